What follows belongs to an exercise in optimizing a design on an open flow for small area and a short achievable clock period; a production flow would make more cautious choices. Where RTL was checked, it was by simulation tests only, not by an equivalence proof against the original. Order is by start time. A run may have started before the one above it ended, and the first run may already hold edits. The series may have gaps, and a smaller design here may also do less where the tests do not look. Only the layout flow was run in runs 11, 13, 15 to 17, 19, 22 to 24, 26, 27, 29, 31 and 33 to 35; the RTL was not checked for function there.

File: flow/design.v
module video_uut (
    input  wire         clk_i       ,
    input  wire         cen_i       ,
    input  wire         rst_i       ,
    input  wire         vid_sel_i   ,
    input  wire [23:0]  vid_rgb_i   ,
    input  wire [1:0]   vh_blank_i  ,
    input  wire [2:0]   dvh_sync_i  ,
    output wire [2:0]   dvh_sync_o  ,
    output wire [23:0]  vid_rgb_o    
); 
    localparam H_RES = 1920; 
    localparam V_RES = 1080;
    localparam V_MID = V_RES / 2; 
    localparam [23:0] BG_COLOR   = 24'h00_00_00;  
    localparam [23:0] WAVE_COLOR = 24'h00_FF_00;  
    localparam LINE_THICKNESS = 6;   
    localparam ANIM_SPEED     = 1;   
    typedef enum logic [1:0] {
        S_IDLE   = 2'd0,
        S_ATTACK = 2'd1,
        S_HOLD   = 2'd2,
        S_DECAY  = 2'd3
    } state_t;
    reg [23:0]  vid_rgb_d1;
    reg [2:0]   dvh_sync_d1;
    reg [11:0]  x_cnt;
    reg [11:0]  y_cnt;
    reg         prev_de, prev_vs; 
    state_t     current_state;
    reg [7:0]   state_timer;      
    reg [3:0]   global_amp;      
    reg [3:0]   target_amp;      
    reg [5:0]   speed_cnt; 
    reg [15:0]  lfsr; 
    reg [15:0]  phase_ofs; 
    reg [4:0]   freq_1;  
    reg [4:0]   freq_2;  
    logic [15:0] idx_1, idx_2;       
    logic [7:0]  saw_1, saw_2;       
    logic signed [8:0]  tri_1, tri_2;  
    logic signed [10:0] combined_raw; 
    logic signed [12:0] wave_height;
    logic signed [12:0] target_y; 
    logic signed [3:0]  jitter;  
    assign idx_1 = (x_cnt + phase_ofs) * (freq_1);
    assign idx_2 = (x_cnt + phase_ofs) * (freq_2);
    assign saw_1 = idx_1[12:5]; 
    assign saw_2 = idx_2[12:5];
    assign tri_1 = (saw_1 > 127) ? (255 - saw_1) - 64 : saw_1 - 64;
    assign tri_2 = (saw_2 > 127) ? (255 - saw_2) - 64 : saw_2 - 64;
    assign combined_raw = tri_1 + tri_2;
    assign wave_height = (combined_raw * $signed({1'b0, global_amp})) / 2;
    assign jitter   = {1'b0, lfsr[1:0]} - 1; 
    assign target_y = $signed(V_MID) + wave_height + jitter;
    always @(posedge clk_i) begin
        if (rst_i) begin
            current_state <= S_IDLE;
            state_timer   <= 0;
            global_amp    <= 0;
            target_amp    <= 0;
            speed_cnt     <= 0;
            lfsr          <= 16'hACE1;
            phase_ofs     <= 0;
            freq_1        <= 12;
            freq_2        <= 18;
            x_cnt         <= 0;
            y_cnt         <= 0;
            prev_de       <= 0;
            prev_vs       <= 0;
            vid_rgb_d1    <= 0;
            dvh_sync_d1   <= 0;
        end
        else if(cen_i) begin
            lfsr <= {lfsr[14:0], lfsr[15] ^ lfsr[13] ^ lfsr[12] ^ lfsr[10]};
            prev_vs <= dvh_sync_i[1];
            if (dvh_sync_i[1] && !prev_vs) begin 
                if (speed_cnt >= ANIM_SPEED) begin 
                    speed_cnt <= 0;
                    case (current_state)
                        S_IDLE: begin
                            global_amp <= 0;
                            if (state_timer == 0) begin
                                current_state <= S_ATTACK;
                                phase_ofs <= lfsr;  
                                if (lfsr[3:0] < 4) target_amp <= 5; 
                                else if (lfsr[3:0] > 10) target_amp <= 10;
                                else target_amp <= lfsr[3:0];
                                freq_1 <= {1'b0, lfsr[3:0]} + 10;  
                                freq_2 <= {1'b0, lfsr[7:4]} + 14; 
                            end
                            else state_timer <= state_timer - 1;
                        end
                        S_ATTACK: begin
                            if (global_amp >= target_amp) begin
                                current_state <= S_HOLD;
                                state_timer   <= {lfsr[4:0], 2'b00};  
                            end
                            else global_amp <= global_amp + 2;  
                        end
                        S_HOLD: begin
                            if (state_timer == 0) current_state <= S_DECAY;
                            else begin
                                state_timer <= state_timer - 1;
                                if (lfsr[1:0] == 2'b11) freq_1 <= freq_1 + 1;
                                if (lfsr[2:0] == 3'b000 && target_amp < 10) target_amp <= target_amp + 1;
                                if (lfsr[2:0] == 3'b111 && target_amp > 3)  target_amp <= target_amp - 1;
                                if (global_amp < target_amp) global_amp <= global_amp + 1;
                                if (global_amp > target_amp) global_amp <= global_amp - 1;
                            end
                        end
                        S_DECAY: begin
                            if (global_amp <= 1) begin  
                                global_amp    <= 0;
                                current_state <= S_IDLE;
                                state_timer   <= {lfsr[5:0], 2'b00};  
                            end
                            else global_amp <= global_amp - 1;
                        end
                    endcase
                end 
                else speed_cnt <= speed_cnt + 1;
            end
            prev_de <= dvh_sync_i[2]; 
            if (dvh_sync_i[1]) begin 
                y_cnt <= 0; x_cnt <= 0;
            end 
            else if (dvh_sync_i[2]) begin
                x_cnt <= x_cnt + 1;
            end 
            else if (prev_de && !dvh_sync_i[2]) begin
                y_cnt <= y_cnt + 1; x_cnt <= 0;
            end
            if ( (y_cnt >= (target_y - (LINE_THICKNESS/2))) && 
                 (y_cnt <  (target_y + (LINE_THICKNESS/2))) ) 
            begin
                vid_rgb_d1 <= WAVE_COLOR; 
            end 
            else begin
                vid_rgb_d1 <= (vid_sel_i) ? BG_COLOR : vid_rgb_i;
            end
            dvh_sync_d1 <= dvh_sync_i;
        end
    end
    assign dvh_sync_o  = dvh_sync_d1;
    assign vid_rgb_o   = vid_rgb_d1;
endmodule
File: flow/config.mk
export PLATFORM = sky130hd
export DESIGN_NAME = video_uut
export DESIGN_NICKNAME = video_uut
export VERILOG_FILES = /design/flow/design.v
export SDC_FILE = /design/flow/constraint.sdc
export NUM_CORES = 4
export LEC_CHECK = 0
export CAP_MARGIN = 20
export CORE_MARGIN = 2
export CORE_UTILIZATION = 40
export SLEW_MARGIN = 20
File: flow/constraint.sdc
create_clock -name core_clock -period 14.0 [get_ports {clk_i}]
set_input_delay 2.8000 -clock core_clock [delete_from_list [all_inputs] [get_ports {clk_i}]]
set_output_delay 2.8000 -clock core_clock [all_outputs]
set_load 0.01 [all_outputs]
File: flow/run.sh
#!/bin/bash
# synth_recipe.tcl (not shown) runs the flow's synth.tcl, then flattens the netlist and writes it again
# the make line also repeats each setting of config.mk as NAME=value (left out here)
make -C /OpenROAD-flow-scripts/flow DESIGN_CONFIG=/design/flow/config.mk WORK_HOME=/design/flow/orfs CLKGATE_MAP_FILE= SYNTH_SCRIPT=/design/flow/synth_recipe.tcl finish
==> run_results.csv, run 1 <==
group,metric,value,unit
worst_hold_path,hold-path-endpoint,"vid_rgb_d1[7]",
global_routing,antenna_found_initial,0,
worst_hold_path,worstHoldPathType,"reg -> reg",
die,start_util,40.5,%
detailed_routing,drt-initial-drc-count,450,
setup_path,worstSetupEndpointType,"register",
setup_path,crit_type,"reg -> reg",
die,die_w,179,µm
setup_path,cp_slowest_stage_delay,540,ps
setup_path,cp_slowest_cell,"fa_1",
detailed_routing,wl,28600,µm
synthesis,synthCells,1499,
synthesis,syn_nets,1759,
timing,finalCriticalPeriod,13540,ps
setup_path,worstPathRequired,14300,ps
global_routing,grt_pass1_vias,9980,
detailed_routing,routedWlPerCell,14.0,µm
synthesis,yosys.area.top_type_share,18.4,%
detailed_routing,via_per_inst,5.11,
detailed_routing,ant_nets,0,
placement,io_buffers,57,
clocking,clockRootBuffer,"clkbuf_16",
cells_and_area,antenna_cells,0,
timing,setup_viol,0,
timing,finalHoldViolations,0,
global_routing,grt.total_usage,17.0,%
die,die_y,179,µm
clocking,clk_pin_slew,50,ps
synthesis,ys_types,80,
timing,worst_pin_slew,1180,ps
detailed_routing,drt_pre_antenna_iters,5,
clocking,cts_tree,"yes",
clocking,cts_max_level,4,
setup_path,startpoint_type,"register",
synthesis,ys.flop_type,"dfxtp_1",
synthesis,synth_edf_count,0,
global_routing,grt_pass1_wl,46700,µm
worst_hold_path,hp-start,"vid_rgb_d1[7]",
clocking,clockBufferDepth,2,
synthesis,synth_area_leaders,"dfxtp_1, ha_1, fa_1, inv_1, and2_1",
setup_path,crit_arrival,13850,ps
cells_and_area,area_delta_synth_final,25.8,%
detailed_routing,vias,10400,
flow_run,max-cap-violations,0,
setup_path,critPathMaxFanout,6,
setup_path,r2r_slack,460,ps
synthesis,syn-cell-area,12300,µm²
setup_path,worstRegToRegCells,60,
synthesis,yosys.area.top_type,"dfxtp_1",
synthesis,synth_seq_cells,113,
timing,fmax,73.8,MHz
placement,place_hpwl,21100,µm
clocking,clock_latency,420,ps
outcome,status,"finished clean",
die,pin_count,60,
timing,setup_tns,0,ps
global_routing,grt-ovfl-total,0,
global_routing,grt_max_degree,65,
cells_and_area,drive_above_1_share,17.5,%
clocking,cts_made_buffers,17,
timing,max-slew-margin-rel,21.3,%
timing,finalCritPeriodShare,96.7,%
synthesis,synth-seq-area-share,18.4,%
clocking,hold_buffers,0,
synthesis,yosysWarnings,1,
synthesis,async_flop_share,0,%
timing,drv_slew,0,
timing,fin_skew,8.20,ps
setup_path,r2r-start,"x_cnt[1]",
cells_and_area,fillCellCount,2809,
worst_hold_path,whs_path_depth,1,
detailed_routing,drc_errors,0,
die,core_area,30400,µm²
synthesis,synth.avg_cell_area,8.21,µm²
placement,place_congestion,0.808,
die,dieArea,32200,µm²
die,rows,64,
cells_and_area,nets,1894,
clocking,numClockSinks,113,
cells_and_area,multi_input_area,10000,µm²
setup_path,r2r-end,"vid_rgb_d1[18]",
cells_and_area,regArea,2260,µm²
[stage by stage]
step | cell area [µm²] | hold slack (ps) | std cells | util (%) | setup WS [ps]
finish | 15500 | 461 | 2042 | 50.9 | 456
global route | 15500 | 477 | 2042 | 50.9 | -119
CTS | 14500 | 465 | 2023 | 47.8 | 25.5
detailed placement | 13800 | 453 | 1986 | 45.4 | -320
global placement | 13800 | 448 | 1985 | 45.3 | -291
floorplan | 12300 | 438 | 1499 | - | 698
[synth_stat cells (7+ instances only)]
master / count
xnor2_1: 58
nor4_1: 9
nand4_1: 12
and3_1: 10
nand2b_1: 24
a21o_1: 14
a32o_1: 17
inv_1: 167
nand3_1: 20
clkbuf_1: 42
or2_2: 7
or3_1: 16
o21a_1: 14
o21ai_0: 44
a21oi_1: 84
xor2_1: 53
nor3_1: 26
fa_1: 76
and2_1: 93
mux2i_1: 18
dfxtp_1: 113
a211oi_1: 13
o211ai_1: 11
a311oi_2: 8
nor2b_1: 20
nand2_1: 144
nor2_1: 125
ha_1: 151
[layout make-up]
type | instances | share of cell area, %
clock buffers | 23 | 3.21
well taps | 396 | 3.20
flip-flops and latches | 113 | 14.6
multi-input cells | 1168 | 64.8
repair buffers | 166 | 9.10
clock inverters | 8 | 0.969
inverters | 168 | 4.07
[repair_timing]
action	CTS	global route
cloned	1	2
gates resized for setup	11	141
endpoints found under the hold margin	0	0
pin swaps	5	112
endpoints found under the setup margin	24	24
setup buffers	5	18
[flip-flops by register name (all words and copies together) (netlist names)]
register and flops:
dvh_sync_d1 3, x_cnt 12, phase_ofs 13, state_timer 8
y_cnt 12, vid_rgb_d1 24, freq_2 4, target_amp 4
lfsr 16, global_amp 4, freq_1 5, speed_cnt 6
current_state 2
[cells by family (layout without fill, tap and decap cells)]
kind of cell,Yosys count,count (layout),synth area share [%]
multiplexers,19,19,1.55
XOR/XNOR,117,117,8.79
buffers and inverters,221,365,6.95
flip-flops,113,113,18.4
AO/OA/AOI/OAI,269,272,15.1
AND/OR/NAND/NOR,533,533,21.5
adder cells (fa/ha/maj),227,227,27.7
[cells in the final DEF, fill, tap and decap left out, drive strengths merged, types with 9 or more instances in the layout]
cell	count
a211oi	13
a21o	15
a21oi	84
a311oi	13
a32o	17
and2	94
and3	11
buf	111
clkbuf	23
clkdlybuf4s50	55
dfxtp	113
fa	76
ha	151
inv	167
mux2i	18
nand2	144
nand2b	24
nand3	20
nand4	12
nor2	126
nor2b	20
nor3	26
nor4	9
o211ai	11
o21a	14
o21ai	48
or3	16
xnor2	62
xor2	53
[routing by layer]
metal | vias up | part of all wire (%) | global-route usage, %
li1 | 5325 | - | -
met1 | 4970 | 49 | 23.3
met2 | 113 | 48 | 29.1
met3 | 24 | 2.4 | 2.15
met4 | 0 | 1.2 | 2.93
met5 | - | 0 | 0
[worst max-delay path, delay by kind of cell, from the launching register on]
family | cells | cell delay [ps]
mux | 1 | 190
simple gates | 10 | 1970
xor+xnor | 7 | 1450
buf+inv | 8 | 720
flops | 1 | 320
compound gates | 19 | 3710
fa+ha+maj | 15 | 5050
[how the worst max path moves through the flow]
| stage | slack, ps | to | start | cells past startpoint |
|---|---|---|---|---|
| floorplan | 700 | vid_rgb_d1[6] | x_cnt[0] | 61 |
| CTS | 30 | vid_rgb_d1[20] | x_cnt[0] | 62 |
| finish | 460 | vid_rgb_d1[18] | x_cnt[1] | 60 |
| detailed placement | -320 | vid_rgb_d1[20] | x_cnt[0] | 61 |
| global placement | -290 | vid_rgb_d1[6] | x_cnt[0] | 63 |
| global route | -120 | vid_rgb_d1[17] | x_cnt[2] | 59 |
Power of run 1 is not shown: the default activity estimate is doubtful for this run.
==> run 2, diff against run 1 <==
==> flow/design.v (replaced) <==
module video_uut (
    input  wire         clk_i       ,
    input  wire         cen_i       ,
    input  wire         rst_i       ,
    input  wire         vid_sel_i   ,
    input  wire [23:0]  vid_rgb_i   ,
    input  wire [1:0]   vh_blank_i  ,
    input  wire [2:0]   dvh_sync_i  ,
    output wire [2:0]   dvh_sync_o  ,
    output wire [23:0]  vid_rgb_o
);
    localparam [1:0] S_IDLE = 2'd0, S_ATTACK = 2'd1, S_HOLD = 2'd2, S_DECAY = 2'd3;
    reg [23:0] vid_rgb_d1;
    reg [2:0]  dvh_sync_d1;
    reg [11:0] x_cnt, y_cnt;
    reg        prev_de, prev_vs;
    reg [1:0]  state;
    reg [7:0]  timer;
    reg [3:0]  amp, tamp;
    reg        spd;            
    reg [15:0] lfsr;
    reg [12:0] phase;          
    reg [4:0]  freq_1, freq_2;
    wire [12:0] s_x   = {1'b0, x_cnt} + phase;
    wire [12:0] idx_1 = s_x * freq_1;
    wire [12:0] idx_2 = s_x * freq_2;
    wire [6:0]  t_1 = idx_1[11:5] ^ {7{idx_1[12]}};
    wire [6:0]  t_2 = idx_2[11:5] ^ {7{idx_2[12]}};
    wire [7:0]  sum = t_1 + t_2;                  
    wire [11:0] q    = sum * amp;
    wire        corr = ~sum[7] & sum[0] & amp[0];
    wire signed [13:0] kbase = $signed({4'b0, 10'd536 | {8'd0, lfsr[1:0]}}) - $signed({4'b0, amp, 6'b0});
    wire signed [13:0] tline = kbase + $signed({3'b0, q[11:1]}) + $signed({13'b0, corr});
    wire signed [13:0] diff  = $signed({2'b0, y_cnt}) - tline;
    wire draw = ~tline[13] & ~diff[13] & (diff < 14'sd6);
    wire vs_rise = dvh_sync_i[1] & ~prev_vs;
    always @(posedge clk_i) begin
        if (rst_i) begin
            state <= S_IDLE; timer <= 0; amp <= 0; tamp <= 0; spd <= 0;
            lfsr <= 16'hACE1; phase <= 0; freq_1 <= 5'd12; freq_2 <= 5'd18;
            x_cnt <= 0; y_cnt <= 0; prev_de <= 0; prev_vs <= 0;
            vid_rgb_d1 <= 0; dvh_sync_d1 <= 0;
        end else if (cen_i) begin
            lfsr <= {lfsr[14:0], lfsr[15] ^ lfsr[13] ^ lfsr[12] ^ lfsr[10]};
            prev_vs <= dvh_sync_i[1];
            if (vs_rise) begin
                spd <= ~spd;
                if (spd) begin
                    case (state)
                        S_IDLE: begin
                            if (timer == 0) begin
                                state <= S_ATTACK;
                                phase <= lfsr[12:0];
                                if (lfsr[3:0] < 4) tamp <= 5;
                                else if (lfsr[3:0] > 10) tamp <= 10;
                                else tamp <= lfsr[3:0];
                                freq_1 <= {1'b0, lfsr[3:0]} + 5'd10;
                                freq_2 <= {1'b0, lfsr[7:4]} + 5'd14;
                            end else timer <= timer - 1;
                        end
                        S_ATTACK: begin
                            if (amp >= tamp) begin
                                state <= S_HOLD;
                                timer <= {1'b0, lfsr[4:0], 2'b00};
                            end else amp <= amp + 2;
                        end
                        S_HOLD: begin
                            if (timer == 0) state <= S_DECAY;
                            else begin
                                timer <= timer - 1;
                                if (lfsr[1:0] == 2'b11) freq_1 <= freq_1 + 1;
                                if (lfsr[2:0] == 3'b000 && tamp < 10) tamp <= tamp + 1;
                                if (lfsr[2:0] == 3'b111 && tamp > 3)  tamp <= tamp - 1;
                                if (amp < tamp) amp <= amp + 1;
                                if (amp > tamp) amp <= amp - 1;
                            end
                        end
                        S_DECAY: begin
                            if (amp <= 1) begin
                                amp <= 0;
                                state <= S_IDLE;
                                timer <= {lfsr[5:0], 2'b00};
                            end else amp <= amp - 1;
                        end
                    endcase
                end
            end
            prev_de <= dvh_sync_i[2];
            if (dvh_sync_i[1]) begin
                y_cnt <= 0; x_cnt <= 0;
            end else if (dvh_sync_i[2]) begin
                x_cnt <= x_cnt + 1;
            end else if (prev_de) begin
                y_cnt <= y_cnt + 1; x_cnt <= 0;
            end
            if (draw) vid_rgb_d1 <= 24'h00FF00;
            else      vid_rgb_d1 <= vid_sel_i ? 24'h0 : vid_rgb_i;
            dvh_sync_d1 <= dvh_sync_i;
        end
    end
    assign dvh_sync_o = dvh_sync_d1;
    assign vid_rgb_o  = vid_rgb_d1;
endmodule
==> run 2 against run 1 <==
Synthesized area is 12% lower. Worst hold slack worse by 4.5 ps. Sequential share of layout area is 3.4 points higher. Critical path type unchanged. Critical endpoint is now vid_rgb_d1[21]. Largest cell class unchanged.
==> run_results.csv, run 2 <==
group,metric,value,unit
worst_hold_path,hp-start,"vid_rgb_d1[6]",
timing,fmax,77.0,MHz
timing,max-slew-margin-rel,34.4,%
timing,worst_pin_slew,977,ps
synthesis,yosys.area.top_type_share,19.9,%
timing,drv_slew,0,
synthesis,synth_common_cells,"nand2_1, inv_1, dfxtp_1, ha_1, nor2_1",
global_routing,grt_pass1_vias,8490,
setup_path,startpoint_type,"register",
synthesis,synth.avg_cell_area,8.10,µm²
timing,rsz0062_at_grt,"false",
global_routing,grt-ovfl-total,0,
synthesis,syn_nets,1547,
timing,finalHoldViolations,0,
die,pin_count,60,
setup_path,r2r-start,"x_cnt[0]",
setup_path,critPathMaxFanout,15,
cells_and_area,layout_commonest_cell,"nand2_1",
setup_path,crit_type,"reg -> reg",
cells_and_area,area_delta_synth_final,10.5,%
synthesis,yosysWarnings,1,
global_routing,grt_pass1_wl,41200,µm
setup_path,worstRegToRegCells,55,
global_routing,grt_max_degree,70,
timing,holdWs,456,ps
global_routing,antenna_found_initial,0,
detailed_routing,ant_nets,0,
worst_hold_path,worstHoldPathType,"reg -> reg",
setup_path,r2r-end,"vid_rgb_d1[21]",
detailed_routing,via_per_inst,5.23,
synthesis,synth_edf_count,0,
detailed_routing,top_layer_used,"met4",
placement,place_hpwl,18500,µm
placement,io_buffers,57,
setup_path,crit_arrival,13270,ps
clocking,hold_buffers,0,
detailed_routing,wl_met2,10900,µm
detailed_routing,vias,8945,
synthesis,ys.flop_type,"dfxtp_1",
setup_path,r2r_slack,1010,ps
timing,finalCriticalPeriod,12990,ps
global_routing,grt.total_usage,17.2,%
timing,setup_viol,0,
die,die_w,169,µm
synthesis,synthMostInstantiatedCell,"nand2_1",
clocking,clk_pin_slew,80,ps
die,dieArea,28500,µm²
placement,place_congestion,0.797,
synthesis,synthCells,1342,
setup_path,crit_family,"adder cells",
setup_path,cp_slowest_cell,"or4b_2",
cells_and_area,largest_register_ffs,24,
detailed_routing,wl_met3,772,µm
die,die_y,169,µm
synthesis,ys_types,70,
detailed_routing,drc_errors,0,
synthesis,yosys.area.top_type,"dfxtp_1",
die,start_util,40.5,%
flow_run,max-cap-violations,0,
clocking,numClockSinks,108,
clocking,clockRootBuffer,"clkbuf_16",
synthesis,syn-cell-area,10900,µm²
cells_and_area,drive_above_1_share,5.69,%
setup_path,worstPathRequired,14270,ps
cells_and_area,antenna_cells,0,
cells_and_area,regMostFlops,"vid_rgb_d1",
clocking,clockBufferDepth,2,
clocking,post_cts.repair.setup_buffers,0,
clocking,clock_latency,350,ps
synthesis,async_flop_share,0,%
worst_hold_path,hold-path-endpoint,"vid_rgb_d1[6]",
detailed_routing,routedWlPerCell,14.1,µm
synthesis,synth_area_leaders,"dfxtp_1, fa_1, ha_1, nand2_1, xnor2_1",
timing,fin_skew,9.85,ps
cells_and_area,final_util,44.8,%
synthesis,synth_seq_cells,108,
die,core_area,26800,µm²
setup_path,worstSetupEndpointType,"register",
cells_and_area,reg_top3,"vid_rgb_d1: 24 flops, lfsr: 16 flops",
outcome,status,"finished clean",
die,rows,60,
timing,finalCritPeriodShare,92.8,%
detailed_routing,wl,24100,µm
clocking,cts_max_level,3,
clocking,cts_made_buffers,9,
clocking,post_cts_resized,0,
cells_and_area,nets,1572,
setup_path,cp_slowest_stage_delay,700,ps
detailed_routing,met1Wirelength,12200,µm
cells_and_area,final_cell_mix,"nand2_1, inv_1, dfxtp_1",
synthesis,synth-seq-area-share,19.9,%
detailed_routing,drt-initial-drc-count,385,
timing,setup_tns,0,ps
worst_hold_path,whs_path_depth,2,
detailed_routing,drt_pre_antenna_iters,5,
setup_path,cp_num_buf_inv,7,
clocking,cts_tree,"yes",
## run 2: how the worst max path moves through the flow
| stage | start | endpoint | slack (ps) | cells past startpoint |
|---|---|---|---|---|
| after floorplan | x_cnt[0] | vid_rgb_d1[16] | 1840 | 57 |
| after global placement | x_cnt[0] | vid_rgb_d1[17] | 1090 | 55 |
| after detailed placement | x_cnt[0] | vid_rgb_d1[21] | 970 | 55 |
| after CTS | x_cnt[0] | vid_rgb_d1[21] | 920 | 55 |
| after global routing | x_cnt[2] | vid_rgb_d1[7] | 10 | 52 |
| final | x_cnt[0] | vid_rgb_d1[21] | 1010 | 55 |
## run 2: routing by layer
| layer | track usage (%) | vias to the layer above |
|---|---|---|
| met5 | 0 | - |
| met4 | 3.64 | 0 |
| met3 | 1.85 | 17 |
| met2 | 28.1 | 128 |
| met1 | 24.8 | 4232 |
| li1 | - | 4568 |
## run 2: cells by family (layout without fill, tap and decap cells)
group           Yosys count  in the layout  synth area share, %
simple gates            493            493                 22.9
compound gates          271            271                 15.8
buf+inv                 184            212                 6.47
mux                      20             20                 1.84
flops                   108            108                 19.9
fa+ha+maj               172            172                 24.5
xor+xnor                 94             94                 8.52
## run 2: per-stage QoR
stage,setup WS (ps),instances,cell area [µm²]
2_1_floorplan,1840,1342,10900
3_3_place_gp,1090,1697,11700
3_5_place_dp,970,1697,11700
4_1_cts,924,1711,12000
5_1_grt,11.3,1711,12000
6_report,1010,1711,12000
## run 2: cell type report
type,instances,area [µm²]
clock buffer,9,225
clock inverter,5,47.5
tap,341,427
fill,2705,14800
multi-input combinational,1050,8000
sequential,108,2160
inverter,128,480
timing repair buffer,70,658
## run 2: worst register-to-register path: cells and delay by family, from the launching register on
family / cells / cell delay (ps)
adders and majority gates: 14 / 5460
buffers and inverters: 7 / 500
DFF: 1 / 430
and+or+nand+nor: 11 / 2010
xor gates and xnor gates: 7 / 1610
AOI/OAI and AO/OA: 16 / 2910
Power of run 2 is not shown: the default activity estimate is doubtful for this run.
==> run 3, diff against run 2 <==
--- a/flow/design.v
+++ b/flow/design.v
@@ -21,28 +21,93 @@
     reg [15:0] lfsr;
     reg [12:0] phase;          
     reg [4:0]  freq_1, freq_2;
-    wire [12:0] s_x   = {1'b0, x_cnt} + phase;
-    wire [12:0] idx_1 = s_x * freq_1;
-    wire [12:0] idx_2 = s_x * freq_2;
-    wire [6:0]  t_1 = idx_1[11:5] ^ {7{idx_1[12]}};
-    wire [6:0]  t_2 = idx_2[11:5] ^ {7{idx_2[12]}};
+    reg [12:0] acc_1, acc_2;   
+    reg [12:0] base_1, base_2; 
+    reg [2:0]  bstep;          
+    function [12:0] add13(input [12:0] a, input [12:0] b);
+        integer i; reg c;
+        begin
+            c = 1'b0;
+            for (i = 0; i < 13; i = i + 1) begin
+                add13[i] = a[i] ^ b[i] ^ c;
+                c = (a[i] & b[i]) | (c & (a[i] ^ b[i]));
+            end
+        end
+    endfunction
+    function [12:0] addf(input [12:0] a, input [4:0] f);
+        integer i; reg c;
+        begin
+            c = 1'b0;
+            for (i = 0; i < 5; i = i + 1) begin
+                addf[i] = a[i] ^ f[i] ^ c;
+                c = (a[i] & f[i]) | (c & (a[i] ^ f[i]));
+            end
+            for (i = 5; i < 13; i = i + 1) begin
+                addf[i] = a[i] ^ c;
+                c = a[i] & c;
+            end
+        end
+    endfunction
+    wire [6:0]  t_1 = acc_1[11:5] ^ {7{acc_1[12]}};
+    wire [6:0]  t_2 = acc_2[11:5] ^ {7{acc_2[12]}};
     wire [7:0]  sum = t_1 + t_2;                  
-    wire [11:0] q    = sum * amp;
-    wire        corr = ~sum[7] & sum[0] & amp[0];
-    wire signed [13:0] kbase = $signed({4'b0, 10'd536 | {8'd0, lfsr[1:0]}}) - $signed({4'b0, amp, 6'b0});
-    wire signed [13:0] tline = kbase + $signed({3'b0, q[11:1]}) + $signed({13'b0, corr});
-    wire signed [13:0] diff  = $signed({2'b0, y_cnt}) - tline;
-    wire draw = ~tline[13] & ~diff[13] & (diff < 14'sd6);
-    wire vs_rise = dvh_sync_i[1] & ~prev_vs;
+    reg  [1:0] a1; reg a1_en; reg a2; reg a2_en; reg a2_neg;
+    always @* begin
+        a1 = 2'd0; a1_en = 1'b1; a2 = 1'b0; a2_en = 1'b0; a2_neg = 1'b0;
+        case (amp)
+            4'd0:  a1_en = 1'b0;
+            4'd1:  a1 = 2'd0;
+            4'd2:  a1 = 2'd1;
+            4'd3:  begin a1 = 2'd1; a2_en = 1'b1; end
+            4'd4:  a1 = 2'd2;
+            4'd5:  begin a1 = 2'd2; a2_en = 1'b1; end
+            4'd6:  begin a1 = 2'd2; a2_en = 1'b1; a2 = 1'b1; end
+            4'd7:  begin a1 = 2'd3; a2_en = 1'b1; a2_neg = 1'b1; end
+            4'd8:  a1 = 2'd3;
+            4'd9:  begin a1 = 2'd3; a2_en = 1'b1; end
+            4'd10: begin a1 = 2'd3; a2_en = 1'b1; a2 = 1'b1; end
+            default: begin a1 = 2'd3; a2_en = 1'b1; a2 = 1'b1; end
+        endcase
+    end
+    wire [10:0] term1 = a1_en ? ({3'b0, sum} << a1) : 11'd0;
+    wire [8:0]  term2 = a2_en ? ({1'b0, sum} << a2) : 9'd0;
+    wire signed [14:0] ybase = $signed({2'b0, y_cnt, 1'b0}) - $signed({3'b0, 11'd1072 | {8'd0, lfsr[1:0], 1'b0}})
+                               + $signed({4'b0, amp, 7'b0});
+    wire        fix  = sum[7] & sum[0] & amp[0];
+    wire signed [14:0] e = ybase - $signed({4'b0, term1}) + (a2_neg ? $signed({6'b0, term2}) : -$signed({6'b0, term2}))
+                           + $signed({14'b0, fix});
+    wire [2:0]  dv = e[3:1];
+    wire draw = (e[14:4] == 11'd0) & (e[3:0] <= 4'd11) & ((y_cnt[11:3] != 0) | (y_cnt[2:0] >= dv));
+    wire vs_rise  = dvh_sync_i[1] & ~prev_vs;
+    wire upd      = vs_rise & spd;
+    wire go       = upd & (state == S_IDLE) & (timer == 0);
+    wire glitch   = upd & (state == S_HOLD) & (timer != 0) & (lfsr[1:0] == 2'b11);
+    wire [4:0] f1_new = {1'b0, lfsr[3:0]} + 5'd10;
+    wire [4:0] f2_new = {1'b0, lfsr[7:4]} + 5'd14;
+    wire        stepping = (bstep != 0);
+    wire [1:0]  bbit = bstep[1:0] - 2'd1;        
+    wire [12:0] b1_sum = add13(stepping ? {base_1[11:0], 1'b0} : base_1, phase & {13{~stepping | freq_1[bbit]}});
+    wire [12:0] b2_sum = add13({base_2[11:0], 1'b0}, phase & {13{freq_2[bbit]}});
+    wire [12:0] b1_nxt = go ? (lfsr[12:0] & {13{f1_new[4]}}) :
+                         (glitch & (&freq_1)) ? 13'd0 :    
+                         (glitch | stepping) ? b1_sum : base_1;
+    wire [12:0] b2_nxt = go ? (lfsr[12:0] & {13{f2_new[4]}}) : stepping ? b2_sum : base_2;
+    wire x_rst = dvh_sync_i[1] | (~dvh_sync_i[2] & prev_de) | (dvh_sync_i[2] & (&x_cnt));
+    wire x_inc = ~dvh_sync_i[1] & dvh_sync_i[2];
     always @(posedge clk_i) begin
         if (rst_i) begin
             state <= S_IDLE; timer <= 0; amp <= 0; tamp <= 0; spd <= 0;
             lfsr <= 16'hACE1; phase <= 0; freq_1 <= 5'd12; freq_2 <= 5'd18;
             x_cnt <= 0; y_cnt <= 0; prev_de <= 0; prev_vs <= 0;
+            acc_1 <= 0; acc_2 <= 0; base_1 <= 0; base_2 <= 0; bstep <= 0;
             vid_rgb_d1 <= 0; dvh_sync_d1 <= 0;
         end else if (cen_i) begin
             lfsr <= {lfsr[14:0], lfsr[15] ^ lfsr[13] ^ lfsr[12] ^ lfsr[10]};
             prev_vs <= dvh_sync_i[1];
+            base_1 <= b1_nxt;
+            base_2 <= b2_nxt;
+            if (go) bstep <= 3'd4;
+            else if (stepping) bstep <= bstep - 1;
             if (vs_rise) begin
                 spd <= ~spd;
                 if (spd) begin
@@ -54,8 +119,8 @@
                                 if (lfsr[3:0] < 4) tamp <= 5;
                                 else if (lfsr[3:0] > 10) tamp <= 10;
                                 else tamp <= lfsr[3:0];
-                                freq_1 <= {1'b0, lfsr[3:0]} + 5'd10;
-                                freq_2 <= {1'b0, lfsr[7:4]} + 5'd14;
+                                freq_1 <= f1_new;
+                                freq_2 <= f2_new;
                             end else timer <= timer - 1;
                         end
                         S_ATTACK: begin
@@ -86,12 +151,12 @@
                 end
             end
             prev_de <= dvh_sync_i[2];
-            if (dvh_sync_i[1]) begin
-                y_cnt <= 0; x_cnt <= 0;
-            end else if (dvh_sync_i[2]) begin
-                x_cnt <= x_cnt + 1;
-            end else if (prev_de) begin
-                y_cnt <= y_cnt + 1; x_cnt <= 0;
+            if (dvh_sync_i[1]) y_cnt <= 0;
+            else if (~dvh_sync_i[2] & prev_de) y_cnt <= y_cnt + 1;
+            if (x_rst) begin
+                x_cnt <= 0; acc_1 <= b1_nxt; acc_2 <= b2_nxt;
+            end else if (x_inc) begin
+                x_cnt <= x_cnt + 1; acc_1 <= addf(acc_1, freq_1); acc_2 <= addf(acc_2, freq_2);
             end
             if (draw) vid_rgb_d1 <= 24'h00FF00;
             else      vid_rgb_d1 <= vid_sel_i ? 24'h0 : vid_rgb_i;
==> run 3 against run 2 <==
Non-clock buffer count did not move. Cell count rose by 12%. First-iteration DRC count rose by 48%. Still clean on timing, DRC and antenna. Routed wire length rose by 26%. Clock-buffer cell count rose by 10.
==> run_results.csv, run 3 <==
group,metric,value,unit
synthesis,yosysWarnings,1,
detailed_routing,drt_pre_antenna_iters,7,
clocking,post_cts_resized,0,
detailed_routing,drc_errors,0,
detailed_routing,via_per_inst,5.47,
setup_path,startpoint_type,"register",
setup_path,crit_family,"adder cells",
die,die_w,178,µm
global_routing,grt_pass1_vias,10000,
synthesis,ys.flop_type,"dfxtp_1",
cells_and_area,nets,1670,
clocking,cts_max_level,4,
die,start_util,40.8,%
flow_run,max-cap-violations,0,
clocking,clockRootBuffer,"clkbuf_16",
detailed_routing,routedWlPerCell,15.9,µm
timing,finalHoldViolations,0,
placement,place_congestion,0.870,
global_routing,antenna_found_initial,0,
synthesis,synthCells,1512,
setup_path,endpoint,"base_1[12]",
global_routing,grt_max_degree,61,
setup_path,worstPathRequired,14350,ps
setup_path,critPathLaunch,"bstep[0]",
setup_path,r2r-start,"bstep[0]",
detailed_routing,drt-initial-drc-count,568,
timing,setup_viol,0,
clocking,clk_pin_slew,70,ps
setup_path,cp_slowest_stage_delay,650,ps
setup_path,worstSetupEndpointType,"register",
synthesis,synth_edf_count,0,
timing,finalCriticalPeriod,7870,ps
cells_and_area,regMostFlops,"vid_rgb_d1",
detailed_routing,vias,10400,
synthesis,synth.avg_cell_area,8.01,µm²
setup_path,worstRegToRegCells,24,
timing,worst_pin_slew,1070,ps
synthesis,synthMostInstantiatedCell,"nand2_1",
cells_and_area,drive_above_1_share,5.07,%
timing,setup_tns,0,ps
clocking,cts_made_buffers,17,
setup_path,worst-path-stages,24,
setup_path,crit_arrival,8220,ps
timing,finalCritPeriodShare,56.2,%
die,pin_count,60,
cells_and_area,final_cell_area,13500,µm²
cells_and_area,antenna_cells,0,
setup_path,crit_type,"reg -> reg",
clocking,post_cts.repair.setup_buffers,0,
synthesis,synth_seq_cells,169,
setup_path,cp_num_buf_inv,3,
timing,drv_slew,0,
synthesis,synth_area_leaders,"dfxtp_1, ha_1, fa_1, nand2_1, nor2_1",
global_routing,grt-ovfl-total,0,
clocking,numClockSinks,169,
setup_path,crit_chain,"inv_1, ha_1, mux4_2, nor2_1, nor2b_1, ha_1, fa_1, fa_1, fa_1, fa_1, fa_1, fa_1, fa_1, fa_1, fa_1, inv_1, fa_1, inv_1, fa_1, a211oi_1, a211oi_1, nor4_1, a21oi_1, a211oi_1",
die,core_area,29700,µm²
setup_path,cpMostUsedCell,"fa_1",
timing,fmax,127,MHz
cells_and_area,largest_register_ffs,24,
clocking,clockBufferDepth,2,
synthesis,synth-seq-area-share,27.9,%
synthesis,ys_types,73,
detailed_routing,ant_nets,0,
timing,fin_skew,12.4,ps
synthesis,yosys.area.top_type,"dfxtp_1",
clocking,hold_buffers,0,
synthesis,yosys.area.top_type_share,27.9,%
detailed_routing,wl,30300,µm
clocking,cts_tree,"yes",
synthesis,synth_common_cells,"nand2_1, dfxtp_1, nor2_1, a21oi_1, inv_1",
setup_path,r2r-end,"base_1[12]",
cells_and_area,final_cell_mix,"nand2_1, dfxtp_1, nor2_1",
synthesis,syn_nets,1676,
cells_and_area,fillCellCount,2921,
global_routing,grt_pass1_wl,50600,µm
die,die_y,178,µm
cells_and_area,layout_commonest_cell,"nand2_1",
setup_path,r2r_slack,6130,ps
placement,placed_area,12900,µm²
cells_and_area,reg_top3,"vid_rgb_d1: 24 flops, lfsr: 16 flops",
placement,io_buffers,57,
die,rows,63,
die,dieArea,31700,µm²
cells_and_area,area_delta_synth_final,11.1,%
synthesis,syn-cell-area,12100,µm²
clocking,clock_latency,450,ps
worst_hold_path,worstHoldPathType,"reg -> reg",
outcome,status,"finished clean",
setup_path,cp_slowest_cell,"nor2_1",
setup_path,critPathMaxFanout,11,
timing,max-slew-margin-rel,28.5,%
global_routing,grt.total_usage,19.9,%
synthesis,async_flop_share,0,%
placement,place_hpwl,21200,µm
timing,rsz0062_at_grt,"false",
==> run 3: cell types whose count changed after synthesis, sizes merged, moves of 39 or more <==
cell / change
nor2: +68
xnor2: -39
mux2i: +39
and2: -64
dfxtp: +61
inv: -42
==> run 3: worst min-delay path by stage <==
stage                           endpoint  depth (start not counted)            from  slack, ps
final                     vid_rgb_d1[21]                          2  vid_rgb_d1[21]        450
after global routing            phase[1]                          2        phase[1]        490
after global placement    vid_rgb_d1[21]                          2  vid_rgb_d1[21]        430
after CTS                 vid_rgb_d1[21]                          2  vid_rgb_d1[21]        460
after detailed placement   vid_rgb_d1[2]                          2   vid_rgb_d1[2]        440
after floorplan                 acc_1[0]                          2        acc_1[0]        440
==> run 3: metrics by stage <==
step | setup WS (ps) | hold WS [ps] | instances | utilization, %
6_report | 6130 | 451 | 1909 | 45.3
5_1_grt | 5680 | 489 | 1909 | 45.3
4_1_cts | 6120 | 456 | 1909 | 45.3
3_5_place_dp | 6160 | 443 | 1877 | 43.4
3_3_place_gp | 6270 | 433 | 1877 | 43.4
2_1_floorplan | 7230 | 436 | 1512 | -
==> run 3: routing by layer <==
metal / GRT usage [%] / vias up / wire, µm
li1: - / 5236 / -
met1: 26.0 / 4967 / 14400
met2: 33.5 / 202 / 14200
met3: 3.54 / 36 / 1260
met4: 5.74 / 0 / 509
met5: 0 / - / 0
==> run 3: tightest hold or removal path, stage by stage, from the launching register on <==
cell and delay (ps):
dfxtp_1 310, nand2_1 50, o21ai_1 50
==> run 3: cell type report <==
type	instances	area, µm²	area share, %
clock buffer	19	443	3.29
tap	390	488	3.63
inverter	88	330	2.45
clock inverter	13	111	0.827
multi-input combinational	1160	8040	59.7
timing repair buffer	70	663	4.93
sequential	169	3380	25.1
==> run 3: cell families (layout without fill, tap and decap cells) <==
kind of cell	after synthesis	after routing	synth area share (%)
AO/OA/AOI/OAI	361	361	19.2
XOR/XNOR	67	67	4.91
adder cells (fa/ha/maj)	131	131	16.4
buffers and inverters	183	190	5.93
flip-flops	169	169	27.9
multiplexers	64	64	5.53
AND/OR/NAND/NOR	537	537	20.1
Power of run 3 is not shown: the default activity estimate is doubtful for this run.
==> run 4, diff against run 3 <==
--- a/flow/design.v
+++ b/flow/design.v
@@ -23,7 +23,7 @@
     reg [4:0]  freq_1, freq_2;
     reg [12:0] acc_1, acc_2;   
     reg [12:0] base_1, base_2; 
-    reg [2:0]  bstep;          
+    reg [3:0]  bsel;           
     function [12:0] add13(input [12:0] a, input [12:0] b);
         integer i; reg c;
         begin
@@ -71,23 +71,29 @@
     end
     wire [10:0] term1 = a1_en ? ({3'b0, sum} << a1) : 11'd0;
     wire [8:0]  term2 = a2_en ? ({1'b0, sum} << a2) : 9'd0;
-    wire signed [14:0] ybase = $signed({2'b0, y_cnt, 1'b0}) - $signed({3'b0, 11'd1072 | {8'd0, lfsr[1:0], 1'b0}})
-                               + $signed({4'b0, amp, 7'b0});
-    wire        fix  = sum[7] & sum[0] & amp[0];
-    wire signed [14:0] e = ybase - $signed({4'b0, term1}) + (a2_neg ? $signed({6'b0, term2}) : -$signed({6'b0, term2}))
-                           + $signed({14'b0, fix});
-    wire [2:0]  dv = e[3:1];
-    wire draw = (e[14:4] == 11'd0) & (e[3:0] <= 4'd11) & ((y_cnt[11:3] != 0) | (y_cnt[2:0] >= dv));
+    wire        add1 = a2_en & ~a2_neg;
+    wire [14:0] ybase = {2'b0, y_cnt, 1'b0} - {3'b0, 11'd1072 | {8'd0, lfsr[1:0], 1'b0}}
+                        + {4'b0, amp, 7'b0} + 15'd1 + {14'b0, add1};
+    wire [14:0] op2 = ~{4'b0, term1};
+    wire [14:0] op3 = a2_en ? (a2_neg ? {6'b0, term2} : ~{6'b0, term2}) : 15'd0;
+    wire        fix = sum[7] & sum[0] & amp[0];
+    wire [14:0] cs_s = ybase ^ op2 ^ op3;
+    wire [14:0] cs_c = {(ybase[13:0] & op2[13:0]) | (ybase[13:0] & op3[13:0]) | (op2[13:0] & op3[13:0]), fix};
+    wire [4:0]  lo  = {1'b0, cs_s[3:0]} + {1'b0, cs_c[3:0]};
+    wire [10:0] hx  = cs_s[14:4] ^ cs_c[14:4];
+    wire [10:0] ho  = cs_s[14:4] | cs_c[14:4];
+    wire        hi_zero = ((hx[0] == lo[4])) & (hx[10:1] == ho[9:0]);
+    wire [2:0]  dv = lo[3:1];
+    wire draw = hi_zero & (lo[3:0] <= 4'd11) & ((y_cnt[11:3] != 0) | (y_cnt[2:0] >= dv));
     wire vs_rise  = dvh_sync_i[1] & ~prev_vs;
     wire upd      = vs_rise & spd;
     wire go       = upd & (state == S_IDLE) & (timer == 0);
     wire glitch   = upd & (state == S_HOLD) & (timer != 0) & (lfsr[1:0] == 2'b11);
     wire [4:0] f1_new = {1'b0, lfsr[3:0]} + 5'd10;
     wire [4:0] f2_new = {1'b0, lfsr[7:4]} + 5'd14;
-    wire        stepping = (bstep != 0);
-    wire [1:0]  bbit = bstep[1:0] - 2'd1;        
-    wire [12:0] b1_sum = add13(stepping ? {base_1[11:0], 1'b0} : base_1, phase & {13{~stepping | freq_1[bbit]}});
-    wire [12:0] b2_sum = add13({base_2[11:0], 1'b0}, phase & {13{freq_2[bbit]}});
+    wire        stepping = |bsel;
+    wire [12:0] b1_sum = (stepping ? {base_1[11:0], 1'b0} : base_1) + (phase & {13{~stepping | (|(bsel & freq_1[3:0]))}});
+    wire [12:0] b2_sum = {base_2[11:0], 1'b0} + (phase & {13{|(bsel & freq_2[3:0])}});
     wire [12:0] b1_nxt = go ? (lfsr[12:0] & {13{f1_new[4]}}) :
                          (glitch & (&freq_1)) ? 13'd0 :    
                          (glitch | stepping) ? b1_sum : base_1;
@@ -99,15 +105,15 @@
             state <= S_IDLE; timer <= 0; amp <= 0; tamp <= 0; spd <= 0;
             lfsr <= 16'hACE1; phase <= 0; freq_1 <= 5'd12; freq_2 <= 5'd18;
             x_cnt <= 0; y_cnt <= 0; prev_de <= 0; prev_vs <= 0;
-            acc_1 <= 0; acc_2 <= 0; base_1 <= 0; base_2 <= 0; bstep <= 0;
+            acc_1 <= 0; acc_2 <= 0; base_1 <= 0; base_2 <= 0; bsel <= 0;
             vid_rgb_d1 <= 0; dvh_sync_d1 <= 0;
         end else if (cen_i) begin
             lfsr <= {lfsr[14:0], lfsr[15] ^ lfsr[13] ^ lfsr[12] ^ lfsr[10]};
             prev_vs <= dvh_sync_i[1];
             base_1 <= b1_nxt;
             base_2 <= b2_nxt;
-            if (go) bstep <= 3'd4;
-            else if (stepping) bstep <= bstep - 1;
+            if (go) bsel <= 4'b1000;
+            else bsel <= {1'b0, bsel[3:1]};
             if (vs_rise) begin
                 spd <= ~spd;
                 if (spd) begin
==> run 4 against run 3 <==
Worst hold slack better by 21 ps. Routed wire length is 3.1% higher. Global-route usage increased by 0.21 points. Clock skew fell by 0.82 ps.
==> run_results.csv, run 4 <==
group,metric,value,unit
outcome,status,"finished clean",
cells_and_area,regMostFlops,"vid_rgb_d1",
clocking,clk_pin_slew,70,ps
synthesis,synth_top_family_by_area,"simple AND/OR/NAND/NOR gates",
detailed_routing,via_per_inst,5.49,
placement,place_hpwl,22000,µm
die,core_area,30300,µm²
cells_and_area,reg_top3,"vid_rgb_d1: 24 flops, lfsr: 16 flops",
clocking,post_cts.repair.setup_buffers,0,
synthesis,ys.flop_type,"dfxtp_1",
synthesis,syn_nets,1706,
clocking,cts_tree,"yes",
timing,holdWs,472,ps
global_routing,antenna_found_initial,0,
synthesis,yosys.area_share.simple,21.8,%
setup_path,worstPathRequired,14340,ps
worst_hold_path,worstHoldPathType,"reg -> reg",
timing,max-slew-margin-rel,30.1,%
synthesis,synthMostInstantiatedCell,"nand2_1",
global_routing,met2_usage,33.1,%
synthesis,ys_types,81,
synthesis,yosys.area.top_type_share,27.8,%
placement,place_congestion,0.824,
detailed_routing,wl,31300,µm
setup_path,worstSetupEndpointType,"register",
clocking,clock_latency,440,ps
clocking,clockBufferDepth,2,
flow_run,max-cap-violations,0,
cells_and_area,stdcell_count,1958,
timing,finalHoldViolations,0,
detailed_routing,vias,10700,
synthesis,synth.area.mux_share,2.89,%
cells_and_area,largest_register_ffs,24,
die,start_util,40.4,%
clocking,hold_buffers,0,
timing,finalCritPeriodShare,41.0,%
placement,dp.cells,1926,
global_routing,grt_max_degree,88,
clocking,post_cts_resized,0,
timing,worst_pin_slew,1040,ps
global_routing,grt_util_met3,2.97,%
timing,drv_slew,0,
global_routing,grt-ovfl-total,0,
timing,finalCriticalPeriod,5740,ps
synthesis,yosys.area.top_type,"dfxtp_1",
synthesis,synth_common_cells,"nand2_1, nor2_1, dfxtp_1, a21oi_1, ha_1",
setup_path,crit_arrival,6080,ps
synthesis,syn-cell-area,12300,µm²
timing,rsz0062_at_grt,"false",
clocking,clockRootBuffer,"clkbuf_16",
synthesis,synth.avg_cell_area,7.91,µm²
die,dieArea,32100,µm²
synthesis,synth-seq-area-share,27.8,%
cells_and_area,antenna_cells,0,
synthesis,synth_seq_cells,170,
detailed_routing,routedWlPerCell,16.0,µm
synthesis,synth_edf_count,0,
synthesis,yosysWarnings,1,
detailed_routing,drt_pre_antenna_iters,5,
global_routing,grt-busiest-layer,"met2",
cells_and_area,area_delta_synth_final,11.9,%
die,die_w,179,µm
timing,setup_viol,0,
clocking,cts_made_buffers,17,
clocking,numClockSinks,170,
global_routing,gr-usage-met1,27.4,%
synthesis,async_flop_share,0,%
timing,fin_skew,11.5,ps
timing,fmax,174,MHz
setup_path,crit_type,"reg -> reg",
die,die_y,179,µm
cells_and_area,drive_above_1_share,4.93,%
setup_path,critPathMaxFanout,13,
cells_and_area,layout_commonest_cell,"nand2_1",
cells_and_area,nets,1704,
detailed_routing,drc_errors,0,
detailed_routing,ant_nets,0,
cells_and_area,final_cell_mix,"nand2_1, nor2_1, dfxtp_1",
synthesis,synthAdderAreaFrac,14.1,%
global_routing,grt.total_usage,20.1,%
die,rows,64,
synthesis,synthCells,1551,
synthesis,synth_compound_area_share,20.9,%
global_routing,grt_pass1_vias,10300,
setup_path,startpoint_type,"register",
detailed_routing,drt-initial-drc-count,759,
die,pin_count,60,
clocking,cts_max_level,4,
timing,setup_tns,0,ps
cells_and_area,final_util,45.2,%
synthesis,synth_area_leaders,"dfxtp_1, ha_1, nand2_1, nor2_1, a21oi_1",
synthesis,synth-xor-area-share,7.42,%
global_routing,grt_pass1_wl,51900,µm
placement,io_buffers,57,
==> run 4: per-layer routing <==
layer / vias to the layer above / wire length, µm / share of wire (%)
met1: 5103 / 15400 / 49
met5: - / 0 / 0
met3: 22 / 1040 / 3.3
li1: 5453 / - / -
met2: 170 / 14400 / 46
met4: 0 / 394 / 1.3
==> run 4: per-stage QoR <==
step	cell area (µm²)	setup slack [ps]
global route	13700	7630
CTS	13700	8210
global placement	13100	8280
finish	13700	8260
floorplan	12300	8960
detailed placement	13100	8220
==> run 4: path summary, 6_finish.rpt <==
path | slack (ps) | endpoint | cells after the start | start
hold reg to reg | 470 | phase[5] | 2 | phase[5]
setup reg to reg | 8260 | vid_rgb_d1[15] | 17 | lfsr[0]
hold / removal | 470 | phase[5] | 2 | phase[5]
setup / recovery | 8260 | vid_rgb_d1[15] | 17 | lfsr[0]
==> run 4: area by class of cell <==
type,instances,area (µm²)
Clock buffer,20,467
Clock inverter,12,185
Fill cell,3015,16600
Inverter,63,236
Multi-Input combinational cell,1224,8250
Sequential cell,170,3400
Tap cell,396,495
Timing Repair Buffer,73,686
==> run 4: kinds of logic (layout without fill, tap and decap cells) <==
| logic type | count (synthesis) | count (layout) |
|---|---|---|
| adders and majority gates | 123 | 123 |
| DFF | 170 | 170 |
| and+or+nand+nor | 575 | 575 |
| muxes | 35 | 35 |
| xor gates and xnor gates | 103 | 103 |
| AOI/OAI and AO/OA | 388 | 388 |
| buffers and inverters | 157 | 168 |
==> run 4: worst max-delay path: stages (launching register included) <==
cell and delay (ps):
dfxtp_1 740, ha_1 300, fa_1 470, nor3_1 300, nor3b_1 580, a41oi_1 240, nor2b_1 140, nor2_1 60
xor2_1 210, fa_1 450, ha_1 320, xnor2_1 150, or2_2 300, nor3b_1 210, nand3_1 100, nor3_1 130
nand4_1 490, a311oi_1 430
Power of run 4 is not shown: the default activity estimate is doubtful for this run.
==> run 5, diff against run 4 <==
--- a/flow/config.mk
+++ b/flow/config.mk
@@ -5,6 +5,7 @@
 export SDC_FILE = /design/flow/constraint.sdc
 export NUM_CORES = 4
 export LEC_CHECK = 0
+export ABC_AREA = 1
 export CAP_MARGIN = 20
 export CORE_MARGIN = 2
 export CORE_UTILIZATION = 40
==> run 5 against run 4 <==
Still clean. Non-clock buffer count decreased by 10. Clock-buffer cell count decreased by 2. Utilization decreased by 0.56 points. Sequential cell count unchanged. Largest cell class unchanged. Synthesized area increased by 3.0%. Setup slack got worse by 330 ps. Cell area increased by 1.9%. Routed wire length increased by 5.4%.
==> run_results.csv, run 5 <==
group,metric,value,unit
outcome,status,"finished clean",
cells_and_area,layout_commonest_cell,"nand2_1",
detailed_routing,ant_nets,0,
setup_path,crit_type,"in -> reg",
cells_and_area,area_delta_synth_final,10.7,%
synthesis,syn-cell-area,12600,µm²
global_routing,antenna_found_initial,0,
clocking,clk_pin_slew,70,ps
timing,setup_viol,0,
cells_and_area,reg_top3,"vid_rgb_d1: 24 flops, lfsr: 16 flops",
global_routing,grt.total_usage,20.4,%
cells_and_area,drive_above_1_share,6.33,%
synthesis,synthCells,1834,
die,die_y,182,µm
synthesis,syn_nets,1989,
setup_path,crit_arrival,6400,ps
worst_hold_path,worstHoldPathType,"reg -> reg",
global_routing,grt_pass1_vias,11100,
timing,finalCritPeriodShare,43.3,%
clocking,post_cts_resized,0,
setup_path,worstPathRequired,14330,ps
clocking,cts_tree,"yes",
cells_and_area,nets,2007,
synthesis,async_flop_share,0,%
die,pin_count,60,
setup_path,worstSetupEndpointType,"register",
setup_path,startpoint_type,"input port",
cells_and_area,fillCellCount,3214,
placement,place_hpwl,24200,µm
flow_run,max-cap-violations,0,
die,die_w,182,µm
setup_path,critPathMaxFanout,52,
global_routing,grt_max_degree,65,
synthesis,synth-seq-area-share,26.9,%
detailed_routing,drt-initial-drc-count,674,
synthesis,yosys.area.top_type_share,26.9,%
synthesis,synth_edf_count,0,
detailed_routing,via_per_inst,5.14,
detailed_routing,wl,32900,µm
timing,finalCriticalPeriod,6070,ps
setup_path,r2r-start,"y_cnt[0]",
cells_and_area,stdcell_count,2267,
setup_path,critPathLaunch,"dvh_sync_i[1]",
synthesis,ys.flop_type,"dfxtp_1",
timing,setup_tns,0,ps
cells_and_area,largest_register_ffs,24,
clocking,post_cts.repair.setup_buffers,0,
clocking,clockRootBuffer,"clkbuf_16",
detailed_routing,routedWlPerCell,14.5,µm
timing,max-slew-margin-rel,43.9,%
cells_and_area,antenna_cells,0,
clocking,cts_made_buffers,17,
synthesis,ys_types,60,
clocking,clock_latency,440,ps
timing,holdWs,460,ps
detailed_routing,vias,11700,
placement,place_congestion,0.901,
timing,worst_pin_slew,841,ps
synthesis,synthMostInstantiatedCell,"nand2_1",
detailed_routing,drc_errors,0,
clocking,hold_buffers,0,
placement,io_buffers,57,
timing,fin_skew,10.8,ps
die,core_area,31300,µm²
placement,dp.cells,2235,
global_routing,grt_pass1_wl,55100,µm
synthesis,synth_area_leaders,"dfxtp_1, ha_1, nand2_1, o21ai_0, inv_1",
global_routing,grt-ovfl-total,0,
clocking,numClockSinks,170,
clocking,clockBufferDepth,2,
synthesis,synth_seq_cells,170,
worst_hold_path,hp-start,"timer[5]",
die,start_util,40.3,%
synthesis,yosys.area.top_type,"dfxtp_1",
timing,drv_slew,0,
synthesis,synth.avg_cell_area,6.89,µm²
timing,rsz0062_at_grt,"false",
timing,fmax,165,MHz
die,rows,65,
die,dieArea,33000,µm²
detailed_routing,drt_pre_antenna_iters,5,
synthesis,synth_common_cells,"nand2_1, inv_1, o21ai_0, nor2_1, dfxtp_1",
cells_and_area,final_cell_mix,"nand2_1, inv_1, o21ai_0",
synthesis,yosysWarnings,1,
clocking,cts_max_level,4,
timing,finalHoldViolations,0,
cells_and_area,regMostFlops,"vid_rgb_d1",
-- run 5: changes by cell type in the layout (fill, tap and decap cells not counted), sizes merged, moves of 32 or more --
cell   change
inv      +223
o21ai    +151
nand2    +146
a21oi     +37
and2      -32
mux2i     -32
-- run 5: per-stage QoR --
| stage | instance area, µm² | worst slack [ps] | utilization (%) |
|---|---|---|---|
| final | 14000 | 7930 | 44.6 |
| after global routing | 14000 | 7630 | 44.6 |
| after CTS | 14000 | 7920 | 44.6 |
| after detailed placement | 13400 | 7450 | 42.8 |
| after global placement | 13400 | 7460 | 42.8 |
| after floorplan | 12600 | 9600 | - |
-- run 5: worst max-delay path, stage by stage --
cell and delay, ps:
clkdlybuf4s50_1 700, a21oi_1 120, nand2_2 500, inv_2 420
o21ai_2 200, nand2_2 220, inv_2 670, nand2_2 180
nor3_4 240, nand2_1 120, nor3_1 150, nor2_1 50
-- run 5: cells by family (layout without fill, tap and decap cells) --
family	count (synthesis)	after routing	synth area share, %
AO/OA/AOI/OAI	468	468	20.6
XOR/XNOR	77	77	5.52
adder cells (fa/ha/maj)	122	122	13.6
buffers and inverters	354	385	11.3
flip-flops	170	170	26.9
AND/OR/NAND/NOR	643	643	22.0
-- run 5: routing by layer --
layer  part of all wire (%)  up-vias  track usage [%]
li1                       -     6019                -
met1                     48     5348             27.2
met2                     46      257             34.0
met3                    4.6       35             3.01
met4                    2.2        0             6.47
met5                      0        -                0
-- run 5: cell type report --
type / count / area, µm² / area share, %
multi-input cells: 1310 / 7790 / 55.8
flip-flops and latches: 170 / 3400 / 24.3
inverters: 290 / 1090 / 7.79
repair buffers: 63 / 613 / 4.39
well taps: 402 / 503 / 3.60
clock buffers: 18 / 439 / 3.14
clock inverters: 14 / 138 / 0.985
-- run 5: final timing paths --
kind	end	slack, ps	depth (start not counted)
setup / recovery	x_cnt[10]	7930	12
hold / removal	timer[5]	460	2
setup reg to reg	vid_rgb_d1[2]	8910	25
hold reg to reg	timer[5]	460	2
Power of run 5 is not shown: the default activity estimate is doubtful for this run.
==> run 6, diff against run 5 <==
--- a/flow/config.mk
+++ b/flow/config.mk
@@ -8,5 +8,6 @@
 export ABC_AREA = 1
 export CAP_MARGIN = 20
 export CORE_MARGIN = 2
-export CORE_UTILIZATION = 40
+export CORE_UTILIZATION = 65
+export PLACE_DENSITY = 0.75
 export SLEW_MARGIN = 20
==> run 6 against run 5 <==
Sequential cell count unchanged. Clock-buffer cell count decreased by 1. First-iteration DRC count increased by 22%. Sequential share of layout area increased by 0.21 points. Clock skew increased by 4.2 ps. Cell area decreased by 0.87%. Die area decreased by 38%. Cell count decreased by 6.2%. Global-route usage increased by 11 points. Register-to-register slack improved by 40 ps.
==> run_results.csv, run 6 <==
group,metric,value,unit
outcome,status,"finished clean",
synthesis,yosys.area.top_type,"dfxtp_1",
die,start_util,66.9,%
timing,setup_viol,0,
synthesis,synth_edf_count,0,
clocking,post_cts.repair.setup_buffers,0,
detailed_routing,drt-initial-drc-count,819,
placement,place_ws,7650,ps
synthesis,synth.avg_cell_area,6.89,µm²
global_routing,grt.total_usage,31.6,%
timing,max-slew-margin-rel,48.0,%
clocking,numClockSinks,170,
cells_and_area,nets,2008,
setup_path,cp_slowest_cell,"inv_2",
placement,io_buffers,57,
synthesis,synth_area_leaders,"dfxtp_1, ha_1, nand2_1, o21ai_0, inv_1",
synthesis,ys.flop_type,"dfxtp_1",
synthesis,syn-cell-area,12600,µm²
synthesis,yosys.area.top_type_share,26.9,%
die,die_w,143,µm
timing,finalCritPeriodShare,42.1,%
cells_and_area,drive_above_1_share,6.38,%
die,core_area,18900,µm²
clocking,post_cts_resized,0,
detailed_routing,drt_pre_antenna_iters,5,
clocking,clk_pin_slew,80,ps
detailed_routing,wl,31700,µm
timing,finalCriticalPeriod,5890,ps
timing,setup_tns,0,ps
setup_path,crit_type,"in -> reg",
cells_and_area,multi_input_area,7790,µm²
die,die_y,143,µm
detailed_routing,drc_errors,0,
cells_and_area,fillCellCount,1585,
synthesis,synthMostInstantiatedCell,"nand2_1",
detailed_routing,routedWlPerCell,14.9,µm
die,rows,50,
cells_and_area,layout_commonest_cell,"nand2_1",
timing,fmax,170,MHz
setup_path,cp_num_buf_inv,3,
timing,worst_pin_slew,779,ps
detailed_routing,vias,11900,
clocking,clockBufferDepth,2,
global_routing,grt_pass1_vias,11200,
cells_and_area,regArea,3400,µm²
clocking,hold_buffers,0,
timing,holdWs,463,ps
clocking,cts_tree,"yes",
cells_and_area,reg_top3,"vid_rgb_d1: 24 flops, lfsr: 16 flops",
cells_and_area,final_util,73.4,%
global_routing,grt_pass1_wl,52700,µm
clocking,cts_max_level,4,
setup_path,worstSetupEndpointType,"register",
setup_path,crit_arrival,6240,ps
detailed_routing,via_per_inst,5.60,
clocking,clockRootBuffer,"clkbuf_16",
synthesis,synth-seq-area-share,26.9,%
synthesis,synth_seq_cells,170,
setup_path,worstPathRequired,14350,ps
setup_path,crit_chain,"clkdlybuf4s50_1, nand2_1, nor4_1, nand2_1, nand2_2, inv_2, o21ai_2, nand2_2, inv_2, nand2_2, nor3_4, nand2_1, nor3_1, nor2_1",
synthesis,ys_types,60,
synthesis,synthCells,1834,
timing,fin_skew,15.0,ps
cells_and_area,largest_register_ffs,24,
setup_path,startpoint_type,"input port",
placement,place_congestion,0.886,
clocking,cts_made_buffers,17,
die,dieArea,20600,µm²
timing,setup_ws,8110,ps
detailed_routing,ant_nets,0,
timing,finalHoldViolations,0,
synthesis,async_flop_share,0,%
global_routing,grt_max_degree,71,
setup_path,critPathMaxFanout,52,
setup_path,crit_family,"simple AND/OR/NAND/NOR gates",
synthesis,yosysWarnings,1,
timing,rsz0062_at_grt,"false",
flow_run,max-cap-violations,0,
synthesis,syn_nets,1989,
global_routing,antenna_found_initial,0,
synthesis,synth_common_cells,"nand2_1, inv_1, o21ai_0, nor2_1, dfxtp_1",
setup_path,cp_slowest_stage_delay,650,ps
cells_and_area,regMostFlops,"vid_rgb_d1",
clocking,clock_latency,450,ps
global_routing,grt-ovfl-total,0,
cells_and_area,final_cell_mix,"nand2_1, inv_1, o21ai_0",
placement,place_hpwl,23300,µm
die,pin_count,60,
worst_hold_path,worstHoldPathType,"reg -> reg",
timing,drv_slew,0,
cells_and_area,antenna_cells,0,
cells_and_area,area_delta_synth_final,9.72,%
[run 6: cell counts after synthesis]
Identical to the previous run, type by type.
[run 6: path summary, 6_finish.rpt]
path                                    start        endpoint  slack (ps)  cells after the start
worst max register to register       y_cnt[0]  vid_rgb_d1[10]        8950                     24
worst min-delay path                 timer[5]        timer[5]         460                      2
worst min register to register       timer[5]        timer[5]         460                      2
worst max-delay path            dvh_sync_i[2]       x_cnt[10]        8110                     14
[run 6: kinds of logic after synthesis]
kind of cell | share of synthesized area, %
flip-flops | 26.9
buffers and inverters | 11.3
AO/OA/AOI/OAI | 20.6
AND/OR/NAND/NOR | 22.0
XOR/XNOR | 5.52
adder cells (fa/ha/maj) | 13.6
[run 6: per-stage QoR]
| step | cells | area [µm²] |
|---|---|---|
| 2_1_floorplan | 1834 | 12600 |
| 6_report | 2126 | 13900 |
| 3_5_place_dp | 2093 | 13200 |
| 4_1_cts | 2125 | 13800 |
| 5_1_grt | 2126 | 13900 |
| 3_3_place_gp | 2093 | 13200 |
[run 6: metal layers]
layer	routed length [µm]	track usage (%)	part of all wire, %
met4	533	8.10	1.7
met1	14400	42.7	45
met2	14800	52.3	47
met3	1980	5.90	6.2
met5	0	0	0
[run 6: worst register-to-register path, delay by kind of cell (launching register included)]
family,cells,cell delay [ps]
AO/OA/AOI/OAI,6,900
flip-flops,1,360
AND/OR/NAND/NOR,8,1070
adder cells (fa/ha/maj),5,1810
XOR/XNOR,3,590
buffers and inverters,2,260
[run 6: layout make-up]
class                      instances  area share [%]
timing repair buffer              64            4.51
sequential                       170            24.6
multi-input combinational       1310            56.2
inverter                         290            7.85
tap                              260            2.35
clock buffer                      17            3.07
clock inverter                    15            1.42
Power of run 6 is not shown: the default activity estimate is doubtful for this run.
==> run 7, diff against run 6 <==
--- a/flow/design.v
+++ b/flow/design.v
@@ -72,23 +72,54 @@
     wire [10:0] term1 = a1_en ? ({3'b0, sum} << a1) : 11'd0;
     wire [8:0]  term2 = a2_en ? ({1'b0, sum} << a2) : 9'd0;
     wire        add1 = a2_en & ~a2_neg;
-    wire [14:0] ybase = {2'b0, y_cnt, 1'b0} - {3'b0, 11'd1072 | {8'd0, lfsr[1:0], 1'b0}}
-                        + {4'b0, amp, 7'b0} + 15'd1 + {14'b0, add1};
+    wire [14:0] y2  = {2'b0, y_cnt, 1'b0} + {4'b0, amp, 7'b0};
+    wire [14:0] kc  = ~{4'b0, 11'd1072 | {8'd0, lfsr[1:0], 1'b0}} + 15'd2 + {14'b0, add1};
     wire [14:0] op2 = ~{4'b0, term1};
     wire [14:0] op3 = a2_en ? (a2_neg ? {6'b0, term2} : ~{6'b0, term2}) : 15'd0;
     wire        fix = sum[7] & sum[0] & amp[0];
-    wire [14:0] cs_s = ybase ^ op2 ^ op3;
-    wire [14:0] cs_c = {(ybase[13:0] & op2[13:0]) | (ybase[13:0] & op3[13:0]) | (op2[13:0] & op3[13:0]), fix};
+    wire [14:0] c1_s = y2 ^ kc ^ op2;
+    wire [14:0] c1_c = {(y2[13:0] & kc[13:0]) | (y2[13:0] & op2[13:0]) | (kc[13:0] & op2[13:0]), fix};
+    wire [14:0] cs_s = c1_s ^ c1_c ^ op3;
+    wire [14:0] cs_c = {(c1_s[13:0] & c1_c[13:0]) | (c1_s[13:0] & op3[13:0]) | (c1_c[13:0] & op3[13:0]), 1'b0};
     wire [4:0]  lo  = {1'b0, cs_s[3:0]} + {1'b0, cs_c[3:0]};
     wire [10:0] hx  = cs_s[14:4] ^ cs_c[14:4];
     wire [10:0] ho  = cs_s[14:4] | cs_c[14:4];
     wire        hi_zero = ((hx[0] == lo[4])) & (hx[10:1] == ho[9:0]);
     wire [2:0]  dv = lo[3:1];
     wire draw = hi_zero & (lo[3:0] <= 4'd11) & ((y_cnt[11:3] != 0) | (y_cnt[2:0] >= dv));
+    wire t_zero = (timer == 8'd0);
+    wire lt = amp < tamp;
+    wire gt = tamp < amp;
+    wire st_idle = (state == S_IDLE), st_att = (state == S_ATTACK), st_hold = (state == S_HOLD), st_dec = (state == S_DECAY);
+    wire hold_run = st_hold & ~t_zero;
+    wire amp_low  = (amp[3:1] == 3'd0);                   
+    wire glitch_c = hold_run & (lfsr[1:0] == 2'b11);
+    wire tamp_inc = hold_run & (lfsr[2:0] == 3'b000) & (tamp < 4'd10);
+    wire tamp_dec = hold_run & (lfsr[2:0] == 3'b111) & (tamp > 4'd3);
+    wire [3:0] tamp_pick = (lfsr[3:0] < 4'd4) ? 4'd5 : (lfsr[3:0] > 4'd10) ? 4'd10 : lfsr[3:0];
+    wire go_c = st_idle & t_zero;
+    wire tamp_we = go_c | tamp_inc | tamp_dec;
+    wire [3:0] tamp_nxt = go_c ? tamp_pick : tamp + (tamp_inc ? 4'd1 : 4'd15);
+    wire amp_up2 = st_att & lt;
+    wire amp_we  = amp_up2 | (hold_run & (lt | gt)) | st_dec;
+    wire [3:0] amp_step = amp_up2 ? 4'd2 : (st_hold & lt) ? 4'd1 : 4'd15;
+    wire [3:0] amp_nxt = (st_dec & amp_low) ? 4'd0 : amp + amp_step;
+    wire timer_ld_h = st_att & ~lt;
+    wire timer_ld_i = st_dec & amp_low;
+    wire timer_we = timer_ld_h | timer_ld_i | ((st_idle | st_hold) & ~t_zero);
+    wire [7:0] timer_nxt = timer_ld_h ? {1'b0, lfsr[4:0], 2'b00} : timer_ld_i ? {lfsr[5:0], 2'b00} : timer - 8'd1;
+    reg  [1:0] st_nxt;
+    always @* begin
+        st_nxt = state;
+        if (go_c) st_nxt = S_ATTACK;
+        if (timer_ld_h) st_nxt = S_HOLD;
+        if (st_hold & t_zero) st_nxt = S_DECAY;
+        if (timer_ld_i) st_nxt = S_IDLE;
+    end
     wire vs_rise  = dvh_sync_i[1] & ~prev_vs;
     wire upd      = vs_rise & spd;
-    wire go       = upd & (state == S_IDLE) & (timer == 0);
-    wire glitch   = upd & (state == S_HOLD) & (timer != 0) & (lfsr[1:0] == 2'b11);
+    wire go       = upd & go_c;
+    wire glitch   = upd & glitch_c;
     wire [4:0] f1_new = {1'b0, lfsr[3:0]} + 5'd10;
     wire [4:0] f2_new = {1'b0, lfsr[7:4]} + 5'd14;
     wire        stepping = |bsel;
@@ -103,70 +134,45 @@
     always @(posedge clk_i) begin
         if (rst_i) begin
             state <= S_IDLE; timer <= 0; amp <= 0; tamp <= 0; spd <= 0;
-            lfsr <= 16'hACE1; phase <= 0; freq_1 <= 5'd12; freq_2 <= 5'd18;
-            x_cnt <= 0; y_cnt <= 0; prev_de <= 0; prev_vs <= 0;
-            acc_1 <= 0; acc_2 <= 0; base_1 <= 0; base_2 <= 0; bsel <= 0;
+            lfsr <= 16'hACE1;
+            y_cnt <= 0; prev_de <= 0; prev_vs <= 0;
             vid_rgb_d1 <= 0; dvh_sync_d1 <= 0;
         end else if (cen_i) begin
             lfsr <= {lfsr[14:0], lfsr[15] ^ lfsr[13] ^ lfsr[12] ^ lfsr[10]};
             prev_vs <= dvh_sync_i[1];
-            base_1 <= b1_nxt;
-            base_2 <= b2_nxt;
-            if (go) bsel <= 4'b1000;
-            else bsel <= {1'b0, bsel[3:1]};
             if (vs_rise) begin
                 spd <= ~spd;
                 if (spd) begin
-                    case (state)
-                        S_IDLE: begin
-                            if (timer == 0) begin
-                                state <= S_ATTACK;
-                                phase <= lfsr[12:0];
-                                if (lfsr[3:0] < 4) tamp <= 5;
-                                else if (lfsr[3:0] > 10) tamp <= 10;
-                                else tamp <= lfsr[3:0];
-                                freq_1 <= f1_new;
-                                freq_2 <= f2_new;
-                            end else timer <= timer - 1;
-                        end
-                        S_ATTACK: begin
-                            if (amp >= tamp) begin
-                                state <= S_HOLD;
-                                timer <= {1'b0, lfsr[4:0], 2'b00};
-                            end else amp <= amp + 2;
-                        end
-                        S_HOLD: begin
-                            if (timer == 0) state <= S_DECAY;
-                            else begin
-                                timer <= timer - 1;
-                                if (lfsr[1:0] == 2'b11) freq_1 <= freq_1 + 1;
-                                if (lfsr[2:0] == 3'b000 && tamp < 10) tamp <= tamp + 1;
-                                if (lfsr[2:0] == 3'b111 && tamp > 3)  tamp <= tamp - 1;
-                                if (amp < tamp) amp <= amp + 1;
-                                if (amp > tamp) amp <= amp - 1;
-                            end
-                        end
-                        S_DECAY: begin
-                            if (amp <= 1) begin
-                                amp <= 0;
-                                state <= S_IDLE;
-                                timer <= {lfsr[5:0], 2'b00};
-                            end else amp <= amp - 1;
-                        end
-                    endcase
+                    state <= st_nxt;
+                    if (timer_we) timer <= timer_nxt;
+                    if (amp_we)   amp   <= amp_nxt;
+                    if (tamp_we)  tamp  <= tamp_nxt;
                 end
             end
             prev_de <= dvh_sync_i[2];
             if (dvh_sync_i[1]) y_cnt <= 0;
             else if (~dvh_sync_i[2] & prev_de) y_cnt <= y_cnt + 1;
+            if (draw) vid_rgb_d1 <= 24'h00FF00;
+            else      vid_rgb_d1 <= vid_sel_i ? 24'h0 : vid_rgb_i;
+            dvh_sync_d1 <= dvh_sync_i;
+        end
+    end
+    always @(posedge clk_i) begin
+        if (cen_i) begin
+            base_1 <= b1_nxt;
+            base_2 <= b2_nxt;
+            if (go) bsel <= 4'b1000;
+            else bsel <= {1'b0, bsel[3:1]};
+            if (go) begin
+                phase  <= lfsr[12:0];
+                freq_1 <= f1_new;
+                freq_2 <= f2_new;
+            end else if (glitch) freq_1 <= freq_1 + 1;
             if (x_rst) begin
                 x_cnt <= 0; acc_1 <= b1_nxt; acc_2 <= b2_nxt;
             end else if (x_inc) begin
                 x_cnt <= x_cnt + 1; acc_1 <= addf(acc_1, freq_1); acc_2 <= addf(acc_2, freq_2);
             end
-            if (draw) vid_rgb_d1 <= 24'h00FF00;
-            else      vid_rgb_d1 <= vid_sel_i ? 24'h0 : vid_rgb_i;
-            dvh_sync_d1 <= dvh_sync_i;
         end
     end
     assign dvh_sync_o = dvh_sync_d1;
==> flow/config.mk (replaced) <==
export PLATFORM = sky130hd
export DESIGN_NAME = video_uut
export DESIGN_NICKNAME = video_uut
export VERILOG_FILES = /design/flow/design.v
export SDC_FILE = /design/flow/constraint.sdc
export NUM_CORES = 4
export LEC_CHECK = 0
export CAP_MARGIN = 20
export CORE_MARGIN = 2
export CORE_UTILIZATION = 40
export SLEW_MARGIN = 20
==> run 7 against run 6 <==
Still clean. Cell area is 6.3% lower. Setup slack worse by 34 ps. Global-route usage is 14 points lower. Sequential cell count stayed put. Via count is 26% lower. Routed wire length is 16% lower. Sequential share of layout area is 8.6 points higher. Clock skew is 2.2 ps higher. Clock-buffer cell count is 1 higher. Critical endpoint is now vid_rgb_d1[19].
==> run_results.csv, run 7 <==
group,metric,value,unit
synthesis,async_flop_share,0,%
timing,worst_pin_slew,1040,ps
synthesis,yosys.area.top_type,"edfxtp_1",
setup_path,crit_arrival,6290,ps
synthesis,synth_area_leaders,"edfxtp_1, dfxtp_1, ha_1, fa_1, nand2_1",
synthesis,yosysWarnings,1,
die,die_w,174,µm
synthesis,ys_types,69,
setup_path,worstSetupEndpointType,"register",
cells_and_area,largest_register_ffs,24,
synthesis,synth_common_cells,"nand2_1, nor2_1, ha_1, edfxtp_1, a21oi_1",
global_routing,grt-ovfl-total,0,
cells_and_area,final_util,45.5,%
global_routing,grt_pass1_wl,44300,µm
die,core_area,28500,µm²
cells_and_area,fillCellCount,2836,
detailed_routing,routedWlPerCell,15.7,µm
timing,finalCriticalPeriod,5930,ps
die,pin_count,60,
die,start_util,40.5,%
global_routing,antenna_found_initial,0,
detailed_routing,vias,8850,
clocking,clock_latency,430,ps
synthesis,syn-cell-area,11600,µm²
timing,fmax,169,MHz
clocking,hold_buffers,0,
clocking,cts_max_level,4,
cells_and_area,layout_commonest_cell,"nand2_1",
synthesis,synth_seq_cells,170,
cells_and_area,drive_above_1_share,5.84,%
clocking,cts_tree,"yes",
clocking,cts_made_buffers,17,
die,die_y,174,µm
synthesis,synth-seq-area-share,37.2,%
synthesis,synth_edf_count,90,
placement,place_congestion,0.810,
flow_run,max-cap-violations,0,
global_routing,grt_max_degree,61,
clocking,clockBufferDepth,2,
clocking,post_cts_resized,0,
clocking,clockRootBuffer,"clkbuf_16",
synthesis,syn_nets,1420,
global_routing,grt_pass1_vias,8606,
outcome,status,"finished clean",
timing,fin_skew,17.2,ps
clocking,numClockSinks,170,
cells_and_area,antenna_cells,0,
cells_and_area,reg_top3,"vid_rgb_d1: 24 flops, lfsr: 16 flops",
synthesis,yosys.area.top_type_share,23.4,%
synthesis,synthCells,1263,
timing,max-slew-margin-rel,30.6,%
timing,finalHoldViolations,0,
setup_path,crit_type,"reg -> reg",
die,rows,62,
cells_and_area,regMostFlops,"vid_rgb_d1",
worst_hold_path,worstHoldPathType,"reg -> reg",
detailed_routing,via_per_inst,5.25,
clocking,post_cts.repair.setup_buffers,0,
placement,io_buffers,57,
detailed_routing,ant_nets,0,
setup_path,worstPathRequired,14360,ps
timing,setup_viol,0,
detailed_routing,wl,26500,µm
detailed_routing,drc_errors,0,
clocking,clk_pin_slew,70,ps
setup_path,critPathMaxFanout,16,
cells_and_area,final_cell_mix,"nand2_1, nor2_1, ha_1",
synthesis,synthMostInstantiatedCell,"nand2_1",
die,dieArea,30300,µm²
global_routing,grt.total_usage,18.0,%
cells_and_area,area_delta_synth_final,12.4,%
timing,setup_tns,0,ps
detailed_routing,drt_pre_antenna_iters,5,
detailed_routing,drt-initial-drc-count,533,
setup_path,startpoint_type,"register",
timing,drv_slew,0,
placement,place_hpwl,19000,µm
timing,finalCritPeriodShare,42.3,%
synthesis,ys.flop_type,"edfxtp_1",
cells_and_area,nets,1446,
timing,rsz0062_at_grt,"false",
synthesis,synth.avg_cell_area,9.15,µm²
[run 7: cell count changes after synthesis, moves of 27 or more]
| cell | delta |
|---|---|
| a21oi_1 | -60 |
| nor2b_1 | +27 |
| nor2_1 | -35 |
| dfxtp_1 | -90 |
| edfxtp_1 | +90 |
| inv_1 | -202 |
| o21ai_0 | -153 |
| nand2_1 | -174 |
| and2_1 | +35 |
| nand3_1 | -32 |
[run 7: area by class of cell]
type / instances / area (µm²) / share of cell area [%]
inverter: 69 / 264 / 2.03
tap: 384 / 480 / 3.70
sequential: 170 / 4300 / 33.1
multi-input combinational: 967 / 6760 / 52.1
clock buffer: 18 / 429 / 3.31
timing repair buffer: 64 / 616 / 4.74
clock inverter: 14 / 129 / 0.992
[run 7: critical path: stages (launching register included)]
cell	delay, ps
edfxtp_1	560
xor2_1	240
ha_1	250
fa_1	410
xnor2_1	330
nand2_1	80
o21ai_0	130
o21ai_0	110
and2_1	190
fa_1	480
inv_1	50
fa_1	560
inv_1	60
fa_1	500
ha_1	300
a21o_1	150
a21oi_1	140
o41a_1	410
nor2b_2	640
a21oi_1	170
nor2_1	120
[run 7: final timing paths]
| check | start | endpoint | slack [ps] | cells past startpoint |
|---|---|---|---|---|
| worst min-delay path | lfsr[14] | lfsr[15] | 480 | 2 |
| worst max-delay path | acc_1[12] | vid_rgb_d1[19] | 8070 | 20 |
| worst max register to register | acc_1[12] | vid_rgb_d1[19] | 8070 | 20 |
| worst min register to register | lfsr[14] | lfsr[15] | 480 | 2 |
[run 7: kinds of logic (layout without fill, tap and decap cells)]
logic type               count (synthesis)  after routing  synth area share (%)
AND/OR/NAND/NOR                        460            460                  18.9
AO/OA/AOI/OAI                          255            255                  13.9
flip-flops                             170            170                  37.2
buffers and inverters                  126            165                  4.32
adder cells (fa/ha/maj)                125            125                  15.5
XOR/XNOR                                87             87                  6.59
multiplexers                            40             40                  3.62
[run 7: through the flow]
| stage | hold slack, ps | setup WS [ps] | instance area (µm²) | instances |
|---|---|---|---|---|
| 3_3_place_gp | 459 | 7780 | 12400 | 1654 |
| 6_report | 480 | 8070 | 13000 | 1686 |
| 3_5_place_dp | 466 | 7720 | 12400 | 1654 |
| 4_1_cts | 479 | 7720 | 13000 | 1686 |
| 5_1_grt | 499 | 7570 | 13000 | 1686 |
| 2_1_floorplan | 445 | 8590 | 11600 | 1263 |
[run 7: layer usage]
layer | GRT usage [%] | share of wire (%) | vias to the layer above | wire length, µm
met3 | 3.11 | 5.2 | 20 | 1380
met4 | 4.24 | 1.0 | 0 | 278
met5 | 0 | 0 | - | 0
li1 | - | - | 4452 | -
met1 | 25.4 | 49 | 4179 | 13100
met2 | 28.7 | 44 | 199 | 11800
Power of run 7 is not shown: the default activity estimate is doubtful for this run.
==> run 8, diff against run 7 <==
==> flow/flow/run.sh (new file) <==
#!/bin/bash
# Standard ORFS layout, with timing repair aiming at extra setup slack so that
# the achieved period (not only the 14 ns clock) is optimised.
set -euo pipefail
bash standard.sh finish SETUP_SLACK_MARGIN=9.5 > flow_make.log 2>&1
==> flow/standard.sh (new file) <==
#!/bin/bash
# synth_recipe.tcl (not shown) runs the flow's synth.tcl, then flattens the netlist and writes it again
# the make line also repeats each setting of config.mk as NAME=value (left out here)
make -C /OpenROAD-flow-scripts/flow DESIGN_CONFIG=/design/flow/config.mk WORK_HOME=/design/flow/orfs CLKGATE_MAP_FILE= SYNTH_SCRIPT=/design/flow/synth_recipe.tcl "${@:-finish}"
removed: flow/run.sh
==> run 8 against run 7 <==
Clock-buffer cell count shrank 1. Setup slack gained 840 ps. Critical path depth grew 2. Die area is the same. Register-to-register slack gained 840 ps. First-iteration DRC count grew 5.4%. Critical path type unchanged.
==> run_results.csv, run 8 <==
group,metric,value,unit
die,rows,62,
outcome,status,"finished clean",
clocking,cts_tree,"yes",
timing,finalCriticalPeriod,5090,ps
timing,fin_skew,18.7,ps
clocking,cts_made_buffers,17,
synthesis,syn-cell-area,11600,µm²
global_routing,grt.total_usage,18.8,%
detailed_routing,via_per_inst,5.30,
timing,setup_tns,0,ps
clocking,hold_buffers,0,
detailed_routing,ant_nets,0,
setup_path,critPathLaunch,"acc_1[5]",
cells_and_area,multi_input_area,7100,µm²
cells_and_area,nets,1486,
clocking,clockBufferDepth,2,
timing,max-slew-margin-rel,35.5,%
die,die_y,174,µm
detailed_routing,met1Wirelength,13300,µm
cells_and_area,final_cell_mix,"nand2_1, nor2_1, edfxtp_1",
die,core_area,28500,µm²
setup_path,r2r-start,"acc_1[5]",
placement,io_buffers,57,
synthesis,synth_seq_cells,170,
detailed_routing,routedWlPerCell,16.5,µm
cells_and_area,fillCellCount,2754,
die,die_w,174,µm
detailed_routing,drc_errors,0,
clocking,clk_pin_slew,80,ps
timing,worst_pin_slew,961,ps
synthesis,synth_area_leaders,"edfxtp_1, dfxtp_1, ha_1, fa_1, nand2_1",
setup_path,r2r_slack,8910,ps
detailed_routing,wl_met3,1550,µm
clocking,cts_max_level,4,
clocking,clock_latency,440,ps
global_routing,grt_pass1_wl,45500,µm
synthesis,async_flop_share,0,%
synthesis,ys.flop_type,"edfxtp_1",
timing,fmax,197,MHz
cells_and_area,antenna_cells,0,
worst_hold_path,whs_path_depth,2,
placement,place_ws,8220,ps
synthesis,yosysWarnings,1,
worst_hold_path,hp-start,"lfsr[14]",
detailed_routing,top_layer_used,"met4",
cells_and_area,largest_register_ffs,24,
detailed_routing,wl,28400,µm
detailed_routing,drt_pre_antenna_iters,5,
timing,finalHoldViolations,0,
synthesis,ys_types,69,
synthesis,syn_nets,1420,
timing,finalCritPeriodShare,36.3,%
setup_path,worstSetupEndpointType,"register",
timing,setup_ws,8910,ps
synthesis,synth_edf_count,90,
setup_path,critPathMaxFanout,8,
global_routing,antenna_found_initial,0,
synthesis,yosys.area.top_type,"edfxtp_1",
synthesis,synth.avg_cell_area,9.15,µm²
worst_hold_path,worstHoldPathType,"reg -> reg",
setup_path,crit_arrival,5390,ps
placement,place_hpwl,19400,µm
cells_and_area,reg_top3,"vid_rgb_d1: 24 flops, lfsr: 16 flops",
detailed_routing,wl_met2,13200,µm
synthesis,synthMostInstantiatedCell,"nand2_1",
flow_run,max-cap-violations,0,
detailed_routing,drt-initial-drc-count,562,
global_routing,grt-ovfl-total,0,
cells_and_area,regMostFlops,"vid_rgb_d1",
synthesis,synth-seq-area-share,37.2,%
placement,place_congestion,0.805,
cells_and_area,drive_above_1_share,13.4,%
setup_path,worstPathRequired,14300,ps
synthesis,synth_common_cells,"nand2_1, nor2_1, ha_1, edfxtp_1, a21oi_1",
die,start_util,40.5,%
detailed_routing,vias,9141,
setup_path,crit_type,"reg -> reg",
timing,rsz0062_at_grt,"true",
cells_and_area,regArea,4300,µm²
synthesis,synthCells,1263,
global_routing,grt_pass1_vias,8813,
setup_path,startpoint_type,"register",
die,pin_count,60,
die,dieArea,30300,µm²
cells_and_area,final_util,48.3,%
global_routing,grt_max_degree,61,
synthesis,yosys.area.top_type_share,23.4,%
timing,drv_slew,0,
setup_path,worstRegToRegCells,22,
timing,setup_viol,0,
clocking,numClockSinks,170,
clocking,clockRootBuffer,"clkbuf_16",
cells_and_area,layout_commonest_cell,"nand2_1",
cells_and_area,area_delta_synth_final,19.4,%
## run 8: timing repair
| item | 4_1_cts | 5_1_grt |
|---|---|---|
| endpoints found under the setup margin | 125 | 38 |
| pin swaps | 28 | 22 |
| buffers inserted | 20 | 15 |
| cloned | 4 | 0 |
| gates resized for setup | 43 | 42 |
## run 8: final cells by class
class | instances | share of cell area [%]
Timing Repair Buffer | 104 | 7.73
Inverter | 69 | 1.97
Tap cell | 384 | 3.48
Multi-Input combinational cell | 967 | 51.4
Clock buffer | 17 | 3.08
Sequential cell | 170 | 31.2
Clock inverter | 15 | 1.10
## run 8: worst max-delay path, cell delays in order, from the launching register on
cell and delay [ps]:
edfxtp_1 470, xor2_1 210, ha_2 200, fa_2 370
buf_6 130, xnor2_2 140, nand2_1 80, o21ai_2 70
o21ai_1 80, and2_1 190, fa_1 480, inv_1 50
fa_1 520, inv_2 50, fa_2 490, ha_4 280
a21o_1 120, a21oi_2 60, o41a_1 460, nor2b_4 170
buf_8 160, a21oi_2 130, nor2_1 40
## run 8: logic make-up after synthesis
logic type | synth area share [%]
DFF | 37.2
buffers and inverters | 4.32
adders and majority gates | 15.5
muxes | 3.62
and+or+nand+nor | 18.9
xor gates and xnor gates | 6.59
AOI/OAI and AO/OA | 13.9
## run 8: path summary, 6_finish.rpt
kind,endpoint
worst min register to register,lfsr[15]
worst max register to register,vid_rgb_d1[23]
worst max-delay path,vid_rgb_d1[23]
worst min-delay path,lfsr[15]
## run 8: metal layers
metal  global-route usage, %  vias up
met3                    4.07       17
met4                    4.34        0
met2                    30.6      230
met5                       0        -
li1                        -     4542
met1                    25.7     4352
## run 8: stage by stage
stage,std cells,cell area (µm²),hold WS [ps]
final,1726,13800,470
after global routing,1726,13800,508
after CTS,1711,13500,477
after detailed placement,1655,12500,460
after global placement,1655,12500,455
after floorplan,1263,11700,445
Power of run 8 is not shown: the default activity estimate is doubtful for this run.
==> run 9, diff against run 8 <==
--- a/flow/design.v
+++ b/flow/design.v
@@ -51,24 +51,11 @@
     wire [6:0]  t_1 = acc_1[11:5] ^ {7{acc_1[12]}};
     wire [6:0]  t_2 = acc_2[11:5] ^ {7{acc_2[12]}};
     wire [7:0]  sum = t_1 + t_2;                  
-    reg  [1:0] a1; reg a1_en; reg a2; reg a2_en; reg a2_neg;
-    always @* begin
-        a1 = 2'd0; a1_en = 1'b1; a2 = 1'b0; a2_en = 1'b0; a2_neg = 1'b0;
-        case (amp)
-            4'd0:  a1_en = 1'b0;
-            4'd1:  a1 = 2'd0;
-            4'd2:  a1 = 2'd1;
-            4'd3:  begin a1 = 2'd1; a2_en = 1'b1; end
-            4'd4:  a1 = 2'd2;
-            4'd5:  begin a1 = 2'd2; a2_en = 1'b1; end
-            4'd6:  begin a1 = 2'd2; a2_en = 1'b1; a2 = 1'b1; end
-            4'd7:  begin a1 = 2'd3; a2_en = 1'b1; a2_neg = 1'b1; end
-            4'd8:  a1 = 2'd3;
-            4'd9:  begin a1 = 2'd3; a2_en = 1'b1; end
-            4'd10: begin a1 = 2'd3; a2_en = 1'b1; a2 = 1'b1; end
-            default: begin a1 = 2'd3; a2_en = 1'b1; a2 = 1'b1; end
-        endcase
-    end
+    wire       a1_en  = (amp != 4'd0);
+    wire [1:0] a1     = (amp >= 4'd7) ? 2'd3 : (amp >= 4'd4) ? 2'd2 : (amp >= 4'd2) ? 2'd1 : 2'd0;
+    wire       a2_en  = ~((amp == 4'd0) | (amp == 4'd1) | (amp == 4'd2) | (amp == 4'd4) | (amp == 4'd8));
+    wire       a2     = (amp == 4'd6) | (amp >= 4'd10);
+    wire       a2_neg = (amp == 4'd7);
     wire [10:0] term1 = a1_en ? ({3'b0, sum} << a1) : 11'd0;
     wire [8:0]  term2 = a2_en ? ({1'b0, sum} << a2) : 9'd0;
     wire        add1 = a2_en & ~a2_neg;
@@ -77,10 +64,9 @@
     wire [14:0] op2 = ~{4'b0, term1};
     wire [14:0] op3 = a2_en ? (a2_neg ? {6'b0, term2} : ~{6'b0, term2}) : 15'd0;
     wire        fix = sum[7] & sum[0] & amp[0];
-    wire [14:0] c1_s = y2 ^ kc ^ op2;
-    wire [14:0] c1_c = {(y2[13:0] & kc[13:0]) | (y2[13:0] & op2[13:0]) | (kc[13:0] & op2[13:0]), fix};
-    wire [14:0] cs_s = c1_s ^ c1_c ^ op3;
-    wire [14:0] cs_c = {(c1_s[13:0] & c1_c[13:0]) | (c1_s[13:0] & op3[13:0]) | (c1_c[13:0] & op3[13:0]), 1'b0};
+    wire [14:0] ypre = y2 + kc;
+    wire [14:0] cs_s = ypre ^ op2 ^ op3;
+    wire [14:0] cs_c = {(ypre[13:0] & op2[13:0]) | (ypre[13:0] & op3[13:0]) | (op2[13:0] & op3[13:0]), fix};
     wire [4:0]  lo  = {1'b0, cs_s[3:0]} + {1'b0, cs_c[3:0]};
     wire [10:0] hx  = cs_s[14:4] ^ cs_c[14:4];
     wire [10:0] ho  = cs_s[14:4] | cs_c[14:4];
==> run 9 against run 8 <==
Still clean. Global-route usage is 0.085 points higher. Cell count is 0.98% higher. Maximum frequency is 4.3% higher. Register-to-register slack better by 210 ps. Sequential cell count is 6 lower. Clock skew is 1.8 ps lower. Utilization is 0.30 points higher. Setup slack better by 210 ps. Synthesized cell count is 2.1% higher. Sequential share of layout area is 1.2 points lower. Critical path depth is 1 higher. Routed wire length is 1.4% higher. Critical path type unchanged. Critical endpoint is now vid_rgb_d1[22]. Highest routed layer unchanged.
==> run_results.csv, run 9 <==
group,metric,value,unit
outcome,status,"finished clean",
global_routing,grt_pass1_wl,47100,µm
synthesis,yosysWarnings,1,
die,rows,62,
synthesis,yosys.area.top_type_share,23.0,%
placement,place_congestion,0.835,
die,dieArea,30800,µm²
synthesis,synth_common_cells,"nand2_1, nor2_1, ha_1, a21oi_1, edfxtp_1",
placement,io_buffers,57,
global_routing,grt-ovfl-total,0,
clocking,clockRootBuffer,"clkbuf_16",
timing,worst_pin_slew,1070,ps
synthesis,synth.avg_cell_area,9.12,µm²
synthesis,syn_nets,1449,
die,core_area,28900,µm²
timing,finalHoldViolations,0,
global_routing,grt_max_degree,70,
synthesis,synthMostInstantiatedCell,"nand2_1",
detailed_routing,drc_errors,0,
synthesis,ys_types,73,
global_routing,antenna_found_initial,0,
timing,finalCriticalPeriod,4880,ps
cells_and_area,reg_top3,"vid_rgb_d1: 24 flops, lfsr: 16 flops",
cells_and_area,area_delta_synth_final,19.3,%
timing,drv_slew,0,
synthesis,yosys.area.top_type,"edfxtp_1",
timing,finalCritPeriodShare,34.8,%
die,die_w,175,µm
die,pin_count,60,
timing,fin_skew,16.9,ps
cells_and_area,layout_commonest_cell,"nand2_1",
synthesis,synthCells,1289,
flow_run,max-cap-violations,0,
cells_and_area,nets,1506,
setup_path,critPathMaxFanout,8,
setup_path,startpoint_type,"register",
detailed_routing,drt_pre_antenna_iters,7,
clocking,clock_latency,430,ps
clocking,cts_tree,"yes",
synthesis,synth_edf_count,90,
timing,fmax,205,MHz
detailed_routing,drt-initial-drc-count,579,
detailed_routing,ant_nets,0,
clocking,cts_made_buffers,17,
timing,rsz0062_at_grt,"true",
timing,max-slew-margin-rel,28.4,%
die,start_util,40.8,%
timing,holdWs,475,ps
detailed_routing,wl,28800,µm
clocking,clockBufferDepth,2,
cells_and_area,regMostFlops,"vid_rgb_d1",
die,die_y,175,µm
setup_path,crit_type,"reg -> reg",
synthesis,syn-cell-area,11800,µm²
clocking,cts_max_level,4,
detailed_routing,vias,9370,
clocking,clk_pin_slew,70,ps
cells_and_area,final_cell_mix,"nand2_1, nor2_1, ha_1",
placement,place_hpwl,20400,µm
cells_and_area,fillCellCount,2765,
cells_and_area,antenna_cells,0,
setup_path,r2r_slack,9120,ps
global_routing,grt_pass1_vias,9262,
detailed_routing,via_per_inst,5.38,
setup_path,worstPathRequired,14320,ps
worst_hold_path,worstHoldPathType,"reg -> reg",
synthesis,ys.flop_type,"edfxtp_1",
synthesis,synth_seq_cells,164,
synthesis,synth_area_leaders,"edfxtp_1, dfxtp_1, ha_1, fa_1, nand2_1",
timing,setup_tns,0,ps
clocking,numClockSinks,164,
setup_path,crit_arrival,5200,ps
global_routing,grt.total_usage,18.9,%
setup_path,worstSetupEndpointType,"register",
cells_and_area,drive_above_1_share,13.0,%
timing,setup_viol,0,
synthesis,async_flop_share,0,%
detailed_routing,routedWlPerCell,16.5,µm
cells_and_area,largest_register_ffs,24,
synthesis,synth-seq-area-share,35.6,%
==> run 9: timing repair <==
action                                  CTS  global route
hold buffers                              0             0
endpoints found under the setup margin  131            38
setup buffers                            22             5
pin swaps                                28            16
resized for setup                        77            28
gates cloned                              1             0
==> run 9: cell type report <==
cell class / instances / area [µm²] / share of cell area (%)
timing repair buffer: 91 / 853 / 6.08
multi-input combinational: 996 / 7620 / 54.3
clock inverter: 14 / 150 / 1.07
clock buffer: 18 / 429 / 3.06
tap: 384 / 480 / 3.42
sequential: 164 / 4210 / 30.0
inverter: 76 / 293 / 2.09
==> run 9: stage by stage <==
stage	setup WS, ps	cells	area (µm²)	utilization, %
6_report	9120	1743	14000	48.6
4_1_cts	9090	1738	13800	47.8
2_1_floorplan	9390	1289	11800	-
3_3_place_gp	7940	1683	12700	44.0
5_1_grt	8850	1743	14000	48.6
3_5_place_dp	7910	1683	12700	44.0
==> run 9: critical path: stages (launching register included) <==
cell	delay [ps]
edfxtp_1	420
buf_6	150
xor2_4	150
ha_4	170
inv_2	50
fa_2	470
xor2_1	160
a21oi_1	120
nor2_1	50
a31oi_1	180
o22ai_2	120
fa_1	520
ha_1	300
nand2_1	50
or3_4	360
nand2_4	80
xnor2_2	70
ha_1	300
inv_2	40
o2111ai_4	200
buf_6	130
nand3_4	100
o31a_4	350
a22o_1	200
==> run 9: cells by family after synthesis <==
kind of cell / Yosys count / synth area share [%]
AND/OR/NAND/NOR: 431 / 17.4
AO/OA/AOI/OAI: 299 / 16.6
flip-flops: 164 / 35.6
buffers and inverters: 130 / 4.27
adder cells (fa/ha/maj): 127 / 15.2
XOR/XNOR: 97 / 7.29
multiplexers: 41 / 3.69
==> run 9: routing by layer <==
layer,up-vias,global-route usage [%],part of all wire (%)
li1,4708,-,-
met1,4457,25.9,48
met2,184,31.4,47
met3,21,3.03,4.4
met4,0,4.34,1.0
met5,-,0,0
==> run 9: worst paths after layout <==
check / from / endpoint / cells after the start
setup reg to reg: acc_1[12] / vid_rgb_d1[22] / 23
setup / recovery: acc_1[12] / vid_rgb_d1[22] / 23
hold / removal: timer[1] / timer[1] / 2
hold reg to reg: timer[1] / timer[1] / 2
Power of run 9 is not shown: the default activity estimate is doubtful for this run.
==> run 10, diff against run 9 <==
==> flow/flow/run.sh (replaced) <==
#!/bin/bash
# Standard ORFS layout, with timing repair aiming at extra setup slack so that
# the achieved period (not only the 14 ns clock) is optimised.
set -euo pipefail
bash standard.sh finish SETUP_SLACK_MARGIN=10 > flow_make.log 2>&1
==> run 10 against run 9 <==
Die area is the same. Global-route usage grew 1.5 points. Critical path depth shrank 2. Utilization grew 2.0 points. Non-clock buffer count grew 26. Clock skew is essentially flat. Critical path type unchanged. Critical endpoint is now vid_rgb_d1[19].
==> run_results.csv, run 10 <==
group,metric,value,unit
outcome,status,"finished clean",
global_routing,grt_pass1_wl,50100,µm
cells_and_area,regMostFlops,"vid_rgb_d1",
die,die_y,175,µm
synthesis,synth_compound_area_share,16.6,%
timing,fmax,197,MHz
synthesis,synth-xor-area-share,7.29,%
timing,worst_pin_slew,823,ps
placement,place_hpwl,21100,µm
detailed_routing,via_per_inst,5.52,
cells_and_area,largest_register_ffs,24,
synthesis,yosys.area.top_type_share,23.0,%
detailed_routing,vias,9769,
synthesis,ys_types,73,
setup_path,crit_arrival,5400,ps
synthesis,synth_top_family_by_area,"simple AND/OR/NAND/NOR gates",
global_routing,grt_max_degree,45,
clocking,cts_tree,"yes",
flow_run,max-cap-violations,0,
synthesis,synth.avg_cell_area,9.12,µm²
detailed_routing,ant_nets,0,
setup_path,crit_type,"reg -> reg",
detailed_routing,drt_pre_antenna_iters,5,
die,dieArea,30800,µm²
die,rows,62,
synthesis,yosysWarnings,1,
cells_and_area,antenna_cells,0,
synthesis,synthMostInstantiatedCell,"nand2_1",
synthesis,synth-seq-area-share,35.6,%
clocking,clockRootBuffer,"clkbuf_16",
synthesis,synth_common_cells,"nand2_1, nor2_1, ha_1, a21oi_1, edfxtp_1",
timing,drv_slew,0,
synthesis,yosys.area.top_type,"edfxtp_1",
synthesis,async_flop_share,0,%
synthesis,syn_nets,1449,
global_routing,grt.total_usage,20.4,%
timing,fin_skew,16.9,ps
die,core_area,28900,µm²
clocking,clk_pin_slew,70,ps
cells_and_area,final_cell_mix,"nand2_1, nor2_1, edfxtp_1",
clocking,clockBufferDepth,2,
cells_and_area,nets,1534,
cells_and_area,area_delta_synth_final,24.2,%
clocking,cts_made_buffers,17,
synthesis,synth.area.mux_share,3.69,%
global_routing,grt_pass1_vias,9526,
timing,finalCritPeriodShare,36.3,%
clocking,cts_max_level,4,
cells_and_area,reg_top3,"vid_rgb_d1: 24 flops, lfsr: 16 flops",
detailed_routing,routedWlPerCell,18.1,µm
die,die_w,175,µm
timing,setup_tns,0,ps
cells_and_area,fillCellCount,2677,
detailed_routing,drt-initial-drc-count,555,
global_routing,antenna_found_initial,0,
die,pin_count,60,
timing,finalHoldViolations,0,
synthesis,synth_area_leaders,"edfxtp_1, dfxtp_1, ha_1, fa_1, nand2_1",
clocking,numClockSinks,164,
setup_path,critPathMaxFanout,8,
timing,rsz0062_at_grt,"true",
setup_path,startpoint_type,"register",
synthesis,ys.flop_type,"edfxtp_1",
setup_path,worstPathRequired,14320,ps
synthesis,synthAdderAreaFrac,15.2,%
worst_hold_path,worstHoldPathType,"reg -> reg",
detailed_routing,wl,32000,µm
cells_and_area,layout_commonest_cell,"nand2_1",
synthesis,yosys.area_share.simple,17.4,%
placement,io_buffers,57,
global_routing,grt-ovfl-total,0,
die,start_util,40.8,%
detailed_routing,drc_errors,0,
timing,setup_viol,0,
timing,max-slew-margin-rel,45.0,%
setup_path,worstSetupEndpointType,"register",
synthesis,synth_edf_count,90,
clocking,clock_latency,440,ps
placement,place_congestion,0.860,
synthesis,synthCells,1289,
timing,finalCriticalPeriod,5080,ps
synthesis,syn-cell-area,11800,µm²
synthesis,synth_seq_cells,164,
cells_and_area,drive_above_1_share,17.8,%
[run 10: area by class of cell]
cell class                 instances  area, µm²  area share [%]
clock buffer                      21        460            3.15
clock inverter                    11        116           0.797
sequential                       164       4200            28.8
inverter                          76        302            2.06
tap                              384        480            3.29
multi-input combinational        998       7780            53.3
timing repair buffer             117       1260            8.62
[run 10: timing repair]
item                                    4_1_cts  5_1_grt
hold buffers                                  0        0
endpoints found under the setup margin      204       83
gates resized for setup                     125       71
cloned                                        6        4
pin swaps                                    23       62
buffers inserted                             29       16
[run 10: cell families (layout without fill, tap and decap cells)]
logic type / Yosys count / in the layout
AOI/OAI and AO/OA: 299 / 300
xor gates and xnor gates: 97 / 97
adders and majority gates: 127 / 127
buffers and inverters: 130 / 225
DFF: 164 / 164
muxes: 41 / 41
and+or+nand+nor: 431 / 433
[run 10: final timing paths]
path / from / endpoint / slack (ps) / depth (start not counted)
setup / recovery: acc_1[12] / vid_rgb_d1[19] / 8920 / 21
setup reg to reg: acc_1[12] / vid_rgb_d1[19] / 8920 / 21
hold / removal: lfsr[14] / lfsr[15] / 470 / 2
hold reg to reg: lfsr[14] / lfsr[15] / 470 / 2
[run 10: through the flow]
| stage | hold WS [ps] | instances | instance area, µm² | worst slack, ps | utilization [%] |
|---|---|---|---|---|---|
| 6_report | 472 | 1771 | 14600 | 8920 | 50.6 |
| 5_1_grt | 490 | 1771 | 14600 | 8710 | 50.6 |
| 4_1_cts | 476 | 1751 | 14100 | 9010 | 48.8 |
| 3_5_place_dp | 461 | 1684 | 12800 | 7880 | 44.3 |
| 3_3_place_gp | 458 | 1684 | 12800 | 7920 | 44.3 |
| 2_1_floorplan | 432 | 1289 | 12000 | 9390 | - |
[run 10: metal layers]
layer / routed length (µm) / global-route usage (%) / part of all wire (%)
met1: 15000 / 28.4 / 47
met2: 15000 / 33.5 / 47
met3: 1350 / 2.99 / 4.2
met4: 619 / 4.79 / 1.9
met5: 0 / 0 / 0
[run 10: worst max-delay path: stages, from the launching register on]
cell       delay, ps
edfxtp_1         540
xor2_2           220
ha_2             210
inv_2             60
fa_2             270
nor2b_2           60
o31a_1           310
o21ai_2          150
nand2b_1         100
xnor2_2          190
mux2_4           300
a2bb2oi_2        140
fa_1             560
inv_2             50
ha_4             230
xnor2_2          140
nor4_2           180
nand2_1          130
nor4_4           300
nand3_4          160
o31a_4           420
a22o_1           220
Power of run 10 is not shown: the default activity estimate is doubtful for this run.
==> run 11, diff against run 10 <==
--- a/flow/design.v
+++ b/flow/design.v
@@ -50,23 +50,29 @@
     endfunction
     wire [6:0]  t_1 = acc_1[11:5] ^ {7{acc_1[12]}};
     wire [6:0]  t_2 = acc_2[11:5] ^ {7{acc_2[12]}};
-    wire [7:0]  sum = t_1 + t_2;                  
-    wire       a1_en  = (amp != 4'd0);
-    wire [1:0] a1     = (amp >= 4'd7) ? 2'd3 : (amp >= 4'd4) ? 2'd2 : (amp >= 4'd2) ? 2'd1 : 2'd0;
-    wire       a2_en  = ~((amp == 4'd0) | (amp == 4'd1) | (amp == 4'd2) | (amp == 4'd4) | (amp == 4'd8));
-    wire       a2     = (amp == 4'd6) | (amp >= 4'd10);
-    wire       a2_neg = (amp == 4'd7);
-    wire [10:0] term1 = a1_en ? ({3'b0, sum} << a1) : 11'd0;
-    wire [8:0]  term2 = a2_en ? ({1'b0, sum} << a2) : 9'd0;
+    wire [7:0]  sum_c = {1'b0, t_1} + {1'b0, t_2};
+    wire        sum7 = sum_c[7];
+    wire        sum0 = t_1[0] ^ t_2[0];
+    reg        a1_en, a2_en, a2, a2_neg;
+    reg  [1:0] a1;
+    wire [9:0]  t1a = a1_en ? ({3'b0, t_1} << a1) : 10'd0;
+    wire [9:0]  t2a = a1_en ? ({3'b0, t_2} << a1) : 10'd0;
+    wire [7:0]  t1b = a2_en ? ({1'b0, t_1} << a2) : 8'd0;
+    wire [7:0]  t2b = a2_en ? ({1'b0, t_2} << a2) : 8'd0;
     wire        add1 = a2_en & ~a2_neg;
-    wire [14:0] y2  = {2'b0, y_cnt, 1'b0} + {4'b0, amp, 7'b0};
-    wire [14:0] kc  = ~{4'b0, 11'd1072 | {8'd0, lfsr[1:0], 1'b0}} + 15'd2 + {14'b0, add1};
-    wire [14:0] op2 = ~{4'b0, term1};
-    wire [14:0] op3 = a2_en ? (a2_neg ? {6'b0, term2} : ~{6'b0, term2}) : 15'd0;
-    wire        fix = sum[7] & sum[0] & amp[0];
-    wire [14:0] ypre = y2 + kc;
-    wire [14:0] cs_s = ypre ^ op2 ^ op3;
-    wire [14:0] cs_c = {(ypre[13:0] & op2[13:0]) | (ypre[13:0] & op3[13:0]) | (op2[13:0] & op3[13:0]), fix};
+    wire [14:0] kc  = ~{4'b0, 11'd1072 | {8'd0, lfsr[1:0], 1'b0}} + 15'd3 + {13'b0, add1, 1'b0} + {4'b0, amp, 7'b0};
+    wire [14:0] o1  = ~{5'b0, t1a};
+    wire [14:0] o2  = ~{5'b0, t2a};
+    wire [14:0] o3  = a2_en ? (a2_neg ? {7'b0, t1b} : ~{7'b0, t1b}) : 15'd0;
+    wire [14:0] o4  = a2_en ? (a2_neg ? {7'b0, t2b} : ~{7'b0, t2b}) : 15'd0;
+    wire        fix = sum7 & sum0 & amp[0];
+    wire [14:0] ypre = {2'b0, y_cnt, 1'b0} + kc;
+    wire [14:0] p_s = o1 ^ o2 ^ o3;
+    wire [14:0] p_c = {(o1[13:0] & o2[13:0]) | (o1[13:0] & o3[13:0]) | (o2[13:0] & o3[13:0]), 1'b0};
+    wire [14:0] q_s = p_s ^ p_c ^ o4;
+    wire [14:0] q_c = {(p_s[13:0] & p_c[13:0]) | (p_s[13:0] & o4[13:0]) | (p_c[13:0] & o4[13:0]), 1'b0};
+    wire [14:0] cs_s = q_s ^ q_c ^ ypre;
+    wire [14:0] cs_c = {(q_s[13:0] & q_c[13:0]) | (q_s[13:0] & ypre[13:0]) | (q_c[13:0] & ypre[13:0]), fix};
     wire [4:0]  lo  = {1'b0, cs_s[3:0]} + {1'b0, cs_c[3:0]};
     wire [10:0] hx  = cs_s[14:4] ^ cs_c[14:4];
     wire [10:0] ho  = cs_s[14:4] | cs_c[14:4];
@@ -120,6 +126,7 @@
     always @(posedge clk_i) begin
         if (rst_i) begin
             state <= S_IDLE; timer <= 0; amp <= 0; tamp <= 0; spd <= 0;
+            a1_en <= 0; a1 <= 0; a2_en <= 0; a2 <= 0; a2_neg <= 0;
             lfsr <= 16'hACE1;
             y_cnt <= 0; prev_de <= 0; prev_vs <= 0;
             vid_rgb_d1 <= 0; dvh_sync_d1 <= 0;
@@ -131,7 +138,14 @@
                 if (spd) begin
                     state <= st_nxt;
                     if (timer_we) timer <= timer_nxt;
-                    if (amp_we)   amp   <= amp_nxt;
+                    if (amp_we) begin
+                        amp    <= amp_nxt;
+                        a1_en  <= (amp_nxt != 4'd0);
+                        a1     <= (amp_nxt >= 4'd7) ? 2'd3 : (amp_nxt >= 4'd4) ? 2'd2 : (amp_nxt >= 4'd2) ? 2'd1 : 2'd0;
+                        a2_en  <= ~((amp_nxt == 4'd0) | (amp_nxt == 4'd1) | (amp_nxt == 4'd2) | (amp_nxt == 4'd4) | (amp_nxt == 4'd8));
+                        a2     <= (amp_nxt == 4'd6) | (amp_nxt >= 4'd10);
+                        a2_neg <= (amp_nxt == 4'd7);
+                    end
                     if (tamp_we)  tamp  <= tamp_nxt;
                 end
             end
==> flow/flow/run.sh (replaced) <==
#!/bin/bash
# Standard ORFS layout, with timing repair aiming at extra setup slack so that
# the achieved period (not only the 14 ns clock) is optimised.
set -euo pipefail
bash standard.sh finish SETUP_SLACK_MARGIN=9.5 > flow_make.log 2>&1
==> run 11 against run 10 <==
Critical path depth increased by 2. Still clean. Critical endpoint is now vid_rgb_d1[3]. Register-to-register slack got worse by 300 ps. Critical path type unchanged. Synthesized cell count increased by 5.6%. Highest routed layer unchanged. Sequential cell count increased by 6.
==> run_results.csv, run 11 <==
group,metric,value,unit
cells_and_area,antenna_cells,0,
synthesis,synthAdderAreaFrac,16.7,%
setup_path,critPathLaunch,"acc_2[12]",
clocking,clockRootBuffer,"clkbuf_16",
clocking,cts_max_level,4,
cells_and_area,final_cell_mix,"nand2_1, nor2_1, a21oi_1, ha_1, edfxtp_1",
clocking,clk_pin_slew,80,ps
synthesis,synth_area_leaders,"edfxtp_1, dfxtp_1, ha_1, fa_1, xnor2_1",
synthesis,synth_compound_area_share,15.0,%
cells_and_area,area_delta_synth_final,18.9,%
cells_and_area,fillCellCount,2877,
timing,finalCritPeriodShare,38.4,%
cells_and_area,nets,1604,
cells_and_area,reg_top3,"vid_rgb_d1: 24 flops, lfsr: 16 flops",
cells_and_area,regMostFlops,"vid_rgb_d1",
timing,max-slew-margin-rel,30.8,%
synthesis,syn_nets,1537,
global_routing,grt.total_usage,19.4,%
synthesis,synth.area.mux_share,4.57,%
setup_path,crit_arrival,5720,ps
synthesis,synth.avg_cell_area,9.21,µm²
die,rows,64,
setup_path,endpoint,"vid_rgb_d1[3]",
timing,fmax,186,MHz
synthesis,synth_seq_cells,170,
timing,fin_skew,19.3,ps
worst_hold_path,worstHoldPathType,"reg -> reg",
setup_path,worstPathRequired,14340,ps
die,dieArea,32800,µm²
setup_path,startpoint_type,"register",
synthesis,syn-cell-area,12500,µm²
placement,place_hpwl,22500,µm
detailed_routing,ant_nets,0,
synthesis,synth_edf_count,90,
setup_path,worstSetupEndpointType,"register",
die,die_w,181,µm
clocking,clock_latency,450,ps
synthesis,synth-xor-area-share,7.70,%
cells_and_area,final_cell_area,14900,µm²
synthesis,synth_top_family_by_area,"simple AND/OR/NAND/NOR gates",
setup_path,crit_type,"reg -> reg",
synthesis,yosys.area_share.simple,17.0,%
timing,setup_tns,0,ps
synthesis,synthMostInstantiatedCell,"nand2_1",
cells_and_area,largest_register_ffs,24,
detailed_routing,routedWlPerCell,17.1,µm
global_routing,grt-ovfl-total,0,
detailed_routing,vias,9990,
detailed_routing,via_per_inst,5.44,
synthesis,synth_common_cells,"nand2_1, nor2_1, a21oi_1, ha_1, edfxtp_1",
clocking,cts_made_buffers,17,
synthesis,ys_types,72,
synthesis,ys.flop_type,"edfxtp_1",
placement,placed_area,13600,µm²
timing,rsz0062_at_grt,"true",
flow_run,max-cap-violations,0,
detailed_routing,drc_errors,0,
placement,io_buffers,57,
clocking,cts_tree,"yes",
setup_path,r2r-end,"vid_rgb_d1[3]",
detailed_routing,drt_pre_antenna_iters,7,
synthesis,async_flop_share,0,%
clocking,numClockSinks,170,
timing,finalCriticalPeriod,5380,ps
detailed_routing,drt-initial-drc-count,686,
die,start_util,40.7,%
timing,setup_viol,0,
setup_path,critPathMaxFanout,7,
die,die_y,181,µm
die,core_area,30700,µm²
die,pin_count,60,
cells_and_area,layout_commonest_cell,"nand2_1",
synthesis,yosys.area.top_type_share,21.6,%
setup_path,r2r_slack,8620,ps
synthesis,synth-seq-area-share,34.4,%
setup_path,worstRegToRegCells,23,
synthesis,yosys.area.top_type,"edfxtp_1",
cells_and_area,drive_above_1_share,12.1,%
timing,drv_slew,0,
setup_path,r2r-start,"acc_2[12]",
timing,finalHoldViolations,0,
synthesis,synthCells,1361,
global_routing,antenna_found_initial,0,
global_routing,grt_pass1_wl,50700,µm
detailed_routing,wl,31400,µm
outcome,status,"finished clean",
global_routing,grt_pass1_vias,9730,
synthesis,yosysWarnings,1,
timing,worst_pin_slew,1040,ps
global_routing,grt_max_degree,54,
placement,place_congestion,0.816,
clocking,clockBufferDepth,2,
==> run 11: worst min-delay path by stage <==
stage | start | end | slack (ps) | cells after the start
3_5_place_dp | vid_rgb_d1[17] | vid_rgb_d1[17] | 460 | 1
2_1_floorplan | lfsr[14] | lfsr[15] | 440 | 2
5_1_grt | vid_rgb_d1[7] | vid_rgb_d1[7] | 500 | 1
6_report | lfsr[14] | lfsr[15] | 480 | 2
3_3_place_gp | vid_rgb_d1[22] | vid_rgb_d1[22] | 460 | 2
4_1_cts | lfsr[14] | lfsr[15] | 490 | 2
==> run 11: cells by family after synthesis <==
group | Yosys count
XOR/XNOR | 108
multiplexers | 55
buffers and inverters | 148
flip-flops | 170
AND/OR/NAND/NOR | 447
AO/OA/AOI/OAI | 290
adder cells (fa/ha/maj) | 143
==> run 11: layout make-up <==
class	count	area, µm²	area share, %
Clock buffer	17	425	2.86
Clock inverter	15	154	1.03
Inverter	89	338	2.27
Multi-Input combinational cell	1043	8130	54.6
Sequential cell	170	4310	29.0
Tap cell	396	495	3.33
Timing Repair Buffer	107	1040	7.01
==> run 11: repair_timing <==
action                     in CTS  in global routing
setup endpoints to repair     172                 87
hold buffers                    0                  0
pin swaps                      14                  8
resized for setup              54                 25
cloned                          1                  0
setup buffers                  25                 11
==> run 11: metrics by stage <==
step,worst slack [ps],hold slack [ps],instances,util (%)
2_1_floorplan,8880,445,1361,-
3_3_place_gp,7890,458,1767,44.3
3_5_place_dp,8040,463,1768,44.3
4_1_cts,8640,486,1826,47.9
5_1_grt,8460,498,1837,48.4
6_report,8620,479,1837,48.4
==> run 11: routing by layer <==
layer / vias up / share of wire (%) / wire length, µm / global-route usage [%]
met1: 4794 / 47 / 14600 / 26.0
met3: 36 / 5.4 / 1680 / 3.69
met4: 0 / 1.5 / 481 / 4.78
met2: 244 / 47 / 14600 / 32.3
li1: 4916 / - / - / -
met5: - / 0 / 0 / 0
==> run 11: worst max-delay path, cell delays in order (launching register included) <==
cell and delay (ps):
edfxtp_1 440, buf_6 170, xnor2_4 180, inv_2 70
mux2i_2 170, o22ai_1 110, and2_1 200, fa_1 450
fa_1 490, inv_1 50, fa_1 480, ha_4 280
buf_4 140, xnor2_2 140, ha_1 280, a21o_1 110
a21oi_1 70, or4_4 490, a2111oi_4 220, buf_6 170
nor4b_4 50, buf_12 180, buf_8 130, a22o_1 190
Power of run 11 is not shown: the default activity estimate is doubtful for this run.
==> run 12, diff against run 11 <==
--- a/flow/design.v
+++ b/flow/design.v
@@ -50,29 +50,19 @@
     endfunction
     wire [6:0]  t_1 = acc_1[11:5] ^ {7{acc_1[12]}};
     wire [6:0]  t_2 = acc_2[11:5] ^ {7{acc_2[12]}};
-    wire [7:0]  sum_c = {1'b0, t_1} + {1'b0, t_2};
-    wire        sum7 = sum_c[7];
-    wire        sum0 = t_1[0] ^ t_2[0];
+    wire [7:0]  sum = t_1 + t_2;                  
     reg        a1_en, a2_en, a2, a2_neg;
     reg  [1:0] a1;
-    wire [9:0]  t1a = a1_en ? ({3'b0, t_1} << a1) : 10'd0;
-    wire [9:0]  t2a = a1_en ? ({3'b0, t_2} << a1) : 10'd0;
-    wire [7:0]  t1b = a2_en ? ({1'b0, t_1} << a2) : 8'd0;
-    wire [7:0]  t2b = a2_en ? ({1'b0, t_2} << a2) : 8'd0;
+    wire [10:0] term1 = a1_en ? ({3'b0, sum} << a1) : 11'd0;
+    wire [8:0]  term2 = a2_en ? ({1'b0, sum} << a2) : 9'd0;
     wire        add1 = a2_en & ~a2_neg;
-    wire [14:0] kc  = ~{4'b0, 11'd1072 | {8'd0, lfsr[1:0], 1'b0}} + 15'd3 + {13'b0, add1, 1'b0} + {4'b0, amp, 7'b0};
-    wire [14:0] o1  = ~{5'b0, t1a};
-    wire [14:0] o2  = ~{5'b0, t2a};
-    wire [14:0] o3  = a2_en ? (a2_neg ? {7'b0, t1b} : ~{7'b0, t1b}) : 15'd0;
-    wire [14:0] o4  = a2_en ? (a2_neg ? {7'b0, t2b} : ~{7'b0, t2b}) : 15'd0;
-    wire        fix = sum7 & sum0 & amp[0];
+    wire [14:0] kc  = ~{4'b0, 11'd1072 | {8'd0, lfsr[1:0], 1'b0}} + 15'd2 + {14'b0, add1} + {4'b0, amp, 7'b0};
+    wire [14:0] op2 = ~{4'b0, term1};
+    wire [14:0] op3 = a2_en ? (a2_neg ? {6'b0, term2} : ~{6'b0, term2}) : 15'd0;
+    wire        fix = sum[7] & sum[0] & amp[0];
     wire [14:0] ypre = {2'b0, y_cnt, 1'b0} + kc;
-    wire [14:0] p_s = o1 ^ o2 ^ o3;
-    wire [14:0] p_c = {(o1[13:0] & o2[13:0]) | (o1[13:0] & o3[13:0]) | (o2[13:0] & o3[13:0]), 1'b0};
-    wire [14:0] q_s = p_s ^ p_c ^ o4;
-    wire [14:0] q_c = {(p_s[13:0] & p_c[13:0]) | (p_s[13:0] & o4[13:0]) | (p_c[13:0] & o4[13:0]), 1'b0};
-    wire [14:0] cs_s = q_s ^ q_c ^ ypre;
-    wire [14:0] cs_c = {(q_s[13:0] & q_c[13:0]) | (q_s[13:0] & ypre[13:0]) | (q_c[13:0] & ypre[13:0]), fix};
+    wire [14:0] cs_s = ypre ^ op2 ^ op3;
+    wire [14:0] cs_c = {(ypre[13:0] & op2[13:0]) | (ypre[13:0] & op3[13:0]) | (op2[13:0] & op3[13:0]), fix};
     wire [4:0]  lo  = {1'b0, cs_s[3:0]} + {1'b0, cs_c[3:0]};
     wire [10:0] hx  = cs_s[14:4] ^ cs_c[14:4];
     wire [10:0] ho  = cs_s[14:4] | cs_c[14:4];
==> run 12 against run 11 <==
Cell count decreased by 4.8%. Synthesized cell count decreased by 3.7%. Register-to-register slack better by 460 ps. Die area down 4.0%. Critical path type unchanged. Critical endpoint is now vid_rgb_d1[13]. Highest routed layer unchanged.
==> run_results.csv, run 12 <==
group,metric,value,unit
timing,rsz0062_at_grt,"true",
placement,place_congestion,0.841,
timing,fin_skew,9.98,ps
clocking,clockBufferDepth,2,
cells_and_area,final_cell_mix,"nand2_1, nor2_1, ha_1",
synthesis,synthCells,1310,
setup_path,crit_type,"reg -> reg",
detailed_routing,drt_pre_antenna_iters,5,
cells_and_area,drive_above_1_share,9.27,%
die,die_y,177,µm
flow_run,max-cap-violations,0,
synthesis,ys_types,74,
global_routing,grt_pass1_wl,47500,µm
die,rows,63,
synthesis,syn-cell-area,12000,µm²
placement,place_hpwl,20400,µm
die,dieArea,31400,µm²
synthesis,synth_seq_cells,170,
setup_path,critPathMaxFanout,12,
cells_and_area,final_cell_area,13900,µm²
cells_and_area,layout_commonest_cell,"nand2_1",
timing,setup_viol,0,
synthesis,synth_edf_count,90,
setup_path,crit_arrival,5250,ps
synthesis,yosys.area.top_type,"edfxtp_1",
placement,io_buffers,57,
die,core_area,29600,µm²
die,pin_count,60,
detailed_routing,via_per_inst,5.38,
detailed_routing,drc_errors,0,
cells_and_area,nets,1506,
synthesis,synth_common_cells,"nand2_1, nor2_1, ha_1, edfxtp_1, dfxtp_1",
cells_and_area,reg_top3,"vid_rgb_d1: 24 flops, lfsr: 16 flops",
cells_and_area,area_delta_synth_final,15.9,%
clocking,clock_latency,430,ps
setup_path,worstPathRequired,14330,ps
global_routing,grt_pass1_vias,9130,
detailed_routing,routedWlPerCell,16.6,µm
synthesis,yosys.area.top_type_share,22.5,%
cells_and_area,final_util,47.0,%
global_routing,grt.total_usage,19.0,%
clocking,clockRootBuffer,"clkbuf_16",
detailed_routing,wl,29100,µm
synthesis,yosysWarnings,1,
synthesis,syn_nets,1470,
detailed_routing,drt-initial-drc-count,580,
detailed_routing,vias,9409,
cells_and_area,antenna_cells,0,
global_routing,grt-ovfl-total,0,
detailed_routing,ant_nets,0,
die,die_w,177,µm
clocking,cts_max_level,4,
timing,drv_slew,0,
die,start_util,40.6,%
global_routing,grt_max_degree,50,
synthesis,synth-seq-area-share,35.8,%
timing,max-slew-margin-rel,27.5,%
timing,finalHoldViolations,0,
timing,worst_pin_slew,1080,ps
timing,setup_tns,0,ps
timing,finalCriticalPeriod,4920,ps
cells_and_area,regMostFlops,"vid_rgb_d1",
synthesis,synth.avg_cell_area,9.17,µm²
synthesis,synth_area_leaders,"edfxtp_1, dfxtp_1, ha_1, fa_1, nand2_1",
synthesis,async_flop_share,0,%
clocking,cts_tree,"yes",
clocking,clk_pin_slew,70,ps
timing,finalCritPeriodShare,35.1,%
setup_path,startpoint_type,"register",
cells_and_area,largest_register_ffs,24,
timing,fmax,203,MHz
clocking,cts_made_buffers,17,
timing,holdWs,467,ps
clocking,numClockSinks,170,
synthesis,synthMostInstantiatedCell,"nand2_1",
worst_hold_path,worstHoldPathType,"reg -> reg",
outcome,status,"finished clean",
setup_path,worstSetupEndpointType,"register",
placement,placed_area,13000,µm²
global_routing,antenna_found_initial,0,
synthesis,ys.flop_type,"edfxtp_1",
## run 12: per-layer routing
| metal | vias to the layer above | global-route usage, % | part of all wire, % | wire [µm] |
|---|---|---|---|---|
| li1 | 4755 | - | - | - |
| met1 | 4510 | 26.7 | 49 | 14400 |
| met2 | 124 | 31.2 | 47 | 13600 |
| met3 | 20 | 2.74 | 2.9 | 846 |
| met4 | 0 | 3.72 | 0.96 | 279 |
| met5 | - | 0 | 0 | 0 |
## run 12: cells by family (layout without fill, tap and decap cells)
family                     Yosys count  count (layout)  synth area share [%]
and+or+nand+nor                    460             460                  18.6
AOI/OAI and AO/OA                  282             283                  15.8
DFF                                170             170                  35.8
buffers and inverters              132             180                  4.30
adders and majority gates          127             127                  14.8
xor gates and xnor gates            98              98                  7.14
muxes                               41              41                  3.54
## run 12: area by class of cell
class | count | area [µm²]
clock buffer | 20 | 467
sequential | 170 | 4310
multi-input combinational | 1009 | 7490
tap | 390 | 488
timing repair buffer | 78 | 771
clock inverter | 12 | 145
inverter | 70 | 263
fill | 2907 | 15700
## run 12: repair_timing
| action | CTS | global route |
|---|---|---|
| cloned | 1 | 0 |
| hold buffers | 0 | 0 |
| pin swaps | 10 | 2 |
| buffers inserted | 13 | 0 |
| endpoints found under the hold margin | 0 | 0 |
| setup endpoints to repair | 137 | 42 |
| resized for setup | 39 | 13 |
## run 12: path summary, 6_finish.rpt
path | startpoint | end | slack, ps | cells after the start
min reg2reg | vid_rgb_d1[16] | vid_rgb_d1[16] | 470 | 1
max | acc_2[12] | vid_rgb_d1[13] | 9080 | 21
min | vid_rgb_d1[16] | vid_rgb_d1[16] | 470 | 1
max reg2reg | acc_2[12] | vid_rgb_d1[13] | 9080 | 21
## run 12: critical path, cell delays in order, from the launching register on
cell	delay (ps)
edfxtp_1	510
xor2_2	200
ha_2	220
fa_2	570
mux2i_1	90
xor2_1	150
and2_1	180
fa_1	480
ha_1	290
nor3b_1	150
a21o_2	210
a21oi_1	180
xor2_1	250
ha_1	190
nor2_1	40
nand3_1	80
a21oi_1	80
nor3_4	210
buf_12	140
o2111ai_4	130
buf_12	200
a311oi_1	250
## run 12: through the flow
stage          setup WS (ps)  std cells
3_3_place_gp            8390       1703
6_report                9080       1749
3_5_place_dp            8360       1703
2_1_floorplan           9420       1310
4_1_cts                 9130       1749
5_1_grt                 8820       1749
Power of run 12 is not shown: the default activity estimate is doubtful for this run.
==> run 13, diff against run 12 <==
--- a/flow/design.v
+++ b/flow/design.v
@@ -51,8 +51,11 @@
     wire [6:0]  t_1 = acc_1[11:5] ^ {7{acc_1[12]}};
     wire [6:0]  t_2 = acc_2[11:5] ^ {7{acc_2[12]}};
     wire [7:0]  sum = t_1 + t_2;                  
-    reg        a1_en, a2_en, a2, a2_neg;
-    reg  [1:0] a1;
+    wire       a1_en  = (amp != 4'd0);
+    wire [1:0] a1     = (amp >= 4'd7) ? 2'd3 : (amp >= 4'd4) ? 2'd2 : (amp >= 4'd2) ? 2'd1 : 2'd0;
+    wire       a2_en  = ~((amp == 4'd0) | (amp == 4'd1) | (amp == 4'd2) | (amp == 4'd4) | (amp == 4'd8));
+    wire       a2     = (amp == 4'd6) | (amp >= 4'd10);
+    wire       a2_neg = (amp == 4'd7);
     wire [10:0] term1 = a1_en ? ({3'b0, sum} << a1) : 11'd0;
     wire [8:0]  term2 = a2_en ? ({1'b0, sum} << a2) : 9'd0;
     wire        add1 = a2_en & ~a2_neg;
@@ -116,7 +119,6 @@
     always @(posedge clk_i) begin
         if (rst_i) begin
             state <= S_IDLE; timer <= 0; amp <= 0; tamp <= 0; spd <= 0;
-            a1_en <= 0; a1 <= 0; a2_en <= 0; a2 <= 0; a2_neg <= 0;
             lfsr <= 16'hACE1;
             y_cnt <= 0; prev_de <= 0; prev_vs <= 0;
             vid_rgb_d1 <= 0; dvh_sync_d1 <= 0;
@@ -128,14 +130,7 @@
                 if (spd) begin
                     state <= st_nxt;
                     if (timer_we) timer <= timer_nxt;
-                    if (amp_we) begin
-                        amp    <= amp_nxt;
-                        a1_en  <= (amp_nxt != 4'd0);
-                        a1     <= (amp_nxt >= 4'd7) ? 2'd3 : (amp_nxt >= 4'd4) ? 2'd2 : (amp_nxt >= 4'd2) ? 2'd1 : 2'd0;
-                        a2_en  <= ~((amp_nxt == 4'd0) | (amp_nxt == 4'd1) | (amp_nxt == 4'd2) | (amp_nxt == 4'd4) | (amp_nxt == 4'd8));
-                        a2     <= (amp_nxt == 4'd6) | (amp_nxt >= 4'd10);
-                        a2_neg <= (amp_nxt == 4'd7);
-                    end
+                    if (amp_we)   amp   <= amp_nxt;
                     if (tamp_we)  tamp  <= tamp_nxt;
                 end
             end
==> flow/flow/run.sh (replaced) <==
#!/bin/bash
# Standard ORFS layout, with timing repair aiming at extra setup slack so that
# the achieved period (not only the 14 ns clock) is optimised, and plain buf_2
# cells (instead of delay buffers) as the port buffers.
set -euo pipefail
bash standard.sh finish SETUP_SLACK_MARGIN=9.5 "BUFFER_PORTS_ARGS=-buffer_cell sky130_fd_sc_hd__buf_2" > flow_make.log 2>&1
--- a/flow/config.mk
+++ b/flow/config.mk
@@ -8,4 +8,5 @@
 export CAP_MARGIN = 20
 export CORE_MARGIN = 2
 export CORE_UTILIZATION = 40
+export CTS_BUF_LIST = sky130_fd_sc_hd__clkbuf_4 sky130_fd_sc_hd__clkbuf_8
 export SLEW_MARGIN = 20
==> run 13 against run 12 <==
Routed wire length down 1.3%. Global-route usage down 0.30 points. Non-clock buffer count up 14. Die area down 2.1%. Critical path type unchanged.
==> run_results.csv, run 13 <==
group,metric,value,unit
outcome,status,"finished clean",
detailed_routing,routedWlPerCell,16.5,µm
setup_path,r2r-start,"acc_1[12]",
die,rows,62,
setup_path,crit_chain,"buf_6, xor2_4, ha_2, inv_2, fa_2, xor2_1, a21oi_1, nor2_1, a31oi_1, o22ai_2, fa_1, ha_1, nand2_1, or3_4, nand2_4, xnor2_2, ha_1, inv_2, o2111ai_4, or4b_4, o31ai_2",
die,pin_count,60,
clocking,clock_latency,460,ps
setup_path,cp_slowest_stage_delay,610,ps
cells_and_area,regArea,4210,µm²
cells_and_area,stdcell_count,1744,
timing,setup_viol,0,
setup_path,cp_num_buf_inv,3,
placement,dp.cells,1683,
global_routing,grt_util_met3,2.90,%
synthesis,async_flop_share,0,%
clocking,cts_tree,"yes",
detailed_routing,vias,9460,
synthesis,synthMostInstantiatedCell,"nand2_1",
synthesis,synth_seq_cells,164,
die,dieArea,30800,µm²
clocking,hold_buffers,0,
synthesis,syn-cell-area,11800,µm²
cells_and_area,nets,1507,
timing,finalCriticalPeriod,4950,ps
worst_hold_path,worstHoldPathType,"reg -> reg",
cells_and_area,antenna_cells,0,
clocking,clk_pin_slew,100,ps
cells_and_area,fillCellCount,2795,
timing,setup_tns,0,ps
clocking,clockRootBuffer,"clkbuf_8",
placement,placed_area,12400,µm²
cells_and_area,final_cell_area,13500,µm²
synthesis,yosysWarnings,1,
placement,io_buffers,57,
global_routing,grt_max_degree,70,
placement,place_hpwl,20600,µm
global_routing,grt-busiest-layer,"met2",
placement,place_congestion,0.870,
synthesis,synth-seq-area-share,35.6,%
die,die_w,175,µm
setup_path,cp_slowest_cell,"or4b_4",
cells_and_area,layout_commonest_cell,"nand2_1",
setup_path,crit_arrival,5320,ps
synthesis,synth_common_cells,"nand2_1, nor2_1, ha_1, a21oi_1, edfxtp_1",
timing,rsz0062_at_grt,"true",
detailed_routing,drt_pre_antenna_iters,5,
global_routing,grt_pass1_wl,46700,µm
global_routing,gr-usage-met1,25.7,%
setup_path,worstPathRequired,14370,ps
cells_and_area,area_delta_synth_final,14.5,%
cells_and_area,drive_above_1_share,16.2,%
timing,fin_skew,20.3,ps
timing,finalHoldViolations,0,
setup_path,r2r_slack,9050,ps
worst_hold_path,hp-start,"timer[1]",
global_routing,antenna_found_initial,0,
setup_path,crit_type,"reg -> reg",
detailed_routing,via_per_inst,5.42,
global_routing,grt-ovfl-total,0,
global_routing,grt_pass1_vias,9159,
synthesis,syn_nets,1449,
synthesis,synth_edf_count,90,
clocking,cts_made_buffers,17,
clocking,numClockSinks,164,
cells_and_area,reg_top3,"vid_rgb_d1: 24 flops, lfsr: 16 flops",
setup_path,critPathMaxFanout,8,
setup_path,worstSetupEndpointType,"register",
timing,max-slew-margin-rel,29.3,%
timing,worst_pin_slew,1060,ps
detailed_routing,ant_nets,0,
setup_path,crit_family,"adder cells",
synthesis,synth_area_leaders,"edfxtp_1, dfxtp_1, ha_1, fa_1, nand2_1",
synthesis,synthCells,1289,
synthesis,ys.flop_type,"edfxtp_1",
synthesis,synth.avg_cell_area,9.12,µm²
global_routing,met2_usage,31.9,%
detailed_routing,wl,28700,µm
synthesis,yosys.area.top_type,"edfxtp_1",
timing,finalCritPeriodShare,35.4,%
synthesis,yosys.area.top_type_share,23.0,%
die,core_area,28900,µm²
setup_path,startpoint_type,"register",
clocking,cts_max_level,4,
timing,drv_slew,0,
cells_and_area,final_cell_mix,"nand2_1, nor2_1, ha_1",
timing,fmax,202,MHz
global_routing,grt.total_usage,18.7,%
cells_and_area,multi_input_area,7470,µm²
cells_and_area,regMostFlops,"vid_rgb_d1",
synthesis,ys_types,73,
flow_run,max-cap-violations,0,
die,die_y,175,µm
die,start_util,40.8,%
cells_and_area,largest_register_ffs,24,
detailed_routing,drt-initial-drc-count,493,
setup_path,critPathLaunch,"acc_1[12]",
detailed_routing,drc_errors,0,
clocking,clockBufferDepth,2,
[run 13: path summary, 6_finish.rpt]
path / to / cells after the start
hold reg to reg: timer[1] / 2
hold / removal: timer[1] / 2
setup reg to reg: vid_rgb_d1[8] / 21
setup / recovery: vid_rgb_d1[8] / 21
[run 13: logic make-up (layout without fill, tap and decap cells)]
group	Yosys count	after routing	synth area share [%]
compound gates	299	300	16.6
simple gates	431	431	17.4
flops	164	164	35.6
mux	41	41	3.69
buf+inv	130	200	4.27
fa+ha+maj	127	127	15.2
xor+xnor	97	97	7.29
[run 13: worst register-to-register path, cell delays in order (launching register included)]
cell       delay, ps
edfxtp_1         390
buf_6            160
xor2_4           190
ha_2             200
inv_2             50
fa_2             450
xor2_1           160
a21oi_1          120
nor2_1            60
a31oi_1          210
o22ai_2          130
fa_1             530
ha_1             310
nand2_1           40
or3_4            350
nand2_4           70
xnor2_2           60
ha_1             290
inv_2             40
o2111ai_4        210
or4b_4           610
o31ai_2          240
[run 13: per-layer routing]
metal  vias to the layer above  routed length, µm  part of all wire, %
met1                      4538              13800                   48
met3                        11               1050                  3.7
met4                         0                151                 0.53
met5                         -                  0                    0
li1                       4730                  -                    -
met2                       181              13700                   48
[run 13: timing repair]
item | in CTS | in global routing
pin swaps | 20 | 16
setup endpoints to repair | 79 | 81
buffers inserted | 24 | 4
gates cloned | 1 | 0
gates resized for setup | 54 | 27
hold endpoints to repair | 0 | 0
[run 13: per-stage QoR]
| stage | hold slack (ps) | setup slack (ps) | util, % |
|---|---|---|---|
| after floorplan | 432 | 9390 | - |
| after global placement | 456 | 8230 | 43.1 |
| after detailed placement | 459 | 8240 | 43.1 |
| after CTS | 481 | 9030 | 46.1 |
| after global routing | 500 | 8820 | 46.7 |
| final | 477 | 9050 | 46.7 |
[run 13: layout make-up]
cell class / instances / area share, %
multi-input cells: 996 / 55.5
inverters: 76 / 2.16
clock inverters: 14 / 1.47
clock buffers: 18 / 1.79
flip-flops and latches: 164 / 31.2
repair buffers: 92 / 4.29
well taps: 384 / 3.57
Power of run 13 is not shown: the default activity estimate is doubtful for this run.
==> run 14, diff against run 13 <==
--- a/flow/design.v
+++ b/flow/design.v
@@ -51,11 +51,8 @@
     wire [6:0]  t_1 = acc_1[11:5] ^ {7{acc_1[12]}};
     wire [6:0]  t_2 = acc_2[11:5] ^ {7{acc_2[12]}};
     wire [7:0]  sum = t_1 + t_2;                  
-    wire       a1_en  = (amp != 4'd0);
-    wire [1:0] a1     = (amp >= 4'd7) ? 2'd3 : (amp >= 4'd4) ? 2'd2 : (amp >= 4'd2) ? 2'd1 : 2'd0;
-    wire       a2_en  = ~((amp == 4'd0) | (amp == 4'd1) | (amp == 4'd2) | (amp == 4'd4) | (amp == 4'd8));
-    wire       a2     = (amp == 4'd6) | (amp >= 4'd10);
-    wire       a2_neg = (amp == 4'd7);
+    reg        a1_en, a2_en, a2, a2_neg;
+    reg  [1:0] a1;
     wire [10:0] term1 = a1_en ? ({3'b0, sum} << a1) : 11'd0;
     wire [8:0]  term2 = a2_en ? ({1'b0, sum} << a2) : 9'd0;
     wire        add1 = a2_en & ~a2_neg;
@@ -119,6 +116,7 @@
     always @(posedge clk_i) begin
         if (rst_i) begin
             state <= S_IDLE; timer <= 0; amp <= 0; tamp <= 0; spd <= 0;
+            a1_en <= 0; a1 <= 0; a2_en <= 0; a2 <= 0; a2_neg <= 0;
             lfsr <= 16'hACE1;
             y_cnt <= 0; prev_de <= 0; prev_vs <= 0;
             vid_rgb_d1 <= 0; dvh_sync_d1 <= 0;
@@ -130,7 +128,14 @@
                 if (spd) begin
                     state <= st_nxt;
                     if (timer_we) timer <= timer_nxt;
-                    if (amp_we)   amp   <= amp_nxt;
+                    if (amp_we) begin
+                        amp    <= amp_nxt;
+                        a1_en  <= (amp_nxt != 4'd0);
+                        a1     <= (amp_nxt >= 4'd7) ? 2'd3 : (amp_nxt >= 4'd4) ? 2'd2 : (amp_nxt >= 4'd2) ? 2'd1 : 2'd0;
+                        a2_en  <= ~((amp_nxt == 4'd0) | (amp_nxt == 4'd1) | (amp_nxt == 4'd2) | (amp_nxt == 4'd4) | (amp_nxt == 4'd8));
+                        a2     <= (amp_nxt == 4'd6) | (amp_nxt >= 4'd10);
+                        a2_neg <= (amp_nxt == 4'd7);
+                    end
                     if (tamp_we)  tamp  <= tamp_nxt;
                 end
             end
==> run 14 against run 13 <==
Still clean on timing, DRC and antenna. Synthesized area up 2.2%. Sequential cell count up 6. Synthesized cell count up 1.6%. Critical path type unchanged. Clock skew down 2.9 ps.
==> run_results.csv, run 14 <==
group,metric,value,unit
outcome,status,"finished clean",
timing,max-slew-margin-rel,28.3,%
timing,finalCritPeriodShare,34.7,%
global_routing,grt-ovfl-total,0,
cells_and_area,layout_commonest_cell,"nand2_1",
clocking,clockBufferDepth,2,
synthesis,synthCells,1310,
global_routing,grt_max_degree,50,
synthesis,async_flop_share,0,%
setup_path,crit_family,"adder cells",
synthesis,synthMostInstantiatedCell,"nand2_1",
cells_and_area,reg_top3,"vid_rgb_d1: 24 flops, lfsr: 16 flops",
synthesis,yosys.area.top_type,"edfxtp_1",
setup_path,cp_num_buf_inv,2,
synthesis,yosysWarnings,1,
flow_run,max-cap-violations,0,
clocking,clock_latency,470,ps
detailed_routing,drt_pre_antenna_iters,5,
timing,finalHoldViolations,0,
synthesis,synth_seq_cells,170,
synthesis,synth.avg_cell_area,9.17,µm²
setup_path,worstSetupEndpointType,"register",
die,pin_count,60,
setup_path,crit_type,"reg -> reg",
timing,finalCriticalPeriod,4850,ps
clocking,clockRootBuffer,"clkbuf_8",
detailed_routing,via_per_inst,5.41,
synthesis,synth_area_leaders,"edfxtp_1, dfxtp_1, ha_1, fa_1, nand2_1",
detailed_routing,drc_errors,0,
cells_and_area,drive_above_1_share,13.1,%
worst_hold_path,worstHoldPathType,"reg -> reg",
global_routing,grt_pass1_vias,9099,
synthesis,synth-seq-area-share,35.8,%
detailed_routing,ant_nets,0,
global_routing,grt_pass1_wl,47700,µm
global_routing,antenna_found_initial,0,
timing,rsz0062_at_grt,"true",
cells_and_area,area_delta_synth_final,12.0,%
worst_hold_path,whs_path_depth,1,
setup_path,cpMostUsedCell,"xor2_1",
setup_path,cp_slowest_stage_delay,570,ps
die,dieArea,31400,µm²
timing,fin_skew,17.5,ps
setup_path,worstPathRequired,14370,ps
die,die_w,177,µm
setup_path,crit_chain,"xor2_1, ha_2, fa_2, mux2i_1, xor2_1, and2_1, fa_1, ha_1, nor3b_1, a21o_2, a21oi_1, xor2_1, ha_1, nor2_1, nand3_1, a21oi_1, nor3_4, buf_4, o2111ai_4, buf_12, a311oi_1",
synthesis,syn-cell-area,12000,µm²
setup_path,cp_slowest_cell,"fa_2",
setup_path,crit_arrival,5220,ps
synthesis,ys.flop_type,"edfxtp_1",
synthesis,synth_common_cells,"nand2_1, nor2_1, ha_1, edfxtp_1, dfxtp_1",
die,core_area,29600,µm²
synthesis,synth_edf_count,90,
die,die_y,177,µm
cells_and_area,largest_register_ffs,24,
setup_path,worstRegToRegCells,21,
detailed_routing,routedWlPerCell,16.7,µm
detailed_routing,drt-initial-drc-count,610,
synthesis,syn_nets,1470,
die,rows,63,
placement,io_buffers,57,
synthesis,ys_types,74,
clocking,hold_buffers,0,
placement,place_congestion,0.869,
cells_and_area,final_cell_mix,"nand2_1, nor2_1, ha_1",
setup_path,critPathMaxFanout,12,
timing,setup_viol,0,
setup_path,startpoint_type,"register",
clocking,clk_pin_slew,90,ps
detailed_routing,vias,9471,
placement,place_hpwl,20500,µm
timing,drv_slew,0,
cells_and_area,regMostFlops,"vid_rgb_d1",
timing,fmax,206,MHz
setup_path,worst-path-stages,21,
clocking,cts_made_buffers,17,
cells_and_area,nets,1509,
clocking,numClockSinks,170,
global_routing,grt.total_usage,19.1,%
detailed_routing,wl,29200,µm
synthesis,yosys.area.top_type_share,22.5,%
die,start_util,40.6,%
clocking,cts_max_level,4,
clocking,cts_tree,"yes",
timing,setup_tns,0,ps
timing,worst_pin_slew,1070,ps
cells_and_area,antenna_cells,0,
-- run 14: changes by cell type after synthesis, sizes merged, moves of 7 or more --
cell / change
or3: -7
buf: +8
a21oi: -31
a311oi: +7
a32o: +16
o22ai: -8
a22o: -18
nor2: +18
xnor2: +7
nand2b: +11
-- run 14: path summary, 6_finish.rpt --
check | start | to | slack (ps)
min | vid_rgb_d1[3] | vid_rgb_d1[3] | 470
max | acc_2[12] | vid_rgb_d1[13] | 9150
max reg2reg | acc_2[12] | vid_rgb_d1[13] | 9150
min reg2reg | vid_rgb_d1[3] | vid_rgb_d1[3] | 470
-- run 14: cells by family after synthesis --
kind of cell | after synthesis | share of synthesized area [%]
flip-flops | 170 | 35.8
AND/OR/NAND/NOR | 460 | 18.6
XOR/XNOR | 98 | 7.14
multiplexers | 41 | 3.54
buffers and inverters | 132 | 4.30
adder cells (fa/ha/maj) | 127 | 14.8
AO/OA/AOI/OAI | 282 | 15.8
-- run 14: layout make-up --
cell class                 count  area (µm²)
multi-input combinational   1010        7450
tap                          390         488
clock inverter                13         189
fill                        2971       16200
clock buffer                  19         255
timing repair buffer          80         498
inverter                      70         263
sequential                   170        4320
-- run 14: metal layers --
layer | track usage [%] | wire (µm) | up-vias
li1 | - | - | 4758
met4 | 4.54 | 381 | 0
met1 | 27.1 | 14500 | 4526
met2 | 30.9 | 13300 | 163
met3 | 2.51 | 980 | 24
met5 | 0 | 0 | -
-- run 14: per-stage QoR --
step | cell area, µm² | hold slack (ps) | util [%] | std cells | worst slack, ps
after floorplan | 12100 | 445 | - | 1310 | 9420
after global placement | 12700 | 444 | 42.7 | 1702 | 8450
after detailed placement | 12700 | 451 | 42.7 | 1702 | 8460
after CTS | 13400 | 473 | 45.1 | 1746 | 9200
after global routing | 13500 | 480 | 45.4 | 1752 | 8850
final | 13500 | 468 | 45.4 | 1752 | 9150
-- run 14: repair_timing --
action | CTS | global route
gates resized for setup | 27 | 12
pin swaps | 10 | 3
setup endpoints to repair | 38 | 43
gates cloned | 2 | 0
buffers inserted | 10 | 6
Power of run 14 is not shown: the default activity estimate is doubtful for this run.
==> run 15, diff against run 14 <==
--- a/flow/design.v
+++ b/flow/design.v
@@ -12,7 +12,7 @@
     localparam [1:0] S_IDLE = 2'd0, S_ATTACK = 2'd1, S_HOLD = 2'd2, S_DECAY = 2'd3;
     reg [23:0] vid_rgb_d1;
     reg [2:0]  dvh_sync_d1;
-    reg [11:0] x_cnt, y_cnt;
+    reg [11:0] x_cnt, y_cnt;    
     reg        prev_de, prev_vs;
     reg [1:0]  state;
     reg [7:0]  timer;
@@ -54,11 +54,10 @@
     reg        a1_en, a2_en, a2, a2_neg;
     reg  [1:0] a1;
     wire [10:0] term1 = a1_en ? ({3'b0, sum} << a1) : 11'd0;
-    wire [8:0]  term2 = a2_en ? ({1'b0, sum} << a2) : 9'd0;
     wire        add1 = a2_en & ~a2_neg;
     wire [14:0] kc  = ~{4'b0, 11'd1072 | {8'd0, lfsr[1:0], 1'b0}} + 15'd2 + {14'b0, add1} + {4'b0, amp, 7'b0};
     wire [14:0] op2 = ~{4'b0, term1};
-    wire [14:0] op3 = a2_en ? (a2_neg ? {6'b0, term2} : ~{6'b0, term2}) : 15'd0;
+    wire [14:0] op3 = ~a2_en ? 15'd0 : a2_neg ? {7'b0, sum} : a2 ? ~{6'b0, sum, 1'b0} : ~{7'b0, sum};
     wire        fix = sum[7] & sum[0] & amp[0];
     wire [14:0] ypre = {2'b0, y_cnt, 1'b0} + kc;
     wire [14:0] cs_s = ypre ^ op2 ^ op3;
@@ -111,7 +110,9 @@
                          (glitch & (&freq_1)) ? 13'd0 :    
                          (glitch | stepping) ? b1_sum : base_1;
     wire [12:0] b2_nxt = go ? (lfsr[12:0] & {13{f2_new[4]}}) : stepping ? b2_sum : base_2;
-    wire x_rst = dvh_sync_i[1] | (~dvh_sync_i[2] & prev_de) | (dvh_sync_i[2] & (&x_cnt));
+    wire x_last = (x_cnt == 12'h800);
+    wire x_fb   = x_cnt[11] ^ x_cnt[10] ^ x_cnt[9] ^ x_cnt[3] ^ (x_cnt[10:0] == 11'd0);
+    wire x_rst = dvh_sync_i[1] | (~dvh_sync_i[2] & prev_de) | (dvh_sync_i[2] & x_last);
     wire x_inc = ~dvh_sync_i[1] & dvh_sync_i[2];
     always @(posedge clk_i) begin
         if (rst_i) begin
@@ -161,7 +162,7 @@
             if (x_rst) begin
                 x_cnt <= 0; acc_1 <= b1_nxt; acc_2 <= b2_nxt;
             end else if (x_inc) begin
-                x_cnt <= x_cnt + 1; acc_1 <= addf(acc_1, freq_1); acc_2 <= addf(acc_2, freq_2);
+                x_cnt <= {x_cnt[10:0], x_fb}; acc_1 <= addf(acc_1, freq_1); acc_2 <= addf(acc_2, freq_2);
             end
         end
     end
==> run 15 against run 14 <==
Register-to-register slack hardly changed. Setup slack worse by 9.7 ps. Synthesized cell count is 2.9% lower. Critical path type unchanged.
==> run_results.csv, run 15 <==
group,metric,value,unit
outcome,status,"finished clean",
synthesis,synthCells,1272,
setup_path,crit_type,"reg -> reg",
detailed_routing,top_layer_used,"met4",
die,start_util,40.8,%
detailed_routing,drt_pre_antenna_iters,5,
detailed_routing,wl_met2,13100,µm
die,rows,62,
timing,rsz0062_at_grt,"true",
timing,setup_tns,0,ps
timing,finalCriticalPeriod,4860,ps
synthesis,syn-cell-area,11700,µm²
global_routing,grt-ovfl-total,0,
setup_path,crit_family,"adder cells",
clocking,numClockSinks,170,
synthesis,syn_nets,1432,
placement,place_hpwl,20200,µm
setup_path,cpMostUsedCell,"nand2_1",
timing,max-slew-margin-rel,31.6,%
synthesis,synth_seq_cells,170,
timing,finalCritPeriodShare,34.7,%
detailed_routing,wl,29300,µm
flow_run,max-cap-violations,0,
clocking,clockRootBuffer,"clkbuf_8",
setup_path,crit_chain,"xor2_1, ha_2, fa_2, buf_4, xnor2_4, nand2_1, o21ai_1, o21ai_1, nand2_1, fa_1, ha_4, nand2_1, o31ai_4, xnor2_2, ha_2, nor4_1, nand4_1, a21oi_2, nor4_4, buf_4, o2111ai_4, clkbuf_16, a32o_1",
detailed_routing,met1Wirelength,14700,µm
clocking,cts_max_level,4,
timing,finalHoldViolations,0,
clocking,clock_latency,470,ps
setup_path,crit_arrival,5220,ps
setup_path,critPathMaxFanout,6,
setup_path,cp_num_buf_inv,3,
synthesis,synth.avg_cell_area,9.22,µm²
placement,io_buffers,57,
clocking,cts_made_buffers,17,
die,die_w,175,µm
die,die_y,175,µm
clocking,clk_pin_slew,120,ps
detailed_routing,via_per_inst,5.43,
synthesis,ys.flop_type,"edfxtp_1",
synthesis,yosys.area.top_type,"edfxtp_1",
die,dieArea,30700,µm²
detailed_routing,routedWlPerCell,17.0,µm
setup_path,cp_slowest_cell,"fa_1",
synthesis,synth_common_cells,"nand2_1, ha_1, nor2_1, edfxtp_1, a21oi_1",
cells_and_area,layout_commonest_cell,"nand2_1",
detailed_routing,drc_errors,0,
global_routing,grt_max_degree,41,
setup_path,startpoint_type,"register",
cells_and_area,regMostFlops,"vid_rgb_d1",
timing,worst_pin_slew,1030,ps
detailed_routing,wl_met3,1170,µm
synthesis,synth-seq-area-share,36.7,%
detailed_routing,drt-initial-drc-count,700,
timing,fin_skew,20.0,ps
clocking,hold_buffers,0,
global_routing,antenna_found_initial,0,
setup_path,cp_slowest_stage_delay,540,ps
synthesis,yosysWarnings,1,
cells_and_area,area_delta_synth_final,14.2,%
placement,place_congestion,0.921,
cells_and_area,nets,1488,
cells_and_area,antenna_cells,0,
die,pin_count,60,
synthesis,synth_edf_count,90,
synthesis,synth_area_leaders,"edfxtp_1, dfxtp_1, ha_1, nand2_1, fa_1",
clocking,cts_tree,"yes",
die,core_area,28800,µm²
cells_and_area,drive_above_1_share,15.4,%
setup_path,worstPathRequired,14360,ps
timing,fmax,206,MHz
synthesis,yosys.area.top_type_share,23.0,%
timing,drv_slew,0,
timing,setup_viol,0,
worst_hold_path,worstHoldPathType,"reg -> reg",
cells_and_area,reg_top3,"vid_rgb_d1: 24 flops, lfsr: 16 flops",
synthesis,ys_types,77,
detailed_routing,ant_nets,0,
detailed_routing,vias,9368,
global_routing,grt.total_usage,19.5,%
global_routing,grt_pass1_wl,47800,µm
synthesis,synthMostInstantiatedCell,"nand2_1",
global_routing,grt_pass1_vias,9184,
setup_path,worstSetupEndpointType,"register",
cells_and_area,largest_register_ffs,24,
cells_and_area,final_cell_mix,"nand2_1, nor2_1, ha_1",
synthesis,async_flop_share,0,%
clocking,clockBufferDepth,2,
[run 15: cell count changes after synthesis, moves of 8 or more]
cell      change
nor3b_1       -8
nand2_1       +8
a31oi_1       +8
a311oi_1      -8
nor2_1       -22
a21oi_1      +20
nand3_1       -8
[run 15: final timing paths]
kind,to,depth (start not counted),slack (ps),startpoint
max,vid_rgb_d1[17],23,9140,acc_2[12]
min,vid_rgb_d1[20],1,470,vid_rgb_d1[20]
max reg2reg,vid_rgb_d1[17],23,9140,acc_2[12]
min reg2reg,vid_rgb_d1[20],1,470,vid_rgb_d1[20]
[run 15: logic make-up (layout without fill, tap and decap cells)]
group                      after synthesis  in the layout  share of synthesized area, %
and+or+nand+nor                        425            425                          17.5
muxes                                   36             36                          3.20
AOI/OAI and AO/OA                      297            299                          16.6
xor gates and xnor gates                84             84                          6.27
DFF                                    170            170                          36.7
adders and majority gates              127            127                          15.2
buffers and inverters                  133            200                          4.51
[run 15: layout make-up]
type / instances / area [µm²]
multi-input combinational: 971 / 7290
fill: 2760 / 15400
inverter: 75 / 290
timing repair buffer: 92 / 636
timing repair inverter: 1 / 5.00
sequential: 170 / 4310
tap: 384 / 480
clock inverter: 14 / 134
clock buffer: 18 / 241
[run 15: layer usage]
layer	vias up	GRT usage [%]
li1	4671	-
met1	4502	27.9
met2	180	31.0
met3	15	3.15
met4	0	4.10
met5	-	0
[run 15: timing repair]
action | 4_1_cts | 5_1_grt
cloned | 3 | 1
pin swaps | 37 | 34
gates resized for setup | 42 | 28
buffers inserted | 17 | 9
setup endpoints to repair | 29 | 37
[run 15: stage by stage]
step / area (µm²) / worst slack [ps] / util, % / hold slack (ps) / std cells
2_1_floorplan: 11800 / 9440 / - / 445 / 1272
3_3_place_gp: 12400 / 8250 / 43.0 / 443 / 1662
3_5_place_dp: 12400 / 8220 / 43.0 / 453 / 1662
4_1_cts: 13200 / 8990 / 45.7 / 476 / 1714
5_1_grt: 13400 / 8890 / 46.5 / 496 / 1725
6_report: 13400 / 9140 / 46.5 / 472 / 1725
Power of run 15 is not shown: the default activity estimate is doubtful for this run.
==> run 16, diff against run 15 <==
--- a/flow/design.v
+++ b/flow/design.v
@@ -10,7 +10,8 @@
     output wire [23:0]  vid_rgb_o
 );
     localparam [1:0] S_IDLE = 2'd0, S_ATTACK = 2'd1, S_HOLD = 2'd2, S_DECAY = 2'd3;
-    reg [23:0] vid_rgb_d1;
+    reg [23:0] vid_rgb_d1;     
+    reg        draw_d1;        
     reg [2:0]  dvh_sync_d1;
     reg [11:0] x_cnt, y_cnt;    
     reg        prev_de, prev_vs;
@@ -120,7 +121,7 @@
             a1_en <= 0; a1 <= 0; a2_en <= 0; a2 <= 0; a2_neg <= 0;
             lfsr <= 16'hACE1;
             y_cnt <= 0; prev_de <= 0; prev_vs <= 0;
-            vid_rgb_d1 <= 0; dvh_sync_d1 <= 0;
+            vid_rgb_d1 <= 0; draw_d1 <= 0; dvh_sync_d1 <= 0;
         end else if (cen_i) begin
             lfsr <= {lfsr[14:0], lfsr[15] ^ lfsr[13] ^ lfsr[12] ^ lfsr[10]};
             prev_vs <= dvh_sync_i[1];
@@ -143,8 +144,8 @@
             prev_de <= dvh_sync_i[2];
             if (dvh_sync_i[1]) y_cnt <= 0;
             else if (~dvh_sync_i[2] & prev_de) y_cnt <= y_cnt + 1;
-            if (draw) vid_rgb_d1 <= 24'h00FF00;
-            else      vid_rgb_d1 <= vid_sel_i ? 24'h0 : vid_rgb_i;
+            draw_d1    <= draw;
+            vid_rgb_d1 <= vid_sel_i ? 24'h0 : vid_rgb_i;
             dvh_sync_d1 <= dvh_sync_i;
         end
     end
@@ -167,5 +168,5 @@
         end
     end
     assign dvh_sync_o = dvh_sync_d1;
-    assign vid_rgb_o  = vid_rgb_d1;
+    assign vid_rgb_o  = draw_d1 ? 24'h00FF00 : vid_rgb_d1;
 endmodule
==> run 16 against run 15 <==
Critical path depth is 21 lower. Synthesized area is 3.5% higher. Cell count is 4.2% higher. Worst hold slack better by 3.1 ps. First-iteration DRC count is 18% lower. Routed wire length is 0.28% lower. Critical path type is now reg -> out. Register-to-register slack better by 450 ps. Synthesized cell count is 7.3% higher. Clock skew is 0.92 ps higher. Maximum frequency is 7.2% higher. Sequential cell count is 1 higher. Global-route usage is 0.60 points lower.
==> run_results.csv, run 16 <==
group,metric,value,unit
setup_path,critPathMaxFanout,25,
synthesis,synth.avg_cell_area,8.89,µm²
clocking,clock_latency,480,ps
synthesis,synthMostInstantiatedCell,"nand2_1",
cells_and_area,reg_top3,"vid_rgb_d1: 24 flops, lfsr: 16 flops",
global_routing,antenna_found_initial,0,
global_routing,grt_pass1_vias,9103,
synthesis,synth-seq-area-share,35.6,%
synthesis,yosysWarnings,1,
setup_path,cp_slowest_cell,"dfxtp_1",
die,die_w,178,µm
timing,finalHoldViolations,0,
cells_and_area,largest_register_ffs,24,
cells_and_area,final_cell_area,13500,µm²
timing,rsz0062_at_grt,"true",
timing,worst_pin_slew,875,ps
synthesis,synth-xor-area-share,6.35,%
synthesis,synth_common_cells,"nand2_1, nor2_1, a21oi_1, ha_1, edfxtp_1",
clocking,clockBufferDepth,2,
clocking,numClockSinks,171,
detailed_routing,drt_pre_antenna_iters,8,
setup_path,worstPathRequired,11200,ps
timing,holdWs,475,ps
setup_path,worstSetupEndpointType,"output port",
placement,io_buffers,57,
timing,max-slew-margin-rel,41.6,%
timing,fmax,220,MHz
global_routing,grt_pass1_wl,47500,µm
cells_and_area,layout_commonest_cell,"nand2_1",
placement,dp.cells,1755,
clocking,cts_made_buffers,17,
synthesis,synth_top_family_by_area,"simple AND/OR/NAND/NOR gates",
synthesis,yosys.area.top_type_share,22.3,%
detailed_routing,ant_nets,0,
setup_path,crit_chain,"or2_2, buf_2",
outcome,status,"finished clean",
synthesis,synth_edf_count,90,
synthesis,syn-cell-area,12100,µm²
synthesis,async_flop_share,0,%
timing,setup_tns,0,ps
die,die_y,178,µm
die,pin_count,60,
setup_path,crit_arrival,1740,ps
setup_path,cp_slowest_stage_delay,900,ps
setup_path,startpoint_type,"register",
detailed_routing,vias,9589,
placement,place_hpwl,21100,µm
placement,place_congestion,0.831,
detailed_routing,drt-initial-drc-count,577,
synthesis,synth_compound_area_share,14.4,%
detailed_routing,wl,29300,µm
synthesis,synth.area.mux_share,3.44,%
global_routing,grt-ovfl-total,0,
cells_and_area,area_delta_synth_final,11.4,%
synthesis,synth_area_leaders,"edfxtp_1, dfxtp_1, ha_1, nand2_1, fa_1",
flow_run,max-cap-violations,0,
die,dieArea,31700,µm²
cells_and_area,nets,1555,
cells_and_area,stdcell_count,1798,
setup_path,crit_type,"reg -> out",
synthesis,syn_nets,1525,
timing,finalCritPeriodShare,32.4,%
synthesis,yosys.area_share.simple,20.8,%
synthesis,synth_seq_cells,171,
cells_and_area,fillCellCount,2964,
timing,fin_skew,21.0,ps
global_routing,grt_max_degree,63,
clocking,cts_tree,"yes",
die,core_area,29800,µm²
synthesis,ys_types,73,
synthesis,yosys.area.top_type,"edfxtp_1",
cells_and_area,drive_above_1_share,12.5,%
cells_and_area,antenna_cells,0,
timing,drv_slew,0,
die,start_util,40.7,%
detailed_routing,drc_errors,0,
cells_and_area,regMostFlops,"vid_rgb_d1",
global_routing,grt.total_usage,18.9,%
timing,finalCriticalPeriod,4540,ps
cells_and_area,final_cell_mix,"nand2_1, nor2_1, a21oi_1, ha_1, edfxtp_1",
die,rows,63,
worst_hold_path,worstHoldPathType,"reg -> reg",
clocking,clk_pin_slew,100,ps
detailed_routing,via_per_inst,5.33,
synthesis,synthCells,1365,
placement,placed_area,12700,µm²
clocking,clockRootBuffer,"clkbuf_8",
clocking,cts_max_level,4,
synthesis,ys.flop_type,"edfxtp_1",
timing,setup_viol,0,
detailed_routing,routedWlPerCell,16.3,µm
synthesis,synthAdderAreaFrac,14.8,%
-- run 16: cell type report --
cell class / count / area, µm² / share of cell area (%)
Timing Repair Buffer: 75 / 483 / 3.57
Multi-Input combinational cell: 1054 / 7500 / 55.5
Inverter: 76 / 285 / 2.11
Sequential cell: 171 / 4330 / 32.1
Clock buffer: 17 / 234 / 1.73
Clock inverter: 15 / 193 / 1.43
Tap cell: 390 / 488 / 3.61
-- run 16: what timing repair did --
| item | in CTS | in global routing |
|---|---|---|
| gates cloned | 1 | 0 |
| setup endpoints to repair | 37 | 36 |
| buffers inserted | 6 | 4 |
| pin swaps | 2 | 8 |
| hold buffers | 0 | 0 |
| resized for setup | 21 | 32 |
-- run 16: critical path, delay by kind of cell (launching register included) --
kind,cells,cell delay (ps)
DFF,1,900
and+or+nand+nor,1,240
buffers and inverters,1,130
-- run 16: stage by stage --
stage / utilization [%] / worst slack [ps]
global route: 45.4 / 9250
floorplan: - / 9410
finish: 45.4 / 9460
global placement: 42.7 / 8500
CTS: 44.8 / 9380
detailed placement: 42.7 / 8510
-- run 16: per-layer routing --
metal  part of all wire [%]  vias up  wire [µm]  global-route usage (%)
met1                     48     4509      14100                    26.3
met5                      0        -          0                       0
met4                   0.92        0        269                    4.27
met2                     46      220      13400                    30.6
met3                    4.9       16       1420                    3.41
li1                       -     4844          -                       -
-- run 16: path summary, 6_finish.rpt --
| check | from | to | slack [ps] | cells after the start |
|---|---|---|---|---|
| min reg2reg | vid_rgb_d1[22] | vid_rgb_d1[22] | 480 | 2 |
| max reg2reg | acc_2[12] | draw_d1 | 9590 | 19 |
| min | vid_rgb_d1[22] | vid_rgb_d1[22] | 480 | 2 |
| max | draw_d1 | vid_rgb_o[14] | 9460 | 2 |
-- run 16: kinds of logic after synthesis --
family | count (synthesis)
AND/OR/NAND/NOR | 516
AO/OA/AOI/OAI | 283
flip-flops | 171
buffers and inverters | 140
adder cells (fa/ha/maj) | 128
XOR/XNOR | 88
multiplexers | 39
Power of run 16 is not shown: the default activity estimate is doubtful for this run.
==> run 17, diff against run 16 <==
==> flow/flow/run.sh (replaced) <==
#!/bin/bash
set -euo pipefail
HERE=$(pwd)
bash standard.sh finish SETUP_SLACK_MARGIN=9.5 DONT_BUFFER_PORTS=1 \
  "PRE_GLOBAL_PLACE_TCL=$HERE/flow/ports.tcl" > flow_make.log 2>&1
==> flow/flow/ports.tcl (new file) <==
# every input and output port gets a buffer, as the standard flow's buffer_ports does
buffer_ports -inputs -buffer_cell sky130_fd_sc_hd__buf_4
buffer_ports -outputs -buffer_cell sky130_fd_sc_hd__buf_2
==> run 17 against run 16 <==
Cell count is 3.0% lower. Sequential share of layout area grew 0.58 points. Synthesized area unchanged. Die area did not move.
==> run_results.csv, run 17 <==
group,metric,value,unit
outcome,status,"finished clean",
setup_path,r2r-start,"acc_2[12]",
setup_path,worstSetupEndpointType,"register",
timing,rsz0062_at_grt,"true",
synthesis,synth-seq-area-share,35.6,%
detailed_routing,ant_nets,0,
setup_path,cp_num_buf_inv,1,
synthesis,synth_common_cells,"nand2_1, nor2_1, a21oi_1, ha_1, edfxtp_1",
cells_and_area,antenna_cells,0,
die,die_w,178,µm
detailed_routing,drc_errors,0,
setup_path,crit_family,"adder cells",
cells_and_area,area_delta_synth_final,9.24,%
synthesis,yosysWarnings,1,
global_routing,grt_pass1_vias,9284,
die,pin_count,60,
clocking,cts_made_buffers,17,
clocking,cts_max_level,4,
synthesis,syn_nets,1525,
synthesis,synthCells,1365,
cells_and_area,final_cell_area,13300,µm²
cells_and_area,stdcell_count,1744,
global_routing,grt-ovfl-total,0,
synthesis,yosys.area.top_type_share,22.3,%
synthesis,synthMostInstantiatedCell,"nand2_1",
cells_and_area,regArea,4330,µm²
setup_path,crit_type,"reg -> reg",
flow_run,max-cap-violations,0,
synthesis,synth_area_leaders,"edfxtp_1, dfxtp_1, ha_1, nand2_1, fa_1",
detailed_routing,via_per_inst,5.43,
die,core_area,29800,µm²
die,rows,63,
cells_and_area,multi_input_area,7580,µm²
clocking,clockRootBuffer,"clkbuf_8",
placement,placed_area,12400,µm²
synthesis,synth_seq_cells,171,
die,dieArea,31700,µm²
timing,max-slew-margin-rel,39.7,%
placement,place_hpwl,20500,µm
cells_and_area,nets,1501,
setup_path,cpMostUsedCell,"ha_2",
timing,finalCritPeriodShare,32.1,%
setup_path,crit_chain,"xor2_2, ha_2, fa_2, xor2_4, nor3_1, a211oi_1, nor2_1, fa_1, ha_4, buf_4, a211oi_2, a211oi_4, o311ai_4, ha_2, nor4_2, nand4_1, a21oi_2, nor4_1, o21ai_0, o21ai_1",
cells_and_area,drive_above_1_share,9.82,%
detailed_routing,wl,29100,µm
die,start_util,40.7,%
timing,fmax,223,MHz
setup_path,crit_arrival,4850,ps
setup_path,startpoint_type,"register",
placement,dp.cells,1697,
timing,fin_skew,19.6,ps
global_routing,grt_max_degree,88,
detailed_routing,drt-initial-drc-count,602,
synthesis,synth_edf_count,90,
worst_hold_path,worstHoldPathType,"reg -> reg",
setup_path,r2r-end,"draw_d1",
global_routing,grt.total_usage,18.8,%
worst_hold_path,hold-path-endpoint,"vid_rgb_d1[22]",
clocking,clockBufferDepth,2,
placement,place_congestion,0.863,
timing,drv_slew,0,
timing,worst_pin_slew,897,ps
clocking,numClockSinks,171,
setup_path,cp_slowest_stage_delay,490,ps
setup_path,worstRegToRegCells,20,
detailed_routing,routedWlPerCell,16.7,µm
setup_path,critPathMaxFanout,4,
global_routing,met2_usage,30.7,%
cells_and_area,reg_top3,"vid_rgb_d1: 24 flops, lfsr: 16 flops",
setup_path,r2r_slack,9510,ps
cells_and_area,final_cell_mix,"nand2_1, nor2_1, a21oi_1",
clocking,clock_latency,480,ps
synthesis,async_flop_share,0,%
global_routing,antenna_found_initial,0,
timing,setup_tns,0,ps
timing,finalHoldViolations,0,
synthesis,ys.flop_type,"edfxtp_1",
die,die_y,178,µm
setup_path,cp_slowest_cell,"edfxtp_1",
global_routing,grt_util_met3,2.71,%
worst_hold_path,whs_path_depth,2,
worst_hold_path,hp-start,"vid_rgb_d1[22]",
placement,io_buffers,55,
detailed_routing,vias,9462,
global_routing,grt_pass1_wl,47600,µm
cells_and_area,regMostFlops,"vid_rgb_d1",
detailed_routing,drt_pre_antenna_iters,5,
global_routing,gr-usage-met1,25.9,%
clocking,clk_pin_slew,100,ps
setup_path,worstPathRequired,14360,ps
timing,finalCriticalPeriod,4490,ps
synthesis,ys_types,73,
clocking,cts_tree,"yes",
timing,setup_viol,0,
synthesis,yosys.area.top_type,"edfxtp_1",
cells_and_area,fillCellCount,2929,
synthesis,syn-cell-area,12100,µm²
clocking,hold_buffers,0,
synthesis,synth.avg_cell_area,8.89,µm²
cells_and_area,largest_register_ffs,24,
global_routing,grt-busiest-layer,"met2",
cells_and_area,layout_commonest_cell,"nand2_1",
[run 17: stage by stage]
stage / utilization [%] / hold WS, ps / setup WS, ps
after CTS: 43.8 / 481 / 9500
after floorplan: - / 442 / 9410
after detailed placement: 41.7 / 460 / 8660
after global routing: 44.5 / 514 / 9240
final: 44.5 / 483 / 9510
after global placement: 41.7 / 452 / 8680
[run 17: cell type report]
cell class                      instances  share of cell area (%)
Multi-Input combinational cell       1054                    57.2
Sequential cell                       171                    32.6
Tap cell                              390                    3.68
Inverter                               76                    2.15
Clock buffer                           17                    1.76
Timing Repair Buffer                   21                    1.30
Clock inverter                         15                    1.26
[run 17: worst reg2reg max path: stages, from the launching register on]
cell      delay (ps)
edfxtp_1         490
xor2_2           210
ha_2             210
fa_2             410
xor2_4           210
nor3_1           150
a211oi_1          80
nor2_1           220
fa_1             490
ha_4             300
buf_4            130
a211oi_2          90
a211oi_4         250
o311ai_4         150
ha_2             230
nor4_2           250
nand4_1          150
a21oi_2          160
nor4_1            70
o21ai_0           70
o21ai_1           70
[run 17: kinds of logic after synthesis]
group	after synthesis	share of synthesized area, %
compound gates	283	14.4
xor+xnor	88	6.35
fa+ha+maj	128	14.8
buf+inv	140	4.51
flops	171	35.6
mux	39	3.44
simple gates	516	20.8
[run 17: layer usage]
metal  vias to the layer above  share of wire, %
met5                         -                 0
met2                       212                45
li1                       4724                 -
met1                      4494                49
met4                         0               2.3
met3                        32               4.1
[run 17: repair_timing]
action,in CTS,in global routing
gates resized for setup,26,30
endpoints found under the setup margin,17,12
buffers inserted,10,5
pin swaps,13,22
[run 17: worst max-delay path by stage]
stage / start / end / depth (start not counted)
floorplan: dvh_sync_i[1] / acc_1[12] / 10
global placement: dvh_sync_i[1] / acc_1[10] / 6
detailed placement: dvh_sync_i[1] / acc_1[10] / 6
CTS: acc_2[12] / draw_d1 / 21
global route: acc_2[12] / draw_d1 / 23
finish: acc_2[12] / draw_d1 / 20
Power of run 17 is not shown: the default activity estimate is doubtful for this run.
==> run 18, diff against run 17 <==
--- a/flow/design.v
+++ b/flow/design.v
@@ -12,6 +12,7 @@
     localparam [1:0] S_IDLE = 2'd0, S_ATTACK = 2'd1, S_HOLD = 2'd2, S_DECAY = 2'd3;
     reg [23:0] vid_rgb_d1;     
     reg        draw_d1;        
+    reg        bg_d1;          
     reg [2:0]  dvh_sync_d1;
     reg [11:0] x_cnt, y_cnt;    
     reg        prev_de, prev_vs;
@@ -121,7 +122,7 @@
             a1_en <= 0; a1 <= 0; a2_en <= 0; a2 <= 0; a2_neg <= 0;
             lfsr <= 16'hACE1;
             y_cnt <= 0; prev_de <= 0; prev_vs <= 0;
-            vid_rgb_d1 <= 0; draw_d1 <= 0; dvh_sync_d1 <= 0;
+            vid_rgb_d1 <= 0; draw_d1 <= 0; bg_d1 <= 1; dvh_sync_d1 <= 0;
         end else if (cen_i) begin
             lfsr <= {lfsr[14:0], lfsr[15] ^ lfsr[13] ^ lfsr[12] ^ lfsr[10]};
             prev_vs <= dvh_sync_i[1];
@@ -145,6 +146,7 @@
             if (dvh_sync_i[1]) y_cnt <= 0;
             else if (~dvh_sync_i[2] & prev_de) y_cnt <= y_cnt + 1;
             draw_d1    <= draw;
+            bg_d1      <= ~draw;
             vid_rgb_d1 <= vid_sel_i ? 24'h0 : vid_rgb_i;
             dvh_sync_d1 <= dvh_sync_i;
         end
@@ -168,5 +170,6 @@
         end
     end
     assign dvh_sync_o = dvh_sync_d1;
-    assign vid_rgb_o  = draw_d1 ? 24'h00FF00 : vid_rgb_d1;
+    assign vid_rgb_o  = {vid_rgb_d1[23:16] & {8{bg_d1}}, vid_rgb_d1[15:8] | {8{draw_d1}},
+                         vid_rgb_d1[7:0] & {8{bg_d1}}};
 endmodule
==> flow/flow/run.sh (replaced) <==
#!/bin/bash
# Standard ORFS layout, with timing repair aiming at extra setup slack so that
# the achieved period (not only the 14 ns clock) is optimised, and plain buf_2
# cells (instead of delay buffers) as the port buffers.
set -euo pipefail
bash standard.sh finish SETUP_SLACK_MARGIN=10 "BUFFER_PORTS_ARGS=-buffer_cell sky130_fd_sc_hd__buf_2" > flow_make.log 2>&1
removed: flow/flow/ports.tcl
==> run 18 against run 17 <==
Still clean on timing, DRC and antenna. Maximum frequency grew 2.6%. Worst hold slack about the same. Clock-buffer cell count is 3 higher. Setup slack improved by 110 ps. Non-clock buffer count rose by 109. Critical path depth down 2. Die area is 0.69% lower. Cell count rose by 4.4%. Synthesized area shrank 0.71%. Largest cell class unchanged.
==> run_results.csv, run 18 <==
group,metric,value,unit
outcome,status,"finished clean",
synthesis,syn_nets,1484,
die,rows,63,
clocking,cts_max_level,4,
synthesis,synth.avg_cell_area,9.10,µm²
global_routing,grt_pass1_wl,51700,µm
timing,drv_slew,0,
setup_path,cp_num_buf_inv,2,
setup_path,worstPathRequired,14360,ps
timing,max-slew-margin-rel,53.0,%
setup_path,crit_type,"reg -> reg",
synthesis,yosys.area.top_type,"edfxtp_1",
worst_hold_path,worstHoldPathType,"reg -> reg",
setup_path,critPathMaxFanout,5,
clocking,numClockSinks,172,
synthesis,yosysWarnings,1,
cells_and_area,reg_top3,"vid_rgb_d1: 24 flops, lfsr: 16 flops",
die,die_y,178,µm
die,die_w,178,µm
timing,rsz0062_at_grt,"true",
synthesis,synthMostInstantiatedCell,"nand2_1",
flow_run,max-cap-violations,0,
die,pin_count,60,
timing,finalCritPeriodShare,31.3,%
timing,fin_skew,13.9,ps
clocking,hold_buffers,0,
cells_and_area,final_cell_mix,"nand2_1, nor2_1, a21oi_1",
synthesis,ys.flop_type,"edfxtp_1",
die,start_util,40.7,%
cells_and_area,antenna_cells,0,
placement,place_hpwl,20600,µm
die,dieArea,31500,µm²
detailed_routing,drt_pre_antenna_iters,4,
synthesis,synth_common_cells,"nand2_1, nor2_1, a21oi_1, ha_1, edfxtp_1",
setup_path,crit_family,"compound AO/OA/AOI/OAI gates",
setup_path,crit_arrival,4730,ps
placement,io_buffers,57,
synthesis,yosys.area.top_type_share,22.4,%
clocking,clockBufferDepth,2,
global_routing,grt-ovfl-total,0,
detailed_routing,drt-initial-drc-count,455,
timing,setup_tns,0,ps
setup_path,crit_chain,"buf_6, xor2_2, ha_2, o21a_1, a21o_1, a21oi_2, xnor2_2, mux2_4, or2_1, o211ai_1, fa_1, inv_2, ha_4, xnor2_2, a311oi_2, nand4_1, a2111oi_4, nor2_1",
setup_path,cpMostUsedCell,"xnor2_2",
placement,place_congestion,0.836,
timing,setup_viol,0,
synthesis,syn-cell-area,12000,µm²
detailed_routing,routedWlPerCell,17.6,µm
setup_path,worstSetupEndpointType,"register",
synthesis,ys_types,76,
cells_and_area,layout_commonest_cell,"nand2_1",
synthesis,async_flop_share,0,%
detailed_routing,drc_errors,0,
timing,finalCriticalPeriod,4380,ps
synthesis,synthCells,1324,
cells_and_area,regArea,4360,µm²
timing,worst_pin_slew,704,ps
clocking,cts_tree,"yes",
timing,fmax,228,MHz
setup_path,cp_slowest_cell,"edfxtp_1",
detailed_routing,via_per_inst,5.43,
global_routing,antenna_found_initial,0,
cells_and_area,regMostFlops,"vid_rgb_d1",
detailed_routing,vias,9874,
die,core_area,29600,µm²
cells_and_area,area_delta_synth_final,22.4,%
cells_and_area,largest_register_ffs,24,
cells_and_area,nets,1577,
cells_and_area,multi_input_area,8000,µm²
synthesis,synth_edf_count,90,
setup_path,cp_slowest_stage_delay,500,ps
global_routing,grt.total_usage,20.8,%
cells_and_area,fillCellCount,2803,
global_routing,grt_max_degree,66,
setup_path,startpoint_type,"register",
synthesis,synth-seq-area-share,36.1,%
clocking,clk_pin_slew,100,ps
synthesis,synth_seq_cells,172,
clocking,cts_made_buffers,17,
clocking,clock_latency,480,ps
detailed_routing,wl,32100,µm
cells_and_area,final_util,49.8,%
clocking,clockRootBuffer,"clkbuf_8",
detailed_routing,ant_nets,0,
cells_and_area,drive_above_1_share,23.6,%
global_routing,grt_pass1_vias,9910,
timing,finalHoldViolations,0,
synthesis,synth_area_leaders,"edfxtp_1, dfxtp_1, ha_1, a21oi_1, fa_1",
## run 18: layer usage
| layer | GRT usage (%) | vias to the layer above | part of all wire (%) |
|---|---|---|---|
| li1 | - | 4883 | - |
| met1 | 28.5 | 4772 | 48 |
| met2 | 33.5 | 183 | 46 |
| met3 | 2.59 | 36 | 3.1 |
| met4 | 7.55 | 0 | 2.4 |
| met5 | 0 | - | 0 |
## run 18: cells by family (layout without fill, tap and decap cells)
kind of cell	count (synthesis)	after routing	synth area share [%]
buffers and inverters	131	236	4.17
AO/OA/AOI/OAI	311	312	16.6
adder cells (fa/ha/maj)	127	127	14.8
XOR/XNOR	87	87	6.32
flip-flops	172	172	36.1
AND/OR/NAND/NOR	455	455	18.5
multiplexers	41	41	3.53
## run 18: area by class of cell
type                    count  share of cell area, %
repair buffers            130                   8.25
well taps                 390                   3.31
multi-input cells        1022                   54.2
inverters                  74                   1.95
clock inverters            12                  0.941
flip-flops and latches    172                   29.6
clock buffers              20                   1.74
## run 18: through the flow
step / worst slack [ps] / std cells / hold slack (ps) / instance area (µm²)
finish: 9620 / 1820 / 483 / 14800
global route: 9430 / 1820 / 518 / 14800
CTS: 9620 / 1810 / 480 / 14300
detailed placement: 8440 / 1723 / 467 / 12900
global placement: 8470 / 1723 / 450 / 12900
floorplan: 9610 / 1324 / 432 / 12300
## run 18: tightest hold or removal path, cell delays in order, from the launching register on
cell and delay (ps):
dfxtp_1 330, nand3_1 60, a21oi_1 50
## run 18: path summary, 6_finish.rpt
kind	cells after the start	from	slack, ps	end
worst max-delay path	18	acc_2[12]	9620	bg_d1
worst min-delay path	2	timer[0]	480	timer[0]
worst max register to register	18	acc_2[12]	9620	bg_d1
worst min register to register	2	timer[0]	480	timer[0]
## run 18: what timing repair did
item                                    4_1_cts  5_1_grt
resized for setup                           126       78
setup buffers                                50        9
endpoints found under the setup margin      179       76
pin swaps                                    44       21
cloned                                        5        1
Power of run 18 is not shown: the default activity estimate is doubtful for this run.
==> run 19, diff against run 18 <==
--- a/flow/design.v
+++ b/flow/design.v
@@ -64,12 +64,19 @@
     wire [14:0] ypre = {2'b0, y_cnt, 1'b0} + kc;
     wire [14:0] cs_s = ypre ^ op2 ^ op3;
     wire [14:0] cs_c = {(ypre[13:0] & op2[13:0]) | (ypre[13:0] & op3[13:0]) | (op2[13:0] & op3[13:0]), fix};
-    wire [4:0]  lo  = {1'b0, cs_s[3:0]} + {1'b0, cs_c[3:0]};
+    wire [3:0]  lg = cs_s[3:0] & cs_c[3:0];
+    wire [3:0]  lp = cs_s[3:0] ^ cs_c[3:0];
+    wire        c1 = lg[0];
+    wire        c2 = lg[1] | (lp[1] & lg[0]);
+    wire        c3 = lg[2] | (lp[2] & lg[1]) | (lp[2] & lp[1] & lg[0]);
+    wire        c4 = lg[3] | (lp[3] & lg[2]) | (lp[3] & lp[2] & lg[1]) | (lp[3] & lp[2] & lp[1] & lg[0]);
+    wire [3:0]  lo  = {lp[3] ^ c3, lp[2] ^ c2, lp[1] ^ c1, lp[0]};
     wire [10:0] hx  = cs_s[14:4] ^ cs_c[14:4];
     wire [10:0] ho  = cs_s[14:4] | cs_c[14:4];
-    wire        hi_zero = ((hx[0] == lo[4])) & (hx[10:1] == ho[9:0]);
+    wire        hi_rest = (hx[10:1] == ho[9:0]);
     wire [2:0]  dv = lo[3:1];
-    wire draw = hi_zero & (lo[3:0] <= 4'd11) & ((y_cnt[11:3] != 0) | (y_cnt[2:0] >= dv));
+    wire        ybig = (y_cnt[11:3] != 0);
+    wire draw = hi_rest & (hx[0] == c4) & ~(lo[3] & lo[2]) & (ybig | (y_cnt[2:0] >= dv));
     wire t_zero = (timer == 8'd0);
     wire lt = amp < tamp;
     wire gt = tamp < amp;
==> flow/flow/run.sh (replaced) <==
#!/bin/bash
# Standard ORFS layout, with timing repair aiming at extra setup slack so that
# the achieved period (not only the 14 ns clock) is optimised, and plain buf_2
# cells (instead of delay buffers) as the port buffers.
set -euo pipefail
bash standard.sh finish SETUP_SLACK_MARGIN=9.5 "BUFFER_PORTS_ARGS=-buffer_cell sky130_fd_sc_hd__buf_2" > flow_make.log 2>&1
==> run 19 against run 18 <==
Setup slack lost 190 ps. Clock-buffer cell count shrank 1. Die area grew 2.5%. Sequential share of layout area grew 2.0 points. Register-to-register slack lost 190 ps. Maximum frequency shrank 4.2%. Critical path type unchanged.
==> run_results.csv, run 19 <==
group,metric,value,unit
outcome,status,"finished clean",
clocking,hold_buffers,0,
timing,finalCritPeriodShare,32.7,%
clocking,cts_made_buffers,17,
placement,io_buffers,57,
setup_path,cp_slowest_stage_delay,510,ps
die,die_w,180,µm
detailed_routing,via_per_inst,5.56,
timing,setup_viol,0,
setup_path,crit_arrival,4940,ps
timing,finalCriticalPeriod,4570,ps
global_routing,antenna_found_initial,0,
setup_path,worstSetupEndpointType,"register",
clocking,cts_max_level,4,
synthesis,yosysWarnings,1,
clocking,clock_latency,470,ps
cells_and_area,final_util,45.2,%
cells_and_area,final_cell_mix,"nand2_1, nor2_1, a21oi_1",
synthesis,ys.flop_type,"edfxtp_1",
synthesis,synth-seq-area-share,35.1,%
timing,setup_tns,0,ps
timing,holdWs,491,ps
cells_and_area,regMostFlops,"vid_rgb_d1",
cells_and_area,largest_register_ffs,24,
die,pin_count,60,
global_routing,grt_pass1_vias,9935,
synthesis,synth_edf_count,90,
synthesis,synth_area_leaders,"edfxtp_1, dfxtp_1, ha_1, fa_1, a21oi_1",
detailed_routing,routedWlPerCell,17.0,µm
setup_path,critPathMaxFanout,3,
placement,place_congestion,0.824,
global_routing,grt_pass1_wl,51200,µm
setup_path,startpoint_type,"register",
synthesis,ys_types,76,
clocking,clk_pin_slew,110,ps
detailed_routing,ant_nets,0,
synthesis,yosys.area.top_type,"edfxtp_1",
cells_and_area,drive_above_1_share,14.4,%
timing,worst_pin_slew,1030,ps
synthesis,synth_seq_cells,172,
cells_and_area,layout_commonest_cell,"nand2_1",
synthesis,synthMostInstantiatedCell,"nand2_1",
setup_path,worstPathRequired,14370,ps
timing,fin_skew,22.4,ps
setup_path,worstRegToRegCells,19,
clocking,clockBufferDepth,2,
synthesis,synth_common_cells,"nand2_1, nor2_1, a21oi_1, ha_1, inv_1",
synthesis,synth.avg_cell_area,9.04,µm²
die,rows,64,
detailed_routing,vias,10100,
setup_path,r2r_slack,9430,ps
die,start_util,40.5,%
worst_hold_path,worstHoldPathType,"reg -> reg",
cells_and_area,area_delta_synth_final,11.5,%
global_routing,grt_max_degree,67,
synthesis,syn_nets,1527,
setup_path,cp_slowest_cell,"fa_1",
cells_and_area,nets,1566,
clocking,cts_tree,"yes",
cells_and_area,reg_top3,"vid_rgb_d1: 24 flops, lfsr: 16 flops",
timing,rsz0062_at_grt,"true",
worst_hold_path,whs_path_depth,2,
setup_path,r2r-end,"bg_d1",
detailed_routing,wl,30900,µm
detailed_routing,drc_errors,0,
placement,place_hpwl,22200,µm
global_routing,grt.total_usage,19.2,%
flow_run,max-cap-violations,0,
clocking,numClockSinks,172,
timing,drv_slew,0,
worst_hold_path,hp-start,"lfsr[14]",
setup_path,crit_type,"reg -> reg",
placement,placed_area,13000,µm²
cells_and_area,antenna_cells,0,
timing,max-slew-margin-rel,31.0,%
synthesis,syn-cell-area,12400,µm²
timing,fmax,219,MHz
die,core_area,30500,µm²
die,dieArea,32300,µm²
setup_path,r2r-start,"acc_2[12]",
synthesis,yosys.area.top_type_share,21.9,%
worst_hold_path,hold-path-endpoint,"lfsr[15]",
setup_path,crit_chain,"xor2_2, ha_2, inv_2, fa_2, nor2b_1, o21a_4, o2111a_1, a211oi_4, mux4_2, nand2b_4, fa_1, inv_2, ha_4, xnor2_2, nor4_2, nand4_1, nor4_2, o2111ai_2, o31a_1",
setup_path,critPathLaunch,"acc_2[12]",
detailed_routing,drt-initial-drc-count,658,
cells_and_area,final_cell_area,13800,µm²
clocking,clockRootBuffer,"clkbuf_8",
global_routing,grt-ovfl-total,0,
timing,finalHoldViolations,0,
synthesis,synthCells,1367,
die,die_y,180,µm
detailed_routing,drt_pre_antenna_iters,5,
synthesis,async_flop_share,0,%
run 19: changes by cell type after synthesis, moves of 12 or more:
| cell | previous run | this run |
|---|---|---|
| a22oi_1 | 8 | 35 |
| nor2b_1 | 39 | 14 |
| inv_1 | 73 | 93 |
| nand3_1 | 16 | 28 |
| xnor2_1 | 51 | 39 |
run 19: per-layer routing:
layer  track usage [%]  up-vias  wire length, µm
met5                 0        -                0
met4              4.72        0              469
met3              3.44       35             1470
met2              32.7      257            14700
met1              25.3     4825            14300
li1                  -     4975                -
run 19: how the worst max path moves through the flow:
stage | end | depth (start not counted)
floorplan | bg_d1 | 20
global placement | phase[11] | 3
detailed placement | a2_neg | 6
CTS | bg_d1 | 19
global route | bg_d1 | 19
finish | bg_d1 | 19
run 19: worst max-delay path, delay by kind of cell (launching register included):
kind                       cells  cell delay, ps
AOI/OAI and AO/OA              5             780
xor gates and xnor gates       2             380
adders and majority gates      4            1320
buffers and inverters          2              90
DFF                            1             490
muxes                          1             470
and+or+nand+nor                5             910
run 19: logic make-up after synthesis:
group,Yosys count,synth area share (%)
AOI/OAI and AO/OA,355,19.0
xor gates and xnor gates,75,5.31
adders and majority gates,127,14.4
buffers and inverters,158,5.07
DFF,172,35.1
muxes,41,3.64
and+or+nand+nor,439,17.4
run 19: cell type report:
| cell class | count | area (µm²) |
|---|---|---|
| clock buffers | 19 | 249 |
| clock inverters | 13 | 135 |
| fillers | 2937 | 16700 |
| inverters | 94 | 357 |
| multi-input cells | 1037 | 7660 |
| flip-flops and latches | 172 | 4360 |
| well taps | 396 | 495 |
| repair buffers | 84 | 522 |
run 19: metrics by stage:
stage	cells	setup slack (ps)
after floorplan	1367	9510
after global placement	1764	8770
after detailed placement	1764	8750
after CTS	1807	9320
after global routing	1815	9180
final	1815	9430
run 19: timing repair:
item                                    in CTS  in global routing
setup buffers                               11                  7
pin swaps                                   16                 22
endpoints found under the setup margin      24                  7
gates resized for setup                     23                 38
endpoints found under the hold margin        0                  0
Power of run 19 is not shown: the default activity estimate is doubtful for this run.
==> run 20, diff against run 19 <==
--- a/flow/design.v
+++ b/flow/design.v
@@ -64,19 +64,12 @@
     wire [14:0] ypre = {2'b0, y_cnt, 1'b0} + kc;
     wire [14:0] cs_s = ypre ^ op2 ^ op3;
     wire [14:0] cs_c = {(ypre[13:0] & op2[13:0]) | (ypre[13:0] & op3[13:0]) | (op2[13:0] & op3[13:0]), fix};
-    wire [3:0]  lg = cs_s[3:0] & cs_c[3:0];
-    wire [3:0]  lp = cs_s[3:0] ^ cs_c[3:0];
-    wire        c1 = lg[0];
-    wire        c2 = lg[1] | (lp[1] & lg[0]);
-    wire        c3 = lg[2] | (lp[2] & lg[1]) | (lp[2] & lp[1] & lg[0]);
-    wire        c4 = lg[3] | (lp[3] & lg[2]) | (lp[3] & lp[2] & lg[1]) | (lp[3] & lp[2] & lp[1] & lg[0]);
-    wire [3:0]  lo  = {lp[3] ^ c3, lp[2] ^ c2, lp[1] ^ c1, lp[0]};
+    wire [4:0]  lo  = {1'b0, cs_s[3:0]} + {1'b0, cs_c[3:0]};
     wire [10:0] hx  = cs_s[14:4] ^ cs_c[14:4];
     wire [10:0] ho  = cs_s[14:4] | cs_c[14:4];
-    wire        hi_rest = (hx[10:1] == ho[9:0]);
+    wire        hi_zero = ((hx[0] == lo[4])) & (hx[10:1] == ho[9:0]);
     wire [2:0]  dv = lo[3:1];
-    wire        ybig = (y_cnt[11:3] != 0);
-    wire draw = hi_rest & (hx[0] == c4) & ~(lo[3] & lo[2]) & (ybig | (y_cnt[2:0] >= dv));
+    wire draw = hi_zero & (lo[3:0] <= 4'd11) & ((y_cnt[11:3] != 0) | (y_cnt[2:0] >= dv));
     wire t_zero = (timer == 8'd0);
     wire lt = amp < tamp;
     wire gt = tamp < amp;
--- a/flow/config.mk
+++ b/flow/config.mk
@@ -7,6 +7,7 @@
 export LEC_CHECK = 0
 export CAP_MARGIN = 20
 export CORE_MARGIN = 2
-export CORE_UTILIZATION = 40
+export CORE_UTILIZATION = 60
 export CTS_BUF_LIST = sky130_fd_sc_hd__clkbuf_4 sky130_fd_sc_hd__clkbuf_8
+export PLACE_DENSITY = 0.7
 export SLEW_MARGIN = 20
==> run 20 against run 19 <==
Still clean. Routed wire length is 4.5% lower. Sequential share of layout area is 0.78 points higher. Synthesized cell count is 3.1% lower. First-iteration DRC count is 18% higher. Die area is 34% lower. Utilization is 23 points higher. Synthesized area is 2.5% lower. Non-clock buffer count is 5 lower. Cell count is 9.5% lower. Worst hold slack worse by 18 ps. Sequential cell count stayed put. Highest routed layer unchanged.
==> run_results.csv, run 20 <==
group,metric,value,unit
synthesis,async_flop_share,0,%
setup_path,crit_type,"reg -> reg",
clocking,numClockSinks,172,
clocking,hold_buffers,0,
cells_and_area,fillCellCount,1613,
timing,finalCritPeriodShare,32.0,%
clocking,cts_tree,"yes",
detailed_routing,wl_met2,13300,µm
synthesis,syn_nets,1484,
die,start_util,61.5,%
cells_and_area,regMostFlops,"vid_rgb_d1",
synthesis,synth_seq_cells,172,
timing,drv_slew,0,
detailed_routing,wl,29500,µm
detailed_routing,wl_met3,1700,µm
cells_and_area,largest_register_ffs,24,
detailed_routing,drt_pre_antenna_iters,7,
cells_and_area,reg_top3,"vid_rgb_d1: 24 flops, lfsr: 16 flops",
timing,rsz0062_at_grt,"true",
die,pin_count,60,
die,die_w,146,µm
setup_path,worstSetupEndpointType,"register",
worst_hold_path,whs_path_depth,2,
synthesis,synth_area_leaders,"edfxtp_1, dfxtp_1, ha_1, a21oi_1, fa_1",
clocking,cts_max_level,4,
detailed_routing,via_per_inst,5.95,
clocking,clk_pin_slew,110,ps
detailed_routing,met1Wirelength,14200,µm
synthesis,ys.flop_type,"edfxtp_1",
timing,finalHoldViolations,0,
flow_run,max-cap-violations,0,
cells_and_area,final_cell_mix,"nand2_1, nor2_1, a21oi_1",
detailed_routing,top_layer_used,"met4",
die,rows,51,
synthesis,synthCells,1324,
setup_path,cp_slowest_stage_delay,540,ps
synthesis,yosysWarnings,1,
placement,place_congestion,0.897,
global_routing,grt_max_degree,66,
global_routing,grt-ovfl-total,0,
worst_hold_path,hp-start,"vid_rgb_d1[22]",
cells_and_area,drive_above_1_share,14.9,%
worst_hold_path,hold-path-endpoint,"vid_rgb_d1[22]",
synthesis,synth.avg_cell_area,9.10,µm²
setup_path,r2r-start,"acc_2[12]",
timing,setup_ws,9530,ps
timing,finalCriticalPeriod,4470,ps
global_routing,antenna_found_initial,0,
clocking,clockRootBuffer,"clkbuf_8",
setup_path,crit_chain,"xor2_1, ha_2, fa_2, a21o_1, a21oi_4, nand3b_1, nand3_2, mux2i_1, nand2_1, o211ai_1, fa_1, inv_1, ha_1, xnor2_1, nor4_1, nand4_1, a2111oi_4, nor2_1",
global_routing,grt.total_usage,27.5,%
synthesis,synth-seq-area-share,36.1,%
detailed_routing,ant_nets,0,
cells_and_area,multi_input_area,7610,µm²
placement,place_hpwl,20600,µm
worst_hold_path,worstHoldPathType,"reg -> reg",
detailed_routing,vias,9770,
timing,worst_pin_slew,1020,ps
synthesis,ys_types,76,
detailed_routing,drt-initial-drc-count,776,
synthesis,yosys.area.top_type,"edfxtp_1",
synthesis,synthMostInstantiatedCell,"nand2_1",
die,dieArea,21200,µm²
placement,io_buffers,57,
detailed_routing,routedWlPerCell,18.0,µm
die,die_y,146,µm
clocking,cts_made_buffers,17,
cells_and_area,layout_commonest_cell,"nand2_1",
synthesis,yosys.area.top_type_share,22.4,%
cells_and_area,regArea,4360,µm²
timing,fin_skew,18.5,ps
setup_path,worstRegToRegCells,18,
synthesis,synth_edf_count,90,
timing,setup_tns,0,ps
cells_and_area,area_delta_synth_final,11.6,%
setup_path,r2r-end,"bg_d1",
placement,place_ws,8740,ps
die,core_area,19600,µm²
setup_path,r2r_slack,9530,ps
cells_and_area,antenna_cells,0,
global_routing,grt_pass1_wl,47400,µm
timing,max-slew-margin-rel,32.3,%
clocking,clockBufferDepth,2,
outcome,status,"finished clean",
setup_path,worstPathRequired,14370,ps
clocking,clock_latency,490,ps
global_routing,grt_pass1_vias,9269,
synthesis,syn-cell-area,12000,µm²
timing,fmax,224,MHz
setup_path,critPathMaxFanout,5,
setup_path,crit_arrival,4840,ps
synthesis,synth_common_cells,"nand2_1, nor2_1, a21oi_1, ha_1, edfxtp_1",
setup_path,cp_slowest_cell,"edfxtp_1",
timing,setup_viol,0,
detailed_routing,drc_errors,0,
cells_and_area,nets,1525,
setup_path,startpoint_type,"register",
[run 20: cell families (layout without fill, tap and decap cells)]
logic type	after synthesis	after routing	synth area share [%]
simple gates	455	455	18.5
fa+ha+maj	127	127	14.8
xor+xnor	87	87	6.32
flops	172	172	36.1
buf+inv	131	185	4.17
mux	41	41	3.53
compound gates	311	311	16.6
[run 20: per-layer routing]
metal  GRT usage, %  up-vias
met2           42.1      281
met4           6.96        0
met3           4.67       29
met5              0        -
li1               -     4779
met1           40.7     4681
[run 20: final cells by class]
cell class,instances,share of cell area (%)
Multi-Input combinational cell,1021,56.6
Sequential cell,172,32.4
Timing Repair Buffer,79,3.54
Clock inverter,14,1.07
Tap cell,265,2.46
Clock buffer,18,1.84
Inverter,74,2.12
[run 20: how the worst max path moves through the flow]
stage,from,to
2_1_floorplan,dvh_sync_i[1],timer[5]
3_3_place_gp,cen_i,bg_d1
3_5_place_dp,cen_i,bg_d1
4_1_cts,rst_i,bg_d1
5_1_grt,acc_2[12],bg_d1
6_report,acc_2[12],bg_d1
[run 20: critical path, delay by kind of cell (launching register included)]
kind / cells / cell delay (ps)
and+or+nand+nor: 6 / 850
muxes: 1 / 230
buffers and inverters: 1 / 70
DFF: 1 / 540
xor gates and xnor gates: 2 / 350
adders and majority gates: 4 / 1320
AOI/OAI and AO/OA: 4 / 980
[run 20: what timing repair did]
item / 4_1_cts / 5_1_grt
endpoints found under the setup margin: 3 / 5
buffers inserted: 3 / 10
gates cloned: 0 / 0
endpoints found under the hold margin: 0 / 0
gates resized for setup: 18 / 68
pin swaps: 4 / 30
[run 20: through the flow]
| stage | hold slack, ps | area, µm² | cells | utilization, % |
|---|---|---|---|---|
| floorplan | 432 | 12100 | 1324 | - |
| global placement | 452 | 12500 | 1598 | 63.9 |
| detailed placement | 463 | 12500 | 1598 | 63.9 |
| CTS | 480 | 13000 | 1633 | 66.5 |
| global route | 518 | 13500 | 1643 | 68.7 |
| finish | 473 | 13500 | 1643 | 68.7 |
Power of run 20 is not shown: the default activity estimate is doubtful for this run.
==> run 21, diff against run 20 <==
--- a/flow/config.mk
+++ b/flow/config.mk
@@ -7,7 +7,6 @@
 export LEC_CHECK = 0
 export CAP_MARGIN = 20
 export CORE_MARGIN = 2
-export CORE_UTILIZATION = 60
+export CORE_UTILIZATION = 40
 export CTS_BUF_LIST = sky130_fd_sc_hd__clkbuf_4 sky130_fd_sc_hd__clkbuf_8
-export PLACE_DENSITY = 0.7
 export SLEW_MARGIN = 20
==> run 21 against run 20 <==
Still clean. Critical path depth shrank 8. Synthesized cell count is the same. Sequential cell count is the same. Worst hold slack gained 3.0 ps.
==> run_results.csv, run 21 <==
group,metric,value,unit
outcome,status,"finished clean",
synthesis,async_flop_share,0,%
setup_path,worst-path-stages,10,
synthesis,synth_area_leaders,"edfxtp_1, dfxtp_1, ha_1, a21oi_1, fa_1",
setup_path,crit_arrival,4770,ps
setup_path,cp_num_buf_inv,3,
global_routing,antenna_found_initial,0,
setup_path,r2r-start,"acc_2[12]",
cells_and_area,layout_commonest_cell,"nand2_1",
timing,finalHoldViolations,0,
setup_path,worstRegToRegCells,18,
cells_and_area,antenna_cells,0,
synthesis,ys_types,76,
placement,place_hpwl,20900,µm
detailed_routing,ant_nets,0,
die,pin_count,60,
cells_and_area,area_delta_synth_final,12.9,%
detailed_routing,drt-initial-drc-count,569,
timing,setup_viol,0,
synthesis,syn-cell-area,12000,µm²
placement,place_congestion,0.833,
setup_path,cp_slowest_cell,"nor2_4",
detailed_routing,wl,29600,µm
setup_path,cp_slowest_stage_delay,330,ps
cells_and_area,largest_register_ffs,24,
cells_and_area,nets,1527,
timing,setup_tns,0,ps
timing,fmax,225,MHz
flow_run,max-cap-violations,0,
synthesis,synth_seq_cells,172,
die,die_y,178,µm
setup_path,crit_chain,"buf_2, and3b_2, nand4_1, buf_12, buf_4, nor2_4, a2111oi_0, a21o_1, a41oi_1, o21a_1",
global_routing,grt_pass1_wl,47600,µm
timing,finalCritPeriodShare,31.7,%
synthesis,yosys.area.top_type,"edfxtp_1",
global_routing,grt.total_usage,18.8,%
cells_and_area,drive_above_1_share,14.5,%
die,start_util,40.7,%
setup_path,r2r_slack,9560,ps
setup_path,crit_family,"simple AND/OR/NAND/NOR gates",
synthesis,syn_nets,1484,
timing,max-slew-margin-rel,52.3,%
synthesis,synth_edf_count,90,
cells_and_area,multi_input_area,7580,µm²
cells_and_area,regMostFlops,"vid_rgb_d1",
detailed_routing,via_per_inst,5.39,
die,dieArea,31500,µm²
die,die_w,178,µm
setup_path,crit_type,"in -> reg",
timing,drv_slew,0,
synthesis,yosysWarnings,1,
clocking,numClockSinks,172,
die,core_area,29600,µm²
synthesis,synth_common_cells,"nand2_1, nor2_1, a21oi_1, ha_1, edfxtp_1",
setup_path,r2r-end,"bg_d1",
clocking,cts_tree,"yes",
global_routing,grt_max_degree,65,
cells_and_area,final_cell_mix,"nand2_1, nor2_1, a21oi_1",
clocking,clockBufferDepth,2,
synthesis,synth-seq-area-share,36.1,%
global_routing,grt-ovfl-total,0,
cells_and_area,fillCellCount,2924,
setup_path,critPathMaxFanout,14,
placement,io_buffers,57,
detailed_routing,drc_errors,0,
setup_path,startpoint_type,"input port",
synthesis,synthMostInstantiatedCell,"nand2_1",
setup_path,critPathLaunch,"dvh_sync_i[1]",
clocking,clockRootBuffer,"clkbuf_8",
clocking,clk_pin_slew,120,ps
clocking,cts_max_level,4,
die,rows,63,
synthesis,synth.avg_cell_area,9.10,µm²
clocking,clock_latency,480,ps
cells_and_area,regArea,4360,µm²
global_routing,grt_pass1_vias,9361,
setup_path,endpoint,"acc_1[9]",
detailed_routing,routedWlPerCell,16.7,µm
timing,finalCriticalPeriod,4440,ps
cells_and_area,reg_top3,"vid_rgb_d1: 24 flops, lfsr: 16 flops",
detailed_routing,vias,9534,
setup_path,worstSetupEndpointType,"register",
setup_path,worstPathRequired,14330,ps
timing,rsz0062_at_grt,"true",
synthesis,synthCells,1324,
synthesis,ys.flop_type,"edfxtp_1",
worst_hold_path,worstHoldPathType,"reg -> reg",
timing,worst_pin_slew,716,ps
synthesis,yosys.area.top_type_share,22.4,%
timing,fin_skew,23.7,ps
detailed_routing,drt_pre_antenna_iters,5,
clocking,cts_made_buffers,17,
[run 21: cell types whose count changed in the layout (fill, tap and decap cells not counted), moves of 2 or more]
cell / before / now
inv_2: 4 / 2
inv_1: 68 / 71
inv_6: 2 / 5
nor2b_1: 39 / 37
nor2b_2: 0 / 2
a21oi_2: 3 / 1
a21oi_1: 102 / 104
o21ai_1: 13 / 11
xor2_1: 26 / 29
inv_8: 7 / 1
clkbuf_4: 0 / 2
xor2_2: 7 / 5
[run 21: cells by family after synthesis]
group	share of synthesized area, %
AND/OR/NAND/NOR	18.5
AO/OA/AOI/OAI	16.6
flip-flops	36.1
buffers and inverters	4.17
adder cells (fa/ha/maj)	14.8
XOR/XNOR	6.32
multiplexers	3.53
[run 21: area by class of cell]
class | instances | area share, %
clock buffer | 19 | 1.83
clock inverter | 13 | 0.957
sequential | 172 | 32.1
inverter | 74 | 2.07
timing repair buffer | 81 | 3.74
tap | 390 | 3.59
multi-input combinational | 1021 | 55.8
[run 21: metal layers]
| metal | global-route usage [%] | part of all wire (%) | up-vias |
|---|---|---|---|
| li1 | - | - | 4766 |
| met5 | 0 | 0 | - |
| met4 | 3.86 | 1.0 | 0 |
| met3 | 3.04 | 4.5 | 17 |
| met1 | 25.9 | 47 | 4540 |
| met2 | 31.0 | 47 | 211 |
[run 21: worst min-delay path by stage]
| stage | to | from | cells after the start | slack [ps] |
|---|---|---|---|---|
| final | vid_rgb_d1[22] | vid_rgb_d1[22] | 2 | 480 |
| after global routing | vid_rgb_d1[22] | vid_rgb_d1[22] | 2 | 520 |
| after CTS | vid_rgb_d1[22] | vid_rgb_d1[22] | 2 | 480 |
| after detailed placement | vid_rgb_d1[22] | vid_rgb_d1[22] | 2 | 470 |
| after global placement | vid_rgb_d1[22] | vid_rgb_d1[22] | 2 | 450 |
| after floorplan | phase[0] | lfsr[0] | 0 | 430 |
[run 21: through the flow]
step / setup WS (ps) / hold slack (ps) / util, % / instance area (µm²) / instances
after floorplan: 9600 / 432 / - / 12100 / 1324
after global placement: 8650 / 453 / 42.8 / 12700 / 1723
after detailed placement: 8620 / 467 / 42.8 / 12700 / 1723
after CTS: 9490 / 483 / 44.6 / 13200 / 1761
after global routing: 9320 / 516 / 45.9 / 13600 / 1770
final: 9560 / 476 / 45.9 / 13600 / 1770
[run 21: timing repair]
item,in CTS,in global routing
buffers inserted,6,8
gates resized for setup,22,59
pin swaps,2,27
setup endpoints to repair,14,4
hold buffers,0,0
gates cloned,0,1
[run 21: worst reg2reg max path, stage by stage, from the launching register on]
cell and delay, ps:
edfxtp_1 510, buf_6 180, xor2_4 170, buf_6 130
fa_2 590, mux2_4 180, nand2_1 90, fa_2 650
ha_4 220, a31oi_4 150, inv_1 60, a21oi_1 170
xnor2_1 110, ha_1 280, o21ai_0 90, nand4_1 140
nand4_1 150, a2111oi_4 390, nor2_1 90
Power of run 21 is not shown: the default activity estimate is doubtful for this run.
==> run 22, diff against run 21 <==
--- a/flow/design.v
+++ b/flow/design.v
@@ -53,8 +53,11 @@
     wire [6:0]  t_1 = acc_1[11:5] ^ {7{acc_1[12]}};
     wire [6:0]  t_2 = acc_2[11:5] ^ {7{acc_2[12]}};
     wire [7:0]  sum = t_1 + t_2;                  
-    reg        a1_en, a2_en, a2, a2_neg;
-    reg  [1:0] a1;
+    wire       a1_en  = (amp != 4'd0);
+    wire [1:0] a1     = (amp >= 4'd7) ? 2'd3 : (amp >= 4'd4) ? 2'd2 : (amp >= 4'd2) ? 2'd1 : 2'd0;
+    wire       a2_en  = ~((amp == 4'd0) | (amp == 4'd1) | (amp == 4'd2) | (amp == 4'd4) | (amp == 4'd8));
+    wire       a2     = (amp == 4'd6) | (amp >= 4'd10);
+    wire       a2_neg = (amp == 4'd7);
     wire [10:0] term1 = a1_en ? ({3'b0, sum} << a1) : 11'd0;
     wire        add1 = a2_en & ~a2_neg;
     wire [14:0] kc  = ~{4'b0, 11'd1072 | {8'd0, lfsr[1:0], 1'b0}} + 15'd2 + {14'b0, add1} + {4'b0, amp, 7'b0};
@@ -119,7 +122,6 @@
     always @(posedge clk_i) begin
         if (rst_i) begin
             state <= S_IDLE; timer <= 0; amp <= 0; tamp <= 0; spd <= 0;
-            a1_en <= 0; a1 <= 0; a2_en <= 0; a2 <= 0; a2_neg <= 0;
             lfsr <= 16'hACE1;
             y_cnt <= 0; prev_de <= 0; prev_vs <= 0;
             vid_rgb_d1 <= 0; draw_d1 <= 0; bg_d1 <= 1; dvh_sync_d1 <= 0;
@@ -131,14 +133,7 @@
                 if (spd) begin
                     state <= st_nxt;
                     if (timer_we) timer <= timer_nxt;
-                    if (amp_we) begin
-                        amp    <= amp_nxt;
-                        a1_en  <= (amp_nxt != 4'd0);
-                        a1     <= (amp_nxt >= 4'd7) ? 2'd3 : (amp_nxt >= 4'd4) ? 2'd2 : (amp_nxt >= 4'd2) ? 2'd1 : 2'd0;
-                        a2_en  <= ~((amp_nxt == 4'd0) | (amp_nxt == 4'd1) | (amp_nxt == 4'd2) | (amp_nxt == 4'd4) | (amp_nxt == 4'd8));
-                        a2     <= (amp_nxt == 4'd6) | (amp_nxt >= 4'd10);
-                        a2_neg <= (amp_nxt == 4'd7);
-                    end
+                    if (amp_we) amp <= amp_nxt;
                     if (tamp_we)  tamp  <= tamp_nxt;
                 end
             end
==> run 22 against run 21 <==
Sequential cell count is 6 lower. Global-route usage is 1.5 points higher. Routed wire length increased by 7.0%. Register-to-register slack worse by 350 ps. Synthesized cell count is 0.98% higher. Clock skew about the same. Maximum frequency shrank 7.3%. First-iteration DRC count increased by 41%. Via count grew 4.1%.
==> run_results.csv, run 22 <==
group,metric,value,unit
synthesis,synth_compound_area_share,16.9,%
setup_path,cpMostUsedCell,"xor2_1",
synthesis,synth.avg_cell_area,9.04,µm²
detailed_routing,drt-initial-drc-count,805,
synthesis,yosysWarnings,1,
global_routing,grt_pass1_vias,9457,
setup_path,startpoint_type,"register",
cells_and_area,area_delta_synth_final,11.4,%
setup_path,crit_family,"adder cells",
detailed_routing,via_per_inst,5.56,
synthesis,synth_seq_cells,166,
die,dieArea,31600,µm²
setup_path,r2r-start,"acc_1[12]",
setup_path,worstSetupEndpointType,"register",
setup_path,crit_type,"reg -> reg",
clocking,clock_latency,470,ps
synthesis,synthCells,1337,
timing,setup_tns,0,ps
synthesis,syn_nets,1497,
cells_and_area,nets,1541,
die,die_y,178,µm
cells_and_area,regMostFlops,"vid_rgb_d1",
setup_path,worstPathRequired,14410,ps
global_routing,grt-ovfl-total,0,
placement,place_congestion,0.858,
setup_path,cp_slowest_cell,"fa_1",
timing,finalHoldViolations,0,
synthesis,synth-seq-area-share,35.0,%
timing,fin_skew,23.4,ps
detailed_routing,vias,9921,
worst_hold_path,hp-start,"vid_rgb_d1[22]",
worst_hold_path,worstHoldPathType,"reg -> reg",
die,start_util,40.7,%
clocking,numClockSinks,166,
clocking,clockRootBuffer,"clkbuf_8",
global_routing,antenna_found_initial,0,
timing,worst_pin_slew,947,ps
timing,max-slew-margin-rel,36.6,%
setup_path,cp_slowest_stage_delay,550,ps
detailed_routing,drc_errors,0,
flow_run,max-cap-violations,0,
cells_and_area,reg_top3,"vid_rgb_d1: 24 flops, lfsr: 16 flops",
synthesis,yosys.area_share.simple,19.1,%
die,rows,63,
synthesis,synth.area.mux_share,3.79,%
cells_and_area,largest_register_ffs,24,
clocking,cts_tree,"yes",
detailed_routing,ant_nets,0,
synthesis,ys_types,73,
cells_and_area,antenna_cells,0,
cells_and_area,drive_above_1_share,14.2,%
synthesis,yosys.area.top_type_share,22.4,%
synthesis,syn-cell-area,12100,µm²
detailed_routing,wl,31600,µm
setup_path,critPathLaunch,"acc_1[12]",
placement,place_hpwl,23000,µm
setup_path,cp_num_buf_inv,3,
timing,rsz0062_at_grt,"true",
die,core_area,29700,µm²
clocking,cts_made_buffers,17,
synthesis,synth_common_cells,"a21oi_1, nor2_1, nand2_1, ha_1, edfxtp_1",
cells_and_area,layout_commonest_cell,"a21oi_1",
setup_path,crit_arrival,5200,ps
clocking,cts_max_level,4,
synthesis,synth-xor-area-share,6.31,%
timing,finalCriticalPeriod,4790,ps
global_routing,grt.total_usage,20.3,%
synthesis,synthMostInstantiatedCell,"a21oi_1",
clocking,hold_buffers,0,
detailed_routing,routedWlPerCell,17.7,µm
synthesis,synth_top_family_by_area,"simple AND/OR/NAND/NOR gates",
timing,drv_slew,0,
synthesis,async_flop_share,0,%
cells_and_area,final_cell_mix,"a21oi_1, nor2_1, nand2_1",
setup_path,crit_chain,"xor2_1, ha_2, fa_2, xor2_4, buf_4, mux2i_1, o22ai_1, fa_1, inv_2, ha_4, and3_4, a221oi_2, xor2_1, ha_1, inv_1, o2111ai_2, o221ai_2, a2111oi_4, a22o_1",
synthesis,synthAdderAreaFrac,14.8,%
synthesis,synth_area_leaders,"edfxtp_1, dfxtp_1, ha_1, a21oi_1, fa_1",
synthesis,ys.flop_type,"edfxtp_1",
timing,finalCritPeriodShare,34.2,%
setup_path,critPathMaxFanout,6,
global_routing,grt_pass1_wl,50700,µm
timing,fmax,209,MHz
timing,setup_viol,0,
synthesis,synth_edf_count,90,
synthesis,yosys.area.top_type,"edfxtp_1",
detailed_routing,drt_pre_antenna_iters,5,
die,pin_count,60,
clocking,clk_pin_slew,100,ps
placement,io_buffers,57,
die,die_w,178,µm
outcome,status,"finished clean",
clocking,clockBufferDepth,2,
global_routing,grt_max_degree,62,
[run 22: cell types whose count changed in the layout (fill, tap and decap cells not counted), sizes merged, moves of 8 or more]
cell,previous run,this run
nand2,131,106
nand3,16,37
nor2,118,110
nor3,18,28
o22ai,2,10
[run 22: layer usage]
layer / vias up / share of wire, % / global-route usage, %
met2: 189 / 49 / 34.5
li1: 4887 / - / -
met1: 4816 / 46 / 27.8
met3: 29 / 3.8 / 2.31
met4: 0 / 1.3 / 4.34
met5: - / 0 / 0
[run 22: kinds of logic after synthesis]
group | count (synthesis)
AND/OR/NAND/NOR | 461
AO/OA/AOI/OAI | 322
flip-flops | 166
buffers and inverters | 130
adder cells (fa/ha/maj) | 127
XOR/XNOR | 87
multiplexers | 44
[run 22: worst paths after layout]
path              cells after the start        endpoint  slack (ps)
setup / recovery                     19         draw_d1        9210
hold / removal                        2  vid_rgb_d1[22]         470
setup reg to reg                     19         draw_d1        9210
hold reg to reg                       2  vid_rgb_d1[22]         470
[run 22: through the flow]
step | worst slack (ps) | hold slack [ps] | cells | util, % | area [µm²]
finish | 9210 | 470 | 1784 | 45.3 | 13500
global route | 9000 | 528 | 1784 | 45.3 | 13500
CTS | 9250 | 473 | 1778 | 45.0 | 13400
detailed placement | 8600 | 459 | 1735 | 42.9 | 12800
global placement | 8630 | 450 | 1735 | 42.9 | 12800
floorplan | 9500 | 442 | 1337 | - | 12100
[run 22: layout make-up]
class	instances	area [µm²]
fill	2890	16300
clock buffer	17	234
clock inverter	15	139
inverter	68	256
sequential	166	4240
timing repair buffer	87	533
multi-input combinational	1041	7570
tap	390	488
[run 22: what timing repair did]
| item | in CTS | in global routing |
|---|---|---|
| pin swaps | 15 | 17 |
| hold endpoints to repair | 0 | 0 |
| setup buffers | 11 | 6 |
| setup endpoints to repair | 11 | 10 |
| gates resized for setup | 35 | 12 |
[run 22: worst reg2reg max path, cell delays in order (launching register included)]
cell       delay (ps)
edfxtp_1          510
xor2_1            220
ha_2              210
fa_2              440
xor2_4            180
buf_4             160
mux2i_1           200
o22ai_1           130
fa_1              550
inv_2              50
ha_4              230
and3_4            170
a221oi_2          240
xor2_1            130
ha_1              300
inv_1              40
o2111ai_2         230
o221ai_2          150
a2111oi_4         430
a22o_1            180
Power of run 22 is not shown: the default activity estimate is doubtful for this run.
==> run 23, diff against run 22 <==
--- a/flow/design.v
+++ b/flow/design.v
@@ -53,11 +53,8 @@
     wire [6:0]  t_1 = acc_1[11:5] ^ {7{acc_1[12]}};
     wire [6:0]  t_2 = acc_2[11:5] ^ {7{acc_2[12]}};
     wire [7:0]  sum = t_1 + t_2;                  
-    wire       a1_en  = (amp != 4'd0);
-    wire [1:0] a1     = (amp >= 4'd7) ? 2'd3 : (amp >= 4'd4) ? 2'd2 : (amp >= 4'd2) ? 2'd1 : 2'd0;
-    wire       a2_en  = ~((amp == 4'd0) | (amp == 4'd1) | (amp == 4'd2) | (amp == 4'd4) | (amp == 4'd8));
-    wire       a2     = (amp == 4'd6) | (amp >= 4'd10);
-    wire       a2_neg = (amp == 4'd7);
+    reg        a1_en, a2_en, a2, a2_neg;
+    reg  [1:0] a1;
     wire [10:0] term1 = a1_en ? ({3'b0, sum} << a1) : 11'd0;
     wire        add1 = a2_en & ~a2_neg;
     wire [14:0] kc  = ~{4'b0, 11'd1072 | {8'd0, lfsr[1:0], 1'b0}} + 15'd2 + {14'b0, add1} + {4'b0, amp, 7'b0};
@@ -111,10 +108,12 @@
     wire        stepping = |bsel;
     wire [12:0] b1_sum = (stepping ? {base_1[11:0], 1'b0} : base_1) + (phase & {13{~stepping | (|(bsel & freq_1[3:0]))}});
     wire [12:0] b2_sum = {base_2[11:0], 1'b0} + (phase & {13{|(bsel & freq_2[3:0])}});
-    wire [12:0] b1_nxt = go ? (lfsr[12:0] & {13{f1_new[4]}}) :
-                         (glitch & (&freq_1)) ? 13'd0 :    
-                         (glitch | stepping) ? b1_sum : base_1;
-    wire [12:0] b2_nxt = go ? (lfsr[12:0] & {13{f2_new[4]}}) : stepping ? b2_sum : base_2;
+    wire        f31    = &freq_1;                       
+    wire [12:0] b1_glt = f31 ? 13'd0 : b1_sum;
+    wire [12:0] b1_ld  = go_c ? (lfsr[12:0] & {13{f1_new[4]}}) : glitch_c ? b1_glt : b1_sum;
+    wire [12:0] b2_ld  = go_c ? (lfsr[12:0] & {13{f2_new[4]}}) : b2_sum;
+    wire [12:0] bb1 = stepping ? b1_sum : base_1;
+    wire [12:0] bb2 = stepping ? b2_sum : base_2;
     wire x_last = (x_cnt == 12'h800);
     wire x_fb   = x_cnt[11] ^ x_cnt[10] ^ x_cnt[9] ^ x_cnt[3] ^ (x_cnt[10:0] == 11'd0);
     wire x_rst = dvh_sync_i[1] | (~dvh_sync_i[2] & prev_de) | (dvh_sync_i[2] & x_last);
@@ -122,6 +121,7 @@
     always @(posedge clk_i) begin
         if (rst_i) begin
             state <= S_IDLE; timer <= 0; amp <= 0; tamp <= 0; spd <= 0;
+            a1_en <= 0; a1 <= 0; a2_en <= 0; a2 <= 0; a2_neg <= 0;
             lfsr <= 16'hACE1;
             y_cnt <= 0; prev_de <= 0; prev_vs <= 0;
             vid_rgb_d1 <= 0; draw_d1 <= 0; bg_d1 <= 1; dvh_sync_d1 <= 0;
@@ -133,7 +133,14 @@
                 if (spd) begin
                     state <= st_nxt;
                     if (timer_we) timer <= timer_nxt;
-                    if (amp_we) amp <= amp_nxt;
+                    if (amp_we) begin
+                        amp    <= amp_nxt;
+                        a1_en  <= (amp_nxt != 4'd0);
+                        a1     <= (amp_nxt >= 4'd7) ? 2'd3 : (amp_nxt >= 4'd4) ? 2'd2 : (amp_nxt >= 4'd2) ? 2'd1 : 2'd0;
+                        a2_en  <= ~((amp_nxt == 4'd0) | (amp_nxt == 4'd1) | (amp_nxt == 4'd2) | (amp_nxt == 4'd4) | (amp_nxt == 4'd8));
+                        a2     <= (amp_nxt == 4'd6) | (amp_nxt >= 4'd10);
+                        a2_neg <= (amp_nxt == 4'd7);
+                    end
                     if (tamp_we)  tamp  <= tamp_nxt;
                 end
             end
@@ -148,8 +155,8 @@
     end
     always @(posedge clk_i) begin
         if (cen_i) begin
-            base_1 <= b1_nxt;
-            base_2 <= b2_nxt;
+            if (go | stepping | glitch) base_1 <= b1_ld;
+            if (go | stepping) base_2 <= b2_ld;
             if (go) bsel <= 4'b1000;
             else bsel <= {1'b0, bsel[3:1]};
             if (go) begin
@@ -158,7 +165,7 @@
                 freq_2 <= f2_new;
             end else if (glitch) freq_1 <= freq_1 + 1;
             if (x_rst) begin
-                x_cnt <= 0; acc_1 <= b1_nxt; acc_2 <= b2_nxt;
+                x_cnt <= 0; acc_1 <= glitch ? b1_glt : bb1; acc_2 <= bb2;
             end else if (x_inc) begin
                 x_cnt <= {x_cnt[10:0], x_fb}; acc_1 <= addf(acc_1, freq_1); acc_2 <= addf(acc_2, freq_2);
             end
==> run 23 against run 22 <==
Worst hold slack better by 15 ps. Non-clock buffer count down 7. Register-to-register slack better by 200 ps. Highest routed layer unchanged. Maximum frequency up 4.4%.
==> run_results.csv, run 23 <==
group,metric,value,unit
detailed_routing,drt-initial-drc-count,695,
cells_and_area,nets,1509,
setup_path,cp_slowest_cell,"edfxtp_1",
timing,finalHoldViolations,0,
clocking,cts_made_buffers,17,
placement,place_congestion,0.855,
cells_and_area,area_delta_synth_final,11.1,%
synthesis,synth_edf_count,90,
synthesis,async_flop_share,0,%
synthesis,synth_area_leaders,"edfxtp_1, dfxtp_1, ha_1, nand2_1, fa_1",
cells_and_area,layout_commonest_cell,"nand2_1",
synthesis,syn_nets,1470,
synthesis,synthCells,1310,
global_routing,grt.total_usage,19.1,%
setup_path,startpoint_type,"register",
synthesis,ys.flop_type,"edfxtp_1",
synthesis,synthMostInstantiatedCell,"nand2_1",
timing,worst_pin_slew,1030,ps
synthesis,yosys.area.top_type,"edfxtp_1",
cells_and_area,largest_register_ffs,24,
detailed_routing,routedWlPerCell,16.5,µm
die,start_util,40.3,%
timing,finalCriticalPeriod,4590,ps
synthesis,synth.avg_cell_area,9.05,µm²
die,core_area,29400,µm²
timing,fmax,218,MHz
outcome,status,"finished clean",
clocking,cts_tree,"yes",
synthesis,synth-seq-area-share,36.6,%
cells_and_area,drive_above_1_share,13.1,%
global_routing,grt_max_degree,66,
die,die_w,176,µm
detailed_routing,vias,9371,
setup_path,critPathMaxFanout,7,
synthesis,yosys.area.top_type_share,22.8,%
cells_and_area,final_cell_mix,"nand2_1, nor2_1, ha_1",
setup_path,worstPathRequired,14420,ps
detailed_routing,drc_errors,0,
timing,setup_viol,0,
setup_path,cp_num_buf_inv,2,
global_routing,grt_pass1_wl,47600,µm
die,dieArea,31000,µm²
setup_path,cp_slowest_stage_delay,480,ps
synthesis,synth_common_cells,"nand2_1, nor2_1, ha_1, edfxtp_1, a21oi_1",
cells_and_area,reg_top3,"vid_rgb_d1: 24 flops, lfsr: 16 flops",
clocking,clk_pin_slew,100,ps
detailed_routing,drt_pre_antenna_iters,5,
clocking,clockRootBuffer,"clkbuf_8",
clocking,clock_latency,470,ps
setup_path,crit_chain,"buf_4, xor2_2, ha_1, a211oi_1, o21bai_1, a31o_2, a21oi_2, mux2i_1, and3_1, fa_1, ha_1, xnor2_1, nor4_2, nand4_1, nor4_4, buf_4, a31o_2",
timing,rsz0062_at_grt,"true",
die,rows,63,
timing,finalCritPeriodShare,32.8,%
cells_and_area,regMostFlops,"vid_rgb_d1",
flow_run,max-cap-violations,0,
setup_path,worstSetupEndpointType,"register",
clocking,clockBufferDepth,2,
clocking,numClockSinks,172,
timing,drv_slew,0,
synthesis,ys_types,74,
timing,max-slew-margin-rel,31.3,%
global_routing,grt-ovfl-total,0,
clocking,cts_max_level,4,
detailed_routing,ant_nets,0,
cells_and_area,antenna_cells,0,
setup_path,crit_arrival,5010,ps
placement,place_hpwl,20700,µm
placement,io_buffers,57,
die,die_y,176,µm
global_routing,grt_pass1_vias,9268,
detailed_routing,via_per_inst,5.35,
synthesis,yosysWarnings,1,
die,pin_count,60,
setup_path,crit_type,"reg -> reg",
synthesis,syn-cell-area,11900,µm²
worst_hold_path,worstHoldPathType,"reg -> reg",
synthesis,synth_seq_cells,172,
setup_path,crit_family,"compound AO/OA/AOI/OAI gates",
detailed_routing,wl,28900,µm
timing,fin_skew,24.8,ps
global_routing,antenna_found_initial,0,
timing,setup_tns,0,ps
==> run 23: cell count changes after synthesis, moves of 13 or more <==
cell	previous run	this run
a22oi_1	8	27
inv_1	66	79
nor2_1	109	127
nor2b_1	35	10
a21oi_1	114	87
nand2_1	106	144
==> run 23: final cells by class <==
type | count | area [µm²]
Clock inverter | 13 | 129
Timing Repair Buffer | 80 | 468
Tap cell | 390 | 488
Clock buffer | 19 | 262
Multi-Input combinational cell | 997 | 7170
Fill cell | 2864 | 16200
Inverter | 80 | 305
Sequential cell | 172 | 4350
Timing Repair inverter | 1 | 5.00
==> run 23: worst paths after layout <==
kind	startpoint	end	slack, ps	cells past startpoint
hold / removal	lfsr[14]	lfsr[15]	480	2
hold reg to reg	lfsr[14]	lfsr[15]	480	2
setup / recovery	acc_2[12]	draw_d1	9410	17
setup reg to reg	acc_2[12]	draw_d1	9410	17
==> run 23: repair_timing <==
item                       CTS  global route
setup endpoints to repair  126            30
pin swaps                    9             6
hold buffers                 0             0
cloned                       1             0
buffers inserted             9             5
gates resized for setup     31            15
==> run 23: per-layer routing <==
metal | GRT usage (%) | up-vias | wire (µm)
met3 | 2.78 | 23 | 1100
li1 | - | 4679 | -
met1 | 25.9 | 4501 | 13700
met5 | 0 | - | 0
met4 | 4.13 | 0 | 307
met2 | 32.4 | 168 | 13800
==> run 23: through the flow <==
step | worst slack, ps | instances | utilization (%) | hold slack, ps | area [µm²]
finish | 9410 | 1752 | 44.8 | 485 | 13200
global route | 9090 | 1752 | 44.8 | 511 | 13200
CTS | 9240 | 1747 | 44.5 | 490 | 13100
detailed placement | 8200 | 1705 | 42.4 | 467 | 12500
global placement | 8250 | 1705 | 42.4 | 458 | 12500
floorplan | 9490 | 1310 | - | 432 | 11900
==> run 23: logic make-up after synthesis <==
kind of cell | Yosys count | share of synthesized area (%)
XOR/XNOR | 92 | 6.79
AO/OA/AOI/OAI | 289 | 16.0
buffers and inverters | 141 | 4.65
flip-flops | 172 | 36.6
multiplexers | 26 | 2.22
adder cells (fa/ha/maj) | 127 | 15.0
AND/OR/NAND/NOR | 463 | 18.7
==> run 23: worst register-to-register path: cells and delay by family, from the launching register on <==
family          cells  cell delay [ps]
compound gates      5             1150
xor+xnor            2              380
fa+ha+maj           3             1040
buf+inv             2              360
flops               1              480
mux                 1              180
simple gates        4              960
Power of run 23 is not shown: the default activity estimate is doubtful for this run.
==> run 24, diff against run 23 <==
--- a/flow/design.v
+++ b/flow/design.v
@@ -116,7 +116,10 @@
     wire [12:0] bb2 = stepping ? b2_sum : base_2;
     wire x_last = (x_cnt == 12'h800);
     wire x_fb   = x_cnt[11] ^ x_cnt[10] ^ x_cnt[9] ^ x_cnt[3] ^ (x_cnt[10:0] == 11'd0);
-    wire x_rst = dvh_sync_i[1] | (~dvh_sync_i[2] & prev_de) | (dvh_sync_i[2] & x_last);
+    wire x_rl  = dvh_sync_i[2] ? x_last : prev_de;     
+    wire x_rst = dvh_sync_i[1] | x_rl;
+    wire        g_r   = ~prev_vs & spd & glitch_c;
+    wire [12:0] r1_vs = g_r ? b1_glt : bb1;
     wire x_inc = ~dvh_sync_i[1] & dvh_sync_i[2];
     always @(posedge clk_i) begin
         if (rst_i) begin
@@ -165,7 +168,7 @@
                 freq_2 <= f2_new;
             end else if (glitch) freq_1 <= freq_1 + 1;
             if (x_rst) begin
-                x_cnt <= 0; acc_1 <= glitch ? b1_glt : bb1; acc_2 <= bb2;
+                x_cnt <= 0; acc_1 <= dvh_sync_i[1] ? r1_vs : bb1; acc_2 <= bb2;
             end else if (x_inc) begin
                 x_cnt <= {x_cnt[10:0], x_fb}; acc_1 <= addf(acc_1, freq_1); acc_2 <= addf(acc_2, freq_2);
             end
==> run 24 against run 23 <==
Sequential share of layout area down 0.57 points. Worst hold slack gained 3.5 ps. Die area up 1.5%. Non-clock buffer count down 2. Cell area is 1.5% higher. Utilization up 0.32 points. Setup slack worse by 68 ps. Cell count is 1.1% higher. Clock-buffer cell count stayed put.
==> run_results.csv, run 24 <==
group,metric,value,unit
outcome,status,"finished clean",
detailed_routing,drc_errors,0,
clocking,cts_tree,"yes",
die,rows,63,
synthesis,synthMostInstantiatedCell,"nand2_1",
clocking,clockBufferDepth,2,
die,start_util,40.6,%
detailed_routing,routedWlPerCell,16.6,µm
clocking,cts_made_buffers,17,
setup_path,crit_type,"reg -> reg",
clocking,clk_pin_slew,120,ps
die,core_area,29600,µm²
placement,place_congestion,0.874,
synthesis,yosys.area.top_type,"edfxtp_1",
timing,setup_viol,0,
synthesis,synth_seq_cells,172,
global_routing,grt.total_usage,19.2,%
clocking,numClockSinks,172,
cells_and_area,reg_top3,"vid_rgb_d1: 24 flops, lfsr: 16 flops",
timing,rsz0062_at_grt,"true",
synthesis,ys_types,81,
timing,finalCriticalPeriod,4660,ps
detailed_routing,via_per_inst,5.34,
die,dieArea,31500,µm²
synthesis,synth_edf_count,90,
synthesis,ys.flop_type,"edfxtp_1",
cells_and_area,regMostFlops,"vid_rgb_d1",
die,die_w,177,µm
synthesis,async_flop_share,0,%
clocking,cts_max_level,4,
cells_and_area,drive_above_1_share,12.4,%
synthesis,yosysWarnings,1,
flow_run,max-cap-violations,0,
synthesis,synth.avg_cell_area,9.04,µm²
synthesis,synth-seq-area-share,36.1,%
detailed_routing,ant_nets,0,
timing,fmax,215,MHz
timing,drv_slew,0,
global_routing,grt_max_degree,65,
timing,max-slew-margin-rel,31.1,%
detailed_routing,drt-initial-drc-count,549,
clocking,clockRootBuffer,"clkbuf_8",
synthesis,syn_nets,1491,
worst_hold_path,worstHoldPathType,"reg -> reg",
timing,setup_tns,0,ps
setup_path,startpoint_type,"register",
synthesis,synth_common_cells,"nand2_1, nor2_1, ha_1, a21oi_1, edfxtp_1",
setup_path,cp_slowest_cell,"fa_1",
clocking,clock_latency,500,ps
setup_path,crit_arrival,5020,ps
cells_and_area,largest_register_ffs,24,
cells_and_area,layout_commonest_cell,"nand2_1",
global_routing,grt_pass1_vias,9235,
global_routing,antenna_found_initial,0,
timing,fin_skew,29.2,ps
setup_path,critPathMaxFanout,4,
cells_and_area,area_delta_synth_final,11.2,%
cells_and_area,fillCellCount,2992,
synthesis,synth_area_leaders,"edfxtp_1, dfxtp_1, ha_1, nand2_1, fa_1",
die,pin_count,60,
detailed_routing,vias,9465,
global_routing,grt-ovfl-total,0,
detailed_routing,wl,29400,µm
cells_and_area,final_util,45.2,%
detailed_routing,drt_pre_antenna_iters,5,
cells_and_area,multi_input_area,7340,µm²
synthesis,synthCells,1331,
timing,finalCritPeriodShare,33.3,%
placement,place_hpwl,20900,µm
cells_and_area,nets,1527,
timing,worst_pin_slew,1030,ps
synthesis,yosys.area.top_type_share,22.5,%
global_routing,grt_pass1_wl,47800,µm
timing,finalHoldViolations,0,
synthesis,syn-cell-area,12000,µm²
die,die_y,177,µm
setup_path,crit_chain,"xor2_2, ha_2, fa_2, xor2_4, nor3_2, a221oi_2, nor2b_2, fa_1, ha_4, nand2_4, nor2_4, a221o_1, a31oi_4, xor2_2, ha_2, nor4_4, nand4_1, a21oi_2, nor4_4, a31oi_1",
setup_path,worstSetupEndpointType,"register",
cells_and_area,final_cell_mix,"nand2_1, nor2_1, ha_1",
placement,io_buffers,57,
setup_path,worstPathRequired,14360,ps
cells_and_area,regArea,4340,µm²
setup_path,cp_slowest_stage_delay,600,ps
run 24: cell count changes after synthesis, sizes merged, moves of 4 or more:
cell    before  now
nor2b       10   37
a22oi       27    6
a21oi       87   96
buf         16   23
clkbuf      45   38
nand2b       8   15
nand3       34   41
nor2       128  122
mux2i       24   29
or3          7   12
or2         14   10
xnor2       51   47
xor2        41   45
run 24: worst paths after layout:
check	startpoint	to	slack (ps)	cells past startpoint
worst max-delay path	acc_2[12]	bg_d1	9340	20
worst min-delay path	vid_rgb_d1[22]	vid_rgb_d1[22]	490	2
worst max register to register	acc_2[12]	bg_d1	9340	20
worst min register to register	vid_rgb_d1[22]	vid_rgb_d1[22]	490	2
run 24: kinds of logic (layout without fill, tap and decap cells):
group / after synthesis / count (layout) / synth area share (%)
other: 0 / 1 / 0
AO/OA/AOI/OAI: 278 / 278 / 15.2
multiplexers: 32 / 32 / 2.69
flip-flops: 172 / 172 / 36.1
buffers and inverters: 139 / 188 / 4.72
XOR/XNOR: 92 / 92 / 6.69
AND/OR/NAND/NOR: 491 / 491 / 19.8
adder cells (fa/ha/maj): 127 / 127 / 14.8
run 24: layout make-up:
| type | instances | share of cell area [%] |
|---|---|---|
| timing repair buffer | 78 | 3.38 |
| inverter | 78 | 2.19 |
| antenna | 1 | 0.0187 |
| tap | 390 | 3.65 |
| clock buffer | 19 | 1.86 |
| multi-input combinational | 1020 | 54.9 |
| sequential | 172 | 32.5 |
| clock inverter | 13 | 1.58 |
run 24: per-stage QoR:
stage | hold WS (ps) | setup slack (ps) | instances | instance area [µm²]
finish | 488 | 9340 | 1771 | 13400
floorplan | 429 | 9560 | 1331 | 12000
detailed placement | 468 | 8590 | 1727 | 12600
global placement | 451 | 8590 | 1727 | 12600
global route | 528 | 9210 | 1770 | 13400
CTS | 484 | 9340 | 1767 | 13300
run 24: worst max-delay path: cells and delay by family, from the launching register on:
family,cells,cell delay (ps)
compound gates,5,940
xor+xnor,3,650
fa+ha+maj,5,1680
flops,1,510
simple gates,7,740
run 24: layer usage:
layer,up-vias,track usage (%),wire length (µm)
met1,4498,26.9,14300
li1,4714,-,-
met4,0,5.19,498
met2,221,30.5,13200
met5,-,0,0
met3,32,3.49,1440
run 24: what timing repair did:
item,CTS,global route
pin swaps,15,14
endpoints found under the setup margin,46,14
resized for setup,37,7
hold buffers,0,0
setup buffers,8,3
Power of run 24 is not shown: the default activity estimate is doubtful for this run.
==> run 25, diff against run 24 <==
--- a/flow/design.v
+++ b/flow/design.v
@@ -108,18 +108,13 @@
     wire        stepping = |bsel;
     wire [12:0] b1_sum = (stepping ? {base_1[11:0], 1'b0} : base_1) + (phase & {13{~stepping | (|(bsel & freq_1[3:0]))}});
     wire [12:0] b2_sum = {base_2[11:0], 1'b0} + (phase & {13{|(bsel & freq_2[3:0])}});
-    wire        f31    = &freq_1;                       
-    wire [12:0] b1_glt = f31 ? 13'd0 : b1_sum;
-    wire [12:0] b1_ld  = go_c ? (lfsr[12:0] & {13{f1_new[4]}}) : glitch_c ? b1_glt : b1_sum;
-    wire [12:0] b2_ld  = go_c ? (lfsr[12:0] & {13{f2_new[4]}}) : b2_sum;
-    wire [12:0] bb1 = stepping ? b1_sum : base_1;
-    wire [12:0] bb2 = stepping ? b2_sum : base_2;
+    wire [12:0] b1_nxt = go ? (lfsr[12:0] & {13{f1_new[4]}}) :
+                         (glitch & (&freq_1)) ? 13'd0 :    
+                         (glitch | stepping) ? b1_sum : base_1;
+    wire [12:0] b2_nxt = go ? (lfsr[12:0] & {13{f2_new[4]}}) : stepping ? b2_sum : base_2;
     wire x_last = (x_cnt == 12'h800);
     wire x_fb   = x_cnt[11] ^ x_cnt[10] ^ x_cnt[9] ^ x_cnt[3] ^ (x_cnt[10:0] == 11'd0);
-    wire x_rl  = dvh_sync_i[2] ? x_last : prev_de;     
-    wire x_rst = dvh_sync_i[1] | x_rl;
-    wire        g_r   = ~prev_vs & spd & glitch_c;
-    wire [12:0] r1_vs = g_r ? b1_glt : bb1;
+    wire x_rst = dvh_sync_i[1] | (~dvh_sync_i[2] & prev_de) | (dvh_sync_i[2] & x_last);
     wire x_inc = ~dvh_sync_i[1] & dvh_sync_i[2];
     always @(posedge clk_i) begin
         if (rst_i) begin
@@ -158,8 +153,8 @@
     end
     always @(posedge clk_i) begin
         if (cen_i) begin
-            if (go | stepping | glitch) base_1 <= b1_ld;
-            if (go | stepping) base_2 <= b2_ld;
+            base_1 <= b1_nxt;
+            base_2 <= b2_nxt;
             if (go) bsel <= 4'b1000;
             else bsel <= {1'b0, bsel[3:1]};
             if (go) begin
@@ -168,7 +163,7 @@
                 freq_2 <= f2_new;
             end else if (glitch) freq_1 <= freq_1 + 1;
             if (x_rst) begin
-                x_cnt <= 0; acc_1 <= dvh_sync_i[1] ? r1_vs : bb1; acc_2 <= bb2;
+                x_cnt <= 0; acc_1 <= b1_nxt; acc_2 <= b2_nxt;
             end else if (x_inc) begin
                 x_cnt <= {x_cnt[10:0], x_fb}; acc_1 <= addf(acc_1, freq_1); acc_2 <= addf(acc_2, freq_2);
             end
--- a/flow/config.mk
+++ b/flow/config.mk
@@ -10,3 +10,4 @@
 export CORE_UTILIZATION = 40
 export CTS_BUF_LIST = sky130_fd_sc_hd__clkbuf_4 sky130_fd_sc_hd__clkbuf_8
 export SLEW_MARGIN = 20
+export TNS_END_PERCENT = 20
==> run 25 against run 24 <==
Still clean on timing, DRC and antenna. Global-route usage is 0.49 points lower. Synthesized cell count is 0.53% lower. Clock skew is 7.1 ps lower. Critical path depth is 2 lower. Die area hardly changed. Non-clock buffer count is 2 lower. Synthesized area hardly changed. Via count is 0.60% higher. First-iteration DRC count is 12% higher. Highest routed layer unchanged.
==> run_results.csv, run 25 <==
group,metric,value,unit
outcome,status,"finished clean",
setup_path,worstSetupEndpointType,"register",
timing,setup_viol,0,
die,dieArea,31500,µm²
global_routing,grt-ovfl-total,0,
global_routing,grt_pass1_wl,47600,µm
setup_path,crit_arrival,4860,ps
synthesis,yosys.area_share.simple,18.5,%
die,die_y,178,µm
detailed_routing,via_per_inst,5.39,
synthesis,synth_common_cells,"nand2_1, nor2_1, a21oi_1, ha_1, edfxtp_1",
global_routing,grt_pass1_vias,9359,
setup_path,cp_slowest_stage_delay,500,ps
synthesis,synth.area.mux_share,3.53,%
synthesis,yosys.area.top_type,"edfxtp_1",
detailed_routing,drt_pre_antenna_iters,5,
placement,placed_area,12700,µm²
synthesis,synth-xor-area-share,6.32,%
cells_and_area,nets,1522,
timing,worst_pin_slew,717,ps
die,core_area,29600,µm²
synthesis,synth_compound_area_share,16.6,%
die,rows,63,
setup_path,worstPathRequired,14350,ps
clocking,clk_pin_slew,120,ps
detailed_routing,drc_errors,0,
timing,finalCritPeriodShare,32.2,%
synthesis,ys.flop_type,"edfxtp_1",
cells_and_area,antenna_cells,0,
clocking,cts_max_level,4,
synthesis,synth_top_family_by_area,"simple AND/OR/NAND/NOR gates",
timing,drv_slew,0,
synthesis,synth-seq-area-share,36.1,%
clocking,clockBufferDepth,2,
synthesis,synth_area_leaders,"edfxtp_1, dfxtp_1, ha_1, a21oi_1, fa_1",
cells_and_area,largest_register_ffs,24,
synthesis,synthMostInstantiatedCell,"nand2_1",
setup_path,crit_type,"reg -> reg",
cells_and_area,final_util,45.0,%
cells_and_area,drive_above_1_share,12.6,%
timing,setup_tns,0,ps
setup_path,crit_chain,"buf_4, xor2_2, ha_1, a211o_1, a21o_1, a21oi_2, xnor2_2, mux2_2, or2_1, o211ai_1, fa_1, inv_1, ha_1, xnor2_1, a311oi_1, nand4_1, a2111oi_4, nor2_1",
synthesis,async_flop_share,0,%
clocking,clock_latency,470,ps
timing,finalHoldViolations,0,
synthesis,synthCells,1324,
detailed_routing,routedWlPerCell,16.4,µm
timing,rsz0062_at_grt,"true",
placement,io_buffers,57,
synthesis,syn_nets,1484,
cells_and_area,reg_top3,"vid_rgb_d1: 24 flops, lfsr: 16 flops",
detailed_routing,wl,29000,µm
setup_path,cp_slowest_cell,"edfxtp_1",
synthesis,yosys.area.top_type_share,22.4,%
setup_path,critPathMaxFanout,5,
die,die_w,178,µm
cells_and_area,stdcell_count,1765,
clocking,cts_made_buffers,17,
detailed_routing,drt-initial-drc-count,615,
global_routing,met2_usage,31.0,%
global_routing,grt.total_usage,18.8,%
clocking,clockRootBuffer,"clkbuf_8",
placement,dp.cells,1723,
global_routing,grt_util_met3,3.04,%
setup_path,cpMostUsedCell,"ha_1",
clocking,hold_buffers,0,
cells_and_area,regMostFlops,"vid_rgb_d1",
cells_and_area,final_cell_area,13300,µm²
synthesis,syn-cell-area,12000,µm²
synthesis,yosysWarnings,1,
placement,place_hpwl,20900,µm
timing,finalCriticalPeriod,4510,ps
synthesis,synth_seq_cells,172,
global_routing,antenna_found_initial,0,
global_routing,grt_max_degree,65,
global_routing,gr-usage-met1,25.9,%
die,pin_count,60,
cells_and_area,final_cell_mix,"nand2_1, nor2_1, a21oi_1",
placement,place_congestion,0.833,
clocking,cts_tree,"yes",
cells_and_area,layout_commonest_cell,"nand2_1",
synthesis,synth_edf_count,90,
global_routing,grt-busiest-layer,"met2",
detailed_routing,vias,9522,
clocking,numClockSinks,172,
die,start_util,40.7,%
timing,fin_skew,22.2,ps
detailed_routing,ant_nets,0,
setup_path,startpoint_type,"register",
cells_and_area,area_delta_synth_final,10.7,%
synthesis,ys_types,76,
synthesis,synthAdderAreaFrac,14.8,%
flow_run,max-cap-violations,0,
timing,max-slew-margin-rel,52.2,%
worst_hold_path,worstHoldPathType,"reg -> reg",
synthesis,synth.avg_cell_area,9.10,µm²
timing,fmax,222,MHz
## run 25: cell types whose count changed in the layout (fill, tap and decap cells not counted), moves of 6 or more
cell | before | now
a211oi_1 | 4 | 14
a21oi_1 | 92 | 104
a22o_1 | 8 | 2
mux2_2 | 3 | 12
nand2_1 | 143 | 128
nand3_1 | 39 | 15
xor2_1 | 39 | 32
## run 25: layout make-up
| type | instances | area [µm²] |
|---|---|---|
| tap | 390 | 488 |
| inverter | 74 | 282 |
| timing repair buffer | 76 | 438 |
| sequential | 172 | 4360 |
| clock buffer | 19 | 249 |
| multi-input combinational | 1021 | 7390 |
| fill | 2949 | 16300 |
| clock inverter | 13 | 130 |
## run 25: cells by family after synthesis
family,Yosys count
mux,41
xor+xnor,87
buf+inv,131
flops,172
compound gates,311
simple gates,455
fa+ha+maj,127
## run 25: metrics by stage
stage | hold WS, ps | setup slack, ps
finish | 475 | 9490
global route | 516 | 9260
CTS | 483 | 9470
detailed placement | 467 | 8620
global placement | 453 | 8650
floorplan | 432 | 9600
## run 25: worst max-delay path, delay by kind of cell (launching register included)
| family | cells | cell delay (ps) |
|---|---|---|
| compound gates | 6 | 1420 |
| fa+ha+maj | 3 | 980 |
| flops | 1 | 500 |
| simple gates | 3 | 460 |
| xor+xnor | 3 | 450 |
| mux | 1 | 300 |
| buf+inv | 2 | 270 |
## run 25: repair_timing
item	CTS	global route
endpoints found under the setup margin	14	6
buffers inserted	6	4
pin swaps	2	9
hold endpoints to repair	0	0
gates cloned	0	0
resized for setup	21	22
## run 25: worst paths after layout
check | startpoint | to | slack (ps) | depth (start not counted)
max | acc_2[12] | bg_d1 | 9490 | 18
min | vid_rgb_d1[22] | vid_rgb_d1[22] | 480 | 2
max reg2reg | acc_2[12] | bg_d1 | 9490 | 18
min reg2reg | vid_rgb_d1[22] | vid_rgb_d1[22] | 480 | 2
## run 25: per-layer routing
layer  routed length (µm)  up-vias  part of all wire [%]
li1                     -     4760                     -
met1                13900     4527                    48
met2                13400      218                    46
met3                 1320       17                   4.6
met4                  303        0                   1.0
met5                    0        -                     0
Power of run 25 is not shown: the default activity estimate is doubtful for this run.
==> run 26, diff against run 25 <==
--- a/flow/design.v
+++ b/flow/design.v
@@ -108,10 +108,12 @@
     wire        stepping = |bsel;
     wire [12:0] b1_sum = (stepping ? {base_1[11:0], 1'b0} : base_1) + (phase & {13{~stepping | (|(bsel & freq_1[3:0]))}});
     wire [12:0] b2_sum = {base_2[11:0], 1'b0} + (phase & {13{|(bsel & freq_2[3:0])}});
-    wire [12:0] b1_nxt = go ? (lfsr[12:0] & {13{f1_new[4]}}) :
-                         (glitch & (&freq_1)) ? 13'd0 :    
-                         (glitch | stepping) ? b1_sum : base_1;
-    wire [12:0] b2_nxt = go ? (lfsr[12:0] & {13{f2_new[4]}}) : stepping ? b2_sum : base_2;
+    wire        f31    = &freq_1;                       
+    wire [12:0] b1_glt = f31 ? 13'd0 : b1_sum;
+    wire [12:0] b1_ld  = go_c ? (lfsr[12:0] & {13{f1_new[4]}}) : glitch_c ? b1_glt : b1_sum;
+    wire [12:0] b2_ld  = go_c ? (lfsr[12:0] & {13{f2_new[4]}}) : b2_sum;
+    wire [12:0] bb1 = stepping ? b1_sum : base_1;
+    wire [12:0] bb2 = stepping ? b2_sum : base_2;
     wire x_last = (x_cnt == 12'h800);
     wire x_fb   = x_cnt[11] ^ x_cnt[10] ^ x_cnt[9] ^ x_cnt[3] ^ (x_cnt[10:0] == 11'd0);
     wire x_rst = dvh_sync_i[1] | (~dvh_sync_i[2] & prev_de) | (dvh_sync_i[2] & x_last);
@@ -153,8 +155,8 @@
     end
     always @(posedge clk_i) begin
         if (cen_i) begin
-            base_1 <= b1_nxt;
-            base_2 <= b2_nxt;
+            if (go | stepping | glitch) base_1 <= b1_ld;
+            if (go | stepping) base_2 <= b2_ld;
             if (go) bsel <= 4'b1000;
             else bsel <= {1'b0, bsel[3:1]};
             if (go) begin
@@ -163,7 +165,7 @@
                 freq_2 <= f2_new;
             end else if (glitch) freq_1 <= freq_1 + 1;
             if (x_rst) begin
-                x_cnt <= 0; acc_1 <= b1_nxt; acc_2 <= b2_nxt;
+                x_cnt <= 0; acc_1 <= glitch ? b1_glt : bb1; acc_2 <= bb2;
             end else if (x_inc) begin
                 x_cnt <= {x_cnt[10:0], x_fb}; acc_1 <= addf(acc_1, freq_1); acc_2 <= addf(acc_2, freq_2);
             end
--- a/flow/config.mk
+++ b/flow/config.mk
@@ -10,4 +10,4 @@
 export CORE_UTILIZATION = 40
 export CTS_BUF_LIST = sky130_fd_sc_hd__clkbuf_4 sky130_fd_sc_hd__clkbuf_8
 export SLEW_MARGIN = 20
-export TNS_END_PERCENT = 20
+export TNS_END_PERCENT = 0
==> run 26 against run 25 <==
Cell area down 0.74%. Largest cell class unchanged. Critical path depth is 11 lower. Maximum frequency shrank 4.4%. Clock skew is 1.6 ps higher. Sequential cell count did not move.
==> run_results.csv, run 26 <==
group,metric,value,unit
detailed_routing,drt-initial-drc-count,623,
setup_path,startpoint_type,"input port",
global_routing,antenna_found_initial,0,
synthesis,async_flop_share,0,%
synthesis,synth_compound_area_share,16.0,%
timing,setup_tns,0,ps
setup_path,worstRegToRegCells,19,
clocking,clockRootBuffer,"clkbuf_8",
cells_and_area,reg_top3,"vid_rgb_d1: 24 flops, lfsr: 16 flops",
cells_and_area,area_delta_synth_final,11.6,%
synthesis,synth.area.mux_share,2.22,%
cells_and_area,fillCellCount,2863,
global_routing,grt_max_degree,66,
synthesis,syn-cell-area,11900,µm²
detailed_routing,via_per_inst,5.37,
setup_path,r2r-end,"draw_d1",
synthesis,yosysWarnings,1,
synthesis,yosys.area.top_type_share,22.8,%
cells_and_area,antenna_cells,0,
cells_and_area,nets,1512,
synthesis,ys.flop_type,"edfxtp_1",
clocking,hold_buffers,0,
cells_and_area,drive_above_1_share,13.6,%
setup_path,crit_arrival,5100,ps
detailed_routing,drc_errors,0,
timing,rsz0062_at_grt,"true",
setup_path,r2r-start,"acc_2[5]",
cells_and_area,regMostFlops,"vid_rgb_d1",
clocking,clock_latency,470,ps
setup_path,critPathMaxFanout,31,
detailed_routing,wl,28900,µm
synthesis,synthAdderAreaFrac,15.0,%
flow_run,max-cap-violations,0,
timing,finalHoldViolations,0,
placement,io_buffers,57,
timing,fin_skew,23.7,ps
die,rows,63,
detailed_routing,ant_nets,0,
global_routing,grt-ovfl-total,0,
synthesis,syn_nets,1470,
die,die_w,176,µm
detailed_routing,drt_pre_antenna_iters,5,
timing,drv_slew,0,
synthesis,synth_top_family_by_area,"simple AND/OR/NAND/NOR gates",
clocking,cts_max_level,4,
clocking,clk_pin_slew,90,ps
setup_path,worstSetupEndpointType,"register",
detailed_routing,vias,9428,
global_routing,grt_pass1_wl,47400,µm
timing,finalCritPeriodShare,33.7,%
detailed_routing,routedWlPerCell,16.5,µm
global_routing,grt_pass1_vias,9258,
synthesis,yosys.area_share.simple,18.7,%
worst_hold_path,hp-start,"lfsr[14]",
synthesis,synthMostInstantiatedCell,"nand2_1",
timing,max-slew-margin-rel,31.8,%
setup_path,worstPathRequired,14390,ps
worst_hold_path,worstHoldPathType,"reg -> reg",
placement,place_congestion,0.855,
die,start_util,40.3,%
setup_path,critPathLaunch,"cen_i",
clocking,cts_made_buffers,17,
cells_and_area,largest_register_ffs,24,
synthesis,synth_common_cells,"nand2_1, nor2_1, ha_1, edfxtp_1, a21oi_1",
synthesis,ys_types,74,
die,pin_count,60,
synthesis,synth_area_leaders,"edfxtp_1, dfxtp_1, ha_1, nand2_1, fa_1",
timing,fmax,212,MHz
clocking,cts_tree,"yes",
setup_path,r2r_slack,9290,ps
timing,worst_pin_slew,1020,ps
clocking,numClockSinks,172,
synthesis,synth_seq_cells,172,
synthesis,synthCells,1310,
clocking,clockBufferDepth,2,
global_routing,grt.total_usage,19.0,%
die,dieArea,31000,µm²
cells_and_area,layout_commonest_cell,"nand2_1",
die,die_y,176,µm
cells_and_area,final_cell_mix,"nand2_1, nor2_1, ha_1",
outcome,status,"finished clean",
synthesis,yosys.area.top_type,"edfxtp_1",
placement,place_hpwl,20700,µm
setup_path,endpoint,"amp[3]",
die,core_area,29400,µm²
synthesis,synth-seq-area-share,36.6,%
synthesis,synth-xor-area-share,6.79,%
synthesis,synth.avg_cell_area,9.05,µm²
synthesis,synth_edf_count,90,
timing,finalCriticalPeriod,4710,ps
setup_path,crit_type,"in -> reg",
timing,setup_viol,0,
## run 26: changes by cell type after synthesis, moves of 6 or more
cell and change:
nand2_1 +14, nor2_1 +9, o21ai_0 +9, nand3_1 +18, a22o_1 +6, nor2b_1 -29
a22oi_1 +19, inv_1 +6, mux2_2 -10, o21ai_1 -7, a21oi_1 -20, a211oi_1 -9
## run 26: worst min path at each step
stage	to	slack, ps	depth (start not counted)
after floorplan	phase[0]	430	0
after global placement	lfsr[15]	460	2
after detailed placement	lfsr[15]	470	2
after CTS	lfsr[15]	490	2
after global routing	lfsr[15]	510	2
final	lfsr[15]	490	2
## run 26: cell type report
type	count	area (µm²)	share of cell area [%]
Clock inverter	13	129	0.974
Sequential cell	172	4350	32.9
Tap cell	390	488	3.69
Inverter	80	308	2.33
Timing Repair inverter	1	5.00	0.0378
Multi-Input combinational cell	997	7200	54.4
Clock buffer	19	262	1.98
Timing Repair Buffer	83	487	3.68
## run 26: routing by layer
layer  GRT usage, %  part of all wire (%)
met1           25.7                    47
met2           32.2                    48
met3           2.78                   3.9
met4           4.20                   1.2
met5              0                     0
## run 26: cells by family (layout without fill, tap and decap cells)
kind of cell / Yosys count / count (layout)
and+or+nand+nor: 463 / 463
buffers and inverters: 141 / 196
xor gates and xnor gates: 92 / 92
DFF: 172 / 172
muxes: 26 / 26
AOI/OAI and AO/OA: 289 / 289
adders and majority gates: 127 / 127
## run 26: timing repair
item / CTS / global route
endpoints found under the setup margin: 126 / 117
pin swaps: 1 / 22
buffers inserted: 6 / 11
gates cloned: 1 / 0
endpoints found under the hold margin: 0 / 0
gates resized for setup: 8 / 44
## run 26: per-stage QoR
stage / setup slack (ps) / utilization (%) / cell area [µm²] / cells / hold WS, ps
2_1_floorplan: 9490 / - / 11900 / 1310 / 432
3_3_place_gp: 8250 / 42.4 / 12500 / 1705 / 458
3_5_place_dp: 8200 / 42.4 / 12500 / 1705 / 467
4_1_cts: 9040 / 44.1 / 13000 / 1744 / 491
5_1_grt: 9040 / 45.0 / 13200 / 1755 / 512
6_report: 9290 / 45.0 / 13200 / 1755 / 486
## run 26: critical path: stages
cell	delay, ps
clkbuf_4	450
nand2_1	220
nor3b_2	450
nand2_1	150
o32a_1	470
or3_1	410
a21oi_1	140
Power of run 26 is not shown: the default activity estimate is doubtful for this run.
==> run 27, diff against run 26 <==
--- a/flow/design.v
+++ b/flow/design.v
@@ -116,7 +116,10 @@
     wire [12:0] bb2 = stepping ? b2_sum : base_2;
     wire x_last = (x_cnt == 12'h800);
     wire x_fb   = x_cnt[11] ^ x_cnt[10] ^ x_cnt[9] ^ x_cnt[3] ^ (x_cnt[10:0] == 11'd0);
-    wire x_rst = dvh_sync_i[1] | (~dvh_sync_i[2] & prev_de) | (dvh_sync_i[2] & x_last);
+    wire x_rl  = dvh_sync_i[2] ? x_last : prev_de;     
+    wire x_rst = dvh_sync_i[1] | x_rl;
+    wire        g_r   = ~prev_vs & spd & glitch_c;
+    wire [12:0] r1_vs = g_r ? b1_glt : bb1;
     wire x_inc = ~dvh_sync_i[1] & dvh_sync_i[2];
     always @(posedge clk_i) begin
         if (rst_i) begin
@@ -165,7 +168,7 @@
                 freq_2 <= f2_new;
             end else if (glitch) freq_1 <= freq_1 + 1;
             if (x_rst) begin
-                x_cnt <= 0; acc_1 <= glitch ? b1_glt : bb1; acc_2 <= bb2;
+                x_cnt <= 0; acc_1 <= dvh_sync_i[1] ? r1_vs : bb1; acc_2 <= bb2;
             end else if (x_inc) begin
                 x_cnt <= {x_cnt[10:0], x_fb}; acc_1 <= addf(acc_1, freq_1); acc_2 <= addf(acc_2, freq_2);
             end
==> run 27 against run 26 <==
Still clean. Sequential share of layout area is 0.50 points lower. Clock-buffer cell count is 2 lower. Register-to-register slack better by 140 ps. Die area is 1.5% higher. Largest cell class unchanged.
==> run_results.csv, run 27 <==
group,metric,value,unit
outcome,status,"finished clean",
global_routing,grt.total_usage,19.4,%
clocking,clockBufferDepth,2,
synthesis,syn-cell-area,12000,µm²
synthesis,synth_top_family_by_area,"simple AND/OR/NAND/NOR gates",
placement,place_congestion,0.887,
timing,fin_skew,13.6,ps
synthesis,synth.avg_cell_area,9.04,µm²
die,rows,63,
synthesis,synth_area_leaders,"edfxtp_1, dfxtp_1, ha_1, nand2_1, fa_1",
die,core_area,29600,µm²
detailed_routing,drc_errors,0,
global_routing,grt-ovfl-total,0,
die,start_util,40.6,%
synthesis,ys_types,81,
timing,setup_tns,0,ps
worst_hold_path,whs_path_depth,2,
timing,setup_viol,0,
timing,finalCritPeriodShare,32.6,%
setup_path,crit_arrival,4920,ps
detailed_routing,via_per_inst,5.35,
setup_path,r2r-start,"acc_2[12]",
detailed_routing,wl,29700,µm
synthesis,yosysWarnings,1,
timing,fmax,219,MHz
detailed_routing,routedWlPerCell,16.7,µm
cells_and_area,final_cell_mix,"nand2_1, nor2_1, ha_1",
synthesis,synth_edf_count,90,
cells_and_area,area_delta_synth_final,11.4,%
synthesis,synth_seq_cells,172,
timing,setup_ws,9430,ps
cells_and_area,final_util,45.3,%
synthesis,synth_compound_area_share,15.2,%
cells_and_area,final_cell_area,13400,µm²
timing,max-slew-margin-rel,33.5,%
synthesis,synthAdderAreaFrac,14.8,%
synthesis,synth_common_cells,"nand2_1, nor2_1, ha_1, a21oi_1, edfxtp_1",
synthesis,synth-xor-area-share,6.69,%
flow_run,max-cap-violations,0,
setup_path,r2r-end,"bg_d1",
clocking,cts_tree,"yes",
setup_path,worstRegToRegCells,20,
timing,finalHoldViolations,0,
worst_hold_path,hp-start,"lfsr[14]",
cells_and_area,reg_top3,"vid_rgb_d1: 24 flops, lfsr: 16 flops",
cells_and_area,nets,1530,
placement,io_buffers,57,
clocking,clk_pin_slew,100,ps
global_routing,grt_pass1_vias,9144,
clocking,cts_max_level,4,
setup_path,startpoint_type,"register",
placement,place_ws,8700,ps
detailed_routing,drt_pre_antenna_iters,5,
setup_path,worstSetupEndpointType,"register",
die,die_w,177,µm
synthesis,synthMostInstantiatedCell,"nand2_1",
global_routing,grt_max_degree,65,
timing,finalCriticalPeriod,4570,ps
detailed_routing,vias,9489,
global_routing,antenna_found_initial,0,
worst_hold_path,worstHoldPathType,"reg -> reg",
clocking,clockRootBuffer,"clkbuf_8",
placement,place_hpwl,21100,µm
detailed_routing,drt-initial-drc-count,571,
timing,rsz0062_at_grt,"true",
synthesis,yosys.area.top_type_share,22.5,%
detailed_routing,ant_nets,0,
synthesis,yosys.area.top_type,"edfxtp_1",
synthesis,ys.flop_type,"edfxtp_1",
die,die_y,177,µm
clocking,numClockSinks,172,
setup_path,crit_type,"reg -> reg",
synthesis,yosys.area_share.simple,19.8,%
clocking,clock_latency,480,ps
cells_and_area,largest_register_ffs,24,
cells_and_area,drive_above_1_share,12.7,%
synthesis,async_flop_share,0,%
global_routing,grt_pass1_wl,48200,µm
worst_hold_path,hold-path-endpoint,"lfsr[15]",
cells_and_area,regMostFlops,"vid_rgb_d1",
setup_path,critPathMaxFanout,3,
synthesis,synth.area.mux_share,2.69,%
placement,placed_area,12600,µm²
timing,drv_slew,0,
setup_path,worstPathRequired,14350,ps
timing,worst_pin_slew,989,ps
die,dieArea,31500,µm²
cells_and_area,antenna_cells,0,
die,pin_count,60,
synthesis,syn_nets,1491,
synthesis,synth-seq-area-share,36.1,%
clocking,cts_made_buffers,17,
synthesis,synthCells,1331,
setup_path,r2r_slack,9430,ps
cells_and_area,layout_commonest_cell,"nand2_1",
[run 27: per-stage QoR]
step | hold slack [ps] | std cells
after floorplan | 429 | 1331
after global placement | 451 | 1729
after detailed placement | 469 | 1729
after CTS | 490 | 1772
after global routing | 521 | 1773
final | 483 | 1773
[run 27: logic make-up after synthesis]
kind of cell / after synthesis
AOI/OAI and AO/OA: 278
xor gates and xnor gates: 92
adders and majority gates: 127
buffers and inverters: 139
DFF: 172
muxes: 32
and+or+nand+nor: 491
[run 27: metal layers]
layer | global-route usage (%) | vias up | wire length, µm
li1 | - | 4729 | -
met1 | 27.4 | 4490 | 14400
met2 | 30.4 | 239 | 13400
met3 | 3.60 | 31 | 1490
met4 | 4.95 | 0 | 405
met5 | 0 | - | 0
[run 27: layout make-up]
cell class | instances | area (µm²)
Clock inverter | 15 | 205
Fill cell | 2972 | 16200
Inverter | 78 | 293
Tap cell | 390 | 488
Clock buffer | 17 | 234
Timing Repair Buffer | 81 | 477
Sequential cell | 172 | 4350
Multi-Input combinational cell | 1020 | 7370
[run 27: how the worst max path moves through the flow]
| stage | from | endpoint | cells past startpoint |
|---|---|---|---|
| after floorplan | cen_i | acc_1[0] | 4 |
| after global placement | acc_2[12] | bg_d1 | 20 |
| after detailed placement | acc_2[12] | bg_d1 | 20 |
| after CTS | acc_2[5] | draw_d1 | 20 |
| after global routing | acc_2[12] | bg_d1 | 20 |
| final | acc_2[12] | bg_d1 | 20 |
[run 27: what timing repair did]
action                     4_1_cts  5_1_grt
setup endpoints to repair       72       71
gates resized for setup         27       19
hold buffers                     0        0
gates cloned                     0        0
buffers inserted                11        1
pin swaps                       17       16
[run 27: critical path: stages (launching register included)]
cell and delay (ps):
edfxtp_1 510, xor2_2 240, ha_2 200, fa_2 560, buf_6 120, mux2i_4 70, o21ai_1 180, nand2_1 90
fa_1 560, ha_4 230, nand2_4 60, nor2_4 40, a221o_1 320, a31oi_4 190, xor2_2 210, ha_2 240
nor4_4 40, nand4_1 120, a21oi_2 70, nor4_4 290, a31oi_1 110
Power of run 27 is not shown: the default activity estimate is doubtful for this run.
==> run 28, diff against run 27 <==
--- a/flow/design.v
+++ b/flow/design.v
@@ -108,18 +108,13 @@
     wire        stepping = |bsel;
     wire [12:0] b1_sum = (stepping ? {base_1[11:0], 1'b0} : base_1) + (phase & {13{~stepping | (|(bsel & freq_1[3:0]))}});
     wire [12:0] b2_sum = {base_2[11:0], 1'b0} + (phase & {13{|(bsel & freq_2[3:0])}});
-    wire        f31    = &freq_1;                       
-    wire [12:0] b1_glt = f31 ? 13'd0 : b1_sum;
-    wire [12:0] b1_ld  = go_c ? (lfsr[12:0] & {13{f1_new[4]}}) : glitch_c ? b1_glt : b1_sum;
-    wire [12:0] b2_ld  = go_c ? (lfsr[12:0] & {13{f2_new[4]}}) : b2_sum;
-    wire [12:0] bb1 = stepping ? b1_sum : base_1;
-    wire [12:0] bb2 = stepping ? b2_sum : base_2;
+    wire [12:0] b1_nxt = go ? (lfsr[12:0] & {13{f1_new[4]}}) :
+                         (glitch & (&freq_1)) ? 13'd0 :    
+                         (glitch | stepping) ? b1_sum : base_1;
+    wire [12:0] b2_nxt = go ? (lfsr[12:0] & {13{f2_new[4]}}) : stepping ? b2_sum : base_2;
     wire x_last = (x_cnt == 12'h800);
     wire x_fb   = x_cnt[11] ^ x_cnt[10] ^ x_cnt[9] ^ x_cnt[3] ^ (x_cnt[10:0] == 11'd0);
-    wire x_rl  = dvh_sync_i[2] ? x_last : prev_de;     
-    wire x_rst = dvh_sync_i[1] | x_rl;
-    wire        g_r   = ~prev_vs & spd & glitch_c;
-    wire [12:0] r1_vs = g_r ? b1_glt : bb1;
+    wire x_rst = dvh_sync_i[1] | (~dvh_sync_i[2] & prev_de) | (dvh_sync_i[2] & x_last);
     wire x_inc = ~dvh_sync_i[1] & dvh_sync_i[2];
     always @(posedge clk_i) begin
         if (rst_i) begin
@@ -158,8 +153,8 @@
     end
     always @(posedge clk_i) begin
         if (cen_i) begin
-            if (go | stepping | glitch) base_1 <= b1_ld;
-            if (go | stepping) base_2 <= b2_ld;
+            base_1 <= b1_nxt;
+            base_2 <= b2_nxt;
             if (go) bsel <= 4'b1000;
             else bsel <= {1'b0, bsel[3:1]};
             if (go) begin
@@ -168,7 +163,7 @@
                 freq_2 <= f2_new;
             end else if (glitch) freq_1 <= freq_1 + 1;
             if (x_rst) begin
-                x_cnt <= 0; acc_1 <= dvh_sync_i[1] ? r1_vs : bb1; acc_2 <= bb2;
+                x_cnt <= 0; acc_1 <= b1_nxt; acc_2 <= b2_nxt;
             end else if (x_inc) begin
                 x_cnt <= {x_cnt[10:0], x_fb}; acc_1 <= addf(acc_1, freq_1); acc_2 <= addf(acc_2, freq_2);
             end
==> run 28 against run 27 <==
Die area about the same. Cell count decreased by 0.51%. Worst hold slack worse by 6.6 ps. Utilization shrank 0.31 points. Via count increased by 0.54%. First-iteration DRC count rose by 15%. Sequential cell count unchanged. Critical path type is now in -> reg. Critical endpoint is now acc_1[6]. Highest routed layer unchanged.
==> run_results.csv, run 28 <==
group,metric,value,unit
timing,finalCritPeriodShare,32.2,%
timing,finalHoldViolations,0,
synthesis,synth.avg_cell_area,9.10,µm²
global_routing,grt_pass1_wl,47600,µm
detailed_routing,drc_errors,0,
clocking,clockRootBuffer,"clkbuf_8",
synthesis,synth_edf_count,90,
setup_path,startpoint_type,"input port",
cells_and_area,regMostFlops,"vid_rgb_d1",
setup_path,worstPathRequired,14210,ps
timing,rsz0062_at_grt,"true",
setup_path,worstSetupEndpointType,"register",
cells_and_area,area_delta_synth_final,10.6,%
clocking,clockBufferDepth,2,
flow_run,max-cap-violations,0,
detailed_routing,via_per_inst,5.41,
detailed_routing,drt-initial-drc-count,654,
die,die_w,178,µm
synthesis,ys.flop_type,"edfxtp_1",
synthesis,synthCells,1324,
cells_and_area,largest_register_ffs,24,
detailed_routing,drt_pre_antenna_iters,5,
setup_path,r2r-start,"acc_2[12]",
outcome,status,"finished clean",
die,start_util,40.7,%
cells_and_area,reg_top3,"vid_rgb_d1: 24 flops, lfsr: 16 flops",
placement,place_congestion,0.833,
die,core_area,29600,µm²
clocking,cts_made_buffers,17,
clocking,clock_latency,480,ps
global_routing,grt_max_degree,65,
worst_hold_path,worstHoldPathType,"reg -> reg",
detailed_routing,wl,29000,µm
detailed_routing,routedWlPerCell,16.5,µm
die,pin_count,60,
setup_path,worstRegToRegCells,18,
setup_path,critPathLaunch,"dvh_sync_i[1]",
global_routing,antenna_found_initial,0,
worst_hold_path,whs_path_depth,2,
timing,max-slew-margin-rel,52.3,%
setup_path,crit_arrival,4720,ps
cells_and_area,antenna_cells,0,
synthesis,async_flop_share,0,%
cells_and_area,nets,1521,
die,dieArea,31500,µm²
placement,place_hpwl,20900,µm
synthesis,synth_area_leaders,"edfxtp_1, dfxtp_1, ha_1, a21oi_1, fa_1",
synthesis,yosys.area.top_type,"edfxtp_1",
cells_and_area,final_cell_mix,"nand2_1, nor2_1, a21oi_1",
timing,finalCriticalPeriod,4500,ps
cells_and_area,drive_above_1_share,12.4,%
timing,worst_pin_slew,715,ps
setup_path,crit_type,"in -> reg",
timing,drv_slew,0,
synthesis,syn_nets,1484,
timing,fin_skew,24.1,ps
clocking,numClockSinks,172,
global_routing,grt-ovfl-total,0,
global_routing,grt.total_usage,18.8,%
synthesis,yosysWarnings,1,
global_routing,grt_pass1_vias,9359,
die,die_y,178,µm
setup_path,r2r_slack,9540,ps
setup_path,r2r-end,"bg_d1",
timing,setup_viol,0,
setup_path,critPathMaxFanout,34,
timing,setup_tns,0,ps
cells_and_area,layout_commonest_cell,"nand2_1",
timing,fmax,222,MHz
synthesis,synth-seq-area-share,36.1,%
synthesis,syn-cell-area,12000,µm²
synthesis,synth_common_cells,"nand2_1, nor2_1, a21oi_1, ha_1, edfxtp_1",
synthesis,synth_seq_cells,172,
detailed_routing,vias,9540,
synthesis,synthMostInstantiatedCell,"nand2_1",
clocking,clk_pin_slew,120,ps
placement,io_buffers,57,
clocking,cts_max_level,4,
die,rows,63,
setup_path,endpoint,"acc_1[6]",
clocking,cts_tree,"yes",
synthesis,yosys.area.top_type_share,22.4,%
detailed_routing,ant_nets,0,
cells_and_area,final_util,44.9,%
synthesis,ys_types,76,
## run 28: cell count changes after synthesis, sizes merged, moves of 10 or more
cell | previous run | this run
a21oi | 96 | 107
nand3 | 41 | 16
nand2 | 146 | 131
buf | 23 | 7
clkbuf | 38 | 50
a211oi | 4 | 14
## run 28: layout make-up
type	instances	area, µm²
Tap cell	390	488
Multi-Input combinational cell	1021	7390
Clock inverter	13	130
Fill cell	2950	16300
Sequential cell	172	4360
Clock buffer	19	249
Inverter	74	282
Timing Repair Buffer	75	430
## run 28: routing by layer
metal	up-vias	track usage, %	part of all wire [%]
met3	18	3.04	4.3
met5	-	0	0
li1	4763	-	-
met2	215	31.0	46
met4	0	3.86	1.1
met1	4544	25.9	48
## run 28: what timing repair did
action,in CTS,in global routing
gates resized for setup,21,21
endpoints found under the hold margin,0,0
pin swaps,1,9
setup buffers,6,3
endpoints found under the setup margin,14,6
hold buffers,0,0
## run 28: kinds of logic (layout without fill, tap and decap cells)
group	after synthesis	count (layout)	synth area share, %
adders and majority gates	127	127	14.8
and+or+nand+nor	455	455	18.5
AOI/OAI and AO/OA	311	311	16.6
xor gates and xnor gates	87	87	6.32
buffers and inverters	131	181	4.17
DFF	172	172	36.1
muxes	41	41	3.53
## run 28: worst max-delay path, cell delays in order
cell and delay [ps]:
buf_2 160, and3b_2 260, nand4_1 120, buf_6 230, o31ai_2 160, buf_4 230, nor2_1 90, o2bb2ai_1 170
a21o_1 200, mux2_2 270
## run 28: metrics by stage
stage                     setup slack [ps]  instance area [µm²]  hold slack (ps)  std cells
after floorplan                       9600                12100              432       1324
after global placement                8650                12700              453       1723
after detailed placement              8620                12700              467       1723
after CTS                             9470                13200              483       1761
after global routing                  9290                13300              516       1764
final                                 9500                13300              476       1764
## run 28: how the worst min path moves through the flow
stage                              start              to  slack, ps
after global placement    vid_rgb_d1[22]  vid_rgb_d1[22]        450
after floorplan                  lfsr[0]        phase[0]        430
after CTS                 vid_rgb_d1[22]  vid_rgb_d1[22]        480
final                     vid_rgb_d1[22]  vid_rgb_d1[22]        480
after global routing      vid_rgb_d1[22]  vid_rgb_d1[22]        520
after detailed placement  vid_rgb_d1[22]  vid_rgb_d1[22]        470
Power of run 28 is not shown: the default activity estimate is doubtful for this run.
==> run 29, diff against run 28 <==
--- a/flow/design.v
+++ b/flow/design.v
@@ -18,7 +18,7 @@
     reg        prev_de, prev_vs;
     reg [1:0]  state;
     reg [7:0]  timer;
-    reg [3:0]  amp, tamp;
+    reg [3:0]  tamp;
     reg        spd;            
     reg [15:0] lfsr;
     reg [12:0] phase;          
@@ -55,6 +55,7 @@
     wire [7:0]  sum = t_1 + t_2;                  
     reg        a1_en, a2_en, a2, a2_neg;
     reg  [1:0] a1;
+    wire [3:0] amp = (a1_en ? (4'd1 << a1) : 4'd0) + (a2_en ? (a2_neg ? 4'd15 : a2 ? 4'd2 : 4'd1) : 4'd0);
     wire [10:0] term1 = a1_en ? ({3'b0, sum} << a1) : 11'd0;
     wire        add1 = a2_en & ~a2_neg;
     wire [14:0] kc  = ~{4'b0, 11'd1072 | {8'd0, lfsr[1:0], 1'b0}} + 15'd2 + {14'b0, add1} + {4'b0, amp, 7'b0};
@@ -118,11 +119,11 @@
     wire x_inc = ~dvh_sync_i[1] & dvh_sync_i[2];
     always @(posedge clk_i) begin
         if (rst_i) begin
-            state <= S_IDLE; timer <= 0; amp <= 0; tamp <= 0; spd <= 0;
+            state <= S_IDLE; timer <= 0; tamp <= 0; spd <= 0;
             a1_en <= 0; a1 <= 0; a2_en <= 0; a2 <= 0; a2_neg <= 0;
             lfsr <= 16'hACE1;
             y_cnt <= 0; prev_de <= 0; prev_vs <= 0;
-            vid_rgb_d1 <= 0; draw_d1 <= 0; bg_d1 <= 1; dvh_sync_d1 <= 0;
+            draw_d1 <= 0; bg_d1 <= 0; dvh_sync_d1 <= 0;
         end else if (cen_i) begin
             lfsr <= {lfsr[14:0], lfsr[15] ^ lfsr[13] ^ lfsr[12] ^ lfsr[10]};
             prev_vs <= dvh_sync_i[1];
@@ -132,7 +133,6 @@
                     state <= st_nxt;
                     if (timer_we) timer <= timer_nxt;
                     if (amp_we) begin
-                        amp    <= amp_nxt;
                         a1_en  <= (amp_nxt != 4'd0);
                         a1     <= (amp_nxt >= 4'd7) ? 2'd3 : (amp_nxt >= 4'd4) ? 2'd2 : (amp_nxt >= 4'd2) ? 2'd1 : 2'd0;
                         a2_en  <= ~((amp_nxt == 4'd0) | (amp_nxt == 4'd1) | (amp_nxt == 4'd2) | (amp_nxt == 4'd4) | (amp_nxt == 4'd8));
@@ -146,11 +146,12 @@
             if (dvh_sync_i[1]) y_cnt <= 0;
             else if (~dvh_sync_i[2] & prev_de) y_cnt <= y_cnt + 1;
             draw_d1    <= draw;
-            bg_d1      <= ~draw;
-            vid_rgb_d1 <= vid_sel_i ? 24'h0 : vid_rgb_i;
+            bg_d1      <= ~draw & ~vid_sel_i;
             dvh_sync_d1 <= dvh_sync_i;
         end
     end
+    always @(posedge clk_i)
+        if (cen_i) vid_rgb_d1 <= vid_rgb_i;
     always @(posedge clk_i) begin
         if (cen_i) begin
             base_1 <= b1_nxt;
@@ -170,6 +171,6 @@
         end
     end
     assign dvh_sync_o = dvh_sync_d1;
-    assign vid_rgb_o  = {vid_rgb_d1[23:16] & {8{bg_d1}}, vid_rgb_d1[15:8] | {8{draw_d1}},
+    assign vid_rgb_o  = {vid_rgb_d1[23:16] & {8{bg_d1}}, (vid_rgb_d1[15:8] & {8{bg_d1}}) | {8{draw_d1}},
                          vid_rgb_d1[7:0] & {8{bg_d1}}};
 endmodule
==> run 29 against run 28 <==
Via count down 2.2%. Synthesized cell count is 3.3% lower. Highest routed layer unchanged. Critical path type unchanged. Utilization is 1.4 points higher.
==> run_results.csv, run 29 <==
group,metric,value,unit
outcome,status,"finished clean",
clocking,clockRootBuffer,"clkbuf_8",
clocking,cts_max_level,4,
timing,drv_slew,0,
detailed_routing,routedWlPerCell,16.7,µm
detailed_routing,top_layer_used,"met4",
detailed_routing,wl,29200,µm
die,pin_count,60,
detailed_routing,drc_errors,0,
cells_and_area,regMostFlops,"vid_rgb_d1",
cells_and_area,multi_input_area,7360,µm²
clocking,clock_latency,470,ps
timing,finalCritPeriodShare,33.5,%
global_routing,antenna_found_initial,0,
synthesis,async_flop_share,0,%
setup_path,critPathMaxFanout,74,
cells_and_area,drive_above_1_share,16.8,%
setup_path,worstPathRequired,14320,ps
synthesis,yosys.area_share.simple,17.8,%
setup_path,crit_family,"compound AO/OA/AOI/OAI gates",
cells_and_area,regArea,4530,µm²
synthesis,synth.area.mux_share,3.74,%
cells_and_area,reg_top3,"vid_rgb_d1: 24 flops, lfsr: 16 flops",
global_routing,grt_pass1_wl,47600,µm
setup_path,startpoint_type,"input port",
setup_path,worstSetupEndpointType,"register",
detailed_routing,drt-initial-drc-count,631,
die,die_w,177,µm
timing,finalHoldViolations,0,
clocking,numClockSinks,168,
setup_path,crit_arrival,5010,ps
cells_and_area,area_delta_synth_final,14.0,%
cells_and_area,largest_register_ffs,24,
timing,worst_pin_slew,1080,ps
detailed_routing,drt_pre_antenna_iters,9,
timing,fin_skew,22.3,ps
timing,setup_tns,0,ps
synthesis,synth_edf_count,114,
die,die_y,177,µm
synthesis,ys.flop_type,"edfxtp_1",
timing,finalCriticalPeriod,4690,ps
clocking,cts_tree,"yes",
global_routing,grt_max_degree,75,
synthesis,synth.avg_cell_area,9.40,µm²
global_routing,grt_pass1_vias,9135,
synthesis,synth-seq-area-share,37.4,%
synthesis,synthCells,1280,
synthesis,yosysWarnings,1,
timing,fmax,213,MHz
synthesis,yosys.area.top_type_share,28.4,%
synthesis,synth_top_family_by_area,"simple AND/OR/NAND/NOR gates",
clocking,clk_pin_slew,100,ps
setup_path,crit_chain,"buf_4, buf_6, nand2_1, a21oi_1, mux2i_1, nor2_1",
synthesis,syn-cell-area,12000,µm²
cells_and_area,fillCellCount,2873,
die,dieArea,31500,µm²
global_routing,grt.total_usage,19.1,%
synthesis,syn_nets,1444,
synthesis,synthMostInstantiatedCell,"nand2_1",
die,start_util,40.6,%
synthesis,synth_area_leaders,"edfxtp_1, ha_1, dfxtp_1, fa_1, nand2_1",
detailed_routing,wl_met3,1150,µm
setup_path,cp_slowest_cell,"a21oi_1",
synthesis,synth-xor-area-share,6.30,%
cells_and_area,antenna_cells,0,
synthesis,synthAdderAreaFrac,15.3,%
worst_hold_path,worstHoldPathType,"reg -> reg",
cells_and_area,nets,1505,
synthesis,synth_common_cells,"nand2_1, edfxtp_1, ha_1, nor2_1, inv_1",
detailed_routing,wl_met2,14000,µm
synthesis,synth_seq_cells,168,
global_routing,grt-ovfl-total,0,
timing,rsz0062_at_grt,"true",
setup_path,cp_num_buf_inv,2,
die,core_area,29600,µm²
placement,place_hpwl,20900,µm
synthesis,synth_compound_area_share,14.8,%
cells_and_area,layout_commonest_cell,"nand2_1",
die,rows,63,
detailed_routing,met1Wirelength,13600,µm
detailed_routing,via_per_inst,5.35,
clocking,cts_made_buffers,17,
clocking,clockBufferDepth,2,
setup_path,cp_slowest_stage_delay,740,ps
synthesis,ys_types,78,
flow_run,max-cap-violations,0,
timing,setup_viol,0,
synthesis,yosys.area.top_type,"edfxtp_1",
setup_path,crit_type,"in -> reg",
placement,io_buffers,57,
placement,place_congestion,0.869,
timing,max-slew-margin-rel,27.8,%
clocking,hold_buffers,0,
cells_and_area,final_cell_mix,"nand2_1, edfxtp_1, ha_1",
detailed_routing,vias,9328,
detailed_routing,ant_nets,0,
## run 29: cell count changes after synthesis, moves of 10 or more
cell and delta:
a21oi_1 -27, nor2b_1 -23, xnor2_1 -13, inv_1 +11, edfxtp_1 +24, dfxtp_1 -28, xor2_1 +10, nand3_1 +12
nor2_1 -27
## run 29: final timing paths
kind | start | end | slack [ps] | cells after the start
min | timer[2] | timer[2] | 490 | 2
min reg2reg | timer[2] | timer[2] | 490 | 2
max | cen_i | a1[1] | 9310 | 6
max reg2reg | acc_2[12] | bg_d1 | 9340 | 21
## run 29: what timing repair did
action                                  CTS  global route
pin swaps                                44            22
gates resized for setup                  85             8
endpoints found under the setup margin   84            50
setup buffers                            31             3
hold endpoints to repair                  0             0
## run 29: cells by family after synthesis
| logic type | Yosys count |
|---|---|
| fa+ha+maj | 131 |
| flops | 168 |
| mux | 43 |
| buf+inv | 142 |
| compound gates | 278 |
| simple gates | 433 |
| xor+xnor | 85 |
## run 29: tightest hold or removal path: cells and delay by family (launching register included)
family / cells / cell delay, ps
AOI/OAI and AO/OA: 2 / 120
DFF: 1 / 320
## run 29: layer usage
layer	GRT usage [%]	up-vias
met3	2.66	25
met4	4.64	0
met5	0	-
met1	26.1	4448
met2	32.0	205
li1	-	4650
## run 29: per-stage QoR
stage	instance area (µm²)	instances	hold WS, ps	setup slack (ps)	utilization [%]
3_5_place_dp	12700	1678	473	8390	42.7
4_1_cts	13600	1741	489	9300	46.0
2_1_floorplan	12100	1280	445	9300	-
5_1_grt	13700	1744	524	9110	46.3
3_3_place_gp	12700	1678	462	8410	42.7
6_report	13700	1744	485	9310	46.3
## run 29: layout make-up
class / instances / area share, %
repair buffers: 98 / 4.48
multi-input cells: 970 / 53.6
inverters: 86 / 2.43
clock inverters: 15 / 1.24
well taps: 390 / 3.55
flip-flops and latches: 168 / 33.0
clock buffers: 17 / 1.70
Power of run 29 is not shown: the default activity estimate is doubtful for this run.
==> run 30, diff against run 29 <==
==> flow/design.v: back to that of run 18 <==
==> flow/flow/run.sh (replaced) <==
#!/bin/bash
# Standard ORFS layout, with timing repair aiming at extra setup slack so that
# the achieved period (not only the 14 ns clock) is optimised, and plain buf_2
# cells (instead of delay buffers) as the port buffers.
set -euo pipefail
bash standard.sh finish SETUP_SLACK_MARGIN=9.8 "BUFFER_PORTS_ARGS=-buffer_cell sky130_fd_sc_hd__buf_2" > flow_make.log 2>&1
==> run 30 against run 29 <==
Clock-buffer cell count did not move. Largest cell class unchanged. Critical endpoint is now bg_d1. Non-clock buffer count fell by 10. Register-to-register slack improved by 250 ps.
==> run_results.csv, run 30 <==
group,metric,value,unit
detailed_routing,via_per_inst,5.38,
clocking,clk_pin_slew,120,ps
cells_and_area,reg_top3,"vid_rgb_d1: 24 flops, lfsr: 16 flops",
cells_and_area,area_delta_synth_final,12.8,%
timing,setup_viol,0,
placement,io_buffers,57,
setup_path,critPathMaxFanout,56,
clocking,clockBufferDepth,2,
timing,fmax,226,MHz
synthesis,synth-seq-area-share,36.1,%
setup_path,crit_type,"in -> reg",
die,dieArea,31500,µm²
cells_and_area,antenna_cells,0,
flow_run,max-cap-violations,0,
timing,worst_pin_slew,959,ps
die,start_util,40.7,%
setup_path,crit_family,"buffers and inverters",
placement,dp.cells,1723,
worst_hold_path,worstHoldPathType,"reg -> reg",
placement,place_hpwl,20500,µm
setup_path,startpoint_type,"input port",
setup_path,worstPathRequired,14360,ps
clocking,cts_made_buffers,17,
clocking,hold_buffers,0,
synthesis,synth_edf_count,90,
synthesis,synth_area_leaders,"edfxtp_1, dfxtp_1, ha_1, a21oi_1, fa_1",
cells_and_area,fillCellCount,2895,
global_routing,grt-ovfl-total,0,
timing,finalHoldViolations,0,
die,die_y,178,µm
cells_and_area,final_util,45.9,%
timing,rsz0062_at_grt,"true",
synthesis,yosys.area.top_type_share,22.4,%
cells_and_area,multi_input_area,7500,µm²
detailed_routing,routedWlPerCell,16.5,µm
synthesis,synth_common_cells,"nand2_1, nor2_1, a21oi_1, ha_1, edfxtp_1",
clocking,clockRootBuffer,"clkbuf_8",
outcome,status,"finished clean",
clocking,clock_latency,470,ps
setup_path,worstSetupEndpointType,"register",
synthesis,yosysWarnings,1,
detailed_routing,ant_nets,0,
global_routing,grt.total_usage,19.1,%
synthesis,synth.avg_cell_area,9.10,µm²
detailed_routing,wl,29300,µm
setup_path,cp_num_buf_inv,2,
setup_path,cp_slowest_cell,"buf_6",
die,die_w,178,µm
synthesis,ys_types,76,
cells_and_area,drive_above_1_share,14.3,%
global_routing,grt_pass1_wl,48200,µm
timing,finalCritPeriodShare,31.6,%
cells_and_area,layout_commonest_cell,"nand2_1",
synthesis,synthMostInstantiatedCell,"nand2_1",
setup_path,crit_arrival,4780,ps
timing,fin_skew,17.4,ps
die,core_area,29600,µm²
timing,setup_tns,0,ps
synthesis,async_flop_share,0,%
synthesis,synth_seq_cells,172,
timing,max-slew-margin-rel,36.0,%
cells_and_area,regMostFlops,"vid_rgb_d1",
detailed_routing,drc_errors,0,
cells_and_area,largest_register_ffs,24,
synthesis,synthCells,1324,
die,rows,63,
clocking,cts_max_level,4,
die,pin_count,60,
timing,drv_slew,0,
global_routing,antenna_found_initial,0,
cells_and_area,stdcell_count,1777,
synthesis,ys.flop_type,"edfxtp_1",
detailed_routing,drt_pre_antenna_iters,5,
placement,place_congestion,0.810,
cells_and_area,regArea,4360,µm²
cells_and_area,final_cell_mix,"nand2_1, nor2_1, a21oi_1",
setup_path,cp_slowest_stage_delay,550,ps
timing,finalCriticalPeriod,4420,ps
detailed_routing,drt-initial-drc-count,592,
global_routing,grt_pass1_vias,9277,
timing,holdWs,480,ps
clocking,numClockSinks,172,
cells_and_area,nets,1534,
detailed_routing,vias,9556,
synthesis,syn_nets,1484,
clocking,cts_tree,"yes",
synthesis,yosys.area.top_type,"edfxtp_1",
synthesis,syn-cell-area,12000,µm²
setup_path,crit_chain,"buf_4, buf_6, nand3_1, nor4_2, nand4_1, a2111oi_4, nor2_1",
global_routing,grt_max_degree,66,
## run 30: changes by cell type after synthesis, moves of 10 or more
cell / delta
xnor2_1: +13
a21oi_1: +27
edfxtp_1: -24
nor2_1: +27
nand3_1: -12
xor2_1: -10
inv_1: -11
nor2b_1: +23
dfxtp_1: +28
## run 30: kinds of logic after synthesis
logic type | Yosys count | share of synthesized area [%]
AO/OA/AOI/OAI | 311 | 16.6
flip-flops | 172 | 36.1
AND/OR/NAND/NOR | 455 | 18.5
buffers and inverters | 131 | 4.17
multiplexers | 41 | 3.53
adder cells (fa/ha/maj) | 127 | 14.8
XOR/XNOR | 87 | 6.32
## run 30: final timing paths
path | start | to | slack, ps | cells past startpoint
max | cen_i | bg_d1 | 9580 | 7
max reg2reg | acc_1[12] | bg_d1 | 9590 | 18
min reg2reg | vid_rgb_d1[22] | vid_rgb_d1[22] | 480 | 2
min | vid_rgb_d1[22] | vid_rgb_d1[22] | 480 | 2
## run 30: per-stage QoR
stage | worst slack, ps | instance area [µm²]
final | 9580 | 13600
after global routing | 9370 | 13600
after CTS | 9670 | 13400
after detailed placement | 8760 | 12700
after global placement | 8790 | 12700
after floorplan | 9610 | 12100
## run 30: repair_timing
action	4_1_cts	5_1_grt
endpoints found under the setup margin	72	42
resized for setup	45	23
cloned	1	0
pin swaps	21	16
buffers inserted	18	3
## run 30: routing by layer
metal  routed length, µm  track usage (%)  up-vias
li1                    -                -     4764
met1               14400             26.7     4590
met2               13300             30.9      183
met3                1180             3.36       19
met4                 361             3.93        0
met5                   0                0        -
## run 30: worst min-delay path, stage by stage, from the launching register on
cell and delay (ps):
dfxtp_1 330, nand2b_1 60, a21oi_1 50
## run 30: area by class of cell
class                           instances  area share [%]
Clock inverter                         15            1.08
Inverter                               74            2.10
Tap cell                              390            3.59
Sequential cell                       172            32.1
Clock buffer                           17            1.72
Multi-Input combinational cell       1021            55.2
Timing Repair Buffer                   88            4.22
Power of run 30 is not shown: the default activity estimate is doubtful for this run.
==> run 31, diff against run 30 <==
--- a/flow/design.v
+++ b/flow/design.v
@@ -114,7 +114,9 @@
     wire [12:0] b2_nxt = go ? (lfsr[12:0] & {13{f2_new[4]}}) : stepping ? b2_sum : base_2;
     wire x_last = (x_cnt == 12'h800);
     wire x_fb   = x_cnt[11] ^ x_cnt[10] ^ x_cnt[9] ^ x_cnt[3] ^ (x_cnt[10:0] == 11'd0);
-    wire x_rst = dvh_sync_i[1] | (~dvh_sync_i[2] & prev_de) | (dvh_sync_i[2] & x_last);
+    wire x_rst = dvh_sync_i[1] | (~dvh_sync_i[2] & prev_de);
+    wire [12:0] inc_1 = addf(acc_1, freq_1) ^ {x_last & freq_1[0], 12'd0};
+    wire [12:0] inc_2 = addf(acc_2, freq_2) ^ {x_last & freq_2[0], 12'd0};
     wire x_inc = ~dvh_sync_i[1] & dvh_sync_i[2];
     always @(posedge clk_i) begin
         if (rst_i) begin
@@ -165,7 +167,7 @@
             if (x_rst) begin
                 x_cnt <= 0; acc_1 <= b1_nxt; acc_2 <= b2_nxt;
             end else if (x_inc) begin
-                x_cnt <= {x_cnt[10:0], x_fb}; acc_1 <= addf(acc_1, freq_1); acc_2 <= addf(acc_2, freq_2);
+                x_cnt <= {x_cnt[10:0], x_fb}; acc_1 <= inc_1; acc_2 <= inc_2;
             end
         end
     end
==> flow/flow/run.sh (replaced) <==
#!/bin/bash
# Standard ORFS layout, with timing repair aiming at extra setup slack so that
# the achieved period (not only the 14 ns clock) is optimised, and plain buf_2
# cells (instead of delay buffers) as the port buffers.
set -euo pipefail
bash standard.sh finish SETUP_SLACK_MARGIN=9.5 "BUFFER_PORTS_ARGS=-buffer_cell sky130_fd_sc_hd__buf_2" > flow_make.log 2>&1
==> run 31 against run 30 <==
Non-clock buffer count is 10 lower. Sequential share of layout area barely moved. Clock-buffer cell count is 1 higher. Register-to-register slack worse by 260 ps. Synthesized cell count up 1.8%. Global-route usage is 0.72 points higher. Cell area down 0.44%. Largest cell class unchanged. Synthesized area increased by 1.1%. Critical path type is now reg -> reg. Setup slack worse by 250 ps. Utilization fell by 0.44 points.
==> run_results.csv, run 31 <==
group,metric,value,unit
die,dieArea,31900,µm²
timing,fmax,214,MHz
synthesis,async_flop_share,0,%
clocking,clockRootBuffer,"clkbuf_8",
detailed_routing,drt_pre_antenna_iters,5,
timing,finalCriticalPeriod,4670,ps
detailed_routing,ant_nets,0,
cells_and_area,layout_commonest_cell,"nand2_1",
clocking,hold_buffers,0,
placement,place_congestion,0.843,
setup_path,cp_slowest_stage_delay,600,ps
global_routing,grt-ovfl-total,0,
synthesis,synth_top_family_by_area,"simple AND/OR/NAND/NOR gates",
clocking,clock_latency,480,ps
synthesis,syn_nets,1508,
die,start_util,40.9,%
global_routing,grt_pass1_wl,49800,µm
clocking,clockBufferDepth,2,
clocking,clk_pin_slew,110,ps
cells_and_area,final_util,45.4,%
synthesis,synth_seq_cells,172,
synthesis,synthAdderAreaFrac,14.6,%
setup_path,crit_chain,"xor2_1, ha_2, fa_2, xnor2_4, nand2_1, o21ai_2, o21ai_1, nand2_1, fa_1, ha_4, nand2_4, nor2_4, a221o_1, a31oi_4, xor2_2, ha_4, nor4_4, nand4_1, nand3_2, nor3_4, a21oi_1",
die,core_area,29800,µm²
cells_and_area,antenna_cells,0,
global_routing,grt_pass1_vias,9449,
timing,setup_tns,0,ps
detailed_routing,via_per_inst,5.38,
timing,drv_slew,0,
worst_hold_path,hp-start,"lfsr[14]",
synthesis,synth_area_leaders,"edfxtp_1, dfxtp_1, ha_1, nand2_1, fa_1",
setup_path,crit_type,"reg -> reg",
cells_and_area,area_delta_synth_final,11.1,%
synthesis,syn-cell-area,12200,µm²
setup_path,r2r-start,"acc_1[12]",
setup_path,worstPathRequired,14380,ps
setup_path,crit_family,"adder cells",
setup_path,critPathMaxFanout,5,
worst_hold_path,whs_path_depth,2,
synthesis,synthCells,1348,
timing,setup_viol,0,
timing,fin_skew,21.0,ps
die,die_y,179,µm
synthesis,yosys.area.top_type_share,22.2,%
setup_path,worstSetupEndpointType,"register",
detailed_routing,drc_errors,0,
synthesis,yosys.area_share.simple,20.1,%
detailed_routing,routedWlPerCell,16.9,µm
timing,worst_pin_slew,964,ps
die,rows,63,
setup_path,cp_slowest_cell,"fa_1",
die,die_w,179,µm
detailed_routing,wl,30200,µm
synthesis,synth-seq-area-share,35.7,%
clocking,numClockSinks,172,
setup_path,worstRegToRegCells,21,
worst_hold_path,worstHoldPathType,"reg -> reg",
synthesis,yosys.area.top_type,"edfxtp_1",
synthesis,synthMostInstantiatedCell,"nand2_1",
placement,io_buffers,57,
die,pin_count,60,
setup_path,r2r-end,"bg_d1",
setup_path,crit_arrival,5050,ps
synthesis,yosysWarnings,1,
detailed_routing,drt-initial-drc-count,681,
timing,finalHoldViolations,0,
synthesis,synth-xor-area-share,6.33,%
synthesis,synth.avg_cell_area,9.04,µm²
cells_and_area,regMostFlops,"vid_rgb_d1",
clocking,cts_max_level,4,
global_routing,grt.total_usage,19.8,%
synthesis,synth_common_cells,"nand2_1, nor2_1, ha_1, a21oi_1, edfxtp_1",
cells_and_area,largest_register_ffs,24,
flow_run,max-cap-violations,0,
synthesis,synth.area.mux_share,3.56,%
timing,rsz0062_at_grt,"true",
synthesis,ys_types,79,
clocking,cts_tree,"yes",
synthesis,synth_compound_area_share,15.2,%
timing,finalCritPeriodShare,33.3,%
detailed_routing,vias,9634,
global_routing,antenna_found_initial,0,
cells_and_area,final_cell_mix,"nand2_1, nor2_1, a21oi_1",
synthesis,ys.flop_type,"edfxtp_1",
cells_and_area,drive_above_1_share,13.1,%
setup_path,startpoint_type,"register",
worst_hold_path,hold-path-endpoint,"lfsr[15]",
setup_path,r2r_slack,9330,ps
timing,max-slew-margin-rel,35.4,%
outcome,status,"finished clean",
setup_path,cp_num_buf_inv,0,
cells_and_area,reg_top3,"vid_rgb_d1: 24 flops, lfsr: 16 flops",
global_routing,grt_max_degree,57,
placement,place_hpwl,21200,µm
synthesis,synth_edf_count,90,
cells_and_area,nets,1548,
clocking,cts_made_buffers,17,
## run 31: cell families (layout without fill, tap and decap cells)
family,after synthesis,count (layout)
flip-flops,172,172
buffers and inverters,136,188
XOR/XNOR,88,88
multiplexers,42,42
AO/OA/AOI/OAI,289,289
adder cells (fa/ha/maj),127,127
AND/OR/NAND/NOR,494,495
## run 31: worst max path at each step
stage	start	to	slack, ps	cells after the start
2_1_floorplan	dvh_sync_i[1]	acc_1[5]	9480	8
3_3_place_gp	dvh_sync_i[1]	acc_1[5]	8380	8
3_5_place_dp	dvh_sync_i[1]	acc_1[5]	8360	8
4_1_cts	lfsr[1]	bg_d1	9410	19
5_1_grt	acc_1[12]	draw_d1	9120	21
6_report	acc_1[12]	bg_d1	9330	21
## run 31: worst reg2reg max path, stage by stage, from the launching register on
cell and delay, ps:
edfxtp_1 520, xor2_1 200, ha_2 230, fa_2 450
xnor2_4 170, nand2_1 90, o21ai_2 70, o21ai_1 150
nand2_1 90, fa_1 600, ha_4 240, nand2_4 70
nor2_4 40, a221o_1 360, a31oi_4 220, xor2_2 240
ha_4 180, nor4_4 40, nand4_1 130, nand3_2 110
nor3_4 280, a21oi_1 100
## run 31: repair_timing
action                     in CTS  in global routing
setup endpoints to repair      53                 26
cloned                          1                  0
resized for setup              24                 22
buffers inserted                9                  3
pin swaps                      15                 18
## run 31: layout make-up
cell class	count	area (µm²)
Timing Repair Buffer	78	465
Tap cell	390	488
Multi-Input combinational cell	1041	7540
Clock buffer	18	248
Sequential cell	172	4350
Inverter	78	297
Clock inverter	14	146
Fill cell	2867	16300
## run 31: layer usage
metal | track usage, % | up-vias | share of wire [%]
li1 | - | 4810 | -
met1 | 27.9 | 4577 | 49
met2 | 31.2 | 221 | 45
met3 | 3.22 | 26 | 4.3
met4 | 5.66 | 0 | 1.6
met5 | 0 | - | 0
## run 31: per-stage QoR
stage               hold WS (ps)  setup slack [ps]  instance area (µm²)  cells
floorplan                    442              9480                12200   1348
global placement             451              8380                12800   1746
detailed placement           460              8360                12800   1746
CTS                          485              9410                13400   1788
global route                 510              9120                13500   1791
finish                       484              9330                13500   1791
Power of run 31 is not shown: the default activity estimate is doubtful for this run.
==> run 32, diff against run 31 <==
--- a/flow/design.v
+++ b/flow/design.v
@@ -114,9 +114,7 @@
     wire [12:0] b2_nxt = go ? (lfsr[12:0] & {13{f2_new[4]}}) : stepping ? b2_sum : base_2;
     wire x_last = (x_cnt == 12'h800);
     wire x_fb   = x_cnt[11] ^ x_cnt[10] ^ x_cnt[9] ^ x_cnt[3] ^ (x_cnt[10:0] == 11'd0);
-    wire x_rst = dvh_sync_i[1] | (~dvh_sync_i[2] & prev_de);
-    wire [12:0] inc_1 = addf(acc_1, freq_1) ^ {x_last & freq_1[0], 12'd0};
-    wire [12:0] inc_2 = addf(acc_2, freq_2) ^ {x_last & freq_2[0], 12'd0};
+    wire x_rst = dvh_sync_i[1] | (~dvh_sync_i[2] & prev_de) | (dvh_sync_i[2] & x_last);
     wire x_inc = ~dvh_sync_i[1] & dvh_sync_i[2];
     always @(posedge clk_i) begin
         if (rst_i) begin
@@ -167,7 +165,7 @@
             if (x_rst) begin
                 x_cnt <= 0; acc_1 <= b1_nxt; acc_2 <= b2_nxt;
             end else if (x_inc) begin
-                x_cnt <= {x_cnt[10:0], x_fb}; acc_1 <= inc_1; acc_2 <= inc_2;
+                x_cnt <= {x_cnt[10:0], x_fb}; acc_1 <= addf(acc_1, freq_1); acc_2 <= addf(acc_2, freq_2);
             end
         end
     end
==> flow/flow/run.sh (replaced) <==
#!/bin/bash
# Standard ORFS layout, with timing repair aiming at extra setup slack so that
# the achieved period (not only the 14 ns clock) is optimised, and plain buf_2
# cells (instead of delay buffers) as the port buffers.
set -euo pipefail
bash standard.sh finish SETUP_SLACK_MARGIN=9.5 MATCH_CELL_FOOTPRINT=0 "BUFFER_PORTS_ARGS=-buffer_cell sky130_fd_sc_hd__buf_2" > flow_make.log 2>&1
==> run 32 against run 31 <==
Clock skew grew 3.1 ps. Clock-buffer cell count grew 1. Synthesized area decreased by 1.1%. Setup slack better by 170 ps. Worst hold slack worse by 7.8 ps. Register-to-register slack improved by 210 ps. Maximum frequency up 3.7%. Synthesized cell count shrank 1.8%. Utilization decreased by 0.47 points. Highest routed layer unchanged.
==> run_results.csv, run 32 <==
group,metric,value,unit
clocking,hold_buffers,0,
timing,drv_slew,0,
timing,setup_tns,0,ps
cells_and_area,area_delta_synth_final,10.6,%
timing,setup_viol,0,
synthesis,synth_edf_count,90,
worst_hold_path,worstHoldPathType,"reg -> reg",
cells_and_area,fillCellCount,2950,
synthesis,synth_common_cells,"nand2_1, nor2_1, a21oi_1, ha_1, edfxtp_1",
synthesis,yosys.area.top_type,"edfxtp_1",
global_routing,antenna_found_initial,0,
die,die_y,178,µm
clocking,cts_tree,"yes",
cells_and_area,reg_top3,"vid_rgb_d1: 24 flops, lfsr: 16 flops",
synthesis,ys.flop_type,"edfxtp_1",
setup_path,endpoint,"acc_1[6]",
detailed_routing,drt-initial-drc-count,654,
timing,worst_pin_slew,715,ps
cells_and_area,antenna_cells,0,
synthesis,syn-cell-area,12000,µm²
setup_path,r2r-end,"bg_d1",
detailed_routing,drc_errors,0,
global_routing,grt.total_usage,18.8,%
timing,fin_skew,24.1,ps
timing,finalHoldViolations,0,
global_routing,grt_pass1_vias,9359,
cells_and_area,regMostFlops,"vid_rgb_d1",
synthesis,synthCells,1324,
global_routing,grt_pass1_wl,47600,µm
synthesis,synth.avg_cell_area,9.10,µm²
setup_path,crit_type,"in -> reg",
global_routing,grt-ovfl-total,0,
die,dieArea,31500,µm²
setup_path,worstSetupEndpointType,"register",
timing,setup_ws,9500,ps
timing,fmax,222,MHz
clocking,clockBufferDepth,2,
clocking,numClockSinks,172,
synthesis,synth-seq-area-share,36.1,%
flow_run,max-cap-violations,0,
clocking,cts_made_buffers,17,
timing,max-slew-margin-rel,52.3,%
cells_and_area,largest_register_ffs,24,
clocking,clk_pin_slew,120,ps
synthesis,yosys.area.top_type_share,22.4,%
clocking,clock_latency,480,ps
setup_path,startpoint_type,"input port",
setup_path,worstPathRequired,14210,ps
setup_path,r2r_slack,9540,ps
placement,place_ws,8620,ps
outcome,status,"finished clean",
setup_path,r2r-start,"acc_2[12]",
synthesis,async_flop_share,0,%
placement,place_hpwl,20900,µm
worst_hold_path,hp-start,"vid_rgb_d1[22]",
timing,finalCriticalPeriod,4500,ps
cells_and_area,nets,1521,
placement,io_buffers,57,
clocking,cts_max_level,4,
setup_path,critPathMaxFanout,34,
timing,finalCritPeriodShare,32.2,%
detailed_routing,drt_pre_antenna_iters,5,
synthesis,synth_seq_cells,172,
synthesis,ys_types,76,
global_routing,grt_max_degree,65,
placement,place_congestion,0.833,
setup_path,critPathLaunch,"dvh_sync_i[1]",
synthesis,synth_area_leaders,"edfxtp_1, dfxtp_1, ha_1, a21oi_1, fa_1",
die,core_area,29600,µm²
setup_path,worstRegToRegCells,18,
die,rows,63,
die,pin_count,60,
synthesis,syn_nets,1484,
detailed_routing,routedWlPerCell,16.5,µm
die,die_w,178,µm
cells_and_area,layout_commonest_cell,"nand2_1",
synthesis,yosysWarnings,1,
detailed_routing,via_per_inst,5.41,
clocking,clockRootBuffer,"clkbuf_8",
detailed_routing,ant_nets,0,
setup_path,crit_arrival,4720,ps
detailed_routing,wl,29000,µm
cells_and_area,drive_above_1_share,12.4,%
cells_and_area,final_cell_mix,"nand2_1, nor2_1, a21oi_1",
synthesis,synthMostInstantiatedCell,"nand2_1",
die,start_util,40.7,%
timing,rsz0062_at_grt,"true",
detailed_routing,vias,9540,
[run 32: logic make-up after synthesis]
| group | Yosys count | share of synthesized area [%] |
|---|---|---|
| compound gates | 311 | 16.6 |
| buf+inv | 131 | 4.17 |
| xor+xnor | 87 | 6.32 |
| mux | 41 | 3.53 |
| flops | 172 | 36.1 |
| simple gates | 455 | 18.5 |
| fa+ha+maj | 127 | 14.8 |
[run 32: cell type report]
cell class                      instances  area, µm²  area share, %
Inverter                               74        282           2.11
Sequential cell                       172       4360           32.7
Timing Repair Buffer                   75        430           3.23
Multi-Input combinational cell       1021       7390           55.4
Tap cell                              390        488           3.66
Clock buffer                           19        249           1.87
Clock inverter                         13        130          0.977
[run 32: routing by layer]
layer | vias up | share of wire, % | wire length [µm] | track usage [%]
met5 | - | 0 | 0 | 0
met4 | 0 | 1.1 | 306 | 3.86
met3 | 18 | 4.3 | 1250 | 3.04
met2 | 215 | 46 | 13500 | 31.0
met1 | 4544 | 48 | 14000 | 25.9
li1 | 4763 | - | - | -
[run 32: critical path: stages]
cell	delay (ps)
buf_2	160
and3b_2	260
nand4_1	120
buf_6	230
o31ai_2	160
buf_4	230
nor2_1	90
o2bb2ai_1	170
a21o_1	200
mux2_2	270
[run 32: what timing repair did]
action | in CTS | in global routing
setup buffers | 6 | 3
endpoints found under the setup margin | 14 | 6
pin swaps | 1 | 9
gates resized for setup | 21 | 21
[run 32: worst min-delay path by stage]
stage                           to  slack [ps]  cells past startpoint
floorplan                 phase[0]         430                      0
finish              vid_rgb_d1[22]         480                      2
detailed placement  vid_rgb_d1[22]         470                      2
global placement    vid_rgb_d1[22]         450                      2
CTS                 vid_rgb_d1[22]         480                      2
global route        vid_rgb_d1[22]         520                      2
[run 32: through the flow]
step,utilization [%],instance area [µm²],std cells,hold slack [ps]
2_1_floorplan,-,12100,1324,432
3_3_place_gp,42.8,12700,1723,453
3_5_place_dp,42.8,12700,1723,467
4_1_cts,44.5,13200,1761,483
5_1_grt,44.9,13300,1764,516
6_report,44.9,13300,1764,476
Power of run 32 is not shown: the default activity estimate is doubtful for this run.
==> run 33, diff against run 32 <==
--- a/flow/design.v
+++ b/flow/design.v
@@ -114,7 +114,9 @@
     wire [12:0] b2_nxt = go ? (lfsr[12:0] & {13{f2_new[4]}}) : stepping ? b2_sum : base_2;
     wire x_last = (x_cnt == 12'h800);
     wire x_fb   = x_cnt[11] ^ x_cnt[10] ^ x_cnt[9] ^ x_cnt[3] ^ (x_cnt[10:0] == 11'd0);
-    wire x_rst = dvh_sync_i[1] | (~dvh_sync_i[2] & prev_de) | (dvh_sync_i[2] & x_last);
+    wire x_rst = dvh_sync_i[1] | (~dvh_sync_i[2] & prev_de);
+    wire [12:0] inc_1 = addf(acc_1, freq_1) ^ {x_last & freq_1[0], 12'd0};
+    wire [12:0] inc_2 = addf(acc_2, freq_2) ^ {x_last & freq_2[0], 12'd0};
     wire x_inc = ~dvh_sync_i[1] & dvh_sync_i[2];
     always @(posedge clk_i) begin
         if (rst_i) begin
@@ -165,7 +167,7 @@
             if (x_rst) begin
                 x_cnt <= 0; acc_1 <= b1_nxt; acc_2 <= b2_nxt;
             end else if (x_inc) begin
-                x_cnt <= {x_cnt[10:0], x_fb}; acc_1 <= addf(acc_1, freq_1); acc_2 <= addf(acc_2, freq_2);
+                x_cnt <= {x_cnt[10:0], x_fb}; acc_1 <= inc_1; acc_2 <= inc_2;
             end
         end
     end
==> run 33 against run 32 <==
Sequential share of layout area fell by 0.60 points. Critical path depth rose by 11. Sequential cell count did not move. Worst hold slack improved by 6.5 ps. Largest cell class unchanged.
==> run_results.csv, run 33 <==
group,metric,value,unit
synthesis,synth.avg_cell_area,9.04,µm²
placement,place_hpwl,21200,µm
cells_and_area,antenna_cells,0,
cells_and_area,area_delta_synth_final,11.2,%
synthesis,synth_edf_count,90,
setup_path,worstPathRequired,14390,ps
detailed_routing,ant_nets,0,
global_routing,antenna_found_initial,0,
clocking,clockBufferDepth,2,
cells_and_area,nets,1551,
synthesis,synth-seq-area-share,35.7,%
timing,fin_skew,22.2,ps
global_routing,grt-ovfl-total,0,
clocking,clock_latency,480,ps
synthesis,yosys.area.top_type,"edfxtp_1",
cells_and_area,regMostFlops,"vid_rgb_d1",
detailed_routing,vias,9670,
timing,worst_pin_slew,968,ps
synthesis,synth_area_leaders,"edfxtp_1, dfxtp_1, ha_1, nand2_1, fa_1",
setup_path,crit_chain,"xor2_1, ha_2, fa_2, xnor2_4, nand2_1, o21ai_2, o21ai_1, nand2_1, fa_1, ha_4, nand2_4, nor2_4, a221o_1, a31oi_4, xor2_2, ha_4, nor4_4, nand4_1, nand3_2, nor3_4, a22o_1",
synthesis,async_flop_share,0,%
detailed_routing,wl,30300,µm
die,core_area,29800,µm²
detailed_routing,drt_pre_antenna_iters,5,
setup_path,crit_arrival,5050,ps
flow_run,max-cap-violations,0,
setup_path,r2r-end,"draw_d1",
cells_and_area,largest_register_ffs,24,
synthesis,syn-cell-area,12200,µm²
die,die_y,179,µm
placement,io_buffers,57,
synthesis,ys.flop_type,"edfxtp_1",
die,dieArea,31900,µm²
timing,fmax,215,MHz
worst_hold_path,worstHoldPathType,"reg -> reg",
cells_and_area,final_cell_mix,"nand2_1, nor2_1, a21oi_1",
synthesis,synthCells,1348,
setup_path,r2r_slack,9340,ps
die,die_w,179,µm
synthesis,syn_nets,1508,
setup_path,worstSetupEndpointType,"register",
setup_path,critPathLaunch,"acc_1[12]",
synthesis,synth_common_cells,"nand2_1, nor2_1, ha_1, a21oi_1, edfxtp_1",
timing,finalCriticalPeriod,4660,ps
placement,place_congestion,0.843,
global_routing,grt_pass1_wl,49800,µm
detailed_routing,drt-initial-drc-count,689,
synthesis,yosysWarnings,1,
clocking,clk_pin_slew,110,ps
timing,rsz0062_at_grt,"true",
timing,setup_viol,0,
timing,finalCritPeriodShare,33.3,%
detailed_routing,drc_errors,0,
synthesis,synthMostInstantiatedCell,"nand2_1",
timing,finalHoldViolations,0,
die,rows,63,
global_routing,grt_pass1_vias,9450,
timing,drv_slew,0,
clocking,clockRootBuffer,"clkbuf_8",
clocking,cts_made_buffers,17,
timing,setup_tns,0,ps
clocking,hold_buffers,0,
clocking,cts_max_level,4,
cells_and_area,drive_above_1_share,13.2,%
clocking,cts_tree,"yes",
synthesis,synth_seq_cells,172,
cells_and_area,reg_top3,"vid_rgb_d1: 24 flops, lfsr: 16 flops",
setup_path,crit_type,"reg -> reg",
setup_path,worstRegToRegCells,21,
setup_path,r2r-start,"acc_1[12]",
timing,max-slew-margin-rel,35.2,%
setup_path,critPathMaxFanout,5,
synthesis,yosys.area.top_type_share,22.2,%
setup_path,cp_slowest_stage_delay,600,ps
setup_path,worst-path-stages,21,
global_routing,grt_max_degree,57,
synthesis,ys_types,79,
die,start_util,40.9,%
clocking,numClockSinks,172,
global_routing,grt.total_usage,19.8,%
die,pin_count,60,
setup_path,crit_family,"adder cells",
detailed_routing,routedWlPerCell,16.9,µm
detailed_routing,via_per_inst,5.39,
setup_path,cp_num_buf_inv,0,
setup_path,endpoint,"draw_d1",
cells_and_area,layout_commonest_cell,"nand2_1",
outcome,status,"finished clean",
setup_path,startpoint_type,"register",
setup_path,cp_slowest_cell,"fa_1",
[run 33: repair_timing]
| action | in CTS | in global routing |
|---|---|---|
| hold endpoints to repair | 0 | 0 |
| gates cloned | 1 | 0 |
| gates resized for setup | 26 | 21 |
| pin swaps | 15 | 18 |
| setup buffers | 9 | 6 |
| setup endpoints to repair | 53 | 26 |
[run 33: final cells by class]
class | count | area (µm²)
fill | 2873 | 16200
multi-input combinational | 1041 | 7530
sequential | 172 | 4350
timing repair buffer | 81 | 488
tap | 390 | 488
inverter | 78 | 299
clock buffer | 18 | 248
clock inverter | 14 | 146
[run 33: worst min path at each step]
stage,from,end,slack [ps],cells after the start
2_1_floorplan,vid_rgb_d1[22],vid_rgb_d1[22],440,2
3_3_place_gp,vid_rgb_d1[22],vid_rgb_d1[22],450,2
6_report,lfsr[14],lfsr[15],480,2
4_1_cts,lfsr[14],lfsr[15],480,2
3_5_place_dp,lfsr[14],lfsr[15],460,2
5_1_grt,vid_rgb_d1[22],vid_rgb_d1[22],510,2
[run 33: per-layer routing]
| metal | GRT usage, % | wire length, µm | vias up |
|---|---|---|---|
| met5 | 0 | 0 | - |
| met4 | 5.66 | 492 | 0 |
| met3 | 3.22 | 1190 | 26 |
| met2 | 31.2 | 13700 | 208 |
| met1 | 28.0 | 14900 | 4616 |
| li1 | - | - | 4820 |
[run 33: through the flow]
stage	util [%]	cells	worst slack, ps	instance area [µm²]	hold WS, ps
after CTS	45.0	1788	9410	13400	485
after floorplan	-	1348	9480	12200	442
after global routing	45.5	1794	9130	13600	510
final	45.5	1794	9340	13600	483
after detailed placement	43.0	1746	8360	12800	460
after global placement	43.0	1746	8380	12800	451
[run 33: worst reg2reg max path, delay by kind of cell (launching register included)]
kind / cells / cell delay [ps]
adder cells (fa/ha/maj): 5 / 1700
AND/OR/NAND/NOR: 8 / 880
flip-flops: 1 / 520
AO/OA/AOI/OAI: 5 / 990
XOR/XNOR: 3 / 500
[run 33: kinds of logic (layout without fill, tap and decap cells)]
group / Yosys count / in the layout / share of synthesized area, %
flops: 172 / 172 / 35.7
mux: 42 / 42 / 3.56
xor+xnor: 88 / 88 / 6.33
compound gates: 289 / 289 / 15.2
buf+inv: 136 / 191 / 4.47
fa+ha+maj: 127 / 127 / 14.6
simple gates: 494 / 495 / 20.1
Power of run 33 is not shown: the default activity estimate is doubtful for this run.
==> run 34, diff against run 33 <==
--- a/flow/design.v
+++ b/flow/design.v
@@ -108,16 +108,19 @@
     wire        stepping = |bsel;
     wire [12:0] b1_sum = (stepping ? {base_1[11:0], 1'b0} : base_1) + (phase & {13{~stepping | (|(bsel & freq_1[3:0]))}});
     wire [12:0] b2_sum = {base_2[11:0], 1'b0} + (phase & {13{|(bsel & freq_2[3:0])}});
-    wire [12:0] b1_nxt = go ? (lfsr[12:0] & {13{f1_new[4]}}) :
-                         (glitch & (&freq_1)) ? 13'd0 :    
-                         (glitch | stepping) ? b1_sum : base_1;
-    wire [12:0] b2_nxt = go ? (lfsr[12:0] & {13{f2_new[4]}}) : stepping ? b2_sum : base_2;
+    wire        f31    = &freq_1;                       
+    wire [12:0] b1_glt = f31 ? 13'd0 : b1_sum;
+    wire [12:0] b1_ld  = go_c ? (lfsr[12:0] & {13{f1_new[4]}}) : glitch_c ? b1_glt : b1_sum;
+    wire [12:0] b2_ld  = go_c ? (lfsr[12:0] & {13{f2_new[4]}}) : b2_sum;
+    wire [12:0] bb1 = stepping ? b1_sum : base_1;
+    wire [12:0] bb2 = stepping ? b2_sum : base_2;
+    wire        g_r   = ~prev_vs & spd & glitch_c;
+    wire [12:0] r1_vs = g_r ? b1_glt : bb1;
     wire x_last = (x_cnt == 12'h800);
     wire x_fb   = x_cnt[11] ^ x_cnt[10] ^ x_cnt[9] ^ x_cnt[3] ^ (x_cnt[10:0] == 11'd0);
-    wire x_rst = dvh_sync_i[1] | (~dvh_sync_i[2] & prev_de);
+    wire x_upd = dvh_sync_i[1] | dvh_sync_i[2] | prev_de;
     wire [12:0] inc_1 = addf(acc_1, freq_1) ^ {x_last & freq_1[0], 12'd0};
     wire [12:0] inc_2 = addf(acc_2, freq_2) ^ {x_last & freq_2[0], 12'd0};
-    wire x_inc = ~dvh_sync_i[1] & dvh_sync_i[2];
     always @(posedge clk_i) begin
         if (rst_i) begin
             state <= S_IDLE; timer <= 0; amp <= 0; tamp <= 0; spd <= 0;
@@ -155,8 +158,8 @@
     end
     always @(posedge clk_i) begin
         if (cen_i) begin
-            base_1 <= b1_nxt;
-            base_2 <= b2_nxt;
+            if (go | stepping | glitch) base_1 <= b1_ld;
+            if (go | stepping) base_2 <= b2_ld;
             if (go) bsel <= 4'b1000;
             else bsel <= {1'b0, bsel[3:1]};
             if (go) begin
@@ -164,10 +167,10 @@
                 freq_1 <= f1_new;
                 freq_2 <= f2_new;
             end else if (glitch) freq_1 <= freq_1 + 1;
-            if (x_rst) begin
-                x_cnt <= 0; acc_1 <= b1_nxt; acc_2 <= b2_nxt;
-            end else if (x_inc) begin
-                x_cnt <= {x_cnt[10:0], x_fb}; acc_1 <= inc_1; acc_2 <= inc_2;
+            if (x_upd) begin
+                x_cnt <= (dvh_sync_i[1] | ~dvh_sync_i[2]) ? 12'd0 : {x_cnt[10:0], x_fb};
+                acc_1 <= dvh_sync_i[1] ? r1_vs : dvh_sync_i[2] ? inc_1 : bb1;
+                acc_2 <= (dvh_sync_i[1] | ~dvh_sync_i[2]) ? bb2 : inc_2;
             end
         end
     end
==> flow/flow/run.sh (replaced) <==
#!/bin/bash
# Standard ORFS layout, with timing repair aiming at extra setup slack so that
# the achieved period (not only the 14 ns clock) is optimised, and plain buf_2
# cells (instead of delay buffers) as the port buffers.
set -euo pipefail
bash standard.sh finish SETUP_SLACK_MARGIN=9.5 "BUFFER_PORTS_ARGS=-buffer_cell sky130_fd_sc_hd__buf_2" > flow_make.log 2>&1
==> run 34 against run 33 <==
Worst hold slack got worse by 6.5 ps. Utilization decreased by 0.85 points. Setup slack improved by 54 ps. Non-clock buffer count decreased by 1. Sequential cell count unchanged. Cell area about the same. Global-route usage decreased by 0.64 points. Clock skew decreased by 4.6 ps. Synthesized area increased by 0.51%. Critical path type is now in -> reg. Highest routed layer unchanged.
==> run_results.csv, run 34 <==
group,metric,value,unit
synthesis,ys.flop_type,"edfxtp_1",
timing,worst_pin_slew,843,ps
global_routing,grt_pass1_wl,48300,µm
detailed_routing,via_per_inst,5.35,
clocking,clock_latency,500,ps
setup_path,critPathMaxFanout,21,
detailed_routing,ant_nets,0,
detailed_routing,drt-initial-drc-count,510,
timing,max-slew-margin-rel,43.8,%
cells_and_area,nets,1555,
synthesis,yosysWarnings,1,
placement,place_hpwl,21000,µm
cells_and_area,antenna_cells,0,
die,dieArea,32000,µm²
clocking,clockRootBuffer,"clkbuf_8",
setup_path,startpoint_type,"input port",
timing,holdWs,476,ps
cells_and_area,drive_above_1_share,13.0,%
synthesis,syn-cell-area,12200,µm²
setup_path,worstPathRequired,14340,ps
synthesis,synth_area_leaders,"edfxtp_1, dfxtp_1, ha_1, a21oi_1, fa_1",
global_routing,grt_pass1_vias,9270,
detailed_routing,routedWlPerCell,16.4,µm
detailed_routing,drc_errors,0,
timing,fmax,217,MHz
global_routing,grt_max_degree,65,
setup_path,crit_type,"in -> reg",
clocking,numClockSinks,172,
cells_and_area,area_delta_synth_final,10.6,%
clocking,cts_tree,"yes",
synthesis,synthCells,1361,
clocking,cts_max_level,4,
timing,rsz0062_at_grt,"true",
setup_path,worstSetupEndpointType,"register",
synthesis,synth_top_family_by_area,"simple AND/OR/NAND/NOR gates",
cells_and_area,final_util,44.6,%
synthesis,synthAdderAreaFrac,14.6,%
detailed_routing,drt_pre_antenna_iters,5,
clocking,hold_buffers,0,
synthesis,synth_seq_cells,172,
die,core_area,30300,µm²
timing,finalHoldViolations,0,
global_routing,grt-ovfl-total,0,
die,start_util,40.3,%
timing,finalCritPeriodShare,32.9,%
detailed_routing,vias,9651,
cells_and_area,largest_register_ffs,24,
placement,io_buffers,57,
clocking,clk_pin_slew,100,ps
synthesis,yosys.area.top_type,"edfxtp_1",
synthesis,synth_compound_area_share,15.8,%
synthesis,synth-xor-area-share,6.78,%
clocking,cts_made_buffers,17,
timing,drv_slew,0,
cells_and_area,layout_commonest_cell,"nor2_1",
cells_and_area,final_cell_mix,"nor2_1, nand2_1, a21oi_1",
die,pin_count,60,
synthesis,yosys.area.top_type_share,22.1,%
timing,setup_viol,0,
cells_and_area,regMostFlops,"vid_rgb_d1",
worst_hold_path,worstHoldPathType,"reg -> reg",
setup_path,crit_arrival,4950,ps
global_routing,grt.total_usage,19.2,%
synthesis,synth.avg_cell_area,9.00,µm²
synthesis,synth.area.mux_share,2.00,%
synthesis,async_flop_share,0,%
global_routing,antenna_found_initial,0,
timing,finalCriticalPeriod,4610,ps
synthesis,synth_common_cells,"nor2_1, nand2_1, a21oi_1, ha_1, edfxtp_1",
clocking,clockBufferDepth,2,
cells_and_area,reg_top3,"vid_rgb_d1: 24 flops, lfsr: 16 flops",
synthesis,synth_edf_count,90,
flow_run,max-cap-violations,0,
detailed_routing,wl,29600,µm
synthesis,synthMostInstantiatedCell,"nor2_1",
synthesis,ys_types,80,
timing,setup_tns,0,ps
timing,fin_skew,17.6,ps
die,die_y,179,µm
placement,place_congestion,0.863,
die,rows,64,
die,die_w,179,µm
synthesis,yosys.area_share.simple,20.7,%
synthesis,synth-seq-area-share,35.5,%
synthesis,syn_nets,1521,
outcome,status,"finished clean",
[run 34: cell count changes in the layout (fill, tap and decap cells not counted), moves of 7 or more]
cell and delta:
a211oi_1 +9, nand2b_1 +9, mux2i_1 -11, or3_1 -8, nand2_1 -22, mux2_2 -7
o31ai_1 -11, o21ai_0 +18
[run 34: critical path: stages]
cell and delay (ps):
buf_2 370, nand2b_1 720, nand2_1 470, nor2_1 290, nor2_1 100, o21ai_0 190
[run 34: through the flow]
step | setup WS, ps | cells | area (µm²)
after floorplan | 9440 | 1361 | 12300
after global placement | 8370 | 1757 | 12800
after detailed placement | 8380 | 1757 | 12800
after CTS | 9380 | 1799 | 13400
after global routing | 9210 | 1804 | 13500
final | 9390 | 1804 | 13500
[run 34: kinds of logic (layout without fill, tap and decap cells)]
logic type      Yosys count  after routing
compound gates          303            303
xor+xnor                 94             94
fa+ha+maj               127            127
buf+inv                 142            189
flops                   172            172
mux                      24             24
simple gates            499            499
[run 34: per-layer routing]
| metal | up-vias | GRT usage, % | wire (µm) |
|---|---|---|---|
| li1 | 4846 | - | - |
| met1 | 4618 | 26.1 | 14200 |
| met2 | 157 | 31.5 | 13900 |
| met3 | 30 | 2.61 | 961 |
| met5 | - | 0 | 0 |
| met4 | 0 | 6.03 | 530 |
[run 34: timing repair]
action / CTS / global route
pin swaps: 15 / 28
setup buffers: 10 / 5
resized for setup: 34 / 13
setup endpoints to repair: 35 / 22
[run 34: final cells by class]
cell class,count,area (µm²)
clock buffer,17,234
multi-input combinational,1047,7520
fill,2919,16800
inverter,77,292
clock inverter,15,178
sequential,172,4360
tap,396,495
timing repair buffer,80,468
[run 34: path summary, 6_finish.rpt]
path	startpoint	to	slack, ps	depth (start not counted)
worst max-delay path	dvh_sync_i[1]	acc_1[7]	9390	6
worst min-delay path	vid_rgb_d1[22]	vid_rgb_d1[22]	480	2
worst max register to register	freq_1[0]	acc_1[12]	9420	19
worst min register to register	vid_rgb_d1[22]	vid_rgb_d1[22]	480	2
Power of run 34 is not shown: the default activity estimate is doubtful for this run.
==> run 35, diff against run 34 <==
--- a/flow/design.v
+++ b/flow/design.v
@@ -23,7 +23,7 @@
     reg [15:0] lfsr;
     reg [12:0] phase;          
     reg [4:0]  freq_1, freq_2;
-    reg [12:0] acc_1, acc_2;   
+    reg [12:0] acc_1, acc_2;
     reg [12:0] base_1, base_2; 
     reg [3:0]  bsel;           
     function [12:0] add13(input [12:0] a, input [12:0] b);
@@ -36,22 +36,21 @@
             end
         end
     endfunction
-    function [12:0] addf(input [12:0] a, input [4:0] f);
-        integer i; reg c;
+    function [12:0] tofold(input [12:0] b);
+        tofold = {b[12], b[11:5] ^ {7{b[12]}}, b[4:0]};
+    endfunction
+    function [12:0] finc(input [12:0] a, input [4:0] f, input w);
+        reg [5:0] lo; reg tmax; reg [6:0] t; reg d;
         begin
-            c = 1'b0;
-            for (i = 0; i < 5; i = i + 1) begin
-                addf[i] = a[i] ^ f[i] ^ c;
-                c = (a[i] & f[i]) | (c & (a[i] ^ f[i]));
-            end
-            for (i = 5; i < 13; i = i + 1) begin
-                addf[i] = a[i] ^ c;
-                c = a[i] & c;
-            end
+            lo   = {1'b0, a[4:0]} + {1'b0, f};
+            tmax = a[12] ? (a[11:5] == 7'h00) : (a[11:5] == 7'h7F);    
+            t    = (lo[5] & ~tmax) ? a[11:5] + (a[12] ? 7'h7F : 7'h01) : a[11:5];
+            d    = a[12] ^ (lo[5] & tmax);
+            finc = {d ^ w, t ^ {7{w}}, lo[4:0]};
         end
     endfunction
-    wire [6:0]  t_1 = acc_1[11:5] ^ {7{acc_1[12]}};
-    wire [6:0]  t_2 = acc_2[11:5] ^ {7{acc_2[12]}};
+    wire [6:0]  t_1 = acc_1[11:5];
+    wire [6:0]  t_2 = acc_2[11:5];
     wire [7:0]  sum = t_1 + t_2;                  
     reg        a1_en, a2_en, a2, a2_neg;
     reg  [1:0] a1;
@@ -119,8 +118,8 @@
     wire x_last = (x_cnt == 12'h800);
     wire x_fb   = x_cnt[11] ^ x_cnt[10] ^ x_cnt[9] ^ x_cnt[3] ^ (x_cnt[10:0] == 11'd0);
     wire x_upd = dvh_sync_i[1] | dvh_sync_i[2] | prev_de;
-    wire [12:0] inc_1 = addf(acc_1, freq_1) ^ {x_last & freq_1[0], 12'd0};
-    wire [12:0] inc_2 = addf(acc_2, freq_2) ^ {x_last & freq_2[0], 12'd0};
+    wire [12:0] inc_1 = finc(acc_1, freq_1, x_last & freq_1[0]);
+    wire [12:0] inc_2 = finc(acc_2, freq_2, x_last & freq_2[0]);
     always @(posedge clk_i) begin
         if (rst_i) begin
             state <= S_IDLE; timer <= 0; amp <= 0; tamp <= 0; spd <= 0;
@@ -169,8 +168,8 @@
             end else if (glitch) freq_1 <= freq_1 + 1;
             if (x_upd) begin
                 x_cnt <= (dvh_sync_i[1] | ~dvh_sync_i[2]) ? 12'd0 : {x_cnt[10:0], x_fb};
-                acc_1 <= dvh_sync_i[1] ? r1_vs : dvh_sync_i[2] ? inc_1 : bb1;
-                acc_2 <= (dvh_sync_i[1] | ~dvh_sync_i[2]) ? bb2 : inc_2;
+                acc_1 <= dvh_sync_i[1] ? tofold(r1_vs) : dvh_sync_i[2] ? inc_1 : tofold(bb1);
+                acc_2 <= (dvh_sync_i[1] | ~dvh_sync_i[2]) ? tofold(bb2) : inc_2;
             end
         end
     end
==> run 35 against run 34 <==
Utilization shrank 0.46 points. Via count grew 9.8%. Critical path depth is the same. Critical endpoint is now acc_1[4]. Highest routed layer unchanged.
==> run_results.csv, run 35 <==
group,metric,value,unit
outcome,status,"finished clean",
synthesis,async_flop_share,0,%
flow_run,max-cap-violations,0,
timing,finalCriticalPeriod,4500,ps
timing,finalCritPeriodShare,32.2,%
cells_and_area,stdcell_count,1954,
clocking,clk_pin_slew,110,ps
timing,max-slew-margin-rel,41.4,%
detailed_routing,ant_nets,0,
global_routing,grt-ovfl-total,0,
setup_path,r2r-start,"acc_2[6]",
clocking,cts_tree,"yes",
global_routing,grt.total_usage,19.4,%
timing,rsz0062_at_grt,"true",
cells_and_area,layout_commonest_cell,"nand2_1",
placement,place_congestion,0.837,
clocking,clockBufferDepth,2,
synthesis,ys.flop_type,"edfxtp_1",
setup_path,worstPathRequired,14240,ps
synthesis,synthMostInstantiatedCell,"nand2_1",
die,die_y,185,µm
clocking,cts_max_level,4,
synthesis,syn-cell-area,13000,µm²
timing,worst_pin_slew,879,ps
synthesis,yosys.area.top_type_share,20.7,%
worst_hold_path,whs_path_depth,2,
global_routing,grt_pass1_wl,53000,µm
synthesis,ys_types,79,
worst_hold_path,worstHoldPathType,"reg -> reg",
synthesis,synth.avg_cell_area,8.86,µm²
setup_path,crit_arrival,4740,ps
detailed_routing,vias,10600,
die,pin_count,60,
clocking,hold_buffers,0,
setup_path,worstRegToRegCells,17,
timing,finalHoldViolations,0,
die,die_w,185,µm
setup_path,worstSetupEndpointType,"register",
cells_and_area,drive_above_1_share,10.6,%
timing,holdWs,484,ps
synthesis,synth-seq-area-share,33.3,%
global_routing,grt_max_degree,68,
clocking,clockRootBuffer,"clkbuf_8",
detailed_routing,drt_pre_antenna_iters,5,
detailed_routing,via_per_inst,5.42,
die,rows,66,
synthesis,synth_common_cells,"nand2_1, nor2_1, ha_1, a21oi_1, edfxtp_1",
global_routing,antenna_found_initial,1,
global_routing,grt_pass1_vias,10200,
cells_and_area,final_cell_mix,"nand2_1, nor2_1, ha_1",
detailed_routing,routedWlPerCell,16.5,µm
detailed_routing,drc_errors,0,
setup_path,critPathMaxFanout,30,
setup_path,endpoint,"acc_1[4]",
timing,setup_tns,0,ps
synthesis,yosys.area.top_type,"edfxtp_1",
cells_and_area,nets,1658,
setup_path,r2r-end,"bg_d1",
timing,fin_skew,16.9,ps
setup_path,critPathLaunch,"dvh_sync_i[1]",
clocking,numClockSinks,172,
die,dieArea,34100,µm²
synthesis,yosysWarnings,1,
synthesis,synth_area_leaders,"edfxtp_1, dfxtp_1, ha_1, xnor2_1, nand2_1",
clocking,clock_latency,480,ps
die,start_util,40.4,%
cells_and_area,area_delta_synth_final,9.34,%
setup_path,r2r_slack,9510,ps
synthesis,synthCells,1472,
setup_path,crit_type,"in -> reg",
timing,drv_slew,0,
detailed_routing,drt-initial-drc-count,595,
synthesis,synth_edf_count,90,
synthesis,synth_seq_cells,172,
placement,dp.cells,1916,
timing,setup_viol,0,
cells_and_area,largest_register_ffs,24,
synthesis,syn_nets,1632,
placement,io_buffers,57,
setup_path,startpoint_type,"input port",
die,core_area,32300,µm²
cells_and_area,regMostFlops,"vid_rgb_d1",
clocking,cts_made_buffers,17,
timing,fmax,222,MHz
cells_and_area,reg_top3,"vid_rgb_d1: 24 flops, lfsr: 16 flops",
detailed_routing,wl,32200,µm
placement,place_hpwl,23600,µm
-- run 35: worst min path at each step --
stage	start	to	slack, ps
after global placement	lfsr[14]	lfsr[15]	460
after CTS	lfsr[14]	lfsr[15]	480
after floorplan	lfsr[14]	lfsr[15]	440
final	lfsr[14]	lfsr[15]	480
after detailed placement	lfsr[14]	lfsr[15]	460
after global routing	lfsr[14]	lfsr[15]	510
-- run 35: through the flow --
step                utilization (%)  area (µm²)  worst slack, ps
floorplan                         -       13100             9500
global placement               42.5       13700             8130
detailed placement             42.5       13700             8100
CTS                            43.9       14200             9370
global route                   44.2       14300             9240
finish                         44.2       14300             9500
-- run 35: area by class of cell --
cell class,instances,area [µm²]
Clock inverter,14,154
Antenna cell,1,2.50
Clock buffer,18,241
Timing Repair Buffer,71,390
Fill cell,3208,18000
Sequential cell,172,4350
Inverter,86,332
Multi-Input combinational cell,1150,8240
Tap cell,442,553
-- run 35: worst max-delay path: stages --
cell and delay (ps):
buf_2 490, nand2_1 240, o21ai_0 530, o21ai_0 200
a222oi_1 380, inv_1 70
-- run 35: cell families after synthesis --
family / count (synthesis) / synth area share (%)
AOI/OAI and AO/OA: 365 / 18.3
xor gates and xnor gates: 127 / 8.53
adders and majority gates: 127 / 13.5
buffers and inverters: 150 / 4.49
DFF: 172 / 33.3
muxes: 49 / 3.82
and+or+nand+nor: 482 / 18.1
-- run 35: timing repair --
action / 4_1_cts / 5_1_grt
buffers inserted: 4 / 1
pin swaps: 3 / 0
hold endpoints to repair: 0 / 0
setup endpoints to repair: 105 / 56
gates resized for setup: 12 / 17
-- run 35: per-layer routing --
metal | up-vias | part of all wire [%] | track usage (%)
met5 | - | 0 | 0
met4 | 0 | 1.1 | 4.45
met3 | 31 | 3.5 | 2.39
met2 | 208 | 47 | 32.6
met1 | 5053 | 48 | 26.8
li1 | 5308 | - | -
Power of run 35 is not shown: the default activity estimate is doubtful for this run.
==> run 36, diff against run 35 <==
==> flow/design.v: back to that of run 18 <==
--- a/flow/config.mk
+++ b/flow/config.mk
@@ -8,6 +8,6 @@
 export CAP_MARGIN = 20
 export CORE_MARGIN = 2
 export CORE_UTILIZATION = 40
-export CTS_BUF_LIST = sky130_fd_sc_hd__clkbuf_4 sky130_fd_sc_hd__clkbuf_8
+export CTS_BUF_LIST = sky130_fd_sc_hd__clkbuf_8
 export SLEW_MARGIN = 20
 export TNS_END_PERCENT = 0
==> run 36 against run 35 <==
Sequential share of layout area grew 2.2 points. Cell count shrank 9.7%. Cell area shrank 6.6%. Clock skew grew 6.2 ps. First-iteration DRC count grew 6.9%. Sequential cell count is the same. Setup slack lost 0.59 ps. Non-clock buffer count grew 4.
==> run_results.csv, run 36 <==
group,metric,value,unit
timing,max-slew-margin-rel,52.4,%
timing,drv_slew,0,
cells_and_area,reg_top3,"vid_rgb_d1: 24 flops, lfsr: 16 flops",
synthesis,synth_seq_cells,172,
setup_path,crit_arrival,4720,ps
clocking,cts_max_level,4,
global_routing,antenna_found_initial,0,
synthesis,ys_types,76,
synthesis,syn_nets,1484,
placement,place_congestion,0.833,
setup_path,cp_slowest_stage_delay,270,ps
synthesis,yosys.area.top_type_share,22.4,%
setup_path,r2r-end,"bg_d1",
die,die_w,178,µm
clocking,hold_buffers,0,
timing,setup_viol,0,
clocking,clockBufferDepth,2,
global_routing,grt_pass1_vias,9355,
worst_hold_path,hold-path-endpoint,"vid_rgb_d1[22]",
cells_and_area,final_cell_mix,"nand2_1, nor2_1, a21oi_1",
synthesis,synthMostInstantiatedCell,"nand2_1",
detailed_routing,via_per_inst,5.38,
synthesis,synth_common_cells,"nand2_1, nor2_1, a21oi_1, ha_1, edfxtp_1",
setup_path,r2r_slack,9540,ps
timing,setup_tns,0,ps
timing,rsz0062_at_grt,"true",
cells_and_area,layout_commonest_cell,"nand2_1",
setup_path,critPathMaxFanout,34,
synthesis,async_flop_share,0,%
die,rows,63,
detailed_routing,ant_nets,0,
setup_path,crit_chain,"buf_2, and3b_2, nand4_1, buf_6, o31ai_2, buf_4, nor2_1, o2bb2ai_1, a21o_1, mux2_2",
synthesis,yosysWarnings,1,
die,core_area,29600,µm²
global_routing,grt.total_usage,18.7,%
cells_and_area,largest_register_ffs,24,
timing,finalCriticalPeriod,4500,ps
clocking,clock_latency,480,ps
setup_path,critPathLaunch,"dvh_sync_i[1]",
synthesis,ys.flop_type,"edfxtp_1",
setup_path,worstRegToRegCells,18,
clocking,cts_tree,"yes",
synthesis,synth-seq-area-share,36.1,%
global_routing,grt-ovfl-total,0,
cells_and_area,nets,1521,
setup_path,cp_slowest_cell,"mux2_2",
clocking,cts_made_buffers,17,
cells_and_area,drive_above_1_share,12.3,%
clocking,clk_pin_slew,120,ps
detailed_routing,drc_errors,0,
synthesis,synth_edf_count,90,
synthesis,synth.avg_cell_area,9.10,µm²
detailed_routing,vias,9499,
setup_path,worstSetupEndpointType,"register",
timing,fin_skew,23.1,ps
timing,finalHoldViolations,0,
cells_and_area,area_delta_synth_final,10.5,%
synthesis,synth_area_leaders,"edfxtp_1, dfxtp_1, ha_1, a21oi_1, fa_1",
timing,worst_pin_slew,714,ps
clocking,numClockSinks,172,
outcome,status,"finished clean",
setup_path,worstPathRequired,14210,ps
die,pin_count,60,
synthesis,synthCells,1324,
detailed_routing,wl,29000,µm
synthesis,yosys.area.top_type,"edfxtp_1",
setup_path,startpoint_type,"input port",
timing,finalCritPeriodShare,32.2,%
worst_hold_path,worstHoldPathType,"reg -> reg",
setup_path,crit_type,"in -> reg",
die,die_y,178,µm
worst_hold_path,hp-start,"vid_rgb_d1[22]",
die,dieArea,31500,µm²
detailed_routing,routedWlPerCell,16.4,µm
synthesis,syn-cell-area,12000,µm²
cells_and_area,antenna_cells,0,
flow_run,max-cap-violations,0,
global_routing,grt_max_degree,65,
setup_path,r2r-start,"acc_2[12]",
global_routing,grt_pass1_wl,47500,µm
cells_and_area,regMostFlops,"vid_rgb_d1",
detailed_routing,drt_pre_antenna_iters,6,
clocking,clockRootBuffer,"clkbuf_8",
placement,io_buffers,57,
placement,place_hpwl,20900,µm
detailed_routing,drt-initial-drc-count,636,
timing,fmax,222,MHz
worst_hold_path,whs_path_depth,2,
die,start_util,40.7,%
-- run 36: changes by cell type in the layout (fill, tap and decap cells not counted), sizes merged, moves of 11 or more --
| cell | delta |
|---|---|
| xnor2 | -32 |
| o21ai | -27 |
| nand3 | -26 |
| a22oi | -23 |
| nor2b | +21 |
| mux2i | -14 |
| a21oi | +13 |
| a21o | -11 |
| inv | -11 |
-- run 36: routing by layer --
layer | wire, µm | share of wire [%] | vias up | global-route usage [%]
li1 | - | - | 4752 | -
met1 | 13900 | 48 | 4533 | 25.9
met2 | 13400 | 46 | 196 | 30.9
met3 | 1290 | 4.4 | 18 | 3.04
met4 | 308 | 1.1 | 0 | 3.86
met5 | 0 | 0 | - | 0
-- run 36: worst max path at each step --
stage	end	slack, ps
floorplan	timer[5]	9600
global placement	acc_1[9]	8650
detailed placement	acc_1[9]	8620
CTS	acc_1[9]	9470
global route	bg_d1	9290
finish	acc_1[6]	9500
-- run 36: cells by family (layout without fill, tap and decap cells) --
group | Yosys count | in the layout | share of synthesized area [%]
XOR/XNOR | 87 | 87 | 6.32
buffers and inverters | 131 | 181 | 4.17
multiplexers | 41 | 41 | 3.53
adder cells (fa/ha/maj) | 127 | 127 | 14.8
flip-flops | 172 | 172 | 36.1
AO/OA/AOI/OAI | 311 | 311 | 16.6
AND/OR/NAND/NOR | 455 | 455 | 18.5
-- run 36: cell type report --
class	instances	area [µm²]
Clock inverter	15	138
Timing Repair Buffer	75	430
Sequential cell	172	4360
Tap cell	390	488
Clock buffer	17	234
Inverter	74	282
Fill cell	2951	16300
Multi-Input combinational cell	1021	7390
-- run 36: critical path: cells and delay by family --
kind / cells / cell delay, ps
buffers and inverters: 3 / 630
AOI/OAI and AO/OA: 3 / 530
and+or+nand+nor: 3 / 470
muxes: 1 / 270
-- run 36: what timing repair did --
action | in CTS | in global routing
pin swaps | 1 | 9
setup buffers | 6 | 3
resized for setup | 21 | 21
setup endpoints to repair | 14 | 6
-- run 36: stage by stage --
step | instance area [µm²] | std cells | hold slack [ps] | utilization (%) | setup WS, ps
floorplan | 12100 | 1324 | 432 | - | 9600
global placement | 12700 | 1723 | 453 | 42.8 | 8650
detailed placement | 12700 | 1723 | 467 | 42.8 | 8620
CTS | 13200 | 1761 | 483 | 44.5 | 9470
global route | 13300 | 1764 | 516 | 44.9 | 9290
finish | 13300 | 1764 | 476 | 44.9 | 9500
Power of run 36 is not shown: the default activity estimate is doubtful for this run.

==> what the ideal ports hide <==
No port has a modelled driver above. Below, the same layouts with a new extraction and two added sets of constraints.
Step 1 assumes that a clkbuf_16 drives the clock port and a buf_2 every other input.
Step 2 times the ports against the registers' clock, not the clock port: input delays grow and output delays shrink by t, the midpoint of the rising clock arrivals with the driver on.
a / b / c = ideal / step 1 / step 2; a / b = the first two.
run	t, ns	slack for setup (ns)	worst hold slack (ns)	worst setup path at the end	clock arrival spread, ns	slew violations	capacitance violations
run 1	0.454	0.456 / 0.456 / 0.456	0.461 / 0.461 / 0.461	register to register	0.009 / 0.008	0 / 0	0 / 0
run 2	0.383	1.009 / 1.009 / 1.009	0.456 / 0.456 / 0.456	register to register	0.010 / 0.010	0 / 0	0 / 0
run 3	0.488	6.127 / 6.127 / 6.127	0.451 / 0.451 / 0.451	register to register	0.012 / 0.012	0 / 0	0 / 0
run 4	0.485	8.258 / 8.258 / 8.188	0.472 / 0.472 / 0.472	input to register	0.011 / 0.011	0 / 0	0 / 0
run 5	0.486	7.932 / 7.948 / 7.462	0.460 / 0.460 / 0.460	input to register	0.010 / 0.010	0 / 0	0 / 0
run 6	0.488	8.108 / 8.124 / 7.636	0.463 / 0.463 / 0.463	input to register	0.015 / 0.016	0 / 0	0 / 0
run 7	0.470	8.074 / 8.074 / 8.074	0.480 / 0.480 / 0.480	register to register	0.018 / 0.018	0 / 0	0 / 0
run 8	0.479	8.911 / 8.911 / 8.911	0.470 / 0.470 / 0.470	register to register	0.019 / 0.020	0 / 0	0 / 0
run 9	0.468	9.121 / 9.121 / 9.121	0.475 / 0.475 / 0.475	register to register	0.017 / 0.016	0 / 0	0 / 0
run 10	0.475	8.919 / 8.919 / 8.919	0.472 / 0.472 / 0.472	register to register	0.018 / 0.018	0 / 0	0 / 0
run 11	0.482	8.620 / 8.620 / 8.620	0.479 / 0.479 / 0.479	register to register	0.019 / 0.019	0 / 0	0 / 0
run 12	0.479	9.081 / 9.081 / 9.081	0.467 / 0.467 / 0.467	register to register	0.010 / 0.010	0 / 0	0 / 0
run 13	0.494	9.049 / 9.049 / 9.049	0.477 / 0.477 / 0.477	register to register	0.020 / 0.021	0 / 0	0 / 0
run 14	0.502	9.145 / 9.145 / 9.144	0.468 / 0.468 / 0.468	input to register	0.017 / 0.017	0 / 0	0 / 0
run 15	0.502	9.135 / 9.135 / 9.008	0.472 / 0.472 / 0.472	input to register	0.022 / 0.022	0 / 0	0 / 0
run 16	0.518	9.462 / 9.413 / 9.095	0.475 / 0.475 / 0.475	input to register	0.021 / 0.021	0 / 0	0 / 0
run 17	0.510	9.509 / 8.291 / 7.782	0.483 / 0.489 / 0.489	input to register	0.023 / 0.023	0 / 88	0 / 1
run 18	0.518	9.622 / 9.622 / 9.361	0.483 / 0.483 / 0.483	input to register	0.014 / 0.014	0 / 0	0 / 0
run 19	0.504	9.428 / 9.428 / 9.191	0.491 / 0.491 / 0.491	input to register	0.022 / 0.023	0 / 0	0 / 0
run 20	0.522	9.527 / 9.527 / 9.091	0.473 / 0.473 / 0.473	input to register	0.019 / 0.019	0 / 0	0 / 0
run 21	0.506	9.557 / 9.560 / 9.054	0.476 / 0.476 / 0.476	input to register	0.029 / 0.029	0 / 0	0 / 0
run 22	0.504	9.209 / 9.209 / 9.066	0.470 / 0.470 / 0.470	input to register	0.026 / 0.026	0 / 0	0 / 0
run 23	0.506	9.409 / 9.409 / 9.102	0.485 / 0.485 / 0.485	input to register	0.026 / 0.025	0 / 0	0 / 0
run 24	0.528	9.341 / 9.341 / 9.122	0.488 / 0.488 / 0.488	input to register	0.029 / 0.030	0 / 0	0 / 0
run 25	0.501	9.494 / 9.494 / 8.997	0.475 / 0.475 / 0.475	input to register	0.028 / 0.028	0 / 0	0 / 0
run 26	0.502	9.288 / 9.292 / 8.807	0.486 / 0.486 / 0.486	input to register	0.024 / 0.025	0 / 0	0 / 0
run 27	0.519	9.432 / 9.432 / 8.960	0.483 / 0.483 / 0.483	input to register	0.014 / 0.014	0 / 0	0 / 0
run 28	0.508	9.497 / 9.500 / 8.991	0.476 / 0.476 / 0.476	input to register	0.030 / 0.029	0 / 0	0 / 0
run 29	0.510	9.310 / 9.282 / 8.771	0.485 / 0.485 / 0.485	input to register	0.024 / 0.025	0 / 0	0 / 0
run 30	0.511	9.580 / 9.584 / 9.073	0.480 / 0.480 / 0.480	input to register	0.020 / 0.020	0 / 0	0 / 0
run 31	0.517	9.332 / 9.332 / 8.837	0.484 / 0.484 / 0.484	input to register	0.022 / 0.022	0 / 0	0 / 0
run 32	0.508	9.497 / 9.500 / 8.991	0.476 / 0.476 / 0.476	input to register	0.030 / 0.029	0 / 0	0 / 0
run 33	0.510	9.339 / 9.339 / 8.847	0.483 / 0.483 / 0.483	input to register	0.023 / 0.023	0 / 0	0 / 0
run 34	0.532	9.393 / 9.413 / 8.881	0.476 / 0.476 / 0.476	input to register	0.019 / 0.020	0 / 0	0 / 0
run 35	0.518	9.499 / 9.508 / 9.007	0.484 / 0.484 / 0.484	input to register	0.018 / 0.018	0 / 0	0 / 0
run 36	0.506	9.498 / 9.501 / 8.996	0.476 / 0.476 / 0.476	input to register	0.027 / 0.027	0 / 0	0 / 0
After both steps every run listed still meets setup and hold. The drivers bring new slew violations in run 17. With drivers on, capacitance violations rise in run 17. The setup slack of run 17, which loses most, moves by -1.218 ns with the drivers and by -1.727 ns with both steps.
